This design comes from an exercise in tuning for small area on the open sky130 flow, not from production work. Where RTL was checked, it was by simulation tests only, not by an equivalence proof against the original. Runs are listed by start time; runs that overlapped did not see each other's results, and the first one shown may already differ from the original design. The series may have gaps, and a smaller design here may also do less where the tests do not look. Only the layout flow was run in runs 2 to 6, 17 to 22 and 25; the RTL was not checked for function there.

==> design.v <==
module CORDIC_COS_SIN #(
    parameter DATA_WIDTH = 16,
    parameter PHASE_WIDTH = 32,
    parameter STAGE = 16
) (
    input clk,
    input rst,
    input en,
    input mode,      
    input signed [DATA_WIDTH-1:0] x0,
    input signed [DATA_WIDTH-1:0] y0,
    input signed [PHASE_WIDTH-1:0] phase,    
    output valid,
    output [DATA_WIDTH:0] cos,
    output [DATA_WIDTH:0] sin
);
parameter K = 32'd39797;     
parameter [PHASE_WIDTH*STAGE-1:0] atan = {32'd128, 32'd256, 32'd448, 32'd896, 32'd1856, 32'd3648, 32'd7360, 32'd14656, 32'd29312,
                                         32'd58688, 32'd117312, 32'd234368, 32'd466944, 32'd919872, 32'd1740992, 32'd2949120};
integer i, j;
wire [1:0] quadrant;
assign quadrant = phase[PHASE_WIDTH-1:PHASE_WIDTH-2];
reg signed [DATA_WIDTH:0] x_pre;
reg signed [DATA_WIDTH:0] y_pre;
reg signed [PHASE_WIDTH-1:0] z_pre;
reg signed [DATA_WIDTH:0] x [0:STAGE-1];
reg signed [DATA_WIDTH:0] y [0:STAGE-1];
reg signed [PHASE_WIDTH-1:0] z [0:STAGE-1];
reg signed [DATA_WIDTH:0] x_shift [0:STAGE-1]; 
reg signed [DATA_WIDTH:0] y_shift [0:STAGE-1];
reg [STAGE-1:0] sign;
always @(*) begin
    for(i=0; i<STAGE; i=i+1)begin
        x_shift[i] = x[i] >>> i;
        y_shift[i] = y[i] >>> i;
        sign[i] = z[i][PHASE_WIDTH-1];
    end
end
wire [DATA_WIDTH:0] x0_pos, x0_neg;
wire [DATA_WIDTH:0] y0_pos, y0_neg;
assign x0_pos = (x0 == 0) ? 0 : {1'b0, x0};
assign x0_neg = (x0 == 0) ? 0 : {1'b1, (~x0)+16'b1};
assign y0_pos = (y0 == 0) ? 0 : {1'b0, y0};
assign y0_neg = (y0 == 0) ? 0 : {1'b1, (~y0)+16'b1};
always @(posedge clk or posedge rst) begin
    if(rst)begin
        x_pre <= 0;
        y_pre <= 0;
        z_pre <= 0;
    end
    else begin
        if(en)begin
            case (quadrant)
                0:begin
                    x_pre <= x0_pos;
                    y_pre <= y0_pos;
                    z_pre <= phase;
                end
                1:begin
                    x_pre <= y0_neg;
                    y_pre <= x0_pos;
                    z_pre <= {2'b00, phase[29:0]};
                end
                2:begin
                    x_pre <= y0_pos;
                    y_pre <= x0_neg;
                    z_pre <= {2'b11, phase[29:0]};
                end
                3:begin
                    x_pre <= x0_pos;
                    y_pre <= y0_pos;
                    z_pre <= phase;
                end
            endcase
        end
        else begin
            x_pre <= 0;
            y_pre <= 0;
            z_pre <= 0;
        end
    end
end
always @(posedge clk or posedge rst) begin
    if(rst)begin
        for(i=0; i<STAGE; i=i+1)begin
            x[i] <= 0;
            y[i] <= 0;
            z[i] <= 0;
        end
    end
    else begin
        x[0] <= x_pre;
        y[0] <= y_pre;
        z[0] <= z_pre;
        for(i=0; i<STAGE-1; i=i+1)begin    
            x[i+1] <= sign[i] ? x[i]+y_shift[i] : x[i]-y_shift[i];
            y[i+1] <= sign[i] ? y[i]-x_shift[i] : y[i]+x_shift[i];
            z[i+1] <= sign[i] ? z[i]+atan[32*(i+1)-1 -: 32] : z[i]-atan[32*(i+1)-1 -: 32];
        end
    end
end
assign cos = x[STAGE-1];
assign sin = y[STAGE-1];
assign valid = en_dly[STAGE];
reg [4:0] cnt;
always @(posedge clk or posedge rst) begin
    if(rst)begin
        cnt <= 0;
    end
    else begin
        if(cnt == 0)begin
            if(en)begin
                cnt <= cnt + 1;
            end
        end
        else begin
            cnt <= (cnt == 16) ? 0 : cnt+1;
        end
    end
end
reg [STAGE:0] en_dly;
always @(posedge clk or posedge rst) begin
    if(rst)begin
        en_dly <= 0;
    end
    else begin
        en_dly[0] <= en;
        for(i=0; i<STAGE; i=i+1)begin
            en_dly[i+1] <= en_dly[i];
        end
    end
end
endmodule
==> run.sh <==
#!/bin/bash
# synth_recipe.tcl (not shown) runs the flow's synth.tcl, then flattens the netlist and writes it again
# the make line also repeats each setting of config.mk as NAME=value (left out here)
make -C /OpenROAD-flow-scripts/flow DESIGN_CONFIG=/design/flow/config.mk WORK_HOME=/design/flow/orfs CLKGATE_MAP_FILE= SYNTH_SCRIPT=/design/flow/synth_recipe.tcl finish
==> config.mk <==
export PLATFORM = sky130hd
export DESIGN_NAME = CORDIC_COS_SIN
export DESIGN_NICKNAME = CORDIC_COS_SIN
export VERILOG_FILES = /design/flow/design.v
export SDC_FILE = /design/flow/constraint.sdc
export NUM_CORES = 4
export LEC_CHECK = 0
export CAP_MARGIN = 20
export CORE_MARGIN = 2
export CORE_UTILIZATION = 40
export SLEW_MARGIN = 20
==> constraint.sdc <==
create_clock -name core_clock -period 5.0 [get_ports {clk}]
set_input_delay 1.0000 -clock core_clock [delete_from_list [all_inputs] [get_ports {clk}]]
set_output_delay 1.0000 -clock core_clock [all_outputs]
set_load 0.01 [all_outputs]
==> results_tabular.tex, run 1 <==
\begin{tabular}{lr}
\hline
Metric & Value \\
\hline
\multicolumn{2}{l}{\textbf{Placement}} \\
\quad Post-DP HPWL & 120 mm \\
\quad Port Buffers & 95 \\
\quad Placer's final routability congestion estimate & 0.884 \\
\multicolumn{2}{l}{\textbf{Floorplanning}} \\
\quad Die outline width & 416 um \\
\quad Vertical extent of the die & 416 um \\
\quad Count of pins on the block boundary & 103 \\
\quad Core Rows & 151 \\
\quad Core region area & 169000 sq um \\
\quad Effective utilization at floorplan & 0.402 \\
\quad Die ar. & 173000 sq um \\
\multicolumn{2}{l}{\textbf{Drt}} \\
\quad Uppermost signal routing layer after detailed routing & met4 \\
\quad Avg Vias per Cell & 5.33 \\
\quad Final ANT Viol Nets & 0 \\
\quad Drt first pass iters & 6 \\
\quad Detailed-routing wirelength on met1 & 67.3 mm \\
\quad Via count of the routed design & 51693 \\
\quad Number of DRC markers in iteration 0 & 2661 \\
\quad Total detailed-routing wirelength & 152 mm \\
\quad WL per Instance & 15.7 um \\
\quad Detailed-routed wire length on met2 & 76.4 mm \\
\quad Met3 wire length & 4.66 mm \\
\quad Number of remaining DRC errors & 0 \\
\multicolumn{2}{l}{\textbf{Worst setup path}} \\
\quad Startpoint kind of the worst setup timing path & flip-flop \\
\quad Startpoint-to-endpoint class of the critical path & reg2reg \\
\quad Data arrival time of the critical path & 4.68 ns \\
\quad Required time worst endpoint & 5.60 ns \\
\quad Worst Path Max Fanout & 4 \\
\quad Worst Setup End Kind & flip-flop \\
\multicolumn{2}{l}{\textbf{Synth}} \\
\quad Number of distinct library cell variants in the gate-level netlist after synthesis & 82 \\
\quad Number of warning messages in the yosys log & 6 \\
\quad Average footprint of a synthesized cell & 9.42 sq um \\
\quad Net count after synthesis & 8202 \\
\quad Post-Synthesis Cells & 7208 \\
\quad Post-synth ARST share & 1.00 \\
\quad Yosys reg bits & 983 \\
\quad Post-synth EDFFs & 0 \\
\quad Post-Syn Area & 67900 sq um \\
\quad Most used flip-flop cell after synthesis & sky130\_fd\_sc\_hd\_\_dfrtp\_1 \\
\quad Register area share after synthesis & 0.362 \\
\multicolumn{2}{l}{\textbf{CTS}} \\
\quad TritonCTS clock tree & built \\
\quad CTS sink cnt & 983 \\
\quad Clock input transition at the sequential cells of the worst setup and hold paths & 0.07 ns \\
\quad Root Driver & sky130\_fd\_sc\_hd\_\_clkbuf\_16 \\
\quad Number of buffers created by CTS & 113 \\
\quad H-tree Lvls & 3 \\
\quad Cells resized by post-CTS repair & 0 \\
\quad Post-CTS Hold Fix Bufs & 0 \\
\quad Maximum buffer depth of the clock tree & 3 \\
\quad Post-CTS setup-driven buffer insertion count & 0 \\
\quad Clock latency at the later pin of the worst-skew pair & 0.73 ns \\
\multicolumn{2}{l}{\textbf{Timing}} \\
\quad Worst hold margin & 0.343 ns \\
\quad Worst clock skew & 0.0364 ns \\
\quad Time the worst path needs with I/O delays and setup & 4.07 ns \\
\quad Unrepaired setup endpoints after global routing & no \\
\quad Crit share post-route & 0.815 \\
\quad Total count of max-transition violations in the final report & 0 \\
\quad Max-slew headroom & 0.425 \\
\quad FMAX & 245 MHz \\
\quad Number of failing hold endpoints at the final stage & 0 \\
\quad Total negative setup slack & 0 ns \\
\quad Slew at the pin closest to its max-slew limit & 0.839 ns \\
\quad Final setup violation count & 0 \\
\multicolumn{2}{l}{\textbf{Cells and area}} \\
\quad Final standard cell utilization of the core & 0.449 \\
\quad Multi-input combinational cell area & 41300 sq um \\
\quad Filler cell count in the final layout & 16012 \\
\quad Most common cell after layout, fill and taps aside & sky130\_fd\_sc\_hd\_\_dfrtp\_1 \\
\quad Diodes inserted & 0 \\
\quad Most used cells in the layout excluding fill and tap cells & 983 x sky130\_fd\_sc\_hd\_\_dfrtp\_1, 882 x sky130\_fd\_sc\_hd\_\_ha\_1, 674 x sky130\_fd\_sc\_hd\_\_a21oi\_1 \\
\quad Fraction of final layout cells sized beyond drive strength 1 & 0.0462 \\
\quad Area growth from synthesis to final layout & 11.8\% \\
\quad \# nets final & 8384 \\
\quad Sequential Area & 24600 sq um \\
\multicolumn{2}{l}{\textbf{Hold path}} \\
\quad Path class of the lowest-slack min-delay path & reg2reg \\
\multicolumn{2}{l}{\textbf{Global route}} \\
\quad Largest net degree at the start of global routing & 144 \\
\quad GRT Overall Usage & 0.176 \\
\quad Vias in the first global route & 51388 \\
\quad First-pass GRT wire length & 256 mm \\
\quad Remaining global-route overflow & 0 \\
\quad Initial antenna violation count & 0 \\
\multicolumn{2}{l}{\textbf{Flow run}} \\
\quad Total of max-cap violations & 0 \\
\multicolumn{2}{l}{\textbf{Status}} \\
\quad Result of the run & timing/DRC/antenna clean \\
\hline
\end{tabular}
==> worst paths after layout <==
kind                            slack (ns)       from   endpoint  cells after the start
min in group asynchronous             0.77        rst   z[6][15]                      2
max in group asynchronous             3.07        rst    y[9][6]                      3
worst max register to register        0.93  x[14][16]  y[15][15]                     14
worst max-delay path                  0.93  x[14][16]  y[15][15]                     14
worst min-delay path                  0.34   y_pre[9]    y[0][9]                      0
worst min register to register        0.34   y_pre[9]    y[0][9]                      0
==> critical path, cell delays in order (launching register included) <==
cell and delay [ns]:
sky130_fd_sc_hd__dfrtp_1 0.41, sky130_fd_sc_hd__inv_1 0.13, sky130_fd_sc_hd__nand3_1 0.10, sky130_fd_sc_hd__ha_1 0.27
sky130_fd_sc_hd__inv_1 0.03, sky130_fd_sc_hd__o21ai_0 0.50, sky130_fd_sc_hd__ha_1 0.37, sky130_fd_sc_hd__a21boi_0 0.19
sky130_fd_sc_hd__o211ai_1 0.28, sky130_fd_sc_hd__a21oi_1 0.13, sky130_fd_sc_hd__a2111oi_0 0.62, sky130_fd_sc_hd__buf_4 0.23
sky130_fd_sc_hd__nor3_1 0.07, sky130_fd_sc_hd__o21ai_0 0.16, sky130_fd_sc_hd__or3b_2 0.44
==> through the flow <==
step | std cells | area, sq um | setup slack (ns)
after floorplan | 7208 | 67900 | -9.54
after detailed placement | 9493 | 71900 | 0.569
after global routing | 9703 | 76000 | 0.760
final | 9703 | 76000 | 0.925
after CTS | 9703 | 76000 | 0.991
after global placement | 9493 | 71900 | 0.563
==> flip-flops by register name, summed over array words and instances, names as in the netlist <==
| signal | flops |
|---|---|
| y | 272 |
| x | 271 |
| z | 364 |
| y_pre | 17 |
| x_pre | 17 |
| z_pre | 25 |
| en_dly | 17 |
==> Yosys cell counts, types with 38 or more instances <==
library cell,count,area [sq um]
sky130_fd_sc_hd__a211oi_1,99,743
sky130_fd_sc_hd__a21boi_0,46,345
sky130_fd_sc_hd__a21o_1,198,1490
sky130_fd_sc_hd__a21oi_1,674,3370
sky130_fd_sc_hd__a31oi_1,67,419
sky130_fd_sc_hd__and2_1,92,576
sky130_fd_sc_hd__and3_1,100,626
sky130_fd_sc_hd__clkbuf_1,76,285
sky130_fd_sc_hd__dfrtp_1,983,24600
sky130_fd_sc_hd__fa_1,44,881
sky130_fd_sc_hd__ha_1,882,11000
sky130_fd_sc_hd__inv_1,452,1700
sky130_fd_sc_hd__mux2i_1,38,380
sky130_fd_sc_hd__nand2_1,422,1580
sky130_fd_sc_hd__nand2b_1,59,369
sky130_fd_sc_hd__nand3_1,162,811
sky130_fd_sc_hd__nor2_1,554,2080
sky130_fd_sc_hd__nor2b_1,108,676
sky130_fd_sc_hd__nor3_1,201,1010
sky130_fd_sc_hd__o21a_1,52,390
sky130_fd_sc_hd__o21ai_0,395,1980
sky130_fd_sc_hd__o21bai_1,81,608
sky130_fd_sc_hd__or3_1,89,557
sky130_fd_sc_hd__xnor2_1,578,5060
sky130_fd_sc_hd__xor2_1,273,2390
==> cell families after synthesis <==
| group | after synthesis | share of synthesized area |
|---|---|---|
| muxes | 62 | 0.00958 |
| AOI/OAI and AO/OA | 1905 | 0.175 |
| xor gates and xnor gates | 852 | 0.110 |
| adders and majority gates | 926 | 0.175 |
| buffers and inverters | 545 | 0.0303 |
| DFF | 983 | 0.362 |
| and+or+nand+nor | 1935 | 0.137 |
==> cell type report <==
class                           count  share of cell area
Sequential cell                   983               0.324
Clock inverter                     52              0.0103
Clock buffer                      158              0.0434
Tap cell                         2218              0.0365
Timing Repair Buffer              155              0.0201
Multi-Input combinational cell   5680               0.543
Inverter                          457              0.0226
==> layer usage <==
metal | up-vias | GRT usage
met2 | 745 | 0.320
met5 | - | 0
met3 | 242 | 0.0229
met1 | 24704 | 0.217
met4 | 0 | 0.0502
li1 | 26002 | -
Power of run 1 is left out: the tool's default activity adds up to more than one toggle a clock period on the data nets, which glitch-free logic cannot reach.
## Run 2: large edit since run 1, in outline
design.v: 133 -> 3296 lines; modules unchanged: 0
  CORDIC_COS_SIN: edited, 133 -> 3296 lines, shown in part
==> module CORDIC_COS_SIN as of run 2, first 59 of 3296 lines <==
module CORDIC_COS_SIN #(
    parameter DATA_WIDTH = 16,
    parameter PHASE_WIDTH = 32,
    parameter STAGE = 16
) (
    input clk,
    input rst,
    input en,
    input mode,
    input signed [DATA_WIDTH-1:0] x0,
    input signed [DATA_WIDTH-1:0] y0,
    input signed [PHASE_WIDTH-1:0] phase,
    output valid,
    output [DATA_WIDTH:0] cos,
    output [DATA_WIDTH:0] sin
);
reg [7:0] vld;
always @(posedge clk or posedge rst)
    if (rst) vld <= 0;
    else vld <= {vld[6:0], en};
assign valid = vld[7];
wire [1:0] q = phase[31:30];
wire signed [24:0] zq = {phase[31], phase[29:6]};
wire [17:0] z0 = (zq > 25'sd102273) ? 18'sd102273 : (zq < -25'sd102274) ? -18'sd102274 : zq[17:0];
wire [16:0] px = {1'b0, x0}, py = {1'b0, y0};
wire [16:0] nx = -px, ny = -py;
wire [16:0] fxa = (q==2'd1 || q==2'd2) ? nx : px;
wire [16:0] fxb = (q[1]==1'b0) ? ny : py;
wire [16:0] fya = q[1] ? nx : px;
wire [16:0] fyb = (q==2'd1 || q==2'd2) ? ny : py;
wire [16:0] x1f = fxa + fxb;
wire [16:0] y1f = fya + fyb;
wire s0_n2 = z0[17];
wire signed [18:0] z1_n1_f = {{1{z0[17]}}, z0} + (s0_n2 ? 19'sd46080 : -19'sd46080);
wire [16:0] z1_n1 = z1_n1_f[16:0];
wire s1_n4 = z1_n1[16];
wire signed [17:0] z2_n3_f = {{1{z1_n1[16]}}, z1_n1} + (s1_n4 ? 18'sd27203 : -18'sd27203);
wire [15:0] z2_n3 = z2_n3_f[15:0];
wire s2_n6 = z2_n3[15];
wire signed [16:0] z3_n5_f = {{1{z2_n3[15]}}, z2_n3} + (s2_n6 ? 17'sd14373 : -17'sd14373);
wire [14:0] z3_n5 = z3_n5_f[14:0];
reg [16:0] xr1, yr1;
reg sr1_1;
reg sr1_2;
reg [14:0] zr1;
always @(posedge clk) begin
    xr1 <= x1f;
    yr1 <= y1f;
    sr1_1 <= s1_n4;
    sr1_2 <= s2_n6;
    zr1 <= z3_n5;
end
wire t9 = ~sr1_1;
wire bb10 = yr1[1] ^ t9;
wire bb11 = yr1[2] ^ t9;
wire bb12 = yr1[3] ^ t9;
wire bb13 = yr1[4] ^ t9;
wire bb14 = yr1[5] ^ t9;
wire bb15 = yr1[6] ^ t9;
==> results_tabular.tex, run 2 <==
\begin{tabular}{lr}
\hline
Metric & Value \\
\hline
\multicolumn{2}{l}{\textbf{Worst setup path}} \\
\quad Worst reg2reg endpoint & yr8[16] \\
\quad Delay of the slowest critical-path stage & 0.39 ns (-0.23 ns) \\
\quad Data arrival time of the critical path & 7.23 ns (+2.55 ns) \\
\quad Worst Setup EP & yr8[16] \\
\quad Worst Setup SP & sr7\_13 \\
\quad Startpoint kind of the worst setup timing path & flip-flop \\
\quad Setup slack of the worst register-to-register path & -1.75 ns (-2.67 ns) \\
\quad Dominant cell type by count on the critical path & sky130\_fd\_sc\_hd\_\_o21a\_1 \\
\quad Required time worst endpoint & 5.48 ns (-0.12 ns) \\
\quad Cell depth of the worst flop-to-flop path & 35 (+21) \\
\quad Highest-delay cell along the critical path & sky130\_fd\_sc\_hd\_\_fa\_2 \\
\quad Startpoint-to-endpoint class of the critical path & reg2reg \\
\quad Start of the worst register-to-register path & sr7\_13 \\
\quad Worst Path Max Fanout & 7 (+3) \\
\quad Worst Setup End Kind & flip-flop \\
\multicolumn{2}{l}{\textbf{Timing}} \\
\quad Time the worst path needs with I/O delays and setup & 6.75 ns (+2.67 ns) \\
\quad Number of failing hold endpoints at the final stage & 0 (unchanged) \\
\quad Total count of max-transition violations in the final report & 0 (unchanged) \\
\quad Max-slew headroom & 0.400 (-0.0241) \\
\quad FMAX & 148 MHz (-40\%) \\
\quad Worst clock skew & 0.0372 ns (+0.000824 ns) \\
\quad Unrepaired setup endpoints after global routing & yes \\
\quad Worst hold margin & 0.334 ns (-0.00923 ns) \\
\quad Final setup violation count & 100 (+100) \\
\quad Worst path setup slack after routing & -1.75 ns (-2.67 ns) \\
\quad Crit share post-route & 1.35 (+0.535) \\
\quad Slew at the pin closest to its max-slew limit & 0.893 ns (+0.0537 ns) \\
\multicolumn{2}{l}{\textbf{Synth}} \\
\quad Post-synth EDFFs & 0 (unchanged) \\
\quad Number of warning messages in the yosys log & 1 (-5) \\
\quad Biggest area consumer among synthesized cells & sky130\_fd\_sc\_hd\_\_dfxtp\_1 \\
\quad Cell types with the largest area share after synthesis & sky130\_fd\_sc\_hd\_\_dfxtp\_1 22\%, sky130\_fd\_sc\_hd\_\_ha\_1 20\%, sky130\_fd\_sc\_hd\_\_xnor2\_1 11\%, sky130\_fd\_sc\_hd\_\_fa\_1 7.9\%, sky130\_fd\_sc\_hd\_\_xor2\_1 7.3\% \\
\quad Fraction of post-synthesis cell area in the top cell type by area & 0.222 (-0.140) \\
\quad Most frequent cell after synthesis & sky130\_fd\_sc\_hd\_\_ha\_1 \\
\quad Number of distinct library cell variants in the gate-level netlist after synthesis & 79 (-3.7\%) \\
\quad Register area share after synthesis & 0.228 (-0.134) \\
\quad Post-Syn Area & 31100 sq um (-54\%) \\
\quad Most used flip-flop cell after synthesis & sky130\_fd\_sc\_hd\_\_dfxtp\_1 \\
\quad Average footprint of a synthesized cell & 9.31 sq um (-1.2\%) \\
\quad Post-synth ARST share & 0.0227 (-0.977) \\
\quad Post-Synthesis Cells & 3343 (-54\%) \\
\quad Net count after synthesis & 4043 (-51\%) \\
\quad Most common library cells after synthesis & 509 x sky130\_fd\_sc\_hd\_\_ha\_1, 400 x sky130\_fd\_sc\_hd\_\_xnor2\_1, 345 x sky130\_fd\_sc\_hd\_\_dfxtp\_1 \\
\quad Yosys reg bits & 353 (-64\%) \\
\multicolumn{2}{l}{\textbf{Floorplanning}} \\
\quad Effective utilization at floorplan & 0.403 (+0.00143) \\
\quad Count of pins on the block boundary & 103 (unchanged) \\
\quad Die ar. & 80000 sq um (-54\%) \\
\quad Vertical extent of the die & 283 um (-32\%) \\
\quad Core Rows & 102 (-32\%) \\
\quad Core region area & 77200 sq um (-54\%) \\
\quad Die outline width & 283 um (-32\%) \\
\multicolumn{2}{l}{\textbf{Drt}} \\
\quad Via count of the routed design & 26527 (-49\%) \\
\quad Final ANT Viol Nets & 0 (unchanged) \\
\quad Total detailed-routing wirelength & 72.4 mm (-52\%) \\
\quad Drt first pass iters & 5 (-1) \\
\quad Avg Vias per Cell & 4.71 (-12\%) \\
\quad WL per Instance & 12.8 um (-18\%) \\
\quad Number of DRC markers in iteration 0 & 539 (-80\%) \\
\quad Number of remaining DRC errors & 0 (unchanged) \\
\multicolumn{2}{l}{\textbf{Flow run}} \\
\quad Total of max-cap violations & 0 (unchanged) \\
\multicolumn{2}{l}{\textbf{CTS}} \\
\quad H-tree Lvls & 2 (-1) \\
\quad CTS sink cnt & 353 (-64\%) \\
\quad Clock input transition at the sequential cells of the worst setup and hold paths & 0.06 ns (about the same) \\
\quad Maximum buffer depth of the clock tree & 3 (unchanged) \\
\quad Number of buffers created by CTS & 44 (-61\%) \\
\quad Clock latency at the later pin of the worst-skew pair & 0.60 ns (-0.13 ns) \\
\quad Post-CTS Hold Fix Bufs & 0 (unchanged) \\
\quad TritonCTS clock tree & built \\
\quad Root Driver & sky130\_fd\_sc\_hd\_\_clkbuf\_16 \\
\multicolumn{2}{l}{\textbf{Global route}} \\
\quad Vias in the first global route & 27087 (-47\%) \\
\quad Initial antenna violation count & 0 (unchanged) \\
\quad First-pass GRT wire length & 119 mm (-53\%) \\
\quad GRT Overall Usage & 0.175 (-0.000791) \\
\quad Remaining global-route overflow & 0 (unchanged) \\
\quad Largest net degree at the start of global routing & 36 (-75\%) \\
\multicolumn{2}{l}{\textbf{Cells and area}} \\
\quad Most common cell after layout, fill and taps aside & sky130\_fd\_sc\_hd\_\_buf\_4 \\
\quad Filler cell count in the final layout & 6455 (-60\%) \\
\quad Area growth from synthesis to final layout & 49.8\% \\
\quad \# nets final & 5264 (-37\%) \\
\quad Diodes inserted & 0 (unchanged) \\
\quad Fraction of final layout cells sized beyond drive strength 1 & 0.377 (+0.331) \\
\quad Most used cells in the layout excluding fill and tap cells & 1045 x sky130\_fd\_sc\_hd\_\_buf\_4, 491 x sky130\_fd\_sc\_hd\_\_ha\_1, 357 x sky130\_fd\_sc\_hd\_\_xnor2\_1 \\
\multicolumn{2}{l}{\textbf{Status}} \\
\quad Result of the run & complete, but fails checks \\
\quad SO Faults & setup timing \\
\multicolumn{2}{l}{\textbf{Hold path}} \\
\quad Hold Path Cell Cnt & 0 (unchanged) \\
\quad Path class of the lowest-slack min-delay path & reg2reg \\
\multicolumn{2}{l}{\textbf{Placement}} \\
\quad Placer's final routability congestion estimate & 0.814 (-7.9\%) \\
\quad Port Buffers & 95 (unchanged) \\
\quad Post-DP HPWL & 56.0 mm (-53\%) \\
\hline
\end{tabular}
## run 2: what timing repair did
action,in CTS,in global routing
gates cloned,0,0
setup endpoints to repair,125,149
buffers inserted,194,98
gates resized for setup,198,416
pin swaps,140,251
## run 2: critical path: cells and delay by family (launching register included)
| kind | cells | cell delay [ns] |
|---|---|---|
| and+or+nand+nor | 4 | 0.40 |
| xor gates and xnor gates | 3 | 0.49 |
| adders and majority gates | 2 | 0.64 |
| AOI/OAI and AO/OA | 25 | 4.59 |
| buffers and inverters | 1 | 0.13 |
| DFF | 1 | 0.38 |
## run 2: through the flow
step	setup TNS (ns)	setup WS, ns	instances	area [sq um]	utilization
floorplan	-53.60	-1.86	3343	32200	-
global placement	-95.23	-2.00	5338	40900	0.530
detailed placement	-101.00	-2.11	5338	40900	0.530
CTS	-74.57	-1.69	5591	44600	0.578
global route	-97.81	-2.10	5637	46600	0.604
finish	-68.21	-1.75	5637	46600	0.604
## run 2: metal layers
layer  share of wire  GRT usage
met4           0.038     0.0664
met5               0          0
met3           0.021     0.0189
met1            0.37      0.172
met2            0.57      0.367
## run 2: logic make-up (layout without fill, tap and decap cells)
| group | count (synthesis) | after routing | synth area share |
|---|---|---|---|
| XOR/XNOR | 672 | 672 | 0.195 |
| buffers and inverters | 322 | 1576 | 0.0396 |
| multiplexers | 22 | 22 | 0.00752 |
| AND/OR/NAND/NOR | 661 | 661 | 0.0979 |
| AO/OA/AOI/OAI | 680 | 680 | 0.147 |
| flip-flops | 353 | 353 | 0.228 |
| adder cells (fa/ha/maj) | 633 | 633 | 0.284 |
## run 2: how the worst min path moves through the flow
stage | startpoint | end
floorplan | zr1[0] | zr2[0]
CTS | zr1[0] | zr2[0]
detailed placement | zr1[0] | zr2[0]
global route | vld[2] | vld[3]
finish | zr1[0] | zr2[0]
global placement | zr1[0] | zr2[0]
## run 2: final cells by class
class                      count  area, sq um  area share
multi-input combinational   2668        25700       0.551
timing repair buffer        1232         9900       0.212
clock inverter                16          255     0.00548
clock buffer                  63         1360      0.0291
sequential                   353         7130       0.153
inverter                     265         1000      0.0215
tap                         1040         1300      0.0279
Power of run 2 is left out for the same reason.
==> inputs of run 3 (changes only) <==
==> design.v (replaced) <==
module CORDIC_COS_SIN #(
    parameter DATA_WIDTH = 16,
    parameter PHASE_WIDTH = 32,
    parameter STAGE = 16
) (
    input clk,
    input rst,
    input en,
    input mode,
    input signed [DATA_WIDTH-1:0] x0,
    input signed [DATA_WIDTH-1:0] y0,
    input signed [PHASE_WIDTH-1:0] phase,
    output valid,
    output [DATA_WIDTH:0] cos,
    output [DATA_WIDTH:0] sin
);
reg [7:0] vld;
always @(posedge clk or posedge rst)
    if (rst) vld <= 0;
    else vld <= {vld[6:0], en};
assign valid = vld[7];
wire [1:0] q = phase[31:30];
wire signed [24:0] zq = {phase[31], phase[29:6]};
wire [17:0] z0 = (zq > 25'sd102273) ? 18'sd102273 : (zq < -25'sd102274) ? -18'sd102274 : zq[17:0];
wire [16:0] px = {1'b0, x0}, py = {1'b0, y0};
wire [16:0] nx = -px, ny = -py;
wire [16:0] fxa = (q==2'd1 || q==2'd2) ? nx : px;
wire [16:0] fxb = (q[1]==1'b0) ? ny : py;
wire [16:0] fya = q[1] ? nx : px;
wire [16:0] fyb = (q==2'd1 || q==2'd2) ? ny : py;
wire [16:0] x1f = fxa + fxb;
wire [16:0] y1f = fya + fyb;
wire s0_n2 = z0[17];
wire signed [18:0] z1_n1_f = {{1{z0[17]}}, z0} + (s0_n2 ? 19'sd46080 : -19'sd46080);
wire [16:0] z1_n1 = z1_n1_f[16:0];
wire s1_n4 = z1_n1[16];
wire signed [17:0] z2_n3_f = {{1{z1_n1[16]}}, z1_n1} + (s1_n4 ? 18'sd27203 : -18'sd27203);
wire [15:0] z2_n3 = z2_n3_f[15:0];
wire s2_n6 = z2_n3[15];
wire signed [16:0] z3_n5_f = {{1{z2_n3[15]}}, z2_n3} + (s2_n6 ? 17'sd14373 : -17'sd14373);
wire [14:0] z3_n5 = z3_n5_f[14:0];
reg [16:0] xr1, yr1;
reg sr1_1;
reg sr1_2;
reg [14:0] zr1;
always @(posedge clk) begin
    xr1 <= x1f;
    yr1 <= y1f;
    sr1_1 <= s1_n4;
    sr1_2 <= s2_n6;
    zr1 <= z3_n5;
end
wire t9 = ~sr1_1;
wire signed [16:0] x2_7_sh = $signed(yr1) >>> 1;
wire [16:0] x2_7 = xr1 + (x2_7_sh ^ {17{t9}}) + t9;
wire signed [16:0] y2_8_sh = $signed(xr1) >>> 1;
wire [16:0] y2_8 = yr1 + (y2_8_sh ^ {17{sr1_1}}) + sr1_1;
wire t12 = ~sr1_2;
wire signed [16:0] x3_10_sh = $signed(y2_8) >>> 2;
wire [16:0] x3_10 = x2_7 + (x3_10_sh ^ {17{t12}}) + t12;
wire signed [16:0] y3_11_sh = $signed(x2_7) >>> 2;
wire [16:0] y3_11 = y2_8 + (y3_11_sh ^ {17{sr1_2}}) + sr1_2;
wire s3_n14 = zr1[14];
wire signed [15:0] z4_n13_f = {{1{zr1[14]}}, zr1} + (s3_n14 ? 16'sd7296 : -16'sd7296);
wire [13:0] z4_n13 = z4_n13_f[13:0];
wire s4_n16 = z4_n13[13];
wire signed [14:0] z5_n15_f = {{1{z4_n13[13]}}, z4_n13} + (s4_n16 ? 15'sd3662 : -15'sd3662);
wire [12:0] z5_n15 = z5_n15_f[12:0];
reg [16:0] xr2, yr2;
reg sr2_3;
reg sr2_4;
reg [12:0] zr2;
always @(posedge clk) begin
    xr2 <= x3_10;
    yr2 <= y3_11;
    sr2_3 <= s3_n14;
    sr2_4 <= s4_n16;
    zr2 <= z5_n15;
end
wire t19 = ~sr2_3;
wire signed [16:0] x4_17_sh = $signed(yr2) >>> 3;
wire [16:0] x4_17 = xr2 + (x4_17_sh ^ {17{t19}}) + t19;
wire signed [16:0] y4_18_sh = $signed(xr2) >>> 3;
wire [16:0] y4_18 = yr2 + (y4_18_sh ^ {17{sr2_3}}) + sr2_3;
wire t22 = ~sr2_4;
wire signed [16:0] x5_20_sh = $signed(y4_18) >>> 4;
wire [16:0] x5_20 = x4_17 + (x5_20_sh ^ {17{t22}}) + t22;
wire signed [16:0] y5_21_sh = $signed(x4_17) >>> 4;
wire [16:0] y5_21 = y4_18 + (y5_21_sh ^ {17{sr2_4}}) + sr2_4;
wire s5_n24 = zr2[12];
wire signed [13:0] z6_n23_f = {{1{zr2[12]}}, zr2} + (s5_n24 ? 14'sd1833 : -14'sd1833);
wire [11:0] z6_n23 = z6_n23_f[11:0];
wire s6_n26 = z6_n23[11];
wire signed [12:0] z7_n25_f = {{1{z6_n23[11]}}, z6_n23} + (s6_n26 ? 13'sd917 : -13'sd917);
wire [10:0] z7_n25 = z7_n25_f[10:0];
reg [16:0] xr3, yr3;
reg sr3_5;
reg sr3_6;
reg [10:0] zr3;
always @(posedge clk) begin
    xr3 <= x5_20;
    yr3 <= y5_21;
    sr3_5 <= s5_n24;
    sr3_6 <= s6_n26;
    zr3 <= z7_n25;
end
wire t29 = ~sr3_5;
wire signed [16:0] x6_27_sh = $signed(yr3) >>> 5;
wire [16:0] x6_27 = xr3 + (x6_27_sh ^ {17{t29}}) + t29;
wire signed [16:0] y6_28_sh = $signed(xr3) >>> 5;
wire [16:0] y6_28 = yr3 + (y6_28_sh ^ {17{sr3_5}}) + sr3_5;
wire t32 = ~sr3_6;
wire signed [16:0] x7_30_sh = $signed(y6_28) >>> 6;
wire [16:0] x7_30 = x6_27 + (x7_30_sh ^ {17{t32}}) + t32;
wire signed [16:0] y7_31_sh = $signed(x6_27) >>> 6;
wire [16:0] y7_31 = y6_28 + (y7_31_sh ^ {17{sr3_6}}) + sr3_6;
wire s7_n34 = zr3[10];
wire signed [11:0] z8_n33_f = {{1{zr3[10]}}, zr3} + (s7_n34 ? 12'sd458 : -12'sd458);
wire [9:0] z8_n33 = z8_n33_f[9:0];
wire s8_n36 = z8_n33[9];
wire signed [10:0] z9_n35_f = {{1{z8_n33[9]}}, z8_n33} + (s8_n36 ? 11'sd229 : -11'sd229);
wire [8:0] z9_n35 = z9_n35_f[8:0];
reg [16:0] xr4, yr4;
reg sr4_7;
reg sr4_8;
reg [8:0] zr4;
always @(posedge clk) begin
    xr4 <= x7_30;
    yr4 <= y7_31;
    sr4_7 <= s7_n34;
    sr4_8 <= s8_n36;
    zr4 <= z9_n35;
end
wire t39 = ~sr4_7;
wire signed [16:0] x8_37_sh = $signed(yr4) >>> 7;
wire [16:0] x8_37 = xr4 + (x8_37_sh ^ {17{t39}}) + t39;
wire signed [16:0] y8_38_sh = $signed(xr4) >>> 7;
wire [16:0] y8_38 = yr4 + (y8_38_sh ^ {17{sr4_7}}) + sr4_7;
wire t42 = ~sr4_8;
wire signed [16:0] x9_40_sh = $signed(y8_38) >>> 8;
wire [16:0] x9_40 = x8_37 + (x9_40_sh ^ {17{t42}}) + t42;
wire signed [16:0] y9_41_sh = $signed(x8_37) >>> 8;
wire [16:0] y9_41 = y8_38 + (y9_41_sh ^ {17{sr4_8}}) + sr4_8;
wire s9_n44 = zr4[8];
wire signed [9:0] z10_n43_f = {{1{zr4[8]}}, zr4} + (s9_n44 ? 10'sd115 : -10'sd115);
wire [7:0] z10_n43 = z10_n43_f[7:0];
wire s10_n46 = z10_n43[7];
wire signed [8:0] z11_n45_f = {{1{z10_n43[7]}}, z10_n43} + (s10_n46 ? 9'sd57 : -9'sd57);
wire [6:0] z11_n45 = z11_n45_f[6:0];
reg [16:0] xr5, yr5;
reg sr5_9;
reg sr5_10;
reg [6:0] zr5;
always @(posedge clk) begin
    xr5 <= x9_40;
    yr5 <= y9_41;
    sr5_9 <= s9_n44;
    sr5_10 <= s10_n46;
    zr5 <= z11_n45;
end
wire t49 = ~sr5_9;
wire signed [16:0] x10_47_sh = $signed(yr5) >>> 9;
wire [16:0] x10_47 = xr5 + (x10_47_sh ^ {17{t49}}) + t49;
wire signed [16:0] y10_48_sh = $signed(xr5) >>> 9;
wire [16:0] y10_48 = yr5 + (y10_48_sh ^ {17{sr5_9}}) + sr5_9;
wire t52 = ~sr5_10;
wire signed [16:0] x11_50_sh = $signed(y10_48) >>> 10;
wire [16:0] x11_50 = x10_47 + (x11_50_sh ^ {17{t52}}) + t52;
wire signed [16:0] y11_51_sh = $signed(x10_47) >>> 10;
wire [16:0] y11_51 = y10_48 + (y11_51_sh ^ {17{sr5_10}}) + sr5_10;
wire s11_n54 = zr5[6];
wire signed [7:0] z12_n53_f = {{1{zr5[6]}}, zr5} + (s11_n54 ? 8'sd29 : -8'sd29);
wire [5:0] z12_n53 = z12_n53_f[5:0];
wire s12_n56 = z12_n53[5];
wire signed [6:0] z13_n55_f = {{1{z12_n53[5]}}, z12_n53} + (s12_n56 ? 7'sd14 : -7'sd14);
wire [4:0] z13_n55 = z13_n55_f[4:0];
reg [16:0] xr6, yr6;
reg sr6_11;
reg sr6_12;
reg [4:0] zr6;
always @(posedge clk) begin
    xr6 <= x11_50;
    yr6 <= y11_51;
    sr6_11 <= s11_n54;
    sr6_12 <= s12_n56;
    zr6 <= z13_n55;
end
wire t59 = ~sr6_11;
wire signed [16:0] x12_57_sh = $signed(yr6) >>> 11;
wire [16:0] x12_57 = xr6 + (x12_57_sh ^ {17{t59}}) + t59;
wire signed [16:0] y12_58_sh = $signed(xr6) >>> 11;
wire [16:0] y12_58 = yr6 + (y12_58_sh ^ {17{sr6_11}}) + sr6_11;
wire t62 = ~sr6_12;
wire signed [16:0] x13_60_sh = $signed(y12_58) >>> 12;
wire [16:0] x13_60 = x12_57 + (x13_60_sh ^ {17{t62}}) + t62;
wire signed [16:0] y13_61_sh = $signed(x12_57) >>> 12;
wire [16:0] y13_61 = y12_58 + (y13_61_sh ^ {17{sr6_12}}) + sr6_12;
wire s13_n64 = zr6[4];
wire signed [5:0] z14_n63_f = {{1{zr6[4]}}, zr6} + (s13_n64 ? 6'sd7 : -6'sd7);
wire [3:0] z14_n63 = z14_n63_f[3:0];
wire s14_n66 = z14_n63[3];
wire signed [4:0] z15_n65_f = {{1{z14_n63[3]}}, z14_n63} + (s14_n66 ? 5'sd4 : -5'sd4);
wire [2:0] z15_n65 = z15_n65_f[2:0];
reg [16:0] xr7, yr7;
reg sr7_13;
reg sr7_14;
always @(posedge clk) begin
    xr7 <= x13_60;
    yr7 <= y13_61;
    sr7_13 <= s13_n64;
    sr7_14 <= s14_n66;
end
wire t69 = ~sr7_13;
wire signed [16:0] x14_67_sh = $signed(yr7) >>> 13;
wire [16:0] x14_67 = xr7 + (x14_67_sh ^ {17{t69}}) + t69;
wire signed [16:0] y14_68_sh = $signed(xr7) >>> 13;
wire [16:0] y14_68 = yr7 + (y14_68_sh ^ {17{sr7_13}}) + sr7_13;
wire t72 = ~sr7_14;
wire signed [16:0] x15_70_sh = $signed(y14_68) >>> 14;
wire [16:0] x15_70 = x14_67 + (x15_70_sh ^ {17{t72}}) + t72;
wire signed [16:0] y15_71_sh = $signed(x14_67) >>> 14;
wire [16:0] y15_71 = y14_68 + (y15_71_sh ^ {17{sr7_14}}) + sr7_14;
reg [16:0] xr8, yr8;
always @(posedge clk) begin
    xr8 <= x15_70;
    yr8 <= y15_71;
end
assign cos = xr8;
assign sin = yr8;
endmodule
==> results_tabular.tex, run 3 <==
\begin{tabular}{lr}
\hline
Metric & Value \\
\hline
\multicolumn{2}{l}{\textbf{CTS}} \\
\quad H-tree Lvls & 2 (unchanged) \\
\quad Root Driver & sky130\_fd\_sc\_hd\_\_clkbuf\_16 \\
\quad TritonCTS clock tree & built \\
\quad Number of buffers created by CTS & 45 (+2.3\%) \\
\quad Maximum buffer depth of the clock tree & 3 (unchanged) \\
\quad Clock latency at the later pin of the worst-skew pair & 0.60 ns (about the same) \\
\quad Clock input transition at the sequential cells of the worst setup and hold paths & 0.06 ns (about the same) \\
\quad CTS sink cnt & 353 (unchanged) \\
\multicolumn{2}{l}{\textbf{Placement}} \\
\quad Port Buffers & 95 (unchanged) \\
\quad Post-Place Worst Slack & -2.73 ns (-0.616 ns) \\
\quad Placed insts & 6152 (+15\%) \\
\quad Placer's final routability congestion estimate & 0.859 (+5.5\%) \\
\quad Post-DP HPWL & 67.3 mm (+20\%) \\
\multicolumn{2}{l}{\textbf{Global route}} \\
\quad Vias in the first global route & 31103 (+15\%) \\
\quad Initial antenna violation count & 0 (unchanged) \\
\quad First-pass GRT wire length & 142 mm (+19\%) \\
\quad GRT Overall Usage & 0.189 (+0.0133) \\
\quad Largest net degree at the start of global routing & 35 (-2.8\%) \\
\quad Remaining global-route overflow & 0 (unchanged) \\
\multicolumn{2}{l}{\textbf{Worst setup path}} \\
\quad Data arrival time of the critical path & 7.12 ns (-0.11 ns) \\
\quad Delay of the slowest critical-path stage & 0.56 ns (+0.17 ns) \\
\quad Worst reg2reg endpoint & xr8[16] \\
\quad Startpoint kind of the worst setup timing path & input port \\
\quad Worst Setup End Kind & flip-flop \\
\quad Required time worst endpoint & 5.46 ns (-0.02 ns) \\
\quad Startpoint-to-endpoint class of the critical path & in2reg \\
\quad Cell depth of the worst flop-to-flop path & 35 (unchanged) \\
\quad Worst Path Max Fanout & 4 (-3) \\
\quad Highest-delay cell along the critical path & sky130\_fd\_sc\_hd\_\_or4\_4 \\
\quad Setup slack of the worst register-to-register path & -0.95 ns (+0.80 ns) \\
\quad Dominant cell type by count on the critical path & sky130\_fd\_sc\_hd\_\_a21oi\_4 \\
\quad Start of the worst register-to-register path & sr7\_13 \\
\multicolumn{2}{l}{\textbf{Synth}} \\
\quad Post-Synthesis Cells & 4064 (+22\%) \\
\quad Cell types with the largest area share after synthesis & sky130\_fd\_sc\_hd\_\_dfxtp\_1 20\%, sky130\_fd\_sc\_hd\_\_ha\_1 20\%, sky130\_fd\_sc\_hd\_\_xnor2\_1 14\%, sky130\_fd\_sc\_hd\_\_xor2\_1 5.5\%, sky130\_fd\_sc\_hd\_\_a21oi\_1 4.6\% \\
\quad Yosys reg bits & 353 (unchanged) \\
\quad Register area share after synthesis & 0.206 (-0.0219) \\
\quad Fraction of post-synthesis cell area in the top cell type by area & 0.201 (-0.0213) \\
\quad Net count after synthesis & 4710 (+16\%) \\
\quad Post-synth ARST share & 0.0227 (unchanged) \\
\quad Average footprint of a synthesized cell & 8.47 sq um (-9.0\%) \\
\quad Post-Syn Area & 34400 sq um (+11\%) \\
\quad Biggest area consumer among synthesized cells & sky130\_fd\_sc\_hd\_\_dfxtp\_1 \\
\quad Number of distinct library cell variants in the gate-level netlist after synthesis & 90 (+14\%) \\
\quad Most common library cells after synthesis & 557 x sky130\_fd\_sc\_hd\_\_xnor2\_1, 539 x sky130\_fd\_sc\_hd\_\_ha\_1, 357 x sky130\_fd\_sc\_hd\_\_nor2\_1 \\
\quad Post-synth EDFFs & 0 (unchanged) \\
\quad Most used flip-flop cell after synthesis & sky130\_fd\_sc\_hd\_\_dfxtp\_1 \\
\quad Most frequent cell after synthesis & sky130\_fd\_sc\_hd\_\_xnor2\_1 \\
\quad Number of warning messages in the yosys log & 1 (unchanged) \\
\multicolumn{2}{l}{\textbf{Floorplanning}} \\
\quad Die ar. & 88400 sq um (+10\%) \\
\quad Core region area & 85300 sq um (+10\%) \\
\quad Core Rows & 107 (+4.9\%) \\
\quad Vertical extent of the die & 297 um (+5.1\%) \\
\quad Effective utilization at floorplan & 0.404 (+0.000554) \\
\quad Count of pins on the block boundary & 103 (unchanged) \\
\quad Die outline width & 297 um (+5.1\%) \\
\multicolumn{2}{l}{\textbf{Drt}} \\
\quad WL per Instance & 13.3 um (+3.4\%) \\
\quad Total detailed-routing wirelength & 86.3 mm (+19\%) \\
\quad Number of DRC markers in iteration 0 & 870 (+61\%) \\
\quad Via count of the routed design & 31510 (+19\%) \\
\quad Avg Vias per Cell & 4.85 (+3.0\%) \\
\quad Drt first pass iters & 5 (unchanged) \\
\quad Number of remaining DRC errors & 0 (unchanged) \\
\quad Final ANT Viol Nets & 0 (unchanged) \\
\multicolumn{2}{l}{\textbf{Status}} \\
\quad Result of the run & complete, but fails checks \\
\quad SO Faults & setup timing \\
\multicolumn{2}{l}{\textbf{Cells and area}} \\
\quad \# nets final & 5966 (+13\%) \\
\quad Number of standard cells in the layout, taps in and fillers out & 6500 (+15\%) \\
\quad Filler cell count in the final layout & 7547 (+17\%) \\
\quad Most common cell after layout, fill and taps aside & sky130\_fd\_sc\_hd\_\_buf\_4 \\
\quad Most used cells in the layout excluding fill and tap cells & 1116 x sky130\_fd\_sc\_hd\_\_buf\_4, 506 x sky130\_fd\_sc\_hd\_\_ha\_1, 489 x sky130\_fd\_sc\_hd\_\_xnor2\_1 \\
\quad Fraction of final layout cells sized beyond drive strength 1 & 0.335 (-0.0425) \\
\quad Area growth from synthesis to final layout & 45.2\% \\
\quad Diodes inserted & 0 (unchanged) \\
\multicolumn{2}{l}{\textbf{Timing}} \\
\quad Worst clock skew & 0.0327 ns (-0.00456 ns) \\
\quad Total count of max-transition violations in the final report & 0 (unchanged) \\
\quad Number of failing hold endpoints at the final stage & 0 (unchanged) \\
\quad Time the worst path needs with I/O delays and setup & 6.66 ns (-0.0927 ns) \\
\quad Max-slew headroom & 0.449 (+0.0488) \\
\quad FMAX & 150 MHz (+1.4\%) \\
\quad Unrepaired setup endpoints after global routing & yes \\
\quad Crit share post-route & 1.33 (-0.0185) \\
\quad Slew at the pin closest to its max-slew limit & 0.825 ns (-0.0679 ns) \\
\quad Final setup violation count & 78 (-22\%) \\
\quad Worst path setup slack after routing & -1.66 ns (+0.0927 ns) \\
\multicolumn{2}{l}{\textbf{Hold path}} \\
\quad Hold path startpoint & vld[5] \\
\quad Hold Path Cell Cnt & 0 (unchanged) \\
\quad WHS Endpoint & vld[6] \\
\quad Path class of the lowest-slack min-delay path & reg2reg \\
\multicolumn{2}{l}{\textbf{Flow run}} \\
\quad Total of max-cap violations & 0 (unchanged) \\
\hline
\end{tabular}
==> run 3: cell type report <==
type | instances | area [sq um] | area share
Sequential cell | 353 | 7140 | 0.143
Tap cell | 1144 | 1430 | 0.0286
Clock inverter | 28 | 292 | 0.00583
Timing Repair Buffer | 1265 | 9960 | 0.199
Clock buffer | 55 | 1220 | 0.0245
Inverter | 290 | 1100 | 0.0219
Multi-Input combinational cell | 3365 | 28800 | 0.577
==> run 3: how the worst max path moves through the flow <==
stage	startpoint	endpoint	slack (ns)	cells past startpoint
after CTS	phase[24]	zr1[13]	-1.38	31
after global routing	phase[11]	zr1[14]	-1.87	32
after global placement	phase[24]	zr1[14]	-2.56	31
after floorplan	phase[24]	zr1[14]	-2.12	33
final	phase[11]	zr1[13]	-1.66	32
after detailed placement	phase[26]	zr1[14]	-2.73	31
==> run 3: metrics by stage <==
step / area (sq um) / util / hold WS [ns] / TNS (ns)
2_1_floorplan: 35300 / - / 0.310 / -28.91
3_3_place_gp: 44200 / 0.518 / 0.314 / -63.75
3_5_place_dp: 44200 / 0.518 / 0.317 / -68.37
4_1_cts: 48500 / 0.569 / 0.330 / -35.01
5_1_grt: 50000 / 0.586 / 0.339 / -68.55
6_report: 50000 / 0.586 / 0.331 / -41.09
==> run 3: timing repair <==
item,4_1_cts,5_1_grt
pin swaps,213,226
endpoints found under the setup margin,99,130
gates cloned,0,0
hold buffers,0,0
gates resized for setup,330,297
setup buffers,245,99
==> run 3: routing by layer <==
layer / track usage / up-vias / part of all wire / routed length [um]
met5: 0 / - / 0 / 0
met4: 0.0552 / 0 / 0.029 / 2520
met3: 0.0233 / 147 / 0.024 / 2080
met2: 0.353 / 318 / 0.51 / 43700
met1: 0.223 / 14389 / 0.44 / 38000
li1: - / 16656 / - / -
==> run 3: worst max-delay path: cells and delay by family <==
family | cells | cell delay (ns)
AO/OA/AOI/OAI | 15 | 2.86
AND/OR/NAND/NOR | 7 | 1.64
adder cells (fa/ha/maj) | 3 | 0.74
buffers and inverters | 4 | 0.46
XOR/XNOR | 2 | 0.28
multiplexers | 1 | 0.12
==> run 3: kinds of logic (layout without fill, tap and decap cells) <==
kind of cell	count (synthesis)	after routing	share of synthesized area
compound gates	1061	1061	0.199
xor+xnor	788	788	0.206
fa+ha+maj	578	578	0.219
buf+inv	346	1638	0.0385
flops	353	353	0.206
mux	24	24	0.00716
simple gates	914	914	0.124
Power of run 3 is left out for the same reason.
==> inputs of run 4 (changes only) <==
--- a/config.mk
+++ b/config.mk
@@ -5,6 +5,7 @@
 export SDC_FILE = /design/flow/constraint.sdc
 export NUM_CORES = 4
 export LEC_CHECK = 0
+export ABC_AREA = 1
 export CAP_MARGIN = 20
 export CORE_MARGIN = 2
 export CORE_UTILIZATION = 40
==> results_tabular.tex, run 4 <==
\begin{tabular}{lr}
\hline
Metric & Value \\
\hline
\multicolumn{2}{l}{\textbf{Synth}} \\
\quad Most common library cells after synthesis & 638 x sky130\_fd\_sc\_hd\_\_xor2\_1, 636 x sky130\_fd\_sc\_hd\_\_nand2\_1, 618 x sky130\_fd\_sc\_hd\_\_inv\_1 \\
\quad Xor/xnor share of the synthesized area & 0.211 (+0.00453) \\
\quad Register area share after synthesis & 0.207 (+0.000233) \\
\quad Post-Syn Area & 34400 sq um (-0.11\%) \\
\quad Area fraction in compound gates after synthesis & 0.146 (-0.0524) \\
\quad Average footprint of a synthesized cell & 7.68 sq um (-9.3\%) \\
\quad Number of distinct library cell variants in the gate-level netlist after synthesis & 52 (-42\%) \\
\quad Share of cell area taken by muxes after synthesis & 0.00175 (-0.00541) \\
\quad Post-Synthesis Cells & 4474 (+10\%) \\
\quad Post-synth ARST share & 0.0227 (unchanged) \\
\quad Cell types with the largest area share after synthesis & sky130\_fd\_sc\_hd\_\_dfxtp\_1 20\%, sky130\_fd\_sc\_hd\_\_ha\_1 20\%, sky130\_fd\_sc\_hd\_\_xor2\_1 16\%, sky130\_fd\_sc\_hd\_\_a21oi\_1 7.1\%, sky130\_fd\_sc\_hd\_\_nand2\_1 6.9\% \\
\quad Fraction of post-synthesis cell area in the top cell type by area & 0.201 (+0.000226) \\
\quad Biggest area consumer among synthesized cells & sky130\_fd\_sc\_hd\_\_dfxtp\_1 \\
\quad Number of warning messages in the yosys log & 1 (unchanged) \\
\quad Yosys reg bits & 353 (unchanged) \\
\quad Most frequent cell after synthesis & sky130\_fd\_sc\_hd\_\_xor2\_1 \\
\quad Most used flip-flop cell after synthesis & sky130\_fd\_sc\_hd\_\_dfxtp\_1 \\
\quad Net count after synthesis & 5120 (+8.7\%) \\
\quad Largest family of logic cells by synthesized area & adder cells \\
\quad Synth Area in Simple Gates & 0.140 (+0.0159) \\
\quad Fraction of the mapped netlist area in adder cells & 0.219 (+0.000247) \\
\quad Post-synth EDFFs & 0 (unchanged) \\
\multicolumn{2}{l}{\textbf{CTS}} \\
\quad Number of buffers created by CTS & 43 (-4.4\%) \\
\quad Clock latency at the later pin of the worst-skew pair & 0.60 ns (about the same) \\
\quad H-tree Lvls & 2 (unchanged) \\
\quad Root Driver & sky130\_fd\_sc\_hd\_\_clkbuf\_16 \\
\quad Clock input transition at the sequential cells of the worst setup and hold paths & 0.06 ns (about the same) \\
\quad CTS sink cnt & 353 (unchanged) \\
\quad TritonCTS clock tree & built \\
\quad Maximum buffer depth of the clock tree & 3 (unchanged) \\
\multicolumn{2}{l}{\textbf{Hold path}} \\
\quad Hold Path Cell Cnt & 0 (unchanged) \\
\quad Hold path startpoint & zr1[0] \\
\quad Path class of the lowest-slack min-delay path & reg2reg \\
\quad WHS Endpoint & zr2[0] \\
\multicolumn{2}{l}{\textbf{Timing}} \\
\quad Slew at the pin closest to its max-slew limit & 0.662 ns (-0.163 ns) \\
\quad Total count of max-transition violations in the final report & 0 (unchanged) \\
\quad Time the worst path needs with I/O delays and setup & 5.33 ns (-1.33 ns) \\
\quad Max-slew headroom & 0.557 (+0.108) \\
\quad Crit share post-route & 1.07 (-0.266) \\
\quad Number of failing hold endpoints at the final stage & 0 (unchanged) \\
\quad Worst path setup slack after routing & -0.326 ns (+1.33 ns) \\
\quad FMAX & 188 MHz (+25\%) \\
\quad Worst clock skew & 0.0294 ns (-0.00329 ns) \\
\quad Worst hold margin & 0.340 ns (+0.00964 ns) \\
\quad Final setup violation count & 9 (-88\%) \\
\quad Unrepaired setup endpoints after global routing & yes \\
\multicolumn{2}{l}{\textbf{Floorplanning}} \\
\quad Die ar. & 88300 sq um (-0.11\%) \\
\quad Vertical extent of the die & 297 um (about the same) \\
\quad Core region area & 85100 sq um (-0.16\%) \\
\quad Core Rows & 107 (unchanged) \\
\quad Count of pins on the block boundary & 103 (unchanged) \\
\quad Die outline width & 297 um (about the same) \\
\quad Effective utilization at floorplan & 0.404 (about the same) \\
\multicolumn{2}{l}{\textbf{Worst setup path}} \\
\quad Setup slack of the worst register-to-register path & -0.33 ns (+0.62 ns) \\
\quad Required time worst endpoint & 5.53 ns (+0.07 ns) \\
\quad Delay of the slowest critical-path stage & 0.32 ns (-0.24 ns) \\
\quad WP buf/inv & 2 (-2) \\
\quad Levels on crit path & 37 (+16\%) \\
\quad Worst Path Max Fanout & 6 (+2) \\
\quad Startpoint kind of the worst setup timing path & flip-flop \\
\quad Startpoint-to-endpoint class of the critical path & reg2reg \\
\quad Data arrival time of the critical path & 5.86 ns (-1.26 ns) \\
\quad Highest-delay cell along the critical path & sky130\_fd\_sc\_hd\_\_dfxtp\_2 \\
\quad Start of the worst register-to-register path & sr6\_11 \\
\quad Worst reg2reg endpoint & yr7[16] \\
\quad Kind of cell with the highest combined delay on the critical path & compound AO/OA/AOI/OAI gates \\
\quad Worst Setup End Kind & flip-flop \\
\quad Cell depth of the worst flop-to-flop path & 37 (+5.7\%) \\
\multicolumn{2}{l}{\textbf{Global route}} \\
\quad Remaining global-route overflow & 0 (unchanged) \\
\quad First-pass GRT wire length & 131 mm (-7.7\%) \\
\quad Largest net degree at the start of global routing & 47 (+34\%) \\
\quad Vias in the first global route & 28812 (-7.4\%) \\
\quad Initial antenna violation count & 0 (unchanged) \\
\quad GRT Overall Usage & 0.174 (-0.0149) \\
\multicolumn{2}{l}{\textbf{Drt}} \\
\quad Via count of the routed design & 30019 (-4.7\%) \\
\quad Total detailed-routing wirelength & 80.7 mm (-6.5\%) \\
\quad Drt first pass iters & 5 (unchanged) \\
\quad Number of DRC markers in iteration 0 & 934 (+7.4\%) \\
\quad Final ANT Viol Nets & 0 (unchanged) \\
\quad Avg Vias per Cell & 4.67 (-3.6\%) \\
\quad WL per Instance & 12.6 um (-5.4\%) \\
\quad Number of remaining DRC errors & 0 (unchanged) \\
\multicolumn{2}{l}{\textbf{Cells and area}} \\
\quad Most common cell after layout, fill and taps aside & sky130\_fd\_sc\_hd\_\_buf\_4 \\
\quad Fraction of final layout cells sized beyond drive strength 1 & 0.219 (-0.116) \\
\quad Diodes inserted & 0 (unchanged) \\
\quad Area growth from synthesis to final layout & 32.4\% \\
\quad Number of standard cells in the layout, taps in and fillers out & 6426 (-1.1\%) \\
\quad \# nets final & 5893 (-1.2\%) \\
\quad Most used cells in the layout excluding fill and tap cells & 658 x sky130\_fd\_sc\_hd\_\_buf\_4, 609 x sky130\_fd\_sc\_hd\_\_xor2\_1, 595 x sky130\_fd\_sc\_hd\_\_inv\_1 \\
\multicolumn{2}{l}{\textbf{Placement}} \\
\quad Placer's final routability congestion estimate & 0.838 (-2.3\%) \\
\quad Placed insts & 6188 (+0.59\%) \\
\quad Port Buffers & 95 (unchanged) \\
\quad Post-DP HPWL & 64.6 mm (-4.0\%) \\
\multicolumn{2}{l}{\textbf{Flow run}} \\
\quad Total of max-cap violations & 0 (unchanged) \\
\multicolumn{2}{l}{\textbf{Status}} \\
\quad SO Faults & setup timing \\
\quad Result of the run & complete, but fails checks \\
\hline
\end{tabular}
run 4: cell types whose count changed after synthesis, sizes merged, moves of 162 or more:
cell	previous run	this run
xor2	217	638
inv	289	627
xnor2	558	190
nand2	185	664
nor2	357	195
a21oi	316	488
run 4: how the worst max path moves through the flow:
stage / startpoint / end / slack [ns]
floorplan: sr7_13 / yr8[16] / -0.28
global placement: phase[8] / zr1[13] / -0.65
detailed placement: phase[14] / zr1[14] / -0.70
CTS: sr6_11 / xr7[16] / -0.37
global route: sr6_11 / yr7[16] / -0.71
finish: sr6_11 / yr7[16] / -0.33
run 4: routing by layer:
metal / track usage / vias up / wire length (um) / part of all wire
met5: 0 / - / 0 / 0
met4: 0.0397 / 0 / 1550 / 0.019
met3: 0.0200 / 92 / 1870 / 0.023
met2: 0.319 / 256 / 40100 / 0.50
met1: 0.215 / 13433 / 37200 / 0.46
li1: - / 16238 / - / -
run 4: final cells by class:
type / instances / area (sq um)
fill: 8055 / 39600
multi-input combinational: 3441 / 26600
sequential: 353 / 7130
timing repair buffer: 777 / 6340
inverter: 631 / 2380
tap: 1144 / 1430
clock buffer: 61 / 1240
clock inverter: 19 / 359
run 4: cells by family after synthesis:
logic type	after synthesis
and+or+nand+nor	1124
AOI/OAI and AO/OA	904
xor gates and xnor gates	828
buffers and inverters	681
adders and majority gates	578
DFF	353
muxes	6
run 4: per-stage QoR:
| stage | utilization | worst slack [ns] | TNS, ns | instance area, sq um |
|---|---|---|---|---|
| after floorplan | - | -0.280 | -0.901 | 34700 |
| after global placement | 0.480 | -0.652 | -10.95 | 40900 |
| after detailed placement | 0.480 | -0.701 | -12.60 | 40900 |
| after CTS | 0.509 | -0.365 | -2.55 | 43300 |
| after global routing | 0.534 | -0.706 | -8.58 | 45500 |
| final | 0.534 | -0.326 | -1.53 | 45500 |
run 4: what timing repair did:
| action | CTS | global route |
|---|---|---|
| buffers inserted | 80 | 86 |
| hold buffers | 0 | 0 |
| setup endpoints to repair | 31 | 88 |
| cloned | 0 | 4 |
| resized for setup | 71 | 367 |
| pin swaps | 62 | 240 |
Power of run 4 is left out for the same reason.
==> inputs of run 5 (changes only) <==
==> design.v: back to that of run 2 <==
==> results_tabular.tex, run 5 <==
\begin{tabular}{lr}
\hline
Metric & Value \\
\hline
\multicolumn{2}{l}{\textbf{Drt}} \\
\quad Number of remaining DRC errors & 0 (unchanged) \\
\quad Final ANT Viol Nets & 0 (unchanged) \\
\quad WL per Instance & 12.1 um (-3.3\%) \\
\quad Via count of the routed design & 27388 (-8.8\%) \\
\quad Avg Vias per Cell & 4.52 (-3.2\%) \\
\quad Total detailed-routing wirelength & 73.5 mm (-8.9\%) \\
\quad Drt first pass iters & 5 (unchanged) \\
\quad Number of DRC markers in iteration 0 & 699 (-25\%) \\
\multicolumn{2}{l}{\textbf{Worst setup path}} \\
\quad Highest-delay cell along the critical path & sky130\_fd\_sc\_hd\_\_fa\_2 \\
\quad Required time worst endpoint & 5.47 ns (-0.06 ns) \\
\quad Delay of the slowest critical-path stage & 0.36 ns (+0.04 ns) \\
\quad Startpoint-to-endpoint class of the critical path & reg2reg \\
\quad Kind of cell with the highest combined delay on the critical path & compound AO/OA/AOI/OAI gates \\
\quad Data arrival time of the critical path & 6.11 ns (+0.25 ns) \\
\quad Setup slack of the worst register-to-register path & -0.64 ns (-0.32 ns) \\
\quad Dominant cell type by count on the critical path & sky130\_fd\_sc\_hd\_\_nand2\_2 \\
\quad WP buf/inv & 4 (+2) \\
\quad Startpoint kind of the worst setup timing path & flip-flop \\
\quad Worst Setup End Kind & flip-flop \\
\quad Worst Path Max Fanout & 4 (-2) \\
\multicolumn{2}{l}{\textbf{Synth}} \\
\quad Post-Synthesis Cells & 3898 (-13\%) \\
\quad Average footprint of a synthesized cell & 8.21 sq um (+6.8\%) \\
\quad Register area share after synthesis & 0.222 (+0.0154) \\
\quad Cell types with the largest area share after synthesis & sky130\_fd\_sc\_hd\_\_dfxtp\_1 22\%, sky130\_fd\_sc\_hd\_\_ha\_1 20\%, sky130\_fd\_sc\_hd\_\_xor2\_1 14\%, sky130\_fd\_sc\_hd\_\_fa\_1 7.7\%, sky130\_fd\_sc\_hd\_\_inv\_1 6.9\% \\
\quad Number of distinct library cell variants in the gate-level netlist after synthesis & 47 (-9.6\%) \\
\quad Post-Syn Area & 32000 sq um (-6.9\%) \\
\quad Most frequent cell after synthesis & sky130\_fd\_sc\_hd\_\_inv\_1 \\
\quad Post-synth ARST share & 0.0227 (unchanged) \\
\quad Net count after synthesis & 4598 (-10\%) \\
\quad Yosys reg bits & 353 (unchanged) \\
\quad Biggest area consumer among synthesized cells & sky130\_fd\_sc\_hd\_\_dfxtp\_1 \\
\quad Most used flip-flop cell after synthesis & sky130\_fd\_sc\_hd\_\_dfxtp\_1 \\
\quad Fraction of post-synthesis cell area in the top cell type by area & 0.216 (+0.0149) \\
\quad Number of warning messages in the yosys log & 1 (unchanged) \\
\quad Most common library cells after synthesis & 588 x sky130\_fd\_sc\_hd\_\_inv\_1, 552 x sky130\_fd\_sc\_hd\_\_nand2\_1, 509 x sky130\_fd\_sc\_hd\_\_ha\_1 \\
\quad Post-synth EDFFs & 0 (unchanged) \\
\multicolumn{2}{l}{\textbf{Placement}} \\
\quad Post-DP HPWL & 55.6 mm (-14\%) \\
\quad Port Buffers & 95 (unchanged) \\
\quad Placer's final routability congestion estimate & 0.820 (-2.2\%) \\
\multicolumn{2}{l}{\textbf{Floorplanning}} \\
\quad Die ar. & 82300 sq um (-6.8\%) \\
\quad Core Rows & 103 (-3.7\%) \\
\quad Effective utilization at floorplan & 0.404 (+0.000635) \\
\quad Die outline width & 287 um (-3.5\%) \\
\quad Count of pins on the block boundary & 103 (unchanged) \\
\quad Core region area & 79100 sq um (-7.1\%) \\
\quad Vertical extent of the die & 287 um (-3.5\%) \\
\multicolumn{2}{l}{\textbf{Timing}} \\
\quad Slew at the pin closest to its max-slew limit & 0.649 ns (-0.0134 ns) \\
\quad Number of failing hold endpoints at the final stage & 0 (unchanged) \\
\quad Final setup violation count & 49 (+40) \\
\quad Crit share post-route & 1.13 (+0.0634) \\
\quad FMAX & 177 MHz (-5.6\%) \\
\quad Max-slew headroom & 0.565 (+0.00732) \\
\quad Worst path setup slack after routing & -0.643 ns (-0.317 ns) \\
\quad Total count of max-transition violations in the final report & 0 (unchanged) \\
\quad Worst clock skew & 0.0342 ns (+0.00486 ns) \\
\quad Worst hold margin & 0.327 ns (-0.0134 ns) \\
\quad Time the worst path needs with I/O delays and setup & 5.64 ns (+0.317 ns) \\
\quad Unrepaired setup endpoints after global routing & yes \\
\multicolumn{2}{l}{\textbf{CTS}} \\
\quad Number of buffers created by CTS & 43 (unchanged) \\
\quad Clock latency at the later pin of the worst-skew pair & 0.59 ns (about the same) \\
\quad TritonCTS clock tree & built \\
\quad CTS sink cnt & 353 (unchanged) \\
\quad H-tree Lvls & 2 (unchanged) \\
\quad Maximum buffer depth of the clock tree & 3 (unchanged) \\
\quad Root Driver & sky130\_fd\_sc\_hd\_\_clkbuf\_16 \\
\quad Post-CTS Hold Fix Bufs & 0 (unchanged) \\
\quad Clock input transition at the sequential cells of the worst setup and hold paths & 0.06 ns (about the same) \\
\multicolumn{2}{l}{\textbf{Global route}} \\
\quad First-pass GRT wire length & 123 mm (-6.8\%) \\
\quad Initial antenna violation count & 0 (unchanged) \\
\quad Remaining global-route overflow & 0 (unchanged) \\
\quad Largest net degree at the start of global routing & 44 (-6.4\%) \\
\quad GRT Overall Usage & 0.175 (+0.00144) \\
\quad Vias in the first global route & 27421 (-4.8\%) \\
\multicolumn{2}{l}{\textbf{Flow run}} \\
\quad Total of max-cap violations & 0 (unchanged) \\
\multicolumn{2}{l}{\textbf{Cells and area}} \\
\quad Fraction of final layout cells sized beyond drive strength 1 & 0.331 (+0.112) \\
\quad Area growth from synthesis to final layout & 43.3\% \\
\quad \# nets final & 5674 (-3.7\%) \\
\quad Most used cells in the layout excluding fill and tap cells & 918 x sky130\_fd\_sc\_hd\_\_buf\_4, 540 x sky130\_fd\_sc\_hd\_\_inv\_1, 479 x sky130\_fd\_sc\_hd\_\_ha\_1 \\
\quad Most common cell after layout, fill and taps aside & sky130\_fd\_sc\_hd\_\_buf\_4 \\
\quad Filler cell count in the final layout & 6830 (-15\%) \\
\quad Diodes inserted & 0 (unchanged) \\
\multicolumn{2}{l}{\textbf{Status}} \\
\quad Result of the run & complete, but fails checks \\
\quad SO Faults & setup timing \\
\multicolumn{2}{l}{\textbf{Hold path}} \\
\quad Path class of the lowest-slack min-delay path & reg2reg \\
\hline
\end{tabular}
## run 5: changes by cell type in the layout (fill, tap and decap cells not counted), sizes merged, moves of 30 or more
cell,previous run,this run
buf,679,980
nand2,665,589
fa,39,123
a21o,20,71
ha,539,509
nand3,187,152
o21ai,213,178
o21bai,124,29
xor2,638,495
a21oi,488,249
## run 5: what timing repair did
action                                  CTS  global route
pin swaps                                98           222
endpoints found under the setup margin   69           116
endpoints found under the hold margin     0             0
resized for setup                       161           411
buffers inserted                        225            85
## run 5: area by class of cell
cell class,count,area [sq um],share of cell area
clock buffer,60,1240,0.0270
clock inverter,18,262,0.00570
inverter,607,2310,0.0504
multi-input combinational,2894,24900,0.544
sequential,353,7130,0.156
tap,1050,1310,0.0287
timing repair buffer,1075,8650,0.189
## run 5: worst paths after layout
kind                            startpoint  endpoint  cells after the start
max in group asynchronous              rst    vld[0]                      2
worst min register to register      zr1[0]    zr2[0]                      0
min in group asynchronous              rst    vld[4]                      2
worst min-delay path                zr1[0]    zr2[0]                      0
worst max-delay path                 sr5_9   xr6[16]                     39
worst max register to register       sr5_9   xr6[16]                     39
## run 5: kinds of logic after synthesis
logic type / count (synthesis) / share of synthesized area
flip-flops: 353 / 0.222
multiplexers: 6 / 0.00195
AND/OR/NAND/NOR: 1012 / 0.136
XOR/XNOR: 700 / 0.192
AO/OA/AOI/OAI: 544 / 0.0949
buffers and inverters: 651 / 0.0769
adder cells (fa/ha/maj): 632 / 0.276
## run 5: per-layer routing
metal,wire [um],track usage,part of all wire
met5,0,0,0
met4,1270,0.0352,0.017
met3,1510,0.0172,0.021
met2,37000,0.322,0.50
met1,33800,0.222,0.46
## run 5: metrics by stage
stage                     utilization  TNS (ns)  area, sq um  setup WS, ns  instances
after global routing            0.579    -36.72        45800         -1.03       6057
after detailed placement        0.508    -27.36        40200        -0.718       5732
after global placement          0.508    -22.32        40200        -0.633       5732
after CTS                       0.555    -11.78        43900        -0.456       6024
after floorplan                     -     -1.21        32700        -0.229       3898
final                           0.579    -15.21        45800        -0.643       6057
Power of run 5 is left out for the same reason.
==> inputs of run 6 (changes only) <==
==> design.v (replaced) <==
module CORDIC_COS_SIN #(
    parameter DATA_WIDTH = 16,
    parameter PHASE_WIDTH = 32,
    parameter STAGE = 16
) (
    input clk,
    input rst,
    input en,
    input mode,
    input signed [DATA_WIDTH-1:0] x0,
    input signed [DATA_WIDTH-1:0] y0,
    input signed [PHASE_WIDTH-1:0] phase,
    output valid,
    output [DATA_WIDTH:0] cos,
    output [DATA_WIDTH:0] sin
);
reg [7:0] vld;
always @(posedge clk or posedge rst)
    if (rst) vld <= 0;
    else vld <= {vld[6:0], en};
assign valid = vld[7];
wire [1:0] q = phase[31:30];
wire signed [24:0] zq = {phase[31], phase[29:6]};    
wire [17:0] z0 = (zq > 25'sd102273) ? 18'sd102273 : (zq < -25'sd102274) ? -18'sd102274 : zq[17:0];
wire [16:0] px = {1'b0, x0}, py = {1'b0, y0};
wire [16:0] nx = -px, ny = -py;
wire [16:0] fxa = (q==2'd1 || q==2'd2) ? nx : px;
wire [16:0] fxb = (q[1]==1'b0) ? ny : py;
wire [16:0] fya = q[1] ? nx : px;
wire [16:0] fyb = (q==2'd1 || q==2'd2) ? ny : py;
wire [16:0] x1 = fxa + fxb;
wire [16:0] y1 = fya + fyb;
wire signed [18:0] z1_f = $signed(z0) + (z0[17] ? 19'sd46080 : -19'sd46080);
wire [16:0] z1 = z1_f[16:0];
reg [16:0] xr1, yr1;
reg [16:0] zr1;
always @(posedge clk) begin
    xr1 <= x1;
    yr1 <= y1;
    zr1 <= z1;
end
wire t1 = ~zr1[16];
wire signed [16:0] x2_sh = $signed(yr1) >>> 1;
wire [16:0] x2 = xr1 + (x2_sh ^ {17{t1}}) + t1;
wire signed [16:0] y2_sh = $signed(xr1) >>> 1;
wire [16:0] y2 = yr1 + (y2_sh ^ {17{zr1[16]}}) + zr1[16];
wire signed [17:0] z2_f = $signed(zr1) + (zr1[16] ? 18'sd27203 : -18'sd27203);
wire [15:0] z2 = z2_f[15:0];
wire t2 = ~z2[15];
wire signed [16:0] x3_sh = $signed(y2) >>> 2;
wire [16:0] x3 = x2 + (x3_sh ^ {17{t2}}) + t2;
wire signed [16:0] y3_sh = $signed(x2) >>> 2;
wire [16:0] y3 = y2 + (y3_sh ^ {17{z2[15]}}) + z2[15];
wire signed [16:0] z3_f = $signed(z2) + (z2[15] ? 17'sd14373 : -17'sd14373);
wire [14:0] z3 = z3_f[14:0];
reg [16:0] xr2, yr2;
reg [14:0] zr2;
always @(posedge clk) begin
    xr2 <= x3;
    yr2 <= y3;
    zr2 <= z3;
end
wire t3 = ~zr2[14];
wire signed [16:0] x4_sh = $signed(yr2) >>> 3;
wire [16:0] x4 = xr2 + (x4_sh ^ {17{t3}}) + t3;
wire signed [16:0] y4_sh = $signed(xr2) >>> 3;
wire [16:0] y4 = yr2 + (y4_sh ^ {17{zr2[14]}}) + zr2[14];
wire signed [15:0] z4_f = $signed(zr2) + (zr2[14] ? 16'sd7296 : -16'sd7296);
wire [13:0] z4 = z4_f[13:0];
wire t4 = ~z4[13];
wire signed [16:0] x5_sh = $signed(y4) >>> 4;
wire [16:0] x5 = x4 + (x5_sh ^ {17{t4}}) + t4;
wire signed [16:0] y5_sh = $signed(x4) >>> 4;
wire [16:0] y5 = y4 + (y5_sh ^ {17{z4[13]}}) + z4[13];
wire signed [14:0] z5_f = $signed(z4) + (z4[13] ? 15'sd3662 : -15'sd3662);
wire [12:0] z5 = z5_f[12:0];
reg [16:0] xr3, yr3;
reg [12:0] zr3;
always @(posedge clk) begin
    xr3 <= x5;
    yr3 <= y5;
    zr3 <= z5;
end
wire t5 = ~zr3[12];
wire signed [16:0] x6_sh = $signed(yr3) >>> 5;
wire [16:0] x6 = xr3 + (x6_sh ^ {17{t5}}) + t5;
wire signed [16:0] y6_sh = $signed(xr3) >>> 5;
wire [16:0] y6 = yr3 + (y6_sh ^ {17{zr3[12]}}) + zr3[12];
wire signed [13:0] z6_f = $signed(zr3) + (zr3[12] ? 14'sd1833 : -14'sd1833);
wire [11:0] z6 = z6_f[11:0];
wire t6 = ~z6[11];
wire signed [16:0] x7_sh = $signed(y6) >>> 6;
wire [16:0] x7 = x6 + (x7_sh ^ {17{t6}}) + t6;
wire signed [16:0] y7_sh = $signed(x6) >>> 6;
wire [16:0] y7 = y6 + (y7_sh ^ {17{z6[11]}}) + z6[11];
wire signed [12:0] z7_f = $signed(z6) + (z6[11] ? 13'sd917 : -13'sd917);
wire [10:0] z7 = z7_f[10:0];
reg [16:0] xr4, yr4;
reg [10:0] zr4;
always @(posedge clk) begin
    xr4 <= x7;
    yr4 <= y7;
    zr4 <= z7;
end
wire t7 = ~zr4[10];
wire signed [16:0] x8_sh = $signed(yr4) >>> 7;
wire [16:0] x8 = xr4 + (x8_sh ^ {17{t7}}) + t7;
wire signed [16:0] y8_sh = $signed(xr4) >>> 7;
wire [16:0] y8 = yr4 + (y8_sh ^ {17{zr4[10]}}) + zr4[10];
wire signed [11:0] z8_f = $signed(zr4) + (zr4[10] ? 12'sd458 : -12'sd458);
wire [9:0] z8 = z8_f[9:0];
wire t8 = ~z8[9];
wire signed [16:0] x9_sh = $signed(y8) >>> 8;
wire [16:0] x9 = x8 + (x9_sh ^ {17{t8}}) + t8;
wire signed [16:0] y9_sh = $signed(x8) >>> 8;
wire [16:0] y9 = y8 + (y9_sh ^ {17{z8[9]}}) + z8[9];
wire signed [10:0] z9_f = $signed(z8) + (z8[9] ? 11'sd229 : -11'sd229);
wire [8:0] z9 = z9_f[8:0];
reg [16:0] xr5, yr5;
reg [8:0] zr5;
always @(posedge clk) begin
    xr5 <= x9;
    yr5 <= y9;
    zr5 <= z9;
end
wire t9 = ~zr5[8];
wire signed [16:0] x10_sh = $signed(yr5) >>> 9;
wire [16:0] x10 = xr5 + (x10_sh ^ {17{t9}}) + t9;
wire signed [16:0] y10_sh = $signed(xr5) >>> 9;
wire [16:0] y10 = yr5 + (y10_sh ^ {17{zr5[8]}}) + zr5[8];
wire signed [9:0] z10_f = $signed(zr5) + (zr5[8] ? 10'sd115 : -10'sd115);
wire [7:0] z10 = z10_f[7:0];
wire t10 = ~z10[7];
wire signed [16:0] x11_sh = $signed(y10) >>> 10;
wire [16:0] x11 = x10 + (x11_sh ^ {17{t10}}) + t10;
wire signed [16:0] y11_sh = $signed(x10) >>> 10;
wire [16:0] y11 = y10 + (y11_sh ^ {17{z10[7]}}) + z10[7];
wire signed [8:0] z11_f = $signed(z10) + (z10[7] ? 9'sd57 : -9'sd57);
wire [6:0] z11 = z11_f[6:0];
reg [16:0] xr6, yr6;
reg [6:0] zr6;
always @(posedge clk) begin
    xr6 <= x11;
    yr6 <= y11;
    zr6 <= z11;
end
wire t11 = ~zr6[6];
wire signed [16:0] x12_sh = $signed(yr6) >>> 11;
wire [16:0] x12 = xr6 + (x12_sh ^ {17{t11}}) + t11;
wire signed [16:0] y12_sh = $signed(xr6) >>> 11;
wire [16:0] y12 = yr6 + (y12_sh ^ {17{zr6[6]}}) + zr6[6];
wire signed [7:0] z12_f = $signed(zr6) + (zr6[6] ? 8'sd29 : -8'sd29);
wire [5:0] z12 = z12_f[5:0];
wire t12 = ~z12[5];
wire signed [16:0] x13_sh = $signed(y12) >>> 12;
wire [16:0] x13 = x12 + (x13_sh ^ {17{t12}}) + t12;
wire signed [16:0] y13_sh = $signed(x12) >>> 12;
wire [16:0] y13 = y12 + (y13_sh ^ {17{z12[5]}}) + z12[5];
wire signed [6:0] z13_f = $signed(z12) + (z12[5] ? 7'sd14 : -7'sd14);
wire [4:0] z13 = z13_f[4:0];
reg [16:0] xr7, yr7;
reg [4:0] zr7;
always @(posedge clk) begin
    xr7 <= x13;
    yr7 <= y13;
    zr7 <= z13;
end
wire t13 = ~zr7[4];
wire signed [16:0] x14_sh = $signed(yr7) >>> 13;
wire [16:0] x14 = xr7 + (x14_sh ^ {17{t13}}) + t13;
wire signed [16:0] y14_sh = $signed(xr7) >>> 13;
wire [16:0] y14 = yr7 + (y14_sh ^ {17{zr7[4]}}) + zr7[4];
wire signed [5:0] z14_f = $signed(zr7) + (zr7[4] ? 6'sd7 : -6'sd7);
wire [3:0] z14 = z14_f[3:0];
reg [16:0] xr8, yr8;
reg [3:0] zr8;
always @(posedge clk) begin
    xr8 <= x14;
    yr8 <= y14;
    zr8 <= z14;
end
wire t14 = ~zr8[3];
wire signed [16:0] x15_sh = $signed(yr8) >>> 14;
wire [16:0] x15 = xr8 + (x15_sh ^ {17{t14}}) + t14;
wire signed [16:0] y15_sh = $signed(xr8) >>> 14;
wire [16:0] y15 = yr8 + (y15_sh ^ {17{zr8[3]}}) + zr8[3];
assign cos = x15;
assign sin = y15;
endmodule
--- a/config.mk
+++ b/config.mk
@@ -5,7 +5,6 @@
 export SDC_FILE = /design/flow/constraint.sdc
 export NUM_CORES = 4
 export LEC_CHECK = 0
-export ABC_AREA = 1
 export CAP_MARGIN = 20
 export CORE_MARGIN = 2
 export CORE_UTILIZATION = 40
==> results_tabular.tex, run 6 <==
\begin{tabular}{lr}
\hline
Metric & Value \\
\hline
\multicolumn{2}{l}{\textbf{Drt}} \\
\quad Final ANT Viol Nets & 0 (unchanged) \\
\quad Drt first pass iters & 5 (unchanged) \\
\quad Total detailed-routing wirelength & 89.2 mm (+21\%) \\
\quad Number of remaining DRC errors & 0 (unchanged) \\
\quad Number of DRC markers in iteration 0 & 1153 (+65\%) \\
\quad Via count of the routed design & 31268 (+14\%) \\
\quad Avg Vias per Cell & 5.16 (+14\%) \\
\quad WL per Instance & 14.7 um (+21\%) \\
\multicolumn{2}{l}{\textbf{CTS}} \\
\quad H-tree Lvls & 2 (unchanged) \\
\quad TritonCTS clock tree & built \\
\quad Clock input transition at the sequential cells of the worst setup and hold paths & 0.06 ns (about the same) \\
\quad Clock latency at the later pin of the worst-skew pair & 0.59 ns (about the same) \\
\quad Root Driver & sky130\_fd\_sc\_hd\_\_clkbuf\_16 \\
\quad CTS sink cnt & 357 (+1.1\%) \\
\quad Maximum buffer depth of the clock tree & 3 (unchanged) \\
\quad Number of buffers created by CTS & 43 (unchanged) \\
\quad Post-CTS Hold Fix Bufs & 0 (unchanged) \\
\multicolumn{2}{l}{\textbf{Floorplanning}} \\
\quad Effective utilization at floorplan & 0.405 (about the same) \\
\quad Core region area & 88600 sq um (+12\%) \\
\quad Core Rows & 109 (+5.8\%) \\
\quad Count of pins on the block boundary & 103 (unchanged) \\
\quad Die ar. & 92100 sq um (+12\%) \\
\quad Vertical extent of the die & 303 um (+5.8\%) \\
\quad Die outline width & 303 um (+5.8\%) \\
\multicolumn{2}{l}{\textbf{Worst setup path}} \\
\quad Startpoint-to-endpoint class of the critical path & reg2reg \\
\quad WP buf/inv & 0 (-4) \\
\quad Kind of cell with the highest combined delay on the critical path & compound AO/OA/AOI/OAI gates \\
\quad Cell depth of the worst flop-to-flop path & 26 (-33\%) \\
\quad Delay of the slowest critical-path stage & 0.38 ns (+0.02 ns) \\
\quad Worst reg2reg endpoint & yr7[16] \\
\quad Required time worst endpoint & 5.52 ns (+0.05 ns) \\
\quad Highest-delay cell along the critical path & sky130\_fd\_sc\_hd\_\_dfxtp\_4 \\
\quad Start of the worst register-to-register path & zr6[6] \\
\quad Setup slack of the worst register-to-register path & -0.25 ns (+0.40 ns) \\
\quad Worst Path Max Fanout & 5 (+1) \\
\quad Worst Setup End Kind & flip-flop \\
\quad Startpoint kind of the worst setup timing path & flip-flop \\
\quad Worst Setup SP & zr6[6] \\
\quad Data arrival time of the critical path & 5.76 ns (-0.35 ns) \\
\multicolumn{2}{l}{\textbf{Global route}} \\
\quad Initial antenna violation count & 0 (unchanged) \\
\quad Vias in the first global route & 30425 (+11\%) \\
\quad Largest net degree at the start of global routing & 28 (-36\%) \\
\quad First-pass GRT wire length & 144 mm (+17\%) \\
\quad GRT Overall Usage & 0.188 (+0.0131) \\
\quad Remaining global-route overflow & 0 (unchanged) \\
\multicolumn{2}{l}{\textbf{Cells and area}} \\
\quad Most used cells in the layout excluding fill and tap cells & 558 x sky130\_fd\_sc\_hd\_\_xnor2\_1, 545 x sky130\_fd\_sc\_hd\_\_buf\_4, 505 x sky130\_fd\_sc\_hd\_\_ha\_1 \\
\quad Diodes inserted & 0 (unchanged) \\
\quad Final design instance area without fill & 45700 sq um (-0.41\%) \\
\quad Most common cell after layout, fill and taps aside & sky130\_fd\_sc\_hd\_\_xnor2\_1 \\
\quad Fraction of final layout cells sized beyond drive strength 1 & 0.206 (-0.125) \\
\quad Filler cell count in the final layout & 8395 (+23\%) \\
\quad \# nets final & 5492 (-3.2\%) \\
\quad Area growth from synthesis to final layout & 27.3\% \\
\quad Final standard cell utilization of the core & 0.515 (-0.0643) \\
\quad Number of standard cells in the layout, taps in and fillers out & 6060 (+0.050\%) \\
\multicolumn{2}{l}{\textbf{Synth}} \\
\quad Yosys reg bits & 357 (+1.1\%) \\
\quad Most used flip-flop cell after synthesis & sky130\_fd\_sc\_hd\_\_dfxtp\_1 \\
\quad Most common library cells after synthesis & 598 x sky130\_fd\_sc\_hd\_\_xnor2\_1, 520 x sky130\_fd\_sc\_hd\_\_ha\_1, 349 x sky130\_fd\_sc\_hd\_\_dfxtp\_1 \\
\quad Number of distinct library cell variants in the gate-level netlist after synthesis & 101 (+110\%) \\
\quad Net count after synthesis & 4839 (+5.2\%) \\
\quad Post-Syn Area & 35900 sq um (+12\%) \\
\quad Post-Synthesis Cells & 4211 (+8.0\%) \\
\quad Number of warning messages in the yosys log & 1 (unchanged) \\
\quad Fraction of post-synthesis cell area in the top cell type by area & 0.195 (-0.0211) \\
\quad Most frequent cell after synthesis & sky130\_fd\_sc\_hd\_\_xnor2\_1 \\
\quad Register area share after synthesis & 0.200 (-0.0217) \\
\quad Cell types with the largest area share after synthesis & sky130\_fd\_sc\_hd\_\_dfxtp\_1 19\%, sky130\_fd\_sc\_hd\_\_ha\_1 18\%, sky130\_fd\_sc\_hd\_\_xnor2\_1 15\%, sky130\_fd\_sc\_hd\_\_xor2\_1 6.0\%, sky130\_fd\_sc\_hd\_\_a21oi\_1 4.5\% \\
\quad Biggest area consumer among synthesized cells & sky130\_fd\_sc\_hd\_\_dfxtp\_1 \\
\quad Average footprint of a synthesized cell & 8.52 sq um (+3.8\%) \\
\quad Post-synth ARST share & 0.0224 (-0.000254) \\
\quad Post-synth EDFFs & 0 (unchanged) \\
\multicolumn{2}{l}{\textbf{Timing}} \\
\quad FMAX & 191 MHz (+7.6\%) \\
\quad Crit share post-route & 1.05 (-0.0794) \\
\quad Time the worst path needs with I/O delays and setup & 5.25 ns (-0.397 ns) \\
\quad Slew at the pin closest to its max-slew limit & 0.849 ns (+0.201 ns) \\
\quad Total count of max-transition violations in the final report & 0 (unchanged) \\
\quad Worst hold margin & 0.327 ns (+0.000596 ns) \\
\quad Final setup violation count & 8 (-84\%) \\
\quad Worst clock skew & 0.0165 ns (-0.0177 ns) \\
\quad Number of failing hold endpoints at the final stage & 0 (unchanged) \\
\quad Max-slew headroom & 0.432 (-0.133) \\
\quad Worst path setup slack after routing & -0.246 ns (+0.397 ns) \\
\quad Unrepaired setup endpoints after global routing & yes \\
\multicolumn{2}{l}{\textbf{Flow run}} \\
\quad Total of max-cap violations & 0 (unchanged) \\
\multicolumn{2}{l}{\textbf{Placement}} \\
\quad Placer's final routability congestion estimate & 0.865 (+5.5\%) \\
\quad Placed insts & 5869 (+2.4\%) \\
\quad Cell area after placement & 41700 sq um (+3.7\%) \\
\quad Post-DP HPWL & 72.0 mm (+30\%) \\
\quad Port Buffers & 95 (unchanged) \\
\multicolumn{2}{l}{\textbf{Hold path}} \\
\quad Hold Path Cell Cnt & 0 (unchanged) \\
\quad Path class of the lowest-slack min-delay path & reg2reg \\
\quad Hold path startpoint & zr2[0] \\
\quad WHS Endpoint & zr3[0] \\
\multicolumn{2}{l}{\textbf{Status}} \\
\quad SO Faults & setup timing \\
\quad Result of the run & complete, but fails checks \\
\hline
\end{tabular}
[run 6: cell types whose count changed in the layout (fill, tap and decap cells not counted), moves of 104 or more]
cell | previous run | this run
sky130_fd_sc_hd__nand2_1 | 457 | 225
sky130_fd_sc_hd__xor2_1 | 444 | 231
sky130_fd_sc_hd__nor2_1 | 136 | 296
sky130_fd_sc_hd__buf_4 | 918 | 545
sky130_fd_sc_hd__xnor2_1 | 191 | 558
sky130_fd_sc_hd__nand2_2 | 106 | 2
sky130_fd_sc_hd__inv_1 | 540 | 189
[run 6: logic make-up after synthesis]
family,synth area share
XOR/XNOR,0.211
buffers and inverters,0.0281
AO/OA/AOI/OAI,0.206
flip-flops,0.200
multiplexers,0.00813
adder cells (fa/ha/maj),0.204
AND/OR/NAND/NOR,0.142
[run 6: worst register-to-register path, delay by kind of cell (launching register included)]
kind                       cells  cell delay, ns
and+or+nand+nor                6            0.89
adders and majority gates      2            0.65
AOI/OAI and AO/OA             14            2.64
DFF                            1            0.38
xor gates and xnor gates       4            0.61
[run 6: area by class of cell]
class | count | area (sq um) | area share
repair buffers | 663 | 5360 | 0.117
multi-input cells | 3595 | 29400 | 0.645
well taps | 1165 | 1460 | 0.0319
inverters | 204 | 776 | 0.0170
clock buffers | 61 | 1240 | 0.0273
flip-flops and latches | 357 | 7210 | 0.158
clock inverters | 15 | 176 | 0.00386
[run 6: per-layer routing]
metal | vias up | track usage | part of all wire
met2 | 387 | 0.373 | 0.53
met1 | 14445 | 0.207 | 0.42
met4 | 0 | 0.0572 | 0.030
li1 | 16296 | - | -
met3 | 140 | 0.0202 | 0.025
met5 | - | 0 | 0
[run 6: how the worst max path moves through the flow]
stage,to,cells after the start
after floorplan,yr7[16],28
after global placement,yr7[16],26
after detailed placement,yr7[16],26
after CTS,yr7[16],26
after global routing,yr7[16],26
final,yr7[16],26
[run 6: through the flow]
step                      setup WS, ns  setup TNS (ns)
after detailed placement        -0.478           -3.72
after global placement          -0.508           -3.32
after floorplan                 -0.298           -1.06
final                           -0.246           -1.26
after CTS                       -0.352          -0.661
after global routing            -0.525           -5.42
[run 6: repair_timing]
action / CTS / global route
cloned: 0 / 0
gates resized for setup: 99 / 264
endpoints found under the setup margin: 36 / 74
pin swaps: 71 / 175
setup buffers: 44 / 79
Power of run 6 is left out for the same reason.
==> inputs of run 7 (changes only) <==
==> design.v (replaced) <==
module CORDIC_COS_SIN #(
    parameter DATA_WIDTH = 16,
    parameter PHASE_WIDTH = 32,
    parameter STAGE = 16
) (
    input clk,
    input rst,
    input en,
    input mode,
    input signed [DATA_WIDTH-1:0] x0,
    input signed [DATA_WIDTH-1:0] y0,
    input signed [PHASE_WIDTH-1:0] phase,
    output valid,
    output [DATA_WIDTH:0] cos,
    output [DATA_WIDTH:0] sin
);
reg [7:0] vld;
always @(posedge clk or posedge rst)
    if (rst) vld <= 0;
    else vld <= {vld[6:0], en};
assign valid = vld[7];
wire [1:0] q = phase[31:30];
wire signed [24:0] zq = {phase[31], phase[29:6]};    
wire [17:0] z0 = (zq > 25'sd102273) ? 18'sd102273 : (zq < -25'sd102274) ? -18'sd102274 : zq[17:0];
wire [16:0] px = {1'b0, x0}, py = {1'b0, y0};
wire [16:0] nx = -px, ny = -py;
wire [16:0] fxa = (q==2'd1 || q==2'd2) ? nx : px;
wire [16:0] fxb = (q[1]==1'b0) ? ny : py;
wire [16:0] fya = q[1] ? nx : px;
wire [16:0] fyb = (q==2'd1 || q==2'd2) ? ny : py;
wire [16:0] x1 = fxa + fxb;
wire [16:0] y1 = fya + fyb;
wire [18:0] z1_f = {{1{z0[17]}}, z0} + (z0[17] ? 19'd46080 : -19'd46080);
wire [16:0] z1 = z1_f[16:0];
reg [16:0] xr1, yr1;
reg [16:0] zr1;
always @(posedge clk) begin
    xr1 <= x1;
    yr1 <= y1;
    zr1 <= z1;
end
wire t1 = ~zr1[16];
wire [16:0] x2_sh = {{1{yr1[16]}}, yr1[16:1]};
wire [16:0] x2 = xr1 + (x2_sh ^ {17{t1}}) + t1;
wire [16:0] y2_sh = {{1{xr1[16]}}, xr1[16:1]};
wire [16:0] y2 = yr1 + (y2_sh ^ {17{zr1[16]}}) + zr1[16];
wire [17:0] z2_f = {{1{zr1[16]}}, zr1} + (zr1[16] ? 18'd27203 : -18'd27203);
wire [15:0] z2 = z2_f[15:0];
wire t2 = ~z2[15];
wire [16:0] x3_sh = {{2{y2[16]}}, y2[16:2]};
wire [16:0] x3 = x2 + (x3_sh ^ {17{t2}}) + t2;
wire [16:0] y3_sh = {{2{x2[16]}}, x2[16:2]};
wire [16:0] y3 = y2 + (y3_sh ^ {17{z2[15]}}) + z2[15];
wire [16:0] z3_f = {{1{z2[15]}}, z2} + (z2[15] ? 17'd14373 : -17'd14373);
wire [14:0] z3 = z3_f[14:0];
reg [16:0] xr2, yr2;
reg [14:0] zr2;
always @(posedge clk) begin
    xr2 <= x3;
    yr2 <= y3;
    zr2 <= z3;
end
wire t3 = ~zr2[14];
wire [16:0] x4_sh = {{3{yr2[16]}}, yr2[16:3]};
wire [16:0] x4 = xr2 + (x4_sh ^ {17{t3}}) + t3;
wire [16:0] y4_sh = {{3{xr2[16]}}, xr2[16:3]};
wire [16:0] y4 = yr2 + (y4_sh ^ {17{zr2[14]}}) + zr2[14];
wire [15:0] z4_f = {{1{zr2[14]}}, zr2} + (zr2[14] ? 16'd7296 : -16'd7296);
wire [13:0] z4 = z4_f[13:0];
wire t4 = ~z4[13];
wire [16:0] x5_sh = {{4{y4[16]}}, y4[16:4]};
wire [16:0] x5 = x4 + (x5_sh ^ {17{t4}}) + t4;
wire [16:0] y5_sh = {{4{x4[16]}}, x4[16:4]};
wire [16:0] y5 = y4 + (y5_sh ^ {17{z4[13]}}) + z4[13];
wire [14:0] z5_f = {{1{z4[13]}}, z4} + (z4[13] ? 15'd3662 : -15'd3662);
wire [12:0] z5 = z5_f[12:0];
reg [16:0] xr3, yr3;
reg [12:0] zr3;
always @(posedge clk) begin
    xr3 <= x5;
    yr3 <= y5;
    zr3 <= z5;
end
wire t5 = ~zr3[12];
wire [16:0] x6_sh = {{5{yr3[16]}}, yr3[16:5]};
wire [16:0] x6 = xr3 + (x6_sh ^ {17{t5}}) + t5;
wire [16:0] y6_sh = {{5{xr3[16]}}, xr3[16:5]};
wire [16:0] y6 = yr3 + (y6_sh ^ {17{zr3[12]}}) + zr3[12];
wire [13:0] z6_f = {{1{zr3[12]}}, zr3} + (zr3[12] ? 14'd1833 : -14'd1833);
wire [11:0] z6 = z6_f[11:0];
wire t6 = ~z6[11];
wire [16:0] x7_sh = {{6{y6[16]}}, y6[16:6]};
wire [16:0] x7 = x6 + (x7_sh ^ {17{t6}}) + t6;
wire [16:0] y7_sh = {{6{x6[16]}}, x6[16:6]};
wire [16:0] y7 = y6 + (y7_sh ^ {17{z6[11]}}) + z6[11];
wire [12:0] z7_f = {{1{z6[11]}}, z6} + (z6[11] ? 13'd917 : -13'd917);
wire [10:0] z7 = z7_f[10:0];
reg [16:0] xr4, yr4;
reg [10:0] zr4;
always @(posedge clk) begin
    xr4 <= x7;
    yr4 <= y7;
    zr4 <= z7;
end
wire t7 = ~zr4[10];
wire [16:0] x8_sh = {{7{yr4[16]}}, yr4[16:7]};
wire [16:0] x8 = xr4 + (x8_sh ^ {17{t7}}) + t7;
wire [16:0] y8_sh = {{7{xr4[16]}}, xr4[16:7]};
wire [16:0] y8 = yr4 + (y8_sh ^ {17{zr4[10]}}) + zr4[10];
wire [11:0] z8_f = {{1{zr4[10]}}, zr4} + (zr4[10] ? 12'd458 : -12'd458);
wire [9:0] z8 = z8_f[9:0];
wire t8 = ~z8[9];
wire [16:0] x9_sh = {{8{y8[16]}}, y8[16:8]};
wire [16:0] x9 = x8 + (x9_sh ^ {17{t8}}) + t8;
wire [16:0] y9_sh = {{8{x8[16]}}, x8[16:8]};
wire [16:0] y9 = y8 + (y9_sh ^ {17{z8[9]}}) + z8[9];
wire [10:0] z9_f = {{1{z8[9]}}, z8} + (z8[9] ? 11'd229 : -11'd229);
wire [8:0] z9 = z9_f[8:0];
reg [16:0] xr5, yr5;
reg [8:0] zr5;
always @(posedge clk) begin
    xr5 <= x9;
    yr5 <= y9;
    zr5 <= z9;
end
wire t9 = ~zr5[8];
wire [16:0] x10_sh = {{9{yr5[16]}}, yr5[16:9]};
wire [16:0] x10 = xr5 + (x10_sh ^ {17{t9}}) + t9;
wire [16:0] y10_sh = {{9{xr5[16]}}, xr5[16:9]};
wire [16:0] y10 = yr5 + (y10_sh ^ {17{zr5[8]}}) + zr5[8];
wire [9:0] z10_f = {{1{zr5[8]}}, zr5} + (zr5[8] ? 10'd115 : -10'd115);
wire [7:0] z10 = z10_f[7:0];
wire t10 = ~z10[7];
wire [16:0] x11_sh = {{10{y10[16]}}, y10[16:10]};
wire [16:0] x11 = x10 + (x11_sh ^ {17{t10}}) + t10;
wire [16:0] y11_sh = {{10{x10[16]}}, x10[16:10]};
wire [16:0] y11 = y10 + (y11_sh ^ {17{z10[7]}}) + z10[7];
wire [8:0] z11_f = {{1{z10[7]}}, z10} + (z10[7] ? 9'd57 : -9'd57);
wire [6:0] z11 = z11_f[6:0];
reg [16:0] xr6, yr6;
reg [6:0] zr6;
always @(posedge clk) begin
    xr6 <= x11;
    yr6 <= y11;
    zr6 <= z11;
end
wire t11 = ~zr6[6];
wire [16:0] x12_sh = {{11{yr6[16]}}, yr6[16:11]};
wire [16:0] x12 = xr6 + (x12_sh ^ {17{t11}}) + t11;
wire [16:0] y12_sh = {{11{xr6[16]}}, xr6[16:11]};
wire [16:0] y12 = yr6 + (y12_sh ^ {17{zr6[6]}}) + zr6[6];
wire [7:0] z12_f = {{1{zr6[6]}}, zr6} + (zr6[6] ? 8'd29 : -8'd29);
wire [5:0] z12 = z12_f[5:0];
wire t12 = ~z12[5];
wire [16:0] x13_sh = {{12{y12[16]}}, y12[16:12]};
wire [16:0] x13 = x12 + (x13_sh ^ {17{t12}}) + t12;
wire [16:0] y13_sh = {{12{x12[16]}}, x12[16:12]};
wire [16:0] y13 = y12 + (y13_sh ^ {17{z12[5]}}) + z12[5];
wire [6:0] z13_f = {{1{z12[5]}}, z12} + (z12[5] ? 7'd14 : -7'd14);
wire [4:0] z13 = z13_f[4:0];
reg [16:0] xr7, yr7;
reg [4:0] zr7;
always @(posedge clk) begin
    xr7 <= x13;
    yr7 <= y13;
    zr7 <= z13;
end
wire t13 = ~zr7[4];
wire [16:0] x14_sh = {{13{yr7[16]}}, yr7[16:13]};
wire [16:0] x14 = xr7 + (x14_sh ^ {17{t13}}) + t13;
wire [16:0] y14_sh = {{13{xr7[16]}}, xr7[16:13]};
wire [16:0] y14 = yr7 + (y14_sh ^ {17{zr7[4]}}) + zr7[4];
wire [5:0] z14_f = {{1{zr7[4]}}, zr7} + (zr7[4] ? 6'd7 : -6'd7);
wire [3:0] z14 = z14_f[3:0];
reg [16:0] xr8, yr8;
reg [3:0] zr8;
always @(posedge clk) begin
    xr8 <= x14;
    yr8 <= y14;
    zr8 <= z14;
end
wire t14 = ~zr8[3];
wire [16:0] x15_sh = {{14{yr8[16]}}, yr8[16:14]};
wire [16:0] x15 = xr8 + (x15_sh ^ {17{t14}}) + t14;
wire [16:0] y15_sh = {{14{xr8[16]}}, xr8[16:14]};
wire [16:0] y15 = yr8 + (y15_sh ^ {17{zr8[3]}}) + zr8[3];
assign cos = x15;
assign sin = y15;
endmodule
--- a/config.mk
+++ b/config.mk
@@ -5,6 +5,7 @@
 export SDC_FILE = /design/flow/constraint.sdc
 export NUM_CORES = 4
 export LEC_CHECK = 0
+export ABC_AREA = 1
 export CAP_MARGIN = 20
 export CORE_MARGIN = 2
 export CORE_UTILIZATION = 40
==> results_tabular.tex, run 7 <==
\begin{tabular}{lr}
\hline
Metric & Value \\
\hline
\multicolumn{2}{l}{\textbf{Synth}} \\
\quad Post-synth EDFFs & 0 (unchanged) \\
\quad Most frequent cell after synthesis & sky130\_fd\_sc\_hd\_\_nand2\_1 \\
\quad Net count after synthesis & 6180 (+28\%) \\
\quad Number of warning messages in the yosys log & 1 (unchanged) \\
\quad Biggest area consumer among synthesized cells & sky130\_fd\_sc\_hd\_\_dfxtp\_1 \\
\quad Post-synth ARST share & 0.0224 (unchanged) \\
\quad Post-Synthesis Cells & 5552 (+32\%) \\
\quad Yosys reg bits & 357 (unchanged) \\
\quad Cell types with the largest area share after synthesis & sky130\_fd\_sc\_hd\_\_dfxtp\_1 18\%, sky130\_fd\_sc\_hd\_\_ha\_1 17\%, sky130\_fd\_sc\_hd\_\_nand2\_1 13\%, sky130\_fd\_sc\_hd\_\_xor2\_1 11\%, sky130\_fd\_sc\_hd\_\_inv\_1 6.1\% \\
\quad Most common library cells after synthesis & 1369 x sky130\_fd\_sc\_hd\_\_nand2\_1, 628 x sky130\_fd\_sc\_hd\_\_inv\_1, 520 x sky130\_fd\_sc\_hd\_\_ha\_1 \\
\quad Register area share after synthesis & 0.185 (-0.0156) \\
\quad Post-Syn Area & 38900 sq um (+8.4\%) \\
\quad Number of distinct library cell variants in the gate-level netlist after synthesis & 64 (-37\%) \\
\quad Most used flip-flop cell after synthesis & sky130\_fd\_sc\_hd\_\_dfxtp\_1 \\
\quad Average footprint of a synthesized cell & 7.01 sq um (-18\%) \\
\quad Fraction of post-synthesis cell area in the top cell type by area & 0.180 (-0.0151) \\
\multicolumn{2}{l}{\textbf{Cells and area}} \\
\quad Fraction of final layout cells sized beyond drive strength 1 & 0.0472 (-0.159) \\
\quad Diodes inserted & 0 (unchanged) \\
\quad Area growth from synthesis to final layout & 11.0\% \\
\quad Most used cells in the layout excluding fill and tap cells & 1369 x sky130\_fd\_sc\_hd\_\_nand2\_1, 628 x sky130\_fd\_sc\_hd\_\_inv\_1, 520 x sky130\_fd\_sc\_hd\_\_ha\_1 \\
\quad Most common cell after layout, fill and taps aside & sky130\_fd\_sc\_hd\_\_nand2\_1 \\
\quad Filler cell count in the final layout & 9875 (+18\%) \\
\quad Final standard cell utilization of the core & 0.447 (-0.0677) \\
\quad \# nets final & 6330 (+15\%) \\
\multicolumn{2}{l}{\textbf{Drt}} \\
\quad WL per Instance & 14.1 um (-4.0\%) \\
\quad Total detailed-routing wirelength & 99.1 mm (+11\%) \\
\quad Number of DRC markers in iteration 0 & 2009 (+74\%) \\
\quad Number of remaining DRC errors & 0 (unchanged) \\
\quad Final ANT Viol Nets & 0 (unchanged) \\
\quad Drt first pass iters & 6 (+1) \\
\quad Via count of the routed design & 34854 (+11\%) \\
\quad Avg Vias per Cell & 4.97 (-3.7\%) \\
\multicolumn{2}{l}{\textbf{CTS}} \\
\quad Clock latency at the later pin of the worst-skew pair & 0.60 ns (about the same) \\
\quad Root Driver & sky130\_fd\_sc\_hd\_\_clkbuf\_16 \\
\quad Number of buffers created by CTS & 44 (+2.3\%) \\
\quad TritonCTS clock tree & built \\
\quad Maximum buffer depth of the clock tree & 3 (unchanged) \\
\quad H-tree Lvls & 2 (unchanged) \\
\quad CTS sink cnt & 357 (unchanged) \\
\quad Clock input transition at the sequential cells of the worst setup and hold paths & 0.06 ns (about the same) \\
\multicolumn{2}{l}{\textbf{Global route}} \\
\quad Initial antenna violation count & 0 (unchanged) \\
\quad GRT Overall Usage & 0.199 (+0.0105) \\
\quad Largest net degree at the start of global routing & 46 (+64\%) \\
\quad Vias in the first global route & 33759 (+11\%) \\
\quad First-pass GRT wire length & 164 mm (+14\%) \\
\quad Remaining global-route overflow & 0 (unchanged) \\
\multicolumn{2}{l}{\textbf{Timing}} \\
\quad Slew at the pin closest to its max-slew limit & 0.761 ns (-0.0881 ns) \\
\quad Total negative setup slack & 0 ns (+1.26 ns) \\
\quad FMAX & 214 MHz (+12\%) \\
\quad Worst clock skew & 0.0150 ns (-0.00147 ns) \\
\quad Worst hold margin & 0.333 ns (+0.00522 ns) \\
\quad Final setup violation count & 0 (-8) \\
\quad Time the worst path needs with I/O delays and setup & 4.67 ns (-0.573 ns) \\
\quad Number of failing hold endpoints at the final stage & 0 (unchanged) \\
\quad Crit share post-route & 0.935 (-0.115) \\
\quad Unrepaired setup endpoints after global routing & no \\
\quad Total count of max-transition violations in the final report & 0 (unchanged) \\
\quad Max-slew headroom & 0.491 (+0.0589) \\
\quad Worst path setup slack after routing & 0.327 ns (+0.573 ns) \\
\multicolumn{2}{l}{\textbf{Worst setup path}} \\
\quad Required time worst endpoint & 4.00 ns (-1.52 ns) \\
\quad Highest-delay cell along the critical path & sky130\_fd\_sc\_hd\_\_clkdlybuf4s50\_1 \\
\quad WP buf/inv & 3 (+3) \\
\quad Kind of cell with the highest combined delay on the critical path & compound AO/OA/AOI/OAI gates \\
\quad Startpoint-to-endpoint class of the critical path & reg2out \\
\quad Worst Setup End Kind & primary output \\
\quad Delay of the slowest critical-path stage & 0.56 ns (+0.18 ns) \\
\quad CP cell instances & xnor2\_1 -> buf\_4 -> ha\_1 -> a21oi\_1 -> inv\_1 -> a31oi\_1 -> o21ai\_1 -> a21boi\_0 -> o21ai\_1 -> a21oi\_1 -> xnor2\_1 -> clkdlybuf4s50\_1 \\
\quad Worst Path Max Fanout & 14 (+9) \\
\quad Data arrival time of the critical path & 3.67 ns (-2.09 ns) \\
\quad Startpoint kind of the worst setup timing path & flip-flop \\
\multicolumn{2}{l}{\textbf{Placement}} \\
\quad Post-Place Worst Slack & 0.182 ns (+0.660 ns) \\
\quad Port Buffers & 95 (unchanged) \\
\quad Post-DP HPWL & 84.0 mm (+17\%) \\
\quad Placer's final routability congestion estimate & 0.906 (+4.7\%) \\
\multicolumn{2}{l}{\textbf{Floorplanning}} \\
\quad Core region area & 96600 sq um (+8.9\%) \\
\quad Core Rows & 114 (+4.6\%) \\
\quad Vertical extent of the die & 316 um (+4.1\%) \\
\quad Die ar. & 99800 sq um (+8.3\%) \\
\quad Count of pins on the block boundary & 103 (unchanged) \\
\quad Die outline width & 316 um (+4.1\%) \\
\quad Effective utilization at floorplan & 0.403 (-0.00185) \\
\multicolumn{2}{l}{\textbf{Hold path}} \\
\quad Path class of the lowest-slack min-delay path & reg2reg \\
\multicolumn{2}{l}{\textbf{Flow run}} \\
\quad Total of max-cap violations & 0 (unchanged) \\
\multicolumn{2}{l}{\textbf{Status}} \\
\quad Result of the run & timing/DRC/antenna clean \\
\hline
\end{tabular}
run 7: cell count changes in the layout (fill, tap and decap cells not counted), moves of 123 or more:
cell and change:
sky130_fd_sc_hd__a21oi_1 +214, sky130_fd_sc_hd__xnor2_1 -333, sky130_fd_sc_hd__nand3_1 +211, sky130_fd_sc_hd__inv_1 +439
sky130_fd_sc_hd__nand2_1 +1144, sky130_fd_sc_hd__o21ai_0 +123, sky130_fd_sc_hd__xor2_1 +276, sky130_fd_sc_hd__buf_4 -492
run 7: path summary, 6_finish.rpt:
check                      slack [ns]  endpoint  cells past startpoint    start
setup / recovery                 0.33   cos[13]                     12   zr8[3]
hold / removal                   0.33    zr3[0]                      0   zr2[0]
setup reg to reg                 0.41   xr5[14]                     20  zr4[10]
hold reg to reg                  0.33    zr3[0]                      0   zr2[0]
max in group asynchronous        4.15    vld[5]                      2      rst
min in group asynchronous        0.64    vld[7]                      2      rst
run 7: stage by stage:
step	cell area (sq um)	cells
2_1_floorplan	38900	5552
3_3_place_gp	41600	6929
3_5_place_dp	41600	6929
4_1_cts	43200	7010
5_1_grt	43200	7012
6_report	43200	7012
run 7: area by class of cell:
type | instances | area (sq um) | share of cell area
clock inverter | 25 | 325 | 0.00753
tap | 1276 | 1600 | 0.0370
sequential | 357 | 7200 | 0.167
inverter | 648 | 2440 | 0.0564
clock buffer | 55 | 1210 | 0.0281
timing repair buffer | 152 | 1420 | 0.0329
multi-input combinational | 4499 | 29000 | 0.671
run 7: timing repair:
item                                   CTS  global route
pin swaps                                1             2
resized for setup                        2            13
hold buffers                             0             0
setup endpoints to repair                2            16
setup buffers                            1             2
endpoints found under the hold margin    0             0
run 7: cells by family (layout without fill, tap and decap cells):
logic type | after synthesis | after routing | synth area share
buf+inv | 696 | 880 | 0.0700
xor+xnor | 745 | 745 | 0.171
simple gates | 2178 | 2178 | 0.240
compound gates | 1016 | 1016 | 0.147
flops | 357 | 357 | 0.185
fa+ha+maj | 560 | 560 | 0.188
run 7: routing by layer:
metal  wire length, um  GRT usage
met5                 0          0
met3              2810     0.0173
met2             48500      0.367
met1             45500      0.245
met4              2320     0.0537
Power of run 7 is left out for the same reason.
==> run 8: too many edits to list; what changed since run 7 <==
design.v: 189 -> 1294 lines; modules unchanged: 0
  CORDIC_COS_SIN: edited, 189 -> 1294 lines, shown in part
==> module CORDIC_COS_SIN, changes in run 8, first 42 of 1339 lines <==
@@ -28,10 +28,11 @@
 wire [16:0] fxb = (q[1]==1'b0) ? ny : py;
 wire [16:0] fya = q[1] ? nx : px;
 wire [16:0] fyb = (q==2'd1 || q==2'd2) ? ny : py;
-wire [16:0] x1 = fxa + fxb;
+wire [16:0] xp1 = fxa + fxb;
 wire [16:0] y1 = fya + fyb;
 wire [18:0] z1_f = {{1{z0[17]}}, z0} + (z0[17] ? 19'd46080 : -19'd46080);
 wire [16:0] z1 = z1_f[16:0];
+wire [16:0] x1 = xp1 ^ {17{~z1[16]}};
 reg [16:0] xr1, yr1;
 reg [16:0] zr1;
 always @(posedge clk) begin
@@ -39,20 +40,164 @@
     yr1 <= y1;
     zr1 <= z1;
 end
-wire t1 = ~zr1[16];
-wire [16:0] x2_sh = {{1{yr1[16]}}, yr1[16:1]};
-wire [16:0] x2 = xr1 + (x2_sh ^ {17{t1}}) + t1;
-wire [16:0] y2_sh = {{1{xr1[16]}}, xr1[16:1]};
-wire [16:0] y2 = yr1 + (y2_sh ^ {17{zr1[16]}}) + zr1[16];
+wire [16:0] xa2_b = {yr1[16], yr1[16], yr1[15], yr1[14], yr1[13], yr1[12], yr1[11], yr1[10], yr1[9], yr1[8], yr1[7], yr1[6], yr1[5], yr1[4], yr1[3], yr1[2], yr1[1]};
+wire [16:0] xa2_p = xr1 ^ xa2_b, xa2_g = xr1 & xa2_b;
+wire [17:0] xa2_c;
+assign xa2_c[0] = 1'b0;
+assign xa2_c[1] = xa2_g[0] | (xa2_p[0] & xa2_c[0]);
+wire xa2_G0 = (xa2_g[1] | (xa2_p[1] & xa2_g[0]));
+wire xa2_P0 = xa2_p[1] & xa2_p[0];
+assign xa2_c[2] = xa2_G0 | (xa2_P0 & xa2_c[0]);
+assign xa2_c[3] = xa2_g[2] | (xa2_p[2] & xa2_c[2]);
+wire xa2_G2 = (xa2_g[3] | (xa2_p[3] & xa2_g[2]));
+wire xa2_P2 = xa2_p[3] & xa2_p[2];
+assign xa2_c[4] = xa2_G2 | (xa2_P2 & xa2_c[2]);
+assign xa2_c[5] = xa2_g[4] | (xa2_p[4] & xa2_c[4]);
+wire xa2_G4 = (xa2_g[5] | (xa2_p[5] & xa2_g[4]));
+wire xa2_P4 = xa2_p[5] & xa2_p[4];
+assign xa2_c[6] = xa2_G4 | (xa2_P4 & xa2_c[4]);
+assign xa2_c[7] = xa2_g[6] | (xa2_p[6] & xa2_c[6]);
+wire xa2_G6 = (xa2_g[7] | (xa2_p[7] & xa2_g[6]));
+wire xa2_P6 = xa2_p[7] & xa2_p[6];
+assign xa2_c[8] = xa2_G6 | (xa2_P6 & xa2_c[6]);
==> results_tabular.tex, run 8 <==
\begin{tabular}{lr}
\hline
Metric & Value \\
\hline
\multicolumn{2}{l}{\textbf{CTS}} \\
\quad CTS sink cnt & 358 (+0.28\%) \\
\quad Number of buffers created by CTS & 45 (+2.3\%) \\
\quad Maximum buffer depth of the clock tree & 3 (unchanged) \\
\quad TritonCTS clock tree & built \\
\quad Clock latency at the later pin of the worst-skew pair & 0.59 ns (about the same) \\
\quad H-tree Lvls & 2 (unchanged) \\
\quad Root Driver & sky130\_fd\_sc\_hd\_\_clkbuf\_16 \\
\quad Clock input transition at the sequential cells of the worst setup and hold paths & 0.06 ns (about the same) \\
\multicolumn{2}{l}{\textbf{Synth}} \\
\quad Post-Synthesis Cells & 4320 (-22\%) \\
\quad Number of warning messages in the yosys log & 1 (unchanged) \\
\quad Biggest area consumer among synthesized cells & sky130\_fd\_sc\_hd\_\_dfxtp\_1 \\
\quad Post-synth EDFFs & 0 (unchanged) \\
\quad Most used flip-flop cell after synthesis & sky130\_fd\_sc\_hd\_\_dfxtp\_1 \\
\quad Most common library cells after synthesis & 840 x sky130\_fd\_sc\_hd\_\_nand2\_1, 754 x sky130\_fd\_sc\_hd\_\_inv\_1, 494 x sky130\_fd\_sc\_hd\_\_ha\_1 \\
\quad Average footprint of a synthesized cell & 8.10 sq um (+16\%) \\
\quad Fraction of post-synthesis cell area in the top cell type by area & 0.200 (+0.0207) \\
\quad Post-Syn Area & 35000 sq um (-10\%) \\
\quad Post-synth ARST share & 0.0223 (-0.0000626) \\
\quad Most frequent cell after synthesis & sky130\_fd\_sc\_hd\_\_nand2\_1 \\
\quad Cell types with the largest area share after synthesis & sky130\_fd\_sc\_hd\_\_dfxtp\_1 20\%, sky130\_fd\_sc\_hd\_\_ha\_1 18\%, sky130\_fd\_sc\_hd\_\_fa\_1 11\%, sky130\_fd\_sc\_hd\_\_xor2\_1 9.2\%, sky130\_fd\_sc\_hd\_\_nand2\_1 9.0\% \\
\quad Net count after synthesis & 5082 (-18\%) \\
\quad Yosys reg bits & 358 (+0.28\%) \\
\quad Number of distinct library cell variants in the gate-level netlist after synthesis & 60 (-6.3\%) \\
\quad Register area share after synthesis & 0.206 (+0.0213) \\
\multicolumn{2}{l}{\textbf{Worst setup path}} \\
\quad Highest-delay cell along the critical path & sky130\_fd\_sc\_hd\_\_clkdlybuf4s50\_1 \\
\quad Delay of the slowest critical-path stage & 0.52 ns (-0.04 ns) \\
\quad Worst Path Max Fanout & 14 (unchanged) \\
\quad Worst Setup End Kind & primary output \\
\quad Dominant cell type by count on the critical path & sky130\_fd\_sc\_hd\_\_inv\_1 \\
\quad Required time worst endpoint & 4.00 ns (about the same) \\
\quad Data arrival time of the critical path & 3.76 ns (+0.09 ns) \\
\quad Startpoint kind of the worst setup timing path & flip-flop \\
\quad CP cell instances & inv\_1 -> buf\_4 -> ha\_1 -> a21o\_1 -> a31oi\_2 -> inv\_1 -> a31oi\_2 -> o21ai\_1 -> nand3\_1 -> nand2\_1 -> nand3\_1 -> nand2\_1 -> nand3\_1 -> nand2\_1 -> inv\_1 -> fa\_1 -> inv\_1 -> clkdlybuf4s50\_1 \\
\quad Startpoint-to-endpoint class of the critical path & reg2out \\
\quad Setup slack of the worst register-to-register path & 0.35 ns (-0.06 ns) \\
\multicolumn{2}{l}{\textbf{Timing}} \\
\quad Time the worst path needs with I/O delays and setup & 4.76 ns (+0.0881 ns) \\
\quad Worst clock skew & 0.0216 ns (+0.00658 ns) \\
\quad Total count of max-transition violations in the final report & 0 (unchanged) \\
\quad Final setup violation count & 0 (unchanged) \\
\quad Slew at the pin closest to its max-slew limit & 0.812 ns (+0.0509 ns) \\
\quad Crit share post-route & 0.952 (+0.0176) \\
\quad FMAX & 210 MHz (-1.8\%) \\
\quad Unrepaired setup endpoints after global routing & yes \\
\quad Max-slew headroom & 0.459 (-0.0322) \\
\quad Number of failing hold endpoints at the final stage & 0 (unchanged) \\
\quad Worst hold margin & 0.318 ns (-0.0150 ns) \\
\multicolumn{2}{l}{\textbf{Cells and area}} \\
\quad Most used cells in the layout excluding fill and tap cells & 836 x sky130\_fd\_sc\_hd\_\_nand2\_1, 752 x sky130\_fd\_sc\_hd\_\_inv\_1, 482 x sky130\_fd\_sc\_hd\_\_ha\_1 \\
\quad Area growth from synthesis to final layout & 13.8\% \\
\quad Fraction of final layout cells sized beyond drive strength 1 & 0.0753 (+0.0281) \\
\quad \# nets final & 5267 (-17\%) \\
\quad Most common cell after layout, fill and taps aside & sky130\_fd\_sc\_hd\_\_nand2\_1 \\
\quad Diodes inserted & 0 (unchanged) \\
\multicolumn{2}{l}{\textbf{Global route}} \\
\quad Vias in the first global route & 26469 (-22\%) \\
\quad Initial antenna violation count & 0 (unchanged) \\
\quad GRT Overall Usage & 0.153 (-0.0457) \\
\quad First-pass GRT wire length & 117 mm (-29\%) \\
\quad Largest net degree at the start of global routing & 45 (-2.2\%) \\
\quad Remaining global-route overflow & 0 (unchanged) \\
\multicolumn{2}{l}{\textbf{Floorplanning}} \\
\quad Vertical extent of the die & 300 um (-5.1\%) \\
\quad Effective utilization at floorplan & 0.403 (about the same) \\
\quad Die outline width & 300 um (-5.1\%) \\
\quad Count of pins on the block boundary & 103 (unchanged) \\
\quad Core region area & 86800 sq um (-10\%) \\
\quad Die ar. & 89800 sq um (-10\%) \\
\quad Core Rows & 108 (-5.3\%) \\
\multicolumn{2}{l}{\textbf{Drt}} \\
\quad Number of DRC markers in iteration 0 & 643 (-68\%) \\
\quad Drt first pass iters & 4 (-2) \\
\quad Final ANT Viol Nets & 0 (unchanged) \\
\quad Avg Vias per Cell & 4.63 (-6.8\%) \\
\quad Number of remaining DRC errors & 0 (unchanged) \\
\quad Via count of the routed design & 26394 (-24\%) \\
\quad Total detailed-routing wirelength & 67.7 mm (-32\%) \\
\quad WL per Instance & 11.9 um (-16\%) \\
\multicolumn{2}{l}{\textbf{Placement}} \\
\quad Placer's final routability congestion estimate & 0.839 (-7.4\%) \\
\quad Port Buffers & 95 (unchanged) \\
\quad Post-DP HPWL & 57.6 mm (-31\%) \\
\multicolumn{2}{l}{\textbf{Hold path}} \\
\quad Path class of the lowest-slack min-delay path & reg2reg \\
\multicolumn{2}{l}{\textbf{Status}} \\
\quad Result of the run & timing/DRC/antenna clean \\
\multicolumn{2}{l}{\textbf{Flow run}} \\
\quad Total of max-cap violations & 0 (unchanged) \\
\hline
\end{tabular}
run 8: changes by cell type in the layout (fill, tap and decap cells not counted), sizes merged, moves of 37 or more:
cell | previous run | this run
nand3 | 299 | 220
a21oi | 481 | 257
fa | 40 | 200
nor2 | 267 | 104
inv | 650 | 769
a21boi | 44 | 6
xor2 | 515 | 396
nand4 | 77 | 37
o21bai | 50 | 13
nand2 | 1420 | 879
o21ai | 295 | 161
run 8: worst max-delay path: cells and delay by family, from the launching register on:
| family | cells | cell delay [ns] |
|---|---|---|
| buf+inv | 6 | 1.00 |
| compound gates | 4 | 0.77 |
| flops | 1 | 0.33 |
| fa+ha+maj | 2 | 0.61 |
| simple gates | 6 | 0.47 |
run 8: metrics by stage:
step | setup WS [ns] | TNS, ns | instance area [sq um] | instances | util
floorplan | 0.183 | 0 | 35000 | 4320 | -
global placement | 0.165 | 0 | 37700 | 5610 | 0.435
detailed placement | 0.130 | 0 | 37700 | 5610 | 0.435
CTS | -0.0264 | -0.0264 | 39300 | 5692 | 0.453
global route | -0.0547 | -0.242 | 39800 | 5695 | 0.459
finish | 0.239 | 0 | 39800 | 5695 | 0.459
run 8: cell type report:
type                    instances  area (sq um)
clock inverters                20           304
inverters                     769          2900
clock buffers                  62          1280
multi-input cells            3153         25000
well taps                    1155          1450
repair buffers                178          1620
fillers                      8602         47000
flip-flops and latches        358          7210
run 8: per-layer routing:
layer / vias up / wire [um] / track usage
met3: 127 / 1460 / 0.0176
met1: 11994 / 26700 / 0.155
met5: - / 0 / 0
met4: 0 / 2080 / 0.0488
li1: 14048 / - / -
met2: 225 / 37500 / 0.318
run 8: kinds of logic (layout without fill, tap and decap cells):
logic type / Yosys count / after routing / share of synthesized area
fa+ha+maj: 694 / 694 / 0.291
flops: 358 / 358 / 0.206
buf+inv: 809 / 1029 / 0.0904
simple gates: 1298 / 1298 / 0.160
compound gates: 513 / 513 / 0.0802
xor+xnor: 648 / 648 / 0.172
run 8: what timing repair did:
action	in CTS	in global routing
pin swaps	0	15
hold buffers	0	0
setup endpoints to repair	3	51
buffers inserted	0	3
gates resized for setup	2	77
gates cloned	0	0
run 8: worst paths after layout:
kind,to,from,cells after the start
setup / recovery,sin[14],xr8[16],18
hold reg to reg,zr3[0],zr2[0],0
max in group asynchronous,vld[5],rst,2
setup reg to reg,xr7[12],xr6[12],28
min in group asynchronous,vld[6],rst,2
hold / removal,zr3[0],zr2[0],0
Power of run 8 is left out for the same reason.
==> inputs of run 9 (changes only) <==
--- a/config.mk
+++ b/config.mk
@@ -9,4 +9,5 @@
 export CAP_MARGIN = 20
 export CORE_MARGIN = 2
 export CORE_UTILIZATION = 40
+export GPL_TIMING_DRIVEN = 0
 export SLEW_MARGIN = 20
==> results_tabular.tex, run 9 <==
\begin{tabular}{lr}
\hline
Metric & Value \\
\hline
\multicolumn{2}{l}{\textbf{Status}} \\
\quad Result of the run & timing/DRC/antenna clean \\
\multicolumn{2}{l}{\textbf{Cells and area}} \\
\quad Most used cells in the layout excluding fill and tap cells & 830 x sky130\_fd\_sc\_hd\_\_nand2\_1, 746 x sky130\_fd\_sc\_hd\_\_inv\_1, 476 x sky130\_fd\_sc\_hd\_\_ha\_1 \\
\quad \# nets final & 5277 (+0.19\%) \\
\quad Multi-input combinational cell area & 25300 sq um (+0.92\%) \\
\quad Sequential Area & 7230 sq um (+0.26\%) \\
\quad Area growth from synthesis to final layout & 14.4\% \\
\quad Diodes inserted & 0 (unchanged) \\
\quad Filler cell count in the final layout & 8579 (-0.27\%) \\
\quad Fraction of final layout cells sized beyond drive strength 1 & 0.0811 (+0.00579) \\
\quad Most common cell after layout, fill and taps aside & sky130\_fd\_sc\_hd\_\_nand2\_1 \\
\multicolumn{2}{l}{\textbf{Placement}} \\
\quad Post-DP HPWL & 58.4 mm (+1.5\%) \\
\quad Placer's final routability congestion estimate & 0.861 (+2.6\%) \\
\quad Port Buffers & 95 (unchanged) \\
\multicolumn{2}{l}{\textbf{Synth}} \\
\quad Post-Synthesis Cells & 4320 (unchanged) \\
\quad Most common library cells after synthesis & 840 x sky130\_fd\_sc\_hd\_\_nand2\_1, 754 x sky130\_fd\_sc\_hd\_\_inv\_1, 494 x sky130\_fd\_sc\_hd\_\_ha\_1 \\
\quad Most frequent cell after synthesis & sky130\_fd\_sc\_hd\_\_nand2\_1 \\
\quad Post-Syn Area & 35000 sq um (unchanged) \\
\quad Yosys reg bits & 358 (unchanged) \\
\quad Post-synth EDFFs & 0 (unchanged) \\
\quad Register area share after synthesis & 0.206 (unchanged) \\
\quad Cell types with the largest area share after synthesis & sky130\_fd\_sc\_hd\_\_dfxtp\_1 20\%, sky130\_fd\_sc\_hd\_\_ha\_1 18\%, sky130\_fd\_sc\_hd\_\_fa\_1 11\%, sky130\_fd\_sc\_hd\_\_xor2\_1 9.2\%, sky130\_fd\_sc\_hd\_\_nand2\_1 9.0\% \\
\quad Biggest area consumer among synthesized cells & sky130\_fd\_sc\_hd\_\_dfxtp\_1 \\
\quad Net count after synthesis & 5082 (unchanged) \\
\quad Post-synth ARST share & 0.0223 (unchanged) \\
\quad Number of warning messages in the yosys log & 1 (unchanged) \\
\quad Average footprint of a synthesized cell & 8.10 sq um (unchanged) \\
\quad Number of distinct library cell variants in the gate-level netlist after synthesis & 60 (unchanged) \\
\quad Most used flip-flop cell after synthesis & sky130\_fd\_sc\_hd\_\_dfxtp\_1 \\
\quad Fraction of post-synthesis cell area in the top cell type by area & 0.200 (unchanged) \\
\multicolumn{2}{l}{\textbf{Timing}} \\
\quad Time the worst path needs with I/O delays and setup & 4.74 ns (-0.0174 ns) \\
\quad Total count of max-transition violations in the final report & 0 (unchanged) \\
\quad Final setup violation count & 0 (unchanged) \\
\quad Crit share post-route & 0.949 (-0.00347) \\
\quad Max-slew headroom & 0.456 (-0.00268) \\
\quad FMAX & 211 MHz (+0.37\%) \\
\quad Worst clock skew & 0.0274 ns (+0.00575 ns) \\
\quad Slew at the pin closest to its max-slew limit & 0.813 ns (+0.00126 ns) \\
\quad Worst hold margin & 0.307 ns (-0.0109 ns) \\
\quad Unrepaired setup endpoints after global routing & yes \\
\quad Number of failing hold endpoints at the final stage & 0 (unchanged) \\
\multicolumn{2}{l}{\textbf{Worst setup path}} \\
\quad Dominant cell type by count on the critical path & sky130\_fd\_sc\_hd\_\_nand3\_1 \\
\quad Setup slack of the worst register-to-register path & 0.30 ns (-0.05 ns) \\
\quad CP cell instances & ha\_1 -> fa\_1 -> nand3\_1 -> nand3\_1 -> a31oi\_2 -> inv\_1 -> a31o\_2 -> a31o\_2 -> nand3\_1 -> nand2\_1 -> inv\_1 -> fa\_1 -> xor2\_1 -> clkdlybuf4s50\_1 \\
\quad Data arrival time of the critical path & 3.74 ns (-0.02 ns) \\
\quad Startpoint-to-endpoint class of the critical path & reg2out \\
\quad Worst reg2reg endpoint & xr4[15] \\
\quad Required time worst endpoint & 4.00 ns (about the same) \\
\quad Worst Setup End Kind & primary output \\
\quad Cell depth of the worst flop-to-flop path & 30 (+7.1\%) \\
\quad Startpoint kind of the worst setup timing path & flip-flop \\
\quad Delay of the slowest critical-path stage & 0.55 ns (+0.03 ns) \\
\quad Start of the worst register-to-register path & zr3[12] \\
\quad Highest-delay cell along the critical path & sky130\_fd\_sc\_hd\_\_clkdlybuf4s50\_1 \\
\quad Worst Path Max Fanout & 3 (-11) \\
\multicolumn{2}{l}{\textbf{Global route}} \\
\quad Remaining global-route overflow & 0 (unchanged) \\
\quad Vias in the first global route & 26213 (-0.97\%) \\
\quad GRT Overall Usage & 0.155 (+0.00182) \\
\quad First-pass GRT wire length & 118 mm (+0.92\%) \\
\quad Largest net degree at the start of global routing & 20 (-56\%) \\
\quad Initial antenna violation count & 0 (unchanged) \\
\multicolumn{2}{l}{\textbf{Floorplanning}} \\
\quad Core Rows & 108 (unchanged) \\
\quad Die ar. & 89800 sq um (unchanged) \\
\quad Vertical extent of the die & 300 um (unchanged) \\
\quad Effective utilization at floorplan & 0.403 (unchanged) \\
\quad Count of pins on the block boundary & 103 (unchanged) \\
\quad Die outline width & 300 um (unchanged) \\
\quad Core region area & 86800 sq um (unchanged) \\
\multicolumn{2}{l}{\textbf{Drt}} \\
\quad Number of DRC markers in iteration 0 & 680 (+5.8\%) \\
\quad Drt first pass iters & 5 (+1) \\
\quad Via count of the routed design & 26466 (+0.27\%) \\
\quad Avg Vias per Cell & 4.64 (+0.11\%) \\
\quad WL per Instance & 12.1 um (+1.5\%) \\
\quad Total detailed-routing wirelength & 68.9 mm (+1.7\%) \\
\quad Number of remaining DRC errors & 0 (unchanged) \\
\quad Final ANT Viol Nets & 0 (unchanged) \\
\multicolumn{2}{l}{\textbf{Hold path}} \\
\quad Hold Path Cell Cnt & 0 (unchanged) \\
\quad Hold path startpoint & zr2[0] \\
\quad WHS Endpoint & zr3[0] \\
\quad Path class of the lowest-slack min-delay path & reg2reg \\
\multicolumn{2}{l}{\textbf{CTS}} \\
\quad CTS sink cnt & 358 (unchanged) \\
\quad Maximum buffer depth of the clock tree & 3 (unchanged) \\
\quad TritonCTS clock tree & built \\
\quad Root Driver & sky130\_fd\_sc\_hd\_\_clkbuf\_16 \\
\quad H-tree Lvls & 2 (unchanged) \\
\quad Number of buffers created by CTS & 44 (-2.2\%) \\
\quad Clock input transition at the sequential cells of the worst setup and hold paths & 0.05 ns (about the same) \\
\quad Post-CTS Hold Fix Bufs & 0 (unchanged) \\
\quad Clock latency at the later pin of the worst-skew pair & 0.58 ns (about the same) \\
\multicolumn{2}{l}{\textbf{Flow run}} \\
\quad Total of max-cap violations & 0 (unchanged) \\
\hline
\end{tabular}
-- run 9: area by class of cell --
type | instances | area share
repair buffers | 150 | 0.0349
plain buffers | 39 | 0.00707
well taps | 1155 | 0.0361
multi-input cells | 3153 | 0.632
clock buffers | 65 | 0.0325
clock inverters | 15 | 0.00419
flip-flops and latches | 358 | 0.181
inverters | 769 | 0.0728
-- run 9: stage by stage --
stage          std cells  instance area (sq um)  setup slack, ns  setup TNS (ns)   util
2_1_floorplan       4320                  35000            0.183               0      -
3_3_place_gp        5570                  37400           -0.981          -24.94  0.431
3_5_place_dp        5570                  37400            -1.03          -26.15  0.431
4_1_cts             5661                  39000          -0.0752         -0.0752  0.450
5_1_grt             5704                  40000           -0.114          -0.333  0.461
6_report            5704                  40000            0.257               0  0.461
-- run 9: routing by layer --
metal  up-vias  wire [um]  global-route usage
li1      14092          -                   -
met1     12038      27400               0.161
met2       232      38000               0.318
met3       104       1720              0.0188
met4         0       1770              0.0442
met5         -          0                   0
-- run 9: cells by family after synthesis --
| family | share of synthesized area |
|---|---|
| adder cells (fa/ha/maj) | 0.291 |
| flip-flops | 0.206 |
| AND/OR/NAND/NOR | 0.160 |
| buffers and inverters | 0.0904 |
| XOR/XNOR | 0.172 |
| AO/OA/AOI/OAI | 0.0802 |
-- run 9: worst max path at each step --
stage	slack, ns	endpoint	depth (start not counted)	start
2_1_floorplan	0.18	xr2[15]	27	zr1[16]
3_3_place_gp	-0.98	xr4[15]	28	zr3[12]
3_5_place_dp	-1.03	xr4[15]	29	zr3[12]
4_1_cts	-0.08	xr4[15]	27	zr3[12]
5_1_grt	-0.11	xr4[15]	28	zr3[12]
6_report	0.26	cos[12]	14	yr8[14]
-- run 9: worst max-delay path: cells and delay by family (launching register included) --
family / cells / cell delay [ns]
and+or+nand+nor: 4 / 0.36
DFF: 1 / 0.33
xor gates and xnor gates: 1 / 0.14
adders and majority gates: 3 / 1.02
buffers and inverters: 3 / 0.68
AOI/OAI and AO/OA: 3 / 0.65
-- run 9: what timing repair did --
action,CTS,global route
endpoints found under the setup margin,78,76
buffers inserted,12,43
gates resized for setup,33,109
pin swaps,1,45
Power of run 9 is left out for the same reason.
==> inputs of run 10 (changes only) <==
--- a/config.mk
+++ b/config.mk
@@ -9,5 +9,5 @@
 export CAP_MARGIN = 20
 export CORE_MARGIN = 2
 export CORE_UTILIZATION = 40
-export GPL_TIMING_DRIVEN = 0
+export CTS_BUF_LIST = sky130_fd_sc_hd__clkbuf_4
 export SLEW_MARGIN = 20
==> results_tabular.tex, run 10 <==
\begin{tabular}{lr}
\hline
Metric & Value \\
\hline
\multicolumn{2}{l}{\textbf{Worst setup path}} \\
\quad Required time worst endpoint & 4.00 ns (about the same) \\
\quad Worst Setup End Kind & primary output \\
\quad Data arrival time of the critical path & 3.71 ns (-0.03 ns) \\
\quad Worst Setup SP & yr8[14] \\
\quad Startpoint-to-endpoint class of the critical path & reg2out \\
\quad Startpoint kind of the worst setup timing path & flip-flop \\
\quad Worst Path Max Fanout & 3 (unchanged) \\
\quad Start of the worst register-to-register path & xr6[12] \\
\multicolumn{2}{l}{\textbf{Floorplanning}} \\
\quad Core Rows & 108 (unchanged) \\
\quad Core region area & 86800 sq um (unchanged) \\
\quad Effective utilization at floorplan & 0.403 (unchanged) \\
\quad Die ar. & 89800 sq um (unchanged) \\
\quad Vertical extent of the die & 300 um (unchanged) \\
\quad Count of pins on the block boundary & 103 (unchanged) \\
\quad Die outline width & 300 um (unchanged) \\
\multicolumn{2}{l}{\textbf{Timing}} \\
\quad Final setup violation count & 0 (unchanged) \\
\quad Worst clock skew & 0.0810 ns (+0.0536 ns) \\
\quad Max-slew headroom & 0.480 (+0.0239) \\
\quad Slew at the pin closest to its max-slew limit & 0.780 ns (-0.0331 ns) \\
\quad FMAX & 212 MHz (+0.70\%) \\
\quad Total negative setup slack & 0 ns (unchanged) \\
\quad Unrepaired setup endpoints after global routing & yes \\
\quad Total count of max-transition violations in the final report & 0 (unchanged) \\
\quad Time the worst path needs with I/O delays and setup & 4.71 ns (-0.0331 ns) \\
\quad Number of failing hold endpoints at the final stage & 0 (unchanged) \\
\quad Crit share post-route & 0.942 (-0.00662) \\
\multicolumn{2}{l}{\textbf{Synth}} \\
\quad Most frequent cell after synthesis & sky130\_fd\_sc\_hd\_\_nand2\_1 \\
\quad Number of warning messages in the yosys log & 1 (unchanged) \\
\quad Post-synth ARST share & 0.0223 (unchanged) \\
\quad Post-synth EDFFs & 0 (unchanged) \\
\quad Cell types with the largest area share after synthesis & sky130\_fd\_sc\_hd\_\_dfxtp\_1 20\%, sky130\_fd\_sc\_hd\_\_ha\_1 18\%, sky130\_fd\_sc\_hd\_\_fa\_1 11\%, sky130\_fd\_sc\_hd\_\_xor2\_1 9.2\%, sky130\_fd\_sc\_hd\_\_nand2\_1 9.0\% \\
\quad Most common library cells after synthesis & 840 x sky130\_fd\_sc\_hd\_\_nand2\_1, 754 x sky130\_fd\_sc\_hd\_\_inv\_1, 494 x sky130\_fd\_sc\_hd\_\_ha\_1 \\
\quad Biggest area consumer among synthesized cells & sky130\_fd\_sc\_hd\_\_dfxtp\_1 \\
\quad Most used flip-flop cell after synthesis & sky130\_fd\_sc\_hd\_\_dfxtp\_1 \\
\quad Number of distinct library cell variants in the gate-level netlist after synthesis & 60 (unchanged) \\
\quad Net count after synthesis & 5082 (unchanged) \\
\quad Register area share after synthesis & 0.206 (unchanged) \\
\quad Post-Syn Area & 35000 sq um (unchanged) \\
\quad Yosys reg bits & 358 (unchanged) \\
\quad Average footprint of a synthesized cell & 8.10 sq um (unchanged) \\
\quad Post-Synthesis Cells & 4320 (unchanged) \\
\quad Fraction of post-synthesis cell area in the top cell type by area & 0.200 (unchanged) \\
\multicolumn{2}{l}{\textbf{CTS}} \\
\quad TritonCTS clock tree & built \\
\quad H-tree Lvls & 3 (+1) \\
\quad Clock latency at the later pin of the worst-skew pair & 0.90 ns (+0.32 ns) \\
\quad Maximum buffer depth of the clock tree & 3 (unchanged) \\
\quad Root Driver & sky130\_fd\_sc\_hd\_\_clkbuf\_4 \\
\quad Number of buffers created by CTS & 99 (+130\%) \\
\quad CTS sink cnt & 358 (unchanged) \\
\quad Clock input transition at the sequential cells of the worst setup and hold paths & 0.07 ns (+0.02 ns) \\
\multicolumn{2}{l}{\textbf{Global route}} \\
\quad Remaining global-route overflow & 0 (unchanged) \\
\quad GRT Overall Usage & 0.154 (-0.000700) \\
\quad Largest net degree at the start of global routing & 45 (+130\%) \\
\quad First-pass GRT wire length & 117 mm (-0.76\%) \\
\quad Initial antenna violation count & 2 (+2) \\
\quad Vias in the first global route & 26815 (+2.3\%) \\
\multicolumn{2}{l}{\textbf{Drt}} \\
\quad Drt first pass iters & 4 (-1) \\
\quad Avg Vias per Cell & 4.63 (-0.25\%) \\
\quad Final ANT Viol Nets & 0 (unchanged) \\
\quad WL per Instance & 11.7 um (-2.9\%) \\
\quad Total detailed-routing wirelength & 67.9 mm (-1.4\%) \\
\quad Number of DRC markers in iteration 0 & 636 (-6.5\%) \\
\quad Number of remaining DRC errors & 0 (unchanged) \\
\quad Via count of the routed design & 26820 (+1.3\%) \\
\multicolumn{2}{l}{\textbf{Cells and area}} \\
\quad \# nets final & 5335 (+1.1\%) \\
\quad Area growth from synthesis to final layout & 13.0\% \\
\quad Fraction of final layout cells sized beyond drive strength 1 & 0.0936 (+0.0125) \\
\quad Most common cell after layout, fill and taps aside & sky130\_fd\_sc\_hd\_\_nand2\_1 \\
\quad Sequential Area & 7210 sq um (-0.22\%) \\
\quad Multi-input combinational cell area & 25100 sq um (-0.58\%) \\
\quad Most used cells in the layout excluding fill and tap cells & 836 x sky130\_fd\_sc\_hd\_\_nand2\_1, 752 x sky130\_fd\_sc\_hd\_\_inv\_1, 480 x sky130\_fd\_sc\_hd\_\_ha\_1 \\
\quad Filler cell count in the final layout & 8696 (+1.4\%) \\
\multicolumn{2}{l}{\textbf{Hold path}} \\
\quad Hold path startpoint & zr2[0] \\
\quad Path class of the lowest-slack min-delay path & reg2reg \\
\multicolumn{2}{l}{\textbf{Status}} \\
\quad Result of the run & timing/DRC/antenna clean \\
\multicolumn{2}{l}{\textbf{Placement}} \\
\quad Placer's final routability congestion estimate & 0.839 (-2.6\%) \\
\quad Post-DP HPWL & 57.6 mm (-1.4\%) \\
\quad Port Buffers & 95 (unchanged) \\
\multicolumn{2}{l}{\textbf{Flow run}} \\
\quad Total of max-cap violations & 0 (unchanged) \\
\hline
\end{tabular}
## run 10: cell counts after synthesis
No cell type changed its count.
## run 10: final cells by class
| cell class | count | area share |
|---|---|---|
| Inverter | 769 | 0.0732 |
| Multi-Input combinational cell | 3153 | 0.635 |
| Sequential cell | 358 | 0.182 |
| Clock buffer | 128 | 0.0243 |
| Clock inverter | 36 | 0.00462 |
| Tap cell | 1155 | 0.0366 |
| Antenna cell | 4 | 0.000253 |
| Timing Repair Buffer | 192 | 0.0431 |
## run 10: routing by layer
metal | vias up | GRT usage | share of wire
li1 | 14235 | - | -
met1 | 12150 | 0.151 | 0.39
met2 | 273 | 0.315 | 0.55
met3 | 162 | 0.0249 | 0.025
met4 | 0 | 0.0610 | 0.036
met5 | - | 0 | 0
## run 10: logic make-up after synthesis
logic type / after synthesis / synth area share
compound gates: 513 / 0.0802
xor+xnor: 648 / 0.172
fa+ha+maj: 694 / 0.291
buf+inv: 809 / 0.0904
flops: 358 / 0.206
simple gates: 1298 / 0.160
## run 10: path summary, 6_finish.rpt
kind                       endpoint  slack, ns  cells past startpoint
min in group asynchronous    vld[2]       0.37                      2
setup reg to reg            xr7[12]       0.37                     28
hold / removal               zr3[0]       0.32                      0
hold reg to reg              zr3[0]       0.32                      0
max in group asynchronous    vld[3]       4.42                      2
setup / recovery            cos[15]       0.29                     15
## run 10: through the flow
| step | hold slack [ns] | cell area (sq um) | instances | setup slack [ns] | util |
|---|---|---|---|---|---|
| after floorplan | 0.310 | 35000 | 4320 | 0.183 | - |
| after global placement | 0.314 | 37700 | 5610 | 0.165 | 0.435 |
| after detailed placement | 0.312 | 37700 | 5610 | 0.130 | 0.435 |
| after CTS | 0.258 | 38900 | 5777 | 0.0124 | 0.449 |
| after global routing | 0.298 | 39500 | 5795 | -0.0669 | 0.456 |
| final | 0.320 | 39500 | 5795 | 0.290 | 0.456 |
## run 10: timing repair
item | CTS | global route
resized for setup | 21 | 77
setup buffers | 3 | 14
endpoints found under the hold margin | 0 | 0
hold buffers | 0 | 0
pin swaps | 4 | 15
endpoints found under the setup margin | 15 | 60
## run 10: worst max-delay path, cell delays in order (launching register included)
cell	delay, ns
sky130_fd_sc_hd__dfxtp_2	0.33
sky130_fd_sc_hd__ha_1	0.19
sky130_fd_sc_hd__fa_2	0.36
sky130_fd_sc_hd__nand3_2	0.09
sky130_fd_sc_hd__nand3_4	0.09
sky130_fd_sc_hd__a31oi_4	0.16
sky130_fd_sc_hd__inv_1	0.06
sky130_fd_sc_hd__a31o_2	0.21
sky130_fd_sc_hd__a31o_2	0.21
sky130_fd_sc_hd__nand3_1	0.06
sky130_fd_sc_hd__nand2_1	0.08
sky130_fd_sc_hd__nand3_1	0.09
sky130_fd_sc_hd__nand2_2	0.08
sky130_fd_sc_hd__fa_1	0.38
sky130_fd_sc_hd__xor2_1	0.16
sky130_fd_sc_hd__dlygate4sd2_1	0.28
Power of run 10 is left out for the same reason.
==> inputs of run 11 (changes only) <==
--- a/config.mk
+++ b/config.mk
@@ -9,5 +9,6 @@
 export CAP_MARGIN = 20
 export CORE_MARGIN = 2
 export CORE_UTILIZATION = 40
-export CTS_BUF_LIST = sky130_fd_sc_hd__clkbuf_4
+export CTS_BUF_LIST = sky130_fd_sc_hd__clkbuf_2 sky130_fd_sc_hd__clkbuf_4
+export CTS_CLUSTER_SIZE = 20
 export SLEW_MARGIN = 20
==> results_tabular.tex, run 11 <==
\begin{tabular}{lr}
\hline
Metric & Value \\
\hline
\multicolumn{2}{l}{\textbf{Drt}} \\
\quad Number of DRC markers in iteration 0 & 636 (unchanged) \\
\quad Via count of the routed design & 26820 (unchanged) \\
\quad Final ANT Viol Nets & 0 (unchanged) \\
\quad WL per Instance & 11.7 um (unchanged) \\
\quad Total detailed-routing wirelength & 67.9 mm (unchanged) \\
\quad Number of remaining DRC errors & 0 (unchanged) \\
\quad Avg Vias per Cell & 4.63 (unchanged) \\
\quad Drt first pass iters & 4 (unchanged) \\
\multicolumn{2}{l}{\textbf{Timing}} \\
\quad Crit share post-route & 0.942 (unchanged) \\
\quad Time the worst path needs with I/O delays and setup & 4.71 ns (unchanged) \\
\quad Number of failing hold endpoints at the final stage & 0 (unchanged) \\
\quad Max-slew headroom & 0.480 (unchanged) \\
\quad Worst clock skew & 0.0810 ns (unchanged) \\
\quad Total count of max-transition violations in the final report & 0 (unchanged) \\
\quad Final setup violation count & 0 (unchanged) \\
\quad Unrepaired setup endpoints after global routing & yes \\
\quad Slew at the pin closest to its max-slew limit & 0.780 ns (unchanged) \\
\quad FMAX & 212 MHz (unchanged) \\
\multicolumn{2}{l}{\textbf{CTS}} \\
\quad Clock latency at the later pin of the worst-skew pair & 0.90 ns (about the same) \\
\quad Maximum buffer depth of the clock tree & 3 (unchanged) \\
\quad Root Driver & sky130\_fd\_sc\_hd\_\_clkbuf\_4 \\
\quad CTS sink cnt & 358 (unchanged) \\
\quad Post-CTS Hold Fix Bufs & 0 (unchanged) \\
\quad TritonCTS clock tree & built \\
\quad H-tree Lvls & 3 (unchanged) \\
\quad Number of buffers created by CTS & 99 (unchanged) \\
\quad Clock input transition at the sequential cells of the worst setup and hold paths & 0.07 ns (about the same) \\
\multicolumn{2}{l}{\textbf{Synth}} \\
\quad Post-Synthesis Cells & 4320 (unchanged) \\
\quad Number of warning messages in the yosys log & 1 (unchanged) \\
\quad Register area share after synthesis & 0.206 (unchanged) \\
\quad Biggest area consumer among synthesized cells & sky130\_fd\_sc\_hd\_\_dfxtp\_1 \\
\quad Yosys reg bits & 358 (unchanged) \\
\quad Number of distinct library cell variants in the gate-level netlist after synthesis & 60 (unchanged) \\
\quad Net count after synthesis & 5082 (unchanged) \\
\quad Post-synth EDFFs & 0 (unchanged) \\
\quad Post-Syn Area & 35000 sq um (unchanged) \\
\quad Post-synth ARST share & 0.0223 (unchanged) \\
\quad Fraction of post-synthesis cell area in the top cell type by area & 0.200 (unchanged) \\
\quad Most used flip-flop cell after synthesis & sky130\_fd\_sc\_hd\_\_dfxtp\_1 \\
\quad Most common library cells after synthesis & 840 x sky130\_fd\_sc\_hd\_\_nand2\_1, 754 x sky130\_fd\_sc\_hd\_\_inv\_1, 494 x sky130\_fd\_sc\_hd\_\_ha\_1 \\
\quad Average footprint of a synthesized cell & 8.10 sq um (unchanged) \\
\quad Cell types with the largest area share after synthesis & sky130\_fd\_sc\_hd\_\_dfxtp\_1 20\%, sky130\_fd\_sc\_hd\_\_ha\_1 18\%, sky130\_fd\_sc\_hd\_\_fa\_1 11\%, sky130\_fd\_sc\_hd\_\_xor2\_1 9.2\%, sky130\_fd\_sc\_hd\_\_nand2\_1 9.0\% \\
\quad Most frequent cell after synthesis & sky130\_fd\_sc\_hd\_\_nand2\_1 \\
\multicolumn{2}{l}{\textbf{Placement}} \\
\quad Placer's final routability congestion estimate & 0.839 (unchanged) \\
\quad Placed insts & 5610 (unchanged) \\
\quad Port Buffers & 95 (unchanged) \\
\quad Post-DP HPWL & 57.6 mm (unchanged) \\
\multicolumn{2}{l}{\textbf{Global route}} \\
\quad Initial antenna violation count & 2 (unchanged) \\
\quad Largest net degree at the start of global routing & 45 (unchanged) \\
\quad First-pass GRT wire length & 117 mm (unchanged) \\
\quad Remaining global-route overflow & 0 (unchanged) \\
\quad Vias in the first global route & 26815 (unchanged) \\
\quad GRT Overall Usage & 0.154 (unchanged) \\
\multicolumn{2}{l}{\textbf{Cells and area}} \\
\quad Most common cell after layout, fill and taps aside & sky130\_fd\_sc\_hd\_\_nand2\_1 \\
\quad Area growth from synthesis to final layout & 13.0\% (unchanged) \\
\quad Multi-input combinational cell area & 25100 sq um (unchanged) \\
\quad Filler cell count in the final layout & 8696 (unchanged) \\
\quad Most used cells in the layout excluding fill and tap cells & 836 x sky130\_fd\_sc\_hd\_\_nand2\_1, 752 x sky130\_fd\_sc\_hd\_\_inv\_1, 480 x sky130\_fd\_sc\_hd\_\_ha\_1 \\
\quad Fraction of final layout cells sized beyond drive strength 1 & 0.0936 (unchanged) \\
\quad Number of standard cells in the layout, taps in and fillers out & 5795 (unchanged) \\
\quad Sequential Area & 7210 sq um (unchanged) \\
\quad \# nets final & 5335 (unchanged) \\
\multicolumn{2}{l}{\textbf{Floorplanning}} \\
\quad Count of pins on the block boundary & 103 (unchanged) \\
\quad Die ar. & 89800 sq um (unchanged) \\
\quad Core Rows & 108 (unchanged) \\
\quad Effective utilization at floorplan & 0.403 (unchanged) \\
\quad Vertical extent of the die & 300 um (unchanged) \\
\quad Die outline width & 300 um (unchanged) \\
\quad Core region area & 86800 sq um (unchanged) \\
\multicolumn{2}{l}{\textbf{Worst setup path}} \\
\quad Startpoint-to-endpoint class of the critical path & reg2out \\
\quad Required time worst endpoint & 4.00 ns (about the same) \\
\quad Worst Setup End Kind & primary output \\
\quad Data arrival time of the critical path & 3.71 ns (about the same) \\
\quad Kind of cell with the highest combined delay on the critical path & adder cells \\
\quad Delay of the slowest critical-path stage & 0.38 ns (about the same) \\
\quad CP cell instances & ha\_1 -> fa\_2 -> nand3\_2 -> nand3\_4 -> a31oi\_4 -> inv\_1 -> a31o\_2 -> a31o\_2 -> nand3\_1 -> nand2\_1 -> nand3\_1 -> nand2\_2 -> fa\_1 -> xor2\_1 -> dlygate4sd2\_1 \\
\quad Worst Path Max Fanout & 3 (unchanged) \\
\quad WP buf/inv & 2 (unchanged) \\
\quad Startpoint kind of the worst setup timing path & flip-flop \\
\quad Highest-delay cell along the critical path & sky130\_fd\_sc\_hd\_\_fa\_1 \\
\multicolumn{2}{l}{\textbf{Flow run}} \\
\quad Total of max-cap violations & 0 (unchanged) \\
\multicolumn{2}{l}{\textbf{Status}} \\
\quad Result of the run & timing/DRC/antenna clean \\
\multicolumn{2}{l}{\textbf{Hold path}} \\
\quad Path class of the lowest-slack min-delay path & reg2reg \\
\hline
\end{tabular}
## run 11: metal layers
| metal | GRT usage | part of all wire |
|---|---|---|
| met5 | 0 | 0 |
| met4 | 0.0610 | 0.036 |
| met3 | 0.0249 | 0.025 |
| met2 | 0.315 | 0.55 |
| met1 | 0.151 | 0.39 |
## run 11: cell type report
class,count,area share
diodes,4,0.000253
clock buffers,128,0.0243
clock inverters,36,0.00462
inverters,769,0.0732
multi-input cells,3153,0.635
flip-flops and latches,358,0.182
well taps,1155,0.0366
repair buffers,192,0.0431
## run 11: path summary, 6_finish.rpt
kind | start | endpoint | slack, ns | cells past startpoint
setup / recovery | yr8[14] | cos[15] | 0.29 | 15
hold / removal | zr2[0] | zr3[0] | 0.32 | 0
setup reg to reg | xr6[12] | xr7[12] | 0.37 | 28
hold reg to reg | zr2[0] | zr3[0] | 0.32 | 0
max in group asynchronous | rst | vld[3] | 4.42 | 2
min in group asynchronous | rst | vld[2] | 0.37 | 2
## run 11: cells by family (layout without fill, tap and decap cells)
logic type | Yosys count | in the layout | share of synthesized area
AND/OR/NAND/NOR | 1298 | 1298 | 0.160
adder cells (fa/ha/maj) | 694 | 694 | 0.291
XOR/XNOR | 648 | 648 | 0.172
buffers and inverters | 809 | 1125 | 0.0904
AO/OA/AOI/OAI | 513 | 513 | 0.0802
flip-flops | 358 | 358 | 0.206
other | 0 | 4 | 0
## run 11: timing repair
action,4_1_cts,5_1_grt
setup endpoints to repair,15,60
pin swaps,4,15
resized for setup,21,77
setup buffers,3,14
## run 11: metrics by stage
stage / worst slack, ns / setup TNS [ns] / hold WS (ns) / utilization / instance area, sq um
global placement: 0.165 / 0 / 0.314 / 0.435 / 37700
floorplan: 0.183 / 0 / 0.310 / - / 35000
global route: -0.0669 / -0.176 / 0.298 / 0.456 / 39500
detailed placement: 0.130 / 0 / 0.312 / 0.435 / 37700
CTS: 0.0124 / 0 / 0.258 / 0.449 / 38900
finish: 0.290 / 0 / 0.320 / 0.456 / 39500
Power of run 11 is left out for the same reason.
==> inputs of run 12 (changes only) <==
--- a/config.mk
+++ b/config.mk
@@ -8,7 +8,8 @@
 export ABC_AREA = 1
 export CAP_MARGIN = 20
 export CORE_MARGIN = 2
-export CORE_UTILIZATION = 40
-export CTS_BUF_LIST = sky130_fd_sc_hd__clkbuf_2 sky130_fd_sc_hd__clkbuf_4
-export CTS_CLUSTER_SIZE = 20
+export CORE_UTILIZATION = 55
+export CTS_BUF_LIST = sky130_fd_sc_hd__clkbuf_4 sky130_fd_sc_hd__clkbuf_8
+export CTS_CLUSTER_DIAMETER = 60
+export CTS_CLUSTER_SIZE = 30
 export SLEW_MARGIN = 20
==> results_tabular.tex, run 12 <==
\begin{tabular}{lr}
\hline
Metric & Value \\
\hline
\multicolumn{2}{l}{\textbf{Worst setup path}} \\
\quad Worst Path Max Fanout & 3 (unchanged) \\
\quad Startpoint-to-endpoint class of the critical path & reg2out \\
\quad Required time worst endpoint & 4.00 ns (about the same) \\
\quad Worst reg2reg endpoint & xr3[15] \\
\quad Dominant cell type by count on the critical path & sky130\_fd\_sc\_hd\_\_nand3\_1 \\
\quad CP cell instances & ha\_1 -> fa\_1 -> nand3\_1 -> nand3\_2 -> a31oi\_4 -> inv\_1 -> a31o\_2 -> a31o\_2 -> nand3\_1 -> nand2\_1 -> nand3\_1 -> nand2\_1 -> fa\_1 -> xnor2\_1 -> dlygate4sd2\_1 \\
\quad Startpoint kind of the worst setup timing path & flip-flop \\
\quad Highest-delay cell along the critical path & sky130\_fd\_sc\_hd\_\_fa\_1 \\
\quad Setup slack of the worst register-to-register path & 0.37 ns (about the same) \\
\quad Delay of the slowest critical-path stage & 0.51 ns (+0.13 ns) \\
\quad Data arrival time of the critical path & 3.72 ns (about the same) \\
\quad Start of the worst register-to-register path & zr2[14] \\
\quad Worst Setup End Kind & primary output \\
\quad Cell depth of the worst flop-to-flop path & 25 (-11\%) \\
\multicolumn{2}{l}{\textbf{Synth}} \\
\quad Post-synth ARST share & 0.0223 (unchanged) \\
\quad Number of warning messages in the yosys log & 1 (unchanged) \\
\quad Biggest area consumer among synthesized cells & sky130\_fd\_sc\_hd\_\_dfxtp\_1 \\
\quad Synth Area in Simple Gates & 0.160 (unchanged) \\
\quad Most frequent cell after synthesis & sky130\_fd\_sc\_hd\_\_nand2\_1 \\
\quad Share of cell area taken by muxes after synthesis & 0 (unchanged) \\
\quad Net count after synthesis & 5082 (unchanged) \\
\quad Average footprint of a synthesized cell & 8.10 sq um (unchanged) \\
\quad Fraction of the mapped netlist area in adder cells & 0.291 (unchanged) \\
\quad Post-Syn Area & 35000 sq um (unchanged) \\
\quad Xor/xnor share of the synthesized area & 0.172 (unchanged) \\
\quad Post-Synthesis Cells & 4320 (unchanged) \\
\quad Area fraction in compound gates after synthesis & 0.0802 (unchanged) \\
\quad Fraction of post-synthesis cell area in the top cell type by area & 0.200 (unchanged) \\
\quad Yosys reg bits & 358 (unchanged) \\
\quad Largest family of logic cells by synthesized area & adder cells \\
\quad Most used flip-flop cell after synthesis & sky130\_fd\_sc\_hd\_\_dfxtp\_1 \\
\quad Most common library cells after synthesis & 840 x sky130\_fd\_sc\_hd\_\_nand2\_1, 754 x sky130\_fd\_sc\_hd\_\_inv\_1, 494 x sky130\_fd\_sc\_hd\_\_ha\_1 \\
\quad Number of distinct library cell variants in the gate-level netlist after synthesis & 60 (unchanged) \\
\quad Cell types with the largest area share after synthesis & sky130\_fd\_sc\_hd\_\_dfxtp\_1 20\%, sky130\_fd\_sc\_hd\_\_ha\_1 18\%, sky130\_fd\_sc\_hd\_\_fa\_1 11\%, sky130\_fd\_sc\_hd\_\_xor2\_1 9.2\%, sky130\_fd\_sc\_hd\_\_nand2\_1 9.0\% \\
\quad Post-synth EDFFs & 0 (unchanged) \\
\quad Register area share after synthesis & 0.206 (unchanged) \\
\multicolumn{2}{l}{\textbf{Global route}} \\
\quad Vias in the first global route & 26037 (-2.9\%) \\
\quad Remaining global-route overflow & 0 (unchanged) \\
\quad GRT Overall Usage & 0.213 (+0.0593) \\
\quad First-pass GRT wire length & 118 mm (+1.2\%) \\
\quad Largest net degree at the start of global routing & 45 (unchanged) \\
\quad Initial antenna violation count & 1 (-1) \\
\multicolumn{2}{l}{\textbf{Timing}} \\
\quad Crit share post-route & 0.944 (+0.00222) \\
\quad Worst hold margin & 0.357 ns (+0.0372 ns) \\
\quad Total count of max-transition violations in the final report & 0 (unchanged) \\
\quad Final setup violation count & 0 (unchanged) \\
\quad Max-slew headroom & 0.443 (-0.0373) \\
\quad Time the worst path needs with I/O delays and setup & 4.72 ns (+0.0111 ns) \\
\quad Slew at the pin closest to its max-slew limit & 0.836 ns (+0.0559 ns) \\
\quad Number of failing hold endpoints at the final stage & 0 (unchanged) \\
\quad FMAX & 212 MHz (-0.24\%) \\
\quad Worst clock skew & 0.0511 ns (-0.0299 ns) \\
\multicolumn{2}{l}{\textbf{CTS}} \\
\quad Maximum buffer depth of the clock tree & 3 (unchanged) \\
\quad Root Driver & sky130\_fd\_sc\_hd\_\_clkbuf\_8 \\
\quad CTS sink cnt & 358 (unchanged) \\
\quad Number of buffers created by CTS & 39 (-61\%) \\
\quad H-tree Lvls & 2 (-1) \\
\quad TritonCTS clock tree & built \\
\quad Clock latency at the later pin of the worst-skew pair & 0.66 ns (-0.24 ns) \\
\quad Clock input transition at the sequential cells of the worst setup and hold paths & 0.10 ns (+0.03 ns) \\
\multicolumn{2}{l}{\textbf{Cells and area}} \\
\quad Final design instance area without fill & 38800 sq um (-1.9\%) \\
\quad Filler cell count in the final layout & 5841 (-33\%) \\
\quad Most used cells in the layout excluding fill and tap cells & 835 x sky130\_fd\_sc\_hd\_\_nand2\_1, 751 x sky130\_fd\_sc\_hd\_\_inv\_1, 483 x sky130\_fd\_sc\_hd\_\_ha\_1 \\
\quad Sequential Area & 7210 sq um (about the same) \\
\quad Area growth from synthesis to final layout & 10.8\% \\
\quad Multi-input combinational cell area & 25000 sq um (-0.26\%) \\
\quad Final standard cell utilization of the core & 0.616 (+0.160) \\
\quad Most common cell after layout, fill and taps aside & sky130\_fd\_sc\_hd\_\_nand2\_1 \\
\quad \# nets final & 5257 (-1.5\%) \\
\quad Fraction of final layout cells sized beyond drive strength 1 & 0.0747 (-0.0189) \\
\multicolumn{2}{l}{\textbf{Status}} \\
\quad Result of the run & timing/DRC/antenna clean \\
\multicolumn{2}{l}{\textbf{Placement}} \\
\quad Post-DP HPWL & 59.0 mm (+2.5\%) \\
\quad Port Buffers & 95 (unchanged) \\
\quad Cell area after placement & 37300 sq um (-1.1\%) \\
\quad Placer's final routability congestion estimate & 0.826 (-1.6\%) \\
\multicolumn{2}{l}{\textbf{Hold path}} \\
\quad Path class of the lowest-slack min-delay path & reg2reg \\
\quad WHS Endpoint & vld[7] \\
\quad Hold Path Cell Cnt & 0 (unchanged) \\
\quad Hold path startpoint & vld[6] \\
\multicolumn{2}{l}{\textbf{Floorplanning}} \\
\quad Die outline width & 256 um (-15\%) \\
\quad Core region area & 63000 sq um (-27\%) \\
\quad Effective utilization at floorplan & 0.555 (+0.152) \\
\quad Count of pins on the block boundary & 103 (unchanged) \\
\quad Core Rows & 92 (-15\%) \\
\quad Vertical extent of the die & 256 um (-15\%) \\
\quad Die ar. & 65600 sq um (-27\%) \\
\multicolumn{2}{l}{\textbf{Drt}} \\
\quad WL per Instance & 12.8 um (+9.1\%) \\
\quad Drt first pass iters & 5 (+1) \\
\quad Number of remaining DRC errors & 0 (unchanged) \\
\quad Avg Vias per Cell & 4.88 (+5.4\%) \\
\quad Total detailed-routing wirelength & 68.7 mm (+1.2\%) \\
\quad Via count of the routed design & 26221 (-2.2\%) \\
\quad Number of DRC markers in iteration 0 & 687 (+8.0\%) \\
\quad Final ANT Viol Nets & 0 (unchanged) \\
\multicolumn{2}{l}{\textbf{Flow run}} \\
\quad Total of max-cap violations & 0 (unchanged) \\
\hline
\end{tabular}
run 12: worst max-delay path by stage:
stage	slack, ns	start	depth (start not counted)	to
after floorplan	0.18	zr1[16]	27	xr2[15]
after detailed placement	0.06	xr5[10]	34	xr6[16]
after global placement	0.08	xr5[10]	34	xr6[16]
after global routing	-0.01	xr5[10]	34	xr6[16]
after CTS	-0.05	xr8[15]	18	sin[14]
final	0.28	yr8[14]	15	cos[14]
run 12: worst max-delay path: cells and delay by family, from the launching register on:
family          cells  cell delay, ns
buf+inv             2            0.34
fa+ha+maj           3            1.12
flops               1            0.35
compound gates      3            0.65
simple gates        6            0.53
xor+xnor            1            0.11
run 12: per-layer routing:
layer / wire length (um) / part of all wire / vias up / global-route usage
li1: - / - / 14026 / -
met1: 28800 / 0.42 / 11923 / 0.234
met2: 36900 / 0.54 / 176 / 0.429
met3: 1160 / 0.017 / 96 / 0.0201
met4: 1810 / 0.026 / 0 / 0.0599
met5: 0 / 0 / - / 0
run 12: cells by family (layout without fill, tap and decap cells):
kind of cell	Yosys count	count (layout)
XOR/XNOR	648	648
buffers and inverters	809	1015
AO/OA/AOI/OAI	513	513
adder cells (fa/ha/maj)	694	694
other	0	1
flip-flops	358	358
AND/OR/NAND/NOR	1298	1298
run 12: final cells by class:
type / instances / area share
clock buffer: 41 / 0.0144
tap: 846 / 0.0273
timing repair buffer: 174 / 0.0409
inverter: 769 / 0.0747
multi-input combinational: 3153 / 0.646
sequential: 358 / 0.186
clock inverter: 31 / 0.0104
antenna: 1 / 0.0000646
run 12: per-stage QoR:
stage               setup slack [ns]  setup TNS (ns)  cells
finish                         0.279               0   5373
global route                 -0.0114         -0.0123   5373
CTS                          -0.0472         -0.0472   5367
detailed placement            0.0581               0   5295
global placement              0.0753               0   5295
floorplan                      0.183               0   4320
run 12: timing repair:
action                     4_1_cts  5_1_grt
gates resized for setup         10       76
setup endpoints to repair        9       47
buffers inserted                 0        5
hold buffers                     0        0
pin swaps                        2       12
Power of run 12 is left out for the same reason.
==> inputs of run 13 (changes only) <==
--- a/design.v
+++ b/design.v
@@ -28,8 +28,82 @@
 wire [16:0] fxb = (q[1]==1'b0) ? ny : py;
 wire [16:0] fya = q[1] ? nx : px;
 wire [16:0] fyb = (q==2'd1 || q==2'd2) ? ny : py;
-wire [16:0] xp1 = fxa + fxb;
-wire [16:0] y1 = fya + fyb;
+wire [16:0] xp1_b = {fxb[16], fxb[15], fxb[14], fxb[13], fxb[12], fxb[11], fxb[10], fxb[9], fxb[8], fxb[7], fxb[6], fxb[5], fxb[4], fxb[3], fxb[2], fxb[1], fxb[0]};
+wire [16:0] xp1_p = fxa ^ xp1_b, xp1_g = fxa & xp1_b;
+wire [17:0] xp1_c;
+assign xp1_c[0] = 1'b0;
+assign xp1_c[1] = xp1_g[0] | (xp1_p[0] & xp1_c[0]);
+wire xp1_G0 = (xp1_g[1] | (xp1_p[1] & xp1_g[0]));
+wire xp1_P0 = xp1_p[1] & xp1_p[0];
+assign xp1_c[2] = xp1_G0 | (xp1_P0 & xp1_c[0]);
+assign xp1_c[3] = xp1_g[2] | (xp1_p[2] & xp1_c[2]);
+wire xp1_G2 = (xp1_g[3] | (xp1_p[3] & xp1_g[2]));
+wire xp1_P2 = xp1_p[3] & xp1_p[2];
+assign xp1_c[4] = xp1_G2 | (xp1_P2 & xp1_c[2]);
+assign xp1_c[5] = xp1_g[4] | (xp1_p[4] & xp1_c[4]);
+wire xp1_G4 = (xp1_g[5] | (xp1_p[5] & xp1_g[4]));
+wire xp1_P4 = xp1_p[5] & xp1_p[4];
+assign xp1_c[6] = xp1_G4 | (xp1_P4 & xp1_c[4]);
+assign xp1_c[7] = xp1_g[6] | (xp1_p[6] & xp1_c[6]);
+wire xp1_G6 = (xp1_g[7] | (xp1_p[7] & xp1_g[6]));
+wire xp1_P6 = xp1_p[7] & xp1_p[6];
+assign xp1_c[8] = xp1_G6 | (xp1_P6 & xp1_c[6]);
+assign xp1_c[9] = xp1_g[8] | (xp1_p[8] & xp1_c[8]);
+wire xp1_G8 = (xp1_g[9] | (xp1_p[9] & xp1_g[8]));
+wire xp1_P8 = xp1_p[9] & xp1_p[8];
+assign xp1_c[10] = xp1_G8 | (xp1_P8 & xp1_c[8]);
+assign xp1_c[11] = xp1_g[10] | (xp1_p[10] & xp1_c[10]);
+wire xp1_G10 = (xp1_g[11] | (xp1_p[11] & xp1_g[10]));
+wire xp1_P10 = xp1_p[11] & xp1_p[10];
+assign xp1_c[12] = xp1_G10 | (xp1_P10 & xp1_c[10]);
+assign xp1_c[13] = xp1_g[12] | (xp1_p[12] & xp1_c[12]);
+wire xp1_G12 = (xp1_g[13] | (xp1_p[13] & xp1_g[12]));
+wire xp1_P12 = xp1_p[13] & xp1_p[12];
+assign xp1_c[14] = xp1_G12 | (xp1_P12 & xp1_c[12]);
+assign xp1_c[15] = xp1_g[14] | (xp1_p[14] & xp1_c[14]);
+wire xp1_G14 = (xp1_g[15] | (xp1_p[15] & xp1_g[14]));
+wire xp1_P14 = xp1_p[15] & xp1_p[14];
+assign xp1_c[16] = xp1_G14 | (xp1_P14 & xp1_c[14]);
+assign xp1_c[17] = xp1_g[16] | (xp1_p[16] & xp1_c[16]);
+wire [16:0] xp1 = xp1_p[16:0] ^ xp1_c[16:0];
+wire [16:0] y1_b = {fyb[16], fyb[15], fyb[14], fyb[13], fyb[12], fyb[11], fyb[10], fyb[9], fyb[8], fyb[7], fyb[6], fyb[5], fyb[4], fyb[3], fyb[2], fyb[1], fyb[0]};
+wire [16:0] y1_p = fya ^ y1_b, y1_g = fya & y1_b;
+wire [17:0] y1_c;
+assign y1_c[0] = 1'b0;
+assign y1_c[1] = y1_g[0] | (y1_p[0] & y1_c[0]);
+wire y1_G0 = (y1_g[1] | (y1_p[1] & y1_g[0]));
+wire y1_P0 = y1_p[1] & y1_p[0];
+assign y1_c[2] = y1_G0 | (y1_P0 & y1_c[0]);
+assign y1_c[3] = y1_g[2] | (y1_p[2] & y1_c[2]);
+wire y1_G2 = (y1_g[3] | (y1_p[3] & y1_g[2]));
+wire y1_P2 = y1_p[3] & y1_p[2];
+assign y1_c[4] = y1_G2 | (y1_P2 & y1_c[2]);
+assign y1_c[5] = y1_g[4] | (y1_p[4] & y1_c[4]);
+wire y1_G4 = (y1_g[5] | (y1_p[5] & y1_g[4]));
+wire y1_P4 = y1_p[5] & y1_p[4];
+assign y1_c[6] = y1_G4 | (y1_P4 & y1_c[4]);
+assign y1_c[7] = y1_g[6] | (y1_p[6] & y1_c[6]);
+wire y1_G6 = (y1_g[7] | (y1_p[7] & y1_g[6]));
+wire y1_P6 = y1_p[7] & y1_p[6];
+assign y1_c[8] = y1_G6 | (y1_P6 & y1_c[6]);
+assign y1_c[9] = y1_g[8] | (y1_p[8] & y1_c[8]);
+wire y1_G8 = (y1_g[9] | (y1_p[9] & y1_g[8]));
+wire y1_P8 = y1_p[9] & y1_p[8];
+assign y1_c[10] = y1_G8 | (y1_P8 & y1_c[8]);
+assign y1_c[11] = y1_g[10] | (y1_p[10] & y1_c[10]);
+wire y1_G10 = (y1_g[11] | (y1_p[11] & y1_g[10]));
+wire y1_P10 = y1_p[11] & y1_p[10];
+assign y1_c[12] = y1_G10 | (y1_P10 & y1_c[10]);
+assign y1_c[13] = y1_g[12] | (y1_p[12] & y1_c[12]);
+wire y1_G12 = (y1_g[13] | (y1_p[13] & y1_g[12]));
+wire y1_P12 = y1_p[13] & y1_p[12];
+assign y1_c[14] = y1_G12 | (y1_P12 & y1_c[12]);
+assign y1_c[15] = y1_g[14] | (y1_p[14] & y1_c[14]);
+wire y1_G14 = (y1_g[15] | (y1_p[15] & y1_g[14]));
+wire y1_P14 = y1_p[15] & y1_p[14];
+assign y1_c[16] = y1_G14 | (y1_P14 & y1_c[14]);
+assign y1_c[17] = y1_g[16] | (y1_p[16] & y1_c[16]);
+wire [16:0] y1 = y1_p[16:0] ^ y1_c[16:0];
 wire [18:0] z1_f = {{1{z0[17]}}, z0} + (z0[17] ? 19'd46080 : -19'd46080);
 wire [16:0] z1 = z1_f[16:0];
 wire [16:0] x1 = xp1 ^ {17{~z1[16]}};
@@ -77,7 +151,7 @@
 wire xa2_P14 = xa2_p[15] & xa2_p[14];
 assign xa2_c[16] = xa2_G14 | (xa2_P14 & xa2_c[14]);
 assign xa2_c[17] = xa2_g[16] | (xa2_p[16] & xa2_c[16]);
-wire [16:0] xa2 = xa2_p ^ xa2_c[16:0];
+wire [16:0] xa2 = xa2_p[16:0] ^ xa2_c[16:0];
 wire [16:0] y2_b = {~xr1[16], ~xr1[16], ~xr1[15], ~xr1[14], ~xr1[13], ~xr1[12], ~xr1[11], ~xr1[10], ~xr1[9], ~xr1[8], ~xr1[7], ~xr1[6], ~xr1[5], ~xr1[4], ~xr1[3], ~xr1[2], ~xr1[1]};
 wire [16:0] y2_p = yr1 ^ y2_b, y2_g = yr1 & y2_b;
 wire [17:0] y2_c;
@@ -115,7 +189,7 @@
 wire y2_P14 = y2_p[15] & y2_p[14];
 assign y2_c[16] = y2_G14 | (y2_P14 & y2_c[14]);
 assign y2_c[17] = y2_g[16] | (y2_p[16] & y2_c[16]);
-wire [16:0] y2 = y2_p ^ y2_c[16:0];
+wire [16:0] y2 = y2_p[16:0] ^ y2_c[16:0];
 wire [17:0] z2_f = {{1{zr1[16]}}, zr1} + (zr1[16] ? 18'd27203 : -18'd27203);
 wire [15:0] z2 = z2_f[15:0];
 wire [16:0] x2 = xa2 ^ {17{zr1[16] ^ z2[15]}};
@@ -151,12 +225,17 @@
 wire xa3_G12 = (xa3_g[13] | (xa3_p[13] & xa3_g[12]));
 wire xa3_P12 = xa3_p[13] & xa3_p[12];
 assign xa3_c[14] = xa3_G12 | (xa3_P12 & xa3_c[12]);
-assign xa3_c[15] = xa3_g[14] | (xa3_p[14] & xa3_c[14]);
-wire xa3_G14 = (xa3_g[15] | (xa3_p[15] & xa3_g[14]));
-wire xa3_P14 = xa3_p[15] & xa3_p[14];
-assign xa3_c[16] = xa3_G14 | (xa3_P14 & xa3_c[14]);
-assign xa3_c[17] = xa3_g[16] | (xa3_p[16] & xa3_c[16]);
-wire [16:0] xa3 = xa3_p ^ xa3_c[16:0];
+wire xa3_sg = y2[16];
+wire [16:14] xa3_or, xa3_and;
+assign xa3_or[14] = xa3_c[14];
+assign xa3_and[14] = xa3_c[14];
+assign xa3_or[15] = xa3_or[14] | x2[14];
+assign xa3_and[15] = xa3_and[14] & x2[14];
+assign xa3_c[15] = xa3_sg ? xa3_or[15] : xa3_and[15];
+assign xa3_or[16] = xa3_or[15] | x2[15];
+assign xa3_and[16] = xa3_and[15] & x2[15];
+assign xa3_c[16] = xa3_sg ? xa3_or[16] : xa3_and[16];
+wire [16:0] xa3 = xa3_p[16:0] ^ xa3_c[16:0];
 wire [16:0] y3_b = {~x2[16], ~x2[16], ~x2[16], ~x2[15], ~x2[14], ~x2[13], ~x2[12], ~x2[11], ~x2[10], ~x2[9], ~x2[8], ~x2[7], ~x2[6], ~x2[5], ~x2[4], ~x2[3], ~x2[2]};
 wire [16:0] y3_p = y2 ^ y3_b, y3_g = y2 & y3_b;
 wire [17:0] y3_c;
@@ -189,12 +268,17 @@
 wire y3_G12 = (y3_g[13] | (y3_p[13] & y3_g[12]));
 wire y3_P12 = y3_p[13] & y3_p[12];
 assign y3_c[14] = y3_G12 | (y3_P12 & y3_c[12]);
-assign y3_c[15] = y3_g[14] | (y3_p[14] & y3_c[14]);
-wire y3_G14 = (y3_g[15] | (y3_p[15] & y3_g[14]));
-wire y3_P14 = y3_p[15] & y3_p[14];
-assign y3_c[16] = y3_G14 | (y3_P14 & y3_c[14]);
-assign y3_c[17] = y3_g[16] | (y3_p[16] & y3_c[16]);
-wire [16:0] y3 = y3_p ^ y3_c[16:0];
+wire y3_sg = ~x2[16];
+wire [16:14] y3_or, y3_and;
+assign y3_or[14] = y3_c[14];
+assign y3_and[14] = y3_c[14];
+assign y3_or[15] = y3_or[14] | y2[14];
+assign y3_and[15] = y3_and[14] & y2[14];
+assign y3_c[15] = y3_sg ? y3_or[15] : y3_and[15];
+assign y3_or[16] = y3_or[15] | y2[15];
+assign y3_and[16] = y3_and[15] & y2[15];
+assign y3_c[16] = y3_sg ? y3_or[16] : y3_and[16];
+wire [16:0] y3 = y3_p[16:0] ^ y3_c[16:0];
 wire [16:0] z3_f = {{1{z2[15]}}, z2} + (z2[15] ? 17'd14373 : -17'd14373);
 wire [14:0] z3 = z3_f[14:0];
 wire [16:0] x3 = xa3 ^ {17{z2[15] ^ z3[14]}};
@@ -234,15 +318,20 @@
 wire xa4_P10 = xa4_p[11] & xa4_p[10];
 assign xa4_c[12] = xa4_G10 | (xa4_P10 & xa4_c[10]);
 assign xa4_c[13] = xa4_g[12] | (xa4_p[12] & xa4_c[12]);
-wire xa4_G12 = (xa4_g[13] | (xa4_p[13] & xa4_g[12]));
-wire xa4_P12 = xa4_p[13] & xa4_p[12];
-assign xa4_c[14] = xa4_G12 | (xa4_P12 & xa4_c[12]);
-assign xa4_c[15] = xa4_g[14] | (xa4_p[14] & xa4_c[14]);
-wire xa4_G14 = (xa4_g[15] | (xa4_p[15] & xa4_g[14]));
-wire xa4_P14 = xa4_p[15] & xa4_p[14];
-assign xa4_c[16] = xa4_G14 | (xa4_P14 & xa4_c[14]);
-assign xa4_c[17] = xa4_g[16] | (xa4_p[16] & xa4_c[16]);
-wire [16:0] xa4 = xa4_p ^ xa4_c[16:0];
+wire xa4_sg = yr2[16];
+wire [16:13] xa4_or, xa4_and;
+assign xa4_or[13] = xa4_c[13];
+assign xa4_and[13] = xa4_c[13];
+assign xa4_or[14] = xa4_or[13] | xr2[13];
+assign xa4_and[14] = xa4_and[13] & xr2[13];
+assign xa4_c[14] = xa4_sg ? xa4_or[14] : xa4_and[14];
+assign xa4_or[15] = xa4_or[14] | xr2[14];
+assign xa4_and[15] = xa4_and[14] & xr2[14];
+assign xa4_c[15] = xa4_sg ? xa4_or[15] : xa4_and[15];
+assign xa4_or[16] = xa4_or[15] | xr2[15];
+assign xa4_and[16] = xa4_and[15] & xr2[15];
+assign xa4_c[16] = xa4_sg ? xa4_or[16] : xa4_and[16];
+wire [16:0] xa4 = xa4_p[16:0] ^ xa4_c[16:0];
 wire [16:0] y4_b = {~xr2[16], ~xr2[16], ~xr2[16], ~xr2[16], ~xr2[15], ~xr2[14], ~xr2[13], ~xr2[12], ~xr2[11], ~xr2[10], ~xr2[9], ~xr2[8], ~xr2[7], ~xr2[6], ~xr2[5], ~xr2[4], ~xr2[3]};
 wire [16:0] y4_p = yr2 ^ y4_b, y4_g = yr2 & y4_b;
 wire [17:0] y4_c;
@@ -272,15 +361,20 @@
 wire y4_P10 = y4_p[11] & y4_p[10];
 assign y4_c[12] = y4_G10 | (y4_P10 & y4_c[10]);
 assign y4_c[13] = y4_g[12] | (y4_p[12] & y4_c[12]);
-wire y4_G12 = (y4_g[13] | (y4_p[13] & y4_g[12]));
-wire y4_P12 = y4_p[13] & y4_p[12];
-assign y4_c[14] = y4_G12 | (y4_P12 & y4_c[12]);
-assign y4_c[15] = y4_g[14] | (y4_p[14] & y4_c[14]);
-wire y4_G14 = (y4_g[15] | (y4_p[15] & y4_g[14]));
-wire y4_P14 = y4_p[15] & y4_p[14];
-assign y4_c[16] = y4_G14 | (y4_P14 & y4_c[14]);
-assign y4_c[17] = y4_g[16] | (y4_p[16] & y4_c[16]);
-wire [16:0] y4 = y4_p ^ y4_c[16:0];
+wire y4_sg = ~xr2[16];
+wire [16:13] y4_or, y4_and;
+assign y4_or[13] = y4_c[13];
+assign y4_and[13] = y4_c[13];
+assign y4_or[14] = y4_or[13] | yr2[13];
+assign y4_and[14] = y4_and[13] & yr2[13];
+assign y4_c[14] = y4_sg ? y4_or[14] : y4_and[14];
+assign y4_or[15] = y4_or[14] | yr2[14];
+assign y4_and[15] = y4_and[14] & yr2[14];
+assign y4_c[15] = y4_sg ? y4_or[15] : y4_and[15];
+assign y4_or[16] = y4_or[15] | yr2[15];
+assign y4_and[16] = y4_and[15] & yr2[15];
+assign y4_c[16] = y4_sg ? y4_or[16] : y4_and[16];
+wire [16:0] y4 = y4_p[16:0] ^ y4_c[16:0];
 wire [15:0] z4_f = {{1{zr2[14]}}, zr2} + (zr2[14] ? 16'd7296 : -16'd7296);
 wire [13:0] z4 = z4_f[13:0];
 wire [16:0] x4 = xa4 ^ {17{zr2[14] ^ z4[13]}};
@@ -312,16 +406,23 @@
 wire xa5_G10 = (xa5_g[11] | (xa5_p[11] & xa5_g[10]));
 wire xa5_P10 = xa5_p[11] & xa5_p[10];
 assign xa5_c[12] = xa5_G10 | (xa5_P10 & xa5_c[10]);
-assign xa5_c[13] = xa5_g[12] | (xa5_p[12] & xa5_c[12]);
-wire xa5_G12 = (xa5_g[13] | (xa5_p[13] & xa5_g[12]));
-wire xa5_P12 = xa5_p[13] & xa5_p[12];
-assign xa5_c[14] = xa5_G12 | (xa5_P12 & xa5_c[12]);
-assign xa5_c[15] = xa5_g[14] | (xa5_p[14] & xa5_c[14]);
-wire xa5_G14 = (xa5_g[15] | (xa5_p[15] & xa5_g[14]));
-wire xa5_P14 = xa5_p[15] & xa5_p[14];
-assign xa5_c[16] = xa5_G14 | (xa5_P14 & xa5_c[14]);
-assign xa5_c[17] = xa5_g[16] | (xa5_p[16] & xa5_c[16]);
-wire [16:0] xa5 = xa5_p ^ xa5_c[16:0];
+wire xa5_sg = y4[16];
+wire [16:12] xa5_or, xa5_and;
+assign xa5_or[12] = xa5_c[12];
+assign xa5_and[12] = xa5_c[12];
+assign xa5_or[13] = xa5_or[12] | x4[12];
+assign xa5_and[13] = xa5_and[12] & x4[12];
+assign xa5_c[13] = xa5_sg ? xa5_or[13] : xa5_and[13];
+assign xa5_or[14] = xa5_or[13] | x4[13];
+assign xa5_and[14] = xa5_and[13] & x4[13];
+assign xa5_c[14] = xa5_sg ? xa5_or[14] : xa5_and[14];
+assign xa5_or[15] = xa5_or[14] | x4[14];
+assign xa5_and[15] = xa5_and[14] & x4[14];
+assign xa5_c[15] = xa5_sg ? xa5_or[15] : xa5_and[15];
+assign xa5_or[16] = xa5_or[15] | x4[15];
+assign xa5_and[16] = xa5_and[15] & x4[15];
+assign xa5_c[16] = xa5_sg ? xa5_or[16] : xa5_and[16];
+wire [16:0] xa5 = xa5_p[16:0] ^ xa5_c[16:0];
 wire [16:0] y5_b = {~x4[16], ~x4[16], ~x4[16], ~x4[16], ~x4[16], ~x4[15], ~x4[14], ~x4[13], ~x4[12], ~x4[11], ~x4[10], ~x4[9], ~x4[8], ~x4[7], ~x4[6], ~x4[5], ~x4[4]};
 wire [16:0] y5_p = y4 ^ y5_b, y5_g = y4 & y5_b;
 wire [17:0] y5_c;
@@ -350,16 +451,23 @@
 wire y5_G10 = (y5_g[11] | (y5_p[11] & y5_g[10]));
 wire y5_P10 = y5_p[11] & y5_p[10];
 assign y5_c[12] = y5_G10 | (y5_P10 & y5_c[10]);
-assign y5_c[13] = y5_g[12] | (y5_p[12] & y5_c[12]);
-wire y5_G12 = (y5_g[13] | (y5_p[13] & y5_g[12]));
-wire y5_P12 = y5_p[13] & y5_p[12];
-assign y5_c[14] = y5_G12 | (y5_P12 & y5_c[12]);
-assign y5_c[15] = y5_g[14] | (y5_p[14] & y5_c[14]);
-wire y5_G14 = (y5_g[15] | (y5_p[15] & y5_g[14]));
-wire y5_P14 = y5_p[15] & y5_p[14];
-assign y5_c[16] = y5_G14 | (y5_P14 & y5_c[14]);
-assign y5_c[17] = y5_g[16] | (y5_p[16] & y5_c[16]);
-wire [16:0] y5 = y5_p ^ y5_c[16:0];
+wire y5_sg = ~x4[16];
+wire [16:12] y5_or, y5_and;
+assign y5_or[12] = y5_c[12];
+assign y5_and[12] = y5_c[12];
+assign y5_or[13] = y5_or[12] | y4[12];
+assign y5_and[13] = y5_and[12] & y4[12];
+assign y5_c[13] = y5_sg ? y5_or[13] : y5_and[13];
+assign y5_or[14] = y5_or[13] | y4[13];
+assign y5_and[14] = y5_and[13] & y4[13];
+assign y5_c[14] = y5_sg ? y5_or[14] : y5_and[14];
+assign y5_or[15] = y5_or[14] | y4[14];
+assign y5_and[15] = y5_and[14] & y4[14];
+assign y5_c[15] = y5_sg ? y5_or[15] : y5_and[15];
+assign y5_or[16] = y5_or[15] | y4[15];
+assign y5_and[16] = y5_and[15] & y4[15];
+assign y5_c[16] = y5_sg ? y5_or[16] : y5_and[16];
+wire [16:0] y5 = y5_p[16:0] ^ y5_c[16:0];
 wire [14:0] z5_f = {{1{z4[13]}}, z4} + (z4[13] ? 15'd3662 : -15'd3662);
 wire [12:0] z5 = z5_f[12:0];
 wire [16:0] x5 = xa5 ^ {17{z4[13] ^ z5[12]}};
@@ -395,19 +503,26 @@
 wire xa6_P8 = xa6_p[9] & xa6_p[8];
 assign xa6_c[10] = xa6_G8 | (xa6_P8 & xa6_c[8]);
 assign xa6_c[11] = xa6_g[10] | (xa6_p[10] & xa6_c[10]);
-wire xa6_G10 = (xa6_g[11] | (xa6_p[11] & xa6_g[10]));
-wire xa6_P10 = xa6_p[11] & xa6_p[10];
-assign xa6_c[12] = xa6_G10 | (xa6_P10 & xa6_c[10]);
-assign xa6_c[13] = xa6_g[12] | (xa6_p[12] & xa6_c[12]);
-wire xa6_G12 = (xa6_g[13] | (xa6_p[13] & xa6_g[12]));
-wire xa6_P12 = xa6_p[13] & xa6_p[12];
-assign xa6_c[14] = xa6_G12 | (xa6_P12 & xa6_c[12]);
-assign xa6_c[15] = xa6_g[14] | (xa6_p[14] & xa6_c[14]);
-wire xa6_G14 = (xa6_g[15] | (xa6_p[15] & xa6_g[14]));
-wire xa6_P14 = xa6_p[15] & xa6_p[14];
-assign xa6_c[16] = xa6_G14 | (xa6_P14 & xa6_c[14]);
-assign xa6_c[17] = xa6_g[16] | (xa6_p[16] & xa6_c[16]);
-wire [16:0] xa6 = xa6_p ^ xa6_c[16:0];
+wire xa6_sg = yr3[16];
+wire [16:11] xa6_or, xa6_and;
+assign xa6_or[11] = xa6_c[11];
+assign xa6_and[11] = xa6_c[11];
+assign xa6_or[12] = xa6_or[11] | xr3[11];
+assign xa6_and[12] = xa6_and[11] & xr3[11];
+assign xa6_c[12] = xa6_sg ? xa6_or[12] : xa6_and[12];
+assign xa6_or[13] = xa6_or[12] | xr3[12];
+assign xa6_and[13] = xa6_and[12] & xr3[12];
+assign xa6_c[13] = xa6_sg ? xa6_or[13] : xa6_and[13];
+assign xa6_or[14] = xa6_or[13] | xr3[13];
+assign xa6_and[14] = xa6_and[13] & xr3[13];
+assign xa6_c[14] = xa6_sg ? xa6_or[14] : xa6_and[14];
+assign xa6_or[15] = xa6_or[14] | xr3[14];
+assign xa6_and[15] = xa6_and[14] & xr3[14];
+assign xa6_c[15] = xa6_sg ? xa6_or[15] : xa6_and[15];
+assign xa6_or[16] = xa6_or[15] | xr3[15];
+assign xa6_and[16] = xa6_and[15] & xr3[15];
+assign xa6_c[16] = xa6_sg ? xa6_or[16] : xa6_and[16];
+wire [16:0] xa6 = xa6_p[16:0] ^ xa6_c[16:0];
 wire [16:0] y6_b = {~xr3[16], ~xr3[16], ~xr3[16], ~xr3[16], ~xr3[16], ~xr3[16], ~xr3[15], ~xr3[14], ~xr3[13], ~xr3[12], ~xr3[11], ~xr3[10], ~xr3[9], ~xr3[8], ~xr3[7], ~xr3[6], ~xr3[5]};
 wire [16:0] y6_p = yr3 ^ y6_b, y6_g = yr3 & y6_b;
 wire [17:0] y6_c;
@@ -433,19 +548,26 @@
 wire y6_P8 = y6_p[9] & y6_p[8];
 assign y6_c[10] = y6_G8 | (y6_P8 & y6_c[8]);
 assign y6_c[11] = y6_g[10] | (y6_p[10] & y6_c[10]);
-wire y6_G10 = (y6_g[11] | (y6_p[11] & y6_g[10]));
-wire y6_P10 = y6_p[11] & y6_p[10];
-assign y6_c[12] = y6_G10 | (y6_P10 & y6_c[10]);
-assign y6_c[13] = y6_g[12] | (y6_p[12] & y6_c[12]);
-wire y6_G12 = (y6_g[13] | (y6_p[13] & y6_g[12]));
-wire y6_P12 = y6_p[13] & y6_p[12];
-assign y6_c[14] = y6_G12 | (y6_P12 & y6_c[12]);
-assign y6_c[15] = y6_g[14] | (y6_p[14] & y6_c[14]);
-wire y6_G14 = (y6_g[15] | (y6_p[15] & y6_g[14]));
-wire y6_P14 = y6_p[15] & y6_p[14];
-assign y6_c[16] = y6_G14 | (y6_P14 & y6_c[14]);
-assign y6_c[17] = y6_g[16] | (y6_p[16] & y6_c[16]);
-wire [16:0] y6 = y6_p ^ y6_c[16:0];
+wire y6_sg = ~xr3[16];
+wire [16:11] y6_or, y6_and;
+assign y6_or[11] = y6_c[11];
+assign y6_and[11] = y6_c[11];
+assign y6_or[12] = y6_or[11] | yr3[11];
+assign y6_and[12] = y6_and[11] & yr3[11];
+assign y6_c[12] = y6_sg ? y6_or[12] : y6_and[12];
+assign y6_or[13] = y6_or[12] | yr3[12];
+assign y6_and[13] = y6_and[12] & yr3[12];
+assign y6_c[13] = y6_sg ? y6_or[13] : y6_and[13];
+assign y6_or[14] = y6_or[13] | yr3[13];
+assign y6_and[14] = y6_and[13] & yr3[13];
+assign y6_c[14] = y6_sg ? y6_or[14] : y6_and[14];
+assign y6_or[15] = y6_or[14] | yr3[14];
+assign y6_and[15] = y6_and[14] & yr3[14];
+assign y6_c[15] = y6_sg ? y6_or[15] : y6_and[15];
+assign y6_or[16] = y6_or[15] | yr3[15];
+assign y6_and[16] = y6_and[15] & yr3[15];
+assign y6_c[16] = y6_sg ? y6_or[16] : y6_and[16];
+wire [16:0] y6 = y6_p[16:0] ^ y6_c[16:0];
 wire [13:0] z6_f = {{1{zr3[12]}}, zr3} + (zr3[12] ? 14'd1833 : -14'd1833);
 wire [11:0] z6 = z6_f[11:0];
 wire [16:0] x6 = xa6 ^ {17{zr3[12] ^ z6[11]}};
@@ -495,7 +617,7 @@
 assign xa7_or[16] = xa7_or[15] | x6[15];
 assign xa7_and[16] = xa7_and[15] & x6[15];
 assign xa7_c[16] = xa7_sg ? xa7_or[16] : xa7_and[16];
-wire [16:0] xa7 = xa7_p ^ xa7_c[16:0];
+wire [16:0] xa7 = xa7_p[16:0] ^ xa7_c[16:0];
 wire [16:0] y7_b = {~x6[16], ~x6[16], ~x6[16], ~x6[16], ~x6[16], ~x6[16], ~x6[16], ~x6[15], ~x6[14], ~x6[13], ~x6[12], ~x6[11], ~x6[10], ~x6[9], ~x6[8], ~x6[7], ~x6[6]};
 wire [16:0] y7_p = y6 ^ y7_b, y7_g = y6 & y7_b;
 wire [17:0] y7_c;
@@ -542,7 +664,7 @@
 assign y7_or[16] = y7_or[15] | y6[15];
 assign y7_and[16] = y7_and[15] & y6[15];
 assign y7_c[16] = y7_sg ? y7_or[16] : y7_and[16];
-wire [16:0] y7 = y7_p ^ y7_c[16:0];
+wire [16:0] y7 = y7_p[16:0] ^ y7_c[16:0];
 wire [12:0] z7_f = {{1{z6[11]}}, z6} + (z6[11] ? 13'd917 : -13'd917);
 wire [10:0] z7 = z7_f[10:0];
 wire [16:0] x7 = xa7 ^ {17{z6[11] ^ z7[10]}};
@@ -574,23 +696,32 @@
 wire xa8_P6 = xa8_p[7] & xa8_p[6];
 assign xa8_c[8] = xa8_G6 | (xa8_P6 & xa8_c[6]);
 assign xa8_c[9] = xa8_g[8] | (xa8_p[8] & xa8_c[8]);
-wire xa8_G8 = (xa8_g[9] | (xa8_p[9] & xa8_g[8]));
-wire xa8_P8 = xa8_p[9] & xa8_p[8];
-assign xa8_c[10] = xa8_G8 | (xa8_P8 & xa8_c[8]);
-assign xa8_c[11] = xa8_g[10] | (xa8_p[10] & xa8_c[10]);
-wire xa8_G10 = (xa8_g[11] | (xa8_p[11] & xa8_g[10]));
-wire xa8_P10 = xa8_p[11] & xa8_p[10];
-assign xa8_c[12] = xa8_G10 | (xa8_P10 & xa8_c[10]);
-assign xa8_c[13] = xa8_g[12] | (xa8_p[12] & xa8_c[12]);
-wire xa8_G12 = (xa8_g[13] | (xa8_p[13] & xa8_g[12]));
-wire xa8_P12 = xa8_p[13] & xa8_p[12];
-assign xa8_c[14] = xa8_G12 | (xa8_P12 & xa8_c[12]);
-assign xa8_c[15] = xa8_g[14] | (xa8_p[14] & xa8_c[14]);
-wire xa8_G14 = (xa8_g[15] | (xa8_p[15] & xa8_g[14]));
-wire xa8_P14 = xa8_p[15] & xa8_p[14];
-assign xa8_c[16] = xa8_G14 | (xa8_P14 & xa8_c[14]);
-assign xa8_c[17] = xa8_g[16] | (xa8_p[16] & xa8_c[16]);
-wire [16:0] xa8 = xa8_p ^ xa8_c[16:0];
+wire xa8_sg = yr4[16];
+wire [16:9] xa8_or, xa8_and;
+assign xa8_or[9] = xa8_c[9];
+assign xa8_and[9] = xa8_c[9];
+assign xa8_or[10] = xa8_or[9] | xr4[9];
+assign xa8_and[10] = xa8_and[9] & xr4[9];
+assign xa8_c[10] = xa8_sg ? xa8_or[10] : xa8_and[10];
+assign xa8_or[11] = xa8_or[10] | xr4[10];
+assign xa8_and[11] = xa8_and[10] & xr4[10];
+assign xa8_c[11] = xa8_sg ? xa8_or[11] : xa8_and[11];
+assign xa8_or[12] = xa8_or[11] | xr4[11];
+assign xa8_and[12] = xa8_and[11] & xr4[11];
+assign xa8_c[12] = xa8_sg ? xa8_or[12] : xa8_and[12];
+assign xa8_or[13] = xa8_or[12] | xr4[12];
+assign xa8_and[13] = xa8_and[12] & xr4[12];
+assign xa8_c[13] = xa8_sg ? xa8_or[13] : xa8_and[13];
+assign xa8_or[14] = xa8_or[13] | xr4[13];
+assign xa8_and[14] = xa8_and[13] & xr4[13];
+assign xa8_c[14] = xa8_sg ? xa8_or[14] : xa8_and[14];
+assign xa8_or[15] = xa8_or[14] | xr4[14];
+assign xa8_and[15] = xa8_and[14] & xr4[14];
+assign xa8_c[15] = xa8_sg ? xa8_or[15] : xa8_and[15];
+assign xa8_or[16] = xa8_or[15] | xr4[15];
+assign xa8_and[16] = xa8_and[15] & xr4[15];
+assign xa8_c[16] = xa8_sg ? xa8_or[16] : xa8_and[16];
+wire [16:0] xa8 = xa8_p[16:0] ^ xa8_c[16:0];
 wire [16:0] y8_b = {~xr4[16], ~xr4[16], ~xr4[16], ~xr4[16], ~xr4[16], ~xr4[16], ~xr4[16], ~xr4[16], ~xr4[15], ~xr4[14], ~xr4[13], ~xr4[12], ~xr4[11], ~xr4[10], ~xr4[9], ~xr4[8], ~xr4[7]};
 wire [16:0] y8_p = yr4 ^ y8_b, y8_g = yr4 & y8_b;
 wire [17:0] y8_c;
@@ -612,23 +743,32 @@
 wire y8_P6 = y8_p[7] & y8_p[6];
 assign y8_c[8] = y8_G6 | (y8_P6 & y8_c[6]);
 assign y8_c[9] = y8_g[8] | (y8_p[8] & y8_c[8]);
-wire y8_G8 = (y8_g[9] | (y8_p[9] & y8_g[8]));
-wire y8_P8 = y8_p[9] & y8_p[8];
-assign y8_c[10] = y8_G8 | (y8_P8 & y8_c[8]);
-assign y8_c[11] = y8_g[10] | (y8_p[10] & y8_c[10]);
-wire y8_G10 = (y8_g[11] | (y8_p[11] & y8_g[10]));
-wire y8_P10 = y8_p[11] & y8_p[10];
-assign y8_c[12] = y8_G10 | (y8_P10 & y8_c[10]);
-assign y8_c[13] = y8_g[12] | (y8_p[12] & y8_c[12]);
-wire y8_G12 = (y8_g[13] | (y8_p[13] & y8_g[12]));
-wire y8_P12 = y8_p[13] & y8_p[12];
-assign y8_c[14] = y8_G12 | (y8_P12 & y8_c[12]);
-assign y8_c[15] = y8_g[14] | (y8_p[14] & y8_c[14]);
-wire y8_G14 = (y8_g[15] | (y8_p[15] & y8_g[14]));
-wire y8_P14 = y8_p[15] & y8_p[14];
-assign y8_c[16] = y8_G14 | (y8_P14 & y8_c[14]);
-assign y8_c[17] = y8_g[16] | (y8_p[16] & y8_c[16]);
-wire [16:0] y8 = y8_p ^ y8_c[16:0];
+wire y8_sg = ~xr4[16];
+wire [16:9] y8_or, y8_and;
+assign y8_or[9] = y8_c[9];
+assign y8_and[9] = y8_c[9];
+assign y8_or[10] = y8_or[9] | yr4[9];
+assign y8_and[10] = y8_and[9] & yr4[9];
+assign y8_c[10] = y8_sg ? y8_or[10] : y8_and[10];
+assign y8_or[11] = y8_or[10] | yr4[10];
+assign y8_and[11] = y8_and[10] & yr4[10];
+assign y8_c[11] = y8_sg ? y8_or[11] : y8_and[11];
+assign y8_or[12] = y8_or[11] | yr4[11];
+assign y8_and[12] = y8_and[11] & yr4[11];
+assign y8_c[12] = y8_sg ? y8_or[12] : y8_and[12];
+assign y8_or[13] = y8_or[12] | yr4[12];
+assign y8_and[13] = y8_and[12] & yr4[12];
+assign y8_c[13] = y8_sg ? y8_or[13] : y8_and[13];
+assign y8_or[14] = y8_or[13] | yr4[13];
+assign y8_and[14] = y8_and[13] & yr4[13];
+assign y8_c[14] = y8_sg ? y8_or[14] : y8_and[14];
+assign y8_or[15] = y8_or[14] | yr4[14];
+assign y8_and[15] = y8_and[14] & yr4[14];
+assign y8_c[15] = y8_sg ? y8_or[15] : y8_and[15];
+assign y8_or[16] = y8_or[15] | yr4[15];
+assign y8_and[16] = y8_and[15] & yr4[15];
+assign y8_c[16] = y8_sg ? y8_or[16] : y8_and[16];
+wire [16:0] y8 = y8_p[16:0] ^ y8_c[16:0];
 wire [11:0] z8_f = {{1{zr4[10]}}, zr4} + (zr4[10] ? 12'd458 : -12'd458);
 wire [9:0] z8 = z8_f[9:0];
 wire [16:0] x8 = xa8 ^ {17{zr4[10] ^ z8[9]}};
@@ -680,7 +820,7 @@
 assign xa9_or[16] = xa9_or[15] | x8[15];
 assign xa9_and[16] = xa9_and[15] & x8[15];
 assign xa9_c[16] = xa9_sg ? xa9_or[16] : xa9_and[16];
-wire [16:0] xa9 = xa9_p ^ xa9_c[16:0];
+wire [16:0] xa9 = xa9_p[16:0] ^ xa9_c[16:0];
 wire [16:0] y9_b = {~x8[16], ~x8[16], ~x8[16], ~x8[16], ~x8[16], ~x8[16], ~x8[16], ~x8[16], ~x8[16], ~x8[15], ~x8[14], ~x8[13], ~x8[12], ~x8[11], ~x8[10], ~x8[9], ~x8[8]};
 wire [16:0] y9_p = y8 ^ y9_b, y9_g = y8 & y9_b;
 wire [17:0] y9_c;
@@ -729,7 +869,7 @@
 assign y9_or[16] = y9_or[15] | y8[15];
 assign y9_and[16] = y9_and[15] & y8[15];
 assign y9_c[16] = y9_sg ? y9_or[16] : y9_and[16];
-wire [16:0] y9 = y9_p ^ y9_c[16:0];
+wire [16:0] y9 = y9_p[16:0] ^ y9_c[16:0];
 wire [10:0] z9_f = {{1{z8[9]}}, z8} + (z8[9] ? 11'd229 : -11'd229);
 wire [8:0] z9 = z9_f[8:0];
 wire [16:0] x9 = xa9 ^ {17{z8[9] ^ z9[8]}};
@@ -757,27 +897,38 @@
 wire xa10_P4 = xa10_p[5] & xa10_p[4];
 assign xa10_c[6] = xa10_G4 | (xa10_P4 & xa10_c[4]);
 assign xa10_c[7] = xa10_g[6] | (xa10_p[6] & xa10_c[6]);
-wire xa10_G6 = (xa10_g[7] | (xa10_p[7] & xa10_g[6]));
-wire xa10_P6 = xa10_p[7] & xa10_p[6];
-assign xa10_c[8] = xa10_G6 | (xa10_P6 & xa10_c[6]);
-assign xa10_c[9] = xa10_g[8] | (xa10_p[8] & xa10_c[8]);
-wire xa10_G8 = (xa10_g[9] | (xa10_p[9] & xa10_g[8]));
-wire xa10_P8 = xa10_p[9] & xa10_p[8];
-assign xa10_c[10] = xa10_G8 | (xa10_P8 & xa10_c[8]);
-assign xa10_c[11] = xa10_g[10] | (xa10_p[10] & xa10_c[10]);
-wire xa10_G10 = (xa10_g[11] | (xa10_p[11] & xa10_g[10]));
-wire xa10_P10 = xa10_p[11] & xa10_p[10];
-assign xa10_c[12] = xa10_G10 | (xa10_P10 & xa10_c[10]);
-assign xa10_c[13] = xa10_g[12] | (xa10_p[12] & xa10_c[12]);
-wire xa10_G12 = (xa10_g[13] | (xa10_p[13] & xa10_g[12]));
-wire xa10_P12 = xa10_p[13] & xa10_p[12];
-assign xa10_c[14] = xa10_G12 | (xa10_P12 & xa10_c[12]);
-assign xa10_c[15] = xa10_g[14] | (xa10_p[14] & xa10_c[14]);
-wire xa10_G14 = (xa10_g[15] | (xa10_p[15] & xa10_g[14]));
-wire xa10_P14 = xa10_p[15] & xa10_p[14];
-assign xa10_c[16] = xa10_G14 | (xa10_P14 & xa10_c[14]);
-assign xa10_c[17] = xa10_g[16] | (xa10_p[16] & xa10_c[16]);
-wire [16:0] xa10 = xa10_p ^ xa10_c[16:0];
+wire xa10_sg = yr5[16];
+wire [16:7] xa10_or, xa10_and;
+assign xa10_or[7] = xa10_c[7];
+assign xa10_and[7] = xa10_c[7];
+assign xa10_or[8] = xa10_or[7] | xr5[7];
+assign xa10_and[8] = xa10_and[7] & xr5[7];
+assign xa10_c[8] = xa10_sg ? xa10_or[8] : xa10_and[8];
+assign xa10_or[9] = xa10_or[8] | xr5[8];
+assign xa10_and[9] = xa10_and[8] & xr5[8];
+assign xa10_c[9] = xa10_sg ? xa10_or[9] : xa10_and[9];
+assign xa10_or[10] = xa10_or[9] | xr5[9];
+assign xa10_and[10] = xa10_and[9] & xr5[9];
+assign xa10_c[10] = xa10_sg ? xa10_or[10] : xa10_and[10];
+assign xa10_or[11] = xa10_or[10] | xr5[10];
+assign xa10_and[11] = xa10_and[10] & xr5[10];
+assign xa10_c[11] = xa10_sg ? xa10_or[11] : xa10_and[11];
+assign xa10_or[12] = xa10_or[11] | xr5[11];
+assign xa10_and[12] = xa10_and[11] & xr5[11];
+assign xa10_c[12] = xa10_sg ? xa10_or[12] : xa10_and[12];
+assign xa10_or[13] = xa10_or[12] | xr5[12];
+assign xa10_and[13] = xa10_and[12] & xr5[12];
+assign xa10_c[13] = xa10_sg ? xa10_or[13] : xa10_and[13];
+assign xa10_or[14] = xa10_or[13] | xr5[13];
+assign xa10_and[14] = xa10_and[13] & xr5[13];
+assign xa10_c[14] = xa10_sg ? xa10_or[14] : xa10_and[14];
+assign xa10_or[15] = xa10_or[14] | xr5[14];
+assign xa10_and[15] = xa10_and[14] & xr5[14];
+assign xa10_c[15] = xa10_sg ? xa10_or[15] : xa10_and[15];
+assign xa10_or[16] = xa10_or[15] | xr5[15];
+assign xa10_and[16] = xa10_and[15] & xr5[15];
+assign xa10_c[16] = xa10_sg ? xa10_or[16] : xa10_and[16];
+wire [16:0] xa10 = xa10_p[16:0] ^ xa10_c[16:0];
 wire [16:0] y10_b = {~xr5[16], ~xr5[16], ~xr5[16], ~xr5[16], ~xr5[16], ~xr5[16], ~xr5[16], ~xr5[16], ~xr5[16], ~xr5[16], ~xr5[15], ~xr5[14], ~xr5[13], ~xr5[12], ~xr5[11], ~xr5[10], ~xr5[9]};
 wire [16:0] y10_p = yr5 ^ y10_b, y10_g = yr5 & y10_b;
 wire [17:0] y10_c;
@@ -795,27 +946,38 @@
 wire y10_P4 = y10_p[5] & y10_p[4];
 assign y10_c[6] = y10_G4 | (y10_P4 & y10_c[4]);
 assign y10_c[7] = y10_g[6] | (y10_p[6] & y10_c[6]);
-wire y10_G6 = (y10_g[7] | (y10_p[7] & y10_g[6]));
-wire y10_P6 = y10_p[7] & y10_p[6];
-assign y10_c[8] = y10_G6 | (y10_P6 & y10_c[6]);
-assign y10_c[9] = y10_g[8] | (y10_p[8] & y10_c[8]);
-wire y10_G8 = (y10_g[9] | (y10_p[9] & y10_g[8]));
-wire y10_P8 = y10_p[9] & y10_p[8];
-assign y10_c[10] = y10_G8 | (y10_P8 & y10_c[8]);
-assign y10_c[11] = y10_g[10] | (y10_p[10] & y10_c[10]);
-wire y10_G10 = (y10_g[11] | (y10_p[11] & y10_g[10]));
-wire y10_P10 = y10_p[11] & y10_p[10];
-assign y10_c[12] = y10_G10 | (y10_P10 & y10_c[10]);
-assign y10_c[13] = y10_g[12] | (y10_p[12] & y10_c[12]);
-wire y10_G12 = (y10_g[13] | (y10_p[13] & y10_g[12]));
-wire y10_P12 = y10_p[13] & y10_p[12];
-assign y10_c[14] = y10_G12 | (y10_P12 & y10_c[12]);
-assign y10_c[15] = y10_g[14] | (y10_p[14] & y10_c[14]);
-wire y10_G14 = (y10_g[15] | (y10_p[15] & y10_g[14]));
-wire y10_P14 = y10_p[15] & y10_p[14];
-assign y10_c[16] = y10_G14 | (y10_P14 & y10_c[14]);
-assign y10_c[17] = y10_g[16] | (y10_p[16] & y10_c[16]);
-wire [16:0] y10 = y10_p ^ y10_c[16:0];
+wire y10_sg = ~xr5[16];
+wire [16:7] y10_or, y10_and;
+assign y10_or[7] = y10_c[7];
+assign y10_and[7] = y10_c[7];
+assign y10_or[8] = y10_or[7] | yr5[7];
+assign y10_and[8] = y10_and[7] & yr5[7];
+assign y10_c[8] = y10_sg ? y10_or[8] : y10_and[8];
+assign y10_or[9] = y10_or[8] | yr5[8];
+assign y10_and[9] = y10_and[8] & yr5[8];
+assign y10_c[9] = y10_sg ? y10_or[9] : y10_and[9];
+assign y10_or[10] = y10_or[9] | yr5[9];
+assign y10_and[10] = y10_and[9] & yr5[9];
+assign y10_c[10] = y10_sg ? y10_or[10] : y10_and[10];
+assign y10_or[11] = y10_or[10] | yr5[10];
+assign y10_and[11] = y10_and[10] & yr5[10];
+assign y10_c[11] = y10_sg ? y10_or[11] : y10_and[11];
+assign y10_or[12] = y10_or[11] | yr5[11];
+assign y10_and[12] = y10_and[11] & yr5[11];
+assign y10_c[12] = y10_sg ? y10_or[12] : y10_and[12];
+assign y10_or[13] = y10_or[12] | yr5[12];
+assign y10_and[13] = y10_and[12] & yr5[12];
+assign y10_c[13] = y10_sg ? y10_or[13] : y10_and[13];
+assign y10_or[14] = y10_or[13] | yr5[13];
+assign y10_and[14] = y10_and[13] & yr5[13];
+assign y10_c[14] = y10_sg ? y10_or[14] : y10_and[14];
+assign y10_or[15] = y10_or[14] | yr5[14];
+assign y10_and[15] = y10_and[14] & yr5[14];
+assign y10_c[15] = y10_sg ? y10_or[15] : y10_and[15];
+assign y10_or[16] = y10_or[15] | yr5[15];
+assign y10_and[16] = y10_and[15] & yr5[15];
+assign y10_c[16] = y10_sg ? y10_or[16] : y10_and[16];
+wire [16:0] y10 = y10_p[16:0] ^ y10_c[16:0];
 wire [9:0] z10_f = {{1{zr5[8]}}, zr5} + (zr5[8] ? 10'd115 : -10'd115);
 wire [7:0] z10 = z10_f[7:0];
 wire [16:0] x10 = xa10 ^ {17{zr5[8] ^ z10[7]}};
@@ -869,7 +1031,7 @@
 assign xa11_or[16] = xa11_or[15] | x10[15];
 assign xa11_and[16] = xa11_and[15] & x10[15];
 assign xa11_c[16] = xa11_sg ? xa11_or[16] : xa11_and[16];
-wire [16:0] xa11 = xa11_p ^ xa11_c[16:0];
+wire [16:0] xa11 = xa11_p[16:0] ^ xa11_c[16:0];
 wire [16:0] y11_b = {~x10[16], ~x10[16], ~x10[16], ~x10[16], ~x10[16], ~x10[16], ~x10[16], ~x10[16], ~x10[16], ~x10[16], ~x10[16], ~x10[15], ~x10[14], ~x10[13], ~x10[12], ~x10[11], ~x10[10]};
 wire [16:0] y11_p = y10 ^ y11_b, y11_g = y10 & y11_b;
 wire [17:0] y11_c;
@@ -920,7 +1082,7 @@
 assign y11_or[16] = y11_or[15] | y10[15];
 assign y11_and[16] = y11_and[15] & y10[15];
 assign y11_c[16] = y11_sg ? y11_or[16] : y11_and[16];
-wire [16:0] y11 = y11_p ^ y11_c[16:0];
+wire [16:0] y11 = y11_p[16:0] ^ y11_c[16:0];
 wire [8:0] z11_f = {{1{z10[7]}}, z10} + (z10[7] ? 9'd57 : -9'd57);
 wire [6:0] z11 = z11_f[6:0];
 wire [16:0] x11 = xa11 ^ {17{z10[7] ^ z11[6]}};
@@ -944,31 +1106,44 @@
 wire xa12_P2 = xa12_p[3] & xa12_p[2];
 assign xa12_c[4] = xa12_G2 | (xa12_P2 & xa12_c[2]);
 assign xa12_c[5] = xa12_g[4] | (xa12_p[4] & xa12_c[4]);
-wire xa12_G4 = (xa12_g[5] | (xa12_p[5] & xa12_g[4]));
-wire xa12_P4 = xa12_p[5] & xa12_p[4];
-assign xa12_c[6] = xa12_G4 | (xa12_P4 & xa12_c[4]);
-assign xa12_c[7] = xa12_g[6] | (xa12_p[6] & xa12_c[6]);
-wire xa12_G6 = (xa12_g[7] | (xa12_p[7] & xa12_g[6]));
-wire xa12_P6 = xa12_p[7] & xa12_p[6];
-assign xa12_c[8] = xa12_G6 | (xa12_P6 & xa12_c[6]);
-assign xa12_c[9] = xa12_g[8] | (xa12_p[8] & xa12_c[8]);
-wire xa12_G8 = (xa12_g[9] | (xa12_p[9] & xa12_g[8]));
-wire xa12_P8 = xa12_p[9] & xa12_p[8];
-assign xa12_c[10] = xa12_G8 | (xa12_P8 & xa12_c[8]);
-assign xa12_c[11] = xa12_g[10] | (xa12_p[10] & xa12_c[10]);
-wire xa12_G10 = (xa12_g[11] | (xa12_p[11] & xa12_g[10]));
-wire xa12_P10 = xa12_p[11] & xa12_p[10];
-assign xa12_c[12] = xa12_G10 | (xa12_P10 & xa12_c[10]);
-assign xa12_c[13] = xa12_g[12] | (xa12_p[12] & xa12_c[12]);
-wire xa12_G12 = (xa12_g[13] | (xa12_p[13] & xa12_g[12]));
-wire xa12_P12 = xa12_p[13] & xa12_p[12];
-assign xa12_c[14] = xa12_G12 | (xa12_P12 & xa12_c[12]);
-assign xa12_c[15] = xa12_g[14] | (xa12_p[14] & xa12_c[14]);
-wire xa12_G14 = (xa12_g[15] | (xa12_p[15] & xa12_g[14]));
-wire xa12_P14 = xa12_p[15] & xa12_p[14];
-assign xa12_c[16] = xa12_G14 | (xa12_P14 & xa12_c[14]);
-assign xa12_c[17] = xa12_g[16] | (xa12_p[16] & xa12_c[16]);
-wire [16:0] xa12 = xa12_p ^ xa12_c[16:0];
+wire xa12_sg = yr6[16];
+wire [16:5] xa12_or, xa12_and;
+assign xa12_or[5] = xa12_c[5];
+assign xa12_and[5] = xa12_c[5];
+assign xa12_or[6] = xa12_or[5] | xr6[5];
+assign xa12_and[6] = xa12_and[5] & xr6[5];
+assign xa12_c[6] = xa12_sg ? xa12_or[6] : xa12_and[6];
+assign xa12_or[7] = xa12_or[6] | xr6[6];
+assign xa12_and[7] = xa12_and[6] & xr6[6];
+assign xa12_c[7] = xa12_sg ? xa12_or[7] : xa12_and[7];
+assign xa12_or[8] = xa12_or[7] | xr6[7];
+assign xa12_and[8] = xa12_and[7] & xr6[7];
+assign xa12_c[8] = xa12_sg ? xa12_or[8] : xa12_and[8];
+assign xa12_or[9] = xa12_or[8] | xr6[8];
+assign xa12_and[9] = xa12_and[8] & xr6[8];
+assign xa12_c[9] = xa12_sg ? xa12_or[9] : xa12_and[9];
+assign xa12_or[10] = xa12_or[9] | xr6[9];
+assign xa12_and[10] = xa12_and[9] & xr6[9];
+assign xa12_c[10] = xa12_sg ? xa12_or[10] : xa12_and[10];
+assign xa12_or[11] = xa12_or[10] | xr6[10];
+assign xa12_and[11] = xa12_and[10] & xr6[10];
+assign xa12_c[11] = xa12_sg ? xa12_or[11] : xa12_and[11];
+assign xa12_or[12] = xa12_or[11] | xr6[11];
+assign xa12_and[12] = xa12_and[11] & xr6[11];
+assign xa12_c[12] = xa12_sg ? xa12_or[12] : xa12_and[12];
+assign xa12_or[13] = xa12_or[12] | xr6[12];
+assign xa12_and[13] = xa12_and[12] & xr6[12];
+assign xa12_c[13] = xa12_sg ? xa12_or[13] : xa12_and[13];
+assign xa12_or[14] = xa12_or[13] | xr6[13];
+assign xa12_and[14] = xa12_and[13] & xr6[13];
+assign xa12_c[14] = xa12_sg ? xa12_or[14] : xa12_and[14];
+assign xa12_or[15] = xa12_or[14] | xr6[14];
+assign xa12_and[15] = xa12_and[14] & xr6[14];
+assign xa12_c[15] = xa12_sg ? xa12_or[15] : xa12_and[15];
+assign xa12_or[16] = xa12_or[15] | xr6[15];
+assign xa12_and[16] = xa12_and[15] & xr6[15];
+assign xa12_c[16] = xa12_sg ? xa12_or[16] : xa12_and[16];
+wire [16:0] xa12 = xa12_p[16:0] ^ xa12_c[16:0];
 wire [16:0] y12_b = {~xr6[16], ~xr6[16], ~xr6[16], ~xr6[16], ~xr6[16], ~xr6[16], ~xr6[16], ~xr6[16], ~xr6[16], ~xr6[16], ~xr6[16], ~xr6[16], ~xr6[15], ~xr6[14], ~xr6[13], ~xr6[12], ~xr6[11]};
 wire [16:0] y12_p = yr6 ^ y12_b, y12_g = yr6 & y12_b;
 wire [17:0] y12_c;
@@ -982,31 +1157,44 @@
 wire y12_P2 = y12_p[3] & y12_p[2];
 assign y12_c[4] = y12_G2 | (y12_P2 & y12_c[2]);
 assign y12_c[5] = y12_g[4] | (y12_p[4] & y12_c[4]);
-wire y12_G4 = (y12_g[5] | (y12_p[5] & y12_g[4]));
-wire y12_P4 = y12_p[5] & y12_p[4];
-assign y12_c[6] = y12_G4 | (y12_P4 & y12_c[4]);
-assign y12_c[7] = y12_g[6] | (y12_p[6] & y12_c[6]);
-wire y12_G6 = (y12_g[7] | (y12_p[7] & y12_g[6]));
-wire y12_P6 = y12_p[7] & y12_p[6];
-assign y12_c[8] = y12_G6 | (y12_P6 & y12_c[6]);
-assign y12_c[9] = y12_g[8] | (y12_p[8] & y12_c[8]);
-wire y12_G8 = (y12_g[9] | (y12_p[9] & y12_g[8]));
-wire y12_P8 = y12_p[9] & y12_p[8];
-assign y12_c[10] = y12_G8 | (y12_P8 & y12_c[8]);
-assign y12_c[11] = y12_g[10] | (y12_p[10] & y12_c[10]);
-wire y12_G10 = (y12_g[11] | (y12_p[11] & y12_g[10]));
-wire y12_P10 = y12_p[11] & y12_p[10];
-assign y12_c[12] = y12_G10 | (y12_P10 & y12_c[10]);
-assign y12_c[13] = y12_g[12] | (y12_p[12] & y12_c[12]);
-wire y12_G12 = (y12_g[13] | (y12_p[13] & y12_g[12]));
-wire y12_P12 = y12_p[13] & y12_p[12];
-assign y12_c[14] = y12_G12 | (y12_P12 & y12_c[12]);
-assign y12_c[15] = y12_g[14] | (y12_p[14] & y12_c[14]);
-wire y12_G14 = (y12_g[15] | (y12_p[15] & y12_g[14]));
-wire y12_P14 = y12_p[15] & y12_p[14];
-assign y12_c[16] = y12_G14 | (y12_P14 & y12_c[14]);
-assign y12_c[17] = y12_g[16] | (y12_p[16] & y12_c[16]);
-wire [16:0] y12 = y12_p ^ y12_c[16:0];
+wire y12_sg = ~xr6[16];
+wire [16:5] y12_or, y12_and;
+assign y12_or[5] = y12_c[5];
+assign y12_and[5] = y12_c[5];
+assign y12_or[6] = y12_or[5] | yr6[5];
+assign y12_and[6] = y12_and[5] & yr6[5];
+assign y12_c[6] = y12_sg ? y12_or[6] : y12_and[6];
+assign y12_or[7] = y12_or[6] | yr6[6];
+assign y12_and[7] = y12_and[6] & yr6[6];
+assign y12_c[7] = y12_sg ? y12_or[7] : y12_and[7];
+assign y12_or[8] = y12_or[7] | yr6[7];
+assign y12_and[8] = y12_and[7] & yr6[7];
+assign y12_c[8] = y12_sg ? y12_or[8] : y12_and[8];
+assign y12_or[9] = y12_or[8] | yr6[8];
+assign y12_and[9] = y12_and[8] & yr6[8];
+assign y12_c[9] = y12_sg ? y12_or[9] : y12_and[9];
+assign y12_or[10] = y12_or[9] | yr6[9];
+assign y12_and[10] = y12_and[9] & yr6[9];
+assign y12_c[10] = y12_sg ? y12_or[10] : y12_and[10];
+assign y12_or[11] = y12_or[10] | yr6[10];
+assign y12_and[11] = y12_and[10] & yr6[10];
+assign y12_c[11] = y12_sg ? y12_or[11] : y12_and[11];
+assign y12_or[12] = y12_or[11] | yr6[11];
+assign y12_and[12] = y12_and[11] & yr6[11];
+assign y12_c[12] = y12_sg ? y12_or[12] : y12_and[12];
+assign y12_or[13] = y12_or[12] | yr6[12];
+assign y12_and[13] = y12_and[12] & yr6[12];
+assign y12_c[13] = y12_sg ? y12_or[13] : y12_and[13];
+assign y12_or[14] = y12_or[13] | yr6[13];
+assign y12_and[14] = y12_and[13] & yr6[13];
+assign y12_c[14] = y12_sg ? y12_or[14] : y12_and[14];
+assign y12_or[15] = y12_or[14] | yr6[14];
+assign y12_and[15] = y12_and[14] & yr6[14];
+assign y12_c[15] = y12_sg ? y12_or[15] : y12_and[15];
+assign y12_or[16] = y12_or[15] | yr6[15];
+assign y12_and[16] = y12_and[15] & yr6[15];
+assign y12_c[16] = y12_sg ? y12_or[16] : y12_and[16];
+wire [16:0] y12 = y12_p[16:0] ^ y12_c[16:0];
 wire [7:0] z12_f = {{1{zr6[6]}}, zr6} + (zr6[6] ? 8'd29 : -8'd29);
 wire [5:0] z12 = z12_f[5:0];
 wire [16:0] x12 = xa12 ^ {17{zr6[6] ^ z12[5]}};
@@ -1062,7 +1250,7 @@
 assign xa13_or[16] = xa13_or[15] | x12[15];
 assign xa13_and[16] = xa13_and[15] & x12[15];
 assign xa13_c[16] = xa13_sg ? xa13_or[16] : xa13_and[16];
-wire [16:0] xa13 = xa13_p ^ xa13_c[16:0];
+wire [16:0] xa13 = xa13_p[16:0] ^ xa13_c[16:0];
 wire [16:0] y13_b = {~x12[16], ~x12[16], ~x12[16], ~x12[16], ~x12[16], ~x12[16], ~x12[16], ~x12[16], ~x12[16], ~x12[16], ~x12[16], ~x12[16], ~x12[16], ~x12[15], ~x12[14], ~x12[13], ~x12[12]};
 wire [16:0] y13_p = y12 ^ y13_b, y13_g = y12 & y13_b;
 wire [17:0] y13_c;
@@ -1115,7 +1303,7 @@
 assign y13_or[16] = y13_or[15] | y12[15];
 assign y13_and[16] = y13_and[15] & y12[15];
 assign y13_c[16] = y13_sg ? y13_or[16] : y13_and[16];
-wire [16:0] y13 = y13_p ^ y13_c[16:0];
+wire [16:0] y13 = y13_p[16:0] ^ y13_c[16:0];
 wire [6:0] z13_f = {{1{z12[5]}}, z12} + (z12[5] ? 7'd14 : -7'd14);
 wire [4:0] z13 = z13_f[4:0];
 wire [16:0] x13 = xa13 ^ {17{z12[5] ^ z13[4]}};
@@ -1135,35 +1323,50 @@
 wire xa14_P0 = xa14_p[1] & xa14_p[0];
 assign xa14_c[2] = xa14_G0 | (xa14_P0 & xa14_c[0]);
 assign xa14_c[3] = xa14_g[2] | (xa14_p[2] & xa14_c[2]);
-wire xa14_G2 = (xa14_g[3] | (xa14_p[3] & xa14_g[2]));
-wire xa14_P2 = xa14_p[3] & xa14_p[2];
-assign xa14_c[4] = xa14_G2 | (xa14_P2 & xa14_c[2]);
-assign xa14_c[5] = xa14_g[4] | (xa14_p[4] & xa14_c[4]);
-wire xa14_G4 = (xa14_g[5] | (xa14_p[5] & xa14_g[4]));
-wire xa14_P4 = xa14_p[5] & xa14_p[4];
-assign xa14_c[6] = xa14_G4 | (xa14_P4 & xa14_c[4]);
-assign xa14_c[7] = xa14_g[6] | (xa14_p[6] & xa14_c[6]);
-wire xa14_G6 = (xa14_g[7] | (xa14_p[7] & xa14_g[6]));
-wire xa14_P6 = xa14_p[7] & xa14_p[6];
-assign xa14_c[8] = xa14_G6 | (xa14_P6 & xa14_c[6]);
-assign xa14_c[9] = xa14_g[8] | (xa14_p[8] & xa14_c[8]);
-wire xa14_G8 = (xa14_g[9] | (xa14_p[9] & xa14_g[8]));
-wire xa14_P8 = xa14_p[9] & xa14_p[8];
-assign xa14_c[10] = xa14_G8 | (xa14_P8 & xa14_c[8]);
-assign xa14_c[11] = xa14_g[10] | (xa14_p[10] & xa14_c[10]);
-wire xa14_G10 = (xa14_g[11] | (xa14_p[11] & xa14_g[10]));
-wire xa14_P10 = xa14_p[11] & xa14_p[10];
-assign xa14_c[12] = xa14_G10 | (xa14_P10 & xa14_c[10]);
-assign xa14_c[13] = xa14_g[12] | (xa14_p[12] & xa14_c[12]);
-wire xa14_G12 = (xa14_g[13] | (xa14_p[13] & xa14_g[12]));
-wire xa14_P12 = xa14_p[13] & xa14_p[12];
-assign xa14_c[14] = xa14_G12 | (xa14_P12 & xa14_c[12]);
-assign xa14_c[15] = xa14_g[14] | (xa14_p[14] & xa14_c[14]);
-wire xa14_G14 = (xa14_g[15] | (xa14_p[15] & xa14_g[14]));
-wire xa14_P14 = xa14_p[15] & xa14_p[14];
-assign xa14_c[16] = xa14_G14 | (xa14_P14 & xa14_c[14]);
-assign xa14_c[17] = xa14_g[16] | (xa14_p[16] & xa14_c[16]);
-wire [16:0] xa14 = xa14_p ^ xa14_c[16:0];
+wire xa14_sg = yr7[16];
+wire [16:3] xa14_or, xa14_and;
+assign xa14_or[3] = xa14_c[3];
+assign xa14_and[3] = xa14_c[3];
+assign xa14_or[4] = xa14_or[3] | xr7[3];
+assign xa14_and[4] = xa14_and[3] & xr7[3];
+assign xa14_c[4] = xa14_sg ? xa14_or[4] : xa14_and[4];
+assign xa14_or[5] = xa14_or[4] | xr7[4];
+assign xa14_and[5] = xa14_and[4] & xr7[4];
+assign xa14_c[5] = xa14_sg ? xa14_or[5] : xa14_and[5];
+assign xa14_or[6] = xa14_or[5] | xr7[5];
+assign xa14_and[6] = xa14_and[5] & xr7[5];
+assign xa14_c[6] = xa14_sg ? xa14_or[6] : xa14_and[6];
+assign xa14_or[7] = xa14_or[6] | xr7[6];
+assign xa14_and[7] = xa14_and[6] & xr7[6];
+assign xa14_c[7] = xa14_sg ? xa14_or[7] : xa14_and[7];
+assign xa14_or[8] = xa14_or[7] | xr7[7];
+assign xa14_and[8] = xa14_and[7] & xr7[7];
+assign xa14_c[8] = xa14_sg ? xa14_or[8] : xa14_and[8];
+assign xa14_or[9] = xa14_or[8] | xr7[8];
+assign xa14_and[9] = xa14_and[8] & xr7[8];
+assign xa14_c[9] = xa14_sg ? xa14_or[9] : xa14_and[9];
+assign xa14_or[10] = xa14_or[9] | xr7[9];
+assign xa14_and[10] = xa14_and[9] & xr7[9];
+assign xa14_c[10] = xa14_sg ? xa14_or[10] : xa14_and[10];
+assign xa14_or[11] = xa14_or[10] | xr7[10];
+assign xa14_and[11] = xa14_and[10] & xr7[10];
+assign xa14_c[11] = xa14_sg ? xa14_or[11] : xa14_and[11];
+assign xa14_or[12] = xa14_or[11] | xr7[11];
+assign xa14_and[12] = xa14_and[11] & xr7[11];
+assign xa14_c[12] = xa14_sg ? xa14_or[12] : xa14_and[12];
+assign xa14_or[13] = xa14_or[12] | xr7[12];
+assign xa14_and[13] = xa14_and[12] & xr7[12];
+assign xa14_c[13] = xa14_sg ? xa14_or[13] : xa14_and[13];
+assign xa14_or[14] = xa14_or[13] | xr7[13];
+assign xa14_and[14] = xa14_and[13] & xr7[13];
+assign xa14_c[14] = xa14_sg ? xa14_or[14] : xa14_and[14];
+assign xa14_or[15] = xa14_or[14] | xr7[14];
+assign xa14_and[15] = xa14_and[14] & xr7[14];
+assign xa14_c[15] = xa14_sg ? xa14_or[15] : xa14_and[15];
+assign xa14_or[16] = xa14_or[15] | xr7[15];
+assign xa14_and[16] = xa14_and[15] & xr7[15];
+assign xa14_c[16] = xa14_sg ? xa14_or[16] : xa14_and[16];
+wire [16:0] xa14 = xa14_p[16:0] ^ xa14_c[16:0];
 wire [16:0] y14_b = {~xr7[16], ~xr7[16], ~xr7[16], ~xr7[16], ~xr7[16], ~xr7[16], ~xr7[16], ~xr7[16], ~xr7[16], ~xr7[16], ~xr7[16], ~xr7[16], ~xr7[16], ~xr7[16], ~xr7[15], ~xr7[14], ~xr7[13]};
 wire [16:0] y14_p = yr7 ^ y14_b, y14_g = yr7 & y14_b;
 wire [17:0] y14_c;
@@ -1173,35 +1376,50 @@
 wire y14_P0 = y14_p[1] & y14_p[0];
 assign y14_c[2] = y14_G0 | (y14_P0 & y14_c[0]);
 assign y14_c[3] = y14_g[2] | (y14_p[2] & y14_c[2]);
-wire y14_G2 = (y14_g[3] | (y14_p[3] & y14_g[2]));
-wire y14_P2 = y14_p[3] & y14_p[2];
-assign y14_c[4] = y14_G2 | (y14_P2 & y14_c[2]);
-assign y14_c[5] = y14_g[4] | (y14_p[4] & y14_c[4]);
-wire y14_G4 = (y14_g[5] | (y14_p[5] & y14_g[4]));
-wire y14_P4 = y14_p[5] & y14_p[4];
-assign y14_c[6] = y14_G4 | (y14_P4 & y14_c[4]);
-assign y14_c[7] = y14_g[6] | (y14_p[6] & y14_c[6]);
-wire y14_G6 = (y14_g[7] | (y14_p[7] & y14_g[6]));
-wire y14_P6 = y14_p[7] & y14_p[6];
-assign y14_c[8] = y14_G6 | (y14_P6 & y14_c[6]);
-assign y14_c[9] = y14_g[8] | (y14_p[8] & y14_c[8]);
-wire y14_G8 = (y14_g[9] | (y14_p[9] & y14_g[8]));
-wire y14_P8 = y14_p[9] & y14_p[8];
-assign y14_c[10] = y14_G8 | (y14_P8 & y14_c[8]);
-assign y14_c[11] = y14_g[10] | (y14_p[10] & y14_c[10]);
-wire y14_G10 = (y14_g[11] | (y14_p[11] & y14_g[10]));
-wire y14_P10 = y14_p[11] & y14_p[10];
-assign y14_c[12] = y14_G10 | (y14_P10 & y14_c[10]);
-assign y14_c[13] = y14_g[12] | (y14_p[12] & y14_c[12]);
-wire y14_G12 = (y14_g[13] | (y14_p[13] & y14_g[12]));
-wire y14_P12 = y14_p[13] & y14_p[12];
-assign y14_c[14] = y14_G12 | (y14_P12 & y14_c[12]);
-assign y14_c[15] = y14_g[14] | (y14_p[14] & y14_c[14]);
-wire y14_G14 = (y14_g[15] | (y14_p[15] & y14_g[14]));
-wire y14_P14 = y14_p[15] & y14_p[14];
-assign y14_c[16] = y14_G14 | (y14_P14 & y14_c[14]);
-assign y14_c[17] = y14_g[16] | (y14_p[16] & y14_c[16]);
-wire [16:0] y14 = y14_p ^ y14_c[16:0];
+wire y14_sg = ~xr7[16];
+wire [16:3] y14_or, y14_and;
+assign y14_or[3] = y14_c[3];
+assign y14_and[3] = y14_c[3];
+assign y14_or[4] = y14_or[3] | yr7[3];
+assign y14_and[4] = y14_and[3] & yr7[3];
+assign y14_c[4] = y14_sg ? y14_or[4] : y14_and[4];
+assign y14_or[5] = y14_or[4] | yr7[4];
+assign y14_and[5] = y14_and[4] & yr7[4];
+assign y14_c[5] = y14_sg ? y14_or[5] : y14_and[5];
+assign y14_or[6] = y14_or[5] | yr7[5];
+assign y14_and[6] = y14_and[5] & yr7[5];
+assign y14_c[6] = y14_sg ? y14_or[6] : y14_and[6];
+assign y14_or[7] = y14_or[6] | yr7[6];
+assign y14_and[7] = y14_and[6] & yr7[6];
+assign y14_c[7] = y14_sg ? y14_or[7] : y14_and[7];
+assign y14_or[8] = y14_or[7] | yr7[7];
+assign y14_and[8] = y14_and[7] & yr7[7];
+assign y14_c[8] = y14_sg ? y14_or[8] : y14_and[8];
+assign y14_or[9] = y14_or[8] | yr7[8];
+assign y14_and[9] = y14_and[8] & yr7[8];
+assign y14_c[9] = y14_sg ? y14_or[9] : y14_and[9];
+assign y14_or[10] = y14_or[9] | yr7[9];
+assign y14_and[10] = y14_and[9] & yr7[9];
+assign y14_c[10] = y14_sg ? y14_or[10] : y14_and[10];
+assign y14_or[11] = y14_or[10] | yr7[10];
+assign y14_and[11] = y14_and[10] & yr7[10];
+assign y14_c[11] = y14_sg ? y14_or[11] : y14_and[11];
+assign y14_or[12] = y14_or[11] | yr7[11];
+assign y14_and[12] = y14_and[11] & yr7[11];
+assign y14_c[12] = y14_sg ? y14_or[12] : y14_and[12];
+assign y14_or[13] = y14_or[12] | yr7[12];
+assign y14_and[13] = y14_and[12] & yr7[12];
+assign y14_c[13] = y14_sg ? y14_or[13] : y14_and[13];
+assign y14_or[14] = y14_or[13] | yr7[13];
+assign y14_and[14] = y14_and[13] & yr7[13];
+assign y14_c[14] = y14_sg ? y14_or[14] : y14_and[14];
+assign y14_or[15] = y14_or[14] | yr7[14];
+assign y14_and[15] = y14_and[14] & yr7[14];
+assign y14_c[15] = y14_sg ? y14_or[15] : y14_and[15];
+assign y14_or[16] = y14_or[15] | yr7[15];
+assign y14_and[16] = y14_and[15] & yr7[15];
+assign y14_c[16] = y14_sg ? y14_or[16] : y14_and[16];
+wire [16:0] y14 = y14_p[16:0] ^ y14_c[16:0];
 wire [5:0] z14_f = {{1{zr7[4]}}, zr7} + (zr7[4] ? 6'd7 : -6'd7);
 wire [3:0] z14 = z14_f[3:0];
 wire [16:0] x14 = xa14 ^ {17{zr7[4] ^ z14[3]}};
@@ -1220,36 +1438,53 @@
 wire xa15_G0 = (xa15_g[1] | (xa15_p[1] & xa15_g[0]));
 wire xa15_P0 = xa15_p[1] & xa15_p[0];
 assign xa15_c[2] = xa15_G0 | (xa15_P0 & xa15_c[0]);
-assign xa15_c[3] = xa15_g[2] | (xa15_p[2] & xa15_c[2]);
-wire xa15_G2 = (xa15_g[3] | (xa15_p[3] & xa15_g[2]));
-wire xa15_P2 = xa15_p[3] & xa15_p[2];
-assign xa15_c[4] = xa15_G2 | (xa15_P2 & xa15_c[2]);
-assign xa15_c[5] = xa15_g[4] | (xa15_p[4] & xa15_c[4]);
-wire xa15_G4 = (xa15_g[5] | (xa15_p[5] & xa15_g[4]));
-wire xa15_P4 = xa15_p[5] & xa15_p[4];
-assign xa15_c[6] = xa15_G4 | (xa15_P4 & xa15_c[4]);
-assign xa15_c[7] = xa15_g[6] | (xa15_p[6] & xa15_c[6]);
-wire xa15_G6 = (xa15_g[7] | (xa15_p[7] & xa15_g[6]));
-wire xa15_P6 = xa15_p[7] & xa15_p[6];
-assign xa15_c[8] = xa15_G6 | (xa15_P6 & xa15_c[6]);
-assign xa15_c[9] = xa15_g[8] | (xa15_p[8] & xa15_c[8]);
-wire xa15_G8 = (xa15_g[9] | (xa15_p[9] & xa15_g[8]));
-wire xa15_P8 = xa15_p[9] & xa15_p[8];
-assign xa15_c[10] = xa15_G8 | (xa15_P8 & xa15_c[8]);
-assign xa15_c[11] = xa15_g[10] | (xa15_p[10] & xa15_c[10]);
-wire xa15_G10 = (xa15_g[11] | (xa15_p[11] & xa15_g[10]));
-wire xa15_P10 = xa15_p[11] & xa15_p[10];
-assign xa15_c[12] = xa15_G10 | (xa15_P10 & xa15_c[10]);
-assign xa15_c[13] = xa15_g[12] | (xa15_p[12] & xa15_c[12]);
-wire xa15_G12 = (xa15_g[13] | (xa15_p[13] & xa15_g[12]));
-wire xa15_P12 = xa15_p[13] & xa15_p[12];
-assign xa15_c[14] = xa15_G12 | (xa15_P12 & xa15_c[12]);
-assign xa15_c[15] = xa15_g[14] | (xa15_p[14] & xa15_c[14]);
-wire xa15_G14 = (xa15_g[15] | (xa15_p[15] & xa15_g[14]));
-wire xa15_P14 = xa15_p[15] & xa15_p[14];
-assign xa15_c[16] = xa15_G14 | (xa15_P14 & xa15_c[14]);
-assign xa15_c[17] = xa15_g[16] | (xa15_p[16] & xa15_c[16]);
-wire [16:0] xa15 = xa15_p ^ xa15_c[16:0];
+wire xa15_sg = yr8[16];
+wire [16:2] xa15_or, xa15_and;
+assign xa15_or[2] = xa15_c[2];
+assign xa15_and[2] = xa15_c[2];
+assign xa15_or[3] = xa15_or[2] | xr8[2];
+assign xa15_and[3] = xa15_and[2] & xr8[2];
+assign xa15_c[3] = xa15_sg ? xa15_or[3] : xa15_and[3];
+assign xa15_or[4] = xa15_or[3] | xr8[3];
+assign xa15_and[4] = xa15_and[3] & xr8[3];
+assign xa15_c[4] = xa15_sg ? xa15_or[4] : xa15_and[4];
+assign xa15_or[5] = xa15_or[4] | xr8[4];
+assign xa15_and[5] = xa15_and[4] & xr8[4];
+assign xa15_c[5] = xa15_sg ? xa15_or[5] : xa15_and[5];
+assign xa15_or[6] = xa15_or[5] | xr8[5];
+assign xa15_and[6] = xa15_and[5] & xr8[5];
+assign xa15_c[6] = xa15_sg ? xa15_or[6] : xa15_and[6];
+assign xa15_or[7] = xa15_or[6] | xr8[6];
+assign xa15_and[7] = xa15_and[6] & xr8[6];
+assign xa15_c[7] = xa15_sg ? xa15_or[7] : xa15_and[7];
+assign xa15_or[8] = xa15_or[7] | xr8[7];
+assign xa15_and[8] = xa15_and[7] & xr8[7];
+assign xa15_c[8] = xa15_sg ? xa15_or[8] : xa15_and[8];
+assign xa15_or[9] = xa15_or[8] | xr8[8];
+assign xa15_and[9] = xa15_and[8] & xr8[8];
+assign xa15_c[9] = xa15_sg ? xa15_or[9] : xa15_and[9];
+assign xa15_or[10] = xa15_or[9] | xr8[9];
+assign xa15_and[10] = xa15_and[9] & xr8[9];
+assign xa15_c[10] = xa15_sg ? xa15_or[10] : xa15_and[10];
+assign xa15_or[11] = xa15_or[10] | xr8[10];
+assign xa15_and[11] = xa15_and[10] & xr8[10];
+assign xa15_c[11] = xa15_sg ? xa15_or[11] : xa15_and[11];
+assign xa15_or[12] = xa15_or[11] | xr8[11];
+assign xa15_and[12] = xa15_and[11] & xr8[11];
+assign xa15_c[12] = xa15_sg ? xa15_or[12] : xa15_and[12];
+assign xa15_or[13] = xa15_or[12] | xr8[12];
+assign xa15_and[13] = xa15_and[12] & xr8[12];
+assign xa15_c[13] = xa15_sg ? xa15_or[13] : xa15_and[13];
+assign xa15_or[14] = xa15_or[13] | xr8[13];
+assign xa15_and[14] = xa15_and[13] & xr8[13];
+assign xa15_c[14] = xa15_sg ? xa15_or[14] : xa15_and[14];
+assign xa15_or[15] = xa15_or[14] | xr8[14];
+assign xa15_and[15] = xa15_and[14] & xr8[14];
+assign xa15_c[15] = xa15_sg ? xa15_or[15] : xa15_and[15];
+assign xa15_or[16] = xa15_or[15] | xr8[15];
+assign xa15_and[16] = xa15_and[15] & xr8[15];
+assign xa15_c[16] = xa15_sg ? xa15_or[16] : xa15_and[16];
+wire [16:0] xa15 = xa15_p[16:0] ^ xa15_c[16:0];
 wire [16:0] y15_b = {~xr8[16], ~xr8[16], ~xr8[16], ~xr8[16], ~xr8[16], ~xr8[16], ~xr8[16], ~xr8[16], ~xr8[16], ~xr8[16], ~xr8[16], ~xr8[16], ~xr8[16], ~xr8[16], ~xr8[16], ~xr8[15], ~xr8[14]};
 wire [16:0] y15_p = yr8 ^ y15_b, y15_g = yr8 & y15_b;
 wire [17:0] y15_c;
@@ -1258,36 +1493,53 @@
 wire y15_G0 = (y15_g[1] | (y15_p[1] & y15_g[0]));
 wire y15_P0 = y15_p[1] & y15_p[0];
 assign y15_c[2] = y15_G0 | (y15_P0 & y15_c[0]);
-assign y15_c[3] = y15_g[2] | (y15_p[2] & y15_c[2]);
-wire y15_G2 = (y15_g[3] | (y15_p[3] & y15_g[2]));
-wire y15_P2 = y15_p[3] & y15_p[2];
-assign y15_c[4] = y15_G2 | (y15_P2 & y15_c[2]);
-assign y15_c[5] = y15_g[4] | (y15_p[4] & y15_c[4]);
-wire y15_G4 = (y15_g[5] | (y15_p[5] & y15_g[4]));
-wire y15_P4 = y15_p[5] & y15_p[4];
-assign y15_c[6] = y15_G4 | (y15_P4 & y15_c[4]);
-assign y15_c[7] = y15_g[6] | (y15_p[6] & y15_c[6]);
-wire y15_G6 = (y15_g[7] | (y15_p[7] & y15_g[6]));
-wire y15_P6 = y15_p[7] & y15_p[6];
-assign y15_c[8] = y15_G6 | (y15_P6 & y15_c[6]);
-assign y15_c[9] = y15_g[8] | (y15_p[8] & y15_c[8]);
-wire y15_G8 = (y15_g[9] | (y15_p[9] & y15_g[8]));
-wire y15_P8 = y15_p[9] & y15_p[8];
-assign y15_c[10] = y15_G8 | (y15_P8 & y15_c[8]);
-assign y15_c[11] = y15_g[10] | (y15_p[10] & y15_c[10]);
-wire y15_G10 = (y15_g[11] | (y15_p[11] & y15_g[10]));
-wire y15_P10 = y15_p[11] & y15_p[10];
-assign y15_c[12] = y15_G10 | (y15_P10 & y15_c[10]);
-assign y15_c[13] = y15_g[12] | (y15_p[12] & y15_c[12]);
-wire y15_G12 = (y15_g[13] | (y15_p[13] & y15_g[12]));
-wire y15_P12 = y15_p[13] & y15_p[12];
-assign y15_c[14] = y15_G12 | (y15_P12 & y15_c[12]);
-assign y15_c[15] = y15_g[14] | (y15_p[14] & y15_c[14]);
-wire y15_G14 = (y15_g[15] | (y15_p[15] & y15_g[14]));
-wire y15_P14 = y15_p[15] & y15_p[14];
-assign y15_c[16] = y15_G14 | (y15_P14 & y15_c[14]);
-assign y15_c[17] = y15_g[16] | (y15_p[16] & y15_c[16]);
-wire [16:0] y15 = y15_p ^ y15_c[16:0];
+wire y15_sg = ~xr8[16];
+wire [16:2] y15_or, y15_and;
+assign y15_or[2] = y15_c[2];
+assign y15_and[2] = y15_c[2];
+assign y15_or[3] = y15_or[2] | yr8[2];
+assign y15_and[3] = y15_and[2] & yr8[2];
+assign y15_c[3] = y15_sg ? y15_or[3] : y15_and[3];
+assign y15_or[4] = y15_or[3] | yr8[3];
+assign y15_and[4] = y15_and[3] & yr8[3];
+assign y15_c[4] = y15_sg ? y15_or[4] : y15_and[4];
+assign y15_or[5] = y15_or[4] | yr8[4];
+assign y15_and[5] = y15_and[4] & yr8[4];
+assign y15_c[5] = y15_sg ? y15_or[5] : y15_and[5];
+assign y15_or[6] = y15_or[5] | yr8[5];
+assign y15_and[6] = y15_and[5] & yr8[5];
+assign y15_c[6] = y15_sg ? y15_or[6] : y15_and[6];
+assign y15_or[7] = y15_or[6] | yr8[6];
+assign y15_and[7] = y15_and[6] & yr8[6];
+assign y15_c[7] = y15_sg ? y15_or[7] : y15_and[7];
+assign y15_or[8] = y15_or[7] | yr8[7];
+assign y15_and[8] = y15_and[7] & yr8[7];
+assign y15_c[8] = y15_sg ? y15_or[8] : y15_and[8];
+assign y15_or[9] = y15_or[8] | yr8[8];
+assign y15_and[9] = y15_and[8] & yr8[8];
+assign y15_c[9] = y15_sg ? y15_or[9] : y15_and[9];
+assign y15_or[10] = y15_or[9] | yr8[9];
+assign y15_and[10] = y15_and[9] & yr8[9];
+assign y15_c[10] = y15_sg ? y15_or[10] : y15_and[10];
+assign y15_or[11] = y15_or[10] | yr8[10];
+assign y15_and[11] = y15_and[10] & yr8[10];
+assign y15_c[11] = y15_sg ? y15_or[11] : y15_and[11];
+assign y15_or[12] = y15_or[11] | yr8[11];
+assign y15_and[12] = y15_and[11] & yr8[11];
+assign y15_c[12] = y15_sg ? y15_or[12] : y15_and[12];
+assign y15_or[13] = y15_or[12] | yr8[12];
+assign y15_and[13] = y15_and[12] & yr8[12];
+assign y15_c[13] = y15_sg ? y15_or[13] : y15_and[13];
+assign y15_or[14] = y15_or[13] | yr8[13];
+assign y15_and[14] = y15_and[13] & yr8[13];
+assign y15_c[14] = y15_sg ? y15_or[14] : y15_and[14];
+assign y15_or[15] = y15_or[14] | yr8[14];
+assign y15_and[15] = y15_and[14] & yr8[14];
+assign y15_c[15] = y15_sg ? y15_or[15] : y15_and[15];
+assign y15_or[16] = y15_or[15] | yr8[15];
+assign y15_and[16] = y15_and[15] & yr8[15];
+assign y15_c[16] = y15_sg ? y15_or[16] : y15_and[16];
+wire [16:0] y15 = y15_p[16:0] ^ y15_c[16:0];
 wire [16:0] x15 = xa15 ^ {17{~zr8[3]}};
 assign cos = x15;
 assign sin = y15;
==> results_tabular.tex, run 13 <==
\begin{tabular}{lr}
\hline
Metric & Value \\
\hline
\multicolumn{2}{l}{\textbf{Cells and area}} \\
\quad Fraction of final layout cells sized beyond drive strength 1 & 0.170 (+0.0956) \\
\quad Filler cell count in the final layout & 5073 (-13\%) \\
\quad Multi-input combinational cell area & 23600 sq um (-5.8\%) \\
\quad \# nets final & 5055 (-3.8\%) \\
\quad Sequential Area & 7250 sq um (+0.50\%) \\
\quad Most common cell after layout, fill and taps aside & sky130\_fd\_sc\_hd\_\_inv\_1 \\
\quad Most used cells in the layout excluding fill and tap cells & 673 x sky130\_fd\_sc\_hd\_\_inv\_1, 632 x sky130\_fd\_sc\_hd\_\_nand2\_1, 503 x sky130\_fd\_sc\_hd\_\_xor2\_1 \\
\quad Area growth from synthesis to final layout & 20.3\% \\
\multicolumn{2}{l}{\textbf{Placement}} \\
\quad Port Buffers & 95 (unchanged) \\
\quad Post-DP HPWL & 57.7 mm (-2.2\%) \\
\quad Post-Place Worst Slack & -0.195 ns (-0.253 ns) \\
\quad Placer's final routability congestion estimate & 0.858 (+3.9\%) \\
\multicolumn{2}{l}{\textbf{Timing}} \\
\quad Slew at the pin closest to its max-slew limit & 0.671 ns (-0.165 ns) \\
\quad Worst path setup slack after routing & 0.0974 ns (-0.181 ns) \\
\quad FMAX & 204 MHz (-3.7\%) \\
\quad Unrepaired setup endpoints after global routing & yes \\
\quad Crit share post-route & 0.981 (+0.0362) \\
\quad Final setup violation count & 0 (unchanged) \\
\quad Total count of max-transition violations in the final report & 0 (unchanged) \\
\quad Worst hold margin & 0.357 ns (-0.000791 ns) \\
\quad Worst clock skew & 0.0382 ns (-0.0129 ns) \\
\quad Max-slew headroom & 0.552 (+0.110) \\
\quad Number of failing hold endpoints at the final stage & 0 (unchanged) \\
\quad Time the worst path needs with I/O delays and setup & 4.90 ns (+0.181 ns) \\
\multicolumn{2}{l}{\textbf{Synth}} \\
\quad Post-synth ARST share & 0.0223 (unchanged) \\
\quad Most common library cells after synthesis & 701 x sky130\_fd\_sc\_hd\_\_inv\_1, 680 x sky130\_fd\_sc\_hd\_\_nand2\_1, 519 x sky130\_fd\_sc\_hd\_\_xor2\_1 \\
\quad Post-synth EDFFs & 0 (unchanged) \\
\quad Register area share after synthesis & 0.224 (+0.0178) \\
\quad Largest family of logic cells by synthesized area & adder cells \\
\quad Net count after synthesis & 4658 (-8.3\%) \\
\quad Synth Area in Simple Gates & 0.166 (+0.00567) \\
\quad Xor/xnor share of the synthesized area & 0.200 (+0.0279) \\
\quad Fraction of the mapped netlist area in adder cells & 0.228 (-0.0636) \\
\quad Share of cell area taken by muxes after synthesis & 0 (unchanged) \\
\quad Average footprint of a synthesized cell & 7.86 sq um (-2.9\%) \\
\quad Post-Synthesis Cells & 4095 (-5.2\%) \\
\quad Fraction of post-synthesis cell area in the top cell type by area & 0.218 (+0.0173) \\
\quad Biggest area consumer among synthesized cells & sky130\_fd\_sc\_hd\_\_dfxtp\_1 \\
\quad Cell types with the largest area share after synthesis & sky130\_fd\_sc\_hd\_\_dfxtp\_1 22\%, sky130\_fd\_sc\_hd\_\_xor2\_1 14\%, sky130\_fd\_sc\_hd\_\_ha\_1 13\%, sky130\_fd\_sc\_hd\_\_fa\_1 9.4\%, sky130\_fd\_sc\_hd\_\_inv\_1 8.2\% \\
\quad Post-Syn Area & 32200 sq um (-7.9\%) \\
\quad Yosys reg bits & 358 (unchanged) \\
\quad Most used flip-flop cell after synthesis & sky130\_fd\_sc\_hd\_\_dfxtp\_1 \\
\quad Number of warning messages in the yosys log & 1 (unchanged) \\
\quad Area fraction in compound gates after synthesis & 0.0933 (+0.0131) \\
\quad Most frequent cell after synthesis & sky130\_fd\_sc\_hd\_\_inv\_1 \\
\quad Number of distinct library cell variants in the gate-level netlist after synthesis & 61 (+1.7\%) \\
\multicolumn{2}{l}{\textbf{Global route}} \\
\quad GRT Overall Usage & 0.231 (+0.0179) \\
\quad Largest net degree at the start of global routing & 40 (-11\%) \\
\quad Vias in the first global route & 25488 (-2.1\%) \\
\quad First-pass GRT wire length & 116 mm (-2.0\%) \\
\quad Initial antenna violation count & 1 (unchanged) \\
\quad Remaining global-route overflow & 0 (unchanged) \\
\multicolumn{2}{l}{\textbf{Floorplanning}} \\
\quad Core region area & 57800 sq um (-8.2\%) \\
\quad Die ar. & 60500 sq um (-7.8\%) \\
\quad Vertical extent of the die & 246 um (-4.0\%) \\
\quad Core Rows & 88 (-4.3\%) \\
\quad Die outline width & 246 um (-4.0\%) \\
\quad Count of pins on the block boundary & 103 (unchanged) \\
\quad Effective utilization at floorplan & 0.557 (+0.00153) \\
\multicolumn{2}{l}{\textbf{CTS}} \\
\quad TritonCTS clock tree & built \\
\quad CTS sink cnt & 358 (unchanged) \\
\quad Clock input transition at the sequential cells of the worst setup and hold paths & 0.11 ns (about the same) \\
\quad Root Driver & sky130\_fd\_sc\_hd\_\_clkbuf\_8 \\
\quad H-tree Lvls & 2 (unchanged) \\
\quad Post-CTS Hold Fix Bufs & 0 (unchanged) \\
\quad Maximum buffer depth of the clock tree & 3 (unchanged) \\
\quad Number of buffers created by CTS & 39 (unchanged) \\
\quad Clock latency at the later pin of the worst-skew pair & 0.65 ns (about the same) \\
\multicolumn{2}{l}{\textbf{Drt}} \\
\quad Final ANT Viol Nets & 0 (unchanged) \\
\quad Total detailed-routing wirelength & 70.1 mm (+2.1\%) \\
\quad WL per Instance & 13.3 um (+3.7\%) \\
\quad Number of remaining DRC errors & 0 (unchanged) \\
\quad Drt first pass iters & 5 (unchanged) \\
\quad Avg Vias per Cell & 4.93 (+1.1\%) \\
\quad Number of DRC markers in iteration 0 & 730 (+6.3\%) \\
\quad Via count of the routed design & 26089 (-0.50\%) \\
\multicolumn{2}{l}{\textbf{Status}} \\
\quad Result of the run & timing/DRC/antenna clean \\
\multicolumn{2}{l}{\textbf{Hold path}} \\
\quad Path class of the lowest-slack min-delay path & reg2reg \\
\multicolumn{2}{l}{\textbf{Flow run}} \\
\quad Total of max-cap violations & 0 (unchanged) \\
\multicolumn{2}{l}{\textbf{Worst setup path}} \\
\quad Kind of cell with the highest combined delay on the critical path & simple AND/OR/NAND/NOR gates \\
\quad Worst Setup End Kind & flip-flop \\
\quad Data arrival time of the critical path & 5.48 ns (+1.76 ns) \\
\quad Highest-delay cell along the critical path & sky130\_fd\_sc\_hd\_\_dfxtp\_2 \\
\quad WP buf/inv & 3 (+1) \\
\quad Startpoint kind of the worst setup timing path & flip-flop \\
\quad Required time worst endpoint & 5.57 ns (+1.57 ns) \\
\quad Dominant cell type by count on the critical path & sky130\_fd\_sc\_hd\_\_nand2\_2 \\
\quad Startpoint-to-endpoint class of the critical path & reg2reg \\
\quad Delay of the slowest critical-path stage & 0.34 ns (-0.17 ns) \\
\quad Worst Path Max Fanout & 4 (+1) \\
\hline
\end{tabular}
-- run 13: timing repair --
item,CTS,global route
pin swaps,7,169
endpoints found under the setup margin,26,112
resized for setup,33,372
gates cloned,0,1
setup buffers,3,50
-- run 13: kinds of logic after synthesis --
group	after synthesis
AOI/OAI and AO/OA	532
xor gates and xnor gates	712
adders and majority gates	495
buffers and inverters	753
DFF	358
and+or+nand+nor	1245
-- run 13: metrics by stage --
stage | cells | instance area (sq um) | utilization | setup TNS (ns)
finish | 5290 | 38700 | 0.670 | 0
global route | 5290 | 38700 | 0.670 | -2.23
CTS | 5239 | 36900 | 0.638 | -0.0549
detailed placement | 5164 | 35800 | 0.619 | -1.15
global placement | 5164 | 35800 | 0.619 | -0.633
floorplan | 4095 | 32200 | - | 0
-- run 13: worst paths after layout --
| check | endpoint | start | cells past startpoint | slack (ns) |
|---|---|---|---|---|
| worst max-delay path | xr7[16] | xr6[12] | 35 | 0.1 |
| worst min-delay path | vld[4] | vld[3] | 0 | 0.36 |
| worst max register to register | xr7[16] | xr6[12] | 35 | 0.1 |
| worst min register to register | vld[4] | vld[3] | 0 | 0.36 |
| max in group asynchronous | vld[3] | rst | 2 | 4.21 |
| min in group asynchronous | vld[0] | rst | 2 | 0.57 |
-- run 13: final cells by class --
class	count	area share
timing repair buffer	393	0.0836
multi-input combinational	2984	0.609
timing repair inverter	1	0.000194
clock buffer	43	0.0151
inverter	715	0.0696
antenna	2	0.000129
clock inverter	29	0.0100
sequential	358	0.187
tap	765	0.0247
-- run 13: metal layers --
metal,up-vias,track usage,wire length [um]
met5,-,0,0
met4,0,0.0617,1910
met3,123,0.0294,1810
met2,270,0.450,37400
met1,11903,0.262,29000
li1,13793,-,-
Power of run 13 is left out for the same reason.
==> inputs of run 14 (changes only) <==
--- a/config.mk
+++ b/config.mk
@@ -6,10 +6,10 @@
 export NUM_CORES = 4
 export LEC_CHECK = 0
 export ABC_AREA = 1
-export CAP_MARGIN = 20
+export CAP_MARGIN = 5
 export CORE_MARGIN = 2
 export CORE_UTILIZATION = 55
 export CTS_BUF_LIST = sky130_fd_sc_hd__clkbuf_4 sky130_fd_sc_hd__clkbuf_8
 export CTS_CLUSTER_DIAMETER = 60
 export CTS_CLUSTER_SIZE = 30
-export SLEW_MARGIN = 20
+export SLEW_MARGIN = 5
==> results_tabular.tex, run 14 <==
\begin{tabular}{lr}
\hline
Metric & Value \\
\hline
\multicolumn{2}{l}{\textbf{Status}} \\
\quad Result of the run & timing/DRC/antenna clean \\
\multicolumn{2}{l}{\textbf{Synth}} \\
\quad Average footprint of a synthesized cell & 7.86 sq um (unchanged) \\
\quad Post-synth ARST share & 0.0223 (unchanged) \\
\quad Most common library cells after synthesis & 701 x sky130\_fd\_sc\_hd\_\_inv\_1, 680 x sky130\_fd\_sc\_hd\_\_nand2\_1, 519 x sky130\_fd\_sc\_hd\_\_xor2\_1 \\
\quad Register area share after synthesis & 0.224 (unchanged) \\
\quad Biggest area consumer among synthesized cells & sky130\_fd\_sc\_hd\_\_dfxtp\_1 \\
\quad Post-Synthesis Cells & 4095 (unchanged) \\
\quad Post-synth EDFFs & 0 (unchanged) \\
\quad Cell types with the largest area share after synthesis & sky130\_fd\_sc\_hd\_\_dfxtp\_1 22\%, sky130\_fd\_sc\_hd\_\_xor2\_1 14\%, sky130\_fd\_sc\_hd\_\_ha\_1 13\%, sky130\_fd\_sc\_hd\_\_fa\_1 9.4\%, sky130\_fd\_sc\_hd\_\_inv\_1 8.2\% \\
\quad Net count after synthesis & 4658 (unchanged) \\
\quad Yosys reg bits & 358 (unchanged) \\
\quad Number of warning messages in the yosys log & 1 (unchanged) \\
\quad Post-Syn Area & 32200 sq um (unchanged) \\
\quad Most used flip-flop cell after synthesis & sky130\_fd\_sc\_hd\_\_dfxtp\_1 \\
\quad Fraction of post-synthesis cell area in the top cell type by area & 0.218 (unchanged) \\
\quad Most frequent cell after synthesis & sky130\_fd\_sc\_hd\_\_inv\_1 \\
\quad Number of distinct library cell variants in the gate-level netlist after synthesis & 61 (unchanged) \\
\multicolumn{2}{l}{\textbf{Drt}} \\
\quad Number of DRC markers in iteration 0 & 730 (unchanged) \\
\quad Final ANT Viol Nets & 0 (unchanged) \\
\quad Number of remaining DRC errors & 0 (unchanged) \\
\quad Drt first pass iters & 5 (unchanged) \\
\quad WL per Instance & 13.3 um (unchanged) \\
\quad Total detailed-routing wirelength & 70.1 mm (unchanged) \\
\quad Via count of the routed design & 26089 (unchanged) \\
\quad Avg Vias per Cell & 4.93 (unchanged) \\
\multicolumn{2}{l}{\textbf{CTS}} \\
\quad CTS sink cnt & 358 (unchanged) \\
\quad TritonCTS clock tree & built \\
\quad Clock input transition at the sequential cells of the worst setup and hold paths & 0.11 ns (about the same) \\
\quad Maximum buffer depth of the clock tree & 3 (unchanged) \\
\quad Number of buffers created by CTS & 39 (unchanged) \\
\quad Post-CTS Hold Fix Bufs & 0 (unchanged) \\
\quad Root Driver & sky130\_fd\_sc\_hd\_\_clkbuf\_8 \\
\quad Clock latency at the later pin of the worst-skew pair & 0.65 ns (about the same) \\
\quad H-tree Lvls & 2 (unchanged) \\
\multicolumn{2}{l}{\textbf{Timing}} \\
\quad Unrepaired setup endpoints after global routing & yes \\
\quad Final setup violation count & 0 (unchanged) \\
\quad Crit share post-route & 0.981 (unchanged) \\
\quad Total count of max-transition violations in the final report & 0 (unchanged) \\
\quad Number of failing hold endpoints at the final stage & 0 (unchanged) \\
\quad Time the worst path needs with I/O delays and setup & 4.90 ns (unchanged) \\
\quad Worst clock skew & 0.0382 ns (unchanged) \\
\quad FMAX & 204 MHz (unchanged) \\
\quad Slew at the pin closest to its max-slew limit & 0.671 ns (unchanged) \\
\quad Max-slew headroom & 0.552 (unchanged) \\
\multicolumn{2}{l}{\textbf{Global route}} \\
\quad Remaining global-route overflow & 0 (unchanged) \\
\quad Initial antenna violation count & 1 (unchanged) \\
\quad First-pass GRT wire length & 116 mm (unchanged) \\
\quad Vias in the first global route & 25488 (unchanged) \\
\quad Largest net degree at the start of global routing & 40 (unchanged) \\
\quad GRT Overall Usage & 0.231 (unchanged) \\
\multicolumn{2}{l}{\textbf{Floorplanning}} \\
\quad Die outline width & 246 um (unchanged) \\
\quad Core Rows & 88 (unchanged) \\
\quad Die ar. & 60500 sq um (unchanged) \\
\quad Vertical extent of the die & 246 um (unchanged) \\
\quad Effective utilization at floorplan & 0.557 (unchanged) \\
\quad Core region area & 57800 sq um (unchanged) \\
\quad Count of pins on the block boundary & 103 (unchanged) \\
\multicolumn{2}{l}{\textbf{Worst setup path}} \\
\quad Startpoint-to-endpoint class of the critical path & reg2reg \\
\quad Highest-delay cell along the critical path & sky130\_fd\_sc\_hd\_\_dfxtp\_2 \\
\quad Data arrival time of the critical path & 5.48 ns (about the same) \\
\quad Required time worst endpoint & 5.57 ns (about the same) \\
\quad Startpoint kind of the worst setup timing path & flip-flop \\
\quad Dominant cell type by count on the critical path & sky130\_fd\_sc\_hd\_\_nand2\_2 \\
\quad Worst Setup End Kind & flip-flop \\
\quad Delay of the slowest critical-path stage & 0.34 ns (about the same) \\
\quad Worst Path Max Fanout & 4 (unchanged) \\
\multicolumn{2}{l}{\textbf{Cells and area}} \\
\quad Number of standard cells in the layout, taps in and fillers out & 5290 (unchanged) \\
\quad Area growth from synthesis to final layout & 20.3\% (unchanged) \\
\quad Most common cell after layout, fill and taps aside & sky130\_fd\_sc\_hd\_\_inv\_1 \\
\quad \# nets final & 5055 (unchanged) \\
\quad Final standard cell utilization of the core & 0.670 (unchanged) \\
\quad Filler cell count in the final layout & 5073 (unchanged) \\
\quad Fraction of final layout cells sized beyond drive strength 1 & 0.170 (unchanged) \\
\quad Most used cells in the layout excluding fill and tap cells & 673 x sky130\_fd\_sc\_hd\_\_inv\_1, 632 x sky130\_fd\_sc\_hd\_\_nand2\_1, 503 x sky130\_fd\_sc\_hd\_\_xor2\_1 \\
\multicolumn{2}{l}{\textbf{Hold path}} \\
\quad Path class of the lowest-slack min-delay path & reg2reg \\
\multicolumn{2}{l}{\textbf{Flow run}} \\
\quad Total of max-cap violations & 0 (unchanged) \\
\multicolumn{2}{l}{\textbf{Placement}} \\
\quad Port Buffers & 95 (unchanged) \\
\quad Placed insts & 5164 (unchanged) \\
\quad Post-DP HPWL & 57.7 mm (unchanged) \\
\quad Placer's final routability congestion estimate & 0.858 (unchanged) \\
\hline
\end{tabular}
-- run 14: cell counts after synthesis --
Identical to the previous run, type by type.
-- run 14: through the flow --
step / worst slack [ns] / setup TNS [ns] / area (sq um) / hold slack [ns]
floorplan: 0.0565 / 0 / 32200 / 0.310
global placement: -0.129 / -0.633 / 35800 / 0.334
detailed placement: -0.195 / -1.15 / 35800 / 0.337
CTS: -0.0520 / -0.0549 / 36900 / 0.359
global route: -0.252 / -2.23 / 38700 / 0.370
finish: 0.0974 / 0 / 38700 / 0.357
-- run 14: metal layers --
layer  vias to the layer above  track usage  part of all wire
li1                      13793            -                 -
met1                     11903        0.262              0.41
met2                       270        0.450              0.53
met3                       123       0.0294             0.026
met4                         0       0.0617             0.027
met5                         -            0                 0
-- run 14: what timing repair did --
action,in CTS,in global routing
endpoints found under the setup margin,26,112
pin swaps,7,169
setup buffers,3,50
gates resized for setup,33,372
gates cloned,0,1
endpoints found under the hold margin,0,0
-- run 14: worst max-delay path: cells and delay by family, from the launching register on --
family                   cells  cell delay, ns
AND/OR/NAND/NOR             22            2.18
flip-flops                   1            0.34
buffers and inverters        3            0.22
adder cells (fa/ha/maj)      3            0.74
XOR/XNOR                     1            0.23
AO/OA/AOI/OAI                6            1.13
-- run 14: cells by family after synthesis --
| logic type | count (synthesis) | share of synthesized area |
|---|---|---|
| AOI/OAI and AO/OA | 532 | 0.0933 |
| xor gates and xnor gates | 712 | 0.200 |
| adders and majority gates | 495 | 0.228 |
| buffers and inverters | 753 | 0.0896 |
| DFF | 358 | 0.224 |
| and+or+nand+nor | 1245 | 0.166 |
-- run 14: cell type report --
type / instances / area [sq um] / share of cell area
multi-input cells: 2984 / 23600 / 0.609
repair inverters: 1 / 7.51 / 0.000194
clock inverters: 29 / 389 / 0.0100
repair buffers: 393 / 3240 / 0.0836
inverters: 715 / 2700 / 0.0696
diodes: 2 / 5.00 / 0.000129
flip-flops and latches: 358 / 7250 / 0.187
clock buffers: 43 / 586 / 0.0151
well taps: 765 / 957 / 0.0247
-- run 14: worst paths after layout --
check / startpoint / end / slack [ns] / cells past startpoint
min in group asynchronous: rst / vld[0] / 0.57 / 2
max in group asynchronous: rst / vld[3] / 4.21 / 2
hold / removal: vld[3] / vld[4] / 0.36 / 0
setup / recovery: xr6[12] / xr7[16] / 0.1 / 35
hold reg to reg: vld[3] / vld[4] / 0.36 / 0
setup reg to reg: xr6[12] / xr7[16] / 0.1 / 35
Power of run 14 is left out for the same reason.
==> inputs of run 15 (changes only) <==
--- a/config.mk
+++ b/config.mk
@@ -6,10 +6,11 @@
 export NUM_CORES = 4
 export LEC_CHECK = 0
 export ABC_AREA = 1
-export CAP_MARGIN = 5
+export CAP_MARGIN = 20
 export CORE_MARGIN = 2
-export CORE_UTILIZATION = 55
+export CORE_UTILIZATION = 70
 export CTS_BUF_LIST = sky130_fd_sc_hd__clkbuf_4 sky130_fd_sc_hd__clkbuf_8
 export CTS_CLUSTER_DIAMETER = 60
 export CTS_CLUSTER_SIZE = 30
-export SLEW_MARGIN = 5
+export GPL_TIMING_DRIVEN = 0
+export SLEW_MARGIN = 20
==> results_tabular.tex, run 15 <==
\begin{tabular}{lr}
\hline
Metric & Value \\
\hline
\multicolumn{2}{l}{\textbf{Status}} \\
\quad Result of the run & complete, but fails checks \\
\quad SO Faults & setup timing \\
\multicolumn{2}{l}{\textbf{Placement}} \\
\quad Post-Place Worst Slack & -1.56 ns (-1.37 ns) \\
\quad Placed insts & 4790 (-7.2\%) \\
\quad Post-DP HPWL & 55.3 mm (-4.2\%) \\
\quad Port Buffers & 95 (unchanged) \\
\quad Placer's final routability congestion estimate & 0.941 (+9.7\%) \\
\multicolumn{2}{l}{\textbf{Flow run}} \\
\quad Total of max-cap violations & 0 (unchanged) \\
\multicolumn{2}{l}{\textbf{Drt}} \\
\quad Final ANT Viol Nets & 0 (unchanged) \\
\quad Drt first pass iters & 8 (+3) \\
\quad Avg Vias per Cell & 5.45 (+11\%) \\
\quad Via count of the routed design & 27285 (+4.6\%) \\
\quad Number of remaining DRC errors & 0 (unchanged) \\
\quad WL per Instance & 15.4 um (+16\%) \\
\quad Total detailed-routing wirelength & 76.9 mm (+9.6\%) \\
\quad Number of DRC markers in iteration 0 & 1427 (+95\%) \\
\multicolumn{2}{l}{\textbf{Synth}} \\
\quad Fraction of post-synthesis cell area in the top cell type by area & 0.218 (unchanged) \\
\quad Post-synth ARST share & 0.0223 (unchanged) \\
\quad Register area share after synthesis & 0.224 (unchanged) \\
\quad Cell types with the largest area share after synthesis & sky130\_fd\_sc\_hd\_\_dfxtp\_1 22\%, sky130\_fd\_sc\_hd\_\_xor2\_1 14\%, sky130\_fd\_sc\_hd\_\_ha\_1 13\%, sky130\_fd\_sc\_hd\_\_fa\_1 9.4\%, sky130\_fd\_sc\_hd\_\_inv\_1 8.2\% \\
\quad Biggest area consumer among synthesized cells & sky130\_fd\_sc\_hd\_\_dfxtp\_1 \\
\quad Net count after synthesis & 4658 (unchanged) \\
\quad Post-Synthesis Cells & 4095 (unchanged) \\
\quad Most frequent cell after synthesis & sky130\_fd\_sc\_hd\_\_inv\_1 \\
\quad Most common library cells after synthesis & 701 x sky130\_fd\_sc\_hd\_\_inv\_1, 680 x sky130\_fd\_sc\_hd\_\_nand2\_1, 519 x sky130\_fd\_sc\_hd\_\_xor2\_1 \\
\quad Post-synth EDFFs & 0 (unchanged) \\
\quad Number of distinct library cell variants in the gate-level netlist after synthesis & 61 (unchanged) \\
\quad Most used flip-flop cell after synthesis & sky130\_fd\_sc\_hd\_\_dfxtp\_1 \\
\quad Yosys reg bits & 358 (unchanged) \\
\quad Number of warning messages in the yosys log & 1 (unchanged) \\
\quad Average footprint of a synthesized cell & 7.86 sq um (unchanged) \\
\quad Post-Syn Area & 32200 sq um (unchanged) \\
\multicolumn{2}{l}{\textbf{Cells and area}} \\
\quad Number of standard cells in the layout, taps in and fillers out & 5003 (-5.4\%) \\
\quad Area growth from synthesis to final layout & 17.1\% \\
\quad Sequential Area & 7270 sq um (+0.31\%) \\
\quad Multi-input combinational cell area & 23900 sq um (+1.1\%) \\
\quad Most common cell after layout, fill and taps aside & sky130\_fd\_sc\_hd\_\_inv\_1 \\
\quad Fraction of final layout cells sized beyond drive strength 1 & 0.148 (-0.0224) \\
\quad Diodes inserted & 0 (-2) \\
\quad Filler cell count in the final layout & 2876 (-43\%) \\
\quad Most used cells in the layout excluding fill and tap cells & 665 x sky130\_fd\_sc\_hd\_\_inv\_1, 630 x sky130\_fd\_sc\_hd\_\_nand2\_1, 499 x sky130\_fd\_sc\_hd\_\_xor2\_1 \\
\quad \# nets final & 4940 (-2.3\%) \\
\multicolumn{2}{l}{\textbf{Floorplanning}} \\
\quad Die ar. & 47700 sq um (-21\%) \\
\quad Core region area & 45400 sq um (-21\%) \\
\quad Effective utilization at floorplan & 0.709 (+0.152) \\
\quad Count of pins on the block boundary & 103 (unchanged) \\
\quad Die outline width & 218 um (-11\%) \\
\quad Core Rows & 78 (-11\%) \\
\quad Vertical extent of the die & 218 um (-11\%) \\
\multicolumn{2}{l}{\textbf{CTS}} \\
\quad Maximum buffer depth of the clock tree & 3 (unchanged) \\
\quad CTS sink cnt & 358 (unchanged) \\
\quad Root Driver & sky130\_fd\_sc\_hd\_\_clkbuf\_8 \\
\quad H-tree Lvls & 2 (unchanged) \\
\quad Clock input transition at the sequential cells of the worst setup and hold paths & 0.10 ns (about the same) \\
\quad TritonCTS clock tree & built \\
\quad Number of buffers created by CTS & 36 (-7.7\%) \\
\quad Clock latency at the later pin of the worst-skew pair & 0.65 ns (about the same) \\
\multicolumn{2}{l}{\textbf{Worst setup path}} \\
\quad Highest-delay cell along the critical path & sky130\_fd\_sc\_hd\_\_dfxtp\_4 \\
\quad Setup slack of the worst register-to-register path & -0.40 ns (-0.50 ns) \\
\quad Worst reg2reg endpoint & xr5[14] \\
\quad Data arrival time of the critical path & 5.95 ns (+0.47 ns) \\
\quad Worst Setup End Kind & flip-flop \\
\quad Dominant cell type by count on the critical path & sky130\_fd\_sc\_hd\_\_nand2\_1 \\
\quad Required time worst endpoint & 5.55 ns (-0.02 ns) \\
\quad Cell depth of the worst flop-to-flop path & 27 (-23\%) \\
\quad Startpoint kind of the worst setup timing path & flip-flop \\
\quad Start of the worst register-to-register path & zr4[10] \\
\quad Startpoint-to-endpoint class of the critical path & reg2reg \\
\quad WP buf/inv & 5 (+2) \\
\quad Delay of the slowest critical-path stage & 0.43 ns (+0.09 ns) \\
\quad Kind of cell with the highest combined delay on the critical path & simple AND/OR/NAND/NOR gates \\
\quad Worst Path Max Fanout & 10 (+6) \\
\multicolumn{2}{l}{\textbf{Timing}} \\
\quad Unrepaired setup endpoints after global routing & yes \\
\quad Crit share post-route & 1.08 (+0.100) \\
\quad Worst clock skew & 0.0434 ns (+0.00524 ns) \\
\quad Total count of max-transition violations in the final report & 0 (unchanged) \\
\quad Time the worst path needs with I/O delays and setup & 5.40 ns (+0.500 ns) \\
\quad FMAX & 185 MHz (-9.3\%) \\
\quad Max-slew headroom & 0.423 (-0.129) \\
\quad Slew at the pin closest to its max-slew limit & 0.862 ns (+0.191 ns) \\
\quad Number of failing hold endpoints at the final stage & 0 (unchanged) \\
\quad Worst path setup slack after routing & -0.403 ns (-0.500 ns) \\
\quad Final setup violation count & 18 (+18) \\
\multicolumn{2}{l}{\textbf{Global route}} \\
\quad Vias in the first global route & 25421 (-0.26\%) \\
\quad Largest net degree at the start of global routing & 20 (-50\%) \\
\quad Remaining global-route overflow & 0 (unchanged) \\
\quad GRT Overall Usage & 0.291 (+0.0596) \\
\quad First-pass GRT wire length & 114 mm (-1.4\%) \\
\quad Initial antenna violation count & 0 (-1) \\
\multicolumn{2}{l}{\textbf{Hold path}} \\
\quad Hold path startpoint & zr2[0] \\
\quad WHS Endpoint & zr3[0] \\
\quad Hold Path Cell Cnt & 0 (unchanged) \\
\quad Path class of the lowest-slack min-delay path & reg2reg \\
\hline
\end{tabular}
run 15: timing repair:
item,in CTS,in global routing
endpoints found under the setup margin,152,121
setup buffers,41,110
pin swaps,44,152
gates resized for setup,151,330
hold buffers,0,0
run 15: worst max path at each step:
stage / from / slack [ns] / depth (start not counted) / endpoint
2_1_floorplan: zr2[14] / 0.06 / 29 / xr3[15]
3_3_place_gp: zr2[14] / -1.51 / 29 / xr3[15]
3_5_place_dp: zr2[14] / -1.56 / 29 / xr3[15]
4_1_cts: yr5[9] / 0.0005 / 29 / yr6[16]
5_1_grt: zr4[10] / -0.66 / 27 / xr5[14]
6_report: zr4[10] / -0.40 / 27 / xr5[14]
run 15: layout make-up:
| type | count | area share |
|---|---|---|
| multi-input combinational | 2984 | 0.633 |
| sequential | 358 | 0.193 |
| inverter | 715 | 0.0719 |
| timing repair buffer | 246 | 0.0557 |
| tap | 600 | 0.0199 |
| clock buffer | 41 | 0.0148 |
| buffer | 36 | 0.00601 |
| clock inverter | 23 | 0.00597 |
run 15: logic make-up after synthesis:
| family | count (synthesis) | synth area share |
|---|---|---|
| flops | 358 | 0.224 |
| buf+inv | 753 | 0.0896 |
| xor+xnor | 712 | 0.200 |
| simple gates | 1245 | 0.166 |
| fa+ha+maj | 495 | 0.228 |
| compound gates | 532 | 0.0933 |
run 15: routing by layer:
metal | GRT usage | share of wire | vias to the layer above
met5 | 0 | 0 | -
met4 | 0.117 | 0.055 | 0
met3 | 0.0244 | 0.037 | 298
met2 | 0.588 | 0.54 | 725
met1 | 0.304 | 0.37 | 12681
li1 | - | - | 13581
run 15: worst reg2reg max path: cells and delay by family (launching register included):
kind / cells / cell delay, ns
flops: 1 / 0.43
buf+inv: 5 / 0.82
simple gates: 13 / 1.95
compound gates: 4 / 0.87
xor+xnor: 2 / 0.31
fa+ha+maj: 3 / 0.96
run 15: per-stage QoR:
stage / util / setup TNS (ns) / hold WS (ns) / cell area [sq um]
2_1_floorplan: - / 0 / 0.310 / 32200
4_1_cts: 0.783 / 0 / 0.335 / 35500
6_report: 0.831 / -2.89 / 0.334 / 37700
3_3_place_gp: 0.747 / -65.87 / 0.313 / 33900
5_1_grt: 0.831 / -10.72 / 0.342 / 37700
3_5_place_dp: 0.747 / -74.52 / 0.312 / 33900
Power of run 15 is left out for the same reason.
==> inputs of run 16 (changes only) <==
--- a/config.mk
+++ b/config.mk
@@ -8,7 +8,7 @@
 export ABC_AREA = 1
 export CAP_MARGIN = 20
 export CORE_MARGIN = 2
-export CORE_UTILIZATION = 70
+export CORE_UTILIZATION = 55
 export CTS_BUF_LIST = sky130_fd_sc_hd__clkbuf_4 sky130_fd_sc_hd__clkbuf_8
 export CTS_CLUSTER_DIAMETER = 60
 export CTS_CLUSTER_SIZE = 30
==> results_tabular.tex, run 16 <==
\begin{tabular}{lr}
\hline
Metric & Value \\
\hline
\multicolumn{2}{l}{\textbf{Status}} \\
\quad Result of the run & timing/DRC/antenna clean \\
\multicolumn{2}{l}{\textbf{Worst setup path}} \\
\quad Worst Path Max Fanout & 3 (-7) \\
\quad Dominant cell type by count on the critical path & sky130\_fd\_sc\_hd\_\_nand2\_2 \\
\quad WP buf/inv & 9 (+4) \\
\quad Worst Setup End Kind & flip-flop \\
\quad Data arrival time of the critical path & 5.47 ns (-0.48 ns) \\
\quad Delay of the slowest critical-path stage & 0.38 ns (-0.05 ns) \\
\quad Startpoint kind of the worst setup timing path & flip-flop \\
\quad Required time worst endpoint & 5.56 ns (about the same) \\
\quad Startpoint-to-endpoint class of the critical path & reg2reg \\
\quad Highest-delay cell along the critical path & sky130\_fd\_sc\_hd\_\_dfxtp\_4 \\
\quad Kind of cell with the highest combined delay on the critical path & simple AND/OR/NAND/NOR gates \\
\multicolumn{2}{l}{\textbf{Timing}} \\
\quad Number of failing hold endpoints at the final stage & 0 (unchanged) \\
\quad Worst path setup slack after routing & 0.0912 ns (+0.494 ns) \\
\quad Crit share post-route & 0.982 (-0.0988) \\
\quad Slew at the pin closest to its max-slew limit & 0.898 ns (+0.0358 ns) \\
\quad Time the worst path needs with I/O delays and setup & 4.91 ns (-0.494 ns) \\
\quad Unrepaired setup endpoints after global routing & yes \\
\quad Max-slew headroom & 0.399 (-0.0239) \\
\quad FMAX & 204 MHz (+10\%) \\
\quad Total count of max-transition violations in the final report & 0 (unchanged) \\
\quad Worst clock skew & 0.0350 ns (-0.00841 ns) \\
\quad Final setup violation count & 0 (-18) \\
\quad Total negative setup slack & 0 ns (+2.89 ns) \\
\multicolumn{2}{l}{\textbf{CTS}} \\
\quad TritonCTS clock tree & built \\
\quad Post-CTS Hold Fix Bufs & 0 (unchanged) \\
\quad Root Driver & sky130\_fd\_sc\_hd\_\_clkbuf\_8 \\
\quad Maximum buffer depth of the clock tree & 3 (unchanged) \\
\quad Number of buffers created by CTS & 38 (+5.6\%) \\
\quad H-tree Lvls & 2 (unchanged) \\
\quad Clock latency at the later pin of the worst-skew pair & 0.65 ns (about the same) \\
\quad Clock input transition at the sequential cells of the worst setup and hold paths & 0.11 ns (about the same) \\
\quad CTS sink cnt & 358 (unchanged) \\
\multicolumn{2}{l}{\textbf{Synth}} \\
\quad Post-synth ARST share & 0.0223 (unchanged) \\
\quad Xor/xnor share of the synthesized area & 0.200 (unchanged) \\
\quad Share of cell area taken by muxes after synthesis & 0 (unchanged) \\
\quad Most common library cells after synthesis & 701 x sky130\_fd\_sc\_hd\_\_inv\_1, 680 x sky130\_fd\_sc\_hd\_\_nand2\_1, 519 x sky130\_fd\_sc\_hd\_\_xor2\_1 \\
\quad Most frequent cell after synthesis & sky130\_fd\_sc\_hd\_\_inv\_1 \\
\quad Net count after synthesis & 4658 (unchanged) \\
\quad Fraction of post-synthesis cell area in the top cell type by area & 0.218 (unchanged) \\
\quad Number of distinct library cell variants in the gate-level netlist after synthesis & 61 (unchanged) \\
\quad Post-Syn Area & 32200 sq um (unchanged) \\
\quad Number of warning messages in the yosys log & 1 (unchanged) \\
\quad Fraction of the mapped netlist area in adder cells & 0.228 (unchanged) \\
\quad Average footprint of a synthesized cell & 7.86 sq um (unchanged) \\
\quad Largest family of logic cells by synthesized area & adder cells \\
\quad Post-synth EDFFs & 0 (unchanged) \\
\quad Most used flip-flop cell after synthesis & sky130\_fd\_sc\_hd\_\_dfxtp\_1 \\
\quad Synth Area in Simple Gates & 0.166 (unchanged) \\
\quad Post-Synthesis Cells & 4095 (unchanged) \\
\quad Area fraction in compound gates after synthesis & 0.0933 (unchanged) \\
\quad Biggest area consumer among synthesized cells & sky130\_fd\_sc\_hd\_\_dfxtp\_1 \\
\quad Yosys reg bits & 358 (unchanged) \\
\quad Register area share after synthesis & 0.224 (unchanged) \\
\quad Cell types with the largest area share after synthesis & sky130\_fd\_sc\_hd\_\_dfxtp\_1 22\%, sky130\_fd\_sc\_hd\_\_xor2\_1 14\%, sky130\_fd\_sc\_hd\_\_ha\_1 13\%, sky130\_fd\_sc\_hd\_\_fa\_1 9.4\%, sky130\_fd\_sc\_hd\_\_inv\_1 8.2\% \\
\multicolumn{2}{l}{\textbf{Drt}} \\
\quad Number of remaining DRC errors & 0 (unchanged) \\
\quad Avg Vias per Cell & 4.99 (-8.5\%) \\
\quad Number of DRC markers in iteration 0 & 959 (-33\%) \\
\quad Final ANT Viol Nets & 0 (unchanged) \\
\quad WL per Instance & 13.8 um (-10\%) \\
\quad Total detailed-routing wirelength & 71.6 mm (-6.9\%) \\
\quad Via count of the routed design & 25814 (-5.4\%) \\
\quad Drt first pass iters & 5 (-3) \\
\multicolumn{2}{l}{\textbf{Floorplanning}} \\
\quad Effective utilization at floorplan & 0.557 (-0.152) \\
\quad Core region area & 57800 sq um (+27\%) \\
\quad Core Rows & 88 (+13\%) \\
\quad Die ar. & 60500 sq um (+27\%) \\
\quad Vertical extent of the die & 246 um (+13\%) \\
\quad Count of pins on the block boundary & 103 (unchanged) \\
\quad Die outline width & 246 um (+13\%) \\
\multicolumn{2}{l}{\textbf{Global route}} \\
\quad Met1 track demand over resource & 0.272 (-0.0317) \\
\quad First-pass GRT wire length & 117 mm (+2.0\%) \\
\quad Remaining global-route overflow & 0 (unchanged) \\
\quad GRT met2 Usage & 0.456 (-0.133) \\
\quad Peak-usage layer in the global routing report & met2 \\
\quad Largest net degree at the start of global routing & 23 (+15\%) \\
\quad Vias in the first global route & 24834 (-2.3\%) \\
\quad GRT Overall Usage & 0.234 (-0.0567) \\
\quad Met3 track demand over resource & 0.0247 (+0.000308) \\
\quad Initial antenna violation count & 0 (unchanged) \\
\multicolumn{2}{l}{\textbf{Cells and area}} \\
\quad Fraction of final layout cells sized beyond drive strength 1 & 0.150 (+0.00233) \\
\quad \# nets final & 4942 (+0.040\%) \\
\quad Most common cell after layout, fill and taps aside & sky130\_fd\_sc\_hd\_\_inv\_1 \\
\quad Diodes inserted & 0 (unchanged) \\
\quad Final standard cell utilization of the core & 0.660 (-0.171) \\
\quad Filler cell count in the final layout & 5174 (+80\%) \\
\quad Most used cells in the layout excluding fill and tap cells & 668 x sky130\_fd\_sc\_hd\_\_inv\_1, 638 x sky130\_fd\_sc\_hd\_\_nand2\_1, 494 x sky130\_fd\_sc\_hd\_\_xor2\_1 \\
\quad Final design instance area without fill & 38100 sq um (+1.2\%) \\
\quad Sequential Area & 7270 sq um (about the same) \\
\quad Multi-input combinational cell area & 23900 sq um (+0.16\%) \\
\quad Area growth from synthesis to final layout & 18.5\% \\
\multicolumn{2}{l}{\textbf{Flow run}} \\
\quad Total of max-cap violations & 0 (unchanged) \\
\multicolumn{2}{l}{\textbf{Placement}} \\
\quad Post-Place Worst Slack & -1.67 ns (-0.108 ns) \\
\quad Port Buffers & 95 (unchanged) \\
\quad Placer's final routability congestion estimate & 0.900 (-4.4\%) \\
\quad Post-DP HPWL & 57.8 mm (+4.5\%) \\
\quad Cell area after placement & 34100 sq um (+0.61\%) \\
\multicolumn{2}{l}{\textbf{Hold path}} \\
\quad Path class of the lowest-slack min-delay path & reg2reg \\
\hline
\end{tabular}
## run 16: final timing paths
path	depth (start not counted)	from	slack [ns]	end
worst max-delay path	37	xr6[12]	0.09	xr7[16]
worst min-delay path	0	zr2[0]	0.35	zr3[0]
worst max register to register	37	xr6[12]	0.09	xr7[16]
worst min register to register	0	zr2[0]	0.35	zr3[0]
max in group asynchronous	2	rst	4.21	vld[7]
min in group asynchronous	2	rst	0.58	vld[4]
## run 16: cell families after synthesis
kind of cell / Yosys count
buffers and inverters: 753
AOI/OAI and AO/OA: 532
and+or+nand+nor: 1245
adders and majority gates: 495
xor gates and xnor gates: 712
DFF: 358
## run 16: cell type report
class,count,area share
Sequential cell,358,0.191
Clock inverter,30,0.0111
Timing Repair Buffer,244,0.0549
Multi-Input combinational cell,2984,0.627
Buffer,37,0.00653
Timing Repair inverter,1,0.000197
Clock buffer,39,0.0141
Inverter,715,0.0709
Tap cell,765,0.0251
## run 16: stage by stage
step                      cells  hold slack, ns
after CTS                  5088           0.345
final                      5173           0.346
after detailed placement   4955           0.318
after floorplan            4095           0.310
after global routing       5173           0.355
after global placement     4955           0.314
## run 16: routing by layer
metal  vias up  part of all wire  routed length [um]
li1      13567                 -                   -
met1     11900              0.42               30200
met2       260              0.53               38100
met3        87             0.023                1660
met4         0             0.023                1630
met5         -                 0                   0
## run 16: what timing repair did
action	CTS	global route
pin swaps	53	147
endpoints found under the setup margin	155	124
setup buffers	64	87
resized for setup	164	309
cloned	1	0
## run 16: worst reg2reg max path, delay by kind of cell (launching register included)
| family | cells | cell delay, ns |
|---|---|---|
| flip-flops | 1 | 0.38 |
| buffers and inverters | 9 | 0.64 |
| AO/OA/AOI/OAI | 7 | 1.21 |
| adder cells (fa/ha/maj) | 4 | 0.99 |
| AND/OR/NAND/NOR | 17 | 1.59 |
Power of run 16 is left out for the same reason.
==> inputs of run 17 (changes only) <==
--- a/design.v
+++ b/design.v
@@ -1423,124 +1423,122 @@
 wire [5:0] z14_f = {{1{zr7[4]}}, zr7} + (zr7[4] ? 6'd7 : -6'd7);
 wire [3:0] z14 = z14_f[3:0];
 wire [16:0] x14 = xa14 ^ {17{zr7[4] ^ z14[3]}};
-reg [16:0] xr8, yr8;
-reg [3:0] zr8;
-always @(posedge clk) begin
-    xr8 <= x14;
-    yr8 <= y14;
-    zr8 <= z14;
-end
-wire [16:0] xa15_b = {yr8[16], yr8[16], yr8[16], yr8[16], yr8[16], yr8[16], yr8[16], yr8[16], yr8[16], yr8[16], yr8[16], yr8[16], yr8[16], yr8[16], yr8[16], yr8[15], yr8[14]};
-wire [16:0] xa15_p = xr8 ^ xa15_b, xa15_g = xr8 & xa15_b;
+wire [16:0] xa15_b = {y14[16], y14[16], y14[16], y14[16], y14[16], y14[16], y14[16], y14[16], y14[16], y14[16], y14[16], y14[16], y14[16], y14[16], y14[16], y14[15], y14[14]};
+wire [16:0] xa15_p = x14 ^ xa15_b, xa15_g = x14 & xa15_b;
 wire [17:0] xa15_c;
 assign xa15_c[0] = 1'b0;
 assign xa15_c[1] = xa15_g[0] | (xa15_p[0] & xa15_c[0]);
 wire xa15_G0 = (xa15_g[1] | (xa15_p[1] & xa15_g[0]));
 wire xa15_P0 = xa15_p[1] & xa15_p[0];
 assign xa15_c[2] = xa15_G0 | (xa15_P0 & xa15_c[0]);
-wire xa15_sg = yr8[16];
+wire xa15_sg = y14[16];
 wire [16:2] xa15_or, xa15_and;
 assign xa15_or[2] = xa15_c[2];
 assign xa15_and[2] = xa15_c[2];
-assign xa15_or[3] = xa15_or[2] | xr8[2];
-assign xa15_and[3] = xa15_and[2] & xr8[2];
+assign xa15_or[3] = xa15_or[2] | x14[2];
+assign xa15_and[3] = xa15_and[2] & x14[2];
 assign xa15_c[3] = xa15_sg ? xa15_or[3] : xa15_and[3];
-assign xa15_or[4] = xa15_or[3] | xr8[3];
-assign xa15_and[4] = xa15_and[3] & xr8[3];
+assign xa15_or[4] = xa15_or[3] | x14[3];
+assign xa15_and[4] = xa15_and[3] & x14[3];
 assign xa15_c[4] = xa15_sg ? xa15_or[4] : xa15_and[4];
-assign xa15_or[5] = xa15_or[4] | xr8[4];
-assign xa15_and[5] = xa15_and[4] & xr8[4];
+assign xa15_or[5] = xa15_or[4] | x14[4];
+assign xa15_and[5] = xa15_and[4] & x14[4];
 assign xa15_c[5] = xa15_sg ? xa15_or[5] : xa15_and[5];
-assign xa15_or[6] = xa15_or[5] | xr8[5];
-assign xa15_and[6] = xa15_and[5] & xr8[5];
+assign xa15_or[6] = xa15_or[5] | x14[5];
+assign xa15_and[6] = xa15_and[5] & x14[5];
 assign xa15_c[6] = xa15_sg ? xa15_or[6] : xa15_and[6];
-assign xa15_or[7] = xa15_or[6] | xr8[6];
-assign xa15_and[7] = xa15_and[6] & xr8[6];
+assign xa15_or[7] = xa15_or[6] | x14[6];
+assign xa15_and[7] = xa15_and[6] & x14[6];
 assign xa15_c[7] = xa15_sg ? xa15_or[7] : xa15_and[7];
-assign xa15_or[8] = xa15_or[7] | xr8[7];
-assign xa15_and[8] = xa15_and[7] & xr8[7];
+assign xa15_or[8] = xa15_or[7] | x14[7];
+assign xa15_and[8] = xa15_and[7] & x14[7];
 assign xa15_c[8] = xa15_sg ? xa15_or[8] : xa15_and[8];
-assign xa15_or[9] = xa15_or[8] | xr8[8];
-assign xa15_and[9] = xa15_and[8] & xr8[8];
+assign xa15_or[9] = xa15_or[8] | x14[8];
+assign xa15_and[9] = xa15_and[8] & x14[8];
 assign xa15_c[9] = xa15_sg ? xa15_or[9] : xa15_and[9];
-assign xa15_or[10] = xa15_or[9] | xr8[9];
-assign xa15_and[10] = xa15_and[9] & xr8[9];
+assign xa15_or[10] = xa15_or[9] | x14[9];
+assign xa15_and[10] = xa15_and[9] & x14[9];
 assign xa15_c[10] = xa15_sg ? xa15_or[10] : xa15_and[10];
-assign xa15_or[11] = xa15_or[10] | xr8[10];
-assign xa15_and[11] = xa15_and[10] & xr8[10];
+assign xa15_or[11] = xa15_or[10] | x14[10];
+assign xa15_and[11] = xa15_and[10] & x14[10];
 assign xa15_c[11] = xa15_sg ? xa15_or[11] : xa15_and[11];
-assign xa15_or[12] = xa15_or[11] | xr8[11];
-assign xa15_and[12] = xa15_and[11] & xr8[11];
+assign xa15_or[12] = xa15_or[11] | x14[11];
+assign xa15_and[12] = xa15_and[11] & x14[11];
 assign xa15_c[12] = xa15_sg ? xa15_or[12] : xa15_and[12];
-assign xa15_or[13] = xa15_or[12] | xr8[12];
-assign xa15_and[13] = xa15_and[12] & xr8[12];
+assign xa15_or[13] = xa15_or[12] | x14[12];
+assign xa15_and[13] = xa15_and[12] & x14[12];
 assign xa15_c[13] = xa15_sg ? xa15_or[13] : xa15_and[13];
-assign xa15_or[14] = xa15_or[13] | xr8[13];
-assign xa15_and[14] = xa15_and[13] & xr8[13];
+assign xa15_or[14] = xa15_or[13] | x14[13];
+assign xa15_and[14] = xa15_and[13] & x14[13];
 assign xa15_c[14] = xa15_sg ? xa15_or[14] : xa15_and[14];
-assign xa15_or[15] = xa15_or[14] | xr8[14];
-assign xa15_and[15] = xa15_and[14] & xr8[14];
+assign xa15_or[15] = xa15_or[14] | x14[14];
+assign xa15_and[15] = xa15_and[14] & x14[14];
 assign xa15_c[15] = xa15_sg ? xa15_or[15] : xa15_and[15];
-assign xa15_or[16] = xa15_or[15] | xr8[15];
-assign xa15_and[16] = xa15_and[15] & xr8[15];
+assign xa15_or[16] = xa15_or[15] | x14[15];
+assign xa15_and[16] = xa15_and[15] & x14[15];
 assign xa15_c[16] = xa15_sg ? xa15_or[16] : xa15_and[16];
 wire [16:0] xa15 = xa15_p[16:0] ^ xa15_c[16:0];
-wire [16:0] y15_b = {~xr8[16], ~xr8[16], ~xr8[16], ~xr8[16], ~xr8[16], ~xr8[16], ~xr8[16], ~xr8[16], ~xr8[16], ~xr8[16], ~xr8[16], ~xr8[16], ~xr8[16], ~xr8[16], ~xr8[16], ~xr8[15], ~xr8[14]};
-wire [16:0] y15_p = yr8 ^ y15_b, y15_g = yr8 & y15_b;
+wire [16:0] y15_b = {~x14[16], ~x14[16], ~x14[16], ~x14[16], ~x14[16], ~x14[16], ~x14[16], ~x14[16], ~x14[16], ~x14[16], ~x14[16], ~x14[16], ~x14[16], ~x14[16], ~x14[16], ~x14[15], ~x14[14]};
+wire [16:0] y15_p = y14 ^ y15_b, y15_g = y14 & y15_b;
 wire [17:0] y15_c;
-assign y15_c[0] = zr8[3];
+assign y15_c[0] = z14[3];
 assign y15_c[1] = y15_g[0] | (y15_p[0] & y15_c[0]);
 wire y15_G0 = (y15_g[1] | (y15_p[1] & y15_g[0]));
 wire y15_P0 = y15_p[1] & y15_p[0];
 assign y15_c[2] = y15_G0 | (y15_P0 & y15_c[0]);
-wire y15_sg = ~xr8[16];
+wire y15_sg = ~x14[16];
 wire [16:2] y15_or, y15_and;
 assign y15_or[2] = y15_c[2];
 assign y15_and[2] = y15_c[2];
-assign y15_or[3] = y15_or[2] | yr8[2];
-assign y15_and[3] = y15_and[2] & yr8[2];
+assign y15_or[3] = y15_or[2] | y14[2];
+assign y15_and[3] = y15_and[2] & y14[2];
 assign y15_c[3] = y15_sg ? y15_or[3] : y15_and[3];
-assign y15_or[4] = y15_or[3] | yr8[3];
-assign y15_and[4] = y15_and[3] & yr8[3];
+assign y15_or[4] = y15_or[3] | y14[3];
+assign y15_and[4] = y15_and[3] & y14[3];
 assign y15_c[4] = y15_sg ? y15_or[4] : y15_and[4];
-assign y15_or[5] = y15_or[4] | yr8[4];
-assign y15_and[5] = y15_and[4] & yr8[4];
+assign y15_or[5] = y15_or[4] | y14[4];
+assign y15_and[5] = y15_and[4] & y14[4];
 assign y15_c[5] = y15_sg ? y15_or[5] : y15_and[5];
-assign y15_or[6] = y15_or[5] | yr8[5];
-assign y15_and[6] = y15_and[5] & yr8[5];
+assign y15_or[6] = y15_or[5] | y14[5];
+assign y15_and[6] = y15_and[5] & y14[5];
 assign y15_c[6] = y15_sg ? y15_or[6] : y15_and[6];
-assign y15_or[7] = y15_or[6] | yr8[6];
-assign y15_and[7] = y15_and[6] & yr8[6];
+assign y15_or[7] = y15_or[6] | y14[6];
+assign y15_and[7] = y15_and[6] & y14[6];
 assign y15_c[7] = y15_sg ? y15_or[7] : y15_and[7];
-assign y15_or[8] = y15_or[7] | yr8[7];
-assign y15_and[8] = y15_and[7] & yr8[7];
+assign y15_or[8] = y15_or[7] | y14[7];
+assign y15_and[8] = y15_and[7] & y14[7];
 assign y15_c[8] = y15_sg ? y15_or[8] : y15_and[8];
-assign y15_or[9] = y15_or[8] | yr8[8];
-assign y15_and[9] = y15_and[8] & yr8[8];
+assign y15_or[9] = y15_or[8] | y14[8];
+assign y15_and[9] = y15_and[8] & y14[8];
 assign y15_c[9] = y15_sg ? y15_or[9] : y15_and[9];
-assign y15_or[10] = y15_or[9] | yr8[9];
-assign y15_and[10] = y15_and[9] & yr8[9];
+assign y15_or[10] = y15_or[9] | y14[9];
+assign y15_and[10] = y15_and[9] & y14[9];
 assign y15_c[10] = y15_sg ? y15_or[10] : y15_and[10];
-assign y15_or[11] = y15_or[10] | yr8[10];
-assign y15_and[11] = y15_and[10] & yr8[10];
+assign y15_or[11] = y15_or[10] | y14[10];
+assign y15_and[11] = y15_and[10] & y14[10];
 assign y15_c[11] = y15_sg ? y15_or[11] : y15_and[11];
-assign y15_or[12] = y15_or[11] | yr8[11];
-assign y15_and[12] = y15_and[11] & yr8[11];
+assign y15_or[12] = y15_or[11] | y14[11];
+assign y15_and[12] = y15_and[11] & y14[11];
 assign y15_c[12] = y15_sg ? y15_or[12] : y15_and[12];
-assign y15_or[13] = y15_or[12] | yr8[12];
-assign y15_and[13] = y15_and[12] & yr8[12];
+assign y15_or[13] = y15_or[12] | y14[12];
+assign y15_and[13] = y15_and[12] & y14[12];
 assign y15_c[13] = y15_sg ? y15_or[13] : y15_and[13];
-assign y15_or[14] = y15_or[13] | yr8[13];
-assign y15_and[14] = y15_and[13] & yr8[13];
+assign y15_or[14] = y15_or[13] | y14[13];
+assign y15_and[14] = y15_and[13] & y14[13];
 assign y15_c[14] = y15_sg ? y15_or[14] : y15_and[14];
-assign y15_or[15] = y15_or[14] | yr8[14];
-assign y15_and[15] = y15_and[14] & yr8[14];
+assign y15_or[15] = y15_or[14] | y14[14];
+assign y15_and[15] = y15_and[14] & y14[14];
 assign y15_c[15] = y15_sg ? y15_or[15] : y15_and[15];
-assign y15_or[16] = y15_or[15] | yr8[15];
-assign y15_and[16] = y15_and[15] & yr8[15];
+assign y15_or[16] = y15_or[15] | y14[15];
+assign y15_and[16] = y15_and[15] & y14[15];
 assign y15_c[16] = y15_sg ? y15_or[16] : y15_and[16];
 wire [16:0] y15 = y15_p[16:0] ^ y15_c[16:0];
-wire [16:0] x15 = xa15 ^ {17{~zr8[3]}};
-assign cos = x15;
-assign sin = y15;
+wire [16:0] x15 = xa15 ^ {17{~z14[3]}};
+reg [16:0] xr8, yr8;
+always @(posedge clk) begin
+    xr8 <= x15;
+    yr8 <= y15;
+end
+assign cos = xr8;
+assign sin = yr8;
 endmodule
==> results_tabular.tex, run 17 <==
\begin{tabular}{lr}
\hline
Metric & Value \\
\hline
\multicolumn{2}{l}{\textbf{Timing}} \\
\quad Max-slew headroom & 0.375 (-0.0245) \\
\quad Unrepaired setup endpoints after global routing & yes \\
\quad FMAX & 205 MHz (+0.65\%) \\
\quad Time the worst path needs with I/O delays and setup & 4.88 ns (-0.0317 ns) \\
\quad Worst clock skew & 0.0599 ns (+0.0249 ns) \\
\quad Total count of max-transition violations in the final report & 0 (unchanged) \\
\quad Number of failing hold endpoints at the final stage & 0 (unchanged) \\
\quad Slew at the pin closest to its max-slew limit & 0.931 ns (+0.0331 ns) \\
\quad Crit share post-route & 0.975 (-0.00634) \\
\quad Final setup violation count & 0 (unchanged) \\
\multicolumn{2}{l}{\textbf{Synth}} \\
\quad Most used flip-flop cell after synthesis & sky130\_fd\_sc\_hd\_\_dfxtp\_1 \\
\quad Post-Syn Area & 32500 sq um (+0.99\%) \\
\quad Post-synth EDFFs & 0 (unchanged) \\
\quad Biggest area consumer among synthesized cells & sky130\_fd\_sc\_hd\_\_dfxtp\_1 \\
\quad Most frequent cell after synthesis & sky130\_fd\_sc\_hd\_\_nand2\_1 \\
\quad Number of warning messages in the yosys log & 1 (unchanged) \\
\quad Cell types with the largest area share after synthesis & sky130\_fd\_sc\_hd\_\_dfxtp\_1 21\%, sky130\_fd\_sc\_hd\_\_ha\_1 13\%, sky130\_fd\_sc\_hd\_\_xor2\_1 13\%, sky130\_fd\_sc\_hd\_\_fa\_1 9.4\%, sky130\_fd\_sc\_hd\_\_nand2\_1 9.3\% \\
\quad Register area share after synthesis & 0.221 (-0.00281) \\
\quad Post-Synthesis Cells & 4192 (+2.4\%) \\
\quad Fraction of post-synthesis cell area in the top cell type by area & 0.215 (-0.00275) \\
\quad Number of distinct library cell variants in the gate-level netlist after synthesis & 57 (-6.6\%) \\
\quad Most common library cells after synthesis & 805 x sky130\_fd\_sc\_hd\_\_nand2\_1, 674 x sky130\_fd\_sc\_hd\_\_inv\_1, 491 x sky130\_fd\_sc\_hd\_\_xor2\_1 \\
\quad Average footprint of a synthesized cell & 7.76 sq um (-1.3\%) \\
\quad Net count after synthesis & 4756 (+2.1\%) \\
\quad Post-synth ARST share & 0.0224 (+0.0000626) \\
\quad Yosys reg bits & 357 (-0.28\%) \\
\multicolumn{2}{l}{\textbf{CTS}} \\
\quad TritonCTS clock tree & built \\
\quad Clock latency at the later pin of the worst-skew pair & 0.68 ns (+0.03 ns) \\
\quad H-tree Lvls & 2 (unchanged) \\
\quad Post-CTS Hold Fix Bufs & 0 (unchanged) \\
\quad Number of buffers created by CTS & 40 (+5.3\%) \\
\quad Maximum buffer depth of the clock tree & 3 (unchanged) \\
\quad CTS sink cnt & 357 (-0.28\%) \\
\quad Root Driver & sky130\_fd\_sc\_hd\_\_clkbuf\_8 \\
\quad Clock input transition at the sequential cells of the worst setup and hold paths & 0.09 ns (-0.02 ns) \\
\multicolumn{2}{l}{\textbf{Drt}} \\
\quad Met3 wire length & 1.99 mm (+20\%) \\
\quad Uppermost signal routing layer after detailed routing & met4 \\
\quad Via count of the routed design & 26879 (+4.1\%) \\
\quad Drt first pass iters & 7 (+2) \\
\quad Final ANT Viol Nets & 0 (unchanged) \\
\quad Number of remaining DRC errors & 0 (unchanged) \\
\quad WL per Instance & 14.1 um (+2.0\%) \\
\quad Detailed-routed wire length on met2 & 38.9 mm (+2.3\%) \\
\quad Detailed-routing wirelength on met1 & 32.8 mm (+8.6\%) \\
\quad Avg Vias per Cell & 5.03 (+0.70\%) \\
\quad Number of DRC markers in iteration 0 & 1007 (+5.0\%) \\
\quad Total detailed-routing wirelength & 75.5 mm (+5.5\%) \\
\multicolumn{2}{l}{\textbf{Floorplanning}} \\
\quad Die outline width & 247 um (+0.49\%) \\
\quad Core Rows & 89 (+1.1\%) \\
\quad Vertical extent of the die & 247 um (+0.49\%) \\
\quad Die ar. & 61100 sq um (+0.97\%) \\
\quad Effective utilization at floorplan & 0.554 (-0.00291) \\
\quad Core region area & 58700 sq um (+1.5\%) \\
\quad Count of pins on the block boundary & 103 (unchanged) \\
\multicolumn{2}{l}{\textbf{Worst setup path}} \\
\quad Dominant cell type by count on the critical path & sky130\_fd\_sc\_hd\_\_nand2\_1 \\
\quad Startpoint kind of the worst setup timing path & flip-flop \\
\quad Required time worst endpoint & 5.56 ns (about the same) \\
\quad Highest-delay cell along the critical path & sky130\_fd\_sc\_hd\_\_fa\_2 \\
\quad Startpoint-to-endpoint class of the critical path & reg2reg \\
\quad WP buf/inv & 4 (-5) \\
\quad Worst Setup End Kind & flip-flop \\
\quad Worst Path Max Fanout & 4 (+1) \\
\quad Kind of cell with the highest combined delay on the critical path & simple AND/OR/NAND/NOR gates \\
\quad Delay of the slowest critical-path stage & 0.40 ns (+0.02 ns) \\
\quad Data arrival time of the critical path & 5.44 ns (-0.03 ns) \\
\multicolumn{2}{l}{\textbf{Global route}} \\
\quad Initial antenna violation count & 1 (+1) \\
\quad GRT Overall Usage & 0.240 (+0.00570) \\
\quad First-pass GRT wire length & 121 mm (+3.9\%) \\
\quad Vias in the first global route & 25564 (+2.9\%) \\
\quad Largest net degree at the start of global routing & 20 (-13\%) \\
\quad Remaining global-route overflow & 0 (unchanged) \\
\multicolumn{2}{l}{\textbf{Cells and area}} \\
\quad \# nets final & 5109 (+3.4\%) \\
\quad Fraction of final layout cells sized beyond drive strength 1 & 0.175 (+0.0251) \\
\quad Most common cell after layout, fill and taps aside & sky130\_fd\_sc\_hd\_\_nand2\_1 \\
\quad Most used cells in the layout excluding fill and tap cells & 750 x sky130\_fd\_sc\_hd\_\_nand2\_1, 630 x sky130\_fd\_sc\_hd\_\_inv\_1, 460 x sky130\_fd\_sc\_hd\_\_xor2\_1 \\
\quad Area growth from synthesis to final layout & 21.2\% \\
\quad Final standard cell utilization of the core & 0.672 (+0.0117) \\
\multicolumn{2}{l}{\textbf{Status}} \\
\quad Result of the run & timing/DRC/antenna clean \\
\multicolumn{2}{l}{\textbf{Placement}} \\
\quad Post-DP HPWL & 58.2 mm (+0.75\%) \\
\quad Placer's final routability congestion estimate & 0.895 (-0.54\%) \\
\quad Port Buffers & 95 (unchanged) \\
\multicolumn{2}{l}{\textbf{Hold path}} \\
\quad Path class of the lowest-slack min-delay path & reg2reg \\
\multicolumn{2}{l}{\textbf{Flow run}} \\
\quad Total of max-cap violations & 0 (unchanged) \\
\hline
\end{tabular}
## run 17: cell count changes after synthesis, moves of 12 or more
cell and delta:
sky130_fd_sc_hd__o22ai_1 -13, sky130_fd_sc_hd__a21oi_1 -12, sky130_fd_sc_hd__inv_1 -27, sky130_fd_sc_hd__xor2_1 -28
sky130_fd_sc_hd__nand2_1 +125, sky130_fd_sc_hd__nand3_1 +26, sky130_fd_sc_hd__nand4_1 +16, sky130_fd_sc_hd__nor2_1 -16
sky130_fd_sc_hd__xnor2_1 +24
## run 17: logic make-up (layout without fill, tap and decap cells)
logic type               Yosys count  in the layout  synth area share
AO/OA/AOI/OAI                    497            497            0.0851
XOR/XNOR                         702            702             0.194
adder cells (fa/ha/maj)          496            496             0.226
buffers and inverters            723           1106            0.0854
flip-flops                       357            357             0.221
multiplexers                       1              1          0.000308
other                              0              1                 0
AND/OR/NAND/NOR                 1416           1416             0.188
## run 17: worst paths after layout
kind | from | end | slack, ns | cells past startpoint
worst max-delay path | yr7[13] | yr8[16] | 0.12 | 33
worst min-delay path | zr2[0] | zr3[0] | 0.33 | 0
worst max register to register | yr7[13] | yr8[16] | 0.12 | 33
worst min register to register | zr2[0] | zr3[0] | 0.33 | 0
max in group asynchronous | rst | vld[0] | 4.20 | 2
min in group asynchronous | rst | vld[7] | 0.58 | 2
## run 17: metal layers
metal  vias up  global-route usage
met4         0              0.0617
met3       107              0.0231
li1      14019                   -
met2       318               0.448
met1     12435               0.293
met5         -                   0
## run 17: final cells by class
cell class	count	area, sq um
timing repair buffer	312	2590
timing repair inverter	1	7.51
fill	5081	19300
clock buffer	46	621
clock inverter	26	314
buffer	40	253
tap	773	967
inverter	681	2590
sequential	357	7250
multi-input combinational	3112	24800
antenna	1	2.50
## run 17: what timing repair did
item,CTS,global route
pin swaps,63,197
endpoints found under the setup margin,160,118
gates resized for setup,177,389
cloned,1,0
buffers inserted,95,122
## run 17: per-stage QoR
step | setup WS [ns] | hold slack (ns) | setup TNS (ns) | cell area, sq um | std cells
4_1_cts | -0.0730 | 0.338 | -0.122 | 36900 | 5228
2_1_floorplan | 0.0845 | 0.310 | 0 | 32500 | 4192
6_report | 0.123 | 0.334 | 0 | 39400 | 5349
3_5_place_dp | -1.42 | 0.315 | -80.56 | 34400 | 5060
5_1_grt | -0.140 | 0.345 | -1.81 | 39400 | 5349
3_3_place_gp | -1.30 | 0.313 | -74.68 | 34400 | 5060
Power of run 17 is left out for the same reason.
==> inputs of run 18 (changes only) <==
--- a/design.v
+++ b/design.v
@@ -1211,45 +1211,82 @@
 wire xa13_P2 = xa13_p[3] & xa13_p[2];
 assign xa13_c[4] = xa13_G2 | (xa13_P2 & xa13_c[2]);
 wire xa13_sg = y12[16];
-wire [16:4] xa13_or, xa13_and;
-assign xa13_or[4] = xa13_c[4];
-assign xa13_and[4] = xa13_c[4];
-assign xa13_or[5] = xa13_or[4] | x12[4];
-assign xa13_and[5] = xa13_and[4] & x12[4];
-assign xa13_c[5] = xa13_sg ? xa13_or[5] : xa13_and[5];
-assign xa13_or[6] = xa13_or[5] | x12[5];
-assign xa13_and[6] = xa13_and[5] & x12[5];
-assign xa13_c[6] = xa13_sg ? xa13_or[6] : xa13_and[6];
-assign xa13_or[7] = xa13_or[6] | x12[6];
-assign xa13_and[7] = xa13_and[6] & x12[6];
-assign xa13_c[7] = xa13_sg ? xa13_or[7] : xa13_and[7];
-assign xa13_or[8] = xa13_or[7] | x12[7];
-assign xa13_and[8] = xa13_and[7] & x12[7];
-assign xa13_c[8] = xa13_sg ? xa13_or[8] : xa13_and[8];
-assign xa13_or[9] = xa13_or[8] | x12[8];
-assign xa13_and[9] = xa13_and[8] & x12[8];
-assign xa13_c[9] = xa13_sg ? xa13_or[9] : xa13_and[9];
-assign xa13_or[10] = xa13_or[9] | x12[9];
-assign xa13_and[10] = xa13_and[9] & x12[9];
-assign xa13_c[10] = xa13_sg ? xa13_or[10] : xa13_and[10];
-assign xa13_or[11] = xa13_or[10] | x12[10];
-assign xa13_and[11] = xa13_and[10] & x12[10];
-assign xa13_c[11] = xa13_sg ? xa13_or[11] : xa13_and[11];
-assign xa13_or[12] = xa13_or[11] | x12[11];
-assign xa13_and[12] = xa13_and[11] & x12[11];
-assign xa13_c[12] = xa13_sg ? xa13_or[12] : xa13_and[12];
-assign xa13_or[13] = xa13_or[12] | x12[12];
-assign xa13_and[13] = xa13_and[12] & x12[12];
-assign xa13_c[13] = xa13_sg ? xa13_or[13] : xa13_and[13];
-assign xa13_or[14] = xa13_or[13] | x12[13];
-assign xa13_and[14] = xa13_and[13] & x12[13];
-assign xa13_c[14] = xa13_sg ? xa13_or[14] : xa13_and[14];
-assign xa13_or[15] = xa13_or[14] | x12[14];
-assign xa13_and[15] = xa13_and[14] & x12[14];
-assign xa13_c[15] = xa13_sg ? xa13_or[15] : xa13_and[15];
-assign xa13_or[16] = xa13_or[15] | x12[15];
-assign xa13_and[16] = xa13_and[15] & x12[15];
-assign xa13_c[16] = xa13_sg ? xa13_or[16] : xa13_and[16];
+wire xa13_or0_1 = x12[5] | x12[4];
+wire xa13_or0_3 = x12[7] | x12[6];
+wire xa13_or0_5 = x12[9] | x12[8];
+wire xa13_or0_7 = x12[11] | x12[10];
+wire xa13_or0_9 = x12[13] | x12[12];
+wire xa13_or0_11 = x12[15] | x12[14];
+wire xa13_or1_2 = x12[6] | xa13_or0_1;
+wire xa13_or1_3 = xa13_or0_3 | xa13_or0_1;
+wire xa13_or1_6 = x12[10] | xa13_or0_5;
+wire xa13_or1_7 = xa13_or0_7 | xa13_or0_5;
+wire xa13_or1_10 = x12[14] | xa13_or0_9;
+wire xa13_or1_11 = xa13_or0_11 | xa13_or0_9;
+wire xa13_or2_4 = x12[8] | xa13_or1_3;
+wire xa13_or2_5 = xa13_or0_5 | xa13_or1_3;
+wire xa13_or2_6 = xa13_or1_6 | xa13_or1_3;
+wire xa13_or2_7 = xa13_or1_7 | xa13_or1_3;
+wire xa13_or3_8 = x12[12] | xa13_or2_7;
+wire xa13_or3_9 = xa13_or0_9 | xa13_or2_7;
+wire xa13_or3_10 = xa13_or1_10 | xa13_or2_7;
+wire xa13_or3_11 = xa13_or1_11 | xa13_or2_7;
+wire xa13_OR5 = x12[4];
+wire xa13_OR6 = xa13_or0_1;
+wire xa13_OR7 = xa13_or1_2;
+wire xa13_OR8 = xa13_or1_3;
+wire xa13_OR9 = xa13_or2_4;
+wire xa13_OR10 = xa13_or2_5;
+wire xa13_OR11 = xa13_or2_6;
+wire xa13_OR12 = xa13_or2_7;
+wire xa13_OR13 = xa13_or3_8;
+wire xa13_OR14 = xa13_or3_9;
+wire xa13_OR15 = xa13_or3_10;
+wire xa13_OR16 = xa13_or3_11;
+wire xa13_and0_1 = x12[5] & x12[4];
+wire xa13_and0_3 = x12[7] & x12[6];
+wire xa13_and0_5 = x12[9] & x12[8];
+wire xa13_and0_7 = x12[11] & x12[10];
+wire xa13_and0_9 = x12[13] & x12[12];
+wire xa13_and0_11 = x12[15] & x12[14];
+wire xa13_and1_2 = x12[6] & xa13_and0_1;
+wire xa13_and1_3 = xa13_and0_3 & xa13_and0_1;
+wire xa13_and1_6 = x12[10] & xa13_and0_5;
+wire xa13_and1_7 = xa13_and0_7 & xa13_and0_5;
+wire xa13_and1_10 = x12[14] & xa13_and0_9;
+wire xa13_and1_11 = xa13_and0_11 & xa13_and0_9;
+wire xa13_and2_4 = x12[8] & xa13_and1_3;
+wire xa13_and2_5 = xa13_and0_5 & xa13_and1_3;
+wire xa13_and2_6 = xa13_and1_6 & xa13_and1_3;
+wire xa13_and2_7 = xa13_and1_7 & xa13_and1_3;
+wire xa13_and3_8 = x12[12] & xa13_and2_7;
+wire xa13_and3_9 = xa13_and0_9 & xa13_and2_7;
+wire xa13_and3_10 = xa13_and1_10 & xa13_and2_7;
+wire xa13_and3_11 = xa13_and1_11 & xa13_and2_7;
+wire xa13_AND5 = x12[4];
+wire xa13_AND6 = xa13_and0_1;
+wire xa13_AND7 = xa13_and1_2;
+wire xa13_AND8 = xa13_and1_3;
+wire xa13_AND9 = xa13_and2_4;
+wire xa13_AND10 = xa13_and2_5;
+wire xa13_AND11 = xa13_and2_6;
+wire xa13_AND12 = xa13_and2_7;
+wire xa13_AND13 = xa13_and3_8;
+wire xa13_AND14 = xa13_and3_9;
+wire xa13_AND15 = xa13_and3_10;
+wire xa13_AND16 = xa13_and3_11;
+assign xa13_c[5] = xa13_sg ? (xa13_c[4] | xa13_OR5) : (xa13_c[4] & xa13_AND5);
+assign xa13_c[6] = xa13_sg ? (xa13_c[4] | xa13_OR6) : (xa13_c[4] & xa13_AND6);
+assign xa13_c[7] = xa13_sg ? (xa13_c[4] | xa13_OR7) : (xa13_c[4] & xa13_AND7);
+assign xa13_c[8] = xa13_sg ? (xa13_c[4] | xa13_OR8) : (xa13_c[4] & xa13_AND8);
+assign xa13_c[9] = xa13_sg ? (xa13_c[4] | xa13_OR9) : (xa13_c[4] & xa13_AND9);
+assign xa13_c[10] = xa13_sg ? (xa13_c[4] | xa13_OR10) : (xa13_c[4] & xa13_AND10);
+assign xa13_c[11] = xa13_sg ? (xa13_c[4] | xa13_OR11) : (xa13_c[4] & xa13_AND11);
+assign xa13_c[12] = xa13_sg ? (xa13_c[4] | xa13_OR12) : (xa13_c[4] & xa13_AND12);
+assign xa13_c[13] = xa13_sg ? (xa13_c[4] | xa13_OR13) : (xa13_c[4] & xa13_AND13);
+assign xa13_c[14] = xa13_sg ? (xa13_c[4] | xa13_OR14) : (xa13_c[4] & xa13_AND14);
+assign xa13_c[15] = xa13_sg ? (xa13_c[4] | xa13_OR15) : (xa13_c[4] & xa13_AND15);
+assign xa13_c[16] = xa13_sg ? (xa13_c[4] | xa13_OR16) : (xa13_c[4] & xa13_AND16);
 wire [16:0] xa13 = xa13_p[16:0] ^ xa13_c[16:0];
 wire [16:0] y13_b = {~x12[16], ~x12[16], ~x12[16], ~x12[16], ~x12[16], ~x12[16], ~x12[16], ~x12[16], ~x12[16], ~x12[16], ~x12[16], ~x12[16], ~x12[16], ~x12[15], ~x12[14], ~x12[13], ~x12[12]};
 wire [16:0] y13_p = y12 ^ y13_b, y13_g = y12 & y13_b;
@@ -1264,45 +1301,82 @@
 wire y13_P2 = y13_p[3] & y13_p[2];
 assign y13_c[4] = y13_G2 | (y13_P2 & y13_c[2]);
 wire y13_sg = ~x12[16];
-wire [16:4] y13_or, y13_and;
-assign y13_or[4] = y13_c[4];
-assign y13_and[4] = y13_c[4];
-assign y13_or[5] = y13_or[4] | y12[4];
-assign y13_and[5] = y13_and[4] & y12[4];
-assign y13_c[5] = y13_sg ? y13_or[5] : y13_and[5];
-assign y13_or[6] = y13_or[5] | y12[5];
-assign y13_and[6] = y13_and[5] & y12[5];
-assign y13_c[6] = y13_sg ? y13_or[6] : y13_and[6];
-assign y13_or[7] = y13_or[6] | y12[6];
-assign y13_and[7] = y13_and[6] & y12[6];
-assign y13_c[7] = y13_sg ? y13_or[7] : y13_and[7];
-assign y13_or[8] = y13_or[7] | y12[7];
-assign y13_and[8] = y13_and[7] & y12[7];
-assign y13_c[8] = y13_sg ? y13_or[8] : y13_and[8];
-assign y13_or[9] = y13_or[8] | y12[8];
-assign y13_and[9] = y13_and[8] & y12[8];
-assign y13_c[9] = y13_sg ? y13_or[9] : y13_and[9];
-assign y13_or[10] = y13_or[9] | y12[9];
-assign y13_and[10] = y13_and[9] & y12[9];
-assign y13_c[10] = y13_sg ? y13_or[10] : y13_and[10];
-assign y13_or[11] = y13_or[10] | y12[10];
-assign y13_and[11] = y13_and[10] & y12[10];
-assign y13_c[11] = y13_sg ? y13_or[11] : y13_and[11];
-assign y13_or[12] = y13_or[11] | y12[11];
-assign y13_and[12] = y13_and[11] & y12[11];
-assign y13_c[12] = y13_sg ? y13_or[12] : y13_and[12];
-assign y13_or[13] = y13_or[12] | y12[12];
-assign y13_and[13] = y13_and[12] & y12[12];
-assign y13_c[13] = y13_sg ? y13_or[13] : y13_and[13];
-assign y13_or[14] = y13_or[13] | y12[13];
-assign y13_and[14] = y13_and[13] & y12[13];
-assign y13_c[14] = y13_sg ? y13_or[14] : y13_and[14];
-assign y13_or[15] = y13_or[14] | y12[14];
-assign y13_and[15] = y13_and[14] & y12[14];
-assign y13_c[15] = y13_sg ? y13_or[15] : y13_and[15];
-assign y13_or[16] = y13_or[15] | y12[15];
-assign y13_and[16] = y13_and[15] & y12[15];
-assign y13_c[16] = y13_sg ? y13_or[16] : y13_and[16];
+wire y13_or0_1 = y12[5] | y12[4];
+wire y13_or0_3 = y12[7] | y12[6];
+wire y13_or0_5 = y12[9] | y12[8];
+wire y13_or0_7 = y12[11] | y12[10];
+wire y13_or0_9 = y12[13] | y12[12];
+wire y13_or0_11 = y12[15] | y12[14];
+wire y13_or1_2 = y12[6] | y13_or0_1;
+wire y13_or1_3 = y13_or0_3 | y13_or0_1;
+wire y13_or1_6 = y12[10] | y13_or0_5;
+wire y13_or1_7 = y13_or0_7 | y13_or0_5;
+wire y13_or1_10 = y12[14] | y13_or0_9;
+wire y13_or1_11 = y13_or0_11 | y13_or0_9;
+wire y13_or2_4 = y12[8] | y13_or1_3;
+wire y13_or2_5 = y13_or0_5 | y13_or1_3;
+wire y13_or2_6 = y13_or1_6 | y13_or1_3;
+wire y13_or2_7 = y13_or1_7 | y13_or1_3;
+wire y13_or3_8 = y12[12] | y13_or2_7;
+wire y13_or3_9 = y13_or0_9 | y13_or2_7;
+wire y13_or3_10 = y13_or1_10 | y13_or2_7;
+wire y13_or3_11 = y13_or1_11 | y13_or2_7;
+wire y13_OR5 = y12[4];
+wire y13_OR6 = y13_or0_1;
+wire y13_OR7 = y13_or1_2;
+wire y13_OR8 = y13_or1_3;
+wire y13_OR9 = y13_or2_4;
+wire y13_OR10 = y13_or2_5;
+wire y13_OR11 = y13_or2_6;
+wire y13_OR12 = y13_or2_7;
+wire y13_OR13 = y13_or3_8;
+wire y13_OR14 = y13_or3_9;
+wire y13_OR15 = y13_or3_10;
+wire y13_OR16 = y13_or3_11;
+wire y13_and0_1 = y12[5] & y12[4];
+wire y13_and0_3 = y12[7] & y12[6];
+wire y13_and0_5 = y12[9] & y12[8];
+wire y13_and0_7 = y12[11] & y12[10];
+wire y13_and0_9 = y12[13] & y12[12];
+wire y13_and0_11 = y12[15] & y12[14];
+wire y13_and1_2 = y12[6] & y13_and0_1;
+wire y13_and1_3 = y13_and0_3 & y13_and0_1;
+wire y13_and1_6 = y12[10] & y13_and0_5;
+wire y13_and1_7 = y13_and0_7 & y13_and0_5;
+wire y13_and1_10 = y12[14] & y13_and0_9;
+wire y13_and1_11 = y13_and0_11 & y13_and0_9;
+wire y13_and2_4 = y12[8] & y13_and1_3;
+wire y13_and2_5 = y13_and0_5 & y13_and1_3;
+wire y13_and2_6 = y13_and1_6 & y13_and1_3;
+wire y13_and2_7 = y13_and1_7 & y13_and1_3;
+wire y13_and3_8 = y12[12] & y13_and2_7;
+wire y13_and3_9 = y13_and0_9 & y13_and2_7;
+wire y13_and3_10 = y13_and1_10 & y13_and2_7;
+wire y13_and3_11 = y13_and1_11 & y13_and2_7;
+wire y13_AND5 = y12[4];
+wire y13_AND6 = y13_and0_1;
+wire y13_AND7 = y13_and1_2;
+wire y13_AND8 = y13_and1_3;
+wire y13_AND9 = y13_and2_4;
+wire y13_AND10 = y13_and2_5;
+wire y13_AND11 = y13_and2_6;
+wire y13_AND12 = y13_and2_7;
+wire y13_AND13 = y13_and3_8;
+wire y13_AND14 = y13_and3_9;
+wire y13_AND15 = y13_and3_10;
+wire y13_AND16 = y13_and3_11;
+assign y13_c[5] = y13_sg ? (y13_c[4] | y13_OR5) : (y13_c[4] & y13_AND5);
+assign y13_c[6] = y13_sg ? (y13_c[4] | y13_OR6) : (y13_c[4] & y13_AND6);
+assign y13_c[7] = y13_sg ? (y13_c[4] | y13_OR7) : (y13_c[4] & y13_AND7);
+assign y13_c[8] = y13_sg ? (y13_c[4] | y13_OR8) : (y13_c[4] & y13_AND8);
+assign y13_c[9] = y13_sg ? (y13_c[4] | y13_OR9) : (y13_c[4] & y13_AND9);
+assign y13_c[10] = y13_sg ? (y13_c[4] | y13_OR10) : (y13_c[4] & y13_AND10);
+assign y13_c[11] = y13_sg ? (y13_c[4] | y13_OR11) : (y13_c[4] & y13_AND11);
+assign y13_c[12] = y13_sg ? (y13_c[4] | y13_OR12) : (y13_c[4] & y13_AND12);
+assign y13_c[13] = y13_sg ? (y13_c[4] | y13_OR13) : (y13_c[4] & y13_AND13);
+assign y13_c[14] = y13_sg ? (y13_c[4] | y13_OR14) : (y13_c[4] & y13_AND14);
+assign y13_c[15] = y13_sg ? (y13_c[4] | y13_OR15) : (y13_c[4] & y13_AND15);
+assign y13_c[16] = y13_sg ? (y13_c[4] | y13_OR16) : (y13_c[4] & y13_AND16);
 wire [16:0] y13 = y13_p[16:0] ^ y13_c[16:0];
 wire [6:0] z13_f = {{1{z12[5]}}, z12} + (z12[5] ? 7'd14 : -7'd14);
 wire [4:0] z13 = z13_f[4:0];
@@ -1423,122 +1497,124 @@
 wire [5:0] z14_f = {{1{zr7[4]}}, zr7} + (zr7[4] ? 6'd7 : -6'd7);
 wire [3:0] z14 = z14_f[3:0];
 wire [16:0] x14 = xa14 ^ {17{zr7[4] ^ z14[3]}};
-wire [16:0] xa15_b = {y14[16], y14[16], y14[16], y14[16], y14[16], y14[16], y14[16], y14[16], y14[16], y14[16], y14[16], y14[16], y14[16], y14[16], y14[16], y14[15], y14[14]};
-wire [16:0] xa15_p = x14 ^ xa15_b, xa15_g = x14 & xa15_b;
+reg [16:0] xr8, yr8;
+reg [3:0] zr8;
+always @(posedge clk) begin
+    xr8 <= x14;
+    yr8 <= y14;
+    zr8 <= z14;
+end
+wire [16:0] xa15_b = {yr8[16], yr8[16], yr8[16], yr8[16], yr8[16], yr8[16], yr8[16], yr8[16], yr8[16], yr8[16], yr8[16], yr8[16], yr8[16], yr8[16], yr8[16], yr8[15], yr8[14]};
+wire [16:0] xa15_p = xr8 ^ xa15_b, xa15_g = xr8 & xa15_b;
 wire [17:0] xa15_c;
 assign xa15_c[0] = 1'b0;
 assign xa15_c[1] = xa15_g[0] | (xa15_p[0] & xa15_c[0]);
 wire xa15_G0 = (xa15_g[1] | (xa15_p[1] & xa15_g[0]));
 wire xa15_P0 = xa15_p[1] & xa15_p[0];
 assign xa15_c[2] = xa15_G0 | (xa15_P0 & xa15_c[0]);
-wire xa15_sg = y14[16];
+wire xa15_sg = yr8[16];
 wire [16:2] xa15_or, xa15_and;
 assign xa15_or[2] = xa15_c[2];
 assign xa15_and[2] = xa15_c[2];
-assign xa15_or[3] = xa15_or[2] | x14[2];
-assign xa15_and[3] = xa15_and[2] & x14[2];
+assign xa15_or[3] = xa15_or[2] | xr8[2];
+assign xa15_and[3] = xa15_and[2] & xr8[2];
 assign xa15_c[3] = xa15_sg ? xa15_or[3] : xa15_and[3];
-assign xa15_or[4] = xa15_or[3] | x14[3];
-assign xa15_and[4] = xa15_and[3] & x14[3];
+assign xa15_or[4] = xa15_or[3] | xr8[3];
+assign xa15_and[4] = xa15_and[3] & xr8[3];
 assign xa15_c[4] = xa15_sg ? xa15_or[4] : xa15_and[4];
-assign xa15_or[5] = xa15_or[4] | x14[4];
-assign xa15_and[5] = xa15_and[4] & x14[4];
+assign xa15_or[5] = xa15_or[4] | xr8[4];
+assign xa15_and[5] = xa15_and[4] & xr8[4];
 assign xa15_c[5] = xa15_sg ? xa15_or[5] : xa15_and[5];
-assign xa15_or[6] = xa15_or[5] | x14[5];
-assign xa15_and[6] = xa15_and[5] & x14[5];
+assign xa15_or[6] = xa15_or[5] | xr8[5];
+assign xa15_and[6] = xa15_and[5] & xr8[5];
 assign xa15_c[6] = xa15_sg ? xa15_or[6] : xa15_and[6];
-assign xa15_or[7] = xa15_or[6] | x14[6];
-assign xa15_and[7] = xa15_and[6] & x14[6];
+assign xa15_or[7] = xa15_or[6] | xr8[6];
+assign xa15_and[7] = xa15_and[6] & xr8[6];
 assign xa15_c[7] = xa15_sg ? xa15_or[7] : xa15_and[7];
-assign xa15_or[8] = xa15_or[7] | x14[7];
-assign xa15_and[8] = xa15_and[7] & x14[7];
+assign xa15_or[8] = xa15_or[7] | xr8[7];
+assign xa15_and[8] = xa15_and[7] & xr8[7];
 assign xa15_c[8] = xa15_sg ? xa15_or[8] : xa15_and[8];
-assign xa15_or[9] = xa15_or[8] | x14[8];
-assign xa15_and[9] = xa15_and[8] & x14[8];
+assign xa15_or[9] = xa15_or[8] | xr8[8];
+assign xa15_and[9] = xa15_and[8] & xr8[8];
 assign xa15_c[9] = xa15_sg ? xa15_or[9] : xa15_and[9];
-assign xa15_or[10] = xa15_or[9] | x14[9];
-assign xa15_and[10] = xa15_and[9] & x14[9];
+assign xa15_or[10] = xa15_or[9] | xr8[9];
+assign xa15_and[10] = xa15_and[9] & xr8[9];
 assign xa15_c[10] = xa15_sg ? xa15_or[10] : xa15_and[10];
-assign xa15_or[11] = xa15_or[10] | x14[10];
-assign xa15_and[11] = xa15_and[10] & x14[10];
+assign xa15_or[11] = xa15_or[10] | xr8[10];
+assign xa15_and[11] = xa15_and[10] & xr8[10];
 assign xa15_c[11] = xa15_sg ? xa15_or[11] : xa15_and[11];
-assign xa15_or[12] = xa15_or[11] | x14[11];
-assign xa15_and[12] = xa15_and[11] & x14[11];
+assign xa15_or[12] = xa15_or[11] | xr8[11];
+assign xa15_and[12] = xa15_and[11] & xr8[11];
 assign xa15_c[12] = xa15_sg ? xa15_or[12] : xa15_and[12];
-assign xa15_or[13] = xa15_or[12] | x14[12];
-assign xa15_and[13] = xa15_and[12] & x14[12];
+assign xa15_or[13] = xa15_or[12] | xr8[12];
+assign xa15_and[13] = xa15_and[12] & xr8[12];
 assign xa15_c[13] = xa15_sg ? xa15_or[13] : xa15_and[13];
-assign xa15_or[14] = xa15_or[13] | x14[13];
-assign xa15_and[14] = xa15_and[13] & x14[13];
+assign xa15_or[14] = xa15_or[13] | xr8[13];
+assign xa15_and[14] = xa15_and[13] & xr8[13];
 assign xa15_c[14] = xa15_sg ? xa15_or[14] : xa15_and[14];
-assign xa15_or[15] = xa15_or[14] | x14[14];
-assign xa15_and[15] = xa15_and[14] & x14[14];
+assign xa15_or[15] = xa15_or[14] | xr8[14];
+assign xa15_and[15] = xa15_and[14] & xr8[14];
 assign xa15_c[15] = xa15_sg ? xa15_or[15] : xa15_and[15];
-assign xa15_or[16] = xa15_or[15] | x14[15];
-assign xa15_and[16] = xa15_and[15] & x14[15];
+assign xa15_or[16] = xa15_or[15] | xr8[15];
+assign xa15_and[16] = xa15_and[15] & xr8[15];
 assign xa15_c[16] = xa15_sg ? xa15_or[16] : xa15_and[16];
 wire [16:0] xa15 = xa15_p[16:0] ^ xa15_c[16:0];
-wire [16:0] y15_b = {~x14[16], ~x14[16], ~x14[16], ~x14[16], ~x14[16], ~x14[16], ~x14[16], ~x14[16], ~x14[16], ~x14[16], ~x14[16], ~x14[16], ~x14[16], ~x14[16], ~x14[16], ~x14[15], ~x14[14]};
-wire [16:0] y15_p = y14 ^ y15_b, y15_g = y14 & y15_b;
+wire [16:0] y15_b = {~xr8[16], ~xr8[16], ~xr8[16], ~xr8[16], ~xr8[16], ~xr8[16], ~xr8[16], ~xr8[16], ~xr8[16], ~xr8[16], ~xr8[16], ~xr8[16], ~xr8[16], ~xr8[16], ~xr8[16], ~xr8[15], ~xr8[14]};
+wire [16:0] y15_p = yr8 ^ y15_b, y15_g = yr8 & y15_b;
 wire [17:0] y15_c;
-assign y15_c[0] = z14[3];
+assign y15_c[0] = zr8[3];
 assign y15_c[1] = y15_g[0] | (y15_p[0] & y15_c[0]);
 wire y15_G0 = (y15_g[1] | (y15_p[1] & y15_g[0]));
 wire y15_P0 = y15_p[1] & y15_p[0];
 assign y15_c[2] = y15_G0 | (y15_P0 & y15_c[0]);
-wire y15_sg = ~x14[16];
+wire y15_sg = ~xr8[16];
 wire [16:2] y15_or, y15_and;
 assign y15_or[2] = y15_c[2];
 assign y15_and[2] = y15_c[2];
-assign y15_or[3] = y15_or[2] | y14[2];
-assign y15_and[3] = y15_and[2] & y14[2];
+assign y15_or[3] = y15_or[2] | yr8[2];
+assign y15_and[3] = y15_and[2] & yr8[2];
 assign y15_c[3] = y15_sg ? y15_or[3] : y15_and[3];
-assign y15_or[4] = y15_or[3] | y14[3];
-assign y15_and[4] = y15_and[3] & y14[3];
+assign y15_or[4] = y15_or[3] | yr8[3];
+assign y15_and[4] = y15_and[3] & yr8[3];
 assign y15_c[4] = y15_sg ? y15_or[4] : y15_and[4];
-assign y15_or[5] = y15_or[4] | y14[4];
-assign y15_and[5] = y15_and[4] & y14[4];
+assign y15_or[5] = y15_or[4] | yr8[4];
+assign y15_and[5] = y15_and[4] & yr8[4];
 assign y15_c[5] = y15_sg ? y15_or[5] : y15_and[5];
-assign y15_or[6] = y15_or[5] | y14[5];
-assign y15_and[6] = y15_and[5] & y14[5];
+assign y15_or[6] = y15_or[5] | yr8[5];
+assign y15_and[6] = y15_and[5] & yr8[5];
 assign y15_c[6] = y15_sg ? y15_or[6] : y15_and[6];
-assign y15_or[7] = y15_or[6] | y14[6];
-assign y15_and[7] = y15_and[6] & y14[6];
+assign y15_or[7] = y15_or[6] | yr8[6];
+assign y15_and[7] = y15_and[6] & yr8[6];
 assign y15_c[7] = y15_sg ? y15_or[7] : y15_and[7];
-assign y15_or[8] = y15_or[7] | y14[7];
-assign y15_and[8] = y15_and[7] & y14[7];
+assign y15_or[8] = y15_or[7] | yr8[7];
+assign y15_and[8] = y15_and[7] & yr8[7];
 assign y15_c[8] = y15_sg ? y15_or[8] : y15_and[8];
-assign y15_or[9] = y15_or[8] | y14[8];
-assign y15_and[9] = y15_and[8] & y14[8];
+assign y15_or[9] = y15_or[8] | yr8[8];
+assign y15_and[9] = y15_and[8] & yr8[8];
 assign y15_c[9] = y15_sg ? y15_or[9] : y15_and[9];
-assign y15_or[10] = y15_or[9] | y14[9];
-assign y15_and[10] = y15_and[9] & y14[9];
+assign y15_or[10] = y15_or[9] | yr8[9];
+assign y15_and[10] = y15_and[9] & yr8[9];
 assign y15_c[10] = y15_sg ? y15_or[10] : y15_and[10];
-assign y15_or[11] = y15_or[10] | y14[10];
-assign y15_and[11] = y15_and[10] & y14[10];
+assign y15_or[11] = y15_or[10] | yr8[10];
+assign y15_and[11] = y15_and[10] & yr8[10];
 assign y15_c[11] = y15_sg ? y15_or[11] : y15_and[11];
-assign y15_or[12] = y15_or[11] | y14[11];
-assign y15_and[12] = y15_and[11] & y14[11];
+assign y15_or[12] = y15_or[11] | yr8[11];
+assign y15_and[12] = y15_and[11] & yr8[11];
 assign y15_c[12] = y15_sg ? y15_or[12] : y15_and[12];
-assign y15_or[13] = y15_or[12] | y14[12];
-assign y15_and[13] = y15_and[12] & y14[12];
+assign y15_or[13] = y15_or[12] | yr8[12];
+assign y15_and[13] = y15_and[12] & yr8[12];
 assign y15_c[13] = y15_sg ? y15_or[13] : y15_and[13];
-assign y15_or[14] = y15_or[13] | y14[13];
-assign y15_and[14] = y15_and[13] & y14[13];
+assign y15_or[14] = y15_or[13] | yr8[13];
+assign y15_and[14] = y15_and[13] & yr8[13];
 assign y15_c[14] = y15_sg ? y15_or[14] : y15_and[14];
-assign y15_or[15] = y15_or[14] | y14[14];
-assign y15_and[15] = y15_and[14] & y14[14];
+assign y15_or[15] = y15_or[14] | yr8[14];
+assign y15_and[15] = y15_and[14] & yr8[14];
 assign y15_c[15] = y15_sg ? y15_or[15] : y15_and[15];
-assign y15_or[16] = y15_or[15] | y14[15];
-assign y15_and[16] = y15_and[15] & y14[15];
+assign y15_or[16] = y15_or[15] | yr8[15];
+assign y15_and[16] = y15_and[15] & yr8[15];
 assign y15_c[16] = y15_sg ? y15_or[16] : y15_and[16];
 wire [16:0] y15 = y15_p[16:0] ^ y15_c[16:0];
-wire [16:0] x15 = xa15 ^ {17{~z14[3]}};
-reg [16:0] xr8, yr8;
-always @(posedge clk) begin
-    xr8 <= x15;
-    yr8 <= y15;
-end
-assign cos = xr8;
-assign sin = yr8;
+wire [16:0] x15 = xa15 ^ {17{~zr8[3]}};
+assign cos = x15;
+assign sin = y15;
 endmodule
==> results_tabular.tex, run 18 <==
\begin{tabular}{lr}
\hline
Metric & Value \\
\hline
\multicolumn{2}{l}{\textbf{Synth}} \\
\quad Average footprint of a synthesized cell & 7.81 sq um (+0.70\%) \\
\quad Net count after synthesis & 4691 (-1.4\%) \\
\quad Post-synth EDFFs & 0 (unchanged) \\
\quad Post-Synthesis Cells & 4129 (-1.5\%) \\
\quad Most common library cells after synthesis & 700 x sky130\_fd\_sc\_hd\_\_inv\_1, 693 x sky130\_fd\_sc\_hd\_\_nand2\_1, 502 x sky130\_fd\_sc\_hd\_\_xor2\_1 \\
\quad Post-Syn Area & 32200 sq um (-0.82\%) \\
\quad Register area share after synthesis & 0.223 (+0.00244) \\
\quad Number of distinct library cell variants in the gate-level netlist after synthesis & 64 (+12\%) \\
\quad Number of warning messages in the yosys log & 1 (unchanged) \\
\quad Yosys reg bits & 358 (+0.28\%) \\
\quad Fraction of post-synthesis cell area in the top cell type by area & 0.217 (+0.00239) \\
\quad Most used flip-flop cell after synthesis & sky130\_fd\_sc\_hd\_\_dfxtp\_1 \\
\quad Biggest area consumer among synthesized cells & sky130\_fd\_sc\_hd\_\_dfxtp\_1 \\
\quad Most frequent cell after synthesis & sky130\_fd\_sc\_hd\_\_inv\_1 \\
\quad Cell types with the largest area share after synthesis & sky130\_fd\_sc\_hd\_\_dfxtp\_1 22\%, sky130\_fd\_sc\_hd\_\_xor2\_1 14\%, sky130\_fd\_sc\_hd\_\_ha\_1 13\%, sky130\_fd\_sc\_hd\_\_fa\_1 9.3\%, sky130\_fd\_sc\_hd\_\_inv\_1 8.1\% \\
\quad Post-synth ARST share & 0.0223 (-0.0000626) \\
\multicolumn{2}{l}{\textbf{Worst setup path}} \\
\quad Delay of the slowest critical-path stage & 0.38 ns (-0.02 ns) \\
\quad Cell depth of the worst flop-to-flop path & 36 (+9.1\%) \\
\quad Dominant cell type by count on the critical path & sky130\_fd\_sc\_hd\_\_inv\_1 \\
\quad Worst Path Max Fanout & 5 (+1) \\
\quad Highest-delay cell along the critical path & sky130\_fd\_sc\_hd\_\_dfxtp\_4 \\
\quad Startpoint-to-endpoint class of the critical path & reg2reg \\
\quad Data arrival time of the critical path & 5.37 ns (-0.07 ns) \\
\quad Worst Setup End Kind & flip-flop \\
\quad Startpoint kind of the worst setup timing path & flip-flop \\
\quad Required time worst endpoint & 5.51 ns (-0.05 ns) \\
\multicolumn{2}{l}{\textbf{Floorplanning}} \\
\quad Die ar. & 60600 sq um (-0.80\%) \\
\quad Core Rows & 88 (-1.1\%) \\
\quad Effective utilization at floorplan & 0.558 (+0.00384) \\
\quad Die outline width & 246 um (-0.40\%) \\
\quad Core region area & 57800 sq um (-1.5\%) \\
\quad Vertical extent of the die & 246 um (-0.40\%) \\
\quad Count of pins on the block boundary & 103 (unchanged) \\
\multicolumn{2}{l}{\textbf{Drt}} \\
\quad Number of DRC markers in iteration 0 & 910 (-9.6\%) \\
\quad Avg Vias per Cell & 4.99 (-0.68\%) \\
\quad Total detailed-routing wirelength & 70.3 mm (-6.9\%) \\
\quad Drt first pass iters & 5 (-2) \\
\quad WL per Instance & 13.5 um (-4.3\%) \\
\quad Number of remaining DRC errors & 0 (unchanged) \\
\quad Via count of the routed design & 25987 (-3.3\%) \\
\quad Final ANT Viol Nets & 0 (unchanged) \\
\multicolumn{2}{l}{\textbf{Global route}} \\
\quad GRT met2 Usage & 0.417 (-0.0302) \\
\quad Remaining global-route overflow & 0 (unchanged) \\
\quad Vias in the first global route & 24675 (-3.5\%) \\
\quad First-pass GRT wire length & 115 mm (-5.2\%) \\
\quad Met3 track demand over resource & 0.0218 (-0.00133) \\
\quad Peak-usage layer in the global routing report & met2 \\
\quad GRT Overall Usage & 0.228 (-0.0121) \\
\quad Largest net degree at the start of global routing & 23 (+15\%) \\
\quad Initial antenna violation count & 1 (unchanged) \\
\quad Met1 track demand over resource & 0.283 (-0.00999) \\
\multicolumn{2}{l}{\textbf{Timing}} \\
\quad Slew at the pin closest to its max-slew limit & 0.886 ns (-0.0447 ns) \\
\quad Final setup violation count & 0 (unchanged) \\
\quad Time the worst path needs with I/O delays and setup & 4.86 ns (-0.0152 ns) \\
\quad Number of failing hold endpoints at the final stage & 0 (unchanged) \\
\quad Unrepaired setup endpoints after global routing & yes \\
\quad Total count of max-transition violations in the final report & 0 (unchanged) \\
\quad FMAX & 206 MHz (+0.31\%) \\
\quad Worst clock skew & 0.0292 ns (-0.0308 ns) \\
\quad Total negative setup slack & 0 ns (unchanged) \\
\quad Crit share post-route & 0.972 (-0.00305) \\
\quad Max-slew headroom & 0.407 (+0.0323) \\
\multicolumn{2}{l}{\textbf{Cells and area}} \\
\quad Final standard cell utilization of the core & 0.659 (-0.0122) \\
\quad \# nets final & 4980 (-2.5\%) \\
\quad Number of standard cells in the layout, taps in and fillers out & 5207 (-2.7\%) \\
\quad Fraction of final layout cells sized beyond drive strength 1 & 0.146 (-0.0292) \\
\quad Most used cells in the layout excluding fill and tap cells & 668 x sky130\_fd\_sc\_hd\_\_inv\_1, 663 x sky130\_fd\_sc\_hd\_\_nand2\_1, 476 x sky130\_fd\_sc\_hd\_\_xor2\_1 \\
\quad Filler cell count in the final layout & 5170 (+1.8\%) \\
\quad Most common cell after layout, fill and taps aside & sky130\_fd\_sc\_hd\_\_inv\_1 \\
\quad Final design instance area without fill & 38100 sq um (-3.3\%) \\
\quad Area growth from synthesis to final layout & 18.2\% \\
\multicolumn{2}{l}{\textbf{CTS}} \\
\quad Clock input transition at the sequential cells of the worst setup and hold paths & 0.11 ns (+0.02 ns) \\
\quad H-tree Lvls & 2 (unchanged) \\
\quad CTS sink cnt & 358 (+0.28\%) \\
\quad Root Driver & sky130\_fd\_sc\_hd\_\_clkbuf\_8 \\
\quad Number of buffers created by CTS & 34 (-15\%) \\
\quad TritonCTS clock tree & built \\
\quad Maximum buffer depth of the clock tree & 3 (unchanged) \\
\quad Clock latency at the later pin of the worst-skew pair & 0.63 ns (-0.05 ns) \\
\multicolumn{2}{l}{\textbf{Hold path}} \\
\quad Path class of the lowest-slack min-delay path & reg2reg \\
\quad Hold Path Cell Cnt & 0 (unchanged) \\
\multicolumn{2}{l}{\textbf{Status}} \\
\quad Result of the run & timing/DRC/antenna clean \\
\multicolumn{2}{l}{\textbf{Placement}} \\
\quad Post-DP HPWL & 56.1 mm (-3.6\%) \\
\quad Placer's final routability congestion estimate & 0.869 (-2.9\%) \\
\quad Cell area after placement & 34100 sq um (-0.83\%) \\
\quad Port Buffers & 94 (-1.1\%) \\
\quad Placed insts & 4988 (-1.4\%) \\
\multicolumn{2}{l}{\textbf{Flow run}} \\
\quad Total of max-cap violations & 0 (unchanged) \\
\hline
\end{tabular}
-- run 18: critical path: cells and delay by family (launching register included) --
| kind | cells | cell delay [ns] |
|---|---|---|
| compound gates | 5 | 0.80 |
| simple gates | 17 | 1.65 |
| buf+inv | 9 | 0.69 |
| xor+xnor | 2 | 0.38 |
| flops | 1 | 0.38 |
| fa+ha+maj | 3 | 0.90 |
-- run 18: metal layers --
layer / vias to the layer above / wire length (um)
met4: 0 / 1630
met2: 238 / 35800
met5: - / 0
li1: 13675 / -
met1: 11979 / 31300
met3: 95 / 1510
-- run 18: layout make-up --
| type | instances | area (sq um) | share of cell area |
|---|---|---|---|
| Antenna cell | 1 | 2.50 | 0.0000657 |
| Clock buffer | 38 | 517 | 0.0136 |
| Sequential cell | 358 | 7260 | 0.191 |
| Buffer | 39 | 259 | 0.00680 |
| Multi-Input combinational cell | 3008 | 23900 | 0.627 |
| Inverter | 723 | 2750 | 0.0721 |
| Tap cell | 765 | 957 | 0.0251 |
| Timing Repair Buffer | 254 | 2200 | 0.0577 |
| Clock inverter | 21 | 270 | 0.00709 |
-- run 18: worst paths after layout --
| path | from | endpoint | slack [ns] |
|---|---|---|---|
| setup / recovery | xr5[9] | xr6[16] | 0.14 |
| hold / removal | zr2[0] | zr3[0] | 0.34 |
| setup reg to reg | xr5[9] | xr6[16] | 0.14 |
| hold reg to reg | zr2[0] | zr3[0] | 0.34 |
| max in group asynchronous | rst | vld[3] | 4.16 |
| min in group asynchronous | rst | vld[1] | 0.61 |
-- run 18: logic make-up (layout without fill, tap and decap cells) --
| group | count (synthesis) | in the layout | synth area share |
|---|---|---|---|
| AND/OR/NAND/NOR | 1277 | 1277 | 0.170 |
| flip-flops | 358 | 358 | 0.223 |
| AO/OA/AOI/OAI | 530 | 530 | 0.0927 |
| multiplexers | 2 | 2 | 0.000621 |
| buffers and inverters | 763 | 1075 | 0.0909 |
| adder cells (fa/ha/maj) | 494 | 494 | 0.227 |
| XOR/XNOR | 705 | 705 | 0.196 |
| other | 0 | 1 | 0 |
-- run 18: timing repair --
item	4_1_cts	5_1_grt
hold endpoints to repair	0	0
endpoints found under the setup margin	137	145
buffers inserted	42	120
resized for setup	132	325
pin swaps	27	168
hold buffers	0	0
-- run 18: through the flow --
step	setup WS, ns	hold slack [ns]
finish	0.138	0.341
global route	-0.204	0.346
CTS	-0.0519	0.344
detailed placement	-1.31	0.315
global placement	-1.32	0.316
floorplan	0.0349	0.310
Power of run 18 is left out for the same reason.
==> inputs of run 19 (changes only) <==
--- a/config.mk
+++ b/config.mk
@@ -13,4 +13,5 @@
 export CTS_CLUSTER_DIAMETER = 60
 export CTS_CLUSTER_SIZE = 30
 export GPL_TIMING_DRIVEN = 0
+export PLACE_DENSITY = 0.75
 export SLEW_MARGIN = 20
==> results_tabular.tex, run 19 <==
\begin{tabular}{lr}
\hline
Metric & Value \\
\hline
\multicolumn{2}{l}{\textbf{Status}} \\
\quad Result of the run & timing/DRC/antenna clean \\
\multicolumn{2}{l}{\textbf{Drt}} \\
\quad Via count of the routed design & 26818 (+3.2\%) \\
\quad Final ANT Viol Nets & 0 (unchanged) \\
\quad Total detailed-routing wirelength & 70.7 mm (+0.62\%) \\
\quad Number of DRC markers in iteration 0 & 1063 (+17\%) \\
\quad WL per Instance & 13.5 um (+0.24\%) \\
\quad Drt first pass iters & 5 (unchanged) \\
\quad Avg Vias per Cell & 5.13 (+2.8\%) \\
\quad Number of remaining DRC errors & 0 (unchanged) \\
\multicolumn{2}{l}{\textbf{Worst setup path}} \\
\quad Dominant cell type by count on the critical path & sky130\_fd\_sc\_hd\_\_inv\_2 \\
\quad Worst reg2reg endpoint & xr6[15] \\
\quad Data arrival time of the critical path & 5.39 ns (+0.02 ns) \\
\quad Worst Setup End Kind & flip-flop \\
\quad Worst Setup EP & xr6[15] \\
\quad Delay of the slowest critical-path stage & 0.39 ns (about the same) \\
\quad Required time worst endpoint & 5.53 ns (+0.02 ns) \\
\quad Startpoint kind of the worst setup timing path & flip-flop \\
\quad Cell depth of the worst flop-to-flop path & 38 (+5.6\%) \\
\quad Start of the worst register-to-register path & xr5[10] \\
\quad Worst Setup SP & xr5[10] \\
\quad Highest-delay cell along the critical path & sky130\_fd\_sc\_hd\_\_fa\_2 \\
\quad Worst Path Max Fanout & 5 (unchanged) \\
\quad Setup slack of the worst register-to-register path & 0.14 ns (about the same) \\
\quad Startpoint-to-endpoint class of the critical path & reg2reg \\
\multicolumn{2}{l}{\textbf{Timing}} \\
\quad Time the worst path needs with I/O delays and setup & 4.86 ns (-0.00676 ns) \\
\quad Crit share post-route & 0.971 (-0.00135) \\
\quad Final setup violation count & 0 (unchanged) \\
\quad Worst clock skew & 0.0313 ns (+0.00211 ns) \\
\quad Number of failing hold endpoints at the final stage & 0 (unchanged) \\
\quad Total negative setup slack & 0 ns (unchanged) \\
\quad Worst hold margin & 0.340 ns (-0.00148 ns) \\
\quad Slew at the pin closest to its max-slew limit & 0.920 ns (+0.0336 ns) \\
\quad Max-slew headroom & 0.385 (-0.0225) \\
\quad Total count of max-transition violations in the final report & 0 (unchanged) \\
\quad FMAX & 206 MHz (+0.14\%) \\
\quad Unrepaired setup endpoints after global routing & yes \\
\multicolumn{2}{l}{\textbf{Global route}} \\
\quad Remaining global-route overflow & 0 (unchanged) \\
\quad Initial antenna violation count & 1 (unchanged) \\
\quad GRT Overall Usage & 0.222 (-0.00581) \\
\quad Vias in the first global route & 25938 (+5.1\%) \\
\quad Largest net degree at the start of global routing & 23 (unchanged) \\
\quad First-pass GRT wire length & 113 mm (-1.3\%) \\
\multicolumn{2}{l}{\textbf{Cells and area}} \\
\quad Most common cell after layout, fill and taps aside & sky130\_fd\_sc\_hd\_\_inv\_1 \\
\quad Final standard cell utilization of the core & 0.665 (+0.00561) \\
\quad Area growth from synthesis to final layout & 19.2\% \\
\quad Fraction of final layout cells sized beyond drive strength 1 & 0.156 (+0.00988) \\
\quad \# nets final & 4997 (+0.34\%) \\
\quad Most used cells in the layout excluding fill and tap cells & 660 x sky130\_fd\_sc\_hd\_\_inv\_1, 644 x sky130\_fd\_sc\_hd\_\_nand2\_1, 480 x sky130\_fd\_sc\_hd\_\_xor2\_1 \\
\multicolumn{2}{l}{\textbf{Synth}} \\
\quad Most common library cells after synthesis & 700 x sky130\_fd\_sc\_hd\_\_inv\_1, 693 x sky130\_fd\_sc\_hd\_\_nand2\_1, 502 x sky130\_fd\_sc\_hd\_\_xor2\_1 \\
\quad Net count after synthesis & 4691 (unchanged) \\
\quad Most used flip-flop cell after synthesis & sky130\_fd\_sc\_hd\_\_dfxtp\_1 \\
\quad Post-Synthesis Cells & 4129 (unchanged) \\
\quad Post-synth EDFFs & 0 (unchanged) \\
\quad Number of distinct library cell variants in the gate-level netlist after synthesis & 64 (unchanged) \\
\quad Fraction of post-synthesis cell area in the top cell type by area & 0.217 (unchanged) \\
\quad Number of warning messages in the yosys log & 1 (unchanged) \\
\quad Most frequent cell after synthesis & sky130\_fd\_sc\_hd\_\_inv\_1 \\
\quad Register area share after synthesis & 0.223 (unchanged) \\
\quad Yosys reg bits & 358 (unchanged) \\
\quad Post-synth ARST share & 0.0223 (unchanged) \\
\quad Post-Syn Area & 32200 sq um (unchanged) \\
\quad Biggest area consumer among synthesized cells & sky130\_fd\_sc\_hd\_\_dfxtp\_1 \\
\quad Cell types with the largest area share after synthesis & sky130\_fd\_sc\_hd\_\_dfxtp\_1 22\%, sky130\_fd\_sc\_hd\_\_xor2\_1 14\%, sky130\_fd\_sc\_hd\_\_ha\_1 13\%, sky130\_fd\_sc\_hd\_\_fa\_1 9.3\%, sky130\_fd\_sc\_hd\_\_inv\_1 8.1\% \\
\quad Average footprint of a synthesized cell & 7.81 sq um (unchanged) \\
\multicolumn{2}{l}{\textbf{Floorplanning}} \\
\quad Die ar. & 60600 sq um (unchanged) \\
\quad Core Rows & 88 (unchanged) \\
\quad Vertical extent of the die & 246 um (unchanged) \\
\quad Die outline width & 246 um (unchanged) \\
\quad Effective utilization at floorplan & 0.558 (unchanged) \\
\quad Count of pins on the block boundary & 103 (unchanged) \\
\quad Core region area & 57800 sq um (unchanged) \\
\multicolumn{2}{l}{\textbf{CTS}} \\
\quad Root Driver & sky130\_fd\_sc\_hd\_\_clkbuf\_8 \\
\quad TritonCTS clock tree & built \\
\quad CTS sink cnt & 358 (unchanged) \\
\quad Post-CTS Hold Fix Bufs & 0 (unchanged) \\
\quad Clock latency at the later pin of the worst-skew pair & 0.64 ns (about the same) \\
\quad Clock input transition at the sequential cells of the worst setup and hold paths & 0.11 ns (about the same) \\
\quad Maximum buffer depth of the clock tree & 3 (unchanged) \\
\quad H-tree Lvls & 2 (unchanged) \\
\quad Number of buffers created by CTS & 37 (+8.8\%) \\
\multicolumn{2}{l}{\textbf{Flow run}} \\
\quad Total of max-cap violations & 0 (unchanged) \\
\multicolumn{2}{l}{\textbf{Placement}} \\
\quad Placer's final routability congestion estimate & 0.896 (+3.1\%) \\
\quad Port Buffers & 94 (unchanged) \\
\quad Post-DP HPWL & 53.5 mm (-4.6\%) \\
\multicolumn{2}{l}{\textbf{Hold path}} \\
\quad Path class of the lowest-slack min-delay path & reg2reg \\
\quad Hold path startpoint & zr2[0] \\
\hline
\end{tabular}
==> run 19: kinds of logic after synthesis <==
kind of cell	count (synthesis)	synth area share
simple gates	1277	0.170
buf+inv	763	0.0909
xor+xnor	705	0.196
compound gates	530	0.0927
fa+ha+maj	494	0.227
flops	358	0.223
mux	2	0.000621
==> run 19: worst max-delay path: cells and delay by family (launching register included) <==
| kind | cells | cell delay [ns] |
|---|---|---|
| buffers and inverters | 9 | 0.63 |
| flip-flops | 1 | 0.35 |
| XOR/XNOR | 1 | 0.16 |
| AO/OA/AOI/OAI | 7 | 0.77 |
| AND/OR/NAND/NOR | 17 | 1.68 |
| adder cells (fa/ha/maj) | 4 | 1.15 |
==> run 19: per-layer routing <==
| metal | vias to the layer above | global-route usage | share of wire |
|---|---|---|---|
| li1 | 13722 | - | - |
| met1 | 12531 | 0.230 | 0.39 |
| met2 | 414 | 0.449 | 0.55 |
| met3 | 151 | 0.0246 | 0.025 |
| met4 | 0 | 0.0848 | 0.034 |
| met5 | - | 0 | 0 |
==> run 19: worst min path at each step <==
stage,end,depth (start not counted)
6_report,zr3[0],0
5_1_grt,vld[1],0
4_1_cts,zr3[0],0
3_5_place_dp,zr3[0],0
3_3_place_gp,zr3[0],0
2_1_floorplan,zr3[0],0
==> run 19: area by class of cell <==
class	count	area (sq um)
inverters	723	2750
diodes	1	2.50
clock buffers	43	561
fillers	4531	19400
multi-input cells	3008	24000
plain buffers	39	267
flip-flops and latches	358	7260
repair buffers	268	2320
well taps	765	957
clock inverters	22	313
==> run 19: what timing repair did <==
action | in CTS | in global routing
endpoints found under the setup margin | 124 | 145
resized for setup | 138 | 358
pin swaps | 35 | 191
setup buffers | 52 | 123
==> run 19: through the flow <==
stage	setup WS [ns]	area, sq um	cells
after floorplan	0.0349	32200	4129
after global placement	-1.34	34100	4988
after detailed placement	-1.51	34100	4988
after CTS	-0.0404	36100	5105
after global routing	-0.212	38400	5227
final	0.145	38400	5227
Power of run 19 is left out for the same reason.
==> inputs of run 20 (changes only) <==
--- a/config.mk
+++ b/config.mk
@@ -8,10 +8,9 @@
 export ABC_AREA = 1
 export CAP_MARGIN = 20
 export CORE_MARGIN = 2
-export CORE_UTILIZATION = 55
+export CORE_UTILIZATION = 62
 export CTS_BUF_LIST = sky130_fd_sc_hd__clkbuf_4 sky130_fd_sc_hd__clkbuf_8
 export CTS_CLUSTER_DIAMETER = 60
 export CTS_CLUSTER_SIZE = 30
 export GPL_TIMING_DRIVEN = 0
-export PLACE_DENSITY = 0.75
 export SLEW_MARGIN = 20
==> results_tabular.tex, run 20 <==
\begin{tabular}{lr}
\hline
Metric & Value \\
\hline
\multicolumn{2}{l}{\textbf{Status}} \\
\quad Result of the run & timing/DRC/antenna clean \\
\multicolumn{2}{l}{\textbf{Synth}} \\
\quad Most common library cells after synthesis & 700 x sky130\_fd\_sc\_hd\_\_inv\_1, 693 x sky130\_fd\_sc\_hd\_\_nand2\_1, 502 x sky130\_fd\_sc\_hd\_\_xor2\_1 \\
\quad Yosys reg bits & 358 (unchanged) \\
\quad Post-synth EDFFs & 0 (unchanged) \\
\quad Number of warning messages in the yosys log & 1 (unchanged) \\
\quad Fraction of the mapped netlist area in adder cells & 0.227 (unchanged) \\
\quad Post-synth ARST share & 0.0223 (unchanged) \\
\quad Biggest area consumer among synthesized cells & sky130\_fd\_sc\_hd\_\_dfxtp\_1 \\
\quad Largest family of logic cells by synthesized area & adder cells \\
\quad Post-Syn Area & 32200 sq um (unchanged) \\
\quad Number of distinct library cell variants in the gate-level netlist after synthesis & 64 (unchanged) \\
\quad Post-Synthesis Cells & 4129 (unchanged) \\
\quad Xor/xnor share of the synthesized area & 0.196 (unchanged) \\
\quad Most used flip-flop cell after synthesis & sky130\_fd\_sc\_hd\_\_dfxtp\_1 \\
\quad Average footprint of a synthesized cell & 7.81 sq um (unchanged) \\
\quad Area fraction in compound gates after synthesis & 0.0927 (unchanged) \\
\quad Share of cell area taken by muxes after synthesis & 0.000621 (unchanged) \\
\quad Synth Area in Simple Gates & 0.170 (unchanged) \\
\quad Fraction of post-synthesis cell area in the top cell type by area & 0.217 (unchanged) \\
\quad Most frequent cell after synthesis & sky130\_fd\_sc\_hd\_\_inv\_1 \\
\quad Cell types with the largest area share after synthesis & sky130\_fd\_sc\_hd\_\_dfxtp\_1 22\%, sky130\_fd\_sc\_hd\_\_xor2\_1 14\%, sky130\_fd\_sc\_hd\_\_ha\_1 13\%, sky130\_fd\_sc\_hd\_\_fa\_1 9.3\%, sky130\_fd\_sc\_hd\_\_inv\_1 8.1\% \\
\quad Net count after synthesis & 4691 (unchanged) \\
\quad Register area share after synthesis & 0.223 (unchanged) \\
\multicolumn{2}{l}{\textbf{Drt}} \\
\quad WL per Instance & 13.9 um (+2.8\%) \\
\quad Drt first pass iters & 5 (unchanged) \\
\quad Via count of the routed design & 26427 (-1.5\%) \\
\quad Number of DRC markers in iteration 0 & 1062 (-0.094\%) \\
\quad Final ANT Viol Nets & 0 (unchanged) \\
\quad Number of remaining DRC errors & 0 (unchanged) \\
\quad Total detailed-routing wirelength & 71.3 mm (+0.85\%) \\
\quad Avg Vias per Cell & 5.15 (+0.42\%) \\
\multicolumn{2}{l}{\textbf{Global route}} \\
\quad Met3 track demand over resource & 0.0318 (+0.00718) \\
\quad Largest net degree at the start of global routing & 23 (unchanged) \\
\quad Met1 track demand over resource & 0.314 (+0.0842) \\
\quad GRT met2 Usage & 0.464 (+0.0155) \\
\quad GRT Overall Usage & 0.256 (+0.0342) \\
\quad Initial antenna violation count & 1 (unchanged) \\
\quad Remaining global-route overflow & 0 (unchanged) \\
\quad Peak-usage layer in the global routing report & met2 \\
\quad First-pass GRT wire length & 114 mm (+0.95\%) \\
\quad Vias in the first global route & 24951 (-3.8\%) \\
\multicolumn{2}{l}{\textbf{Cells and area}} \\
\quad Fraction of final layout cells sized beyond drive strength 1 & 0.153 (-0.00314) \\
\quad Sequential Area & 7260 sq um (about the same) \\
\quad Most used cells in the layout excluding fill and tap cells & 663 x sky130\_fd\_sc\_hd\_\_inv\_1, 646 x sky130\_fd\_sc\_hd\_\_nand2\_1, 479 x sky130\_fd\_sc\_hd\_\_xor2\_1 \\
\quad Most common cell after layout, fill and taps aside & sky130\_fd\_sc\_hd\_\_inv\_1 \\
\quad Filler cell count in the final layout & 4058 (-10\%) \\
\quad Area growth from synthesis to final layout & 18.5\% \\
\quad \# nets final & 4984 (-0.26\%) \\
\quad Final design instance area without fill & 38200 sq um (-0.61\%) \\
\quad Multi-input combinational cell area & 24000 sq um (unchanged) \\
\multicolumn{2}{l}{\textbf{CTS}} \\
\quad Clock input transition at the sequential cells of the worst setup and hold paths & 0.10 ns (about the same) \\
\quad Post-CTS Hold Fix Bufs & 0 (unchanged) \\
\quad Root Driver & sky130\_fd\_sc\_hd\_\_clkbuf\_8 \\
\quad H-tree Lvls & 2 (unchanged) \\
\quad Number of buffers created by CTS & 35 (-5.4\%) \\
\quad Clock latency at the later pin of the worst-skew pair & 0.64 ns (about the same) \\
\quad TritonCTS clock tree & built \\
\quad Maximum buffer depth of the clock tree & 3 (unchanged) \\
\quad CTS sink cnt & 358 (unchanged) \\
\multicolumn{2}{l}{\textbf{Worst setup path}} \\
\quad Worst Setup EP & xr6[16] \\
\quad Setup slack of the worst register-to-register path & 0.13 ns (about the same) \\
\quad Dominant cell type by count on the critical path & sky130\_fd\_sc\_hd\_\_nand2\_2 \\
\quad Delay of the slowest critical-path stage & 0.36 ns (-0.03 ns) \\
\quad Worst reg2reg endpoint & xr6[16] \\
\quad Startpoint kind of the worst setup timing path & flip-flop \\
\quad Levels on crit path & 37 (-2.6\%) \\
\quad Required time worst endpoint & 5.54 ns (about the same) \\
\quad Data arrival time of the critical path & 5.41 ns (+0.02 ns) \\
\quad Cell depth of the worst flop-to-flop path & 37 (-2.6\%) \\
\quad Worst Setup SP & xr5[10] \\
\quad Worst Setup End Kind & flip-flop \\
\quad Startpoint-to-endpoint class of the critical path & reg2reg \\
\quad Highest-delay cell along the critical path & sky130\_fd\_sc\_hd\_\_dfxtp\_2 \\
\quad Worst Path Max Fanout & 5 (unchanged) \\
\quad Kind of cell with the highest combined delay on the critical path & simple AND/OR/NAND/NOR gates \\
\quad Start of the worst register-to-register path & xr5[10] \\
\quad WP buf/inv & 8 (-1) \\
\multicolumn{2}{l}{\textbf{Floorplanning}} \\
\quad Core Rows & 83 (-5.7\%) \\
\quad Vertical extent of the die & 232 um (-5.7\%) \\
\quad Die ar. & 53900 sq um (-11\%) \\
\quad Effective utilization at floorplan & 0.627 (+0.0695) \\
\quad Core region area & 51400 sq um (-11\%) \\
\quad Die outline width & 232 um (-5.7\%) \\
\quad Count of pins on the block boundary & 103 (unchanged) \\
\multicolumn{2}{l}{\textbf{Timing}} \\
\quad Time the worst path needs with I/O delays and setup & 4.87 ns (+0.0149 ns) \\
\quad Number of failing hold endpoints at the final stage & 0 (unchanged) \\
\quad Max-slew headroom & 0.434 (+0.0498) \\
\quad Final setup violation count & 0 (unchanged) \\
\quad Worst hold margin & 0.340 ns (+0.000306 ns) \\
\quad Unrepaired setup endpoints after global routing & yes \\
\quad Worst clock skew & 0.0398 ns (+0.00851 ns) \\
\quad Total count of max-transition violations in the final report & 0 (unchanged) \\
\quad Slew at the pin closest to its max-slew limit & 0.846 ns (-0.0744 ns) \\
\quad FMAX & 205 MHz (-0.31\%) \\
\quad Crit share post-route & 0.974 (+0.00298) \\
\multicolumn{2}{l}{\textbf{Placement}} \\
\quad Post-DP HPWL & 55.7 mm (+4.0\%) \\
\quad Placer's final routability congestion estimate & 0.881 (-1.7\%) \\
\quad Cell area after placement & 34000 sq um (-0.31\%) \\
\quad Port Buffers & 94 (unchanged) \\
\multicolumn{2}{l}{\textbf{Hold path}} \\
\quad Path class of the lowest-slack min-delay path & reg2reg \\
\multicolumn{2}{l}{\textbf{Flow run}} \\
\quad Total of max-cap violations & 0 (unchanged) \\
\hline
\end{tabular}
run 20: cell types whose count changed in the layout (fill, tap and decap cells not counted), moves of 4 or more:
| cell | delta |
|---|---|
| sky130_fd_sc_hd__ha_1 | -9 |
| sky130_fd_sc_hd__clkinvlp_4 | -4 |
| sky130_fd_sc_hd__o21ai_0 | -4 |
| sky130_fd_sc_hd__ha_2 | +4 |
| sky130_fd_sc_hd__nor2_2 | -4 |
| sky130_fd_sc_hd__o21ai_1 | +6 |
| sky130_fd_sc_hd__nor2_1 | +4 |
| sky130_fd_sc_hd__buf_4 | -9 |
| sky130_fd_sc_hd__inv_8 | +6 |
| sky130_fd_sc_hd__ha_4 | +5 |
| sky130_fd_sc_hd__clkbuf_4 | -4 |
| sky130_fd_sc_hd__xnor2_1 | -4 |
run 20: per-stage QoR:
step | util | cells | setup slack, ns | setup TNS, ns
final | 0.743 | 5129 | 0.130 | 0
after global routing | 0.743 | 5129 | -0.251 | -2.60
after CTS | 0.696 | 5004 | -0.0223 | -0.0223
after detailed placement | 0.662 | 4903 | -1.42 | -69.68
after global placement | 0.662 | 4903 | -1.40 | -64.66
after floorplan | - | 4129 | 0.0349 | 0
run 20: timing repair:
item                                    CTS  global route
endpoints found under the setup margin  135           134
setup buffers                            38           126
endpoints found under the hold margin     0             0
resized for setup                       129           361
pin swaps                                26           164
run 20: worst reg2reg max path, delay by kind of cell, from the launching register on:
family	cells	cell delay, ns
flops	1	0.36
xor+xnor	2	0.36
compound gates	5	0.79
simple gates	19	1.84
buf+inv	8	0.55
fa+ha+maj	3	0.90
run 20: layout make-up:
type	instances	share of cell area
multi-input cells	3008	0.628
flip-flops and latches	358	0.190
inverters	723	0.0719
repair buffers	258	0.0581
well taps	680	0.0223
clock buffers	38	0.0135
clock inverters	25	0.00930
plain buffers	38	0.00639
diodes	1	0.0000655
run 20: worst min-delay path by stage:
stage / end / cells past startpoint / slack [ns] / from
final: zr3[0] / 0 / 0.34 / zr2[0]
after global routing: zr3[0] / 0 / 0.35 / zr2[0]
after CTS: zr3[0] / 0 / 0.33 / zr2[0]
after detailed placement: zr3[0] / 0 / 0.32 / zr2[0]
after global placement: zr3[0] / 0 / 0.31 / zr2[0]
after floorplan: zr3[0] / 0 / 0.31 / zr2[0]
run 20: cell families (layout without fill, tap and decap cells):
group / Yosys count / after routing
buffers and inverters: 763 / 1082
AND/OR/NAND/NOR: 1277 / 1277
adder cells (fa/ha/maj): 494 / 494
multiplexers: 2 / 2
XOR/XNOR: 705 / 705
AO/OA/AOI/OAI: 530 / 530
flip-flops: 358 / 358
other: 0 / 1
run 20: routing by layer:
layer,wire length [um],up-vias,part of all wire
met5,0,-,0
met4,2220,0,0.031
met3,2090,123,0.029
met2,35800,359,0.50
met1,31200,12255,0.44
li1,-,13690,-
Power of run 20 is left out for the same reason.
==> inputs of run 21 (changes only) <==
--- a/config.mk
+++ b/config.mk
@@ -5,10 +5,10 @@
 export SDC_FILE = /design/flow/constraint.sdc
 export NUM_CORES = 4
 export LEC_CHECK = 0
-export ABC_AREA = 1
+export ABC_AREA = 0
 export CAP_MARGIN = 20
 export CORE_MARGIN = 2
-export CORE_UTILIZATION = 62
+export CORE_UTILIZATION = 55
 export CTS_BUF_LIST = sky130_fd_sc_hd__clkbuf_4 sky130_fd_sc_hd__clkbuf_8
 export CTS_CLUSTER_DIAMETER = 60
 export CTS_CLUSTER_SIZE = 30
==> results_tabular.tex, run 21 <==
\begin{tabular}{lr}
\hline
Metric & Value \\
\hline
\multicolumn{2}{l}{\textbf{Status}} \\
\quad Result of the run & complete, but fails checks \\
\quad SO Faults & setup timing \\
\multicolumn{2}{l}{\textbf{Synth}} \\
\quad Most used flip-flop cell after synthesis & sky130\_fd\_sc\_hd\_\_dfxtp\_1 \\
\quad Biggest area consumer among synthesized cells & sky130\_fd\_sc\_hd\_\_dfxtp\_1 \\
\quad Most common library cells after synthesis & 551 x sky130\_fd\_sc\_hd\_\_xnor2\_1, 350 x sky130\_fd\_sc\_hd\_\_dfxtp\_1, 348 x sky130\_fd\_sc\_hd\_\_inv\_1 \\
\quad Post-Syn Area & 32000 sq um (-0.83\%) \\
\quad Post-synth ARST share & 0.0223 (unchanged) \\
\quad Cell types with the largest area share after synthesis & sky130\_fd\_sc\_hd\_\_dfxtp\_1 22\%, sky130\_fd\_sc\_hd\_\_xnor2\_1 15\%, sky130\_fd\_sc\_hd\_\_ha\_1 13\%, sky130\_fd\_sc\_hd\_\_fa\_1 9.4\%, sky130\_fd\_sc\_hd\_\_xor2\_1 6.1\% \\
\quad Most frequent cell after synthesis & sky130\_fd\_sc\_hd\_\_xnor2\_1 \\
\quad Post-Synthesis Cells & 3580 (-13\%) \\
\quad Average footprint of a synthesized cell & 8.93 sq um (+14\%) \\
\quad Net count after synthesis & 4142 (-12\%) \\
\quad Number of warning messages in the yosys log & 1 (unchanged) \\
\quad Post-synth EDFFs & 0 (unchanged) \\
\quad Yosys reg bits & 358 (unchanged) \\
\quad Fraction of post-synthesis cell area in the top cell type by area & 0.219 (+0.00183) \\
\quad Register area share after synthesis & 0.225 (+0.00188) \\
\quad Number of distinct library cell variants in the gate-level netlist after synthesis & 91 (+42\%) \\
\multicolumn{2}{l}{\textbf{Flow run}} \\
\quad Total of max-cap violations & 0 (unchanged) \\
\multicolumn{2}{l}{\textbf{Timing}} \\
\quad Slew at the pin closest to its max-slew limit & 0.842 ns (-0.00369 ns) \\
\quad Number of failing hold endpoints at the final stage & 0 (unchanged) \\
\quad Worst clock skew & 0.0292 ns (-0.0106 ns) \\
\quad Worst path setup slack after routing & -0.449 ns (-0.579 ns) \\
\quad Final setup violation count & 23 (+23) \\
\quad FMAX & 184 MHz (-11\%) \\
\quad Crit share post-route & 1.09 (+0.116) \\
\quad Unrepaired setup endpoints after global routing & yes \\
\quad Time the worst path needs with I/O delays and setup & 5.45 ns (+0.579 ns) \\
\quad Max-slew headroom & 0.435 (about the same) \\
\quad Total count of max-transition violations in the final report & 0 (unchanged) \\
\multicolumn{2}{l}{\textbf{Drt}} \\
\quad Drt first pass iters & 5 (unchanged) \\
\quad WL per Instance & 16.1 um (+16\%) \\
\quad Avg Vias per Cell & 5.39 (+4.6\%) \\
\quad Number of remaining DRC errors & 0 (unchanged) \\
\quad Via count of the routed design & 25391 (-3.9\%) \\
\quad Number of DRC markers in iteration 0 & 1074 (+1.1\%) \\
\quad Final ANT Viol Nets & 0 (unchanged) \\
\quad Total detailed-routing wirelength & 75.9 mm (+6.3\%) \\
\multicolumn{2}{l}{\textbf{CTS}} \\
\quad Root Driver & sky130\_fd\_sc\_hd\_\_clkbuf\_8 \\
\quad Clock latency at the later pin of the worst-skew pair & 0.63 ns (about the same) \\
\quad TritonCTS clock tree & built \\
\quad Number of buffers created by CTS & 38 (+8.6\%) \\
\quad Maximum buffer depth of the clock tree & 3 (unchanged) \\
\quad H-tree Lvls & 2 (unchanged) \\
\quad CTS sink cnt & 358 (unchanged) \\
\quad Clock input transition at the sequential cells of the worst setup and hold paths & 0.10 ns (about the same) \\
\multicolumn{2}{l}{\textbf{Floorplanning}} \\
\quad Die ar. & 60100 sq um (+12\%) \\
\quad Effective utilization at floorplan & 0.555 (-0.0720) \\
\quad Vertical extent of the die & 245 um (+5.6\%) \\
\quad Count of pins on the block boundary & 103 (unchanged) \\
\quad Die outline width & 245 um (+5.6\%) \\
\quad Core Rows & 88 (+6.0\%) \\
\quad Core region area & 57600 sq um (+12\%) \\
\multicolumn{2}{l}{\textbf{Worst setup path}} \\
\quad Worst Path Max Fanout & 4 (-1) \\
\quad Startpoint kind of the worst setup timing path & flip-flop \\
\quad Required time worst endpoint & 5.50 ns (-0.04 ns) \\
\quad Worst Setup End Kind & flip-flop \\
\quad Delay of the slowest critical-path stage & 0.48 ns (+0.12 ns) \\
\quad Highest-delay cell along the critical path & sky130\_fd\_sc\_hd\_\_or4\_4 \\
\quad Startpoint-to-endpoint class of the critical path & reg2reg \\
\quad Data arrival time of the critical path & 5.95 ns (+0.54 ns) \\
\multicolumn{2}{l}{\textbf{Global route}} \\
\quad Remaining global-route overflow & 0 (unchanged) \\
\quad First-pass GRT wire length & 122 mm (+6.9\%) \\
\quad Initial antenna violation count & 0 (-1) \\
\quad GRT Overall Usage & 0.244 (-0.0118) \\
\quad Largest net degree at the start of global routing & 21 (-8.7\%) \\
\quad Vias in the first global route & 25481 (+2.1\%) \\
\multicolumn{2}{l}{\textbf{Cells and area}} \\
\quad Most used cells in the layout excluding fill and tap cells & 469 x sky130\_fd\_sc\_hd\_\_xnor2\_1, 325 x sky130\_fd\_sc\_hd\_\_inv\_1, 324 x sky130\_fd\_sc\_hd\_\_dfxtp\_1 \\
\quad Area growth from synthesis to final layout & 23.0\% \\
\quad \# nets final & 4477 (-10\%) \\
\quad Diodes inserted & 0 (-1) \\
\quad Most common cell after layout, fill and taps aside & sky130\_fd\_sc\_hd\_\_xnor2\_1 \\
\quad Fraction of final layout cells sized beyond drive strength 1 & 0.195 (+0.0424) \\
\multicolumn{2}{l}{\textbf{Placement}} \\
\quad Port Buffers & 90 (-4.3\%) \\
\quad Post-Place Worst Slack & -1.73 ns (-0.307 ns) \\
\quad Post-DP HPWL & 58.4 mm (+4.8\%) \\
\quad Placer's final routability congestion estimate & 0.854 (-3.1\%) \\
\multicolumn{2}{l}{\textbf{Hold path}} \\
\quad Path class of the lowest-slack min-delay path & reg2reg \\
\hline
\end{tabular}
run 21: changes by cell type after synthesis, moves of 85 or more:
cell,before,now
sky130_fd_sc_hd__a21o_1,26,111
sky130_fd_sc_hd__inv_1,700,348
sky130_fd_sc_hd__nand2_1,693,184
sky130_fd_sc_hd__nand3_1,188,55
sky130_fd_sc_hd__o21ai_0,184,93
sky130_fd_sc_hd__xnor2_1,186,551
sky130_fd_sc_hd__xor2_1,502,224
run 21: metrics by stage:
step / cell area, sq um / TNS, ns / hold WS (ns) / util / instances
5_1_grt: 39300 / -12.09 / 0.345 / 0.683 / 4709
6_report: 39300 / -3.14 / 0.335 / 0.683 / 4709
4_1_cts: 37100 / -5.69 / 0.339 / 0.644 / 4615
3_3_place_gp: 34100 / -112.12 / 0.317 / 0.593 / 4435
2_1_floorplan: 32300 / -2.70 / 0.310 / - / 3580
3_5_place_dp: 34100 / -127.50 / 0.318 / 0.593 / 4435
run 21: what timing repair did:
action,4_1_cts,5_1_grt
gates resized for setup,249,316
buffers inserted,114,95
pin swaps,129,200
setup endpoints to repair,196,168
hold endpoints to repair,0,0
hold buffers,0,0
run 21: path summary, 6_finish.rpt:
kind | from | end | slack [ns] | depth (start not counted)
max in group asynchronous | rst | vld[4] | 4.18 | 2
max | yr4[7] | yr5[16] | -0.45 | 25
min reg2reg | zr2[0] | zr3[0] | 0.33 | 0
min in group asynchronous | rst | vld[2] | 0.61 | 2
max reg2reg | yr4[7] | yr5[16] | -0.45 | 25
min | zr2[0] | zr3[0] | 0.33 | 0
run 21: layout make-up:
cell class,instances,area [sq um]
Multi-Input combinational cell,2806,26000
Fill cell,4598,18200
Sequential cell,358,7260
Timing Repair Buffer,298,2560
Inverter,349,1330
Tap cell,765,957
Clock buffer,42,566
Buffer,64,390
Clock inverter,27,313
run 21: cells by family after synthesis:
logic type	after synthesis	synth area share
simple gates	864	0.137
xor+xnor	789	0.221
compound gates	617	0.126
fa+ha+maj	494	0.228
buf+inv	416	0.0497
flops	358	0.225
mux	42	0.0133
run 21: metal layers:
| layer | share of wire | vias to the layer above | global-route usage |
|---|---|---|---|
| met1 | 0.44 | 12185 | 0.301 |
| li1 | - | 12772 | - |
| met4 | 0.020 | 0 | 0.0646 |
| met3 | 0.024 | 109 | 0.0251 |
| met2 | 0.52 | 325 | 0.452 |
| met5 | 0 | - | 0 |
run 21: critical path: cells and delay by family (launching register included):
family | cells | cell delay [ns]
AOI/OAI and AO/OA | 9 | 1.48
xor gates and xnor gates | 3 | 0.40
adders and majority gates | 4 | 0.97
buffers and inverters | 2 | 0.08
DFF | 1 | 0.35
muxes | 1 | 0.18
and+or+nand+nor | 6 | 1.88
Power of run 21 is left out for the same reason.
==> inputs of run 22 (changes only) <==
--- a/config.mk
+++ b/config.mk
@@ -5,7 +5,7 @@
 export SDC_FILE = /design/flow/constraint.sdc
 export NUM_CORES = 4
 export LEC_CHECK = 0
-export ABC_AREA = 0
+export ABC_AREA = 1
 export CAP_MARGIN = 20
 export CORE_MARGIN = 2
 export CORE_UTILIZATION = 55
@@ -13,4 +13,5 @@
 export CTS_CLUSTER_DIAMETER = 60
 export CTS_CLUSTER_SIZE = 30
 export GPL_TIMING_DRIVEN = 0
+export SETUP_SLACK_MARGIN = -0.1
 export SLEW_MARGIN = 20
==> results_tabular.tex, run 22 <==
\begin{tabular}{lr}
\hline
Metric & Value \\
\hline
\multicolumn{2}{l}{\textbf{Synth}} \\
\quad Area fraction in compound gates after synthesis & 0.0927 (-0.0331) \\
\quad Number of warning messages in the yosys log & 1 (unchanged) \\
\quad Average footprint of a synthesized cell & 7.81 sq um (-13\%) \\
\quad Number of distinct library cell variants in the gate-level netlist after synthesis & 64 (-30\%) \\
\quad Net count after synthesis & 4691 (+13\%) \\
\quad Fraction of post-synthesis cell area in the top cell type by area & 0.217 (-0.00183) \\
\quad Post-Syn Area & 32200 sq um (+0.84\%) \\
\quad Share of cell area taken by muxes after synthesis & 0.000621 (-0.0127) \\
\quad Yosys reg bits & 358 (unchanged) \\
\quad Most frequent cell after synthesis & sky130\_fd\_sc\_hd\_\_inv\_1 \\
\quad Biggest area consumer among synthesized cells & sky130\_fd\_sc\_hd\_\_dfxtp\_1 \\
\quad Post-synth EDFFs & 0 (unchanged) \\
\quad Synth Area in Simple Gates & 0.170 (+0.0329) \\
\quad Most common library cells after synthesis & 700 x sky130\_fd\_sc\_hd\_\_inv\_1, 693 x sky130\_fd\_sc\_hd\_\_nand2\_1, 502 x sky130\_fd\_sc\_hd\_\_xor2\_1 \\
\quad Most used flip-flop cell after synthesis & sky130\_fd\_sc\_hd\_\_dfxtp\_1 \\
\quad Fraction of the mapped netlist area in adder cells & 0.227 (-0.00191) \\
\quad Xor/xnor share of the synthesized area & 0.196 (-0.0245) \\
\quad Cell types with the largest area share after synthesis & sky130\_fd\_sc\_hd\_\_dfxtp\_1 22\%, sky130\_fd\_sc\_hd\_\_xor2\_1 14\%, sky130\_fd\_sc\_hd\_\_ha\_1 13\%, sky130\_fd\_sc\_hd\_\_fa\_1 9.3\%, sky130\_fd\_sc\_hd\_\_inv\_1 8.1\% \\
\quad Largest family of logic cells by synthesized area & adder cells \\
\quad Post-Synthesis Cells & 4129 (+15\%) \\
\quad Post-synth ARST share & 0.0223 (unchanged) \\
\quad Register area share after synthesis & 0.223 (-0.00188) \\
\multicolumn{2}{l}{\textbf{Timing}} \\
\quad Number of failing hold endpoints at the final stage & 0 (unchanged) \\
\quad Total count of max-transition violations in the final report & 0 (unchanged) \\
\quad Slew at the pin closest to its max-slew limit & 0.895 ns (+0.0529 ns) \\
\quad Time the worst path needs with I/O delays and setup & 4.90 ns (-0.550 ns) \\
\quad Unrepaired setup endpoints after global routing & yes \\
\quad Final setup violation count & 0 (-100\%) \\
\quad Crit share post-route & 0.980 (-0.110) \\
\quad Max-slew headroom & 0.401 (-0.0333) \\
\quad FMAX & 204 MHz (+11\%) \\
\quad Worst clock skew & 0.0302 ns (+0.000996 ns) \\
\quad Worst hold margin & 0.339 ns (+0.00490 ns) \\
\multicolumn{2}{l}{\textbf{Global route}} \\
\quad First-pass GRT wire length & 114 mm (-6.6\%) \\
\quad GRT Overall Usage & 0.227 (-0.0178) \\
\quad Largest net degree at the start of global routing & 23 (+9.5\%) \\
\quad Remaining global-route overflow & 0 (unchanged) \\
\quad Initial antenna violation count & 1 (+1) \\
\quad Vias in the first global route & 24501 (-3.8\%) \\
\multicolumn{2}{l}{\textbf{Floorplanning}} \\
\quad Vertical extent of the die & 246 um (+0.41\%) \\
\quad Effective utilization at floorplan & 0.558 (+0.00254) \\
\quad Core Rows & 88 (unchanged) \\
\quad Die outline width & 246 um (+0.41\%) \\
\quad Die ar. & 60600 sq um (+0.83\%) \\
\quad Count of pins on the block boundary & 103 (unchanged) \\
\quad Core region area & 57800 sq um (+0.38\%) \\
\multicolumn{2}{l}{\textbf{Cells and area}} \\
\quad Multi-input combinational cell area & 23600 sq um (-9.2\%) \\
\quad Number of standard cells in the layout, taps in and fillers out & 5173 (+9.9\%) \\
\quad Filler cell count in the final layout & 5240 (+14\%) \\
\quad Fraction of final layout cells sized beyond drive strength 1 & 0.125 (-0.0707) \\
\quad \# nets final & 4946 (+10\%) \\
\quad Area growth from synthesis to final layout & 16.3\% \\
\quad Sequential Area & 7250 sq um (about the same) \\
\quad Most common cell after layout, fill and taps aside & sky130\_fd\_sc\_hd\_\_inv\_1 \\
\quad Most used cells in the layout excluding fill and tap cells & 676 x sky130\_fd\_sc\_hd\_\_inv\_1, 673 x sky130\_fd\_sc\_hd\_\_nand2\_1, 479 x sky130\_fd\_sc\_hd\_\_xor2\_1 \\
\multicolumn{2}{l}{\textbf{Worst setup path}} \\
\quad Startpoint-to-endpoint class of the critical path & reg2reg \\
\quad Delay of the slowest critical-path stage & 0.36 ns (-0.12 ns) \\
\quad Kind of cell with the highest combined delay on the critical path & simple AND/OR/NAND/NOR gates \\
\quad Worst Setup End Kind & flip-flop \\
\quad Required time worst endpoint & 5.51 ns (about the same) \\
\quad Highest-delay cell along the critical path & sky130\_fd\_sc\_hd\_\_dfxtp\_2 \\
\quad Data arrival time of the critical path & 5.41 ns (-0.54 ns) \\
\quad WP buf/inv & 7 (+5) \\
\quad Worst Path Max Fanout & 4 (unchanged) \\
\quad Startpoint kind of the worst setup timing path & flip-flop \\
\multicolumn{2}{l}{\textbf{Drt}} \\
\quad Number of remaining DRC errors & 0 (unchanged) \\
\quad Final ANT Viol Nets & 0 (unchanged) \\
\quad Drt first pass iters & 5 (unchanged) \\
\quad WL per Instance & 13.4 um (-17\%) \\
\quad Number of DRC markers in iteration 0 & 948 (-12\%) \\
\quad Total detailed-routing wirelength & 69.5 mm (-8.4\%) \\
\quad Via count of the routed design & 25822 (+1.7\%) \\
\quad Avg Vias per Cell & 4.99 (-7.4\%) \\
\multicolumn{2}{l}{\textbf{Hold path}} \\
\quad Path class of the lowest-slack min-delay path & reg2reg \\
\multicolumn{2}{l}{\textbf{CTS}} \\
\quad Number of buffers created by CTS & 34 (-11\%) \\
\quad H-tree Lvls & 2 (unchanged) \\
\quad CTS sink cnt & 358 (unchanged) \\
\quad Clock input transition at the sequential cells of the worst setup and hold paths & 0.11 ns (about the same) \\
\quad Maximum buffer depth of the clock tree & 3 (unchanged) \\
\quad Root Driver & sky130\_fd\_sc\_hd\_\_clkbuf\_8 \\
\quad Clock latency at the later pin of the worst-skew pair & 0.62 ns (about the same) \\
\quad Post-CTS Hold Fix Bufs & 0 (unchanged) \\
\quad TritonCTS clock tree & built \\
\multicolumn{2}{l}{\textbf{Placement}} \\
\quad Placed insts & 4988 (+12\%) \\
\quad Port Buffers & 94 (+4.4\%) \\
\quad Post-DP HPWL & 56.1 mm (-3.8\%) \\
\quad Placer's final routability congestion estimate & 0.869 (+1.8\%) \\
\multicolumn{2}{l}{\textbf{Status}} \\
\quad Result of the run & timing/DRC/antenna clean \\
\multicolumn{2}{l}{\textbf{Flow run}} \\
\quad Total of max-cap violations & 0 (unchanged) \\
\hline
\end{tabular}
[run 22: changes by cell type after synthesis, moves of 91 or more]
cell                      change
sky130_fd_sc_hd__inv_1      +352
sky130_fd_sc_hd__nand2_1    +509
sky130_fd_sc_hd__nand3_1    +133
sky130_fd_sc_hd__o21ai_0     +91
sky130_fd_sc_hd__xnor2_1    -365
sky130_fd_sc_hd__xor2_1     +278
[run 22: timing repair]
item | CTS | global route
resized for setup | 89 | 275
pin swaps | 10 | 112
endpoints found under the setup margin | 123 | 144
buffers inserted | 23 | 105
[run 22: layout make-up]
class | instances | area share
antenna | 1 | 0.0000667
buffer | 38 | 0.00637
inverter | 723 | 0.0732
sequential | 358 | 0.193
clock inverter | 21 | 0.00721
timing repair buffer | 221 | 0.0517
multi-input combinational | 3008 | 0.629
tap | 765 | 0.0255
clock buffer | 38 | 0.0138
[run 22: cells by family after synthesis]
family / count (synthesis)
flip-flops: 358
AO/OA/AOI/OAI: 530
AND/OR/NAND/NOR: 1277
adder cells (fa/ha/maj): 494
XOR/XNOR: 705
buffers and inverters: 763
multiplexers: 2
[run 22: final timing paths]
check,cells after the start,end,from,slack [ns]
max in group asynchronous,2,vld[3],rst,4.16
min in group asynchronous,2,vld[1],rst,0.62
worst max-delay path,36,xr6[16],xr5[10],0.10
worst min-delay path,0,zr3[0],zr2[0],0.34
worst min register to register,0,zr3[0],zr2[0],0.34
worst max register to register,36,xr6[16],xr5[10],0.10
[run 22: worst reg2reg max path, delay by kind of cell, from the launching register on]
family / cells / cell delay, ns
fa+ha+maj: 3 / 0.72
compound gates: 6 / 1.15
xor+xnor: 2 / 0.39
flops: 1 / 0.36
simple gates: 18 / 1.78
buf+inv: 7 / 0.41
[run 22: through the flow]
stage	setup TNS (ns)	setup slack, ns	cell area (sq um)	utilization
4_1_cts	-1.96	-0.104	35500	0.614
5_1_grt	-5.58	-0.279	37500	0.649
2_1_floorplan	0	0.0349	32200	-
3_5_place_dp	-65.62	-1.31	34100	0.591
6_report	0	0.101	37500	0.649
3_3_place_gp	-64.18	-1.32	34100	0.591
[run 22: metal layers]
| metal | wire [um] | global-route usage | vias up |
|---|---|---|---|
| met1 | 31200 | 0.282 | 11895 |
| met5 | 0 | 0 | - |
| met2 | 35200 | 0.413 | 237 |
| li1 | - | - | 13597 |
| met3 | 1510 | 0.0223 | 93 |
| met4 | 1600 | 0.0640 | 0 |
Power of run 22 is left out for the same reason.
==> inputs of run 23 (changes only) <==
--- a/design.v
+++ b/design.v
@@ -793,33 +793,54 @@
 wire xa9_P6 = xa9_p[7] & xa9_p[6];
 assign xa9_c[8] = xa9_G6 | (xa9_P6 & xa9_c[6]);
 wire xa9_sg = y8[16];
-wire [16:8] xa9_or, xa9_and;
-assign xa9_or[8] = xa9_c[8];
-assign xa9_and[8] = xa9_c[8];
-assign xa9_or[9] = xa9_or[8] | x8[8];
-assign xa9_and[9] = xa9_and[8] & x8[8];
-assign xa9_c[9] = xa9_sg ? xa9_or[9] : xa9_and[9];
-assign xa9_or[10] = xa9_or[9] | x8[9];
-assign xa9_and[10] = xa9_and[9] & x8[9];
-assign xa9_c[10] = xa9_sg ? xa9_or[10] : xa9_and[10];
-assign xa9_or[11] = xa9_or[10] | x8[10];
-assign xa9_and[11] = xa9_and[10] & x8[10];
-assign xa9_c[11] = xa9_sg ? xa9_or[11] : xa9_and[11];
-assign xa9_or[12] = xa9_or[11] | x8[11];
-assign xa9_and[12] = xa9_and[11] & x8[11];
-assign xa9_c[12] = xa9_sg ? xa9_or[12] : xa9_and[12];
-assign xa9_or[13] = xa9_or[12] | x8[12];
-assign xa9_and[13] = xa9_and[12] & x8[12];
-assign xa9_c[13] = xa9_sg ? xa9_or[13] : xa9_and[13];
-assign xa9_or[14] = xa9_or[13] | x8[13];
-assign xa9_and[14] = xa9_and[13] & x8[13];
-assign xa9_c[14] = xa9_sg ? xa9_or[14] : xa9_and[14];
-assign xa9_or[15] = xa9_or[14] | x8[14];
-assign xa9_and[15] = xa9_and[14] & x8[14];
-assign xa9_c[15] = xa9_sg ? xa9_or[15] : xa9_and[15];
-assign xa9_or[16] = xa9_or[15] | x8[15];
-assign xa9_and[16] = xa9_and[15] & x8[15];
-assign xa9_c[16] = xa9_sg ? xa9_or[16] : xa9_and[16];
+wire xa9_or0_1 = x8[9] | x8[8];
+wire xa9_or0_3 = x8[11] | x8[10];
+wire xa9_or0_5 = x8[13] | x8[12];
+wire xa9_or0_7 = x8[15] | x8[14];
+wire xa9_or1_2 = x8[10] | xa9_or0_1;
+wire xa9_or1_3 = xa9_or0_3 | xa9_or0_1;
+wire xa9_or1_6 = x8[14] | xa9_or0_5;
+wire xa9_or1_7 = xa9_or0_7 | xa9_or0_5;
+wire xa9_or2_4 = x8[12] | xa9_or1_3;
+wire xa9_or2_5 = xa9_or0_5 | xa9_or1_3;
+wire xa9_or2_6 = xa9_or1_6 | xa9_or1_3;
+wire xa9_or2_7 = xa9_or1_7 | xa9_or1_3;
+wire xa9_OR9 = x8[8];
+wire xa9_OR10 = xa9_or0_1;
+wire xa9_OR11 = xa9_or1_2;
+wire xa9_OR12 = xa9_or1_3;
+wire xa9_OR13 = xa9_or2_4;
+wire xa9_OR14 = xa9_or2_5;
+wire xa9_OR15 = xa9_or2_6;
+wire xa9_OR16 = xa9_or2_7;
+wire xa9_and0_1 = x8[9] & x8[8];
+wire xa9_and0_3 = x8[11] & x8[10];
+wire xa9_and0_5 = x8[13] & x8[12];
+wire xa9_and0_7 = x8[15] & x8[14];
+wire xa9_and1_2 = x8[10] & xa9_and0_1;
+wire xa9_and1_3 = xa9_and0_3 & xa9_and0_1;
+wire xa9_and1_6 = x8[14] & xa9_and0_5;
+wire xa9_and1_7 = xa9_and0_7 & xa9_and0_5;
+wire xa9_and2_4 = x8[12] & xa9_and1_3;
+wire xa9_and2_5 = xa9_and0_5 & xa9_and1_3;
+wire xa9_and2_6 = xa9_and1_6 & xa9_and1_3;
+wire xa9_and2_7 = xa9_and1_7 & xa9_and1_3;
+wire xa9_AND9 = x8[8];
+wire xa9_AND10 = xa9_and0_1;
+wire xa9_AND11 = xa9_and1_2;
+wire xa9_AND12 = xa9_and1_3;
+wire xa9_AND13 = xa9_and2_4;
+wire xa9_AND14 = xa9_and2_5;
+wire xa9_AND15 = xa9_and2_6;
+wire xa9_AND16 = xa9_and2_7;
+assign xa9_c[9] = xa9_sg ? (xa9_c[8] | xa9_OR9) : (xa9_c[8] & xa9_AND9);
+assign xa9_c[10] = xa9_sg ? (xa9_c[8] | xa9_OR10) : (xa9_c[8] & xa9_AND10);
+assign xa9_c[11] = xa9_sg ? (xa9_c[8] | xa9_OR11) : (xa9_c[8] & xa9_AND11);
+assign xa9_c[12] = xa9_sg ? (xa9_c[8] | xa9_OR12) : (xa9_c[8] & xa9_AND12);
+assign xa9_c[13] = xa9_sg ? (xa9_c[8] | xa9_OR13) : (xa9_c[8] & xa9_AND13);
+assign xa9_c[14] = xa9_sg ? (xa9_c[8] | xa9_OR14) : (xa9_c[8] & xa9_AND14);
+assign xa9_c[15] = xa9_sg ? (xa9_c[8] | xa9_OR15) : (xa9_c[8] & xa9_AND15);
+assign xa9_c[16] = xa9_sg ? (xa9_c[8] | xa9_OR16) : (xa9_c[8] & xa9_AND16);
 wire [16:0] xa9 = xa9_p[16:0] ^ xa9_c[16:0];
 wire [16:0] y9_b = {~x8[16], ~x8[16], ~x8[16], ~x8[16], ~x8[16], ~x8[16], ~x8[16], ~x8[16], ~x8[16], ~x8[15], ~x8[14], ~x8[13], ~x8[12], ~x8[11], ~x8[10], ~x8[9], ~x8[8]};
 wire [16:0] y9_p = y8 ^ y9_b, y9_g = y8 & y9_b;
@@ -842,33 +863,54 @@
 wire y9_P6 = y9_p[7] & y9_p[6];
 assign y9_c[8] = y9_G6 | (y9_P6 & y9_c[6]);
 wire y9_sg = ~x8[16];
-wire [16:8] y9_or, y9_and;
-assign y9_or[8] = y9_c[8];
-assign y9_and[8] = y9_c[8];
-assign y9_or[9] = y9_or[8] | y8[8];
-assign y9_and[9] = y9_and[8] & y8[8];
-assign y9_c[9] = y9_sg ? y9_or[9] : y9_and[9];
-assign y9_or[10] = y9_or[9] | y8[9];
-assign y9_and[10] = y9_and[9] & y8[9];
-assign y9_c[10] = y9_sg ? y9_or[10] : y9_and[10];
-assign y9_or[11] = y9_or[10] | y8[10];
-assign y9_and[11] = y9_and[10] & y8[10];
-assign y9_c[11] = y9_sg ? y9_or[11] : y9_and[11];
-assign y9_or[12] = y9_or[11] | y8[11];
-assign y9_and[12] = y9_and[11] & y8[11];
-assign y9_c[12] = y9_sg ? y9_or[12] : y9_and[12];
-assign y9_or[13] = y9_or[12] | y8[12];
-assign y9_and[13] = y9_and[12] & y8[12];
-assign y9_c[13] = y9_sg ? y9_or[13] : y9_and[13];
-assign y9_or[14] = y9_or[13] | y8[13];
-assign y9_and[14] = y9_and[13] & y8[13];
-assign y9_c[14] = y9_sg ? y9_or[14] : y9_and[14];
-assign y9_or[15] = y9_or[14] | y8[14];
-assign y9_and[15] = y9_and[14] & y8[14];
-assign y9_c[15] = y9_sg ? y9_or[15] : y9_and[15];
-assign y9_or[16] = y9_or[15] | y8[15];
-assign y9_and[16] = y9_and[15] & y8[15];
-assign y9_c[16] = y9_sg ? y9_or[16] : y9_and[16];
+wire y9_or0_1 = y8[9] | y8[8];
+wire y9_or0_3 = y8[11] | y8[10];
+wire y9_or0_5 = y8[13] | y8[12];
+wire y9_or0_7 = y8[15] | y8[14];
+wire y9_or1_2 = y8[10] | y9_or0_1;
+wire y9_or1_3 = y9_or0_3 | y9_or0_1;
+wire y9_or1_6 = y8[14] | y9_or0_5;
+wire y9_or1_7 = y9_or0_7 | y9_or0_5;
+wire y9_or2_4 = y8[12] | y9_or1_3;
+wire y9_or2_5 = y9_or0_5 | y9_or1_3;
+wire y9_or2_6 = y9_or1_6 | y9_or1_3;
+wire y9_or2_7 = y9_or1_7 | y9_or1_3;
+wire y9_OR9 = y8[8];
+wire y9_OR10 = y9_or0_1;
+wire y9_OR11 = y9_or1_2;
+wire y9_OR12 = y9_or1_3;
+wire y9_OR13 = y9_or2_4;
+wire y9_OR14 = y9_or2_5;
+wire y9_OR15 = y9_or2_6;
+wire y9_OR16 = y9_or2_7;
+wire y9_and0_1 = y8[9] & y8[8];
+wire y9_and0_3 = y8[11] & y8[10];
+wire y9_and0_5 = y8[13] & y8[12];
+wire y9_and0_7 = y8[15] & y8[14];
+wire y9_and1_2 = y8[10] & y9_and0_1;
+wire y9_and1_3 = y9_and0_3 & y9_and0_1;
+wire y9_and1_6 = y8[14] & y9_and0_5;
+wire y9_and1_7 = y9_and0_7 & y9_and0_5;
+wire y9_and2_4 = y8[12] & y9_and1_3;
+wire y9_and2_5 = y9_and0_5 & y9_and1_3;
+wire y9_and2_6 = y9_and1_6 & y9_and1_3;
+wire y9_and2_7 = y9_and1_7 & y9_and1_3;
+wire y9_AND9 = y8[8];
+wire y9_AND10 = y9_and0_1;
+wire y9_AND11 = y9_and1_2;
+wire y9_AND12 = y9_and1_3;
+wire y9_AND13 = y9_and2_4;
+wire y9_AND14 = y9_and2_5;
+wire y9_AND15 = y9_and2_6;
+wire y9_AND16 = y9_and2_7;
+assign y9_c[9] = y9_sg ? (y9_c[8] | y9_OR9) : (y9_c[8] & y9_AND9);
+assign y9_c[10] = y9_sg ? (y9_c[8] | y9_OR10) : (y9_c[8] & y9_AND10);
+assign y9_c[11] = y9_sg ? (y9_c[8] | y9_OR11) : (y9_c[8] & y9_AND11);
+assign y9_c[12] = y9_sg ? (y9_c[8] | y9_OR12) : (y9_c[8] & y9_AND12);
+assign y9_c[13] = y9_sg ? (y9_c[8] | y9_OR13) : (y9_c[8] & y9_AND13);
+assign y9_c[14] = y9_sg ? (y9_c[8] | y9_OR14) : (y9_c[8] & y9_AND14);
+assign y9_c[15] = y9_sg ? (y9_c[8] | y9_OR15) : (y9_c[8] & y9_AND15);
+assign y9_c[16] = y9_sg ? (y9_c[8] | y9_OR16) : (y9_c[8] & y9_AND16);
 wire [16:0] y9 = y9_p[16:0] ^ y9_c[16:0];
 wire [10:0] z9_f = {{1{z8[9]}}, z8} + (z8[9] ? 11'd229 : -11'd229);
 wire [8:0] z9 = z9_f[8:0];
@@ -998,39 +1040,66 @@
 wire xa11_P4 = xa11_p[5] & xa11_p[4];
 assign xa11_c[6] = xa11_G4 | (xa11_P4 & xa11_c[4]);
 wire xa11_sg = y10[16];
-wire [16:6] xa11_or, xa11_and;
-assign xa11_or[6] = xa11_c[6];
-assign xa11_and[6] = xa11_c[6];
-assign xa11_or[7] = xa11_or[6] | x10[6];
-assign xa11_and[7] = xa11_and[6] & x10[6];
-assign xa11_c[7] = xa11_sg ? xa11_or[7] : xa11_and[7];
-assign xa11_or[8] = xa11_or[7] | x10[7];
-assign xa11_and[8] = xa11_and[7] & x10[7];
-assign xa11_c[8] = xa11_sg ? xa11_or[8] : xa11_and[8];
-assign xa11_or[9] = xa11_or[8] | x10[8];
-assign xa11_and[9] = xa11_and[8] & x10[8];
-assign xa11_c[9] = xa11_sg ? xa11_or[9] : xa11_and[9];
-assign xa11_or[10] = xa11_or[9] | x10[9];
-assign xa11_and[10] = xa11_and[9] & x10[9];
-assign xa11_c[10] = xa11_sg ? xa11_or[10] : xa11_and[10];
-assign xa11_or[11] = xa11_or[10] | x10[10];
-assign xa11_and[11] = xa11_and[10] & x10[10];
-assign xa11_c[11] = xa11_sg ? xa11_or[11] : xa11_and[11];
-assign xa11_or[12] = xa11_or[11] | x10[11];
-assign xa11_and[12] = xa11_and[11] & x10[11];
-assign xa11_c[12] = xa11_sg ? xa11_or[12] : xa11_and[12];
-assign xa11_or[13] = xa11_or[12] | x10[12];
-assign xa11_and[13] = xa11_and[12] & x10[12];
-assign xa11_c[13] = xa11_sg ? xa11_or[13] : xa11_and[13];
-assign xa11_or[14] = xa11_or[13] | x10[13];
-assign xa11_and[14] = xa11_and[13] & x10[13];
-assign xa11_c[14] = xa11_sg ? xa11_or[14] : xa11_and[14];
-assign xa11_or[15] = xa11_or[14] | x10[14];
-assign xa11_and[15] = xa11_and[14] & x10[14];
-assign xa11_c[15] = xa11_sg ? xa11_or[15] : xa11_and[15];
-assign xa11_or[16] = xa11_or[15] | x10[15];
-assign xa11_and[16] = xa11_and[15] & x10[15];
-assign xa11_c[16] = xa11_sg ? xa11_or[16] : xa11_and[16];
+wire xa11_or0_1 = x10[7] | x10[6];
+wire xa11_or0_3 = x10[9] | x10[8];
+wire xa11_or0_5 = x10[11] | x10[10];
+wire xa11_or0_7 = x10[13] | x10[12];
+wire xa11_or0_9 = x10[15] | x10[14];
+wire xa11_or1_2 = x10[8] | xa11_or0_1;
+wire xa11_or1_3 = xa11_or0_3 | xa11_or0_1;
+wire xa11_or1_6 = x10[12] | xa11_or0_5;
+wire xa11_or1_7 = xa11_or0_7 | xa11_or0_5;
+wire xa11_or2_4 = x10[10] | xa11_or1_3;
+wire xa11_or2_5 = xa11_or0_5 | xa11_or1_3;
+wire xa11_or2_6 = xa11_or1_6 | xa11_or1_3;
+wire xa11_or2_7 = xa11_or1_7 | xa11_or1_3;
+wire xa11_or3_8 = x10[14] | xa11_or2_7;
+wire xa11_or3_9 = xa11_or0_9 | xa11_or2_7;
+wire xa11_OR7 = x10[6];
+wire xa11_OR8 = xa11_or0_1;
+wire xa11_OR9 = xa11_or1_2;
+wire xa11_OR10 = xa11_or1_3;
+wire xa11_OR11 = xa11_or2_4;
+wire xa11_OR12 = xa11_or2_5;
+wire xa11_OR13 = xa11_or2_6;
+wire xa11_OR14 = xa11_or2_7;
+wire xa11_OR15 = xa11_or3_8;
+wire xa11_OR16 = xa11_or3_9;
+wire xa11_and0_1 = x10[7] & x10[6];
+wire xa11_and0_3 = x10[9] & x10[8];
+wire xa11_and0_5 = x10[11] & x10[10];
+wire xa11_and0_7 = x10[13] & x10[12];
+wire xa11_and0_9 = x10[15] & x10[14];
+wire xa11_and1_2 = x10[8] & xa11_and0_1;
+wire xa11_and1_3 = xa11_and0_3 & xa11_and0_1;
+wire xa11_and1_6 = x10[12] & xa11_and0_5;
+wire xa11_and1_7 = xa11_and0_7 & xa11_and0_5;
+wire xa11_and2_4 = x10[10] & xa11_and1_3;
+wire xa11_and2_5 = xa11_and0_5 & xa11_and1_3;
+wire xa11_and2_6 = xa11_and1_6 & xa11_and1_3;
+wire xa11_and2_7 = xa11_and1_7 & xa11_and1_3;
+wire xa11_and3_8 = x10[14] & xa11_and2_7;
+wire xa11_and3_9 = xa11_and0_9 & xa11_and2_7;
+wire xa11_AND7 = x10[6];
+wire xa11_AND8 = xa11_and0_1;
+wire xa11_AND9 = xa11_and1_2;
+wire xa11_AND10 = xa11_and1_3;
+wire xa11_AND11 = xa11_and2_4;
+wire xa11_AND12 = xa11_and2_5;
+wire xa11_AND13 = xa11_and2_6;
+wire xa11_AND14 = xa11_and2_7;
+wire xa11_AND15 = xa11_and3_8;
+wire xa11_AND16 = xa11_and3_9;
+assign xa11_c[7] = xa11_sg ? (xa11_c[6] | xa11_OR7) : (xa11_c[6] & xa11_AND7);
+assign xa11_c[8] = xa11_sg ? (xa11_c[6] | xa11_OR8) : (xa11_c[6] & xa11_AND8);
+assign xa11_c[9] = xa11_sg ? (xa11_c[6] | xa11_OR9) : (xa11_c[6] & xa11_AND9);
+assign xa11_c[10] = xa11_sg ? (xa11_c[6] | xa11_OR10) : (xa11_c[6] & xa11_AND10);
+assign xa11_c[11] = xa11_sg ? (xa11_c[6] | xa11_OR11) : (xa11_c[6] & xa11_AND11);
+assign xa11_c[12] = xa11_sg ? (xa11_c[6] | xa11_OR12) : (xa11_c[6] & xa11_AND12);
+assign xa11_c[13] = xa11_sg ? (xa11_c[6] | xa11_OR13) : (xa11_c[6] & xa11_AND13);
+assign xa11_c[14] = xa11_sg ? (xa11_c[6] | xa11_OR14) : (xa11_c[6] & xa11_AND14);
+assign xa11_c[15] = xa11_sg ? (xa11_c[6] | xa11_OR15) : (xa11_c[6] & xa11_AND15);
+assign xa11_c[16] = xa11_sg ? (xa11_c[6] | xa11_OR16) : (xa11_c[6] & xa11_AND16);
 wire [16:0] xa11 = xa11_p[16:0] ^ xa11_c[16:0];
 wire [16:0] y11_b = {~x10[16], ~x10[16], ~x10[16], ~x10[16], ~x10[16], ~x10[16], ~x10[16], ~x10[16], ~x10[16], ~x10[16], ~x10[16], ~x10[15], ~x10[14], ~x10[13], ~x10[12], ~x10[11], ~x10[10]};
 wire [16:0] y11_p = y10 ^ y11_b, y11_g = y10 & y11_b;
@@ -1049,39 +1118,66 @@
 wire y11_P4 = y11_p[5] & y11_p[4];
 assign y11_c[6] = y11_G4 | (y11_P4 & y11_c[4]);
 wire y11_sg = ~x10[16];
-wire [16:6] y11_or, y11_and;
-assign y11_or[6] = y11_c[6];
-assign y11_and[6] = y11_c[6];
-assign y11_or[7] = y11_or[6] | y10[6];
-assign y11_and[7] = y11_and[6] & y10[6];
-assign y11_c[7] = y11_sg ? y11_or[7] : y11_and[7];
-assign y11_or[8] = y11_or[7] | y10[7];
-assign y11_and[8] = y11_and[7] & y10[7];
-assign y11_c[8] = y11_sg ? y11_or[8] : y11_and[8];
-assign y11_or[9] = y11_or[8] | y10[8];
-assign y11_and[9] = y11_and[8] & y10[8];
-assign y11_c[9] = y11_sg ? y11_or[9] : y11_and[9];
-assign y11_or[10] = y11_or[9] | y10[9];
-assign y11_and[10] = y11_and[9] & y10[9];
-assign y11_c[10] = y11_sg ? y11_or[10] : y11_and[10];
-assign y11_or[11] = y11_or[10] | y10[10];
-assign y11_and[11] = y11_and[10] & y10[10];
-assign y11_c[11] = y11_sg ? y11_or[11] : y11_and[11];
-assign y11_or[12] = y11_or[11] | y10[11];
-assign y11_and[12] = y11_and[11] & y10[11];
-assign y11_c[12] = y11_sg ? y11_or[12] : y11_and[12];
-assign y11_or[13] = y11_or[12] | y10[12];
-assign y11_and[13] = y11_and[12] & y10[12];
-assign y11_c[13] = y11_sg ? y11_or[13] : y11_and[13];
-assign y11_or[14] = y11_or[13] | y10[13];
-assign y11_and[14] = y11_and[13] & y10[13];
-assign y11_c[14] = y11_sg ? y11_or[14] : y11_and[14];
-assign y11_or[15] = y11_or[14] | y10[14];
-assign y11_and[15] = y11_and[14] & y10[14];
-assign y11_c[15] = y11_sg ? y11_or[15] : y11_and[15];
-assign y11_or[16] = y11_or[15] | y10[15];
-assign y11_and[16] = y11_and[15] & y10[15];
-assign y11_c[16] = y11_sg ? y11_or[16] : y11_and[16];
+wire y11_or0_1 = y10[7] | y10[6];
+wire y11_or0_3 = y10[9] | y10[8];
+wire y11_or0_5 = y10[11] | y10[10];
+wire y11_or0_7 = y10[13] | y10[12];
+wire y11_or0_9 = y10[15] | y10[14];
+wire y11_or1_2 = y10[8] | y11_or0_1;
+wire y11_or1_3 = y11_or0_3 | y11_or0_1;
+wire y11_or1_6 = y10[12] | y11_or0_5;
+wire y11_or1_7 = y11_or0_7 | y11_or0_5;
+wire y11_or2_4 = y10[10] | y11_or1_3;
+wire y11_or2_5 = y11_or0_5 | y11_or1_3;
+wire y11_or2_6 = y11_or1_6 | y11_or1_3;
+wire y11_or2_7 = y11_or1_7 | y11_or1_3;
+wire y11_or3_8 = y10[14] | y11_or2_7;
+wire y11_or3_9 = y11_or0_9 | y11_or2_7;
+wire y11_OR7 = y10[6];
+wire y11_OR8 = y11_or0_1;
+wire y11_OR9 = y11_or1_2;
+wire y11_OR10 = y11_or1_3;
+wire y11_OR11 = y11_or2_4;
+wire y11_OR12 = y11_or2_5;
+wire y11_OR13 = y11_or2_6;
+wire y11_OR14 = y11_or2_7;
+wire y11_OR15 = y11_or3_8;
+wire y11_OR16 = y11_or3_9;
+wire y11_and0_1 = y10[7] & y10[6];
+wire y11_and0_3 = y10[9] & y10[8];
+wire y11_and0_5 = y10[11] & y10[10];
+wire y11_and0_7 = y10[13] & y10[12];
+wire y11_and0_9 = y10[15] & y10[14];
+wire y11_and1_2 = y10[8] & y11_and0_1;
+wire y11_and1_3 = y11_and0_3 & y11_and0_1;
+wire y11_and1_6 = y10[12] & y11_and0_5;
+wire y11_and1_7 = y11_and0_7 & y11_and0_5;
+wire y11_and2_4 = y10[10] & y11_and1_3;
+wire y11_and2_5 = y11_and0_5 & y11_and1_3;
+wire y11_and2_6 = y11_and1_6 & y11_and1_3;
+wire y11_and2_7 = y11_and1_7 & y11_and1_3;
+wire y11_and3_8 = y10[14] & y11_and2_7;
+wire y11_and3_9 = y11_and0_9 & y11_and2_7;
+wire y11_AND7 = y10[6];
+wire y11_AND8 = y11_and0_1;
+wire y11_AND9 = y11_and1_2;
+wire y11_AND10 = y11_and1_3;
+wire y11_AND11 = y11_and2_4;
+wire y11_AND12 = y11_and2_5;
+wire y11_AND13 = y11_and2_6;
+wire y11_AND14 = y11_and2_7;
+wire y11_AND15 = y11_and3_8;
+wire y11_AND16 = y11_and3_9;
+assign y11_c[7] = y11_sg ? (y11_c[6] | y11_OR7) : (y11_c[6] & y11_AND7);
+assign y11_c[8] = y11_sg ? (y11_c[6] | y11_OR8) : (y11_c[6] & y11_AND8);
+assign y11_c[9] = y11_sg ? (y11_c[6] | y11_OR9) : (y11_c[6] & y11_AND9);
+assign y11_c[10] = y11_sg ? (y11_c[6] | y11_OR10) : (y11_c[6] & y11_AND10);
+assign y11_c[11] = y11_sg ? (y11_c[6] | y11_OR11) : (y11_c[6] & y11_AND11);
+assign y11_c[12] = y11_sg ? (y11_c[6] | y11_OR12) : (y11_c[6] & y11_AND12);
+assign y11_c[13] = y11_sg ? (y11_c[6] | y11_OR13) : (y11_c[6] & y11_AND13);
+assign y11_c[14] = y11_sg ? (y11_c[6] | y11_OR14) : (y11_c[6] & y11_AND14);
+assign y11_c[15] = y11_sg ? (y11_c[6] | y11_OR15) : (y11_c[6] & y11_AND15);
+assign y11_c[16] = y11_sg ? (y11_c[6] | y11_OR16) : (y11_c[6] & y11_AND16);
 wire [16:0] y11 = y11_p[16:0] ^ y11_c[16:0];
 wire [8:0] z11_f = {{1{z10[7]}}, z10} + (z10[7] ? 9'd57 : -9'd57);
 wire [6:0] z11 = z11_f[6:0];
--- a/config.mk
+++ b/config.mk
@@ -13,5 +13,4 @@
 export CTS_CLUSTER_DIAMETER = 60
 export CTS_CLUSTER_SIZE = 30
 export GPL_TIMING_DRIVEN = 0
-export SETUP_SLACK_MARGIN = -0.1
 export SLEW_MARGIN = 20
==> results_tabular.tex, run 23 <==
\begin{tabular}{lr}
\hline
Metric & Value \\
\hline
\multicolumn{2}{l}{\textbf{Timing}} \\
\quad Total negative setup slack & 0 ns (unchanged) \\
\quad Max-slew headroom & 0.309 (-0.0922) \\
\quad Unrepaired setup endpoints after global routing & yes \\
\quad Total count of max-transition violations in the final report & 0 (unchanged) \\
\quad Worst hold margin & 0.343 ns (+0.00380 ns) \\
\quad Crit share post-route & 0.967 (-0.0126) \\
\quad Final setup violation count & 0 (unchanged) \\
\quad FMAX & 207 MHz (+1.3\%) \\
\quad Worst clock skew & 0.0387 ns (+0.00851 ns) \\
\quad Slew at the pin closest to its max-slew limit & 1.03 ns (+0.138 ns) \\
\quad Number of failing hold endpoints at the final stage & 0 (unchanged) \\
\quad Time the worst path needs with I/O delays and setup & 4.84 ns (-0.0629 ns) \\
\multicolumn{2}{l}{\textbf{Synth}} \\
\quad Number of warning messages in the yosys log & 1 (unchanged) \\
\quad Most frequent cell after synthesis & sky130\_fd\_sc\_hd\_\_nand2\_1 \\
\quad Average footprint of a synthesized cell & 7.66 sq um (-2.0\%) \\
\quad Register area share after synthesis & 0.221 (-0.00283) \\
\quad Post-Syn Area & 32700 sq um (+1.3\%) \\
\quad Yosys reg bits & 358 (unchanged) \\
\quad Post-Synthesis Cells & 4266 (+3.3\%) \\
\quad Biggest area consumer among synthesized cells & sky130\_fd\_sc\_hd\_\_dfxtp\_1 \\
\quad Net count after synthesis & 4829 (+2.9\%) \\
\quad Post-synth ARST share & 0.0223 (unchanged) \\
\quad Post-synth EDFFs & 0 (unchanged) \\
\quad Cell types with the largest area share after synthesis & sky130\_fd\_sc\_hd\_\_dfxtp\_1 21\%, sky130\_fd\_sc\_hd\_\_xor2\_1 14\%, sky130\_fd\_sc\_hd\_\_ha\_1 13\%, sky130\_fd\_sc\_hd\_\_nand2\_1 9.6\%, sky130\_fd\_sc\_hd\_\_fa\_1 9.3\% \\
\quad Most used flip-flop cell after synthesis & sky130\_fd\_sc\_hd\_\_dfxtp\_1 \\
\quad Number of distinct library cell variants in the gate-level netlist after synthesis & 60 (-6.3\%) \\
\quad Fraction of post-synthesis cell area in the top cell type by area & 0.215 (-0.00276) \\
\quad Most common library cells after synthesis & 835 x sky130\_fd\_sc\_hd\_\_nand2\_1, 697 x sky130\_fd\_sc\_hd\_\_inv\_1, 512 x sky130\_fd\_sc\_hd\_\_xor2\_1 \\
\multicolumn{2}{l}{\textbf{Drt}} \\
\quad WL per Instance & 13.2 um (-1.7\%) \\
\quad Total detailed-routing wirelength & 69.7 mm (+0.21\%) \\
\quad Final ANT Viol Nets & 0 (unchanged) \\
\quad Number of DRC markers in iteration 0 & 1099 (+16\%) \\
\quad Drt first pass iters & 5 (unchanged) \\
\quad Avg Vias per Cell & 5.03 (+0.76\%) \\
\quad Via count of the routed design & 26525 (+2.7\%) \\
\quad Number of remaining DRC errors & 0 (unchanged) \\
\multicolumn{2}{l}{\textbf{Floorplanning}} \\
\quad Count of pins on the block boundary & 103 (unchanged) \\
\quad Vertical extent of the die & 248 um (+0.63\%) \\
\quad Core region area & 58900 sq um (+1.9\%) \\
\quad Die outline width & 248 um (+0.63\%) \\
\quad Effective utilization at floorplan & 0.554 (-0.00341) \\
\quad Core Rows & 89 (+1.1\%) \\
\quad Die ar. & 61400 sq um (+1.3\%) \\
\multicolumn{2}{l}{\textbf{Placement}} \\
\quad Port Buffers & 95 (+1.1\%) \\
\quad Placer's final routability congestion estimate & 0.876 (+0.75\%) \\
\quad Cell area after placement & 34600 sq um (+1.3\%) \\
\quad Post-DP HPWL & 56.9 mm (+1.4\%) \\
\multicolumn{2}{l}{\textbf{Global route}} \\
\quad Largest net degree at the start of global routing & 25 (+8.7\%) \\
\quad GRT Overall Usage & 0.227 (+0.000406) \\
\quad Initial antenna violation count & 0 (-1) \\
\quad Remaining global-route overflow & 0 (unchanged) \\
\quad Vias in the first global route & 25114 (+2.5\%) \\
\quad First-pass GRT wire length & 116 mm (+1.5\%) \\
\multicolumn{2}{l}{\textbf{CTS}} \\
\quad Clock latency at the later pin of the worst-skew pair & 0.65 ns (+0.03 ns) \\
\quad Maximum buffer depth of the clock tree & 3 (unchanged) \\
\quad Clock input transition at the sequential cells of the worst setup and hold paths & 0.11 ns (about the same) \\
\quad CTS sink cnt & 358 (unchanged) \\
\quad Post-CTS Hold Fix Bufs & 0 (unchanged) \\
\quad Number of buffers created by CTS & 38 (+12\%) \\
\quad Root Driver & sky130\_fd\_sc\_hd\_\_clkbuf\_8 \\
\quad TritonCTS clock tree & built \\
\quad H-tree Lvls & 2 (unchanged) \\
\multicolumn{2}{l}{\textbf{Worst setup path}} \\
\quad Delay of the slowest critical-path stage & 0.40 ns (+0.04 ns) \\
\quad Worst Setup End Kind & flip-flop \\
\quad Start of the worst register-to-register path & zr1[16] \\
\quad Required time worst endpoint & 5.51 ns (about the same) \\
\quad Startpoint-to-endpoint class of the critical path & reg2reg \\
\quad Data arrival time of the critical path & 5.35 ns (-0.06 ns) \\
\quad Worst Setup SP & zr1[16] \\
\quad Highest-delay cell along the critical path & sky130\_fd\_sc\_hd\_\_dfxtp\_4 \\
\quad Worst Path Max Fanout & 5 (+1) \\
\quad Startpoint kind of the worst setup timing path & flip-flop \\
\multicolumn{2}{l}{\textbf{Cells and area}} \\
\quad \# nets final & 5034 (+1.8\%) \\
\quad Most used cells in the layout excluding fill and tap cells & 818 x sky130\_fd\_sc\_hd\_\_nand2\_1, 679 x sky130\_fd\_sc\_hd\_\_inv\_1, 489 x sky130\_fd\_sc\_hd\_\_xor2\_1 \\
\quad Fraction of final layout cells sized beyond drive strength 1 & 0.0944 (-0.0302) \\
\quad Final design instance area without fill & 37400 sq um (-0.26\%) \\
\quad Diodes inserted & 0 (-1) \\
\quad Final standard cell utilization of the core & 0.635 (-0.0138) \\
\quad Most common cell after layout, fill and taps aside & sky130\_fd\_sc\_hd\_\_nand2\_1 \\
\quad Area growth from synthesis to final layout & 14.5\% \\
\quad Filler cell count in the final layout & 5498 (+4.9\%) \\
\multicolumn{2}{l}{\textbf{Hold path}} \\
\quad Hold path startpoint & zr2[0] \\
\quad Path class of the lowest-slack min-delay path & reg2reg \\
\multicolumn{2}{l}{\textbf{Flow run}} \\
\quad Total of max-cap violations & 0 (unchanged) \\
\multicolumn{2}{l}{\textbf{Status}} \\
\quad Result of the run & timing/DRC/antenna clean \\
\hline
\end{tabular}
[run 23: cell families after synthesis]
group                      synth area share
adders and majority gates             0.224
DFF                                   0.221
xor gates and xnor gates              0.192
and+or+nand+nor                       0.186
AOI/OAI and AO/OA                    0.0885
buffers and inverters                0.0890
[run 23: through the flow]
step	worst slack, ns	instances
2_1_floorplan	0.141	4266
3_3_place_gp	-1.06	5134
3_5_place_dp	-1.08	5134
4_1_cts	0.00883	5219
5_1_grt	-0.109	5274
6_report	0.164	5274
[run 23: what timing repair did]
action / in CTS / in global routing
gates resized for setup: 72 / 239
setup endpoints to repair: 121 / 125
buffers inserted: 15 / 57
pin swaps: 7 / 54
[run 23: final cells by class]
cell class	count	area [sq um]	area share
tap	773	967	0.0259
buffer	47	308	0.00823
multi-input combinational	3154	23700	0.634
sequential	358	7240	0.194
timing repair buffer	167	1520	0.0407
inverter	705	2660	0.0712
clock buffer	39	537	0.0143
clock inverter	31	444	0.0119
[run 23: worst paths after layout]
path                           end  depth (start not counted)  slack (ns)
min in group asynchronous   vld[0]                          2        0.58
max in group asynchronous   vld[3]                          2        4.20
hold reg to reg             zr3[0]                          0        0.34
setup reg to reg           xr2[13]                         29        0.16
setup / recovery           xr2[13]                         29        0.16
hold / removal              zr3[0]                          0        0.34
[run 23: routing by layer]
layer  vias to the layer above  part of all wire  global-route usage
met2                       289              0.51               0.418
met1                     12188              0.44               0.280
met3                        97             0.026              0.0263
li1                      13951                 -                   -
met4                         0             0.022              0.0592
met5                         -                 0                   0
[run 23: worst max-delay path, delay by kind of cell, from the launching register on]
| kind | cells | cell delay (ns) |
|---|---|---|
| xor+xnor | 4 | 0.64 |
| fa+ha+maj | 4 | 1.23 |
| simple gates | 10 | 1.05 |
| compound gates | 3 | 0.45 |
| flops | 1 | 0.40 |
| buf+inv | 8 | 0.96 |
Power of run 23 is left out for the same reason.
==> inputs of run 24 (changes only) <==
--- a/config.mk
+++ b/config.mk
@@ -13,4 +13,5 @@
 export CTS_CLUSTER_DIAMETER = 60
 export CTS_CLUSTER_SIZE = 30
 export GPL_TIMING_DRIVEN = 0
+export SETUP_SLACK_MARGIN = -0.1
 export SLEW_MARGIN = 20
==> results_tabular.tex, run 24 <==
\begin{tabular}{lr}
\hline
Metric & Value \\
\hline
\multicolumn{2}{l}{\textbf{Drt}} \\
\quad Final ANT Viol Nets & 0 (unchanged) \\
\quad Avg Vias per Cell & 5.01 (-0.41\%) \\
\quad Via count of the routed design & 26236 (-1.1\%) \\
\quad WL per Instance & 13.2 um (-0.44\%) \\
\quad Drt first pass iters & 5 (unchanged) \\
\quad Number of remaining DRC errors & 0 (unchanged) \\
\quad Number of DRC markers in iteration 0 & 969 (-12\%) \\
\quad Total detailed-routing wirelength & 68.9 mm (-1.1\%) \\
\multicolumn{2}{l}{\textbf{Global route}} \\
\quad Vias in the first global route & 25064 (-0.20\%) \\
\quad GRT Overall Usage & 0.227 (-0.000440) \\
\quad First-pass GRT wire length & 116 mm (-0.22\%) \\
\quad Remaining global-route overflow & 0 (unchanged) \\
\quad Largest net degree at the start of global routing & 24 (-4.0\%) \\
\quad Initial antenna violation count & 1 (+1) \\
\multicolumn{2}{l}{\textbf{Synth}} \\
\quad Cell types with the largest area share after synthesis & sky130\_fd\_sc\_hd\_\_dfxtp\_1 21\%, sky130\_fd\_sc\_hd\_\_xor2\_1 14\%, sky130\_fd\_sc\_hd\_\_ha\_1 13\%, sky130\_fd\_sc\_hd\_\_nand2\_1 9.6\%, sky130\_fd\_sc\_hd\_\_fa\_1 9.3\% \\
\quad Post-Synthesis Cells & 4266 (unchanged) \\
\quad Post-Syn Area & 32700 sq um (unchanged) \\
\quad Net count after synthesis & 4829 (unchanged) \\
\quad Number of distinct library cell variants in the gate-level netlist after synthesis & 60 (unchanged) \\
\quad Most common library cells after synthesis & 835 x sky130\_fd\_sc\_hd\_\_nand2\_1, 697 x sky130\_fd\_sc\_hd\_\_inv\_1, 512 x sky130\_fd\_sc\_hd\_\_xor2\_1 \\
\quad Yosys reg bits & 358 (unchanged) \\
\quad Post-synth ARST share & 0.0223 (unchanged) \\
\quad Post-synth EDFFs & 0 (unchanged) \\
\quad Register area share after synthesis & 0.221 (unchanged) \\
\quad Number of warning messages in the yosys log & 1 (unchanged) \\
\quad Fraction of post-synthesis cell area in the top cell type by area & 0.215 (unchanged) \\
\quad Most used flip-flop cell after synthesis & sky130\_fd\_sc\_hd\_\_dfxtp\_1 \\
\quad Average footprint of a synthesized cell & 7.66 sq um (unchanged) \\
\quad Most frequent cell after synthesis & sky130\_fd\_sc\_hd\_\_nand2\_1 \\
\quad Biggest area consumer among synthesized cells & sky130\_fd\_sc\_hd\_\_dfxtp\_1 \\
\multicolumn{2}{l}{\textbf{Worst setup path}} \\
\quad Required time worst endpoint & 5.58 ns (+0.07 ns) \\
\quad Kind of cell with the highest combined delay on the critical path & compound AO/OA/AOI/OAI gates \\
\quad Worst reg2reg endpoint & xr4[13] \\
\quad Startpoint kind of the worst setup timing path & flip-flop \\
\quad Data arrival time of the critical path & 5.39 ns (+0.04 ns) \\
\quad Delay of the slowest critical-path stage & 0.41 ns (about the same) \\
\quad Worst Setup End Kind & flip-flop \\
\quad Setup slack of the worst register-to-register path & 0.19 ns (+0.02 ns) \\
\quad Cell depth of the worst flop-to-flop path & 27 (-6.9\%) \\
\quad Startpoint-to-endpoint class of the critical path & reg2reg \\
\quad WP buf/inv & 2 (-6) \\
\quad Dominant cell type by count on the critical path & sky130\_fd\_sc\_hd\_\_nand2\_1 \\
\quad Worst Path Max Fanout & 3 (-2) \\
\quad Highest-delay cell along the critical path & sky130\_fd\_sc\_hd\_\_fa\_1 \\
\quad Start of the worst register-to-register path & xr3[5] \\
\multicolumn{2}{l}{\textbf{CTS}} \\
\quad Maximum buffer depth of the clock tree & 3 (unchanged) \\
\quad H-tree Lvls & 2 (unchanged) \\
\quad TritonCTS clock tree & built \\
\quad Clock input transition at the sequential cells of the worst setup and hold paths & 0.12 ns (about the same) \\
\quad Number of buffers created by CTS & 37 (-2.6\%) \\
\quad CTS sink cnt & 358 (unchanged) \\
\quad Clock latency at the later pin of the worst-skew pair & 0.64 ns (about the same) \\
\quad Root Driver & sky130\_fd\_sc\_hd\_\_clkbuf\_8 \\
\multicolumn{2}{l}{\textbf{Placement}} \\
\quad Placed insts & 5134 (unchanged) \\
\quad Port Buffers & 95 (unchanged) \\
\quad Placer's final routability congestion estimate & 0.878 (+0.23\%) \\
\quad Post-DP HPWL & 56.8 mm (-0.21\%) \\
\multicolumn{2}{l}{\textbf{Hold path}} \\
\quad Hold path startpoint & zr2[0] \\
\quad Path class of the lowest-slack min-delay path & reg2reg \\
\quad WHS Endpoint & zr3[0] \\
\quad Hold Path Cell Cnt & 0 (unchanged) \\
\multicolumn{2}{l}{\textbf{Cells and area}} \\
\quad Most used cells in the layout excluding fill and tap cells & 822 x sky130\_fd\_sc\_hd\_\_nand2\_1, 686 x sky130\_fd\_sc\_hd\_\_inv\_1, 493 x sky130\_fd\_sc\_hd\_\_xor2\_1 \\
\quad Area growth from synthesis to final layout & 12.9\% \\
\quad Final standard cell utilization of the core & 0.626 (-0.00911) \\
\quad Number of standard cells in the layout, taps in and fillers out & 5238 (-0.68\%) \\
\quad Fraction of final layout cells sized beyond drive strength 1 & 0.0766 (-0.0178) \\
\quad \# nets final & 5001 (-0.66\%) \\
\quad Most common cell after layout, fill and taps aside & sky130\_fd\_sc\_hd\_\_nand2\_1 \\
\quad Filler cell count in the final layout & 5515 (+0.31\%) \\
\multicolumn{2}{l}{\textbf{Timing}} \\
\quad Number of failing hold endpoints at the final stage & 0 (unchanged) \\
\quad Max-slew headroom & 0.307 (-0.00223) \\
\quad Crit share post-route & 0.963 (-0.00466) \\
\quad Worst clock skew & 0.0494 ns (+0.0106 ns) \\
\quad Total count of max-transition violations in the final report & 0 (unchanged) \\
\quad Slew at the pin closest to its max-slew limit & 1.04 ns (+0.00334 ns) \\
\quad FMAX & 208 MHz (+0.48\%) \\
\quad Final setup violation count & 0 (unchanged) \\
\quad Unrepaired setup endpoints after global routing & yes \\
\quad Time the worst path needs with I/O delays and setup & 4.81 ns (-0.0233 ns) \\
\multicolumn{2}{l}{\textbf{Floorplanning}} \\
\quad Vertical extent of the die & 248 um (unchanged) \\
\quad Die outline width & 248 um (unchanged) \\
\quad Core region area & 58900 sq um (unchanged) \\
\quad Core Rows & 89 (unchanged) \\
\quad Die ar. & 61400 sq um (unchanged) \\
\quad Count of pins on the block boundary & 103 (unchanged) \\
\quad Effective utilization at floorplan & 0.554 (unchanged) \\
\multicolumn{2}{l}{\textbf{Flow run}} \\
\quad Total of max-cap violations & 0 (unchanged) \\
\multicolumn{2}{l}{\textbf{Status}} \\
\quad Result of the run & timing/DRC/antenna clean \\
\hline
\end{tabular}
## run 24: cell type report
cell class | count | area, sq um | share of cell area
Sequential cell | 358 | 7240 | 0.196
Multi-Input combinational cell | 3154 | 23500 | 0.638
Buffer | 48 | 297 | 0.00804
Inverter | 705 | 2660 | 0.0721
Antenna cell | 1 | 2.50 | 0.0000679
Timing Repair Buffer | 134 | 1270 | 0.0344
Clock buffer | 37 | 509 | 0.0138
Tap cell | 773 | 967 | 0.0262
Clock inverter | 28 | 402 | 0.0109
## run 24: worst max path at each step
stage	end	from	slack [ns]	depth (start not counted)
CTS	xr5[15]	zr4[10]	-0.1	27
detailed placement	xr1[15]	phase[31]	-1.12	22
global placement	xr1[15]	phase[31]	-1.09	22
global route	xr4[14]	xr3[5]	-0.20	28
floorplan	xr2[13]	zr1[16]	-0.08	27
finish	xr4[13]	xr3[5]	0.19	27
## run 24: repair_timing
action,4_1_cts,5_1_grt
hold buffers,0,0
setup buffers,7,32
gates resized for setup,51,201
endpoints found under the setup margin,118,123
pin swaps,3,33
## run 24: logic make-up after synthesis
family	Yosys count	synth area share
AND/OR/NAND/NOR	1434	0.186
buffers and inverters	754	0.0890
XOR/XNOR	704	0.192
AO/OA/AOI/OAI	521	0.0885
adder cells (fa/ha/maj)	495	0.224
flip-flops	358	0.221
## run 24: worst register-to-register path, delay by kind of cell (launching register included)
kind	cells	cell delay, ns
AND/OR/NAND/NOR	12	1.28
flip-flops	1	0.39
adder cells (fa/ha/maj)	3	1.01
XOR/XNOR	3	0.64
AO/OA/AOI/OAI	7	1.29
buffers and inverters	2	0.18
## run 24: metrics by stage
stage                     hold slack [ns]  setup slack [ns]  cell area (sq um)  TNS (ns)
after global routing                0.355            -0.204              36900     -5.26
after floorplan                     0.310           -0.0836              32700   -0.0972
after CTS                           0.342           -0.0977              35800     -1.13
after global placement              0.317             -1.09              34600    -55.74
final                               0.337             0.187              36900         0
after detailed placement            0.318             -1.12              34600    -60.26
## run 24: routing by layer
metal  track usage  wire [um]  up-vias
li1              -          -    13901
met1         0.279      30800    11986
met2         0.417      34900      249
met3        0.0229       1550      100
met4        0.0641       1630        0
met5             0          0        -
Power of run 24 is left out for the same reason.
==> inputs of run 25 (changes only) <==
--- a/design.v
+++ b/design.v
@@ -596,27 +596,38 @@
 wire xa7_P8 = xa7_p[9] & xa7_p[8];
 assign xa7_c[10] = xa7_G8 | (xa7_P8 & xa7_c[8]);
 wire xa7_sg = y6[16];
-wire [16:10] xa7_or, xa7_and;
-assign xa7_or[10] = xa7_c[10];
-assign xa7_and[10] = xa7_c[10];
-assign xa7_or[11] = xa7_or[10] | x6[10];
-assign xa7_and[11] = xa7_and[10] & x6[10];
-assign xa7_c[11] = xa7_sg ? xa7_or[11] : xa7_and[11];
-assign xa7_or[12] = xa7_or[11] | x6[11];
-assign xa7_and[12] = xa7_and[11] & x6[11];
-assign xa7_c[12] = xa7_sg ? xa7_or[12] : xa7_and[12];
-assign xa7_or[13] = xa7_or[12] | x6[12];
-assign xa7_and[13] = xa7_and[12] & x6[12];
-assign xa7_c[13] = xa7_sg ? xa7_or[13] : xa7_and[13];
-assign xa7_or[14] = xa7_or[13] | x6[13];
-assign xa7_and[14] = xa7_and[13] & x6[13];
-assign xa7_c[14] = xa7_sg ? xa7_or[14] : xa7_and[14];
-assign xa7_or[15] = xa7_or[14] | x6[14];
-assign xa7_and[15] = xa7_and[14] & x6[14];
-assign xa7_c[15] = xa7_sg ? xa7_or[15] : xa7_and[15];
-assign xa7_or[16] = xa7_or[15] | x6[15];
-assign xa7_and[16] = xa7_and[15] & x6[15];
-assign xa7_c[16] = xa7_sg ? xa7_or[16] : xa7_and[16];
+wire xa7_or0_1 = x6[11] | x6[10];
+wire xa7_or0_3 = x6[13] | x6[12];
+wire xa7_or0_5 = x6[15] | x6[14];
+wire xa7_or1_2 = x6[12] | xa7_or0_1;
+wire xa7_or1_3 = xa7_or0_3 | xa7_or0_1;
+wire xa7_or2_4 = x6[14] | xa7_or1_3;
+wire xa7_or2_5 = xa7_or0_5 | xa7_or1_3;
+wire xa7_OR11 = x6[10];
+wire xa7_OR12 = xa7_or0_1;
+wire xa7_OR13 = xa7_or1_2;
+wire xa7_OR14 = xa7_or1_3;
+wire xa7_OR15 = xa7_or2_4;
+wire xa7_OR16 = xa7_or2_5;
+wire xa7_and0_1 = x6[11] & x6[10];
+wire xa7_and0_3 = x6[13] & x6[12];
+wire xa7_and0_5 = x6[15] & x6[14];
+wire xa7_and1_2 = x6[12] & xa7_and0_1;
+wire xa7_and1_3 = xa7_and0_3 & xa7_and0_1;
+wire xa7_and2_4 = x6[14] & xa7_and1_3;
+wire xa7_and2_5 = xa7_and0_5 & xa7_and1_3;
+wire xa7_AND11 = x6[10];
+wire xa7_AND12 = xa7_and0_1;
+wire xa7_AND13 = xa7_and1_2;
+wire xa7_AND14 = xa7_and1_3;
+wire xa7_AND15 = xa7_and2_4;
+wire xa7_AND16 = xa7_and2_5;
+assign xa7_c[11] = xa7_sg ? (xa7_c[10] | xa7_OR11) : (xa7_c[10] & xa7_AND11);
+assign xa7_c[12] = xa7_sg ? (xa7_c[10] | xa7_OR12) : (xa7_c[10] & xa7_AND12);
+assign xa7_c[13] = xa7_sg ? (xa7_c[10] | xa7_OR13) : (xa7_c[10] & xa7_AND13);
+assign xa7_c[14] = xa7_sg ? (xa7_c[10] | xa7_OR14) : (xa7_c[10] & xa7_AND14);
+assign xa7_c[15] = xa7_sg ? (xa7_c[10] | xa7_OR15) : (xa7_c[10] & xa7_AND15);
+assign xa7_c[16] = xa7_sg ? (xa7_c[10] | xa7_OR16) : (xa7_c[10] & xa7_AND16);
 wire [16:0] xa7 = xa7_p[16:0] ^ xa7_c[16:0];
 wire [16:0] y7_b = {~x6[16], ~x6[16], ~x6[16], ~x6[16], ~x6[16], ~x6[16], ~x6[16], ~x6[15], ~x6[14], ~x6[13], ~x6[12], ~x6[11], ~x6[10], ~x6[9], ~x6[8], ~x6[7], ~x6[6]};
 wire [16:0] y7_p = y6 ^ y7_b, y7_g = y6 & y7_b;
@@ -643,27 +654,38 @@
 wire y7_P8 = y7_p[9] & y7_p[8];
 assign y7_c[10] = y7_G8 | (y7_P8 & y7_c[8]);
 wire y7_sg = ~x6[16];
-wire [16:10] y7_or, y7_and;
-assign y7_or[10] = y7_c[10];
-assign y7_and[10] = y7_c[10];
-assign y7_or[11] = y7_or[10] | y6[10];
-assign y7_and[11] = y7_and[10] & y6[10];
-assign y7_c[11] = y7_sg ? y7_or[11] : y7_and[11];
-assign y7_or[12] = y7_or[11] | y6[11];
-assign y7_and[12] = y7_and[11] & y6[11];
-assign y7_c[12] = y7_sg ? y7_or[12] : y7_and[12];
-assign y7_or[13] = y7_or[12] | y6[12];
-assign y7_and[13] = y7_and[12] & y6[12];
-assign y7_c[13] = y7_sg ? y7_or[13] : y7_and[13];
-assign y7_or[14] = y7_or[13] | y6[13];
-assign y7_and[14] = y7_and[13] & y6[13];
-assign y7_c[14] = y7_sg ? y7_or[14] : y7_and[14];
-assign y7_or[15] = y7_or[14] | y6[14];
-assign y7_and[15] = y7_and[14] & y6[14];
-assign y7_c[15] = y7_sg ? y7_or[15] : y7_and[15];
-assign y7_or[16] = y7_or[15] | y6[15];
-assign y7_and[16] = y7_and[15] & y6[15];
-assign y7_c[16] = y7_sg ? y7_or[16] : y7_and[16];
+wire y7_or0_1 = y6[11] | y6[10];
+wire y7_or0_3 = y6[13] | y6[12];
+wire y7_or0_5 = y6[15] | y6[14];
+wire y7_or1_2 = y6[12] | y7_or0_1;
+wire y7_or1_3 = y7_or0_3 | y7_or0_1;
+wire y7_or2_4 = y6[14] | y7_or1_3;
+wire y7_or2_5 = y7_or0_5 | y7_or1_3;
+wire y7_OR11 = y6[10];
+wire y7_OR12 = y7_or0_1;
+wire y7_OR13 = y7_or1_2;
+wire y7_OR14 = y7_or1_3;
+wire y7_OR15 = y7_or2_4;
+wire y7_OR16 = y7_or2_5;
+wire y7_and0_1 = y6[11] & y6[10];
+wire y7_and0_3 = y6[13] & y6[12];
+wire y7_and0_5 = y6[15] & y6[14];
+wire y7_and1_2 = y6[12] & y7_and0_1;
+wire y7_and1_3 = y7_and0_3 & y7_and0_1;
+wire y7_and2_4 = y6[14] & y7_and1_3;
+wire y7_and2_5 = y7_and0_5 & y7_and1_3;
+wire y7_AND11 = y6[10];
+wire y7_AND12 = y7_and0_1;
+wire y7_AND13 = y7_and1_2;
+wire y7_AND14 = y7_and1_3;
+wire y7_AND15 = y7_and2_4;
+wire y7_AND16 = y7_and2_5;
+assign y7_c[11] = y7_sg ? (y7_c[10] | y7_OR11) : (y7_c[10] & y7_AND11);
+assign y7_c[12] = y7_sg ? (y7_c[10] | y7_OR12) : (y7_c[10] & y7_AND12);
+assign y7_c[13] = y7_sg ? (y7_c[10] | y7_OR13) : (y7_c[10] & y7_AND13);
+assign y7_c[14] = y7_sg ? (y7_c[10] | y7_OR14) : (y7_c[10] & y7_AND14);
+assign y7_c[15] = y7_sg ? (y7_c[10] | y7_OR15) : (y7_c[10] & y7_AND15);
+assign y7_c[16] = y7_sg ? (y7_c[10] | y7_OR16) : (y7_c[10] & y7_AND16);
 wire [16:0] y7 = y7_p[16:0] ^ y7_c[16:0];
 wire [12:0] z7_f = {{1{z6[11]}}, z6} + (z6[11] ? 13'd917 : -13'd917);
 wire [10:0] z7 = z7_f[10:0];
==> results_tabular.tex, run 25 <==
\begin{tabular}{lr}
\hline
Metric & Value \\
\hline
\multicolumn{2}{l}{\textbf{Cells and area}} \\
\quad Area growth from synthesis to final layout & 16.9\% \\
\quad Most used cells in the layout excluding fill and tap cells & 712 x sky130\_fd\_sc\_hd\_\_nand2\_1, 675 x sky130\_fd\_sc\_hd\_\_inv\_1, 528 x sky130\_fd\_sc\_hd\_\_xor2\_1 \\
\quad Filler cell count in the final layout & 5167 (-6.3\%) \\
\quad \# nets final & 5018 (+0.34\%) \\
\quad Fraction of final layout cells sized beyond drive strength 1 & 0.135 (+0.0584) \\
\quad Final standard cell utilization of the core & 0.653 (+0.0274) \\
\quad Final design instance area without fill & 37900 sq um (+2.8\%) \\
\quad Most common cell after layout, fill and taps aside & sky130\_fd\_sc\_hd\_\_nand2\_1 \\
\multicolumn{2}{l}{\textbf{Synth}} \\
\quad Yosys reg bits & 358 (unchanged) \\
\quad Average footprint of a synthesized cell & 7.72 sq um (+0.86\%) \\
\quad Post-Synthesis Cells & 4198 (-1.6\%) \\
\quad Register area share after synthesis & 0.222 (+0.00167) \\
\quad Number of distinct library cell variants in the gate-level netlist after synthesis & 65 (+8.3\%) \\
\quad Most frequent cell after synthesis & sky130\_fd\_sc\_hd\_\_nand2\_1 \\
\quad Post-synth EDFFs & 0 (unchanged) \\
\quad Post-synth ARST share & 0.0223 (unchanged) \\
\quad Most used flip-flop cell after synthesis & sky130\_fd\_sc\_hd\_\_dfxtp\_1 \\
\quad Fraction of post-synthesis cell area in the top cell type by area & 0.216 (+0.00162) \\
\quad Net count after synthesis & 4747 (-1.7\%) \\
\quad Most common library cells after synthesis & 740 x sky130\_fd\_sc\_hd\_\_nand2\_1, 714 x sky130\_fd\_sc\_hd\_\_inv\_1, 547 x sky130\_fd\_sc\_hd\_\_xor2\_1 \\
\quad Post-Syn Area & 32400 sq um (-0.75\%) \\
\quad Biggest area consumer among synthesized cells & sky130\_fd\_sc\_hd\_\_dfxtp\_1 \\
\quad Number of warning messages in the yosys log & 1 (unchanged) \\
\quad Cell types with the largest area share after synthesis & sky130\_fd\_sc\_hd\_\_dfxtp\_1 22\%, sky130\_fd\_sc\_hd\_\_xor2\_1 15\%, sky130\_fd\_sc\_hd\_\_ha\_1 13\%, sky130\_fd\_sc\_hd\_\_fa\_1 9.3\%, sky130\_fd\_sc\_hd\_\_nand2\_1 8.6\% \\
\multicolumn{2}{l}{\textbf{Floorplanning}} \\
\quad Die outline width & 247 um (-0.37\%) \\
\quad Die ar. & 60900 sq um (-0.74\%) \\
\quad Core Rows & 88 (-1.1\%) \\
\quad Vertical extent of the die & 247 um (-0.37\%) \\
\quad Core region area & 58000 sq um (-1.5\%) \\
\quad Count of pins on the block boundary & 103 (unchanged) \\
\quad Effective utilization at floorplan & 0.559 (+0.00420) \\
\multicolumn{2}{l}{\textbf{Placement}} \\
\quad Port Buffers & 94 (-1.1\%) \\
\quad Placer's final routability congestion estimate & 0.870 (-0.88\%) \\
\quad Post-DP HPWL & 56.5 mm (-0.45\%) \\
\quad Cell area after placement & 34300 sq um (-0.70\%) \\
\multicolumn{2}{l}{\textbf{Global route}} \\
\quad Largest net degree at the start of global routing & 24 (unchanged) \\
\quad First-pass GRT wire length & 117 mm (+0.79\%) \\
\quad Remaining global-route overflow & 0 (unchanged) \\
\quad Vias in the first global route & 24981 (-0.33\%) \\
\quad GRT Overall Usage & 0.231 (+0.00461) \\
\quad Initial antenna violation count & 1 (unchanged) \\
\multicolumn{2}{l}{\textbf{Drt}} \\
\quad Total detailed-routing wirelength & 71.0 mm (+3.1\%) \\
\quad Number of DRC markers in iteration 0 & 949 (-2.1\%) \\
\quad Drt first pass iters & 5 (unchanged) \\
\quad Final ANT Viol Nets & 0 (unchanged) \\
\quad Via count of the routed design & 26141 (-0.36\%) \\
\quad WL per Instance & 13.5 um (+2.6\%) \\
\quad Avg Vias per Cell & 4.97 (-0.85\%) \\
\quad Number of remaining DRC errors & 0 (unchanged) \\
\multicolumn{2}{l}{\textbf{CTS}} \\
\quad CTS sink cnt & 358 (unchanged) \\
\quad Root Driver & sky130\_fd\_sc\_hd\_\_clkbuf\_8 \\
\quad H-tree Lvls & 2 (unchanged) \\
\quad TritonCTS clock tree & built \\
\quad Maximum buffer depth of the clock tree & 3 (unchanged) \\
\quad Clock latency at the later pin of the worst-skew pair & 0.65 ns (about the same) \\
\quad Clock input transition at the sequential cells of the worst setup and hold paths & 0.10 ns (-0.02 ns) \\
\quad Number of buffers created by CTS & 37 (unchanged) \\
\multicolumn{2}{l}{\textbf{Worst setup path}} \\
\quad Highest-delay cell along the critical path & sky130\_fd\_sc\_hd\_\_dfxtp\_4 \\
\quad Startpoint-to-endpoint class of the critical path & reg2reg \\
\quad Data arrival time of the critical path & 5.43 ns (+0.04 ns) \\
\quad Startpoint kind of the worst setup timing path & flip-flop \\
\quad Delay of the slowest critical-path stage & 0.39 ns (-0.02 ns) \\
\quad Worst reg2reg endpoint & xr3[16] \\
\quad Setup slack of the worst register-to-register path & 0.12 ns (-0.06 ns) \\
\quad Dominant cell type by count on the critical path & sky130\_fd\_sc\_hd\_\_inv\_2 \\
\quad WP buf/inv & 7 (+5) \\
\quad Worst Path Max Fanout & 8 (+5) \\
\quad Start of the worst register-to-register path & zr2[14] \\
\quad Kind of cell with the highest combined delay on the critical path & compound AO/OA/AOI/OAI gates \\
\quad Worst Setup End Kind & flip-flop \\
\quad Required time worst endpoint & 5.55 ns (-0.03 ns) \\
\quad Cell depth of the worst flop-to-flop path & 31 (+15\%) \\
\multicolumn{2}{l}{\textbf{Hold path}} \\
\quad Hold Path Cell Cnt & 0 (unchanged) \\
\quad Hold path startpoint & zr2[0] \\
\quad WHS Endpoint & zr3[0] \\
\quad Path class of the lowest-slack min-delay path & reg2reg \\
\multicolumn{2}{l}{\textbf{Timing}} \\
\quad Unrepaired setup endpoints after global routing & yes \\
\quad Final setup violation count & 0 (unchanged) \\
\quad Total count of max-transition violations in the final report & 0 (unchanged) \\
\quad FMAX & 205 MHz (-1.3\%) \\
\quad Time the worst path needs with I/O delays and setup & 4.88 ns (+0.0624 ns) \\
\quad Max-slew headroom & 0.408 (+0.101) \\
\quad Number of failing hold endpoints at the final stage & 0 (unchanged) \\
\quad Total negative setup slack & 0 ns (unchanged) \\
\quad Slew at the pin closest to its max-slew limit & 0.885 ns (-0.151 ns) \\
\quad Worst clock skew & 0.0537 ns (+0.00437 ns) \\
\quad Worst hold margin & 0.338 ns (+0.00156 ns) \\
\quad Crit share post-route & 0.975 (+0.0125) \\
\multicolumn{2}{l}{\textbf{Status}} \\
\quad Result of the run & timing/DRC/antenna clean \\
\multicolumn{2}{l}{\textbf{Flow run}} \\
\quad Total of max-cap violations & 0 (unchanged) \\
\hline
\end{tabular}
==> run 25: cell count changes in the layout (fill, tap and decap cells not counted), moves of 16 or more <==
cell,before,now
sky130_fd_sc_hd__nand2_1,822,712
sky130_fd_sc_hd__buf_4,43,138
sky130_fd_sc_hd__nand3_1,234,178
sky130_fd_sc_hd__xor2_1,493,528
sky130_fd_sc_hd__xnor2_1,171,139
sky130_fd_sc_hd__ha_1,326,299
sky130_fd_sc_hd__inv_2,12,38
sky130_fd_sc_hd__nor2_1,192,216
sky130_fd_sc_hd__nor2_2,14,31
sky130_fd_sc_hd__a21oi_1,169,153
sky130_fd_sc_hd__or2_2,7,23
==> run 25: worst max-delay path by stage <==
stage               endpoint  cells past startpoint    start
floorplan            xr3[16]                     31  zr2[14]
global placement     xr3[16]                     31  zr2[14]
detailed placement   xr3[16]                     31  zr2[14]
CTS                  xr3[16]                     30  zr2[14]
global route         sin[16]                     27  xr8[14]
finish               xr3[16]                     31  zr2[14]
==> run 25: through the flow <==
| stage | worst slack (ns) | instances |
|---|---|---|
| detailed placement | -1.60 | 5057 |
| global route | -0.247 | 5264 |
| CTS | -0.174 | 5159 |
| finish | 0.125 | 5264 |
| floorplan | -0.0834 | 4198 |
| global placement | -1.60 | 5057 |
==> run 25: kinds of logic after synthesis <==
logic type | share of synthesized area
AO/OA/AOI/OAI | 0.0920
AND/OR/NAND/NOR | 0.178
buffers and inverters | 0.0902
XOR/XNOR | 0.197
adder cells (fa/ha/maj) | 0.220
flip-flops | 0.222
==> run 25: timing repair <==
action | in CTS | in global routing
hold buffers | 0 | 0
setup endpoints to repair | 156 | 142
pin swaps | 16 | 124
resized for setup | 111 | 314
buffers inserted | 35 | 104
==> run 25: layer usage <==
layer / vias to the layer above / global-route usage / wire, um
li1: 13824 / - / -
met1: 11905 / 0.277 / 31000
met2: 296 / 0.431 / 36200
met3: 116 / 0.0231 / 1820
met4: 0 / 0.0734 / 2060
met5: - / 0 / 0
==> run 25: cell type report <==
cell class                      instances  area (sq um)  area share
Buffer                                 38           224     0.00591
Timing Repair Buffer                  233          1990      0.0524
Clock buffer                           38           523      0.0138
Multi-Input combinational cell       3074         23800       0.628
Clock inverter                         29           357     0.00941
Antenna cell                            2          5.00    0.000132
Sequential cell                       358          7270       0.192
Inverter                              727          2760      0.0728
Tap cell                              765           957      0.0252
Power of run 25 is left out for the same reason.
==> inputs of run 26 (changes only) <==
==> design.v: back to that of run 23 <==
--- a/config.mk
+++ b/config.mk
@@ -8,7 +8,7 @@
 export ABC_AREA = 1
 export CAP_MARGIN = 20
 export CORE_MARGIN = 2
-export CORE_UTILIZATION = 55
+export CORE_UTILIZATION = 50
 export CTS_BUF_LIST = sky130_fd_sc_hd__clkbuf_4 sky130_fd_sc_hd__clkbuf_8
 export CTS_CLUSTER_DIAMETER = 60
 export CTS_CLUSTER_SIZE = 30
==> results_tabular.tex, run 26 <==
\begin{tabular}{lr}
\hline
Metric & Value \\
\hline
\multicolumn{2}{l}{\textbf{Drt}} \\
\quad Number of DRC markers in iteration 0 & 978 (+3.1\%) \\
\quad WL per Instance & 12.8 um (-5.0\%) \\
\quad Via count of the routed design & 26141 (unchanged) \\
\quad Avg Vias per Cell & 4.90 (-1.4\%) \\
\quad Drt first pass iters & 5 (unchanged) \\
\quad Number of remaining DRC errors & 0 (unchanged) \\
\quad Final ANT Viol Nets & 0 (unchanged) \\
\quad Total detailed-routing wirelength & 68.5 mm (-3.6\%) \\
\multicolumn{2}{l}{\textbf{Synth}} \\
\quad Average footprint of a synthesized cell & 7.66 sq um (-0.85\%) \\
\quad Most common library cells after synthesis & 835 x sky130\_fd\_sc\_hd\_\_nand2\_1, 697 x sky130\_fd\_sc\_hd\_\_inv\_1, 512 x sky130\_fd\_sc\_hd\_\_xor2\_1 \\
\quad Post-Synthesis Cells & 4266 (+1.6\%) \\
\quad Post-synth ARST share & 0.0223 (unchanged) \\
\quad Most used flip-flop cell after synthesis & sky130\_fd\_sc\_hd\_\_dfxtp\_1 \\
\quad Net count after synthesis & 4829 (+1.7\%) \\
\quad Biggest area consumer among synthesized cells & sky130\_fd\_sc\_hd\_\_dfxtp\_1 \\
\quad Register area share after synthesis & 0.221 (-0.00167) \\
\quad Post-Syn Area & 32700 sq um (+0.76\%) \\
\quad Yosys reg bits & 358 (unchanged) \\
\quad Most frequent cell after synthesis & sky130\_fd\_sc\_hd\_\_nand2\_1 \\
\quad Number of warning messages in the yosys log & 1 (unchanged) \\
\quad Fraction of post-synthesis cell area in the top cell type by area & 0.215 (-0.00162) \\
\quad Post-synth EDFFs & 0 (unchanged) \\
\quad Cell types with the largest area share after synthesis & sky130\_fd\_sc\_hd\_\_dfxtp\_1 21\%, sky130\_fd\_sc\_hd\_\_xor2\_1 14\%, sky130\_fd\_sc\_hd\_\_ha\_1 13\%, sky130\_fd\_sc\_hd\_\_nand2\_1 9.6\%, sky130\_fd\_sc\_hd\_\_fa\_1 9.3\% \\
\quad Number of distinct library cell variants in the gate-level netlist after synthesis & 60 (-7.7\%) \\
\multicolumn{2}{l}{\textbf{Global route}} \\
\quad Initial antenna violation count & 1 (unchanged) \\
\quad GRT Overall Usage & 0.203 (-0.0281) \\
\quad Largest net degree at the start of global routing & 21 (-13\%) \\
\quad Remaining global-route overflow & 0 (unchanged) \\
\quad Vias in the first global route & 24801 (-0.72\%) \\
\quad First-pass GRT wire length & 115 mm (-1.3\%) \\
\multicolumn{2}{l}{\textbf{Placement}} \\
\quad Cell area after placement & 34700 sq um (+1.0\%) \\
\quad Placer's final routability congestion estimate & 0.888 (+2.0\%) \\
\quad Port Buffers & 95 (+1.1\%) \\
\quad Placed insts & 5216 (+3.1\%) \\
\quad Post-DP HPWL & 56.5 mm (about the same) \\
\multicolumn{2}{l}{\textbf{Worst setup path}} \\
\quad Highest-delay cell along the critical path & sky130\_fd\_sc\_hd\_\_dfxtp\_4 \\
\quad Startpoint-to-endpoint class of the critical path & reg2reg \\
\quad Setup slack of the worst register-to-register path & 0.17 ns (+0.04 ns) \\
\quad Data arrival time of the critical path & 5.32 ns (-0.11 ns) \\
\quad Startpoint kind of the worst setup timing path & flip-flop \\
\quad Dominant cell type by count on the critical path & sky130\_fd\_sc\_hd\_\_nand2\_1 \\
\quad Worst Path Max Fanout & 8 (unchanged) \\
\quad Delay of the slowest critical-path stage & 0.42 ns (+0.03 ns) \\
\quad Required time worst endpoint & 5.49 ns (-0.06 ns) \\
\quad Worst Setup End Kind & flip-flop \\
\multicolumn{2}{l}{\textbf{CTS}} \\
\quad Clock latency at the later pin of the worst-skew pair & 0.64 ns (about the same) \\
\quad Root Driver & sky130\_fd\_sc\_hd\_\_clkbuf\_8 \\
\quad TritonCTS clock tree & built \\
\quad Clock input transition at the sequential cells of the worst setup and hold paths & 0.11 ns (about the same) \\
\quad H-tree Lvls & 2 (unchanged) \\
\quad Number of buffers created by CTS & 37 (unchanged) \\
\quad Post-CTS Hold Fix Bufs & 0 (unchanged) \\
\quad CTS sink cnt & 358 (unchanged) \\
\quad Maximum buffer depth of the clock tree & 3 (unchanged) \\
\multicolumn{2}{l}{\textbf{Timing}} \\
\quad Time the worst path needs with I/O delays and setup & 4.83 ns (-0.0417 ns) \\
\quad Total count of max-transition violations in the final report & 0 (unchanged) \\
\quad Max-slew headroom & 0.321 (-0.0872) \\
\quad Crit share post-route & 0.967 (-0.00835) \\
\quad Unrepaired setup endpoints after global routing & yes \\
\quad FMAX & 207 MHz (+0.86\%) \\
\quad Worst clock skew & 0.0564 ns (+0.00265 ns) \\
\quad Final setup violation count & 0 (unchanged) \\
\quad Number of failing hold endpoints at the final stage & 0 (unchanged) \\
\quad Slew at the pin closest to its max-slew limit & 1.01 ns (+0.130 ns) \\
\multicolumn{2}{l}{\textbf{Cells and area}} \\
\quad Most common cell after layout, fill and taps aside & sky130\_fd\_sc\_hd\_\_nand2\_1 \\
\quad Filler cell count in the final layout & 6234 (+21\%) \\
\quad Number of standard cells in the layout, taps in and fillers out & 5339 (+1.4\%) \\
\quad \# nets final & 5020 (+0.040\%) \\
\quad Area growth from synthesis to final layout & 13.3\% \\
\quad Final design instance area without fill & 37000 sq um (-2.4\%) \\
\quad Most used cells in the layout excluding fill and tap cells & 824 x sky130\_fd\_sc\_hd\_\_nand2\_1, 686 x sky130\_fd\_sc\_hd\_\_inv\_1, 492 x sky130\_fd\_sc\_hd\_\_xor2\_1 \\
\quad Fraction of final layout cells sized beyond drive strength 1 & 0.0812 (-0.0538) \\
\quad Multi-input combinational cell area & 23500 sq um (-1.4\%) \\
\quad Sequential Area & 7240 sq um (-0.48\%) \\
\multicolumn{2}{l}{\textbf{Floorplanning}} \\
\quad Effective utilization at floorplan & 0.507 (-0.0520) \\
\quad Core Rows & 93 (+5.7\%) \\
\quad Core region area & 64500 sq um (+11\%) \\
\quad Die outline width & 260 um (+5.2\%) \\
\quad Die ar. & 67400 sq um (+11\%) \\
\quad Count of pins on the block boundary & 103 (unchanged) \\
\quad Vertical extent of the die & 260 um (+5.2\%) \\
\multicolumn{2}{l}{\textbf{Flow run}} \\
\quad Total of max-cap violations & 0 (unchanged) \\
\multicolumn{2}{l}{\textbf{Hold path}} \\
\quad Path class of the lowest-slack min-delay path & reg2reg \\
\multicolumn{2}{l}{\textbf{Status}} \\
\quad Result of the run & timing/DRC/antenna clean \\
\hline
\end{tabular}
-- run 26: cell types whose count changed after synthesis, moves of 8 or more --
cell                      change
sky130_fd_sc_hd__nor2_1      -38
sky130_fd_sc_hd__nor3_1      -11
sky130_fd_sc_hd__a21oi_1      +8
sky130_fd_sc_hd__inv_1       -17
sky130_fd_sc_hd__ha_1        +13
sky130_fd_sc_hd__nand3_1     +56
sky130_fd_sc_hd__nand4_1     +11
sky130_fd_sc_hd__nor4_1       -9
sky130_fd_sc_hd__or2_2       -17
sky130_fd_sc_hd__xor2_1      -35
sky130_fd_sc_hd__xnor2_1     +31
sky130_fd_sc_hd__nand2_1     +95
-- run 26: logic make-up (layout without fill, tap and decap cells) --
logic type,after synthesis,after routing,share of synthesized area
simple gates,1434,1434,0.186
buf+inv,754,970,0.0890
xor+xnor,704,704,0.192
compound gates,521,521,0.0885
fa+ha+maj,495,495,0.224
flops,358,358,0.221
other cells,0,2,0
-- run 26: path summary, 6_finish.rpt --
path,startpoint,endpoint,cells past startpoint
setup / recovery,zr1[16],xr2[13],29
hold / removal,zr2[0],zr3[0],0
setup reg to reg,zr1[16],xr2[13],29
hold reg to reg,zr2[0],zr3[0],0
max in group asynchronous,rst,vld[5],2
min in group asynchronous,rst,vld[1],2
-- run 26: metrics by stage --
| step | hold slack (ns) | setup slack [ns] | util | TNS, ns |
|---|---|---|---|---|
| after CTS | 0.342 | -0.146 | 0.555 | -1.81 |
| after global routing | 0.345 | -0.181 | 0.574 | -5.65 |
| final | 0.339 | 0.166 | 0.574 | 0 |
| after detailed placement | 0.320 | -1.12 | 0.538 | -57.03 |
| after floorplan | 0.310 | -0.0836 | - | -0.0972 |
| after global placement | 0.315 | -1.07 | 0.538 | -54.60 |
-- run 26: layout make-up --
class,instances,share of cell area
tap,855,0.0289
inverter,705,0.0719
timing repair buffer,154,0.0383
sequential,358,0.196
antenna,2,0.000135
clock buffer,38,0.0141
clock inverter,26,0.00836
buffer,47,0.00771
multi-input combinational,3154,0.635
-- run 26: layer usage --
layer | vias to the layer above | wire [um] | GRT usage
met5 | - | 0 | 0
met4 | 0 | 1530 | 0.0508
met3 | 97 | 1490 | 0.0203
met2 | 234 | 34900 | 0.378
met1 | 11886 | 30500 | 0.249
li1 | 13924 | - | -
-- run 26: timing repair --
item                       4_1_cts  5_1_grt
setup endpoints to repair      113      125
setup buffers                   10       49
pin swaps                        4       37
resized for setup               48      200
-- run 26: critical path, delay by kind of cell (launching register included) --
kind                       cells  cell delay [ns]
and+or+nand+nor               11             1.01
adders and majority gates      4             1.16
xor gates and xnor gates       4             0.70
buffers and inverters          6             0.75
DFF                            1             0.42
AOI/OAI and AO/OA              4             0.67
Power of run 26 is left out for the same reason.
==> inputs of run 27 (changes only) <==
==> flow/run.sh (new file) <==
#!/bin/bash
set -euo pipefail
bash standard.sh BUFFER_PORTS_ARGS="-buffer_cell sky130_fd_sc_hd__buf_2" finish > standard_flow.log 2>&1
==> standard.sh (new file) <==
#!/bin/bash
# synth_recipe.tcl (not shown) runs the flow's synth.tcl, then flattens the netlist and writes it again
# the make line also repeats each setting of config.mk as NAME=value (left out here)
make -C /OpenROAD-flow-scripts/flow DESIGN_CONFIG=/design/flow/config.mk WORK_HOME=/design/flow/orfs CLKGATE_MAP_FILE= SYNTH_SCRIPT=/design/flow/synth_recipe.tcl "${@:-finish}"
--- a/config.mk
+++ b/config.mk
@@ -8,7 +8,7 @@
 export ABC_AREA = 1
 export CAP_MARGIN = 20
 export CORE_MARGIN = 2
-export CORE_UTILIZATION = 50
+export CORE_UTILIZATION = 55
 export CTS_BUF_LIST = sky130_fd_sc_hd__clkbuf_4 sky130_fd_sc_hd__clkbuf_8
 export CTS_CLUSTER_DIAMETER = 60
 export CTS_CLUSTER_SIZE = 30
removed: run.sh
==> results_tabular.tex, run 27 <==
\begin{tabular}{lr}
\hline
Metric & Value \\
\hline
\multicolumn{2}{l}{\textbf{Status}} \\
\quad Result of the run & timing/DRC/antenna clean \\
\multicolumn{2}{l}{\textbf{Drt}} \\
\quad Number of remaining DRC errors & 0 (unchanged) \\
\quad WL per Instance & 13.1 um (+2.0\%) \\
\quad Total detailed-routing wirelength & 68.7 mm (+0.37\%) \\
\quad Final ANT Viol Nets & 0 (unchanged) \\
\quad Avg Vias per Cell & 4.97 (+1.6\%) \\
\quad Via count of the routed design & 26130 (-0.042\%) \\
\quad Drt first pass iters & 7 (+2) \\
\quad Number of DRC markers in iteration 0 & 950 (-2.9\%) \\
\multicolumn{2}{l}{\textbf{Floorplanning}} \\
\quad Die outline width & 248 um (-4.6\%) \\
\quad Count of pins on the block boundary & 103 (unchanged) \\
\quad Core region area & 58900 sq um (-8.6\%) \\
\quad Vertical extent of the die & 248 um (-4.6\%) \\
\quad Die ar. & 61400 sq um (-9.0\%) \\
\quad Effective utilization at floorplan & 0.554 (+0.0478) \\
\quad Core Rows & 89 (-4.3\%) \\
\multicolumn{2}{l}{\textbf{CTS}} \\
\quad Post-CTS Hold Fix Bufs & 0 (unchanged) \\
\quad Maximum buffer depth of the clock tree & 3 (unchanged) \\
\quad Clock input transition at the sequential cells of the worst setup and hold paths & 0.10 ns (about the same) \\
\quad CTS sink cnt & 358 (unchanged) \\
\quad TritonCTS clock tree & built \\
\quad Clock latency at the later pin of the worst-skew pair & 0.64 ns (about the same) \\
\quad Number of buffers created by CTS & 37 (unchanged) \\
\quad H-tree Lvls & 2 (unchanged) \\
\quad Root Driver & sky130\_fd\_sc\_hd\_\_clkbuf\_8 \\
\multicolumn{2}{l}{\textbf{Timing}} \\
\quad Worst clock skew & 0.0369 ns (-0.0195 ns) \\
\quad Worst hold margin & 0.277 ns (-0.0614 ns) \\
\quad Max-slew headroom & 0.309 (-0.0117) \\
\quad Crit share post-route & 0.957 (-0.00925) \\
\quad Slew at the pin closest to its max-slew limit & 1.03 ns (+0.0175 ns) \\
\quad Total count of max-transition violations in the final report & 0 (unchanged) \\
\quad Time the worst path needs with I/O delays and setup & 4.79 ns (-0.0463 ns) \\
\quad Number of failing hold endpoints at the final stage & 0 (unchanged) \\
\quad Unrepaired setup endpoints after global routing & yes \\
\quad Final setup violation count & 0 (unchanged) \\
\quad FMAX & 209 MHz (+0.97\%) \\
\multicolumn{2}{l}{\textbf{Cells and area}} \\
\quad Area growth from synthesis to final layout & 11.6\% \\
\quad Filler cell count in the final layout & 5617 (-9.9\%) \\
\quad Number of standard cells in the layout, taps in and fillers out & 5255 (-1.6\%) \\
\quad Most used cells in the layout excluding fill and tap cells & 827 x sky130\_fd\_sc\_hd\_\_nand2\_1, 685 x sky130\_fd\_sc\_hd\_\_inv\_1, 491 x sky130\_fd\_sc\_hd\_\_xor2\_1 \\
\quad Multi-input combinational cell area & 23500 sq um (-0.12\%) \\
\quad Final standard cell utilization of the core & 0.619 (+0.0450) \\
\quad Sequential Area & 7230 sq um (about the same) \\
\quad \# nets final & 5016 (-0.080\%) \\
\quad Fraction of final layout cells sized beyond drive strength 1 & 0.0969 (+0.0156) \\
\quad Most common cell after layout, fill and taps aside & sky130\_fd\_sc\_hd\_\_nand2\_1 \\
\quad Final design instance area without fill & 36500 sq um (-1.4\%) \\
\multicolumn{2}{l}{\textbf{Worst setup path}} \\
\quad Highest-delay cell along the critical path & sky130\_fd\_sc\_hd\_\_dfxtp\_4 \\
\quad Startpoint-to-endpoint class of the critical path & reg2reg \\
\quad Kind of cell with the highest combined delay on the critical path & compound AO/OA/AOI/OAI gates \\
\quad WP buf/inv & 8 (+2) \\
\quad Startpoint kind of the worst setup timing path & flip-flop \\
\quad Worst Setup End Kind & flip-flop \\
\quad Required time worst endpoint & 5.53 ns (+0.04 ns) \\
\quad Worst Path Max Fanout & 10 (+2) \\
\quad Delay of the slowest critical-path stage & 0.43 ns (about the same) \\
\quad Dominant cell type by count on the critical path & sky130\_fd\_sc\_hd\_\_a31oi\_4 \\
\quad Data arrival time of the critical path & 5.32 ns (about the same) \\
\multicolumn{2}{l}{\textbf{Global route}} \\
\quad Largest net degree at the start of global routing & 23 (+9.5\%) \\
\quad Initial antenna violation count & 1 (unchanged) \\
\quad First-pass GRT wire length & 115 mm (-0.36\%) \\
\quad GRT Overall Usage & 0.225 (+0.0222) \\
\quad Remaining global-route overflow & 0 (unchanged) \\
\quad Vias in the first global route & 24774 (-0.11\%) \\
\multicolumn{2}{l}{\textbf{Flow run}} \\
\quad Total of max-cap violations & 0 (unchanged) \\
\multicolumn{2}{l}{\textbf{Synth}} \\
\quad Post-Synthesis Cells & 4266 (unchanged) \\
\quad Most common library cells after synthesis & 835 x sky130\_fd\_sc\_hd\_\_nand2\_1, 697 x sky130\_fd\_sc\_hd\_\_inv\_1, 512 x sky130\_fd\_sc\_hd\_\_xor2\_1 \\
\quad Most used flip-flop cell after synthesis & sky130\_fd\_sc\_hd\_\_dfxtp\_1 \\
\quad Biggest area consumer among synthesized cells & sky130\_fd\_sc\_hd\_\_dfxtp\_1 \\
\quad Post-synth ARST share & 0.0223 (unchanged) \\
\quad Cell types with the largest area share after synthesis & sky130\_fd\_sc\_hd\_\_dfxtp\_1 21\%, sky130\_fd\_sc\_hd\_\_xor2\_1 14\%, sky130\_fd\_sc\_hd\_\_ha\_1 13\%, sky130\_fd\_sc\_hd\_\_nand2\_1 9.6\%, sky130\_fd\_sc\_hd\_\_fa\_1 9.3\% \\
\quad Most frequent cell after synthesis & sky130\_fd\_sc\_hd\_\_nand2\_1 \\
\quad Number of warning messages in the yosys log & 1 (unchanged) \\
\quad Number of distinct library cell variants in the gate-level netlist after synthesis & 60 (unchanged) \\
\quad Yosys reg bits & 358 (unchanged) \\
\quad Average footprint of a synthesized cell & 7.66 sq um (unchanged) \\
\quad Register area share after synthesis & 0.221 (unchanged) \\
\quad Post-Syn Area & 32700 sq um (unchanged) \\
\quad Fraction of post-synthesis cell area in the top cell type by area & 0.215 (unchanged) \\
\quad Net count after synthesis & 4829 (unchanged) \\
\quad Post-synth EDFFs & 0 (unchanged) \\
\multicolumn{2}{l}{\textbf{Placement}} \\
\quad Placed insts & 5134 (-1.6\%) \\
\quad Placer's final routability congestion estimate & 0.859 (-3.2\%) \\
\quad Port Buffers & 95 (unchanged) \\
\quad Post-DP HPWL & 56.7 mm (+0.26\%) \\
\quad Cell area after placement & 34100 sq um (-1.7\%) \\
\multicolumn{2}{l}{\textbf{Hold path}} \\
\quad Path class of the lowest-slack min-delay path & in2async \\
\hline
\end{tabular}
[run 27: metal layers]
metal | wire, um | track usage | up-vias
li1 | - | - | 13917
met1 | 30800 | 0.275 | 11885
met2 | 34800 | 0.420 | 239
met3 | 1550 | 0.0216 | 89
met4 | 1510 | 0.0613 | 0
met5 | 0 | 0 | -
[run 27: cell families (layout without fill, tap and decap cells)]
| kind of cell | count (synthesis) | in the layout | share of synthesized area |
|---|---|---|---|
| AO/OA/AOI/OAI | 521 | 521 | 0.0885 |
| XOR/XNOR | 704 | 704 | 0.192 |
| adder cells (fa/ha/maj) | 495 | 495 | 0.224 |
| buffers and inverters | 754 | 969 | 0.0890 |
| flip-flops | 358 | 358 | 0.221 |
| other | 0 | 1 | 0 |
| AND/OR/NAND/NOR | 1434 | 1434 | 0.186 |
[run 27: final timing paths]
path	slack (ns)	depth (start not counted)	to	from
worst max-delay path	0.21	27	xr5[15]	zr4[10]
min in group core_clock	0.34	0	zr3[0]	zr2[0]
max in group asynchronous	4.50	2	vld[7]	rst
worst min register to register	0.34	0	zr3[0]	zr2[0]
worst max register to register	0.21	27	xr5[15]	zr4[10]
worst min-delay path	0.28	2	vld[3]	rst
[run 27: metrics by stage]
stage | setup WS (ns) | setup TNS (ns)
after floorplan | -0.0836 | -0.0972
after global placement | -1.02 | -52.84
after detailed placement | -1.12 | -58.02
after CTS | -0.168 | -2.07
after global routing | -0.140 | -5.46
final | 0.213 | 0
[run 27: area by class of cell]
type / instances / area share
Timing Repair Buffer: 150 / 0.0244
Clock buffer: 38 / 0.0143
Buffer: 47 / 0.00786
Clock inverter: 29 / 0.0118
Sequential cell: 358 / 0.198
Antenna cell: 1 / 0.0000686
Inverter: 705 / 0.0731
Multi-Input combinational cell: 3154 / 0.643
Tap cell: 773 / 0.0265
[run 27: what timing repair did]
item / 4_1_cts / 5_1_grt
buffers inserted: 7 / 48
resized for setup: 42 / 173
gates cloned: 0 / 0
endpoints found under the setup margin: 116 / 134
pin swaps: 3 / 38
Power of run 27 is left out for the same reason.
==> inputs of run 28 (changes only) <==
==> flow/run.sh (replaced) <==
#!/bin/bash
set -euo pipefail
bash standard.sh BUFFER_PORTS_ARGS="-buffer_cell sky130_fd_sc_hd__buf_1" finish > standard_flow.log 2>&1
==> results_tabular.tex, run 28 <==
\begin{tabular}{lr}
\hline
Metric & Value \\
\hline
\multicolumn{2}{l}{\textbf{Synth}} \\
\quad Cell types with the largest area share after synthesis & sky130\_fd\_sc\_hd\_\_dfxtp\_1 21\%, sky130\_fd\_sc\_hd\_\_xor2\_1 14\%, sky130\_fd\_sc\_hd\_\_ha\_1 13\%, sky130\_fd\_sc\_hd\_\_nand2\_1 9.6\%, sky130\_fd\_sc\_hd\_\_fa\_1 9.3\% \\
\quad Average footprint of a synthesized cell & 7.66 sq um (unchanged) \\
\quad Number of distinct library cell variants in the gate-level netlist after synthesis & 60 (unchanged) \\
\quad Net count after synthesis & 4829 (unchanged) \\
\quad Register area share after synthesis & 0.221 (unchanged) \\
\quad Fraction of post-synthesis cell area in the top cell type by area & 0.215 (unchanged) \\
\quad Yosys reg bits & 358 (unchanged) \\
\quad Most frequent cell after synthesis & sky130\_fd\_sc\_hd\_\_nand2\_1 \\
\quad Most common library cells after synthesis & 835 x sky130\_fd\_sc\_hd\_\_nand2\_1, 697 x sky130\_fd\_sc\_hd\_\_inv\_1, 512 x sky130\_fd\_sc\_hd\_\_xor2\_1 \\
\quad Post-synth ARST share & 0.0223 (unchanged) \\
\quad Post-synth EDFFs & 0 (unchanged) \\
\quad Post-Syn Area & 32700 sq um (unchanged) \\
\quad Number of warning messages in the yosys log & 1 (unchanged) \\
\quad Post-Synthesis Cells & 4266 (unchanged) \\
\quad Biggest area consumer among synthesized cells & sky130\_fd\_sc\_hd\_\_dfxtp\_1 \\
\quad Most used flip-flop cell after synthesis & sky130\_fd\_sc\_hd\_\_dfxtp\_1 \\
\multicolumn{2}{l}{\textbf{Drt}} \\
\quad Total detailed-routing wirelength & 70.0 mm (+1.9\%) \\
\quad Met3 wire length & 1.69 mm (+9.4\%) \\
\quad Via count of the routed design & 26170 (+0.15\%) \\
\quad Number of DRC markers in iteration 0 & 865 (-8.9\%) \\
\quad Uppermost signal routing layer after detailed routing & met4 \\
\quad Avg Vias per Cell & 4.98 (+0.11\%) \\
\quad Drt first pass iters & 8 (+1) \\
\quad Final ANT Viol Nets & 0 (unchanged) \\
\quad Detailed-routing wirelength on met1 & 31.6 mm (+2.5\%) \\
\quad WL per Instance & 13.3 um (+1.8\%) \\
\quad Number of remaining DRC errors & 0 (unchanged) \\
\quad Detailed-routed wire length on met2 & 35.4 mm (+1.6\%) \\
\multicolumn{2}{l}{\textbf{Worst setup path}} \\
\quad Dominant cell type by count on the critical path & sky130\_fd\_sc\_hd\_\_nand2\_1 \\
\quad Kind of cell with the highest combined delay on the critical path & compound AO/OA/AOI/OAI gates \\
\quad Delay of the slowest critical-path stage & 0.37 ns (-0.06 ns) \\
\quad WP buf/inv & 5 (-3) \\
\quad Startpoint kind of the worst setup timing path & flip-flop \\
\quad Worst Path Max Fanout & 10 (unchanged) \\
\quad Required time worst endpoint & 5.59 ns (+0.06 ns) \\
\quad Worst Setup End Kind & flip-flop \\
\quad Highest-delay cell along the critical path & sky130\_fd\_sc\_hd\_\_dfxtp\_2 \\
\quad Startpoint-to-endpoint class of the critical path & reg2reg \\
\quad Data arrival time of the critical path & 5.41 ns (+0.09 ns) \\
\multicolumn{2}{l}{\textbf{Placement}} \\
\quad Port Buffers & 95 (unchanged) \\
\quad Placer's final routability congestion estimate & 0.872 (+1.4\%) \\
\quad Post-DP HPWL & 57.5 mm (+1.5\%) \\
\quad Cell area after placement & 34000 sq um (-0.35\%) \\
\quad Post-Place Worst Slack & -1.12 ns (-0.00577 ns) \\
\multicolumn{2}{l}{\textbf{CTS}} \\
\quad CTS sink cnt & 358 (unchanged) \\
\quad Root Driver & sky130\_fd\_sc\_hd\_\_clkbuf\_8 \\
\quad H-tree Lvls & 2 (unchanged) \\
\quad Number of buffers created by CTS & 38 (+2.7\%) \\
\quad Clock latency at the later pin of the worst-skew pair & 0.66 ns (+0.02 ns) \\
\quad Maximum buffer depth of the clock tree & 3 (unchanged) \\
\quad TritonCTS clock tree & built \\
\quad Post-CTS Hold Fix Bufs & 0 (unchanged) \\
\quad Clock input transition at the sequential cells of the worst setup and hold paths & 0.12 ns (+0.02 ns) \\
\multicolumn{2}{l}{\textbf{Global route}} \\
\quad Largest net degree at the start of global routing & 21 (-8.7\%) \\
\quad Initial antenna violation count & 1 (unchanged) \\
\quad GRT Overall Usage & 0.229 (+0.00318) \\
\quad Vias in the first global route & 24875 (+0.41\%) \\
\quad First-pass GRT wire length & 116 mm (+1.3\%) \\
\quad Remaining global-route overflow & 0 (unchanged) \\
\multicolumn{2}{l}{\textbf{Cells and area}} \\
\quad Filler cell count in the final layout & 5666 (+0.87\%) \\
\quad Most common cell after layout, fill and taps aside & sky130\_fd\_sc\_hd\_\_nand2\_1 \\
\quad Fraction of final layout cells sized beyond drive strength 1 & 0.0785 (-0.0183) \\
\quad Most used cells in the layout excluding fill and tap cells & 825 x sky130\_fd\_sc\_hd\_\_nand2\_1, 684 x sky130\_fd\_sc\_hd\_\_inv\_1, 491 x sky130\_fd\_sc\_hd\_\_xor2\_1 \\
\quad Area growth from synthesis to final layout & 11.2\% \\
\quad Final design instance area without fill & 36300 sq um (-0.39\%) \\
\quad \# nets final & 5017 (+0.020\%) \\
\multicolumn{2}{l}{\textbf{Floorplanning}} \\
\quad Core region area & 58900 sq um (unchanged) \\
\quad Effective utilization at floorplan & 0.554 (unchanged) \\
\quad Core Rows & 89 (unchanged) \\
\quad Die outline width & 248 um (unchanged) \\
\quad Die ar. & 61400 sq um (unchanged) \\
\quad Vertical extent of the die & 248 um (unchanged) \\
\quad Count of pins on the block boundary & 103 (unchanged) \\
\multicolumn{2}{l}{\textbf{Timing}} \\
\quad FMAX & 207 MHz (-0.81\%) \\
\quad Worst path setup slack after routing & 0.174 ns (-0.0389 ns) \\
\quad Max-slew headroom & 0.295 (-0.0139) \\
\quad Final setup violation count & 0 (unchanged) \\
\quad Crit share post-route & 0.965 (+0.00778) \\
\quad Time the worst path needs with I/O delays and setup & 4.83 ns (+0.0389 ns) \\
\quad Total count of max-transition violations in the final report & 0 (unchanged) \\
\quad Slew at the pin closest to its max-slew limit & 1.05 ns (+0.0208 ns) \\
\quad Number of failing hold endpoints at the final stage & 0 (unchanged) \\
\quad Worst clock skew & 0.0611 ns (+0.0242 ns) \\
\multicolumn{2}{l}{\textbf{Hold path}} \\
\quad Path class of the lowest-slack min-delay path & in2async \\
\multicolumn{2}{l}{\textbf{Flow run}} \\
\quad Total of max-cap violations & 0 (unchanged) \\
\multicolumn{2}{l}{\textbf{Status}} \\
\quad Result of the run & timing/DRC/antenna clean \\
\hline
\end{tabular}
-- run 28: what timing repair did --
item	4_1_cts	5_1_grt
pin swaps	3	43
buffers inserted	8	46
gates resized for setup	47	188
endpoints found under the setup margin	116	123
-- run 28: kinds of logic after synthesis --
| logic type | count (synthesis) | share of synthesized area |
|---|---|---|
| AO/OA/AOI/OAI | 521 | 0.0885 |
| XOR/XNOR | 704 | 0.192 |
| adder cells (fa/ha/maj) | 495 | 0.224 |
| buffers and inverters | 754 | 0.0890 |
| flip-flops | 358 | 0.221 |
| AND/OR/NAND/NOR | 1434 | 0.186 |
-- run 28: metrics by stage --
step | utilization | hold slack (ns) | TNS [ns] | instances
after floorplan | - | 0.310 | -0.0972 | 4266
after global placement | 0.577 | 0.320 | -54.58 | 5134
after detailed placement | 0.577 | 0.322 | -57.25 | 5134
after CTS | 0.597 | 0.210 | -1.73 | 5211
after global routing | 0.616 | 0.268 | -4.40 | 5257
final | 0.616 | 0.265 | 0 | 5257
-- run 28: cell type report --
type	count	area, sq um	area share
clock buffer	41	552	0.0152
clock inverter	28	339	0.00934
timing repair buffer	149	778	0.0214
multi-input combinational	3154	23500	0.646
buffer	48	302	0.00830
antenna	1	2.50	0.0000689
inverter	705	2670	0.0734
sequential	358	7230	0.199
tap	773	967	0.0266
-- run 28: path summary, 6_finish.rpt --
path                               from      to  slack (ns)  cells past startpoint
worst max register to register  xr6[12]  xr7[7]        0.17                     26
max in group asynchronous           rst  vld[5]        4.51                      2
worst min register to register   zr2[0]  zr3[0]        0.35                      0
worst max-delay path            xr6[12]  xr7[7]        0.17                     26
min in group core_clock          zr2[0]  zr3[0]        0.35                      0
worst min-delay path                rst  vld[1]        0.26                      2
-- run 28: worst reg2reg max path, stage by stage (launching register included) --
cell	delay, ns
sky130_fd_sc_hd__dfxtp_2	0.37
sky130_fd_sc_hd__inv_1	0.09
sky130_fd_sc_hd__ha_1	0.34
sky130_fd_sc_hd__a21oi_1	0.16
sky130_fd_sc_hd__nand2_1	0.10
sky130_fd_sc_hd__a21o_1	0.17
sky130_fd_sc_hd__a21oi_2	0.22
sky130_fd_sc_hd__fa_2	0.29
sky130_fd_sc_hd__nand3_1	0.13
sky130_fd_sc_hd__nor2_1	0.15
sky130_fd_sc_hd__nand2_1	0.10
sky130_fd_sc_hd__inv_1	0.08
sky130_fd_sc_hd__nand3_1	0.09
sky130_fd_sc_hd__nor2_2	0.16
sky130_fd_sc_hd__nand4_1	0.14
sky130_fd_sc_hd__o21ai_2	0.18
sky130_fd_sc_hd__nand2_1	0.10
sky130_fd_sc_hd__xor2_2	0.21
sky130_fd_sc_hd__inv_1	0.09
sky130_fd_sc_hd__ha_1	0.36
sky130_fd_sc_hd__nand2_1	0.09
sky130_fd_sc_hd__nand2_1	0.08
sky130_fd_sc_hd__a31oi_4	0.23
sky130_fd_sc_hd__inv_1	0.12
sky130_fd_sc_hd__clkbuf_4	0.21
sky130_fd_sc_hd__o31ai_2	0.28
sky130_fd_sc_hd__xor2_1	0.23
-- run 28: layer usage --
metal	global-route usage	up-vias
met5	0	-
met4	0.0553	0
li1	-	13921
met2	0.424	276
met1	0.284	11904
met3	0.0205	69
Power of run 28 is left out for the same reason.
==> inputs of run 29 (changes only) <==
==> flow/run.sh (replaced) <==
#!/bin/bash
set -euo pipefail
bash standard.sh BUFFER_PORTS_ARGS="-buffer_cell sky130_fd_sc_hd__buf_2" finish > standard_flow.log 2>&1
--- a/config.mk
+++ b/config.mk
@@ -13,5 +13,5 @@
 export CTS_CLUSTER_DIAMETER = 60
 export CTS_CLUSTER_SIZE = 30
 export GPL_TIMING_DRIVEN = 0
-export SETUP_SLACK_MARGIN = -0.1
+export SETUP_SLACK_MARGIN = -0.2
 export SLEW_MARGIN = 20
==> results_tabular.tex, run 29 <==
\begin{tabular}{lr}
\hline
Metric & Value \\
\hline
\multicolumn{2}{l}{\textbf{Cells and area}} \\
\quad Most used cells in the layout excluding fill and tap cells & 830 x sky130\_fd\_sc\_hd\_\_nand2\_1, 690 x sky130\_fd\_sc\_hd\_\_inv\_1, 497 x sky130\_fd\_sc\_hd\_\_xor2\_1 \\
\quad Filler cell count in the final layout & 5665 (-0.018\%) \\
\quad Multi-input combinational cell area & 23200 sq um (-1.1\%) \\
\quad Most common cell after layout, fill and taps aside & sky130\_fd\_sc\_hd\_\_nand2\_1 \\
\quad Fraction of final layout cells sized beyond drive strength 1 & 0.0851 (+0.00655) \\
\quad \# nets final & 5002 (-0.30\%) \\
\quad Sequential Area & 7230 sq um (about the same) \\
\quad Number of standard cells in the layout, taps in and fillers out & 5241 (-0.30\%) \\
\quad Area growth from synthesis to final layout & 10.6\% \\
\multicolumn{2}{l}{\textbf{Synth}} \\
\quad Number of distinct library cell variants in the gate-level netlist after synthesis & 60 (unchanged) \\
\quad Yosys reg bits & 358 (unchanged) \\
\quad Number of warning messages in the yosys log & 1 (unchanged) \\
\quad Most common library cells after synthesis & 835 x sky130\_fd\_sc\_hd\_\_nand2\_1, 697 x sky130\_fd\_sc\_hd\_\_inv\_1, 512 x sky130\_fd\_sc\_hd\_\_xor2\_1 \\
\quad Most used flip-flop cell after synthesis & sky130\_fd\_sc\_hd\_\_dfxtp\_1 \\
\quad Post-synth EDFFs & 0 (unchanged) \\
\quad Cell types with the largest area share after synthesis & sky130\_fd\_sc\_hd\_\_dfxtp\_1 21\%, sky130\_fd\_sc\_hd\_\_xor2\_1 14\%, sky130\_fd\_sc\_hd\_\_ha\_1 13\%, sky130\_fd\_sc\_hd\_\_nand2\_1 9.6\%, sky130\_fd\_sc\_hd\_\_fa\_1 9.3\% \\
\quad Net count after synthesis & 4829 (unchanged) \\
\quad Biggest area consumer among synthesized cells & sky130\_fd\_sc\_hd\_\_dfxtp\_1 \\
\quad Average footprint of a synthesized cell & 7.66 sq um (unchanged) \\
\quad Fraction of post-synthesis cell area in the top cell type by area & 0.215 (unchanged) \\
\quad Post-Synthesis Cells & 4266 (unchanged) \\
\quad Post-Syn Area & 32700 sq um (unchanged) \\
\quad Most frequent cell after synthesis & sky130\_fd\_sc\_hd\_\_nand2\_1 \\
\quad Register area share after synthesis & 0.221 (unchanged) \\
\quad Post-synth ARST share & 0.0223 (unchanged) \\
\multicolumn{2}{l}{\textbf{Drt}} \\
\quad Avg Vias per Cell & 4.98 (about the same) \\
\quad Via count of the routed design & 26097 (-0.28\%) \\
\quad Detailed-routed wire length on met2 & 34.6 mm (-2.3\%) \\
\quad Detailed-routing wirelength on met1 & 30.8 mm (-2.5\%) \\
\quad Total detailed-routing wirelength & 68.4 mm (-2.3\%) \\
\quad Final ANT Viol Nets & 0 (unchanged) \\
\quad Met3 wire length & 1.42 mm (-16\%) \\
\quad Number of DRC markers in iteration 0 & 942 (+8.9\%) \\
\quad Number of remaining DRC errors & 0 (unchanged) \\
\quad WL per Instance & 13.0 um (-2.0\%) \\
\quad Drt first pass iters & 5 (-3) \\
\quad Uppermost signal routing layer after detailed routing & met4 \\
\multicolumn{2}{l}{\textbf{Worst setup path}} \\
\quad Required time worst endpoint & 5.57 ns (-0.02 ns) \\
\quad Startpoint-to-endpoint class of the critical path & reg2reg \\
\quad Worst Path Max Fanout & 10 (unchanged) \\
\quad Highest-delay cell along the critical path & sky130\_fd\_sc\_hd\_\_dfxtp\_4 \\
\quad Delay of the slowest critical-path stage & 0.41 ns (+0.04 ns) \\
\quad Startpoint kind of the worst setup timing path & flip-flop \\
\quad Worst Setup End Kind & flip-flop \\
\quad Data arrival time of the critical path & 5.39 ns (-0.02 ns) \\
\quad Dominant cell type by count on the critical path & sky130\_fd\_sc\_hd\_\_nand2\_1 \\
\quad Worst Setup SP & zr1[16] \\
\quad Start of the worst register-to-register path & zr1[16] \\
\multicolumn{2}{l}{\textbf{Timing}} \\
\quad FMAX & 207 MHz (+0.13\%) \\
\quad Unrepaired setup endpoints after global routing & yes \\
\quad Max-slew headroom & 0.301 (+0.00577) \\
\quad Worst clock skew & 0.0403 ns (-0.0208 ns) \\
\quad Time the worst path needs with I/O delays and setup & 4.82 ns (-0.00620 ns) \\
\quad Slew at the pin closest to its max-slew limit & 1.04 ns (-0.00862 ns) \\
\quad Final setup violation count & 0 (unchanged) \\
\quad Crit share post-route & 0.964 (-0.00124) \\
\quad Total count of max-transition violations in the final report & 0 (unchanged) \\
\quad Worst hold margin & 0.277 ns (+0.0122 ns) \\
\quad Number of failing hold endpoints at the final stage & 0 (unchanged) \\
\quad Total negative setup slack & 0 ns (unchanged) \\
\multicolumn{2}{l}{\textbf{CTS}} \\
\quad TritonCTS clock tree & built \\
\quad Clock input transition at the sequential cells of the worst setup and hold paths & 0.11 ns (about the same) \\
\quad CTS sink cnt & 358 (unchanged) \\
\quad H-tree Lvls & 2 (unchanged) \\
\quad Clock latency at the later pin of the worst-skew pair & 0.65 ns (about the same) \\
\quad Maximum buffer depth of the clock tree & 3 (unchanged) \\
\quad Root Driver & sky130\_fd\_sc\_hd\_\_clkbuf\_8 \\
\quad Post-CTS Hold Fix Bufs & 0 (unchanged) \\
\quad Number of buffers created by CTS & 37 (-2.6\%) \\
\multicolumn{2}{l}{\textbf{Global route}} \\
\quad Remaining global-route overflow & 0 (unchanged) \\
\quad GRT Overall Usage & 0.225 (-0.00331) \\
\quad Initial antenna violation count & 1 (unchanged) \\
\quad Vias in the first global route & 24761 (-0.46\%) \\
\quad First-pass GRT wire length & 115 mm (-1.3\%) \\
\quad Largest net degree at the start of global routing & 23 (+9.5\%) \\
\multicolumn{2}{l}{\textbf{Hold path}} \\
\quad Path class of the lowest-slack min-delay path & in2async \\
\multicolumn{2}{l}{\textbf{Floorplanning}} \\
\quad Count of pins on the block boundary & 103 (unchanged) \\
\quad Effective utilization at floorplan & 0.554 (unchanged) \\
\quad Die outline width & 248 um (unchanged) \\
\quad Die ar. & 61400 sq um (unchanged) \\
\quad Core Rows & 89 (unchanged) \\
\quad Vertical extent of the die & 248 um (unchanged) \\
\quad Core region area & 58900 sq um (unchanged) \\
\multicolumn{2}{l}{\textbf{Placement}} \\
\quad Post-DP HPWL & 56.7 mm (-1.5\%) \\
\quad Placed insts & 5134 (unchanged) \\
\quad Placer's final routability congestion estimate & 0.859 (-1.4\%) \\
\quad Port Buffers & 95 (unchanged) \\
\multicolumn{2}{l}{\textbf{Flow run}} \\
\quad Total of max-cap violations & 0 (unchanged) \\
\multicolumn{2}{l}{\textbf{Status}} \\
\quad Result of the run & timing/DRC/antenna clean \\
\hline
\end{tabular}
==> run 29: critical path: cells and delay by family, from the launching register on <==
kind,cells,cell delay (ns)
and+or+nand+nor,11,1.16
xor gates and xnor gates,4,0.80
AOI/OAI and AO/OA,3,0.46
DFF,1,0.41
adders and majority gates,4,1.16
buffers and inverters,7,0.79
==> run 29: layer usage <==
layer	vias up	GRT usage
li1	13888	-
met1	11896	0.274
met2	219	0.420
met3	94	0.0216
met4	0	0.0613
met5	-	0
==> run 29: kinds of logic (layout without fill, tap and decap cells) <==
logic type,Yosys count,count (layout),synth area share
adders and majority gates,495,495,0.224
xor gates and xnor gates,704,704,0.192
DFF,358,358,0.221
and+or+nand+nor,1434,1434,0.186
buffers and inverters,754,955,0.0890
AOI/OAI and AO/OA,521,521,0.0885
other,0,1,0
==> run 29: final timing paths <==
check / cells after the start / slack (ns) / endpoint
worst min register to register: 0 / 0.34 / zr3[0]
worst max register to register: 29 / 0.18 / xr2[13]
worst min-delay path: 2 / 0.28 / vld[3]
max in group asynchronous: 2 / 4.50 / vld[7]
min in group core_clock: 0 / 0.34 / zr3[0]
worst max-delay path: 29 / 0.18 / xr2[13]
==> run 29: cell type report <==
type	instances	area share
Buffer	47	0.00776
Clock inverter	29	0.0119
Antenna cell	1	0.0000693
Clock buffer	38	0.0145
Timing Repair Buffer	136	0.0221
Sequential cell	358	0.200
Tap cell	773	0.0268
Multi-Input combinational cell	3154	0.643
Inverter	705	0.0738
==> run 29: through the flow <==
stage / setup WS (ns) / utilization / area [sq um]
global route: -0.230 / 0.613 / 36100
CTS: -0.199 / 0.598 / 35200
detailed placement: -1.12 / 0.579 / 34100
finish: 0.180 / 0.613 / 36100
global placement: -1.02 / 0.579 / 34100
floorplan: -0.0836 / - / 32700
==> run 29: what timing repair did <==
item,4_1_cts,5_1_grt
endpoints found under the setup margin,106,112
buffers inserted,2,39
gates resized for setup,34,132
pin swaps,1,26
Power of run 29 is left out for the same reason.
==> inputs of run 30 (changes only) <==
==> flow/run.sh (replaced) <==
#!/bin/bash
set -euo pipefail
bash standard.sh BUFFER_PORTS_ARGS="-buffer_cell sky130_fd_sc_hd__buf_1" finish > standard_flow.log 2>&1
==> results_tabular.tex, run 30 <==
\begin{tabular}{lr}
\hline
Metric & Value \\
\hline
\multicolumn{2}{l}{\textbf{Status}} \\
\quad Result of the run & timing/DRC/antenna clean \\
\multicolumn{2}{l}{\textbf{Placement}} \\
\quad Post-DP HPWL & 57.5 mm (+1.5\%) \\
\quad Port Buffers & 95 (unchanged) \\
\quad Placer's final routability congestion estimate & 0.872 (+1.4\%) \\
\quad Post-Place Worst Slack & -1.12 ns (-0.00577 ns) \\
\quad Cell area after placement & 34000 sq um (-0.35\%) \\
\multicolumn{2}{l}{\textbf{Worst setup path}} \\
\quad Data arrival time of the critical path & 5.41 ns (+0.02 ns) \\
\quad Delay of the slowest critical-path stage & 0.42 ns (about the same) \\
\quad WP buf/inv & 2 (-5) \\
\quad Dominant cell type by count on the critical path & sky130\_fd\_sc\_hd\_\_nand2\_1 \\
\quad Worst Setup End Kind & flip-flop \\
\quad Highest-delay cell along the critical path & sky130\_fd\_sc\_hd\_\_fa\_1 \\
\quad Startpoint-to-endpoint class of the critical path & reg2reg \\
\quad Worst Path Max Fanout & 3 (-7) \\
\quad Required time worst endpoint & 5.54 ns (-0.03 ns) \\
\quad Startpoint kind of the worst setup timing path & flip-flop \\
\quad Kind of cell with the highest combined delay on the critical path & simple AND/OR/NAND/NOR gates \\
\multicolumn{2}{l}{\textbf{Floorplanning}} \\
\quad Die ar. & 61400 sq um (unchanged) \\
\quad Vertical extent of the die & 248 um (unchanged) \\
\quad Die outline width & 248 um (unchanged) \\
\quad Effective utilization at floorplan & 0.554 (unchanged) \\
\quad Core Rows & 89 (unchanged) \\
\quad Core region area & 58900 sq um (unchanged) \\
\quad Count of pins on the block boundary & 103 (unchanged) \\
\multicolumn{2}{l}{\textbf{Drt}} \\
\quad Detailed-routing wirelength on met1 & 31.3 mm (+1.8\%) \\
\quad WL per Instance & 13.2 um (+1.4\%) \\
\quad Number of remaining DRC errors & 0 (unchanged) \\
\quad Detailed-routed wire length on met2 & 35.1 mm (+1.4\%) \\
\quad Number of DRC markers in iteration 0 & 850 (-9.8\%) \\
\quad Via count of the routed design & 26086 (-0.042\%) \\
\quad Total detailed-routing wirelength & 69.4 mm (+1.5\%) \\
\quad Met3 wire length & 1.58 mm (+12\%) \\
\quad Avg Vias per Cell & 4.98 (about the same) \\
\quad Uppermost signal routing layer after detailed routing & met4 \\
\quad Drt first pass iters & 7 (+2) \\
\quad Final ANT Viol Nets & 0 (unchanged) \\
\multicolumn{2}{l}{\textbf{Global route}} \\
\quad Vias in the first global route & 24854 (+0.38\%) \\
\quad Initial antenna violation count & 1 (unchanged) \\
\quad Remaining global-route overflow & 0 (unchanged) \\
\quad First-pass GRT wire length & 116 mm (+1.0\%) \\
\quad Largest net degree at the start of global routing & 21 (-8.7\%) \\
\quad GRT Overall Usage & 0.228 (+0.00254) \\
\multicolumn{2}{l}{\textbf{Cells and area}} \\
\quad Fraction of final layout cells sized beyond drive strength 1 & 0.0674 (-0.0177) \\
\quad Filler cell count in the final layout & 5692 (+0.48\%) \\
\quad Area growth from synthesis to final layout & 10.1\% \\
\quad Final design instance area without fill & 36000 sq um (-0.42\%) \\
\quad \# nets final & 5003 (+0.020\%) \\
\quad Most common cell after layout, fill and taps aside & sky130\_fd\_sc\_hd\_\_nand2\_1 \\
\quad Most used cells in the layout excluding fill and tap cells & 830 x sky130\_fd\_sc\_hd\_\_nand2\_1, 686 x sky130\_fd\_sc\_hd\_\_inv\_1, 496 x sky130\_fd\_sc\_hd\_\_xor2\_1 \\
\multicolumn{2}{l}{\textbf{CTS}} \\
\quad TritonCTS clock tree & built \\
\quad Clock latency at the later pin of the worst-skew pair & 0.66 ns (about the same) \\
\quad Number of buffers created by CTS & 38 (+2.7\%) \\
\quad Root Driver & sky130\_fd\_sc\_hd\_\_clkbuf\_8 \\
\quad Clock input transition at the sequential cells of the worst setup and hold paths & 0.10 ns (about the same) \\
\quad Maximum buffer depth of the clock tree & 3 (unchanged) \\
\quad CTS sink cnt & 358 (unchanged) \\
\quad H-tree Lvls & 2 (unchanged) \\
\quad Post-CTS Hold Fix Bufs & 0 (unchanged) \\
\multicolumn{2}{l}{\textbf{Timing}} \\
\quad Total count of max-transition violations in the final report & 0 (unchanged) \\
\quad Slew at the pin closest to its max-slew limit & 1.03 ns (-0.0116 ns) \\
\quad Number of failing hold endpoints at the final stage & 0 (unchanged) \\
\quad Final setup violation count & 0 (unchanged) \\
\quad Worst clock skew & 0.0641 ns (+0.0239 ns) \\
\quad Time the worst path needs with I/O delays and setup & 4.87 ns (+0.0520 ns) \\
\quad FMAX & 205 MHz (-1.1\%) \\
\quad Worst path setup slack after routing & 0.128 ns (-0.0520 ns) \\
\quad Crit share post-route & 0.974 (+0.0104) \\
\quad Max-slew headroom & 0.309 (+0.00774) \\
\quad Unrepaired setup endpoints after global routing & yes \\
\multicolumn{2}{l}{\textbf{Synth}} \\
\quad Post-Synthesis Cells & 4266 (unchanged) \\
\quad Most common library cells after synthesis & 835 x sky130\_fd\_sc\_hd\_\_nand2\_1, 697 x sky130\_fd\_sc\_hd\_\_inv\_1, 512 x sky130\_fd\_sc\_hd\_\_xor2\_1 \\
\quad Most used flip-flop cell after synthesis & sky130\_fd\_sc\_hd\_\_dfxtp\_1 \\
\quad Post-synth ARST share & 0.0223 (unchanged) \\
\quad Yosys reg bits & 358 (unchanged) \\
\quad Number of warning messages in the yosys log & 1 (unchanged) \\
\quad Register area share after synthesis & 0.221 (unchanged) \\
\quad Most frequent cell after synthesis & sky130\_fd\_sc\_hd\_\_nand2\_1 \\
\quad Net count after synthesis & 4829 (unchanged) \\
\quad Number of distinct library cell variants in the gate-level netlist after synthesis & 60 (unchanged) \\
\quad Biggest area consumer among synthesized cells & sky130\_fd\_sc\_hd\_\_dfxtp\_1 \\
\quad Post-Syn Area & 32700 sq um (unchanged) \\
\quad Average footprint of a synthesized cell & 7.66 sq um (unchanged) \\
\quad Post-synth EDFFs & 0 (unchanged) \\
\quad Cell types with the largest area share after synthesis & sky130\_fd\_sc\_hd\_\_dfxtp\_1 21\%, sky130\_fd\_sc\_hd\_\_xor2\_1 14\%, sky130\_fd\_sc\_hd\_\_ha\_1 13\%, sky130\_fd\_sc\_hd\_\_nand2\_1 9.6\%, sky130\_fd\_sc\_hd\_\_fa\_1 9.3\% \\
\quad Fraction of post-synthesis cell area in the top cell type by area & 0.215 (unchanged) \\
\multicolumn{2}{l}{\textbf{Flow run}} \\
\quad Total of max-cap violations & 0 (unchanged) \\
\multicolumn{2}{l}{\textbf{Hold path}} \\
\quad Path class of the lowest-slack min-delay path & in2async \\
\hline
\end{tabular}
[run 30: area by class of cell]
cell class                 instances  area, sq um  area share
timing repair buffer             136          669      0.0186
clock buffer                      41          552      0.0153
inverter                         705         2660      0.0740
buffer                            47          285     0.00793
sequential                       358         7230       0.201
multi-input combinational       3154        23200       0.646
tap                              773          967      0.0269
clock inverter                    28          339     0.00943
antenna                            1         2.50   0.0000696
[run 30: logic make-up (layout without fill, tap and decap cells)]
family                     after synthesis  count (layout)  share of synthesized area
xor gates and xnor gates               704             704                      0.192
and+or+nand+nor                       1434            1434                      0.186
buffers and inverters                  754             957                     0.0890
DFF                                    358             358                      0.221
adders and majority gates              495             495                      0.224
other                                    0               1                          0
AOI/OAI and AO/OA                      521             521                     0.0885
[run 30: worst paths after layout]
path,from,to,slack (ns),cells after the start
max reg2reg,xr3[6],xr4[14],0.13,29
max,xr3[6],xr4[14],0.13,29
max in group asynchronous,rst,vld[5],4.52,2
min,rst,vld[1],0.26,2
min reg2reg,zr2[0],zr3[0],0.35,0
min in group core_clock,zr2[0],zr3[0],0.35,0
[run 30: layer usage]
layer | track usage | vias up
li1 | - | 13901
met1 | 0.283 | 11838
met2 | 0.423 | 269
met3 | 0.0205 | 78
met4 | 0.0553 | 0
met5 | 0 | -
[run 30: through the flow]
step	util	cells	TNS, ns	hold slack [ns]
after floorplan	-	4266	-0.0972	0.310
after global placement	0.577	5134	-54.58	0.320
after detailed placement	0.577	5134	-57.25	0.322
after CTS	0.595	5205	-4.86	0.210
after global routing	0.610	5243	-10.83	0.266
final	0.610	5243	0	0.264
[run 30: timing repair]
action | 4_1_cts | 5_1_grt
pin swaps | 1 | 28
setup buffers | 2 | 39
setup endpoints to repair | 102 | 109
resized for setup | 37 | 149
Power of run 30 is left out for the same reason.

-- port drivers added, routing unchanged --
The results above use ideal ports. As a check the final layouts listed here were re-extracted and re-timed, cells and wires unchanged.
Step 1 sets driving cells, clkbuf_16 on the clock port and buf_2 on the other inputs (assumed; they add their load-dependent delay and slew).
Step 2 times the ports against the registers' clock, not the clock port: input delays grow and output delays shrink by t, the midpoint of the rising clock arrivals with the driver on.
a / b / c = ideal ports / drivers / drivers and shift; a / b = the first two.
run	t, ns	setup WS [ns]	hold WS [ns]
run 1	0.799	0.925 / 0.925 / 0.605	0.343 / 0.343 / 0.343
run 2	0.643	-1.749 / -1.749 / -1.749	0.334 / 0.334 / 0.334
run 3	0.648	-1.657 / -1.651 / -2.299	0.331 / 0.331 / 0.331
run 4	0.655	-0.326 / -0.326 / -0.326	0.340 / 0.340 / 0.340
run 5	0.635	-0.643 / -0.643 / -0.643	0.327 / 0.327 / 0.327
run 6	0.641	-0.246 / -0.246 / -0.246	0.327 / 0.327 / 0.327
run 7	0.663	0.327 / 0.259 / 0.388	0.333 / 0.333 / 0.333
run 8	0.639	0.239 / 0.180 / 0.223	0.318 / 0.318 / 0.318
run 9	0.629	0.257 / 0.193 / -0.191	0.307 / 0.307 / 0.307
run 10	0.920	0.290 / 0.232 / 0.201	0.320 / 0.320 / 0.320
run 11	0.920	0.290 / 0.232 / 0.201	0.320 / 0.320 / 0.320
run 12	0.686	0.279 / 0.216 / 0.134	0.357 / 0.357 / 0.357
run 13	0.685	0.097 / 0.097 / -0.030	0.357 / 0.357 / 0.357
run 14	0.685	0.097 / 0.097 / -0.030	0.357 / 0.357 / 0.357
run 15	0.684	-0.403 / -0.403 / -0.403	0.334 / 0.334 / 0.334
run 16	0.689	0.091 / 0.091 / -0.277	0.346 / 0.346 / 0.346
run 17	0.712	0.123 / 0.123 / -0.237	0.334 / 0.334 / 0.334
run 18	0.666	0.138 / 0.138 / -0.342	0.341 / 0.341 / 0.341
run 19	0.688	0.145 / 0.144 / -0.311	0.340 / 0.340 / 0.340
run 20	0.688	0.130 / 0.130 / -0.355	0.340 / 0.340 / 0.340
run 21	0.682	-0.449 / -0.449 / -0.449	0.335 / 0.335 / 0.335
run 22	0.663	0.101 / 0.101 / -0.279	0.339 / 0.339 / 0.339
run 23	0.685	0.164 / 0.164 / -0.318	0.343 / 0.343 / 0.343
run 24	0.665	0.187 / 0.187 / -0.361	0.337 / 0.337 / 0.337
run 25	0.680	0.125 / 0.092 / -0.405	0.338 / 0.338 / 0.338
run 26	0.670	0.166 / 0.166 / -0.376	0.339 / 0.339 / 0.339
run 27	0.674	0.213 / 0.213 / -0.285	0.277 / 0.241 / 0.341
run 28	0.684	0.174 / 0.174 / -0.268	0.265 / 0.232 / 0.346
run 29	0.674	0.180 / 0.180 / -0.420	0.277 / 0.241 / 0.341
run 30	0.685	0.128 / 0.128 / -0.293	0.264 / 0.233 / 0.347
With both steps, setup timing fails in 17 of these runs, where it was met with ideal ports. For run 3, which loses most, drivers alone change the setup slack by +0.006 ns; drivers and shift together by -0.642 ns.
